Context: an optimization exercise on an open-source flow, tuned for small area, a short achievable clock period and few clock cycles per item. The choices shown serve that exercise and are no tape-out recipe.
At most, simulation tests tie the RTL to the original design; equivalence was not proved.
Order is by start time. A run may have started before the one above it ended, and the first run may already hold edits.
Not every run is shown, and edits may drop behaviour that the tests do not exercise.
Only the layout flow was run in runs 2 to 4, 7 to 16, 20, 21, 24, 25, 29 and 32; the RTL was not checked for function there.
No activity file was given, so power comes from the tool's default toggle rates.

==> design/flow/design.v <==
module riscv_base_divider (
    input           clk_i,
    input           rst_i,
    input           opcode_valid_i,      
    input  [31:0]   opcode_opcode_i,     
    input  [31:0]   opcode_pc_i,         
    input           opcode_invalid_i,    
    input  [4:0]    opcode_rd_idx_i,     
    input  [4:0]    opcode_ra_idx_i,     
    input  [4:0]    opcode_rb_idx_i,     
    input  [31:0]   opcode_ra_operand_i, 
    input  [31:0]   opcode_rb_operand_i, 
    output          writeback_valid_o,   
    output [31:0]   writeback_value_o    
);
    wire inst_div_w  = (opcode_opcode_i & 32'hfe00707f) == 32'h2004033;     
    wire inst_divu_w = (opcode_opcode_i & 32'hfe00707f) == 32'h2005033;   
    wire inst_rem_w  = (opcode_opcode_i & 32'hfe00707f) == 32'h2006033;     
    wire inst_remu_w = (opcode_opcode_i & 32'hfe00707f) == 32'h2007033;   
    wire div_rem_inst_w = inst_div_w | inst_divu_w | inst_rem_w | inst_remu_w;
    wire signed_operation_w = inst_div_w | inst_rem_w;
    wire div_operation_w = inst_div_w | inst_divu_w;
    wire div_by_zero_w = (opcode_rb_operand_i == 32'h0);
    wire overflow_w = signed_operation_w & 
                      (opcode_ra_operand_i == 32'h80000000) & 
                      (opcode_rb_operand_i == 32'hFFFFFFFF);
    wire valid_div_req_w = opcode_valid_i & div_rem_inst_w & ~opcode_invalid_i;
    wire div_start_w = valid_div_req_w & ~div_by_zero_w & ~overflow_w & ~div_busy_q;
    wire special_case_w = valid_div_req_w & (div_by_zero_w | overflow_w);
    wire div_complete_w = (cycle_counter_q == 5'd0) & div_busy_q;
    wire dividend_negative_w = signed_operation_w & opcode_ra_operand_i[31];
    wire divisor_negative_w = signed_operation_w & opcode_rb_operand_i[31];
    wire result_negative_w = signed_operation_w & 
                             ((div_operation_w & (opcode_ra_operand_i[31] ^ opcode_rb_operand_i[31])) |
                              (~div_operation_w & opcode_ra_operand_i[31]));  
    wire [31:0] dividend_abs_w = dividend_negative_w ? (~opcode_ra_operand_i + 1'b1) : opcode_ra_operand_i;
    wire [31:0] divisor_abs_w = divisor_negative_w ? (~opcode_rb_operand_i + 1'b1) : opcode_rb_operand_i;
    reg [31:0] remainder_q;      
    reg [31:0] quotient_q;       
    reg [31:0] divisor_q;        
    reg [5:0]  cycle_counter_q;  
    reg        div_busy_q;       
    reg        div_inst_q;       
    reg        invert_result_q;  
    reg        valid_q;          
    reg [31:0] result_q;         
    always @(posedge clk_i or posedge rst_i) begin
        if (rst_i) begin
            div_busy_q <= 1'b0;
        end else begin
            if (div_start_w) begin
                div_busy_q <= 1'b1;
            end else if (div_complete_w) begin
                div_busy_q <= 1'b0;
            end
        end
    end
    always @(posedge clk_i or posedge rst_i) begin
        if (rst_i) begin
            cycle_counter_q <= 6'd0;
        end else begin
            if (div_start_w) begin
                cycle_counter_q <= 6'd32;  
            end else if (div_busy_q & (cycle_counter_q != 6'd0)) begin
                cycle_counter_q <= cycle_counter_q - 1'b1;
            end
        end
    end
    always @(posedge clk_i or posedge rst_i) begin
        if (rst_i) begin
            div_inst_q <= 1'b0;
        end else begin
            if (div_start_w) begin
                div_inst_q <= div_operation_w;
            end
        end
    end
    always @(posedge clk_i or posedge rst_i) begin
        if (rst_i) begin
            invert_result_q <= 1'b0;
        end else begin
            if (div_start_w) begin
                invert_result_q <= result_negative_w & |opcode_rb_operand_i;
            end
        end
    end
    always @(posedge clk_i or posedge rst_i) begin
        if (rst_i) begin
            divisor_q <= 32'h0;
        end else begin
            if (div_start_w) begin
                divisor_q <= divisor_abs_w;
            end
        end
    end
    always @(posedge clk_i or posedge rst_i) begin
        if (rst_i) begin
            remainder_q <= 32'h0;
            quotient_q <= 32'h0;
        end else begin
            if (div_start_w) begin
                remainder_q <= 32'h0;
                quotient_q <= dividend_abs_w;   
            end else if (div_busy_q & (cycle_counter_q != 5'd0)) begin
                remainder_q <= {remainder_q[30:0], quotient_q[31]};
                quotient_q <= quotient_q << 1;
                if ({1'b0, remainder_q[30:0], quotient_q[31]} >= {1'b0, divisor_q}) begin
                    remainder_q <= {remainder_q[30:0], quotient_q[31]} - divisor_q;
                    quotient_q[0] <= 1'b1;   
                end else begin
                    quotient_q[0] <= 1'b0;   
                end
            end
        end
    end
    always @(posedge clk_i or posedge rst_i) begin
        if (rst_i) begin
            valid_q <= 1'b0;
        end else begin
            valid_q <= div_complete_w | special_case_w;
        end
    end
    wire [31:0] final_quotient_w = invert_result_q ? (~quotient_q + 1'b1) : quotient_q;
    wire [31:0] final_remainder_w = invert_result_q ? (~remainder_q + 1'b1) : remainder_q;
    always @(posedge clk_i or posedge rst_i) begin
        if (rst_i) begin
            result_q <= 32'h0;
        end else begin
            if (div_complete_w) begin
                result_q <= div_inst_q ? final_quotient_w : final_remainder_w;
            end else if (special_case_w) begin
                if (div_by_zero_w) begin
                    result_q <= div_operation_w ? 32'hFFFFFFFF : opcode_ra_operand_i;
                end else if (overflow_w) begin
                    result_q <= div_operation_w ? 32'h80000000 : 32'h0;
                end
            end
        end
    end
    assign writeback_valid_o = valid_q;
    assign writeback_value_o = result_q;
endmodule
==> design/flow/run.sh <==
#!/bin/bash
# synth_recipe.tcl (not shown) runs the flow's synth.tcl, then flattens the netlist and writes it again
# the make line also repeats each setting of config.mk as NAME=value (left out here)
make -C /OpenROAD-flow-scripts/flow DESIGN_CONFIG=/design/flow/config.mk WORK_HOME=/design/flow/orfs CLKGATE_MAP_FILE= SYNTH_SCRIPT=/design/flow/synth_recipe.tcl finish
==> design/flow/config.mk <==
export PLATFORM = sky130hd
export DESIGN_NAME = riscv_base_divider
export DESIGN_NICKNAME = riscv_base_divider
export VERILOG_FILES = /design/flow/design.v
export SDC_FILE = /design/flow/constraint.sdc
export NUM_CORES = 4
export LEC_CHECK = 0
export CAP_MARGIN = 20
export CORE_MARGIN = 2
export CORE_UTILIZATION = 40
export SLEW_MARGIN = 20
==> design/flow/constraint.sdc <==
create_clock -name core_clock -period 6.0 [get_ports {clk_i}]
set_input_delay 1.2000 -clock core_clock [delete_from_list [all_inputs] [get_ports {clk_i}]]
set_output_delay 1.2000 -clock core_clock [all_outputs]
set_load 0.01 [all_outputs]
==> impl_results.md, run 1 <==
- Status: complete, no violations
- Total leakage power: approximately 5 nW
- Slew Limit Headroom: 0.422
- HPWL after detailed placement: about 24000 um
- Crit path max-delay cell type: or4_1
- Skew-Pair Late Insertion Delay: approximately 0.43 ns
- Xor and xnor area share after synthesis: 0.109
- Syn Area/Cell: ~8 sq um
- Initial antenna violation count: 0
- Internal power: between 3 and 4 mW
- Global Route Usage Sum: 0.238
- RePlAce Congestion: about 0.87
- Die Y: 170 um
- Hold Path Sink: result_q[19]$_DFFE_PP0P_
- Fill cells: between 2000 and 3000
- Hold Path Class: register to register
- Core area: ~27000 sq um
- Area delta synth->final: 18.2%
- CTS H-tree lvls: 4
- Net Sw Power: about 2.7 mW
- DRT iter0 DRCs: approximately 770
- Share of layout cells above drive strength 1: 0.0493
- Proportion of power drawn by flip-flops and latches: 0.298
- Minimum clock period: about 4.4 ns
- Setup skew after layout: just over 0.009 ns
- Post-CTS Setup Bufs: 0
- Unrepaired setup endpoints after global routing: no
- Crit. path cell count: 9
- Placed Cells: 1770
- Yosys warns: 1
- Cell family with most CP delay: simple AND/OR/NAND/NOR gates
- Reg-to-reg slack, setup: between 2 and 2.5 ns
- Switch share: 0.443
- Peak supply drop: roughly 0.3 mV
- Max Slew Vio Count: 0
- Final nets: 1634
- Routed wire per std cell: 18.6 um
- Asr flop ratio synth: 1.00
- Largest family of logic cells by synthesized area: compound AO/OA/AOI/OAI gates
- Initial Util: 0.407
- Clk pwr share: 0.177
- Post-Syn Instances: 1371
- Boundary Pins: 180
- Worst min-delay path startpoint: result_q[19]$_DFFE_PP0P_
- Crit share post-route: 0.733
- Area of the die: 28700 sq um
- Crit Path Max Fanout: 39
- CP arrival: between 4 and 5 ns
- FF+latch count, synth: between 100 and 150
- Register Area: approximately 3500 sq um
- Synth Flop Type: dfrtp_1
- FMAX: 227 MHz
- Finish-stage setup viols: 0
- Drt first pass iters: 5
- Required time worst endpoint: 6.34 ns
- FF-to-FF End: remainder_q[31]$_DFFE_PP0P_
- Number of global-route vias before repair: 9938
- Worst Setup End Kind: register
- Logic pwr share: 0.524
- Largest stage delay on the critical path: around 0.64 ns
- Multi-input logic area: roughly 7000 sq um
- Final ANT Viol Nets: 0
- Critical path class: input port to register
- TritonCTS clock tree: built
- Largest net degree at the start of global routing: 95
- Hold Buf Count CTS: 0
- IO Port Bufs: approximately 120
- Slew @ Worst Pin: about 0.87 ns
- Hold violation total from the final report: 0
- Synth Area in Simple Gates: 0.209
- Total chip power: around 6 mW
- Worst-path clk slew: ~0.060 ns
- Row count: 60
- Worst path bufs/invs: 2
- R2R Path Start: quotient_q[31]$_DFFE_PP0P_
- Dpl cell area: roughly 12000 sq um
- Avg Vias per Cell: 5.78
- Worst R2R Path Depth: 11
- DRC Markers: 0
- Worst hold stages: 2
- Max Root-Sink Buffers: 2
- Final Non-Filler Cells: between 1500 and 2000
- Clock Sinks: around 140
- Mapped Area: ~11000 sq um
- Clock root buffer: clkbuf_16
- Via count: ~10000
- Cell area after layout: between 10000 and 15000 sq um
- Crit-path cells: clkdlybuf4s50_1, or4_1, nor4_1, nand3_1, nor3_1, or4_4, and2_4, inv_1, o221ai_1
- First-pass GRT wire length: 54300 um
- Max-cap violations: 0
- Total grt overflow: 0
- Sequential area share after synthesis: 0.315
- Area share of fa/ha/maj cells after synthesis: 0.0452
- Compound-gate portion of the synthesized area: 0.253
- # resized after CTS: 0
- CTS Buf Count: 17
- PwrDens: roughly 470 nW/um^2
- # diodes: 0
- Post-synth EDFFs: 0
- Final TNS setup: 0 ns
- Synth Net Count: 1557
- Netlist cell types: between 70 and 80
- Startpoint Class: input port
- Die extent in x: 170 um
- Mux contribution to synthesized area: 0.0159
- DRT Wirelength: between 30000 and 40000 um
-- metrics by stage --
step           worst slack (ns)   util  hold slack [ns]
4_1_cts                    1.65  0.481            0.482
3_5_place_dp               1.23  0.459            0.469
3_3_place_gp               1.26  0.459            0.462
5_1_grt                    1.38  0.481            0.509
6_report                   1.60  0.481            0.478
2_1_floorplan              1.10      -            0.450
-- power by group through the flow --
stage               Sequential [mW]  Combinational [mW]  Clock (mW)
global route                   1.85                3.56        1.12
CTS                            1.78                3.15        1.08
floorplan                      1.65                2.36           0
detailed placement             1.80                3.13           0
finish                         1.80                3.16        1.07
global placement               1.79                3.11           0
-- cell usage in the layout (no fill, tap or decap), drive strengths merged, types with 9 or more instances in the layout --
cell type      count
a21o              14
a21oi            102
a221o             24
a31oi             15
and2              13
and3              10
buf               20
clkbuf            24
clkdlybuf4s50    117
dfrtp            138
ha                38
inv               59
mux2i             14
nand2            155
nand2b            15
nand3             46
nand4             20
nor2              89
nor3              26
nor4              19
o211ai            28
o21a              10
o21ai            146
o31ai             28
o41ai             14
or2                9
or3               21
or4               16
xnor2             72
xor2              65
-- sequential cells by signal, summed over array words and instances (netlist names) --
register	cells
valid_q	1
remainder_q	32
quotient_q	32
divisor_q	32
div_inst_q	1
result_q	32
cycle_counter_q	6
invert_result_q	1
div_busy_q	1
-- how the worst max path moves through the flow --
| stage | to | start | slack [ns] |
|---|---|---|---|
| floorplan | cycle_counter_q[0]$_DFFE_PP0P_ | rst_i | 1.10 |
| global placement | quotient_q[0]$_DFFE_PP0P_ | opcode_ra_operand_i[17] | 1.26 |
| detailed placement | quotient_q[0]$_DFFE_PP0P_ | opcode_ra_operand_i[17] | 1.23 |
| CTS | quotient_q[0]$_DFFE_PP0P_ | opcode_ra_operand_i[17] | 1.65 |
| global route | quotient_q[1]$_DFFE_PP0P_ | opcode_ra_operand_i[17] | 1.38 |
| finish | quotient_q[0]$_DFFE_PP0P_ | opcode_ra_operand_i[17] | 1.60 |
-- synth_stat cells, types with 17 or more instances --
| cell type | count | area share |
|---|---|---|
| a21oi_1 | 102 | 0.047 |
| a221o_1 | 24 | 0.022 |
| clkbuf_1 | 60 | 0.021 |
| dfrtp_1 | 138 | 0.32 |
| ha_1 | 38 | 0.043 |
| inv_1 | 58 | 0.020 |
| nand2_1 | 155 | 0.053 |
| nand3_1 | 46 | 0.021 |
| nand4_1 | 20 | 0.011 |
| nor2_1 | 89 | 0.030 |
| nor3_1 | 26 | 0.012 |
| nor4_1 | 17 | 0.0097 |
| o211ai_1 | 28 | 0.019 |
| o21ai_0 | 142 | 0.065 |
| o31ai_1 | 28 | 0.019 |
| or3_1 | 21 | 0.012 |
| xnor2_1 | 72 | 0.058 |
| xor2_1 | 65 | 0.052 |
-- worst reg2reg max path, cell delays in order (launching register included) --
cell and delay, ns:
dfrtp_1 0.46, inv_1 0.11, ha_1 0.24, fa_1 0.38, nand2b_1 0.19, a21o_1 0.21, a21oi_1 0.38, nor4b_1 0.13
o211ai_1 0.59, nand2_1 0.56, or3_1 0.52, nand3_1 0.08
-- layout make-up --
class | count | share of cell area
clock buffer | 24 | 0.0379
inverter | 60 | 0.0178
timing repair buffer | 137 | 0.102
sequential | 138 | 0.266
tap | 341 | 0.0329
clock inverter | 7 | 0.00695
multi-input combinational | 1094 | 0.536
-- logic make-up after synthesis --
| group | Yosys count |
|---|---|
| adders and majority gates | 39 |
| buffers and inverters | 139 |
| AOI/OAI and AO/OA | 439 |
| DFF | 138 |
| muxes | 16 |
| and+or+nand+nor | 463 |
| xor gates and xnor gates | 137 |
-- layer usage --
layer,share of wire,GRT usage
met2,0.46,0.393
met1,0.48,0.332
met5,0,0
met4,0.019,0.0635
met3,0.044,0.0257
Testbench counts, summed over its fixed seeds: cycles 108,800, divs 3,200.
==> run 2, diff against run 1 <==
==> design/flow/design.v (replaced) <==
module riscv_base_divider (
    input           clk_i,
    input           rst_i,
    input           opcode_valid_i,
    input  [31:0]   opcode_opcode_i,
    input  [31:0]   opcode_pc_i,
    input           opcode_invalid_i,
    input  [4:0]    opcode_rd_idx_i,
    input  [4:0]    opcode_ra_idx_i,
    input  [4:0]    opcode_rb_idx_i,
    input  [31:0]   opcode_ra_operand_i,
    input  [31:0]   opcode_rb_operand_i,
    output          writeback_valid_o,
    output [31:0]   writeback_value_o
);
    wire inst_div_w  = (opcode_opcode_i & 32'hfe00707f) == 32'h2004033;
    wire inst_divu_w = (opcode_opcode_i & 32'hfe00707f) == 32'h2005033;
    wire inst_rem_w  = (opcode_opcode_i & 32'hfe00707f) == 32'h2006033;
    wire inst_remu_w = (opcode_opcode_i & 32'hfe00707f) == 32'h2007033;
    wire div_rem_inst_w = inst_div_w | inst_divu_w | inst_rem_w | inst_remu_w;
    wire valid_req_w = opcode_valid_i & div_rem_inst_w & ~opcode_invalid_i;
    localparam [1:0] S_IDLE = 2'd0, S_SETUP = 2'd1, S_ITER = 2'd2, S_FIX = 2'd3;
    reg [1:0]  state_q;
    reg        valid_q;
    reg [32:0] rem_q;      
    reg [32:0] div_q;      
    reg [31:0] quo_q;      
    reg [5:0]  cnt_q;
    reg        is_div_q;
    reg        signed_q;
    reg        an_q;       
    reg        sub_q;      
    function [5:0] bitlen;
        input [31:0] x;
        integer i;
        begin
            bitlen = 6'd0;
            for (i = 0; i < 32; i = i + 1)
                if (x[i]) bitlen = i + 1;
        end
    endfunction
    wire        an_w   = rem_q[32];
    wire        bn_w   = div_q[32];
    wire [5:0]  ma_w   = bitlen(rem_q[31:0] ^ {32{an_w}});
    wire [5:0]  mb_w   = bitlen(div_q[31:0] ^ {32{bn_w}});
    wire        bzero_w = (div_q == 33'd0);
    wire [6:0]  s_w    = {1'b0, ma_w} - {1'b0, mb_w} + {6'd0, an_w};
    wire        sneg_w = s_w[6];
    wire [32:0] dshift_w = div_q << s_w[5:0];
    wire [32:0] t_w    = sub_q ? (rem_q - div_q) : (rem_q + div_q);
    wire        tzero_w = (t_w == 33'd0);
    wire        acc_w  = an_q ? (t_w[32] | tzero_w) : ~t_w[32];
    wire        last_w = (cnt_q == 6'd0);
    wire        fix_w  = is_div_q & ~sub_q;
    always @(posedge clk_i or posedge rst_i) begin
        if (rst_i) begin
            state_q <= S_IDLE;
            valid_q <= 1'b0;
        end else begin
            valid_q <= 1'b0;
            case (state_q)
                S_IDLE:  if (valid_req_w) state_q <= S_SETUP;
                S_SETUP: if (bzero_w | sneg_w) begin
                             state_q <= S_IDLE;
                             valid_q <= 1'b1;
                         end else
                             state_q <= S_ITER;
                S_ITER:  if (last_w) begin
                             if (fix_w) state_q <= S_FIX;
                             else begin
                                 state_q <= S_IDLE;
                                 valid_q <= 1'b1;
                             end
                         end
                default: begin
                             state_q <= S_IDLE;
                             valid_q <= 1'b1;
                         end
            endcase
        end
    end
    always @(posedge clk_i) begin
        case (state_q)
            S_IDLE: begin
                is_div_q <= ~opcode_opcode_i[13];
                signed_q <= ~opcode_opcode_i[12];
                rem_q <= {~opcode_opcode_i[12] & opcode_ra_operand_i[31], opcode_ra_operand_i};
                div_q <= {~opcode_opcode_i[12] & opcode_rb_operand_i[31], opcode_rb_operand_i};
            end
            S_SETUP: begin
                an_q  <= an_w;
                sub_q <= ~(an_w ^ bn_w);
                quo_q <= {32{bzero_w}};
                cnt_q <= s_w[5:0];
                div_q <= dshift_w;
            end
            S_ITER: begin
                if (acc_w) rem_q <= t_w;
                quo_q <= {quo_q[30:0], acc_w};
                div_q <= {div_q[32], div_q[32:1]};
                cnt_q <= cnt_q - 6'd1;
            end
            default: begin
                quo_q <= ~quo_q + 32'd1;
            end
        endcase
    end
    assign writeback_valid_o = valid_q;
    assign writeback_value_o = is_div_q ? quo_q : rem_q[31:0];
endmodule
==> impl_results.md, run 2 <==
- Netlist cell types: between 80 and 90
- Crit Path Max Fanout: 5
- Critical path class: register to register
- Top layer in use: met4
- Crit share post-route: 0.957
- Area of the die: roughly 32000 sq um
- Via count: around 12000
- Initial Util: 0.407
- Post-synth EDFFs: between 100 and 150
- Hold violation total from the final report: 0
- Synth top area share: 0.266
- Skew-Pair Late Insertion Delay: roughly 0.38 ns
- Routed wire per std cell: between 15 and 20 um
- Share of layout cells above drive strength 1: 0.185
- Post-Syn Instances: ~1500
- Minimum clock period: about 5.7 ns
- Status: complete, no violations
- Multi-input logic area: between 8000 and 9000 sq um
- Top cells by count, synth: nand2_1 (180), nor2_1 (164), a21oi_1 (150)
- Die Y: around 180 um
- Syn Area/Cell: around 8.0 sq um
- Die extent in x: around 180 um
- DRT Wirelength: just under 40000 um
- Largest stage delay on the critical path: about 0.7 ns
- Startpoint Class: register
- Setup skew after layout: between 0.015 and 0.02 ns
- Fill cells: 2837
- FMAX: about 170 MHz
- Clock Sinks: 110
- TritonCTS clock tree: built
- Dpl cell area: about 14000 sq um
- Number of global-route vias before repair: approximately 11000
- Regs by FF count: div_q x33, rem_q x33, quo_q x31
- Required time worst endpoint: about 6 ns
- # diodes: 0
- Top-count cell post-synth: nand2_1
- Boundary Pins: 180
- IO Port Bufs: 117
- FF+latch count, synth: between 100 and 150
- Yosys warns: 1
- Met3 WL: 2320 um
- Drt first pass iters: 6
- CTS Buf Count: 9
- Min setup slack post-route: approximately 0.26 ns
- Area delta synth->final: 24.9%
- CP arrival: a little under 6 ns
- Final ANT Viol Nets: 0
- Max Root-Sink Buffers: 2
- Clock root buffer: clkbuf_16
- First-pass GRT wire length: between 60000 and 70000 um
- Register Area: roughly 3300 sq um
- Row count: 63
- Max Slew Vio Count: 0
- Cell area after layout: 15100 sq um
- Met2 WL: 19100 um
- Hold Buf Count CTS: 0
- Worst-path clk slew: ~0.080 ns
- Slew Limit Headroom: 0.514
- Mapped Area: between 10000 and 15000 sq um
- Commonest non-fill, non-tap cell in the layout: nand2_1
- Main area contributors after synthesis: edfxtp_1 (27%), a21oi_1 (6.2%), nand2_1 (5.6%), ha_1 (5.5%), xnor2_1 (5.1%)
- Worst Setup End Kind: register
- Sequential area share after synthesis: 0.272
- Max-cap violations: 0
- Crit path max-delay cell type: fa_2
- Post-place setup slack: -0.0725 ns
- DRC Markers: 0
- Post-synth top area cell: edfxtp_1
- Core area: a little under 30000 sq um
- Synth Flop Type: edfxtp_1
- Hold Path Class: register to register
- Largest net degree at the start of global routing: 74
- Finish-stage setup viols: 0
- RePlAce Congestion: roughly 0.9
- DRT iter0 DRCs: about 950
- Initial antenna violation count: 0
- Global Route Usage Sum: 0.248
- Commonest cells after routing, fill and taps aside: nand2_1 (176), nor2_1 (159), a21oi_1 (138)
- Final nets: around 1900
- Unrepaired setup endpoints after global routing: yes
- Asr flop ratio synth: 0.0273
- Synth Net Count: between 1500 and 2000
- CTS H-tree lvls: 3
- Slew @ Worst Pin: 0.728 ns
- Avg Vias per Cell: ~5.9
- Total grt overflow: 0
- DRT met1 WL: 17300 um
- HPWL after detailed placement: around 30000 um
[run 2: cell types whose count changed after synthesis, sizes merged, moves of 21 or more]
cell	change
mux2	+52
clkbuf	+37
a221o	-21
xor2	-38
nor3	+30
dfrtp	-135
a21oi	+52
a22oi	+22
nand2	+25
o21ai	-63
nor2	+75
o31ai	-23
edfxtp	+107
[run 2: kinds of logic (layout without fill, tap and decap cells)]
kind of cell | after synthesis | in the layout | share of synthesized area
buffers and inverters | 161 | 306 | 0.0514
muxes | 102 | 102 | 0.108
xor gates and xnor gates | 98 | 98 | 0.0710
adders and majority gates | 55 | 55 | 0.0582
and+or+nand+nor | 564 | 564 | 0.216
AOI/OAI and AO/OA | 420 | 420 | 0.224
DFF | 110 | 110 | 0.272
[run 2: stage by stage]
step	hold WS (ns)	setup TNS (ns)	utilization	cells
5_1_grt	0.657	-0.522	0.508	2045
4_1_cts	0.619	0	0.495	2037
3_3_place_gp	0.568	-0.208	0.481	2018
6_report	0.618	0	0.508	2045
3_5_place_dp	0.589	-0.253	0.481	2018
2_1_floorplan	0.491	0	-	1510
[run 2: layer usage]
| metal | track usage | up-vias |
|---|---|---|
| met1 | 0.335 | 5718 |
| met3 | 0.0274 | 74 |
| met2 | 0.421 | 455 |
| li1 | - | 5816 |
| met5 | 0 | - |
| met4 | 0.0635 | 0 |
[run 2: final timing paths]
check | from | end | slack (ns) | depth (start not counted)
setup / recovery | rem_q[1]$_DFFE_PP_ | div_q[22]$_DFFE_PP_ | 0.26 | 28
hold / removal | cnt_q[0]$_DFFE_PN_ | cnt_q[0]$_DFFE_PN_ | 0.62 | 1
setup reg to reg | rem_q[1]$_DFFE_PP_ | div_q[22]$_DFFE_PP_ | 0.26 | 28
hold reg to reg | cnt_q[0]$_DFFE_PN_ | cnt_q[0]$_DFFE_PN_ | 0.62 | 1
max in group asynchronous | rst_i | state_q[1]$_DFFE_PP0P_ | 4.87 | 2
min in group asynchronous | rst_i | valid_q$_DFF_PP0_ | 1.00 | 2
[run 2: repair_timing]
item,4_1_cts,5_1_grt
pin swaps,5,39
buffers inserted,2,8
setup endpoints to repair,11,66
gates cloned,1,1
resized for setup,18,84
[run 2: area by class of cell]
class | count | area share
Multi-Input combinational cell | 1239 | 0.569
Sequential cell | 110 | 0.218
Timing Repair Buffer | 240 | 0.148
Tap cell | 390 | 0.0323
Clock buffer | 9 | 0.0149
Inverter | 50 | 0.0124
Clock inverter | 7 | 0.00588
[run 2: critical path: cells and delay by family (launching register included)]
family / cells / cell delay (ns)
buffers and inverters: 6 / 0.81
flip-flops: 1 / 0.44
AND/OR/NAND/NOR: 5 / 0.79
multiplexers: 2 / 0.77
AO/OA/AOI/OAI: 12 / 1.58
adder cells (fa/ha/maj): 3 / 1.06
Power of run 2 is not shown: default switching activity piles up to over one toggle a cycle in this logic, so the estimate is an artifact.
==> run 3, diff against run 2 <==
==> design/flow/design.v (replaced) <==
module riscv_base_divider (
    input           clk_i,
    input           rst_i,
    input           opcode_valid_i,
    input  [31:0]   opcode_opcode_i,
    input  [31:0]   opcode_pc_i,
    input           opcode_invalid_i,
    input  [4:0]    opcode_rd_idx_i,
    input  [4:0]    opcode_ra_idx_i,
    input  [4:0]    opcode_rb_idx_i,
    input  [31:0]   opcode_ra_operand_i,
    input  [31:0]   opcode_rb_operand_i,
    output          writeback_valid_o,
    output [31:0]   writeback_value_o
);
    wire inst_div_w  = (opcode_opcode_i & 32'hfe00707f) == 32'h2004033;
    wire inst_divu_w = (opcode_opcode_i & 32'hfe00707f) == 32'h2005033;
    wire inst_rem_w  = (opcode_opcode_i & 32'hfe00707f) == 32'h2006033;
    wire inst_remu_w = (opcode_opcode_i & 32'hfe00707f) == 32'h2007033;
    wire div_rem_inst_w = inst_div_w | inst_divu_w | inst_rem_w | inst_remu_w;
    wire valid_req_w = opcode_valid_i & div_rem_inst_w & ~opcode_invalid_i;
    localparam [1:0] S_IDLE = 2'd0, S_SETUP = 2'd1, S_ITER = 2'd2;
    reg [1:0]  state_q;
    reg        valid_q;
    reg [33:0] rem_q;      
    reg [33:0] div_q;      
    reg [31:0] quo_q;      
    reg [5:0]  cnt_q;      
    reg        is_div_q;
    reg        an_q;       
    reg        sub_q;      
    reg        inv_q;      
    function [5:0] msb32;
        input [31:0] x;
        reg [15:0] n1; reg [15:0] p1;
        reg [7:0]  n2; reg [15:0] p2;
        reg [3:0]  n3; reg [11:0] p3;
        reg [1:0]  n4; reg [7:0]  p4;
        integer i;
        begin
            for (i = 0; i < 16; i = i + 1) begin
                n1[i] = x[2*i+1] | x[2*i];
                p1[i] = x[2*i+1];
            end
            for (i = 0; i < 8; i = i + 1) begin
                n2[i] = n1[2*i+1] | n1[2*i];
                p2[2*i+:2] = n1[2*i+1] ? {1'b1, p1[2*i+1]} : {1'b0, p1[2*i]};
            end
            for (i = 0; i < 4; i = i + 1) begin
                n3[i] = n2[2*i+1] | n2[2*i];
                p3[3*i+:3] = n2[2*i+1] ? {1'b1, p2[2*(2*i+1)+:2]} : {1'b0, p2[2*(2*i)+:2]};
            end
            for (i = 0; i < 2; i = i + 1) begin
                n4[i] = n3[2*i+1] | n3[2*i];
                p4[4*i+:4] = n3[2*i+1] ? {1'b1, p3[3*(2*i+1)+:3]} : {1'b0, p3[3*(2*i)+:3]};
            end
            msb32 = {n4[1] | n4[0], n4[1] ? {1'b1, p4[7:4]} : {1'b0, p4[3:0]}};
        end
    endfunction
    wire        sgn_w   = ~opcode_opcode_i[12];
    wire        an_in_w = sgn_w & opcode_ra_operand_i[31];
    wire        bn_in_w = sgn_w & opcode_rb_operand_i[31];
    wire [5:0]  ma_w    = msb32(opcode_ra_operand_i ^ {32{an_in_w}});
    wire [5:0]  mb_w    = msb32(opcode_rb_operand_i ^ {32{bn_in_w}});
    wire [5:0]  s_w     = {1'b0, ma_w[4:0]} - {1'b0, mb_w[4:0]}
                          + {5'd0, ma_w[5]} - {5'd0, mb_w[5]} + {5'd0, an_in_w};
    wire [33:0] t_w     = rem_q + (div_q ^ {34{sub_q}}) + {33'd0, sub_q};
    wire        tzero_w = (t_w == 34'd0);
    wire        acc_w   = an_q ? (t_w[33] | tzero_w) : ~t_w[33];
    wire        bzero_w  = (div_q == 34'd0);
    wire        negq_w   = is_div_q & ~sub_q & ~bzero_w;
    wire        presub_w = acc_w & ~(is_div_q & sub_q);
    wire        last_w   = (cnt_q == 6'd0);
    always @(posedge clk_i or posedge rst_i) begin
        if (rst_i) begin
            state_q <= S_IDLE;
            valid_q <= 1'b0;
        end else begin
            valid_q <= 1'b0;
            case (state_q)
                S_IDLE:  if (valid_req_w) state_q <= S_SETUP;
                S_SETUP: if (bzero_w | ~acc_w) begin
                             state_q <= S_IDLE;
                             valid_q <= 1'b1;
                         end else
                             state_q <= S_ITER;
                default: if (last_w) begin
                             state_q <= S_IDLE;
                             valid_q <= 1'b1;
                         end
            endcase
        end
    end
    always @(posedge clk_i) begin
        case (state_q)
            S_IDLE: begin
                is_div_q <= ~opcode_opcode_i[13];
                an_q     <= an_in_w;
                sub_q    <= ~(an_in_w ^ bn_in_w);
                rem_q    <= {{2{an_in_w}}, opcode_ra_operand_i};
                div_q    <= {{2{bn_in_w}}, opcode_rb_operand_i};
                cnt_q    <= s_w;
            end
            S_SETUP: begin
                if (presub_w & ~bzero_w) rem_q <= t_w;
                inv_q <= negq_w;
                quo_q <= {32{bzero_w | (negq_w & acc_w)}};
                div_q <= div_q << cnt_q;
            end
            default: begin
                if (acc_w) rem_q <= t_w;
                quo_q <= {quo_q[30:0], acc_w ^ inv_q};
                div_q <= {div_q[33], div_q[33:1]};
                cnt_q <= cnt_q - 6'd1;
            end
        endcase
    end
    assign writeback_valid_o = valid_q;
    assign writeback_value_o = is_div_q ? quo_q : rem_q[31:0];
endmodule
--- a/design/flow/config.mk
+++ b/design/flow/config.mk
@@ -9,3 +9,4 @@
 export CORE_MARGIN = 2
 export CORE_UTILIZATION = 40
+export SETUP_SLACK_MARGIN = 3.0
 export SLEW_MARGIN = 20
==> impl_results.md, run 3 <==
- Status: complete, no violations
- DRC Markers: 0
- DRT iter0 DRCs: ~1200
- HPWL after detailed placement: slightly above 30000 um
- Max Slew Vio Count: 0
- Largest net degree at the start of global routing: just over 50
- Crit share post-route: 0.776
- Core area: between 20000 and 30000 sq um
- Row count: 61
- CP arrival: between 4 and 5 ns
- Main area contributors after synthesis: edfxtp_1 (20%), nand2_1 (6.7%), dfxtp_1 (5.8%), ha_1 (5.2%), mux2_2 (5.1%)
- CP startpoint: opcode_opcode_i[12]
- First-pass GRT wire length: between 60000 and 70000 um
- FMAX: ~210 MHz
- Compound-gate portion of the synthesized area: 0.250
- Minimum clock period: 4.66 ns
- Post-Syn Instances: between 1000 and 1500
- Unrepaired setup endpoints after global routing: yes
- Avg Vias per Cell: between 6 and 7
- Netlist cell types: 83
- Max-cap violations: 0
- Worst min-delay path startpoint: quo_q[13]$_DFFE_PN_
- Skew-Pair Late Insertion Delay: 0.44 ns
- Die Y: 172 um
- Area delta synth->final: 41.0%
- TritonCTS clock tree: built
- Drt first pass iters: 7
- Clock Sinks: about 110
- Xor and xnor area share after synthesis: 0.0525
- Routed wire per std cell: ~22 um
- Fill cells: 2528
- Synth Flop Type: edfxtp_1
- Final nets: approximately 1800
- Dpl cell area: 13000 sq um
- Syn Area/Cell: 8.11 sq um
- Synth top area share: 0.205
- Post-synth top area cell: edfxtp_1
- Share of layout cells above drive strength 1: 0.301
- Largest family of logic cells by synthesized area: compound AO/OA/AOI/OAI gates
- Clock root buffer: clkbuf_16
- Worst Setup End Kind: register
- Hold Buf Count CTS: 0
- Worst hold stages: 2
- Boundary Pins: 180
- Worst-path clk slew: approximately 0.06 ns
- Finish-stage setup viols: 0
- Total grt overflow: 0
- Setup skew after layout: around 0.013 ns
- Slew Limit Headroom: 0.415
- Slew @ Worst Pin: approximately 0.88 ns
- Global Route Usage Sum: 0.295
- Regs by FF count: div_q x34, rem_q x34, quo_q x32
- Yosys warns: 1
- IO Port Bufs: roughly 120
- Crit Path Max Fanout: 5
- Final ANT Viol Nets: 0
- Commonest cells after routing, fill and taps aside: nand2_1 (192), edfxtp_1 (77), nor2_1 (76)
- Post-synth EDFFs: slightly below 80
- DRT Wirelength: approximately 44000 um
- Asr flop ratio synth: 0.0265
- Hold Path Sink: quo_q[14]$_DFFE_PN_
- Initial Util: 0.407
- Die extent in x: 172 um
- Mapped Area: between 10000 and 15000 sq um
- FF-to-FF End: rem_q[11]$_DFFE_PP_
- Hold Path Class: register to register
- R2R Path Start: sub_q$_DFFE_PP_
- FF+latch count, synth: 113
- Fin util: 0.573
- Reg-to-reg slack, setup: around 1.6 ns
- Sequential area share after synthesis: 0.270
- Number of global-route vias before repair: roughly 11000
- Area share of fa/ha/maj cells after synthesis: 0.0609
- Critical path class: input port to register
- Cell area after layout: 15900 sq um
- RePlAce Congestion: between 0.9 and 1
- Commonest non-fill, non-tap cell in the layout: nand2_1
- Area of the die: ~30000 sq um
- CTS H-tree lvls: 4
- Synth Net Count: 1591
- Synth Area in Simple Gates: 0.206
- Top-count cell post-synth: nand2_1
- Via count: 12100
- Hold violation total from the final report: 0
- Worst R2R Path Depth: 15
- Required time worst endpoint: ~6 ns
- CTS Buf Count: 17
- Mux contribution to synthesized area: 0.113
- Final TNS setup: 0 ns
- Startpoint Class: input port
- Top cells by count, synth: nand2_1 (202), o21ai_0 (98), a21oi_1 (92)
- Initial antenna violation count: 1
- # diodes: 0
- Max Root-Sink Buffers: 2
[run 3: cell types whose count changed after synthesis, moves of 17 or more]
cell      change
a21oi_1      -58
clkbuf_1     -40
dfxtp_1      +33
edfxtp_1     -30
nand2_1      +22
nor2_1       -79
nor3_1       -17
o21ai_0      +17
o21ai_2      +29
xnor2_1      -52
xor2_1       +19
[run 3: routing by layer]
metal / track usage / part of all wire / routed length [um]
met5: 0 / 0.00023 / 10
met4: 0.108 / 0.032 / 1410
met3: 0.0501 / 0.092 / 4020
met2: 0.438 / 0.43 / 18800
met1: 0.428 / 0.45 / 19500
[run 3: kinds of logic (layout without fill, tap and decap cells)]
family                     Yosys count  after routing
AOI/OAI and AO/OA                  422            423
xor gates and xnor gates            66             66
adders and majority gates           52             52
buffers and inverters              136            316
DFF                                113            113
muxes                              109            109
and+or+nand+nor                    494            494
[run 3: cell type report]
class                           instances  area, sq um  area share
Clock buffer                           20          467      0.0293
Clock inverter                         12          133     0.00833
Inverter                               53          216      0.0136
Multi-Input combinational cell       1144         9220       0.579
Sequential cell                       113         3050       0.191
Tap cell                              378          473      0.0297
Timing Repair Buffer                  231         2370       0.149
[run 3: stage by stage]
| step | hold WS (ns) | setup slack (ns) | std cells |
|---|---|---|---|
| floorplan | 0.477 | 1.17 | 1392 |
| global placement | 0.521 | 0.193 | 1828 |
| CTS | 0.543 | 1.34 | 1928 |
| global route | 0.563 | 1.20 | 1951 |
| detailed placement | 0.530 | 0.130 | 1828 |
| finish | 0.543 | 1.34 | 1951 |
[run 3: worst max path at each step]
stage	depth (start not counted)	slack (ns)	end
floorplan	22	1.17	cnt_q[5]$_DFFE_PN_
global placement	22	0.19	cnt_q[5]$_DFFE_PN_
detailed placement	22	0.13	cnt_q[5]$_DFFE_PN_
CTS	22	1.34	cnt_q[5]$_DFFE_PN_
global route	22	1.20	cnt_q[5]$_DFFE_PN_
finish	22	1.34	cnt_q[5]$_DFFE_PN_
[run 3: critical path, stage by stage]
cell,delay [ns]
buf_12,0.10
nand2b_4,0.16
inv_8,0.09
buf_6,0.12
a31oi_4,0.08
o22ai_2,0.22
a21oi_1,0.09
or3_1,0.32
a21oi_2,0.17
o21ai_2,0.07
a222oi_1,0.32
fa_1,0.52
fa_2,0.37
inv_2,0.07
ha_4,0.12
inv_2,0.03
fa_2,0.32
inv_2,0.06
a21o_1,0.11
a21oi_2,0.05
xnor2_1,0.13
a21oi_1,0.08
[run 3: timing repair]
item                                   4_1_cts  5_1_grt
endpoints found under the hold margin        0        0
setup endpoints to repair                  132      110
pin swaps                                   68       59
buffers inserted                            58       23
resized for setup                          296      137
cloned                                      10        0
Power of run 3 is not shown: the default activity estimate is doubtful for this run.
==> run 4, diff against run 3 <==
--- a/design/flow/config.mk
+++ b/design/flow/config.mk
@@ -9,4 +9,4 @@
 export CORE_MARGIN = 2
 export CORE_UTILIZATION = 40
-export SETUP_SLACK_MARGIN = 3.0
+export SETUP_SLACK_MARGIN = 3.6
 export SLEW_MARGIN = 20
==> impl_results.md, run 4 <==
- Max Root-Sink Buffers: 2
- Slew Limit Headroom: 0.436
- Area of the die: about 30000 sq um
- Commonest cells after routing, fill and taps aside: nand2_1 (181), buf_4 (101), edfxtp_1 (77)
- Routed wire per std cell: approximately 24 um
- FMAX: about 220 MHz
- Core area: between 20000 and 30000 sq um
- Total grt overflow: 0
- Area delta synth->final: 55.4%
- Required time worst endpoint: 6.17 ns
- Max Slew Vio Count: 0
- RePlAce Congestion: roughly 0.94
- FF+latch count, synth: between 100 and 150
- Top cells by count, synth: nand2_1 (202), o21ai_0 (98), a21oi_1 (92)
- TritonCTS clock tree: built
- Top-count cell post-synth: nand2_1
- CTS Buf Count: 17
- Via count: around 13000
- # diodes: 0
- Worst Setup End Kind: register
- Netlist cell types: 83
- Initial antenna violation count: 0
- Largest net degree at the start of global routing: 75
- Minimum clock period: roughly 4.6 ns
- Crit Path Max Fanout: 5
- DRT Wirelength: 47800 um
- Finish-stage setup viols: 0
- Row count: 61
- Skew-Pair Late Insertion Delay: approximately 0.44 ns
- Clock root buffer: clkbuf_16
- Mux contribution to synthesized area: 0.113
- Min setup slack post-route: roughly 1.4 ns
- Avg Vias per Cell: about 6.3
- Cell area after layout: around 18000 sq um
- Compound-gate portion of the synthesized area: 0.250
- Post-synth top area cell: edfxtp_1
- Synth Area in Simple Gates: 0.206
- Regs by FF count: div_q x34, rem_q x34, quo_q x32
- Synth top area share: 0.205
- Mapped Area: around 11000 sq um
- CP arrival: just under 5 ns
- Hold Path Class: register to register
- HPWL after detailed placement: between 20000 and 30000 um
- First-pass GRT wire length: ~68000 um
- Dpl cell area: 13100 sq um
- Initial Util: 0.407
- CTS H-tree lvls: 4
- Sequential area share after synthesis: 0.270
- Final TNS setup: 0 ns
- Worst-path clk slew: 0.06 ns
- Status: complete, no violations
- Yosys warns: 1
- Commonest non-fill, non-tap cell in the layout: nand2_1
- Global Route Usage Sum: 0.307
- Fill cells: between 2000 and 2500
- DRT iter0 DRCs: 1524
- Fin util: 0.632
- Hold Buf Count CTS: 0
- Number of global-route vias before repair: approximately 11000
- Post-synth EDFFs: slightly below 80
- Startpoint Class: input port
- Final nets: around 1800
- Die Y: around 170 um
- Drt first pass iters: 6
- Largest family of logic cells by synthesized area: compound AO/OA/AOI/OAI gates
- Synth Net Count: 1591
- Syn Area/Cell: 8.11 sq um
- Setup skew after layout: 0.00860 ns
- Post-place setup slack: about 0.22 ns
- Area share of fa/ha/maj cells after synthesis: 0.0609
- Post-Syn Instances: approximately 1400
- Die extent in x: between 150 and 200 um
- Max-cap violations: 0
- Multi-input logic area: 9990 sq um
- Unrepaired setup endpoints after global routing: yes
- Clock Sinks: ~110
- Slew @ Worst Pin: around 0.85 ns
- Register Area: 3050 sq um
- Critical path class: input port to register
- Hold violation total from the final report: 0
- Share of layout cells above drive strength 1: 0.388
- Synth Flop Type: edfxtp_1
- Crit share post-route: 0.772
- IO Port Bufs: ~120
- Final ANT Viol Nets: 0
- Xor and xnor area share after synthesis: 0.0525
- Asr flop ratio synth: 0.0265
- DRC Markers: 0
- Main area contributors after synthesis: edfxtp_1 (20%), nand2_1 (6.7%), dfxtp_1 (5.8%), ha_1 (5.2%), mux2_2 (5.1%)
- Boundary Pins: 180
## run 4: path summary, 6_finish.rpt
kind,slack (ns),start,cells after the start,end
setup reg to reg,1.60,sub_q$_DFFE_PP_,16,quo_q[28]$_DFFE_PN_
hold / removal,0.55,quo_q[11]$_DFFE_PN_,2,quo_q[12]$_DFFE_PN_
setup / recovery,1.37,opcode_ra_operand_i[3],20,cnt_q[5]$_DFFE_PN_
max in group asynchronous,4.89,rst_i,2,state_q[0]$_DFFE_PP0P_
hold reg to reg,0.55,quo_q[11]$_DFFE_PN_,2,quo_q[12]$_DFFE_PN_
min in group asynchronous,0.94,rst_i,2,valid_q$_DFF_PP0_
## run 4: cell type report
class / count / area share
Multi-Input combinational cell: 1145 / 0.569
Timing Repair Buffer: 299 / 0.184
Sequential cell: 113 / 0.174
Tap cell: 378 / 0.0269
Clock buffer: 20 / 0.0249
Inverter: 53 / 0.0131
Clock inverter: 12 / 0.00805
## run 4: per-stage QoR
step / hold WS (ns) / instances
6_report: 0.546 / 2020
5_1_grt: 0.571 / 2020
4_1_cts: 0.549 / 1974
3_5_place_dp: 0.533 / 1831
3_3_place_gp: 0.519 / 1831
2_1_floorplan: 0.477 / 1392
## run 4: layer usage
layer	global-route usage	wire (um)	vias up
li1	-	-	5707
met1	0.429	19700	6063
met2	0.467	21200	738
met3	0.0639	5010	144
met4	0.112	1910	0
met5	0	0	-
## run 4: repair_timing
item                                   in CTS  in global routing
buffers inserted                           98                 45
setup endpoints to repair                 175                159
gates cloned                               13                  1
pin swaps                                  80                 91
endpoints found under the hold margin       0                  0
resized for setup                         526                163
## run 4: critical path: stages
cell and delay [ns]:
clkdlybuf4s15_1 0.25, nor3_2 0.22, a31oi_1 0.08, o22ai_2 0.22, a21oi_2 0.07, or3_1 0.33, a21oi_2 0.17, o21ai_2 0.07
a222oi_1 0.32, fa_1 0.51, fa_2 0.37, inv_2 0.07, ha_4 0.12, inv_2 0.03, fa_2 0.32, inv_2 0.07
a21o_1 0.11, a21oi_2 0.05, xnor2_1 0.13, a21oi_1 0.08
## run 4: cells by family after synthesis
logic type	after synthesis
DFF	113
AOI/OAI and AO/OA	422
xor gates and xnor gates	66
adders and majority gates	52
and+or+nand+nor	494
buffers and inverters	136
muxes	109
Power of run 4 is left out: the tool's default activity adds up to more than one toggle a clock period on the data nets, which glitch-free logic cannot reach.
==> run 5, diff against run 4 <==
--- a/design/flow/design.v
+++ b/design/flow/design.v
@@ -27,10 +27,14 @@
     reg [31:0] quo_q;      
     reg [5:0]  cnt_q;      
+    reg [5:0]  mb_q;       
     reg        is_div_q;
     reg        an_q;       
     reg        sub_q;      
+    reg        bzero_q;    
     reg        inv_q;      
-    function [5:0] msb32;
-        input [31:0] x;
+    function [5:0] sigbits;
+        input [31:0] v;
+        input        top;
+        reg [31:0] y;
         reg [15:0] n1; reg [15:0] p1;
         reg [7:0]  n2; reg [15:0] p2;
@@ -39,7 +43,8 @@
         integer i;
         begin
+            y = v ^ {top, v[31:1]};
             for (i = 0; i < 16; i = i + 1) begin
-                n1[i] = x[2*i+1] | x[2*i];
-                p1[i] = x[2*i+1];
+                n1[i] = y[2*i+1] | y[2*i];
+                p1[i] = y[2*i+1];
             end
             for (i = 0; i < 8; i = i + 1) begin
@@ -55,5 +60,5 @@
                 p4[4*i+:4] = n3[2*i+1] ? {1'b1, p3[3*(2*i+1)+:3]} : {1'b0, p3[3*(2*i)+:3]};
             end
-            msb32 = {n4[1] | n4[0], n4[1] ? {1'b1, p4[7:4]} : {1'b0, p4[3:0]}};
+            sigbits = {n4[1] | n4[0], n4[1] ? {1'b1, p4[7:4]} : {1'b0, p4[3:0]}};
         end
     endfunction
@@ -61,13 +66,37 @@
     wire        an_in_w = sgn_w & opcode_ra_operand_i[31];
     wire        bn_in_w = sgn_w & opcode_rb_operand_i[31];
-    wire [5:0]  ma_w    = msb32(opcode_ra_operand_i ^ {32{an_in_w}});
-    wire [5:0]  mb_w    = msb32(opcode_rb_operand_i ^ {32{bn_in_w}});
-    wire [5:0]  s_w     = {1'b0, ma_w[4:0]} - {1'b0, mb_w[4:0]}
-                          + {5'd0, ma_w[5]} - {5'd0, mb_w[5]} + {5'd0, an_in_w};
-    wire [33:0] t_w     = rem_q + (div_q ^ {34{sub_q}}) + {33'd0, sub_q};
-    wire        tzero_w = (t_w == 34'd0);
+    wire        sub_in_w = ~(an_in_w ^ bn_in_w);
+    reg  [34:0] pg_g, pg_p;
+    integer     k, d;
+    always @* begin
+        pg_g = {rem_q & div_q, sub_q};
+        pg_p = {rem_q ^ div_q, 1'b0};
+        for (d = 1; d < 64; d = d * 2)
+            for (k = 0; k < 35; k = k + 1)
+                if (k % (2*d) == 2*d-1) begin
+                    pg_g[k] = pg_g[k] | (pg_p[k] & pg_g[k-d]);
+                    pg_p[k] = pg_p[k] & pg_p[k-d];
+                end
+        for (d = 16; d >= 1; d = d / 2)
+            for (k = 0; k < 35; k = k + 1)
+                if (k >= 3*d-1 && (k - (3*d-1)) % (2*d) == 0) begin
+                    pg_g[k] = pg_g[k] | (pg_p[k] & pg_g[k-d]);
+                    pg_p[k] = pg_p[k] & pg_p[k-d];
+                end
+    end
+    wire [33:0] hp_w    = rem_q ^ div_q;
+    wire [33:0] t_w     = hp_w ^ pg_g[33:0];
+    wire [33:0] zb_w    = ~(hp_w ^ {rem_q[32:0] | div_q[32:0], sub_q});
+    wire        tzero_w = &zb_w;
     wire        acc_w   = an_q ? (t_w[33] | tzero_w) : ~t_w[33];
-    wire        bzero_w  = (div_q == 34'd0);
-    wire        negq_w   = is_div_q & ~sub_q & ~bzero_w;
+    wire [5:0]  s_w      = cnt_q - mb_q + {5'd0, an_q};
+    reg  [33:0] dsh_w;
+    integer     j;
+    always @* begin
+        dsh_w = div_q;
+        for (j = 0; j < 6; j = j + 1)
+            if (s_w[j]) dsh_w = (dsh_w << (1 << j)) | ({34{sub_q}} & ((34'd1 << (1 << j)) - 34'd1));
+    end
+    wire        negq_w   = is_div_q & ~sub_q & ~bzero_q;
     wire        presub_w = acc_w & ~(is_div_q & sub_q);
     wire        last_w   = (cnt_q == 6'd0);
@@ -80,5 +109,5 @@
             case (state_q)
                 S_IDLE:  if (valid_req_w) state_q <= S_SETUP;
-                S_SETUP: if (bzero_w | ~acc_w) begin
+                S_SETUP: if (bzero_q | ~acc_w) begin
                              state_q <= S_IDLE;
                              valid_q <= 1'b1;
@@ -92,4 +121,6 @@
         end
     end
+    wire [5:0] ma_in_w = sigbits(opcode_ra_operand_i, an_in_w);
+    wire [5:0] mb_in_w = sigbits(opcode_rb_operand_i, bn_in_w);
     always @(posedge clk_i) begin
         case (state_q)
@@ -97,14 +128,17 @@
                 is_div_q <= ~opcode_opcode_i[13];
                 an_q     <= an_in_w;
-                sub_q    <= ~(an_in_w ^ bn_in_w);
+                sub_q    <= sub_in_w;
+                bzero_q  <= (opcode_rb_operand_i == 32'd0);
                 rem_q    <= {{2{an_in_w}}, opcode_ra_operand_i};
-                div_q    <= {{2{bn_in_w}}, opcode_rb_operand_i};
-                cnt_q    <= s_w;
+                div_q    <= {{2{bn_in_w}}, opcode_rb_operand_i} ^ {34{sub_in_w}};
+                cnt_q    <= {1'b0, ma_in_w[4:0]} + {5'd0, ma_in_w[5]};
+                mb_q     <= {1'b0, mb_in_w[4:0]} + {5'd0, mb_in_w[5]};
             end
             S_SETUP: begin
-                if (presub_w & ~bzero_w) rem_q <= t_w;
+                if (presub_w & ~bzero_q) rem_q <= t_w;
                 inv_q <= negq_w;
-                quo_q <= {32{bzero_w | (negq_w & acc_w)}};
-                div_q <= div_q << cnt_q;
+                quo_q <= {32{bzero_q | (negq_w & acc_w)}};
+                div_q <= dsh_w;
+                cnt_q <= s_w;
             end
             default: begin
--- a/design/flow/config.mk
+++ b/design/flow/config.mk
@@ -9,4 +9,4 @@
 export CORE_MARGIN = 2
 export CORE_UTILIZATION = 40
-export SETUP_SLACK_MARGIN = 3.6
+export SETUP_SLACK_MARGIN = 3.2
 export SLEW_MARGIN = 20
==> impl_results.md, run 5 <==
- Fill cells: ~2500
- Yosys warns: 1
- First-pass GRT wire length: around 66000 um
- Slew Limit Headroom: 0.349
- Die extent in x: 174 um
- Critical path class: register to register
- DRC Markers: 0
- Hold Buf Count CTS: 0
- Total leakage power: around 7 nW
- Sequential area share after synthesis: 0.276
- Final ANT Viol Nets: 0
- Largest net degree at the start of global routing: 79
- Switch share: 0.441
- Main area contributors after synthesis: edfxtp_1 (20%), ha_1 (10%), dfxtp_1 (6.6%), xnor2_1 (6.1%), mux4_2 (5.8%)
- Peak supply drop: roughly 0.53 mV
- Commonest cells after routing, fill and taps aside: nand2_1 (152), buf_4 (137), inv_1 (89)
- Top cells by count, synth: nand2_1 (174), inv_1 (128), o21ai_0 (97)
- Die Y: 174 um
- CTS Buf Count: 17
- Clock root buffer: clkbuf_16
- Row count: between 60 and 70
- Register Area: ~3300 sq um
- Max-cap violations: 0
- Startpoint Class: register
- Proportion of power drawn by flip-flops and latches: 0.167
- Post-synth EDFFs: a little under 80
- Via count: 11700
- HPWL after detailed placement: just under 30000 um
- DRT Wirelength: roughly 45000 um
- RePlAce Congestion: between 0.9 and 1
- Crit share post-route: 0.582
- TritonCTS clock tree: built
- Synth top area share: 0.204
- Unrepaired setup endpoints after global routing: yes
- Setup skew after layout: 0.0195 ns
- Hold Path Class: register to register
- PwrDens: 371 nW/um^2
- Max Root-Sink Buffers: 2
- CP arrival: between 3 and 4 ns
- Clock Sinks: between 100 and 150
- Final nets: approximately 1800
- Commonest non-fill, non-tap cell in the layout: nand2_1
- Syn Area/Cell: 8.65 sq um
- CP startpoint: sub_q$_DFFE_PP_
- Net Sw Power: ~2.7 mW
- Top-count cell post-synth: nand2_1
- FMAX: approximately 290 MHz
- Clk pwr share: 0.187
- FF+latch count, synth: 120
- Drt first pass iters: 6
- # diodes: 0
- Slew @ Worst Pin: a little under 1 ns
- Number of global-route vias before repair: 10900
- Netlist cell types: 72
- Area delta synth->final: 43.5%
- Worst min-delay path startpoint: div_q[32]$_DFFE_PP_
- Synth Net Count: 1603
- Max Slew Vio Count: 0
- Fin util: 0.582
- Core area: 28600 sq um
- Initial Util: 0.405
- CTS H-tree lvls: 4
- Avg Vias per Cell: around 6
- Crit Path Max Fanout: 4
- Boundary Pins: 180
- Area of the die: approximately 30000 sq um
- Minimum clock period: roughly 3.5 ns
- Asr flop ratio synth: 0.0250
- Initial antenna violation count: 0
- R2R Path Start: sub_q$_DFFE_PP_
- Total grt overflow: 0
- Final TNS setup: 0 ns
- Multi-input logic area: 9080 sq um
- Share of layout cells above drive strength 1: 0.396
- Global Route Usage Sum: 0.285
- Logic pwr share: 0.646
- Worst Setup End Kind: register
- Routed wire per std cell: approximately 23 um
- DRT iter0 DRCs: between 1000 and 1500
- Status: complete, no violations
- Regs by FF count: div_q x34, rem_q x34, quo_q x32
- IO Port Bufs: roughly 120
- Post-Syn Instances: about 1300
- Dpl cell area: 13400 sq um
- Synth Flop Type: edfxtp_1
- Post-synth top area cell: edfxtp_1
- Internal power: between 3 and 4 mW
- Mapped Area: about 12000 sq um
- Finish-stage setup viols: 0
- Required time worst endpoint: 6.17 ns
- Cell area after layout: 16700 sq um
- Hold violation total from the final report: 0
- Skew-Pair Late Insertion Delay: roughly 0.44 ns
- Worst-path clk slew: 0.06 ns
==> run 5: changes by cell type in the layout (fill, tap and decap cells not counted), sizes merged, moves of 24 or more <==
cell,previous run,this run
a21o,14,42
clkdlybuf4s50,48,24
ha,47,96
inv,49,128
mux2,51,1
mux2i,49,21
nand2,203,174
o21ai,133,100
xnor2,19,81
==> run 5: metrics by stage <==
step | instances | total power, mW | setup WS [ns] | hold WS [ns]
3_3_place_gp | 1788 | 3.83 | 1.66 | 0.526
6_report | 1979 | 6.18 | 2.51 | 0.543
3_5_place_dp | 1788 | 3.84 | 1.63 | 0.532
2_1_floorplan | 1342 | 3.07 | 0.803 | 0.470
5_1_grt | 1979 | 6.43 | 2.43 | 0.557
4_1_cts | 1907 | 5.56 | 2.60 | 0.542
==> run 5: metal layers <==
layer	track usage	vias to the layer above	part of all wire
met4	0.121	0	0.046
met2	0.453	643	0.46
met1	0.390	5704	0.41
li1	-	5271	-
met5	0	-	0
met3	0.0387	119	0.082
==> run 5: cell type report <==
class,instances,share of cell area
Inverter,130,0.0313
Tap cell,384,0.0289
Sequential cell,120,0.197
Timing Repair Buffer,293,0.160
Clock buffer,18,0.0258
Multi-Input combinational cell,1020,0.545
Clock inverter,14,0.0123
==> run 5: cells by family after synthesis <==
kind of cell             synth area share
AO/OA/AOI/OAI                       0.212
AND/OR/NAND/NOR                     0.145
buffers and inverters              0.0679
flip-flops                          0.276
XOR/XNOR                           0.0860
adder cells (fa/ha/maj)             0.135
multiplexers                       0.0776
==> run 5: final timing paths <==
check                      cells after the start  slack [ns]                endpoint
max                                           11        2.51     rem_q[26]$_DFFE_PP_
min                                            1        0.54       div_q[31]$_DFF_P_
max reg2reg                                   11        2.51     rem_q[26]$_DFFE_PP_
min reg2reg                                    1        0.54       div_q[31]$_DFF_P_
max in group asynchronous                      2        4.93  state_q[1]$_DFFE_PP0P_
min in group asynchronous                      2        0.93       valid_q$_DFF_PP0_
==> run 5: power groups by stage <==
stage	clock network [mW]	registers (mW)	logic, mW
after floorplan	0	1.00	2.07
after global placement	0	1.05	2.78
after detailed placement	0	1.05	2.79
after CTS	1.15	1.03	3.38
after global routing	1.18	1.04	4.21
final	1.16	1.03	3.99
==> run 5: timing repair <==
action,in CTS,in global routing
gates resized for setup,521,233
setup buffers,80,66
pin swaps,55,98
cloned,7,6
setup endpoints to repair,172,168
==> run 5: worst max-delay path, cell delays in order, from the launching register on <==
cell and delay [ns]:
edfxtp_1 0.51, fa_2 0.45, a21o_1 0.18, a41o_1 0.23, o31ai_4 0.36, a21oi_2 0.15, a211o_1 0.39, a21o_1 0.18
a21o_1 0.18, fa_2 0.41, xnor2_2 0.13, o21ai_1 0.07
Testbench counts for the RTL of run 5, summed over its fixed seeds: cycles 24,731, divs 3,200.
==> run 6, diff against run 5 <==
--- a/design/flow/config.mk
+++ b/design/flow/config.mk
@@ -9,4 +9,4 @@
 export CORE_MARGIN = 2
 export CORE_UTILIZATION = 40
-export SETUP_SLACK_MARGIN = 3.2
+export SETUP_SLACK_MARGIN = 2.0
 export SLEW_MARGIN = 20
==> impl_results.md, run 6 <==
- Internal power: between 2 and 3 mW
- Synth top area share: 0.204
- Net Sw Power: roughly 2.3 mW
- Crit path max-delay cell type: a221oi_2
- Asr flop ratio synth: 0.0250
- Setup skew after layout: 0.0128 ns
- Crit share post-route: 0.646
- Number of global-route vias before repair: 10000
- HPWL after detailed placement: between 20000 and 30000 um
- Global Route Usage Sum: 0.246
- Clock root buffer: clkbuf_16
- RePlAce Congestion: just over 0.9
- Final Non-Filler Cells: 1831
- IO Port Bufs: around 120
- Hold Path Class: register to register
- Required time worst endpoint: 6.15 ns
- Synth Flop Type: edfxtp_1
- Final nets: between 1500 and 2000
- Startpoint Class: register
- Drt first pass iters: 5
- Most used cell, CP: a21oi_1
- Synth Net Count: 1603
- Commonest non-fill, non-tap cell in the layout: nand2_1
- Minimum clock period: between 3 and 4 ns
- Avg Vias per Cell: 5.62
- DRC Markers: 0
- Area of the die: just over 30000 sq um
- First-pass GRT wire length: ~58000 um
- Area delta synth->final: 20.8%
- CP arrival: about 4 ns
- Critical path class: register to register
- Worst hold stages: 1
- Crit-path cells: inv_1, ha_1, a21oi_1, o21ai_0, a221oi_2, a21oi_1, a211o_1, a221o_1, fa_1, xnor2_1, a21oi_1
- Netlist cell types: 72
- Clock Sinks: 120
- Slew @ Worst Pin: 0.832 ns
- Clk pwr share: 0.219
- Post-synth top area cell: edfxtp_1
- Die Y: 174 um
- Core area: 28600 sq um
- CTS Buf Count: 17
- Share of layout cells above drive strength 1: 0.116
- Proportion of power drawn by flip-flops and latches: 0.209
- Initial Util: 0.405
- Row count: 62
- CTS H-tree lvls: 4
- Reg-to-reg slack, setup: between 2 and 2.5 ns
- Post-Syn Instances: about 1300
- # diodes: 0
- Max Root-Sink Buffers: 2
- Switch share: 0.461
- Final ANT Viol Nets: 0
- Slew Limit Headroom: 0.444
- Peak supply drop: 0.251 mV
- Top-count cell post-synth: nand2_1
- Initial antenna violation count: 0
- Boundary Pins: 180
- Fill cells: ~2700
- DRT Wirelength: about 38000 um
- Regs by FF count: div_q x34, rem_q x34, quo_q x32
- Via count: between 10000 and 15000
- Worst R2R Path Depth: 11
- Post-synth EDFFs: a little under 80
- PwrDens: roughly 350 nW/um^2
- Max Slew Vio Count: 0
- FMAX: approximately 260 MHz
- FF+latch count, synth: 120
- Routed wire per std cell: between 20 and 25 um
- Largest stage delay on the critical path: 0.58 ns
- DRT iter0 DRCs: 887
- Yosys warns: 1
- Commonest cells after routing, fill and taps aside: nand2_1 (174), inv_1 (128), clkdlybuf4s50_1 (111)
- Max-cap violations: 0
- Syn Area/Cell: ~8.6 sq um
- Crit Path Max Fanout: 7
- Skew-Pair Late Insertion Delay: 0.44 ns
- Final TNS setup: 0 ns
- Finish-stage setup viols: 0
- TritonCTS clock tree: built
- Total leakage power: about 6 nW
- Die extent in x: 174 um
- Hold violation total from the final report: 0
- Status: complete, no violations
- Worst path bufs/invs: 1
- Worst-path clk slew: around 0.07 ns
- Unrepaired setup endpoints after global routing: no
- Placed Cells: about 1800
- Hold Path Sink: cnt_q[0]$_DFF_P_
- Mapped Area: roughly 12000 sq um
- Total grt overflow: 0
- Worst min-delay path startpoint: cnt_q[0]$_DFF_P_
- Logic pwr share: 0.573
- R2R Path Start: div_q[10]$_DFF_P_
- Cell family with most CP delay: compound AO/OA/AOI/OAI gates
- Main area contributors after synthesis: edfxtp_1 (20%), ha_1 (10%), dfxtp_1 (6.6%), xnor2_1 (6.1%), mux4_2 (5.8%)
- Top cells by count, synth: nand2_1 (174), inv_1 (128), o21ai_0 (97)
- Largest net degree at the start of global routing: 68
- Sequential area share after synthesis: 0.276
- FF-to-FF End: rem_q[32]$_DFFE_PP_
- Worst Setup End Kind: register
-- run 6: cell type report --
class	instances	area (sq um)	area share
clock buffers	17	425	0.0303
clock inverters	15	166	0.0119
inverters	130	488	0.0348
multi-input cells	1019	7840	0.559
flip-flops and latches	120	3210	0.229
well taps	384	480	0.0343
repair buffers	146	1410	0.100
-- run 6: layer usage --
metal | share of wire | GRT usage | vias up
met3 | 0.056 | 0.0306 | 59
met1 | 0.46 | 0.342 | 4924
met5 | 0 | 0 | -
met4 | 0.025 | 0.0837 | 0
met2 | 0.46 | 0.398 | 372
li1 | - | - | 4942
-- run 6: power by group through the flow --
stage	clock network (mW)	registers, mW	logic, mW
5_1_grt	1.11	1.03	3.02
6_report	1.07	1.02	2.81
4_1_cts	1.08	1.02	2.74
3_3_place_gp	0	1.04	2.71
3_5_place_dp	0	1.04	2.72
2_1_floorplan	0	1.00	1.97
-- run 6: repair_timing --
item	4_1_cts	5_1_grt
endpoints found under the setup margin	32	26
hold buffers	0	0
gates resized for setup	12	15
hold endpoints to repair	0	0
pin swaps	1	1
setup buffers	1	4
cloned	0	0
-- run 6: worst max-delay path by stage --
| stage | start | to | depth (start not counted) | slack (ns) |
|---|---|---|---|---|
| after floorplan | div_q[12]$_DFF_P_ | rem_q[0]$_DFFE_PP_ | 11 | 0.80 |
| after global placement | opcode_rb_operand_i[31] | mb_q[4]$_DFFE_PP_ | 12 | 1.24 |
| after detailed placement | opcode_rb_operand_i[31] | mb_q[4]$_DFFE_PP_ | 12 | 1.16 |
| after CTS | opcode_ra_operand_i[24] | cnt_q[1]$_DFF_P_ | 11 | 2.01 |
| after global routing | div_q[10]$_DFF_P_ | rem_q[32]$_DFFE_PP_ | 11 | 2.00 |
| final | div_q[10]$_DFF_P_ | rem_q[32]$_DFFE_PP_ | 11 | 2.13 |
-- run 6: through the flow --
step / setup slack [ns] / power, mW / hold slack, ns / area, sq um / util
global route: 2.00 / 5.16 / 0.571 / 14000 / 0.490
CTS: 2.01 / 4.85 / 0.534 / 13900 / 0.486
detailed placement: 1.16 / 3.76 / 0.515 / 13300 / 0.464
global placement: 1.24 / 3.75 / 0.524 / 13300 / 0.464
finish: 2.13 / 4.90 / 0.538 / 14000 / 0.490
floorplan: 0.803 / 2.97 / 0.465 / 11700 / -
-- run 6: kinds of logic (layout without fill, tap and decap cells) --
kind of cell | after synthesis | count (layout) | synth area share
AOI/OAI and AO/OA | 373 | 373 | 0.212
adders and majority gates | 114 | 114 | 0.135
muxes | 52 | 52 | 0.0776
buffers and inverters | 203 | 308 | 0.0679
xor gates and xnor gates | 114 | 114 | 0.0860
DFF | 120 | 120 | 0.276
and+or+nand+nor | 366 | 366 | 0.145
==> run 7, diff against run 6 <==
--- a/design/flow/design.v
+++ b/design/flow/design.v
@@ -108,5 +108,8 @@
             valid_q <= 1'b0;
             case (state_q)
-                S_IDLE:  if (valid_req_w) state_q <= S_SETUP;
+                S_IDLE:  if (valid_req_w) begin
+                             if (early_w) valid_q <= 1'b1;
+                             else         state_q <= S_SETUP;
+                         end
                 S_SETUP: if (bzero_q | ~acc_w) begin
                              state_q <= S_IDLE;
@@ -123,7 +126,11 @@
     wire [5:0] ma_in_w = sigbits(opcode_ra_operand_i, an_in_w);
     wire [5:0] mb_in_w = sigbits(opcode_rb_operand_i, bn_in_w);
+    wire [6:0] ma_cnt_w = {2'b0, ma_in_w[4:0]} + {6'd0, ma_in_w[5]} + {6'd0, an_in_w};
+    wire [6:0] mb_cnt_w = {2'b0, mb_in_w[4:0]} + {6'd0, mb_in_w[5]};
+    wire       early_w  = ma_cnt_w < mb_cnt_w;
     always @(posedge clk_i) begin
         case (state_q)
             S_IDLE: begin
+                quo_q    <= 32'd0;
                 is_div_q <= ~opcode_opcode_i[13];
                 an_q     <= an_in_w;
--- a/design/flow/config.mk
+++ b/design/flow/config.mk
@@ -8,5 +8,5 @@
 export CAP_MARGIN = 20
 export CORE_MARGIN = 2
-export CORE_UTILIZATION = 40
+export CORE_UTILIZATION = 60
 export SETUP_SLACK_MARGIN = 2.0
 export SLEW_MARGIN = 20
==> impl_results.md, run 7 <==
- Status: complete, no violations
- Max Root-Sink Buffers: 2
- Max Slew Vio Count: 0
- Hold Buf Count CTS: 0
- Asr flop ratio synth: 0.0250
- Commonest non-fill, non-tap cell in the layout: nand2_1
- Syn Area/Cell: slightly above 8 sq um
- CP startpoint: opcode_rb_operand_i[23]
- TritonCTS clock tree: built
- Post-Syn Instances: about 1400
- Crit Path Max Fanout: 3
- Crit share post-route: 0.679
- FF+latch count, synth: 120
- Finish-stage setup viols: 0
- Register Area: between 2000 and 3000 sq um
- Avg Vias per Cell: ~6.3
- Synth Flop Type: dfxtp_1
- Netlist cell types: between 70 and 80
- Max-cap violations: 0
- PwrDens: 352 nW/um^2
- Clock Sinks: 120
- Via count: roughly 11000
- DRT Wirelength: between 30000 and 40000 um
- Post-synth EDFFs: 47
- R2R Path Start: div_q[14]$_DFF_P_
- Core area: 18800 sq um
- Hold violation total from the final report: 0
- Unrepaired setup endpoints after global routing: yes
- Final nets: around 1800
- HPWL after detailed placement: 27800 um
- Yosys warns: 1
- Required time worst endpoint: roughly 6.4 ns
- Initial Util: 0.612
- Die Y: about 140 um
- CTS H-tree lvls: 4
- Share of layout cells above drive strength 1: 0.176
- Routed wire per std cell: ~21 um
- First-pass GRT wire length: roughly 57000 um
- Boundary Pins: 180
- Area of the die: 20300 sq um
- Clock root buffer: clkbuf_16
- Largest net degree at the start of global routing: 85
- Commonest cells after routing, fill and taps aside: nand2_1 (194), inv_1 (125), o21ai_0 (119)
- Drt first pass iters: 5
- Sequential area share after synthesis: 0.251
- Fill cells: between 1000 and 1500
- Slew Limit Headroom: 0.273
- Mapped Area: ~11000 sq um
- Post-synth top area cell: edfxtp_1
- # diodes: 0
- Area delta synth->final: 22.8%
- Die extent in x: approximately 140 um
- Total grt overflow: 0
- IO Port Bufs: 117
- Multi-input logic area: around 8300 sq um
- Global Route Usage Sum: 0.370
- DRC Markers: 0
- Startpoint Class: input port
- Synth top area share: 0.123
- Hold Path Class: register to register
- Number of global-route vias before repair: 10400
- Skew-Pair Late Insertion Delay: 0.43 ns
- Worst-path clk slew: roughly 0.060 ns
- FMAX: 245 MHz
- Top cells by count, synth: nand2_1 (195), inv_1 (133), o21ai_0 (126)
- Setup skew after layout: 0.0132 ns
- Total leakage power: ~6.2 nW
- Top-count cell post-synth: nand2_1
- CTS Buf Count: 17
- Final ANT Viol Nets: 0
- Initial antenna violation count: 0
- CP arrival: 4.45 ns
- Synth Net Count: around 1700
- DRT iter0 DRCs: between 1000 and 1500
- Worst Setup End Kind: register
- Regs by FF count: div_q x34, rem_q x34, quo_q x32
- Minimum clock period: between 4 and 5 ns
- Row count: 50
- Critical path class: input port to register
- Peak supply drop: 0.302 mV
- Slew @ Worst Pin: between 1 and 1.5 ns
- Final TNS setup: 0 ns
- RePlAce Congestion: between 1 and 1.5
- Worst min-delay path startpoint: quo_q[5]$_DFF_P_
- Total chip power: around 5 mW
- Main area contributors after synthesis: edfxtp_1 (12%), dfxtp_1 (12%), ha_1 (11%), xnor2_1 (6.6%), nand2_1 (6.4%)
==> run 7: cell count changes after synthesis, moves of 10 or more <==
cell,change
edfxtp_1,-32
a21o_2,-26
dfxtp_1,+32
a2bb2oi_1,-14
o21ai_0,+29
nand2_2,+31
o21bai_1,-16
a22oi_1,+10
nand2_1,+21
==> run 7: cell families after synthesis <==
kind of cell | after synthesis | share of synthesized area
AO/OA/AOI/OAI | 376 | 0.204
XOR/XNOR | 116 | 0.0884
adder cells (fa/ha/maj) | 122 | 0.145
AND/OR/NAND/NOR | 412 | 0.166
multiplexers | 53 | 0.0731
buffers and inverters | 207 | 0.0719
flip-flops | 120 | 0.251
==> run 7: repair_timing <==
item,in CTS,in global routing
setup endpoints to repair,21,12
resized for setup,130,102
pin swaps,30,30
setup buffers,27,12
==> run 7: cell type report <==
type,instances,area share
well taps,234,0.0208
clock inverters,11,0.00931
repair buffers,172,0.105
flip-flops and latches,120,0.205
inverters,134,0.0356
clock buffers,21,0.0357
multi-input cells,1079,0.589
==> run 7: routing by layer <==
metal  global-route usage  vias to the layer above  routed length (um)
met4                0.143                        0                1520
met2                0.566                      642               16700
met3               0.0851                      100                4010
li1                     -                     5183                   -
met1                0.509                     5227               15300
met5                    0                        -                   0
==> run 7: path summary, 6_finish.rpt <==
check	endpoint	slack, ns	depth (start not counted)
worst min-delay path	quo_q[6]$_DFF_P_	0.46	2
worst max register to register	rem_q[29]$_DFFE_PP_	2.15	13
max in group asynchronous	state_q[1]$_DFFE_PP0P_	4.87	2
worst max-delay path	valid_q$_DFF_PP0_	1.92	21
min in group asynchronous	state_q[0]$_DFFE_PP0P_	0.98	2
worst min register to register	quo_q[6]$_DFF_P_	0.46	2
==> run 7: through the flow <==
| stage | util | instance area, sq um | setup WS, ns | instances | hold slack, ns |
|---|---|---|---|---|---|
| 5_1_grt | 0.752 | 14100 | 1.61 | 1771 | 0.475 |
| 4_1_cts | 0.741 | 13900 | 1.81 | 1759 | 0.464 |
| 2_1_floorplan | - | 11600 | 1.89 | 1406 | 0.427 |
| 6_report | 0.752 | 14100 | 1.92 | 1771 | 0.463 |
| 3_5_place_dp | 0.689 | 12900 | 0.914 | 1700 | 0.451 |
| 3_3_place_gp | 0.689 | 12900 | 0.949 | 1699 | 0.445 |
==> run 7: worst max-delay path: stages <==
cell and delay [ns]:
clkdlybuf4s15_1 0.25, inv_2 0.08, ha_4 0.24, nor4_4 0.21, o21ai_1 0.14, a21oi_1 0.21, nor2_1 0.08, nor2_1 0.18
o21ai_1 0.09, a21oi_1 0.17, ha_2 0.25, ha_4 0.21, inv_2 0.06, ha_4 0.19, a21o_1 0.16, a21oi_2 0.10
nor2b_1 0.05, o21ai_1 0.11, nand2b_1 0.12, a211oi_2 0.23, a211o_1 0.12
==> run 7: report_power, final <==
| group | leakage (nW) | switching, mW | total [mW] | internal [mW] |
|---|---|---|---|---|
| registers | 1.11 | 0.0958 | 1.00 | 0.906 |
| clock network | 0.314 | 0.413 | 1.10 | 0.691 |
| logic | 4.75 | 1.76 | 2.86 | 1.10 |
==> run 8, diff against run 7 <==
--- a/design/flow/design.v
+++ b/design/flow/design.v
@@ -88,5 +88,5 @@
     wire [33:0] t_w     = hp_w ^ pg_g[33:0];
     wire [33:0] zb_w    = ~(hp_w ^ {rem_q[32:0] | div_q[32:0], sub_q});
-    wire        tzero_w = &zb_w;
+    wire        tzero_w = (t_w == 34'd0);
     wire        acc_w   = an_q ? (t_w[33] | tzero_w) : ~t_w[33];
     wire [5:0]  s_w      = cnt_q - mb_q + {5'd0, an_q};
==> impl_results.md, run 8 <==
- Syn Area/Cell: ~8.5 sq um
- CTS H-tree lvls: 4
- Slew Limit Headroom: 0.443
- Regs by FF count: div_q x34, rem_q x34, quo_q x32
- Die Y: between 100 and 150 um
- Final ANT Viol Nets: 0
- Clock root buffer: clkbuf_16
- Top-count cell post-synth: nand2_1
- Boundary Pins: 180
- Asr flop ratio synth: 0.0250
- Commonest non-fill, non-tap cell in the layout: nand2_1
- IO Port Bufs: around 120
- Commonest cells after routing, fill and taps aside: nand2_1 (155), o21ai_0 (91), a21oi_1 (79)
- Number of global-route vias before repair: around 10000
- Total chip power: about 5.2 mW
- TritonCTS clock tree: built
- Final nets: about 1600
- Crit share post-route: 0.858
- Yosys warns: 1
- Finish-stage setup viols: 0
- Minimum clock period: slightly above 5 ns
- Unrepaired setup endpoints after global routing: yes
- First-pass GRT wire length: 54300 um
- Fill cells: between 1000 and 1500
- Synth Net Count: 1483
- Initial Util: 0.612
- Avg Vias per Cell: 6.61
- Synth Flop Type: dfxtp_1
- Die extent in x: 137 um
- Area share of fa/ha/maj cells after synthesis: 0.119
- Total grt overflow: 0
- Routed wire per std cell: 23.5 um
- CTS Buf Count: 17
- Initial antenna violation count: 0
- PwrDens: approximately 370 nW/um^2
- Post-Syn Instances: roughly 1200
- Synth Area in Simple Gates: 0.149
- Post-synth top area cell: edfxtp_1
- Share of layout cells above drive strength 1: 0.220
- RePlAce Congestion: slightly below 1
- Drt first pass iters: 7
- Xor and xnor area share after synthesis: 0.0695
- Setup skew after layout: 0.0143 ns
- Synth top area share: 0.133
- Final TNS setup: 0 ns
- Global Route Usage Sum: 0.387
- Main area contributors after synthesis: edfxtp_1 (13%), dfxtp_1 (13%), ha_1 (8.3%), nand2_1 (5.6%), xnor2_1 (4.6%)
- DRC Markers: 0
- Status: complete, no violations
- Worst-path clk slew: approximately 0.060 ns
- Max-cap violations: 0
- Crit Path Max Fanout: 3
- DRT Wirelength: between 30000 and 40000 um
- # diodes: 0
- FF+latch count, synth: 120
- Area delta synth->final: 31.8%
- Hold Buf Count CTS: 0
- Mapped Area: about 11000 sq um
- Worst R2R Path Depth: 19
- Max Root-Sink Buffers: 2
- Peak supply drop: 0.320 mV
- Sequential area share after synthesis: 0.273
- Largest family of logic cells by synthesized area: compound AO/OA/AOI/OAI gates
- Hold Path Class: register to register
- Mux contribution to synthesized area: 0.114
- Top cells by count, synth: nand2_1 (158), o21ai_0 (97), inv_1 (88)
- Total leakage power: just over 6 nW
- Netlist cell types: about 70
- Area of the die: approximately 19000 sq um
- Startpoint Class: register
- Clock Sinks: 120
- Largest net degree at the start of global routing: 69
- CP arrival: 5.52 ns
- Skew-Pair Late Insertion Delay: 0.44 ns
- DRT iter0 DRCs: 1388
- Core area: 17300 sq um
- Worst hold stages: 1
- Post-synth EDFFs: between 40 and 50
- Required time worst endpoint: approximately 6.4 ns
- Reg-to-reg slack, setup: 0.85 ns
- Worst Setup End Kind: register
- Compound-gate portion of the synthesized area: 0.217
- Row count: 48
- FMAX: 194 MHz
- HPWL after detailed placement: ~26000 um
- Via count: 10900
- Slew @ Worst Pin: roughly 0.83 ns
- Hold violation total from the final report: 0
- Max Slew Vio Count: 0
- Critical path class: register to register
## run 8: cell count changes after synthesis, moves of 24 or more
cell	change
a21o_1	+24
ha_1	-33
inv_1	-45
mux2_2	+26
mux2i_1	+26
nand2_1	-37
nand2_2	-31
o21ai_0	-29
xnor2_1	-31
## run 8: cells by family after synthesis
logic type,after synthesis
buffers and inverters,155
XOR/XNOR,84
AO/OA/AOI/OAI,356
flip-flops,120
multiplexers,97
AND/OR/NAND/NOR,346
adder cells (fa/ha/maj),89
## run 8: power breakdown
group / switching [mW] / total [mW] / internal (mW)
combinational: 1.87 / 3.09 / 1.22
clock: 0.433 / 1.14 / 0.706
sequential: 0.0904 / 0.996 / 0.906
total: 2.39 / 5.22 / 2.83
## run 8: through the flow
stage / instances / worst slack [ns] / utilization / area, sq um / hold WS, ns
finish: 1642 / 0.853 / 0.807 / 14000 / 0.452
global route: 1642 / 0.779 / 0.807 / 14000 / 0.466
CTS: 1619 / 0.997 / 0.779 / 13500 / 0.454
detailed placement: 1550 / 0.452 / 0.700 / 12100 / 0.437
global placement: 1550 / 0.552 / 0.700 / 12100 / 0.430
floorplan: 1247 / 1.20 / - / 10700 / 0.424
## run 8: path summary, 6_finish.rpt
check	to	startpoint
worst min register to register	quo_q[21]$_DFF_P_	quo_q[20]$_DFF_P_
min in group asynchronous	valid_q$_DFF_PP0_	rst_i
worst min-delay path	quo_q[21]$_DFF_P_	quo_q[20]$_DFF_P_
worst max-delay path	quo_q[0]$_DFF_P_	sub_q$_DFFE_PP_
max in group asynchronous	state_q[1]$_DFFE_PP0P_	rst_i
worst max register to register	quo_q[0]$_DFF_P_	sub_q$_DFFE_PP_
## run 8: cell type report
type                       instances  area [sq um]  share of cell area
clock buffer                      19           475              0.0341
clock inverter                    12           160              0.0115
sequential                       120          2890               0.207
multi-input combinational        972          7830               0.561
inverter                          89           339              0.0243
tap                              225           282              0.0202
timing repair buffer             205          1970               0.141
## run 8: layer usage
| metal | GRT usage | share of wire | vias up |
|---|---|---|---|
| met5 | 0 | 0 | - |
| met2 | 0.598 | 0.44 | 812 |
| li1 | - | - | 4811 |
| met1 | 0.516 | 0.39 | 5062 |
| met3 | 0.101 | 0.11 | 169 |
| met4 | 0.164 | 0.054 | 0 |
## run 8: what timing repair did
| item | in CTS | in global routing |
|---|---|---|
| pin swaps | 38 | 29 |
| resized for setup | 222 | 49 |
| gates cloned | 3 | 4 |
| buffers inserted | 35 | 18 |
| setup endpoints to repair | 82 | 83 |
## run 8: worst max-delay path, cell delays in order (launching register included)
cell and delay, ns:
edfxtp_1 0.43, fa_2 0.46, a211oi_4 0.30, o211ai_1 0.18
or4b_4 0.27, a21oi_4 0.06, or2_4 0.25, a31o_4 0.24
fa_2 0.47, nand2b_4 0.16, or4_4 0.50, nor4_4 0.24
nand4_1 0.22, nand3_2 0.15, mux2i_4 0.09, buf_4 0.16
buf_6 0.12, buf_4 0.14, nor4_1 0.44, a211o_1 0.20
==> run 9, diff against run 8 <==
--- a/design/flow/design.v
+++ b/design/flow/design.v
@@ -88,5 +88,5 @@
     wire [33:0] t_w     = hp_w ^ pg_g[33:0];
     wire [33:0] zb_w    = ~(hp_w ^ {rem_q[32:0] | div_q[32:0], sub_q});
-    wire        tzero_w = (t_w == 34'd0);
+    wire        tzero_w = &zb_w;
     wire        acc_w   = an_q ? (t_w[33] | tzero_w) : ~t_w[33];
     wire [5:0]  s_w      = cnt_q - mb_q + {5'd0, an_q};
--- a/design/flow/config.mk
+++ b/design/flow/config.mk
@@ -8,5 +8,5 @@
 export CAP_MARGIN = 20
 export CORE_MARGIN = 2
-export CORE_UTILIZATION = 60
+export CORE_UTILIZATION = 40
 export SETUP_SLACK_MARGIN = 2.0
 export SLEW_MARGIN = 20
==> impl_results.md, run 9 <==
- R2R Path Start: div_q[14]$_DFF_P_
- Crit Path Max Fanout: 7
- IO Port Bufs: 117
- Status: complete, no violations
- Die Y: about 170 um
- Initial antenna violation count: 1
- CP arrival: 4.41 ns
- Number of global-route vias before repair: roughly 10000
- FMAX: approximately 250 MHz
- Slew @ Worst Pin: ~1.1 ns
- Hold Path Class: register to register
- Row count: between 60 and 70
- Regs by FF count: div_q x34, rem_q x34, quo_q x32
- Core area: about 28000 sq um
- CTS H-tree lvls: 4
- Max Slew Vio Count: 0
- Worst-path clk slew: 0.06 ns
- Finish-stage setup viols: 0
- Critical path class: input port to register
- Fin util: 0.501
- Routed wire per std cell: between 20 and 25 um
- Worst hold stages: 2
- Crit share post-route: 0.673
- Fill cells: roughly 2800
- Post-synth EDFFs: 47
- Worst R2R Path Depth: 10
- Syn Area/Cell: 8.17 sq um
- Hold Path Sink: quo_q[5]$_DFF_P_
- Avg Vias per Cell: around 5.6
- RePlAce Congestion: around 0.94
- Multi-input logic area: 8300 sq um
- Boundary Pins: 180
- FF-to-FF End: rem_q[17]$_DFFE_PP_
- Top-count cell post-synth: nand2_1
- Placed Cells: about 1900
- Clock Sinks: 120
- Hold violation total from the final report: 0
- Post-Syn Instances: 1406
- First-pass GRT wire length: a little under 60000 um
- Drt first pass iters: 6
- DRT Wirelength: approximately 39000 um
- FF+latch count, synth: 120
- Final Non-Filler Cells: 1929
- PwrDens: 345 nW/um^2
- Global Route Usage Sum: 0.254
- Initial Util: 0.404
- Largest net degree at the start of global routing: 86
- Die extent in x: roughly 170 um
- Via count: 10800
- Synth Net Count: between 1500 and 2000
- Worst Setup End Kind: register
- HPWL after detailed placement: a little under 30000 um
- Required time worst endpoint: around 6.4 ns
- Yosys warns: 1
- Synth top area share: 0.123
- Final ANT Viol Nets: 0
- Max-cap violations: 0
- Top cells by count, synth: nand2_1 (195), inv_1 (133), o21ai_0 (126)
- Commonest cells after routing, fill and taps aside: nand2_1 (195), inv_1 (123), o21ai_0 (122)
- Minimum clock period: 4.04 ns
- Worst min-delay path startpoint: quo_q[4]$_DFF_P_
- Slew Limit Headroom: 0.289
- Synth Flop Type: dfxtp_1
- Register Area: approximately 2900 sq um
- Peak supply drop: 0.347 mV
- Skew-Pair Late Insertion Delay: 0.43 ns
- Area delta synth->final: 24.1%
- Clock root buffer: clkbuf_16
- Commonest non-fill, non-tap cell in the layout: nand2_1
- Final nets: 1800
- Total grt overflow: 0
- Unrepaired setup endpoints after global routing: yes
- TritonCTS clock tree: built
- Setup skew after layout: around 0.014 ns
- Asr flop ratio synth: 0.0250
- Netlist cell types: 75
- Mapped Area: roughly 11000 sq um
- Post-synth top area cell: edfxtp_1
- CTS Buf Count: 17
- Total leakage power: 6.12 nW
- Sequential area share after synthesis: 0.251
- Area of the die: 30100 sq um
- Main area contributors after synthesis: edfxtp_1 (12%), dfxtp_1 (12%), ha_1 (11%), xnor2_1 (6.6%), nand2_1 (6.4%)
- Share of layout cells above drive strength 1: 0.179
- Max Root-Sink Buffers: 2
- DRT iter0 DRCs: ~890
- DRC Markers: 0
- Final TNS setup: 0 ns
- Reg-to-reg slack, setup: about 2.1 ns
- Startpoint Class: input port
==> run 9: changes by cell type after synthesis, sizes merged, moves of 10 or more <==
| cell | previous run | this run |
|---|---|---|
| nand2 | 158 | 226 |
| inv | 88 | 133 |
| ha | 70 | 103 |
| o21ai | 98 | 129 |
| xnor2 | 56 | 87 |
| mux2 | 34 | 7 |
| mux2i | 48 | 22 |
| a21o | 42 | 19 |
| a21oi | 86 | 97 |
| a22oi | 14 | 24 |
==> run 9: routing by layer <==
layer | GRT usage | share of wire | up-vias
li1 | - | - | 5183
met1 | 0.344 | 0.44 | 5166
met2 | 0.395 | 0.45 | 425
met3 | 0.0618 | 0.077 | 65
met4 | 0.0886 | 0.033 | 0
met5 | 0 | 0 | -
==> run 9: repair_timing <==
action                                  in CTS  in global routing
pin swaps                                   28                 19
endpoints found under the setup margin      15                 24
resized for setup                          188                 45
cloned                                       1                  0
setup buffers                               26                 16
hold buffers                                 0                  0
==> run 9: final cells by class <==
| class | count | area share |
|---|---|---|
| clock inverter | 9 | 0.00711 |
| timing repair buffer | 178 | 0.106 |
| antenna | 1 | 0.000176 |
| clock buffer | 23 | 0.0328 |
| sequential | 120 | 0.203 |
| tap | 384 | 0.0337 |
| inverter | 134 | 0.0353 |
| multi-input combinational | 1080 | 0.582 |
==> run 9: kinds of logic (layout without fill, tap and decap cells) <==
group                    Yosys count  after routing  synth area share
buffers and inverters            207            344            0.0719
multiplexers                      53             53            0.0731
XOR/XNOR                         116            116            0.0884
AO/OA/AOI/OAI                    376            377             0.204
other                              0              1                 0
AND/OR/NAND/NOR                  412            412             0.166
adder cells (fa/ha/maj)          122            122             0.145
flip-flops                       120            120             0.251
==> run 9: worst max path at each step <==
stage                             from                end  slack, ns  cells after the start
6_report       opcode_ra_operand_i[26]  valid_q$_DFF_PP0_       1.96                     18
3_3_place_gp   opcode_rb_operand_i[31]  valid_q$_DFF_PP0_       0.87                     18
5_1_grt        opcode_ra_operand_i[26]  valid_q$_DFF_PP0_       1.83                     18
2_1_floorplan  opcode_ra_operand_i[26]  valid_q$_DFF_PP0_       1.89                     16
4_1_cts        opcode_ra_operand_i[25]  valid_q$_DFF_PP0_       1.91                     18
3_5_place_dp   opcode_rb_operand_i[31]  valid_q$_DFF_PP0_       0.85                     18
==> run 9: worst max-delay path, cell delays in order <==
cell,delay (ns)
buf_6,0.11
or3_4,0.36
or3_4,0.35
o21ai_4,0.07
nor2b_4,0.16
a21boi_2,0.17
a221oi_2,0.07
buf_4,0.15
fa_2,0.39
ha_4,0.28
ha_4,0.18
a21o_1,0.16
a21oi_2,0.12
nor2b_1,0.05
o21ai_1,0.11
nand2b_1,0.13
a211oi_2,0.22
a211o_1,0.12
==> run 9: stage by stage <==
step	power, mW	cell area (sq um)	worst slack [ns]	hold slack [ns]
finish	4.91	14300	1.96	0.450
global route	5.22	14300	1.83	0.477
CTS	4.78	14100	1.91	0.451
detailed placement	3.72	13100	0.846	0.440
global placement	3.72	13100	0.870	0.431
floorplan	2.93	11600	1.89	0.427
==> run 9: report_power, final <==
group	switching, mW	total [mW]	internal, mW	leakage, nW
Combinational	1.78	2.91	1.14	4.73
Sequential	0.0843	0.990	0.906	1.11
Clock	0.384	1.01	0.629	0.272
==> run 10, diff against run 9 <==
--- a/design/flow/design.v
+++ b/design/flow/design.v
@@ -67,8 +67,19 @@
     wire        bn_in_w = sgn_w & opcode_rb_operand_i[31];
     wire        sub_in_w = ~(an_in_w ^ bn_in_w);
+    reg  [33:0] lowz_w;
+    integer     m, e;
+    always @* begin
+        lowz_w = {~bn_in_w, ~opcode_rb_operand_i, 1'b1};
+        for (e = 1; e < 64; e = e * 2)
+            for (m = 0; m < 34; m = m + 1)
+                if (m % (2*e) == 2*e-1) lowz_w[m] = lowz_w[m] & lowz_w[m-e];
+        for (e = 16; e >= 1; e = e / 2)
+            for (m = 0; m < 34; m = m + 1)
+                if (m >= 3*e-1 && (m - (3*e-1)) % (2*e) == 0) lowz_w[m] = lowz_w[m] & lowz_w[m-e];
+    end
     reg  [34:0] pg_g, pg_p;
     integer     k, d;
     always @* begin
-        pg_g = {rem_q & div_q, sub_q};
+        pg_g = {rem_q & div_q, 1'b1};
         pg_p = {rem_q ^ div_q, 1'b0};
         for (d = 1; d < 64; d = d * 2)
@@ -87,6 +98,5 @@
     wire [33:0] hp_w    = rem_q ^ div_q;
     wire [33:0] t_w     = hp_w ^ pg_g[33:0];
-    wire [33:0] zb_w    = ~(hp_w ^ {rem_q[32:0] | div_q[32:0], sub_q});
-    wire        tzero_w = &zb_w;
+    wire        tzero_w = &hp_w;
     wire        acc_w   = an_q ? (t_w[33] | tzero_w) : ~t_w[33];
     wire [5:0]  s_w      = cnt_q - mb_q + {5'd0, an_q};
@@ -96,5 +106,5 @@
         dsh_w = div_q;
         for (j = 0; j < 6; j = j + 1)
-            if (s_w[j]) dsh_w = (dsh_w << (1 << j)) | ({34{sub_q}} & ((34'd1 << (1 << j)) - 34'd1));
+            if (s_w[j]) dsh_w = (dsh_w << (1 << j)) | ((34'd1 << (1 << j)) - 34'd1);
     end
     wire        negq_w   = is_div_q & ~sub_q & ~bzero_q;
@@ -108,8 +118,5 @@
             valid_q <= 1'b0;
             case (state_q)
-                S_IDLE:  if (valid_req_w) begin
-                             if (early_w) valid_q <= 1'b1;
-                             else         state_q <= S_SETUP;
-                         end
+                S_IDLE:  if (valid_req_w) state_q <= S_SETUP;
                 S_SETUP: if (bzero_q | ~acc_w) begin
                              state_q <= S_IDLE;
@@ -126,11 +133,7 @@
     wire [5:0] ma_in_w = sigbits(opcode_ra_operand_i, an_in_w);
     wire [5:0] mb_in_w = sigbits(opcode_rb_operand_i, bn_in_w);
-    wire [6:0] ma_cnt_w = {2'b0, ma_in_w[4:0]} + {6'd0, ma_in_w[5]} + {6'd0, an_in_w};
-    wire [6:0] mb_cnt_w = {2'b0, mb_in_w[4:0]} + {6'd0, mb_in_w[5]};
-    wire       early_w  = ma_cnt_w < mb_cnt_w;
     always @(posedge clk_i) begin
         case (state_q)
             S_IDLE: begin
-                quo_q    <= 32'd0;
                 is_div_q <= ~opcode_opcode_i[13];
                 an_q     <= an_in_w;
@@ -138,5 +141,5 @@
                 bzero_q  <= (opcode_rb_operand_i == 32'd0);
                 rem_q    <= {{2{an_in_w}}, opcode_ra_operand_i};
-                div_q    <= {{2{bn_in_w}}, opcode_rb_operand_i} ^ {34{sub_in_w}};
+                div_q    <= {{2{bn_in_w}}, opcode_rb_operand_i} ^ ({34{sub_in_w}} | lowz_w);
                 cnt_q    <= {1'b0, ma_in_w[4:0]} + {5'd0, ma_in_w[5]};
                 mb_q     <= {1'b0, mb_in_w[4:0]} + {5'd0, mb_in_w[5]};
==> impl_results.md, run 10 <==
- Share of layout cells above drive strength 1: 0.124
- Minimum clock period: approximately 3.9 ns
- Yosys warns: 1
- CTS Buf Count: 17
- Post-Syn Instances: ~1300
- FMAX: ~260 MHz
- Hold Path Class: register to register
- Top layer in use: met4
- Hold violation total from the final report: 0
- Synth Net Count: between 1500 and 2000
- First-pass GRT wire length: just over 50000 um
- Sequential area share after synthesis: 0.294
- Worst R2R Path Depth: 12
- Via count: just under 10000
- Unrepaired setup endpoints after global routing: yes
- Number of global-route vias before repair: 9242
- Clock root buffer: clkbuf_16
- HPWL after detailed placement: roughly 25000 um
- DRT Wirelength: about 33000 um
- Synth Flop Type: edfxtp_1
- Syn Area/Cell: just over 8 sq um
- Peak supply drop: a little over 0.3 mV
- DRT met1 WL: 14900 um
- FF-to-FF End: div_q[32]$_DFFE_PP_
- Core area: between 20000 and 30000 sq um
- DRC Markers: 0
- Dpl cell area: 12400 sq um
- Max Root-Sink Buffers: 2
- Regs by FF count: div_q x34, rem_q x34, quo_q x32
- Final ANT Viol Nets: 0
- IO Port Bufs: 117
- Boundary Pins: 180
- Total leakage power: 5.40 nW
- CP startpoint: an_q$_DFFE_PP_
- Worst hold slack: roughly 0.53 ns
- Post-synth EDFFs: ~80
- Max Slew Vio Count: 0
- Mapped Area: around 11000 sq um
- Global Route Usage Sum: 0.227
- Required time worst endpoint: 6.16 ns
- CP arrival: between 4 and 5 ns
- Top cells by count, synth: nand2_1 (203), a21oi_1 (110), inv_1 (102)
- Reg-to-reg slack, setup: around 2.1 ns
- Top-count cell post-synth: nand2_1
- Avg Vias per Cell: roughly 5.6
- Netlist cell types: 74
- Finish-stage setup viols: 0
- Initial Util: 0.405
- Status: complete, no violations
- Placed Cells: 1737
- Total grt overflow: 0
- Area delta synth->final: 21.2%
- Area of the die: between 20000 and 30000 sq um
- Clock Sinks: 120
- FF+latch count, synth: 120
- Crit share post-route: 0.647
- Worst Setup End Kind: register
- TritonCTS clock tree: built
- RePlAce Congestion: between 0.9 and 1
- CTS H-tree lvls: 4
- Worst-path clk slew: approximately 0.060 ns
- Max-cap violations: 0
- Die Y: around 170 um
- PwrDens: between 300 and 400 nW/um^2
- Slew @ Worst Pin: approximately 1.2 ns
- Slew Limit Headroom: 0.227
- Row count: 60
- Main area contributors after synthesis: edfxtp_1 (22%), ha_1 (9.2%), nand2_1 (7.0%), dfxtp_1 (7.0%), a21oi_1 (5.1%)
- Synth top area share: 0.218
- DRT iter0 DRCs: around 720
- Final nets: ~1700
- Final Non-Filler Cells: 1775
- Critical path class: register to register
- Met3 WL: between 2000 and 2500 um
- Setup skew after layout: roughly 0.016 ns
- Largest net degree at the start of global routing: slightly above 80
- # diodes: 0
- CP endpoint: div_q[32]$_DFFE_PP_
- Cell area after layout: around 13000 sq um
- Fill cells: approximately 2600
- Met2 WL: about 15000 um
- Skew-Pair Late Insertion Delay: between 0.4 and 0.5 ns
- Drt first pass iters: 5
- Crit Path Max Fanout: 21
- Die extent in x: 169 um
- Commonest non-fill, non-tap cell in the layout: nand2_1
- Post-synth top area cell: edfxtp_1
- Asr flop ratio synth: 0.0250
- Startpoint Class: register
- Commonest cells after routing, fill and taps aside: nand2_1 (203), clkdlybuf4s50_1 (109), a21oi_1 (108)
- Routed wire per std cell: about 19 um
- R2R Path Start: an_q$_DFFE_PP_
- Final TNS setup: 0 ns
- Initial antenna violation count: 0
run 10: changes by cell type after synthesis, moves of 24 or more:
| cell | delta |
|---|---|
| inv_1 | -31 |
| nor2_1 | +31 |
| a22oi_1 | -24 |
| dfxtp_1 | -32 |
| o21ai_0 | -25 |
| xnor2_1 | -41 |
| edfxtp_1 | +32 |
run 10: cell type report:
cell class | instances | area, sq um | area share
Clock buffer | 19 | 433 | 0.0328
Clock inverter | 13 | 154 | 0.0117
Inverter | 102 | 387 | 0.0293
Multi-Input combinational cell | 1038 | 7220 | 0.546
Sequential cell | 120 | 3210 | 0.243
Tap cell | 341 | 427 | 0.0323
Timing Repair Buffer | 142 | 1380 | 0.105
run 10: cells by family after synthesis:
family	share of synthesized area
mux	0.0766
fa+ha+maj	0.123
flops	0.294
compound gates	0.189
simple gates	0.200
xor+xnor	0.0514
buf+inv	0.0649
run 10: stage by stage:
step / total power [mW] / worst slack (ns) / utilization
finish: 4.64 / 2.12 / 0.491
global route: 4.94 / 1.89 / 0.491
CTS: 4.54 / 1.92 / 0.486
detailed placement: 3.48 / 1.27 / 0.463
global placement: 3.47 / 1.34 / 0.463
floorplan: 2.77 / 1.14 / -
run 10: repair_timing:
action	4_1_cts	5_1_grt
hold buffers	0	0
gates resized for setup	6	28
cloned	0	1
pin swaps	2	4
setup buffers	1	4
endpoints found under the setup margin	16	35
run 10: where the power goes:
group	switching (mW)	internal [mW]	leakage (nW)	total (mW)
combinational	1.59	0.985	3.98	2.57
clock	0.406	0.650	0.281	1.06
sequential	0.0769	0.935	1.14	1.01
total	2.07	2.57	5.40	4.64
run 10: metal layers:
layer  vias to the layer above  GRT usage
met5                         -          0
met4                         0     0.0684
met3                        42     0.0484
met2                       276      0.362
met1                      4657      0.310
li1                       4924          -
run 10: critical path, stage by stage, from the launching register on:
cell	delay, ns
edfxtp_1	0.42
inv_1	0.09
ha_1	0.28
inv_1	0.04
ha_2	0.18
fa_1	0.52
xnor2_2	0.88
o21ai_0	0.36
nand2_1	0.14
o311ai_0	0.15
o21ai_1	0.12
a21oi_1	0.08
a221o_1	0.35
run 10: worst min-delay path by stage:
stage / endpoint / cells after the start / start / slack [ns]
detailed placement: div_q[21]$_DFF_P_ / 2 / div_q[22]$_DFF_P_ / 0.51
CTS: div_q[29]$_DFF_P_ / 2 / div_q[30]$_DFF_P_ / 0.52
global route: div_q[21]$_DFF_P_ / 2 / div_q[22]$_DFF_P_ / 0.56
floorplan: div_q[29]$_DFF_P_ / 2 / div_q[30]$_DFF_P_ / 0.46
global placement: div_q[21]$_DFF_P_ / 2 / div_q[22]$_DFF_P_ / 0.49
finish: div_q[21]$_DFF_P_ / 2 / div_q[22]$_DFF_P_ / 0.53
==> run 11, diff against run 10 <==
--- a/design/flow/design.v
+++ b/design/flow/design.v
@@ -118,5 +118,8 @@
             valid_q <= 1'b0;
             case (state_q)
-                S_IDLE:  if (valid_req_w) state_q <= S_SETUP;
+                S_IDLE:  if (valid_req_w) begin
+                             if (early_w) valid_q <= 1'b1;
+                             else         state_q <= S_SETUP;
+                         end
                 S_SETUP: if (bzero_q | ~acc_w) begin
                              state_q <= S_IDLE;
@@ -133,7 +136,12 @@
     wire [5:0] ma_in_w = sigbits(opcode_ra_operand_i, an_in_w);
     wire [5:0] mb_in_w = sigbits(opcode_rb_operand_i, bn_in_w);
+    wire       lt0_w   = ma_in_w[4:0] < mb_in_w[4:0];
+    wire       lt1_w   = {1'b0, ma_in_w[4:0]} + 6'd1 < {1'b0, mb_in_w[4:0]};
+    wire       early_w = mb_in_w[5] & (ma_in_w[5] ? (an_in_w ? lt1_w : lt0_w)
+                                                  : (~an_in_w | (mb_in_w[4:0] != 5'd0)));
     always @(posedge clk_i) begin
         case (state_q)
             S_IDLE: begin
+                quo_q    <= 32'd0;
                 is_div_q <= ~opcode_opcode_i[13];
                 an_q     <= an_in_w;
==> impl_results.md, run 11 <==
- Via count: ~10000
- Total leakage power: approximately 5.9 nW
- DRC Markers: 0
- Max Slew Vio Count: 0
- Post-synth top area cell: edfxtp_1
- DRT iter0 DRCs: just under 1000
- Mapped Area: around 11000 sq um
- Regs by FF count: div_q x34, rem_q x34, quo_q x32
- Hold violation total from the final report: 0
- Max-cap violations: 0
- Post-Syn Instances: between 1000 and 1500
- Register Area: 2890 sq um
- First-pass GRT wire length: between 50000 and 60000 um
- CTS H-tree lvls: 4
- Share of layout cells above drive strength 1: 0.169
- Slew @ Worst Pin: around 0.96 ns
- CP arrival: 4.27 ns
- Minimum clock period: slightly below 4 ns
- Die Y: 169 um
- Critical path class: input port to register
- Crit Path Max Fanout: 5
- TritonCTS clock tree: built
- Row count: 60
- CTS Buf Count: 17
- Global Route Usage Sum: 0.257
- Synth Net Count: about 1600
- Total grt overflow: 0
- Clock root buffer: clkbuf_16
- Final TNS setup: 0 ns
- Avg Vias per Cell: around 5.8
- Top cells by count, synth: nand2_1 (218), inv_1 (95), nor2_1 (93)
- Required time worst endpoint: 6.31 ns
- HPWL after detailed placement: 27800 um
- # diodes: 0
- Initial antenna violation count: 0
- Cell area after layout: around 14000 sq um
- Area of the die: roughly 28000 sq um
- Dpl cell area: between 10000 and 15000 sq um
- Hold Buf Count CTS: 0
- Finish-stage setup viols: 0
- Multi-input logic area: approximately 7900 sq um
- Status: complete, no violations
- Unrepaired setup endpoints after global routing: yes
- Initial Util: 0.404
- Largest net degree at the start of global routing: 93
- Number of global-route vias before repair: 9755
- FMAX: around 250 MHz
- FF+latch count, synth: 120
- Sequential area share after synthesis: 0.267
- Syn Area/Cell: 8.26 sq um
- Core area: between 20000 and 30000 sq um
- Area delta synth->final: 26.9%
- DRT Wirelength: ~37000 um
- Slew Limit Headroom: 0.359
- Post-synth EDFFs: 47
- Crit share post-route: 0.660
- Commonest non-fill, non-tap cell in the layout: nand2_1
- Final ANT Viol Nets: 0
- Netlist cell types: 84
- Synth Flop Type: dfxtp_1
- Drt first pass iters: 5
- Fill cells: ~2500
- Final nets: 1693
- PwrDens: around 330 nW/um^2
- Asr flop ratio synth: 0.0250
- Worst Setup End Kind: register
- Main area contributors after synthesis: edfxtp_1 (13%), dfxtp_1 (13%), ha_1 (10%), nand2_1 (7.6%), xnor2_1 (4.1%)
- Synth top area share: 0.130
- Setup skew after layout: around 0.014 ns
- IO Port Bufs: about 120
- Startpoint Class: input port
- Worst-path clk slew: roughly 0.070 ns
- Boundary Pins: 180
- Top-count cell post-synth: nand2_1
- Max Root-Sink Buffers: 2
- RePlAce Congestion: roughly 0.95
- Commonest cells after routing, fill and taps aside: nand2_1 (218), nor2_1 (91), inv_1 (87)
- Clock Sinks: 120
- Routed wire per std cell: 20.5 um
- Peak supply drop: approximately 0.35 mV
- Skew-Pair Late Insertion Delay: 0.43 ns
- Hold Path Class: register to register
- Yosys warns: 1
- Die extent in x: approximately 170 um
[run 11: cell types whose count changed in the layout (fill, tap and decap cells not counted), sizes merged, moves of 10 or more]
cell and change:
a21oi -38, clkdlybuf4s50 -28, buf +38, a21o +10, mux2i +16, dfxtp +32
o21ai -18, edfxtp -32, nand2 -16
[run 11: cell type report]
cell class,instances,area share
Clock inverter,15,0.0126
Timing Repair Buffer,176,0.115
Multi-Input combinational cell,1030,0.573
Clock buffer,17,0.0310
Tap cell,341,0.0310
Inverter,96,0.0266
Sequential cell,120,0.210
[run 11: what timing repair did]
item	CTS	global route
endpoints found under the setup margin	23	11
pin swaps	12	25
buffers inserted	14	22
resized for setup	49	116
[run 11: power breakdown]
group	switching (mW)	leakage [nW]	total (mW)	internal (mW)
sequential	0.0859	1.12	0.990	0.904
clock	0.470	0.298	1.07	0.598
combinational	1.52	4.50	2.51	0.986
total	2.08	5.92	4.57	2.49
[run 11: worst max-delay path, stage by stage]
cell and delay, ns:
clkdlybuf4s50_1 0.55, inv_2 0.09, ha_4 0.26, nor4_4 0.37
nand4_1 0.15, buf_4 0.18, o2111ai_2 0.20, inv_1 0.12
ha_1 0.24, o41ai_2 0.32, o21ai_1 0.10, nand2_1 0.07
a31o_1 0.12, o21ai_1 0.08, a22o_1 0.20
[run 11: logic make-up after synthesis]
logic type | synth area share
mux | 0.0960
simple gates | 0.189
xor+xnor | 0.0558
fa+ha+maj | 0.133
buf+inv | 0.0594
compound gates | 0.201
flops | 0.267
[run 11: per-stage QoR]
stage / setup slack [ns] / hold slack [ns] / power [mW] / utilization / cells
after CTS: 1.95 / 0.441 / 4.44 / 0.492 / 1773
final: 2.04 / 0.439 / 4.57 / 0.513 / 1795
after global placement: 1.05 / 0.425 / 3.32 / 0.463 / 1727
after global routing: 1.91 / 0.448 / 4.81 / 0.513 / 1795
after floorplan: 1.99 / 0.418 / 2.63 / - / 1312
after detailed placement: 1.03 / 0.431 / 3.33 / 0.463 / 1727
[run 11: layer usage]
layer / GRT usage / vias to the layer above / wire [um]
li1: - / 4991 / -
met1: 0.371 / 4977 / 17100
met2: 0.402 / 415 / 16700
met3: 0.0304 / 54 / 2150
met4: 0.0776 / 0 / 877
met5: 0 / - / 0
[run 11: final timing paths]
check,cells after the start,endpoint,slack (ns),start
hold / removal,2,quo_q[15]$_DFF_P_,0.44,quo_q[14]$_DFF_P_
setup / recovery,15,state_q[0]$_DFFE_PP0P_,2.04,opcode_rb_operand_i[26]
setup reg to reg,12,div_q[23]$_DFF_P_,2.35,an_q$_DFFE_PP_
hold reg to reg,2,quo_q[15]$_DFF_P_,0.44,quo_q[14]$_DFF_P_
max in group asynchronous,2,state_q[1]$_DFFE_PP0P_,4.88,rst_i
min in group asynchronous,2,valid_q$_DFF_PP0_,0.96,rst_i
==> run 12, diff against run 11 <==
--- a/design/flow/design.v
+++ b/design/flow/design.v
@@ -118,8 +118,5 @@
             valid_q <= 1'b0;
             case (state_q)
-                S_IDLE:  if (valid_req_w) begin
-                             if (early_w) valid_q <= 1'b1;
-                             else         state_q <= S_SETUP;
-                         end
+                S_IDLE:  if (valid_req_w) state_q <= S_SETUP;
                 S_SETUP: if (bzero_q | ~acc_w) begin
                              state_q <= S_IDLE;
@@ -136,12 +133,7 @@
     wire [5:0] ma_in_w = sigbits(opcode_ra_operand_i, an_in_w);
     wire [5:0] mb_in_w = sigbits(opcode_rb_operand_i, bn_in_w);
-    wire       lt0_w   = ma_in_w[4:0] < mb_in_w[4:0];
-    wire       lt1_w   = {1'b0, ma_in_w[4:0]} + 6'd1 < {1'b0, mb_in_w[4:0]};
-    wire       early_w = mb_in_w[5] & (ma_in_w[5] ? (an_in_w ? lt1_w : lt0_w)
-                                                  : (~an_in_w | (mb_in_w[4:0] != 5'd0)));
     always @(posedge clk_i) begin
         case (state_q)
             S_IDLE: begin
-                quo_q    <= 32'd0;
                 is_div_q <= ~opcode_opcode_i[13];
                 an_q     <= an_in_w;
==> design/flow/flow/run.sh (new file) <==
#!/bin/bash
set -euo pipefail
export BUFFER_PORTS_ARGS="-buffer_cell sky130_fd_sc_hd__buf_2"
bash standard.sh > flow.log 2>&1
==> design/flow/standard.sh (new file) <==
#!/bin/bash
# synth_recipe.tcl (not shown) runs the flow's synth.tcl, then flattens the netlist and writes it again
# the make line also repeats each setting of config.mk as NAME=value (left out here)
make -C /OpenROAD-flow-scripts/flow DESIGN_CONFIG=/design/flow/config.mk WORK_HOME=/design/flow/orfs CLKGATE_MAP_FILE= SYNTH_SCRIPT=/design/flow/synth_recipe.tcl "${@:-finish}"
removed: design/flow/run.sh
==> impl_results.md, run 12 <==
- Status: complete, no violations
- Netlist cell types: between 70 and 80
- Crit-path cells: buf_2, or4_1, o22ai_2, and2b_2, o211ai_1, o211ai_1, nand3_1, a221oi_1, ha_1, ha_1, nand2b_1, o311ai_0, a221oi_1, a21oi_1
- Placed Cells: 1736
- Hold violation total from the final report: 0
- Area share of fa/ha/maj cells after synthesis: 0.123
- Number of global-route vias before repair: approximately 9200
- Critical path class: input port to register
- Synth Area in Simple Gates: 0.200
- Max Slew Vio Count: 0
- DRC Markers: 0
- Clk pwr share: 0.227
- Total chip power: roughly 4.5 mW
- Logic pwr share: 0.549
- Compound-gate portion of the synthesized area: 0.189
- Row count: 60
- Drt first pass iters: 5
- Largest stage delay on the critical path: between 0.5 and 0.6 ns
- TritonCTS clock tree: built
- Mux contribution to synthesized area: 0.0766
- Net Sw Power: just over 2 mW
- Finish-stage setup viols: 0
- Min setup slack post-route: around 2.2 ns
- Largest family of logic cells by synthesized area: simple AND/OR/NAND/NOR gates
- Largest net degree at the start of global routing: 82
- Dpl cell area: 11800 sq um
- Total leakage power: between 5 and 6 nW
- Peak supply drop: a little over 0.3 mV
- Area delta synth->final: 14.5%
- Fill cells: 2658
- CTS H-tree lvls: 4
- Regs by FF count: div_q x34, rem_q x34, quo_q x32
- Startpoint Class: input port
- Skew-Pair Late Insertion Delay: about 0.42 ns
- Synth Net Count: 1577
- RePlAce Congestion: ~0.96
- PwrDens: approximately 360 nW/um^2
- Final TNS setup: 0 ns
- Final nets: around 1700
- Setup skew after layout: around 0.012 ns
- CP arrival: between 4 and 5 ns
- Crit path max-delay cell type: or4_1
- DRT iter0 DRCs: approximately 800
- Final Non-Filler Cells: 1770
- Main area contributors after synthesis: edfxtp_1 (22%), ha_1 (9.2%), nand2_1 (7.0%), dfxtp_1 (7.0%), a21oi_1 (5.1%)
- First-pass GRT wire length: around 50000 um
- Worst-path clk slew: around 0.06 ns
- Clock root buffer: clkbuf_16
- Total grt overflow: 0
- Hold Path Class: register to register
- IO Port Bufs: about 120
- Proportion of power drawn by flip-flops and latches: 0.224
- Internal power: about 2.5 mW
- Die Y: about 170 um
- Global Route Usage Sum: 0.228
- Post-synth top area cell: edfxtp_1
- Initial antenna violation count: 0
- Via count: 9949
- # diodes: 0
- Commonest cells after routing, fill and taps aside: nand2_1 (203), buf_2 (117), a21oi_1 (110)
- Crit share post-route: 0.630
- Top layer in use: met4
- Switch share: 0.447
- DRT Wirelength: 32500 um
- FF+latch count, synth: 120
- Crit Path Max Fanout: 7
- CTS Buf Count: 17
- Post-place setup slack: between 1.5 and 2 ns
- Avg Vias per Cell: about 5.6
- Slew @ Worst Pin: 1.02 ns
- Boundary Pins: 180
- Share of layout cells above drive strength 1: 0.191
- Syn Area/Cell: 8.18 sq um
- Initial Util: 0.405
- Met3 WL: between 1500 and 2000 um
- Mapped Area: roughly 11000 sq um
- Routed wire per std cell: approximately 18 um
- Area of the die: approximately 29000 sq um
- Met2 WL: between 10000 and 15000 um
- Final ANT Viol Nets: 0
- Slew Limit Headroom: 0.318
- Worst Setup End Kind: register
- Max Root-Sink Buffers: 2
- Cell area after layout: approximately 12000 sq um
- Post-Syn Instances: ~1300
- Max-cap violations: 0
- Sequential area share after synthesis: 0.294
- DRT met1 WL: approximately 15000 um
- Worst path bufs/invs: 1
- Synth top area share: 0.218
- Commonest non-fill, non-tap cell in the layout: nand2_1
- Asr flop ratio synth: 0.0250
- FMAX: approximately 260 MHz
- Clock Sinks: 120
- Yosys warns: 1
- Required time worst endpoint: 6.35 ns
- Cell family with most CP delay: compound AO/OA/AOI/OAI gates
- Post-synth EDFFs: roughly 80
- Top-count cell post-synth: nand2_1
- Xor and xnor area share after synthesis: 0.0514
- HPWL after detailed placement: roughly 25000 um
- Unrepaired setup endpoints after global routing: no
- Top cells by count, synth: nand2_1 (203), a21oi_1 (110), inv_1 (102)
- Synth Flop Type: edfxtp_1
- Die extent in x: roughly 170 um
- Core area: ~27000 sq um
- Minimum clock period: roughly 3.8 ns
==> run 12: changes by cell type in the layout (fill, tap and decap cells not counted), moves of 14 or more <==
cell / change
dfxtp_1: -32
nand2_2: +31
inv_1: +14
mux2i_1: -17
buf_4: -37
nand2_1: -15
edfxtp_1: +32
ha_4: -16
clkdlybuf4s50_1: -81
o21ai_1: -27
a21oi_1: +37
buf_2: +115
o21ai_0: +46
==> run 12: path summary, 6_finish.rpt <==
check                                        start                      to  slack [ns]  depth (start not counted)
min                              div_q[22]$_DFF_P_       div_q[21]$_DFF_P_        0.52                          2
max                        opcode_ra_operand_i[11]        cnt_q[4]$_DFF_P_        2.22                         14
max reg2reg                         an_q$_DFFE_PP_       div_q[27]$_DFF_P_        2.23                         14
min in group asynchronous                    rst_i       valid_q$_DFF_PP0_        0.64                          2
min reg2reg                      div_q[22]$_DFF_P_       div_q[21]$_DFF_P_        0.52                          2
max in group asynchronous                    rst_i  state_q[0]$_DFFE_PP0P_        5.20                          2
==> run 12: kinds of logic (layout without fill, tap and decap cells) <==
family | count (synthesis) | count (layout)
AO/OA/AOI/OAI | 340 | 340
XOR/XNOR | 64 | 64
adder cells (fa/ha/maj) | 97 | 97
buffers and inverters | 176 | 272
flip-flops | 120 | 120
multiplexers | 59 | 59
AND/OR/NAND/NOR | 477 | 477
==> run 12: power groups by stage <==
stage          logic [mW]  registers, mW  clock network [mW]
6_report             2.49           1.02                1.03
5_1_grt              2.74           1.02                1.07
4_1_cts              2.42           1.01                1.04
3_5_place_dp         2.39           1.03                   0
3_3_place_gp         2.37           1.03                   0
2_1_floorplan        1.78          0.995                   0
==> run 12: area by class of cell <==
cell class / count / area (sq um) / share of cell area
multi-input cells: 1037 / 7130 / 0.571
well taps: 341 / 427 / 0.0342
repair buffers: 138 / 747 / 0.0599
inverters: 102 / 387 / 0.0310
clock inverters: 6 / 60.1 / 0.00481
clock buffers: 26 / 522 / 0.0418
flip-flops and latches: 120 / 3210 / 0.257
==> run 12: metrics by stage <==
stage / hold slack, ns / util
floorplan: 0.462 / -
global placement: 0.497 / 0.441
detailed placement: 0.500 / 0.441
CTS: 0.511 / 0.463
global route: 0.545 / 0.464
finish: 0.519 / 0.464
==> run 12: routing by layer <==
metal / global-route usage / vias up
li1: - / 4905
met1: 0.320 / 4699
met2: 0.358 / 290
met3: 0.0346 / 55
met4: 0.0792 / 0
met5: 0 / -
==> run 12: timing repair <==
item / in CTS / in global routing
buffers inserted: 2 / 0
gates cloned: 0 / 0
resized for setup: 2 / 7
hold endpoints to repair: 0 / 0
hold buffers: 0 / 0
pin swaps: 0 / 0
setup endpoints to repair: 12 / 19
==> run 12: tightest hold or removal path, cell delays in order, from the launching register on <==
cell,delay (ns)
dfxtp_1,0.34
inv_1,0.06
mux2i_1,0.06
==> run 13, diff against run 12 <==
==> design/flow/flow/run.sh (replaced) <==
#!/bin/bash
set -euo pipefail
export BUFFER_PORTS_ARGS="-buffer_cell sky130_fd_sc_hd__buf_1"
bash standard.sh > flow.log 2>&1
==> impl_results.md, run 13 <==
- Status: complete, no violations
- Startpoint Class: register
- Share of layout cells above drive strength 1: 0.109
- Final TNS setup: 0 ns
- # diodes: 0
- Core area: 26900 sq um
- Worst R2R Path Depth: 13
- Area of the die: roughly 29000 sq um
- Worst-path clk slew: approximately 0.060 ns
- Slew Limit Headroom: 0.336
- Row count: 60
- Synth Area in Simple Gates: 0.200
- Total chip power: between 4 and 5 mW
- TritonCTS clock tree: built
- R2R Path Start: an_q$_DFFE_PP_
- Worst Setup End Kind: register
- DRC Markers: 0
- Minimum clock period: 3.85 ns
- Via count: 9937
- Xor and xnor area share after synthesis: 0.0514
- Total grt overflow: 0
- FMAX: around 260 MHz
- Mapped Area: 10900 sq um
- Regs by FF count: div_q x34, rem_q x34, quo_q x32
- Post-place setup slack: between 1.5 and 2 ns
- Final nets: 1662
- Largest net degree at the start of global routing: a little over 80
- Internal power: about 2.5 mW
- Max Slew Vio Count: 0
- Asr flop ratio synth: 0.0250
- Commonest cells after routing, fill and taps aside: nand2_1 (203), buf_1 (117), a21oi_1 (109)
- Grt peak-use layer: met2
- Post-synth EDFFs: 79
- Switch share: 0.445
- Clock Sinks: between 100 and 150
- Total leakage power: approximately 5 nW
- DRT iter0 DRCs: 748
- Synth top area share: 0.218
- Hold violation total from the final report: 0
- Compound-gate portion of the synthesized area: 0.189
- Met2 GRT Util: 0.360
- Slew @ Worst Pin: 0.995 ns
- CTS H-tree lvls: 4
- Global Route Usage Sum: 0.227
- Syn Area/Cell: roughly 8.2 sq um
- FF-to-FF End: div_q[23]$_DFF_P_
- Top-count cell post-synth: nand2_1
- Hold Buf Count CTS: 0
- DRT Wirelength: between 30000 and 40000 um
- Yosys warns: 1
- Crit share post-route: 0.642
- CP arrival: around 4 ns
- Clk pwr share: 0.228
- Top cells by count, synth: nand2_1 (203), a21oi_1 (110), inv_1 (102)
- Proportion of power drawn by flip-flops and latches: 0.222
- Unrepaired setup endpoints after global routing: yes
- Max-cap violations: 0
- Sequential area share after synthesis: 0.294
- FF+latch count, synth: between 100 and 150
- Crit Path Max Fanout: 19
- Netlist cell types: 74
- Die Y: roughly 170 um
- Boundary Pins: 180
- Post-synth top area cell: edfxtp_1
- Critical path class: register to register
- Drt first pass iters: 6
- RePlAce Congestion: ~1
- Met1 Track Usage GR: 0.321
- Worst min-delay path startpoint: div_q[22]$_DFF_P_
- Commonest non-fill, non-tap cell in the layout: nand2_1
- Synth Net Count: around 1600
- Min setup slack post-route: between 2 and 2.5 ns
- HPWL after detailed placement: around 25000 um
- Area delta synth->final: 13.4%
- Hold Path Sink: div_q[21]$_DFF_P_
- Mux contribution to synthesized area: 0.0766
- Routed wire per std cell: ~18 um
- CTS Buf Count: 17
- Reg-to-reg slack, setup: approximately 2.1 ns
- Number of global-route vias before repair: around 9000
- Initial antenna violation count: 0
- Max Root-Sink Buffers: 2
- Largest stage delay on the critical path: approximately 0.55 ns
- Required time worst endpoint: roughly 6.3 ns
- Hold Path Class: register to register
- Worst hold stages: 2
- Area share of fa/ha/maj cells after synthesis: 0.123
- Finish-stage setup viols: 0
- Initial Util: 0.405
- Peak supply drop: 0.372 mV
- Post-Syn Instances: between 1000 and 1500
- Logic pwr share: 0.549
- Crit-path cells: inv_1, ha_1, inv_1, ha_2, fa_1, buf_6, buf_6, o21ai_0, mux2i_1, o21ai_0, nand3_1, a211oi_1, a21oi_1
- Clock root buffer: clkbuf_16
- PwrDens: around 370 nW/um^2
- Cell area after layout: around 12000 sq um
- Setup skew after layout: between 0.01 and 0.015 ns
- Synth Flop Type: edfxtp_1
- Met3 Usage GRT: 0.0297
- Largest family of logic cells by synthesized area: simple AND/OR/NAND/NOR gates
- Fill cells: roughly 2700
- Die extent in x: approximately 170 um
- Crit path max-delay cell type: o21ai_0
- Dpl cell area: around 12000 sq um
- Skew-Pair Late Insertion Delay: ~0.43 ns
- Avg Vias per Cell: roughly 5.6
- Net Sw Power: a little over 2 mW
- Main area contributors after synthesis: edfxtp_1 (22%), ha_1 (9.2%), nand2_1 (7.0%), dfxtp_1 (7.0%), a21oi_1 (5.1%)
- First-pass GRT wire length: about 50000 um
- Final ANT Viol Nets: 0
- IO Port Bufs: between 100 and 150
==> run 13: changes by cell type in the layout (fill, tap and decap cells not counted), sizes merged <==
cell and change:
buf +2, inv -1, clkbuf -4, bufinv +2, clkinvlp +1, clkinv +2
==> run 13: kinds of logic (layout without fill, tap and decap cells) <==
family                     Yosys count  after routing
DFF                                120            120
and+or+nand+nor                    477            477
adders and majority gates           97             97
buffers and inverters              176            274
muxes                               59             59
AOI/OAI and AO/OA                  340            340
xor gates and xnor gates            64             64
==> run 13: repair_timing <==
action / in CTS / in global routing
buffers inserted: 0 / 2
endpoints found under the setup margin: 0 / 14
resized for setup: 0 / 10
==> run 13: worst max path at each step <==
stage,from,cells after the start,slack (ns),endpoint
after floorplan,rem_q[3]$_DFFE_PP_,11,1.14,rem_q[0]$_DFFE_PP_
after global placement,opcode_ra_operand_i[11],14,1.71,cnt_q[4]$_DFF_P_
after detailed placement,opcode_ra_operand_i[11],14,1.62,cnt_q[4]$_DFF_P_
after CTS,opcode_ra_operand_i[11],14,2.06,cnt_q[4]$_DFF_P_
after global routing,opcode_ra_operand_i[11],14,1.95,cnt_q[4]$_DFF_P_
final,an_q$_DFFE_PP_,13,2.15,div_q[23]$_DFF_P_
==> run 13: critical path: cells and delay by family (launching register included) <==
family | cells | cell delay [ns]
AOI/OAI and AO/OA | 4 | 1.37
muxes | 1 | 0.33
and+or+nand+nor | 1 | 0.09
DFF | 1 | 0.43
adders and majority gates | 3 | 0.95
buffers and inverters | 4 | 0.52
==> run 13: power by group through the flow <==
stage                     registers (mW)  logic, mW  clock network, mW
after global routing                1.02       2.77               1.09
after global placement              1.03       2.38                  0
after floorplan                    0.995       1.78                  0
after detailed placement            1.03       2.40                  0
final                               1.02       2.51               1.04
after CTS                           1.01       2.41               1.06
==> run 13: area by class of cell <==
cell class              instances  area [sq um]  share of cell area
clock buffers                  22           454              0.0368
clock inverters                10           129              0.0104
inverters                     102           387              0.0313
multi-input cells            1037          7130               0.577
flip-flops and latches        120          3210               0.260
well taps                     341           427              0.0345
repair buffers                140           619              0.0501
==> run 13: through the flow <==
step | hold WS, ns | utilization | std cells
finish | 0.531 | 0.460 | 1772
floorplan | 0.462 | - | 1333
CTS | 0.525 | 0.457 | 1770
global placement | 0.500 | 0.436 | 1738
detailed placement | 0.515 | 0.436 | 1738
global route | 0.534 | 0.460 | 1772
==> run 13: per-layer routing <==
layer  vias to the layer above  wire length (um)  share of wire
met2                       319             15000           0.46
met1                      4676             15100           0.47
met3                        42              1570          0.048
met4                         0               776          0.024
met5                         -                 0              0
li1                       4900                 -              -
==> run 14, diff against run 13 <==
--- a/design/flow/design.v
+++ b/design/flow/design.v
@@ -118,5 +118,8 @@
             valid_q <= 1'b0;
             case (state_q)
-                S_IDLE:  if (valid_req_w) state_q <= S_SETUP;
+                S_IDLE:  if (valid_req_w) begin
+                             if (early_w) valid_q <= 1'b1;
+                             else         state_q <= S_SETUP;
+                         end
                 S_SETUP: if (bzero_q | ~acc_w) begin
                              state_q <= S_IDLE;
@@ -133,7 +136,12 @@
     wire [5:0] ma_in_w = sigbits(opcode_ra_operand_i, an_in_w);
     wire [5:0] mb_in_w = sigbits(opcode_rb_operand_i, bn_in_w);
+    wire       lt0_w   = ma_in_w[4:0] < mb_in_w[4:0];
+    wire       lt1_w   = {1'b0, ma_in_w[4:0]} + 6'd1 < {1'b0, mb_in_w[4:0]};
+    wire       early_w = mb_in_w[5] & (ma_in_w[5] ? (an_in_w ? lt1_w : lt0_w)
+                                                  : (~an_in_w | (mb_in_w[4:0] != 5'd0)));
     always @(posedge clk_i) begin
         case (state_q)
             S_IDLE: begin
+                quo_q    <= 32'd0;
                 is_div_q <= ~opcode_opcode_i[13];
                 an_q     <= an_in_w;
==> design/flow/flow/run.sh (replaced) <==
#!/bin/bash
set -euo pipefail
export BUFFER_PORTS_ARGS="-buffer_cell sky130_fd_sc_hd__buf_2"
bash standard.sh > flow.log 2>&1
==> impl_results.md, run 14 <==
- Peak supply drop: 0.291 mV
- RePlAce Congestion: about 0.96
- Register Area: 2890 sq um
- TritonCTS clock tree: built
- DRT iter0 DRCs: roughly 1100
- Finish-stage setup viols: 0
- Total grt overflow: 0
- Post-synth EDFFs: 47
- Post-Syn Instances: between 1000 and 1500
- Largest net degree at the start of global routing: 70
- Crit. path cell count: 17
- CP endpoint: valid_q$_DFF_PP0_
- CP startpoint: opcode_ra_operand_i[10]
- Initial Util: 0.404
- Setup skew after layout: roughly 0.013 ns
- Crit Path Max Fanout: 6
- Boundary Pins: 180
- Fill cells: 2595
- Startpoint Class: input port
- Worst path bufs/invs: 1
- Crit path max-delay cell type: or4_4
- Crit share post-route: 0.660
- Area delta synth->final: 16.2%
- Slew Limit Headroom: 0.491
- Final ANT Viol Nets: 0
- Total chip power: approximately 4.4 mW
- Via count: about 10000
- Netlist cell types: between 80 and 90
- Worst-path clk slew: 0.07 ns
- Dpl cell area: roughly 12000 sq um
- Drt first pass iters: 8
- Main area contributors after synthesis: edfxtp_1 (13%), dfxtp_1 (13%), ha_1 (10%), nand2_1 (7.6%), xnor2_1 (4.1%)
- DRC Markers: 0
- Sequential area share after synthesis: 0.267
- Most used cell, CP: o211ai_1
- Final TNS setup: 0 ns
- Area of the die: between 20000 and 30000 sq um
- Top-count cell post-synth: nand2_1
- Top cells by count, synth: nand2_1 (218), inv_1 (95), nor2_1 (93)
- Global Route Usage Sum: 0.244
- Max-cap violations: 0
- Crit-path cells: buf_6, or4_4, o22ai_4, and2b_4, a221oi_2, o221ai_2, a21o_1, ha_2, nand3_2, xnor2_2, ha_1, o41ai_2, o21ai_1, nand2_1, a31o_1, o211ai_1, o211ai_1
- Die extent in x: about 170 um
- FF-to-FF End: div_q[22]$_DFF_P_
- Hold violation total from the final report: 0
- Synth Net Count: ~1600
- Placed Cells: 1722
- IO Port Bufs: approximately 120
- Commonest cells after routing, fill and taps aside: nand2_1 (218), buf_2 (114), inv_1 (95)
- Slew @ Worst Pin: approximately 0.74 ns
- Total leakage power: 5.66 nW
- Post-synth top area cell: edfxtp_1
- Row count: 60
- Clock Sinks: 120
- Required time worst endpoint: approximately 6.3 ns
- Commonest non-fill, non-tap cell in the layout: nand2_1
- CP arrival: 4.26 ns
- Synth top area share: 0.130
- Die Y: about 170 um
- Worst R2R Path Depth: 11
- Reg-to-reg slack, setup: ~2.2 ns
- Max Slew Vio Count: 0
- Regs by FF count: div_q x34, rem_q x34, quo_q x32
- Critical path class: input port to register
- Minimum clock period: 3.96 ns
- Syn Area/Cell: between 8 and 9 sq um
- FF+latch count, synth: 120
- Cell family with most CP delay: compound AO/OA/AOI/OAI gates
- HPWL after detailed placement: around 27000 um
- CTS H-tree lvls: 4
- First-pass GRT wire length: about 54000 um
- FMAX: roughly 250 MHz
- Max Root-Sink Buffers: 2
- PwrDens: roughly 350 nW/um^2
- Final Non-Filler Cells: ~1800
- Final nets: approximately 1700
- Yosys warns: 1
- Cell area after layout: between 10000 and 15000 sq um
- # diodes: 0
- Worst Setup End Kind: register
- CTS Buf Count: 17
- Number of global-route vias before repair: 9432
- Share of layout cells above drive strength 1: 0.190
- Core area: about 27000 sq um
- Clock root buffer: clkbuf_16
- Routed wire per std cell: a little under 20 um
- Unrepaired setup endpoints after global routing: yes
- DRT Wirelength: 35100 um
- R2R Path Start: an_q$_DFFE_PP_
- Multi-input logic area: ~7500 sq um
- Largest stage delay on the critical path: ~0.54 ns
- Avg Vias per Cell: approximately 5.8
- Hold Path Class: register to register
- Initial antenna violation count: 0
- Synth Flop Type: dfxtp_1
- Asr flop ratio synth: 0.0250
- Mapped Area: about 11000 sq um
- Hold Buf Count CTS: 0
- Skew-Pair Late Insertion Delay: between 0.4 and 0.5 ns
- Status: complete, no violations
-- run 14: cell count changes after synthesis, moves of 10 or more --
| cell | change |
|---|---|
| o21ai_0 | -44 |
| a21oi_1 | -36 |
| dfxtp_1 | +32 |
| edfxtp_1 | -32 |
| nand2_2 | -31 |
| o21ai_1 | +28 |
| mux2i_1 | +16 |
| nand2_1 | +15 |
| a21o_1 | +10 |
-- run 14: per-layer routing --
layer,vias up,share of wire,global-route usage
met5,-,0,0
met3,81,0.069,0.0348
li1,4928,-,-
met1,4837,0.46,0.349
met2,426,0.44,0.374
met4,0,0.034,0.0937
-- run 14: area by class of cell --
class                           instances  area share
Inverter                               96      0.0288
Clock inverter                         14      0.0113
Timing Repair Buffer                  146      0.0656
Tap cell                              341      0.0339
Multi-Input combinational cell       1030       0.595
Sequential cell                       120       0.230
Clock buffer                           18      0.0358
-- run 14: kinds of logic (layout without fill, tap and decap cells) --
logic type / count (synthesis) / count (layout) / share of synthesized area
buf+inv: 162 / 274 / 0.0594
mux: 80 / 80 / 0.0960
xor+xnor: 69 / 69 / 0.0558
compound gates: 330 / 330 / 0.201
flops: 120 / 120 / 0.267
fa+ha+maj: 105 / 105 / 0.133
simple gates: 446 / 446 / 0.189
-- run 14: worst min-delay path by stage --
stage	startpoint	to	slack, ns	depth (start not counted)
2_1_floorplan	quo_q[13]$_DFF_P_	quo_q[14]$_DFF_P_	0.42	2
3_3_place_gp	quo_q[4]$_DFF_P_	quo_q[5]$_DFF_P_	0.42	2
3_5_place_dp	quo_q[14]$_DFF_P_	quo_q[15]$_DFF_P_	0.43	2
4_1_cts	quo_q[20]$_DFF_P_	quo_q[21]$_DFF_P_	0.44	2
5_1_grt	quo_q[20]$_DFF_P_	quo_q[21]$_DFF_P_	0.45	2
6_report	quo_q[20]$_DFF_P_	quo_q[21]$_DFF_P_	0.43	2
-- run 14: worst reg2reg max path, delay by kind of cell (launching register included) --
kind | cells | cell delay (ns)
flip-flops | 1 | 0.39
AO/OA/AOI/OAI | 4 | 1.18
adder cells (fa/ha/maj) | 3 | 1.29
multiplexers | 1 | 0.59
buffers and inverters | 2 | 0.15
AND/OR/NAND/NOR | 1 | 0.08
-- run 14: report_power, final --
group          internal [mW]  switching [mW]
clock                  0.578           0.462
combinational          0.897            1.45
sequential             0.904          0.0930
total                   2.38            2.00
-- run 14: timing repair --
action,in CTS,in global routing
gates resized for setup,5,22
buffers inserted,4,7
pin swaps,5,18
hold endpoints to repair,0,0
endpoints found under the setup margin,11,29
-- run 14: through the flow --
stage	hold WS (ns)	utilization	setup slack, ns
2_1_floorplan	0.418	-	1.99
3_3_place_gp	0.422	0.439	1.45
3_5_place_dp	0.429	0.439	1.41
4_1_cts	0.439	0.463	2.00
5_1_grt	0.450	0.470	1.90
6_report	0.433	0.470	2.04
==> run 15, diff against run 14 <==
--- a/design/flow/design.v
+++ b/design/flow/design.v
@@ -23,6 +23,6 @@
     reg [1:0]  state_q;
     reg        valid_q;
-    reg [33:0] rem_q;      
-    reg [33:0] div_q;      
+    reg [32:0] rem_q;      
+    reg [32:0] div_q;      
     reg [31:0] quo_q;      
     reg [5:0]  cnt_q;      
@@ -67,16 +67,16 @@
     wire        bn_in_w = sgn_w & opcode_rb_operand_i[31];
     wire        sub_in_w = ~(an_in_w ^ bn_in_w);
-    reg  [33:0] lowz_w;
+    reg  [32:0] lowz_w;
     integer     m, e;
     always @* begin
-        lowz_w = {~bn_in_w, ~opcode_rb_operand_i, 1'b1};
+        lowz_w = {~opcode_rb_operand_i, 1'b1};
         for (e = 1; e < 64; e = e * 2)
-            for (m = 0; m < 34; m = m + 1)
+            for (m = 0; m < 33; m = m + 1)
                 if (m % (2*e) == 2*e-1) lowz_w[m] = lowz_w[m] & lowz_w[m-e];
         for (e = 16; e >= 1; e = e / 2)
-            for (m = 0; m < 34; m = m + 1)
+            for (m = 0; m < 33; m = m + 1)
                 if (m >= 3*e-1 && (m - (3*e-1)) % (2*e) == 0) lowz_w[m] = lowz_w[m] & lowz_w[m-e];
     end
-    reg  [34:0] pg_g, pg_p;
+    reg  [33:0] pg_g, pg_p;
     integer     k, d;
     always @* begin
@@ -84,5 +84,5 @@
         pg_p = {rem_q ^ div_q, 1'b0};
         for (d = 1; d < 64; d = d * 2)
-            for (k = 0; k < 35; k = k + 1)
+            for (k = 0; k < 34; k = k + 1)
                 if (k % (2*d) == 2*d-1) begin
                     pg_g[k] = pg_g[k] | (pg_p[k] & pg_g[k-d]);
@@ -90,5 +90,5 @@
                 end
         for (d = 16; d >= 1; d = d / 2)
-            for (k = 0; k < 35; k = k + 1)
+            for (k = 0; k < 34; k = k + 1)
                 if (k >= 3*d-1 && (k - (3*d-1)) % (2*d) == 0) begin
                     pg_g[k] = pg_g[k] | (pg_p[k] & pg_g[k-d]);
@@ -96,15 +96,15 @@
                 end
     end
-    wire [33:0] hp_w    = rem_q ^ div_q;
-    wire [33:0] t_w     = hp_w ^ pg_g[33:0];
+    wire [32:0] hp_w    = rem_q ^ div_q;
+    wire [32:0] t_w     = hp_w ^ pg_g[32:0];
     wire        tzero_w = &hp_w;
-    wire        acc_w   = an_q ? (t_w[33] | tzero_w) : ~t_w[33];
+    wire        acc_w   = an_q ? (t_w[32] | tzero_w) : ~t_w[32];
     wire [5:0]  s_w      = cnt_q - mb_q + {5'd0, an_q};
-    reg  [33:0] dsh_w;
+    reg  [32:0] dsh_w;
     integer     j;
     always @* begin
         dsh_w = div_q;
         for (j = 0; j < 6; j = j + 1)
-            if (s_w[j]) dsh_w = (dsh_w << (1 << j)) | ((34'd1 << (1 << j)) - 34'd1);
+            if (s_w[j]) dsh_w = (dsh_w << (1 << j)) | ((33'd1 << (1 << j)) - 33'd1);
     end
     wire        negq_w   = is_div_q & ~sub_q & ~bzero_q;
@@ -122,5 +122,5 @@
                              else         state_q <= S_SETUP;
                          end
-                S_SETUP: if (bzero_q | ~acc_w) begin
+                S_SETUP: if (bzero_q | ~acc_w | tzero_w) begin
                              state_q <= S_IDLE;
                              valid_q <= 1'b1;
@@ -148,6 +148,6 @@
                 sub_q    <= sub_in_w;
                 bzero_q  <= (opcode_rb_operand_i == 32'd0);
-                rem_q    <= {{2{an_in_w}}, opcode_ra_operand_i};
-                div_q    <= {{2{bn_in_w}}, opcode_rb_operand_i} ^ ({34{sub_in_w}} | lowz_w);
+                rem_q    <= {an_in_w, opcode_ra_operand_i};
+                div_q    <= {bn_in_w, opcode_rb_operand_i} ^ ({33{sub_in_w}} | lowz_w);
                 cnt_q    <= {1'b0, ma_in_w[4:0]} + {5'd0, ma_in_w[5]};
                 mb_q     <= {1'b0, mb_in_w[4:0]} + {5'd0, mb_in_w[5]};
@@ -156,5 +156,6 @@
                 if (presub_w & ~bzero_q) rem_q <= t_w;
                 inv_q <= negq_w;
-                quo_q <= {32{bzero_q | (negq_w & acc_w)}};
+                quo_q <= {{31{bzero_q | (negq_w & acc_w)}},
+                          bzero_q | (negq_w & acc_w) | (tzero_w & is_div_q & sub_q)};
                 div_q <= dsh_w;
                 cnt_q <= s_w;
@@ -163,5 +164,5 @@
                 if (acc_w) rem_q <= t_w;
                 quo_q <= {quo_q[30:0], acc_w ^ inv_q};
-                div_q <= {div_q[33], div_q[33:1]};
+                div_q <= {div_q[32], div_q[32:1]};
                 cnt_q <= cnt_q - 6'd1;
             end
==> design/flow/flow/run.sh (replaced) <==
#!/bin/bash
set -euo pipefail
export BUFFER_PORTS_ARGS="-buffer_cell sky130_fd_sc_hd__buf_1"
bash standard.sh > flow.log 2>&1
==> impl_results.md, run 15 <==
- Status: complete, no violations
- Startpoint Class: input port
- Sequential area share after synthesis: 0.270
- Avg Vias per Cell: between 5 and 6
- Yosys warns: 1
- Worst-path clk slew: roughly 0.050 ns
- Via count: between 10000 and 15000
- Crit Path Max Fanout: 3
- Required time worst endpoint: approximately 6.3 ns
- Peak supply drop: 0.223 mV
- Clock Sinks: 118
- # diodes: 0
- Top-count cell post-synth: nand2_1
- Total leakage power: around 5.2 nW
- Share of layout cells above drive strength 1: 0.131
- Die extent in x: roughly 170 um
- Worst hold slack: roughly 0.44 ns
- Commonest non-fill, non-tap cell in the layout: nand2_1
- TritonCTS clock tree: built
- Area of the die: between 20000 and 30000 sq um
- Commonest cells after routing, fill and taps aside: nand2_1 (187), buf_1 (112), nor2_1 (95)
- Synth Net Count: 1512
- Crit-path cells: buf_8, or4_1, o22a_1, or4_1, a31oi_1, or3_4, ha_4, a31oi_4, a21oi_2, ha_1, a221oi_2, a21oi_1, o41a_1, a41oi_2, o21ai_1
- HPWL after detailed placement: approximately 27000 um
- Worst Setup End Kind: register
- PwrDens: ~330 nW/um^2
- Unrepaired setup endpoints after global routing: yes
- Initial Util: 0.405
- Most used cell, CP: or4_1
- Final nets: 1632
- Synth top area share: 0.132
- RePlAce Congestion: 0.966
- Global Route Usage Sum: 0.249
- Post-synth EDFFs: 46
- DRT iter0 DRCs: around 950
- CTS Buf Count: 17
- Hold violation total from the final report: 0
- Crit path max-delay cell type: or4_1
- Largest net degree at the start of global routing: 83
- Slew @ Worst Pin: ~0.94 ns
- Initial antenna violation count: 0
- Skew-Pair Late Insertion Delay: approximately 0.43 ns
- Max-cap violations: 0
- IO Port Bufs: ~120
- CP arrival: around 4.6 ns
- Post-synth top area cell: dfxtp_1
- Asr flop ratio synth: 0.0254
- Synth Flop Type: dfxtp_1
- DRT Wirelength: approximately 35000 um
- Routed wire per std cell: about 20 um
- Top cells by count, synth: nand2_1 (188), nor2_1 (95), inv_1 (93)
- Row count: 59
- Final TNS setup: 0 ns
- Final ANT Viol Nets: 0
- Clock root buffer: clkbuf_16
- Slew Limit Headroom: 0.377
- DRC Markers: 0
- Hold Path Class: register to register
- Post-Syn Instances: 1261
- Area delta synth->final: 17.4%
- Die Y: 166 um
- Largest stage delay on the critical path: 0.50 ns
- FMAX: ~230 MHz
- CTS H-tree lvls: 4
- Total grt overflow: 0
- Netlist cell types: 84
- Critical path class: input port to register
- Max Root-Sink Buffers: 2
- Main area contributors after synthesis: dfxtp_1 (13%), edfxtp_1 (13%), ha_1 (10%), nand2_1 (6.7%), mux4_2 (4.5%)
- Setup skew after layout: around 0.013 ns
- Minimum clock period: 4.27 ns
- First-pass GRT wire length: 54000 um
- Max Slew Vio Count: 0
- Number of global-route vias before repair: approximately 9500
- Syn Area/Cell: roughly 8.3 sq um
- Crit share post-route: 0.711
- Core area: roughly 26000 sq um
- FF+latch count, synth: 118
- Fill cells: approximately 2500
- Boundary Pins: 180
- Drt first pass iters: 6
- Regs by FF count: div_q x33, rem_q x33, quo_q x32
- Finish-stage setup viols: 0
- Mapped Area: about 10000 sq um
[run 15: worst paths after layout]
check                                         from                     end  slack, ns  cells past startpoint
min                              quo_q[14]$_DFF_P_       quo_q[15]$_DFF_P_       0.44                      2
max                        opcode_ra_operand_i[12]  state_q[0]$_DFFE_PP0P_       1.73                     15
min reg2reg                      quo_q[14]$_DFF_P_       quo_q[15]$_DFF_P_       0.44                      2
max in group asynchronous                    rst_i  state_q[1]$_DFFE_PP0P_       5.25                      2
max reg2reg                       div_q[5]$_DFF_P_     rem_q[26]$_DFFE_PP_       2.13                     16
min in group asynchronous                    rst_i  state_q[1]$_DFFE_PP0P_       0.60                      2
[run 15: cell families after synthesis]
kind of cell,share of synthesized area
compound gates,0.194
xor+xnor,0.0559
fa+ha+maj,0.136
buf+inv,0.0598
flops,0.270
mux,0.0961
simple gates,0.188
[run 15: worst max-delay path, delay by kind of cell]
| kind | cells | cell delay [ns] |
|---|---|---|
| adder cells (fa/ha/maj) | 2 | 0.43 |
| buffers and inverters | 1 | 0.10 |
| AO/OA/AOI/OAI | 9 | 1.65 |
| AND/OR/NAND/NOR | 3 | 1.18 |
[run 15: power breakdown]
group	switching, mW	leakage (nW)	internal [mW]
registers	0.0807	1.10	0.892
logic	1.32	3.85	0.853
clock network	0.372	0.260	0.582
total	1.77	5.21	2.33
[run 15: metrics by stage]
step	instances	setup WS [ns]	cell area [sq um]	total power [mW]	util
after floorplan	1261	1.64	10500	2.46	-
after global placement	1669	0.977	11300	2.99	0.436
after detailed placement	1669	0.808	11300	3.01	0.436
after CTS	1717	1.73	12100	4.02	0.469
after global routing	1727	1.55	12300	4.33	0.475
final	1727	1.73	12300	4.10	0.475
[run 15: final cells by class]
| cell class | instances | area (sq um) | share of cell area |
|---|---|---|---|
| Sequential cell | 118 | 2840 | 0.231 |
| Clock buffer | 21 | 460 | 0.0374 |
| Tap cell | 335 | 419 | 0.0340 |
| Multi-Input combinational cell | 988 | 7300 | 0.592 |
| Inverter | 94 | 353 | 0.0286 |
| Clock inverter | 9 | 80.1 | 0.00650 |
| Timing Repair Buffer | 162 | 865 | 0.0702 |
[run 15: timing repair]
item                       in CTS  in global routing
hold buffers                    0                  0
gates resized for setup        38                 21
pin swaps                      13                 15
gates cloned                    2                  0
setup buffers                  16                 10
setup endpoints to repair      71                 73
[run 15: per-layer routing]
| metal | vias up | track usage | wire (um) |
|---|---|---|---|
| met5 | - | 0 | 0 |
| met3 | 42 | 0.0338 | 2020 |
| met1 | 4899 | 0.350 | 16000 |
| met2 | 351 | 0.403 | 16500 |
| li1 | 4804 | - | - |
| met4 | 0 | 0.0677 | 721 |
==> run 16, diff against run 15 <==
--- a/design/flow/design.v
+++ b/design/flow/design.v
@@ -32,5 +32,4 @@
     reg        sub_q;      
     reg        bzero_q;    
-    reg        inv_q;      
     function [5:0] sigbits;
         input [31:0] v;
@@ -155,5 +154,4 @@
             S_SETUP: begin
                 if (presub_w & ~bzero_q) rem_q <= t_w;
-                inv_q <= negq_w;
                 quo_q <= {{31{bzero_q | (negq_w & acc_w)}},
                           bzero_q | (negq_w & acc_w) | (tzero_w & is_div_q & sub_q)};
@@ -163,5 +161,5 @@
             default: begin
                 if (acc_w) rem_q <= t_w;
-                quo_q <= {quo_q[30:0], acc_w ^ inv_q};
+                quo_q <= {quo_q[30:0], acc_w ^ negq_w};
                 div_q <= {div_q[32], div_q[32:1]};
                 cnt_q <= cnt_q - 6'd1;
--- a/design/flow/config.mk
+++ b/design/flow/config.mk
@@ -9,4 +9,4 @@
 export CORE_MARGIN = 2
 export CORE_UTILIZATION = 40
-export SETUP_SLACK_MARGIN = 2.0
+export SETUP_SLACK_MARGIN = 2.4
 export SLEW_MARGIN = 20
==> impl_results.md, run 16 <==
- Final ANT Viol Nets: 0
- Die extent in x: 166 um
- Clk pwr share: 0.231
- Unrepaired setup endpoints after global routing: yes
- Routed wire per std cell: approximately 21 um
- Grt peak-use layer: met2
- Critical path class: input port to register
- CTS Buf Count: 17
- Share of layout cells above drive strength 1: 0.209
- Logic pwr share: 0.547
- FF+latch count, synth: approximately 120
- Hold Buf Count CTS: 0
- Synth Flop Type: dfxtp_1
- Avg Vias per Cell: 5.89
- Multi-input logic area: about 7900 sq um
- Final TNS setup: 0 ns
- Post-synth EDFFs: 45
- Post-Syn Instances: between 1000 and 1500
- DRT iter0 DRCs: between 900 and 1000
- Max Slew Vio Count: 0
- Slew @ Worst Pin: ~0.98 ns
- First-pass GRT wire length: 55400 um
- Asr flop ratio synth: 0.0256
- Post-synth top area cell: dfxtp_1
- Synth Area in Simple Gates: 0.169
- Die Y: approximately 170 um
- Minimum clock period: between 4 and 5 ns
- Mapped Area: 10500 sq um
- # diodes: 0
- Total chip power: roughly 4.4 mW
- DRT Wirelength: approximately 37000 um
- PwrDens: 328 nW/um^2
- Hold violation total from the final report: 0
- Largest family of logic cells by synthesized area: compound AO/OA/AOI/OAI gates
- Largest stage delay on the critical path: between 0.5 and 0.6 ns
- Area delta synth->final: 26.9%
- Main area contributors after synthesis: dfxtp_1 (13%), edfxtp_1 (13%), ha_1 (10%), nand2_1 (5.4%), xnor2_1 (4.1%)
- Synth Net Count: around 1500
- Peak supply drop: around 0.26 mV
- Compound-gate portion of the synthesized area: 0.225
- Core area: approximately 26000 sq um
- Startpoint Class: input port
- Slew Limit Headroom: 0.349
- CTS H-tree lvls: 4
- Met3 Usage GRT: 0.0388
- Synth top area share: 0.132
- Area share of fa/ha/maj cells after synthesis: 0.137
- Total grt overflow: 0
- Internal power: 2.40 mW
- Fill cells: about 2400
- TritonCTS clock tree: built
- Mux contribution to synthesized area: 0.0879
- Worst-path clk slew: about 0.070 ns
- Met1 Track Usage GR: 0.353
- Max Root-Sink Buffers: 2
- Number of global-route vias before repair: between 9000 and 10000
- Yosys warns: 1
- Register Area: between 2000 and 3000 sq um
- Xor and xnor area share after synthesis: 0.0559
- Drt first pass iters: 5
- DRC Markers: 0
- FMAX: between 200 and 250 MHz
- Skew-Pair Late Insertion Delay: approximately 0.43 ns
- Clock Sinks: between 100 and 150
- RePlAce Congestion: 0.912
- Syn Area/Cell: approximately 8.5 sq um
- Global Route Usage Sum: 0.255
- Status: complete, no violations
- Netlist cell types: 84
- Commonest non-fill, non-tap cell in the layout: nand2_1
- Crit-path cells: clkbuf_2, or4_4, o22ai_1, and4_2, a41oi_4, nand3b_1, xnor2_1, ha_1, a21o_1, nand2_1, nand3b_1, buf_4, a41oi_4, nor3_2, a221o_1
- Met2 GRT Util: 0.412
- Worst Setup End Kind: register
- Setup skew after layout: between 0.015 and 0.02 ns
- Via count: between 10000 and 15000
- CP arrival: between 4 and 5 ns
- Crit path max-delay cell type: or4_4
- Initial antenna violation count: 0
- Required time worst endpoint: about 6.3 ns
- Area of the die: between 20000 and 30000 sq um
- Regs by FF count: div_q x33, rem_q x33, quo_q x32
- Crit Path Max Fanout: 7
- Top cells by count, synth: nand2_1 (151), inv_1 (90), ha_1 (88)
- Hold Path Class: register to register
- Top-count cell post-synth: nand2_1
- Crit share post-route: 0.687
- Finish-stage setup viols: 0
- Clock root buffer: clkbuf_16
- Sequential area share after synthesis: 0.267
- Row count: 59
- IO Port Bufs: 117
- Boundary Pins: 180
- Max-cap violations: 0
- Proportion of power drawn by flip-flops and latches: 0.222
- Initial Util: 0.405
- Total leakage power: between 5 and 6 nW
- Net Sw Power: around 2.0 mW
- Final nets: between 1500 and 2000
- HPWL after detailed placement: ~27000 um
- Switch share: 0.450
- Commonest cells after routing, fill and taps aside: nand2_1 (146), buf_1 (96), inv_1 (89)
- Largest net degree at the start of global routing: 86
## run 16: cell types whose count changed in the layout (fill, tap and decap cells not counted), sizes merged, moves of 9 or more
cell,delta
a21o,+32
o211ai,+10
a21oi,-21
nand2,-33
nor2,-10
buf,+24
nor2b,+9
## run 16: kinds of logic (layout without fill, tap and decap cells)
family	count (synthesis)	count (layout)
adder cells (fa/ha/maj)	105	105
flip-flops	117	117
buffers and inverters	156	320
XOR/XNOR	67	67
AND/OR/NAND/NOR	379	383
multiplexers	71	71
AO/OA/AOI/OAI	348	348
## run 16: area by class of cell
class,instances,area share
multi-input cells,974,0.593
repair buffers,196,0.0942
inverters,92,0.0262
clock buffers,18,0.0338
flip-flops and latches,117,0.212
well taps,335,0.0314
clock inverters,14,0.00939
## run 16: timing repair
item	CTS	global route
buffers inserted	41	19
setup endpoints to repair	89	91
cloned	5	3
gates resized for setup	85	74
pin swaps	32	23
## run 16: final timing paths
path,start,end,slack [ns],depth (start not counted)
setup reg to reg,rem_q[3]$_DFFE_PP_,quo_q[18]$_DFF_P_,1.89,19
setup / recovery,opcode_ra_operand_i[27],state_q[0]$_DFFE_PP0P_,1.88,15
min in group asynchronous,rst_i,valid_q$_DFF_PP0_,0.61,2
max in group asynchronous,rst_i,state_q[1]$_DFFE_PP0P_,5.25,2
hold / removal,quo_q[11]$_DFF_P_,quo_q[12]$_DFF_P_,0.45,1
hold reg to reg,quo_q[11]$_DFF_P_,quo_q[12]$_DFF_P_,0.45,1
## run 16: worst max-delay path, delay by kind of cell
kind / cells / cell delay (ns)
AOI/OAI and AO/OA: 5 / 1.04
xor gates and xnor gates: 1 / 0.14
adders and majority gates: 1 / 0.33
buffers and inverters: 2 / 0.34
and+or+nand+nor: 6 / 1.39
## run 16: power by group through the flow
stage	Sequential, mW	Clock [mW]	Combinational [mW]
finish	0.973	1.01	2.39
detailed placement	0.985	0	2.05
global placement	0.983	0	2.04
global route	0.978	1.05	2.56
CTS	0.970	1.02	2.19
floorplan	0.942	0	1.54
## run 16: stage by stage
step           instance area (sq um)  instances  hold WS, ns   util  setup slack (ns)
2_1_floorplan                  10700       1243        0.420      -              1.88
3_3_place_gp                   11400       1646        0.425  0.441              1.16
3_5_place_dp                   11400       1646        0.438  0.441              1.11
4_1_cts                        12800       1724        0.452  0.495              2.02
5_1_grt                        13300       1746        0.459  0.514              1.77
6_report                       13300       1746        0.446  0.514              1.88
## run 16: routing by layer
metal,vias up,routed length [um]
met5,-,0
met3,61,2310
met4,0,960
li1,4868,-
met2,433,17100
met1,4924,16300
==> run 17, diff against run 16 <==
--- a/design/flow/design.v
+++ b/design/flow/design.v
@@ -99,5 +99,5 @@
     wire        tzero_w = &hp_w;
     wire        acc_w   = an_q ? (t_w[32] | tzero_w) : ~t_w[32];
-    wire [5:0]  s_w      = cnt_q - mb_q + {5'd0, an_q};
+    wire [5:0]  s_w      = cnt_q - mb_q;
     reg  [32:0] dsh_w;
     integer     j;
@@ -110,4 +110,6 @@
     wire        presub_w = acc_w & ~(is_div_q & sub_q);
     wire        last_w   = (cnt_q == 6'd0);
+    wire       early_w = (state_q == S_SETUP) & (cnt_q < mb_q);
+    wire       idle_w  = (state_q == S_IDLE) | early_w;
     always @(posedge clk_i or posedge rst_i) begin
         if (rst_i) begin
@@ -117,9 +119,8 @@
             valid_q <= 1'b0;
             case (state_q)
-                S_IDLE:  if (valid_req_w) begin
-                             if (early_w) valid_q <= 1'b1;
-                             else         state_q <= S_SETUP;
-                         end
-                S_SETUP: if (bzero_q | ~acc_w | tzero_w) begin
+                S_IDLE:  if (valid_req_w) state_q <= S_SETUP;
+                S_SETUP: if (early_w) begin
+                             if (!valid_req_w) state_q <= S_IDLE;
+                         end else if (bzero_q | ~acc_w | tzero_w) begin
                              state_q <= S_IDLE;
                              valid_q <= 1'b1;
@@ -135,11 +136,7 @@
     wire [5:0] ma_in_w = sigbits(opcode_ra_operand_i, an_in_w);
     wire [5:0] mb_in_w = sigbits(opcode_rb_operand_i, bn_in_w);
-    wire       lt0_w   = ma_in_w[4:0] < mb_in_w[4:0];
-    wire       lt1_w   = {1'b0, ma_in_w[4:0]} + 6'd1 < {1'b0, mb_in_w[4:0]};
-    wire       early_w = mb_in_w[5] & (ma_in_w[5] ? (an_in_w ? lt1_w : lt0_w)
-                                                  : (~an_in_w | (mb_in_w[4:0] != 5'd0)));
     always @(posedge clk_i) begin
-        case (state_q)
-            S_IDLE: begin
+        case ({idle_w, state_q})
+            {1'b1, S_IDLE}, {1'b1, S_SETUP}: begin
                 quo_q    <= 32'd0;
                 is_div_q <= ~opcode_opcode_i[13];
@@ -149,8 +146,8 @@
                 rem_q    <= {an_in_w, opcode_ra_operand_i};
                 div_q    <= {bn_in_w, opcode_rb_operand_i} ^ ({33{sub_in_w}} | lowz_w);
-                cnt_q    <= {1'b0, ma_in_w[4:0]} + {5'd0, ma_in_w[5]};
+                cnt_q    <= {1'b0, ma_in_w[4:0]} + {5'd0, ma_in_w[5]} + {5'd0, an_in_w};
                 mb_q     <= {1'b0, mb_in_w[4:0]} + {5'd0, mb_in_w[5]};
             end
-            S_SETUP: begin
+            {1'b0, S_SETUP}: begin
                 if (presub_w & ~bzero_q) rem_q <= t_w;
                 quo_q <= {{31{bzero_q | (negq_w & acc_w)}},
@@ -167,5 +164,5 @@
         endcase
     end
-    assign writeback_valid_o = valid_q;
+    assign writeback_valid_o = valid_q | early_w;
     assign writeback_value_o = is_div_q ? quo_q : rem_q[31:0];
 endmodule
==> impl_results.md, run 17 <==
- Status: complete, no violations
- Netlist cell types: slightly below 80
- Yosys warns: 1
- Final nets: approximately 1500
- Post-Syn Instances: 1186
- Initial Util: 0.408
- Synth top area share: 0.134
- DRT iter0 DRCs: 990
- CP arrival: 3.72 ns
- Area delta synth->final: 19.0%
- Asr flop ratio synth: 0.0256
- Top cells by count, synth: nand2_1 (117), a21oi_1 (93), nor2_1 (84)
- Startpoint Class: register
- Slew Limit Headroom: 0.358
- Global Route Usage Sum: 0.257
- Regs by FF count: div_q x33, rem_q x33, quo_q x32
- Minimum clock period: 3.58 ns
- Required time worst endpoint: 6.14 ns
- Commonest cells after routing, fill and taps aside: nand2_1 (116), buf_1 (112), a21oi_1 (87)
- Top-count cell post-synth: nand2_1
- Routed wire per std cell: between 20 and 25 um
- Core area: about 25000 sq um
- Dpl cell area: 11200 sq um
- Skew-Pair Late Insertion Delay: around 0.43 ns
- Total grt overflow: 0
- Clock Sinks: 117
- Peak supply drop: roughly 0.20 mV
- Max-cap violations: 0
- Synth Net Count: approximately 1400
- First-pass GRT wire length: ~52000 um
- Final ANT Viol Nets: 0
- Finish-stage setup viols: 0
- Mapped Area: ~10000 sq um
- Sequential area share after synthesis: 0.273
- HPWL after detailed placement: ~26000 um
- Worst Setup End Kind: register
- Drt first pass iters: 5
- Share of layout cells above drive strength 1: 0.153
- Fill cells: approximately 2400
- Worst-path clk slew: about 0.060 ns
- Die extent in x: approximately 160 um
- PwrDens: about 330 nW/um^2
- Max Slew Vio Count: 0
- Via count: around 9800
- Post-synth top area cell: dfxtp_1
- RePlAce Congestion: about 1
- Slew @ Worst Pin: 0.954 ns
- Die Y: approximately 160 um
- TritonCTS clock tree: built
- Total leakage power: about 5.3 nW
- Row count: 58
- DRT Wirelength: between 30000 and 40000 um
- CTS Buf Count: 17
- # diodes: 0
- Total chip power: ~4 mW
- Setup skew after layout: about 0.0083 ns
- Syn Area/Cell: 8.66 sq um
- Synth Flop Type: dfxtp_1
- Largest net degree at the start of global routing: 69
- Crit-path cells: ha_4, a21o_1, a21o_1, a21oi_1, o21a_1, o31ai_4, a21oi_2, o21ai_2, fa_2, xnor2_2, nand3_1, o21a_1, o21ai_2, a21boi_4, buf_6, clkbuf_16
- FF+latch count, synth: approximately 120
- Unrepaired setup endpoints after global routing: yes
- Cell area after layout: roughly 12000 sq um
- Final TNS setup: 0 ns
- Crit path max-delay cell type: edfxtp_1
- Clock root buffer: clkbuf_16
- Crit share post-route: 0.596
- Area of the die: between 20000 and 30000 sq um
- Largest stage delay on the critical path: 0.43 ns
- DRC Markers: 0
- Number of global-route vias before repair: ~9000
- Avg Vias per Cell: between 5 and 6
- FMAX: ~280 MHz
- Hold Path Class: register to register
- Critical path class: register to register
- Hold violation total from the final report: 0
- Crit Path Max Fanout: 8
- Initial antenna violation count: 0
- Post-synth EDFFs: 45
- Boundary Pins: between 150 and 200
- IO Port Bufs: roughly 120
- Commonest non-fill, non-tap cell in the layout: nand2_1
- CTS H-tree lvls: 4
- Main area contributors after synthesis: dfxtp_1 (13%), edfxtp_1 (13%), ha_1 (9.1%), mux2i_1 (4.6%), a21oi_1 (4.5%)
- Max Root-Sink Buffers: 2
-- run 17: cell count changes in the layout (fill, tap and decap cells not counted), moves of 8 or more --
cell / before / now
a21oi_1: 64 / 87
a2bb2oi_1: 1 / 9
buf_1: 96 / 112
buf_4: 64 / 27
ha_1: 73 / 63
inv_1: 89 / 68
mux2_2: 30 / 40
mux2i_1: 26 / 47
nand2_1: 146 / 116
o211ai_1: 22 / 7
o21ai_0: 51 / 39
o21ai_1: 20 / 10
-- run 17: where the power goes --
part	switching (mW)	leakage (nW)	total, mW	internal (mW)
clock	0.425	0.280	1.02	0.591
combinational	1.21	3.95	2.06	0.846
sequential	0.0888	1.09	0.973	0.884
total	1.73	5.31	4.05	2.32
-- run 17: final cells by class --
class,count,area [sq um],share of cell area
Tap cell,330,413,0.0338
Clock inverter,14,138,0.0113
Multi-Input combinational cell,929,7220,0.591
Clock buffer,18,439,0.0359
Inverter,76,298,0.0244
Sequential cell,117,2820,0.231
Timing Repair Buffer,157,900,0.0736
-- run 17: worst paths after layout --
check	from	endpoint	slack (ns)	cells past startpoint
worst min-delay path	quo_q[4]$_DFF_P_	quo_q[5]$_DFF_P_	0.45	1
worst max register to register	rem_q[8]$_DFFE_PP_	rem_q[16]$_DFFE_PP_	2.42	16
max in group asynchronous	rst_i	state_q[1]$_DFFE_PP0P_	5.26	2
worst min register to register	quo_q[4]$_DFF_P_	quo_q[5]$_DFF_P_	0.45	1
worst max-delay path	rem_q[8]$_DFFE_PP_	rem_q[16]$_DFFE_PP_	2.42	16
min in group asynchronous	rst_i	valid_q$_DFF_PP0_	0.60	2
-- run 17: logic make-up after synthesis --
logic type / count (synthesis) / synth area share
AO/OA/AOI/OAI: 342 / 0.222
XOR/XNOR: 61 / 0.0520
adder cells (fa/ha/maj): 93 / 0.126
buffers and inverters: 140 / 0.0550
flip-flops: 117 / 0.273
multiplexers: 101 / 0.118
AND/OR/NAND/NOR: 332 / 0.153
-- run 17: layer usage --
layer	vias to the layer above	global-route usage	wire [um]
met5	-	0	0
met4	0	0.0953	1160
met3	77	0.0503	2690
met2	424	0.394	15600
met1	4666	0.357	15700
li1	4598	-	-
-- run 17: critical path: cells and delay by family (launching register included) --
family                     cells  cell delay [ns]
adders and majority gates      2             0.65
AOI/OAI and AO/OA             10             1.62
xor gates and xnor gates       1             0.17
and+or+nand+nor                1             0.09
buffers and inverters          2             0.34
DFF                            1             0.43
-- run 17: repair_timing --
action,CTS,global route
cloned,2,4
gates resized for setup,29,17
pin swaps,3,5
setup endpoints to repair,83,78
hold buffers,0,0
setup buffers,11,7
-- run 17: through the flow --
stage	setup slack, ns	utilization	hold WS [ns]	instances
detailed placement	1.64	0.445	0.436	1585
finish	2.42	0.486	0.449	1641
floorplan	2.40	-	0.425	1186
global route	2.25	0.486	0.461	1641
global placement	1.69	0.445	0.430	1585
CTS	2.42	0.477	0.449	1630
Testbench counts for the RTL of run 17, summed over its fixed seeds: cycles 23,427, divs 3,200.
==> run 18, diff against run 17 <==
--- a/design/flow/config.mk
+++ b/design/flow/config.mk
@@ -9,4 +9,4 @@
 export CORE_MARGIN = 2
 export CORE_UTILIZATION = 40
-export SETUP_SLACK_MARGIN = 2.4
+export SETUP_SLACK_MARGIN = 2.0
 export SLEW_MARGIN = 20
==> impl_results.md, run 18 <==
- Status: complete, no violations
- Worst-path clk slew: 0.06 ns
- Worst path bufs/invs: 2
- Hold Buf Count CTS: 0
- Die Y: ~160 um
- Clock root buffer: clkbuf_16
- Worst Setup End Kind: register
- Area delta synth->final: 15.0%
- Clk pwr share: 0.269
- Post-place setup slack: ~1.1 ns
- Largest stage delay on the critical path: approximately 0.42 ns
- Final TNS setup: 0 ns
- Peak supply drop: roughly 0.24 mV
- Proportion of power drawn by flip-flops and latches: 0.239
- Area of the die: 27000 sq um
- Net Sw Power: approximately 1.7 mW
- Fill cells: between 2000 and 2500
- PwrDens: 342 nW/um^2
- Initial Util: 0.408
- DRC Markers: 0
- Post-synth EDFFs: 45
- Total grt overflow: 0
- Final ANT Viol Nets: 0
- Synth Net Count: around 1400
- CTS Buf Count: 17
- TritonCTS clock tree: built
- Worst min-delay path startpoint: quo_q[5]$_DFF_P_
- Minimum clock period: approximately 3.8 ns
- Crit-path cells: ha_1, a21o_1, a21o_1, a211oi_2, buf_4, o31ai_4, a21oi_2, o21ai_1, fa_1, xnor2_2, nand3_1, o21a_1, o21ai_1, a21boi_4, buf_12
- FF+latch count, synth: 117
- DRT Wirelength: roughly 34000 um
- Finish-stage setup viols: 0
- First-pass GRT wire length: approximately 52000 um
- Crit Path Max Fanout: 16
- Share of layout cells above drive strength 1: 0.111
- Total leakage power: around 5.2 nW
- Row count: 58
- Hold Path Class: register to register
- Setup skew after layout: about 0.011 ns
- Internal power: approximately 2.3 mW
- # diodes: 0
- Hold violation total from the final report: 0
- Slew Limit Headroom: 0.345
- RePlAce Congestion: around 0.94
- Required time worst endpoint: 6.13 ns
- CP arrival: 3.92 ns
- Core area: between 20000 and 30000 sq um
- Logic pwr share: 0.492
- Clock Sinks: about 120
- Global Route Usage Sum: 0.253
- Multi-input logic area: ~7000 sq um
- Slew @ Worst Pin: ~0.96 ns
- Cell family with most CP delay: compound AO/OA/AOI/OAI gates
- Via count: 9644
- Sequential area share after synthesis: 0.273
- Critical path class: register to register
- DRT iter0 DRCs: 935
- Boundary Pins: 180
- FMAX: 264 MHz
- Top cells by count, synth: nand2_1 (117), a21oi_1 (93), nor2_1 (84)
- Crit path max-delay cell type: edfxtp_1
- Initial antenna violation count: 0
- Post-Syn Instances: 1186
- Main area contributors after synthesis: dfxtp_1 (13%), edfxtp_1 (13%), ha_1 (9.1%), mux2i_1 (4.6%), a21oi_1 (4.5%)
- Mapped Area: between 10000 and 15000 sq um
- Syn Area/Cell: a little under 9 sq um
- Synth Flop Type: dfxtp_1
- Avg Vias per Cell: roughly 5.9
- Number of global-route vias before repair: 8886
- Post-synth top area cell: dfxtp_1
- Asr flop ratio synth: 0.0256
- Final nets: roughly 1500
- Max-cap violations: 0
- Crit share post-route: 0.631
- Min setup slack post-route: roughly 2.2 ns
- Drt first pass iters: 6
- Commonest non-fill, non-tap cell in the layout: buf_1
- Register Area: about 2800 sq um
- CTS H-tree lvls: 4
- Startpoint Class: register
- CP startpoint: rem_q[4]$_DFFE_PP_
- Top-count cell post-synth: nand2_1
- HPWL after detailed placement: between 20000 and 30000 um
- Netlist cell types: roughly 80
- Routed wire per std cell: between 20 and 25 um
- Switch share: 0.419
- R2R Path Start: rem_q[4]$_DFFE_PP_
- Synth top area share: 0.134
- Largest net degree at the start of global routing: 69
- Regs by FF count: div_q x33, rem_q x33, quo_q x32
- Die extent in x: 164 um
- IO Port Bufs: between 100 and 150
- Skew-Pair Late Insertion Delay: roughly 0.42 ns
- Yosys warns: 1
- Max Root-Sink Buffers: 2
- Commonest cells after routing, fill and taps aside: buf_1 (117), nand2_1 (116), a21oi_1 (92)
- Max Slew Vio Count: 0
- Unrepaired setup endpoints after global routing: yes
## run 18: worst paths after layout
check                      slack [ns]  cells after the start                endpoint
max in group asynchronous        5.26                      2  state_q[1]$_DFFE_PP0P_
setup reg to reg                 2.21                     15     rem_q[22]$_DFFE_PP_
hold / removal                   0.45                      1        quo_q[6]$_DFF_P_
min in group asynchronous        0.60                      2  state_q[0]$_DFFE_PP0P_
hold reg to reg                  0.45                      1        quo_q[6]$_DFF_P_
setup / recovery                 2.21                     15     rem_q[22]$_DFFE_PP_
## run 18: routing by layer
metal / share of wire / vias to the layer above / GRT usage
li1: - / 4543 / -
met1: 0.44 / 4631 / 0.353
met2: 0.45 / 416 / 0.397
met3: 0.082 / 54 / 0.0540
met4: 0.020 / 0 / 0.0666
met5: 0 / - / 0
## run 18: power groups by stage
stage,logic (mW),registers (mW),clock network [mW]
5_1_grt,2.15,0.973,1.12
3_3_place_gp,1.89,0.981,0
2_1_floorplan,1.46,0.943,0
3_5_place_dp,1.90,0.982,0
4_1_cts,1.92,0.965,1.10
6_report,1.99,0.967,1.09
## run 18: logic make-up (layout without fill, tap and decap cells)
| kind of cell | Yosys count | in the layout | synth area share |
|---|---|---|---|
| and+or+nand+nor | 332 | 332 | 0.153 |
| AOI/OAI and AO/OA | 342 | 342 | 0.222 |
| xor gates and xnor gates | 61 | 61 | 0.0520 |
| muxes | 101 | 101 | 0.118 |
| adders and majority gates | 93 | 93 | 0.126 |
| buffers and inverters | 140 | 252 | 0.0550 |
| DFF | 117 | 117 | 0.273 |
## run 18: timing repair
action	CTS	global route
gates cloned	0	0
setup endpoints to repair	66	70
pin swaps	2	4
gates resized for setup	4	18
buffers inserted	3	6
## run 18: cell type report
type                            instances  share of cell area
Tap cell                              330              0.0349
Sequential cell                       117               0.238
Clock inverter                         12              0.0106
Timing Repair Buffer                  144              0.0571
Inverter                               76              0.0241
Clock buffer                           20              0.0423
Multi-Input combinational cell        929               0.593
## run 18: per-stage QoR
stage                     cells   util  area (sq um)  power [mW]  hold slack, ns
after floorplan            1186      -         10300        2.40           0.425
after global placement     1587  0.438         11000        2.87           0.430
after detailed placement   1587  0.438         11000        2.88           0.438
after CTS                  1622  0.464         11700        3.98           0.454
after global routing       1628  0.469         11800        4.24           0.460
final                      1628  0.469         11800        4.04           0.449
==> run 19, diff against run 18 <==
--- a/design/flow/config.mk
+++ b/design/flow/config.mk
@@ -9,4 +9,4 @@
 export CORE_MARGIN = 2
 export CORE_UTILIZATION = 40
-export SETUP_SLACK_MARGIN = 2.0
+export SETUP_SLACK_MARGIN = 2.8
 export SLEW_MARGIN = 20
==> impl_results.md, run 19 <==
- Status: complete, no violations
- Worst Setup End Kind: register
- Top-count cell post-synth: nand2_1
- Routed wire per std cell: around 22 um
- Critical path class: register to register
- Slew Limit Headroom: 0.449
- Synth top area share: 0.134
- Slew @ Worst Pin: roughly 0.82 ns
- R2R Path Start: rem_q[1]$_DFFE_PP_
- Final TNS setup: 0 ns
- Sequential area share after synthesis: 0.273
- Max Slew Vio Count: 0
- Met3 Usage GRT: 0.0424
- Synth Flop Type: dfxtp_1
- FF+latch count, synth: around 120
- Global Route Usage Sum: 0.274
- Max-cap violations: 0
- Required time worst endpoint: 6.13 ns
- Initial antenna violation count: 1
- RePlAce Congestion: between 0.9 and 1
- FF-to-FF End: rem_q[0]$_DFFE_PP_
- Asr flop ratio synth: 0.0256
- Proportion of power drawn by flip-flops and latches: 0.230
- Via count: 10200
- Crit share post-route: 0.611
- Startpoint Class: register
- FMAX: 273 MHz
- Hold Path Sink: quo_q[16]$_DFF_P_
- Commonest cells after routing, fill and taps aside: nand2_1 (115), buf_1 (85), a21oi_1 (82)
- IO Port Bufs: between 100 and 150
- Most used cell, CP: buf_6
- Boundary Pins: between 150 and 200
- Crit path max-delay cell type: fa_2
- Finish-stage setup viols: 0
- Final ANT Viol Nets: 0
- Commonest non-fill, non-tap cell in the layout: nand2_1
- Fill cells: about 2300
- Initial Util: 0.408
- DRT iter0 DRCs: roughly 1100
- Cell area after layout: between 10000 and 15000 sq um
- Hold violation total from the final report: 0
- Final nets: between 1500 and 2000
- Cell family with most CP delay: compound AO/OA/AOI/OAI gates
- Logic pwr share: 0.543
- Worst R2R Path Depth: 17
- Largest stage delay on the critical path: 0.41 ns
- Met1 Track Usage GR: 0.385
- Hold Buf Count CTS: 0
- Area delta synth->final: 30.1%
- Minimum clock period: about 3.7 ns
- Row count: slightly below 60
- Worst hold stages: 1
- Internal power: about 2.5 mW
- Post-synth EDFFs: 45
- Post-Syn Instances: 1186
- Worst min-delay path startpoint: quo_q[15]$_DFF_P_
- Grt peak-use layer: met2
- CTS H-tree lvls: 4
- Worst path bufs/invs: 3
- Regs by FF count: div_q x33, rem_q x33, quo_q x32
- Worst-path clk slew: 0.05 ns
- Netlist cell types: 79
- Largest net degree at the start of global routing: just under 70
- Area of the die: approximately 27000 sq um
- Main area contributors after synthesis: dfxtp_1 (13%), edfxtp_1 (13%), ha_1 (9.1%), mux2i_1 (4.6%), a21oi_1 (4.5%)
- PwrDens: 319 nW/um^2
- Share of layout cells above drive strength 1: 0.256
- DRC Markers: 0
- Crit-path cells: ha_1, nor2b_1, o21ai_1, a21oi_1, a211oi_4, o31ai_4, a21oi_2, o21ai_2, fa_2, xnor2_4, nand3_2, o21a_4, nand2b_4, a21boi_4, buf_6, buf_6, buf_12
- TritonCTS clock tree: built
- Skew-Pair Late Insertion Delay: about 0.42 ns
- Post-synth top area cell: dfxtp_1
- Top cells by count, synth: nand2_1 (117), a21oi_1 (93), nor2_1 (84)
- First-pass GRT wire length: about 56000 um
- CTS Buf Count: 17
- Hold Path Class: register to register
- Avg Vias per Cell: between 5 and 6
- Mapped Area: between 10000 and 15000 sq um
- Net Sw Power: between 1.5 and 2 mW
- Clock Sinks: roughly 120
- Core area: ~25000 sq um
- Max Root-Sink Buffers: 2
- Unrepaired setup endpoints after global routing: yes
- Total leakage power: between 5 and 6 nW
- CP arrival: between 3 and 4 ns
- Reg-to-reg slack, setup: 2.33 ns
- Clk pwr share: 0.227
- Dpl cell area: 11300 sq um
- DRT Wirelength: 37100 um
- HPWL after detailed placement: 26300 um
- Syn Area/Cell: about 8.7 sq um
- Number of global-route vias before repair: 9760
- Setup skew after layout: approximately 0.016 ns
- Synth Net Count: around 1400
- Total grt overflow: 0
- Drt first pass iters: 6
- Yosys warns: 1
- Die Y: between 150 and 200 um
- Peak supply drop: around 0.16 mV
- Crit Path Max Fanout: 6
- Met2 GRT Util: 0.430
- Switch share: 0.419
- Clock root buffer: clkbuf_16
- Die extent in x: 164 um
- # diodes: 0
## run 19: cell counts after synthesis
No cell type changed its count.
## run 19: final cells by class
class                           count  area, sq um  share of cell area
Clock buffer                       25          507              0.0379
Tap cell                          330          413              0.0309
Multi-Input combinational cell    931         7720               0.578
Timing Repair inverter              1         7.51            0.000562
Timing Repair Buffer              212         1520               0.114
Sequential cell                   117         2830               0.211
Inverter                           76          324              0.0242
Clock inverter                      7         46.3             0.00346
## run 19: through the flow
| step | power [mW] | cells | setup slack [ns] | hold slack (ns) | util |
|---|---|---|---|---|---|
| 4_1_cts | 4.06 | 1669 | 2.40 | 0.452 | 0.510 |
| 3_5_place_dp | 2.91 | 1586 | 1.58 | 0.436 | 0.447 |
| 6_report | 4.26 | 1699 | 2.33 | 0.451 | 0.531 |
| 2_1_floorplan | 2.43 | 1186 | 2.40 | 0.424 | - |
| 3_3_place_gp | 2.89 | 1586 | 1.65 | 0.430 | 0.447 |
| 5_1_grt | 4.46 | 1699 | 2.20 | 0.470 | 0.531 |
## run 19: metal layers
metal | vias up | routed length [um] | part of all wire
met1 | 4899 | 16100 | 0.43
met3 | 77 | 2970 | 0.080
met2 | 490 | 17100 | 0.46
met4 | 2 | 939 | 0.025
met5 | - | 13 | 0.00035
li1 | 4708 | - | -
## run 19: kinds of logic after synthesis
family	Yosys count	synth area share
AOI/OAI and AO/OA	342	0.222
xor gates and xnor gates	61	0.0520
adders and majority gates	93	0.126
buffers and inverters	140	0.0550
DFF	117	0.273
muxes	101	0.118
and+or+nand+nor	332	0.153
## run 19: worst max-delay path by stage
stage	depth (start not counted)	start	slack [ns]	to
final	17	rem_q[1]$_DFFE_PP_	2.33	rem_q[0]$_DFFE_PP_
after global routing	18	rem_q[1]$_DFFE_PP_	2.20	quo_q[7]$_DFF_P_
after CTS	17	rem_q[16]$_DFFE_PP_	2.40	rem_q[20]$_DFFE_PP_
after detailed placement	10	opcode_ra_operand_i[31]	1.58	cnt_q[2]$_DFF_P_
after global placement	10	opcode_ra_operand_i[31]	1.65	cnt_q[2]$_DFF_P_
after floorplan	14	rem_q[16]$_DFFE_PP_	2.40	rem_q[0]$_DFFE_PP_
## run 19: what timing repair did
action,CTS,global route
buffers inserted,44,29
cloned,7,1
hold endpoints to repair,0,0
resized for setup,135,79
endpoints found under the setup margin,103,100
pin swaps,30,35
## run 19: power groups by stage
stage / registers [mW] / logic, mW / clock network [mW]
after floorplan: 0.946 / 1.49 / 0
after global placement: 0.988 / 1.90 / 0
after detailed placement: 0.990 / 1.92 / 0
after CTS: 0.974 / 2.12 / 0.972
after global routing: 0.981 / 2.47 / 1.01
final: 0.978 / 2.31 / 0.967
==> run 20, diff against run 19 <==
--- a/design/flow/design.v
+++ b/design/flow/design.v
@@ -31,9 +31,9 @@
     reg        an_q;       
     reg        sub_q;      
-    reg        bzero_q;    
     function [5:0] sigbits;
         input [31:0] v;
         input        top;
         reg [31:0] y;
+        reg [31:0] x;
         reg [15:0] n1; reg [15:0] p1;
         reg [7:0]  n2; reg [15:0] p2;
@@ -43,7 +43,8 @@
         begin
             y = v ^ {top, v[31:1]};
+            x = {y[30:0], 1'b1};
             for (i = 0; i < 16; i = i + 1) begin
-                n1[i] = y[2*i+1] | y[2*i];
-                p1[i] = y[2*i+1];
+                n1[i] = x[2*i+1] | x[2*i];
+                p1[i] = x[2*i+1];
             end
             for (i = 0; i < 8; i = i + 1) begin
@@ -59,5 +60,5 @@
                 p4[4*i+:4] = n3[2*i+1] ? {1'b1, p3[3*(2*i+1)+:3]} : {1'b0, p3[3*(2*i)+:3]};
             end
-            sigbits = {n4[1] | n4[0], n4[1] ? {1'b1, p4[7:4]} : {1'b0, p4[3:0]}};
+            sigbits = y[31] ? 6'd32 : {1'b0, n4[1] ? {1'b1, p4[7:4]} : {1'b0, p4[3:0]}};
         end
     endfunction
@@ -99,5 +100,5 @@
     wire        tzero_w = &hp_w;
     wire        acc_w   = an_q ? (t_w[32] | tzero_w) : ~t_w[32];
-    wire [5:0]  s_w      = cnt_q - mb_q;
+    wire [6:0]  s_w      = {1'b0, cnt_q} - {1'b0, mb_q} + {6'd0, an_q};
     reg  [32:0] dsh_w;
     integer     j;
@@ -107,8 +108,9 @@
             if (s_w[j]) dsh_w = (dsh_w << (1 << j)) | ((33'd1 << (1 << j)) - 33'd1);
     end
+    wire        bzero_q  = (mb_q == 6'd0) & (an_q ^ sub_q);
     wire        negq_w   = is_div_q & ~sub_q & ~bzero_q;
     wire        presub_w = acc_w & ~(is_div_q & sub_q);
     wire        last_w   = (cnt_q == 6'd0);
-    wire       early_w = (state_q == S_SETUP) & (cnt_q < mb_q);
+    wire       early_w = (state_q == S_SETUP) & s_w[6];
     wire       idle_w  = (state_q == S_IDLE) | early_w;
     always @(posedge clk_i or posedge rst_i) begin
@@ -143,9 +145,8 @@
                 an_q     <= an_in_w;
                 sub_q    <= sub_in_w;
-                bzero_q  <= (opcode_rb_operand_i == 32'd0);
                 rem_q    <= {an_in_w, opcode_ra_operand_i};
                 div_q    <= {bn_in_w, opcode_rb_operand_i} ^ ({33{sub_in_w}} | lowz_w);
-                cnt_q    <= {1'b0, ma_in_w[4:0]} + {5'd0, ma_in_w[5]} + {5'd0, an_in_w};
-                mb_q     <= {1'b0, mb_in_w[4:0]} + {5'd0, mb_in_w[5]};
+                cnt_q    <= ma_in_w;
+                mb_q     <= mb_in_w;
             end
             {1'b0, S_SETUP}: begin
@@ -154,5 +155,5 @@
                           bzero_q | (negq_w & acc_w) | (tzero_w & is_div_q & sub_q)};
                 div_q <= dsh_w;
-                cnt_q <= s_w;
+                cnt_q <= s_w[5:0];
             end
             default: begin
--- a/design/flow/config.mk
+++ b/design/flow/config.mk
@@ -9,4 +9,5 @@
 export CORE_MARGIN = 2
 export CORE_UTILIZATION = 40
-export SETUP_SLACK_MARGIN = 2.8
+export CTS_BUF_LIST = sky130_fd_sc_hd__clkbuf_8
+export SETUP_SLACK_MARGIN = 2.4
 export SLEW_MARGIN = 20
==> impl_results.md, run 20 <==
- Die extent in x: between 150 and 200 um
- CP arrival: between 2 and 3 ns
- Crit Path Max Fanout: 3
- Regs by FF count: div_q x33, rem_q x33, quo_q x32
- Die Y: approximately 160 um
- Max Root-Sink Buffers: 2
- Crit share post-route: 0.665
- Largest net degree at the start of global routing: 81
- Final nets: about 1500
- Yosys warns: 1
- Top cells by count, synth: nand2_1 (142), a21oi_1 (92), nor2_1 (82)
- Max Slew Vio Count: 0
- Worst-path clk slew: roughly 0.080 ns
- Initial Util: 0.405
- Worst hold stages: 1
- Hold Path Class: register to register
- Clk pwr share: 0.195
- Via count: 9472
- Unrepaired setup endpoints after global routing: yes
- Startpoint Class: register
- Routed wire per std cell: 19.0 um
- Worst Setup End Kind: primary output
- Synth top area share: 0.136
- Slew Limit Headroom: 0.265
- Syn Area/Cell: around 8.6 sq um
- Skew-Pair Late Insertion Delay: roughly 0.46 ns
- Cell area after layout: about 12000 sq um
- Commonest non-fill, non-tap cell in the layout: nand2_1
- DRT Wirelength: roughly 31000 um
- Net Sw Power: about 1.6 mW
- Netlist cell types: 82
- Clock root buffer: clkbuf_8
- Post-synth top area cell: dfxtp_1
- Area of the die: 26700 sq um
- Multi-input logic area: between 7000 and 8000 sq um
- Fill cells: approximately 2500
- Peak supply drop: 0.151 mV
- FMAX: ~250 MHz
- PwrDens: roughly 320 nW/um^2
- Total grt overflow: 0
- Setup skew after layout: 0.0119 ns
- Switch share: 0.423
- Main area contributors after synthesis: dfxtp_1 (14%), edfxtp_1 (13%), ha_1 (7.8%), nand2_1 (5.3%), mux2_2 (4.8%)
- Finish-stage setup viols: 0
- DRT iter0 DRCs: 849
- Slew @ Worst Pin: around 1.1 ns
- Global Route Usage Sum: 0.232
- Register Area: between 2000 and 3000 sq um
- Asr flop ratio synth: 0.0259
- IO Port Bufs: approximately 120
- DRC Markers: 0
- Sequential area share after synthesis: 0.274
- FF+latch count, synth: 116
- Top-count cell post-synth: nand2_1
- Proportion of power drawn by flip-flops and latches: 0.264
- Hold violation total from the final report: 0
- Number of global-route vias before repair: 8948
- Mapped Area: 10200 sq um
- Synth Net Count: ~1400
- TritonCTS clock tree: built
- Max-cap violations: 0
- Minimum clock period: approximately 4.0 ns
- Share of layout cells above drive strength 1: 0.157
- HPWL after detailed placement: 22600 um
- CTS H-tree lvls: 4
- Core area: ~25000 sq um
- Dpl cell area: between 10000 and 15000 sq um
- Commonest cells after routing, fill and taps aside: nand2_1 (142), buf_1 (116), a21oi_1 (87)
- Final ANT Viol Nets: 0
- # diodes: 0
- First-pass GRT wire length: roughly 48000 um
- Status: complete, no violations
- Critical path class: register to primary output
- Internal power: about 2.2 mW
- Avg Vias per Cell: ~5.7
- CTS Buf Count: 17
- Drt first pass iters: 8
- Row count: a little under 60
- Logic pwr share: 0.541
- Final TNS setup: 0 ns
- Boundary Pins: 180
- Post-synth EDFFs: between 40 and 50
- Worst R2R Path Depth: 17
- Initial antenna violation count: 0
- RePlAce Congestion: 0.917
- Clock Sinks: roughly 120
- Post-Syn Instances: approximately 1200
- Synth Flop Type: dfxtp_1
- Total leakage power: 5.09 nW
- Required time worst endpoint: 4.80 ns
- Area delta synth->final: 17.7%
-- run 20: final cells by class --
type | count | area share
sequential | 116 | 0.233
inverter | 75 | 0.0243
clock inverter | 15 | 0.0126
multi-input combinational | 933 | 0.599
tap | 330 | 0.0346
timing repair buffer | 163 | 0.0767
clock buffer | 17 | 0.0196
-- run 20: through the flow --
| step | hold WS [ns] | utilization | std cells | worst slack, ns | total power [mW] |
|---|---|---|---|---|---|
| after floorplan | 0.425 | - | 1179 | 2.42 | 2.33 |
| after global placement | 0.430 | 0.434 | 1582 | 1.81 | 2.78 |
| after detailed placement | 0.435 | 0.434 | 1582 | 1.78 | 2.78 |
| after CTS | 0.453 | 0.464 | 1631 | 2.01 | 3.60 |
| after global routing | 0.479 | 0.477 | 1649 | 1.90 | 4.04 |
| final | 0.449 | 0.477 | 1649 | 2.01 | 3.80 |
-- run 20: power by group through the flow --
stage	sequential (mW)	clock (mW)	combinational, mW
after global routing	1.01	0.780	2.24
after detailed placement	1.02	0	1.77
after CTS	1.00	0.748	1.85
after floorplan	0.967	0	1.36
final	1.00	0.741	2.06
after global placement	1.02	0	1.77
-- run 20: path summary, 6_finish.rpt --
kind	start	end	slack, ns
hold / removal	quo_q[28]$_DFF_P_	quo_q[29]$_DFF_P_	0.45
min in group asynchronous	rst_i	valid_q$_DFF_PP0_	0.57
max in group asynchronous	rst_i	state_q[1]$_DFFE_PP0P_	5.29
hold reg to reg	quo_q[28]$_DFF_P_	quo_q[29]$_DFF_P_	0.45
setup / recovery	mb_q[0]$_SDFFCE_PP0P_	writeback_valid_o	2.01
setup reg to reg	rem_q[8]$_DFFE_PP_	quo_q[0]$_DFF_P_	2.37
-- run 20: cell families after synthesis --
group,after synthesis,share of synthesized area
AOI/OAI and AO/OA,335,0.216
xor gates and xnor gates,75,0.0647
adders and majority gates,80,0.111
buffers and inverters,134,0.0565
DFF,116,0.274
muxes,85,0.113
and+or+nand+nor,354,0.165
-- run 20: routing by layer --
metal	wire, um	vias up	GRT usage
li1	-	4563	-
met1	13700	4531	0.311
met2	14900	334	0.385
met3	2020	44	0.0389
met4	715	0	0.0628
met5	0	-	0
-- run 20: what timing repair did --
item                                    CTS  global route
resized for setup                        38            33
hold buffers                              0             0
buffers inserted                         15            13
cloned                                    2             5
pin swaps                                14            14
endpoints found under the setup margin  118            83
-- run 20: critical path, stage by stage (launching register included) --
cell and delay [ns]:
edfxtp_1 0.44, ha_1 0.29, inv_1 0.09, ha_4 0.14, inv_2 0.03, fa_2 0.33, nand2b_4 0.17, a21o_1 0.20
a311oi_4 0.33, a31o_2 0.21, buf_6 0.10
==> run 21, diff against run 20 <==
--- a/design/flow/config.mk
+++ b/design/flow/config.mk
@@ -9,5 +9,4 @@
 export CORE_MARGIN = 2
 export CORE_UTILIZATION = 40
-export CTS_BUF_LIST = sky130_fd_sc_hd__clkbuf_8
 export SETUP_SLACK_MARGIN = 2.4
 export SLEW_MARGIN = 20
==> impl_results.md, run 21 <==
- Required time worst endpoint: ~4.8 ns
- Routed wire per std cell: about 19 um
- Via count: between 9000 and 10000
- Initial antenna violation count: 0
- CTS H-tree lvls: 4
- Finish-stage setup viols: 0
- Commonest cells after routing, fill and taps aside: nand2_1 (142), buf_1 (116), a21oi_1 (87)
- Cell area after layout: 12200 sq um
- Yosys warns: 1
- Asr flop ratio synth: 0.0259
- Top-count cell post-synth: nand2_1
- IO Port Bufs: around 120
- Global Route Usage Sum: 0.233
- Worst hold slack: around 0.45 ns
- Sequential area share after synthesis: 0.274
- Hold Path Class: register to register
- Largest net degree at the start of global routing: a little over 80
- Worst-path clk slew: ~0.06 ns
- CP arrival: roughly 2.8 ns
- Row count: 58
- DRT Wirelength: just over 30000 um
- FMAX: between 200 and 300 MHz
- CTS Buf Count: 17
- HPWL after detailed placement: ~23000 um
- Post-Syn Instances: 1179
- Synth Flop Type: dfxtp_1
- Commonest non-fill, non-tap cell in the layout: nand2_1
- Total leakage power: between 5 and 6 nW
- Core area: 25000 sq um
- Top cells by count, synth: nand2_1 (142), a21oi_1 (92), nor2_1 (82)
- Met2 WL: 14900 um
- Slew Limit Headroom: 0.349
- Minimum clock period: 3.95 ns
- Syn Area/Cell: roughly 8.6 sq um
- Unrepaired setup endpoints after global routing: yes
- Mapped Area: between 10000 and 15000 sq um
- Drt first pass iters: 6
- Max-cap violations: 0
- Hold violation total from the final report: 0
- DRC Markers: 0
- First-pass GRT wire length: ~48000 um
- RePlAce Congestion: 0.917
- Post-place setup slack: between 1.5 and 2 ns
- Clock root buffer: clkbuf_16
- Skew-Pair Late Insertion Delay: about 0.44 ns
- Avg Vias per Cell: approximately 5.8
- Crit Path Max Fanout: 3
- Slew @ Worst Pin: a little under 1 ns
- Total grt overflow: 0
- Final ANT Viol Nets: 0
- Dpl cell area: around 11000 sq um
- Synth Net Count: 1406
- Final TNS setup: 0 ns
- DRT iter0 DRCs: approximately 800
- Netlist cell types: 82
- Post-synth top area cell: dfxtp_1
- Clock Sinks: between 100 and 150
- Initial Util: 0.405
- Synth top area share: 0.136
- FF+latch count, synth: 116
- Number of global-route vias before repair: 8978
- Startpoint Class: register
- Status: complete, no violations
- Max Slew Vio Count: 0
- Share of layout cells above drive strength 1: 0.160
- Hold Buf Count CTS: 0
- Fill cells: 2436
- Worst Setup End Kind: primary output
- Main area contributors after synthesis: dfxtp_1 (14%), edfxtp_1 (13%), ha_1 (7.8%), nand2_1 (5.3%), mux2_2 (4.8%)
- Max Root-Sink Buffers: 2
- Crit share post-route: 0.658
- Min setup slack post-route: between 2 and 2.5 ns
- Final nets: between 1500 and 2000
- Regs by FF count: div_q x33, rem_q x33, quo_q x32
- Critical path class: register to primary output
- Multi-input logic area: 7120 sq um
- Setup skew after layout: approximately 0.015 ns
- Met3 WL: 2070 um
- Total chip power: roughly 4.1 mW
- PwrDens: between 300 and 400 nW/um^2
- Die extent in x: 163 um
- Area of the die: 26700 sq um
- Die Y: ~160 um
- Top layer in use: met4
- TritonCTS clock tree: built
- Area delta synth->final: 19.9%
- DRT met1 WL: 13400 um
- Register Area: 2790 sq um
- # diodes: 0
- Peak supply drop: roughly 0.23 mV
- Post-synth EDFFs: 44
- Boundary Pins: between 150 and 200
run 21: stage by stage:
step / instances / util
6_report: 1651 / 0.486
5_1_grt: 1651 / 0.486
4_1_cts: 1632 / 0.472
3_5_place_dp: 1582 / 0.434
3_3_place_gp: 1582 / 0.434
2_1_floorplan: 1179 / -
run 21: final timing paths:
path	to	start	slack, ns	cells past startpoint
max reg2reg	rem_q[4]$_DFFE_PP_	rem_q[8]$_DFFE_PP_	2.42	16
max in group asynchronous	state_q[1]$_DFFE_PP0P_	rst_i	5.26	2
max	writeback_valid_o	mb_q[0]$_SDFFCE_PP0P_	2.05	10
min reg2reg	quo_q[5]$_DFF_P_	quo_q[4]$_DFF_P_	0.45	1
min in group asynchronous	valid_q$_DFF_PP0_	rst_i	0.60	2
min	quo_q[5]$_DFF_P_	quo_q[4]$_DFF_P_	0.45	1
run 21: metal layers:
layer / global-route usage / up-vias
li1: - / 4560
met1: 0.312 / 4557
met2: 0.380 / 338
met3: 0.0411 / 52
met4: 0.0809 / 0
met5: 0 / -
run 21: final cells by class:
type                            count  share of cell area
Tap cell                          330              0.0339
Timing Repair Buffer              168              0.0809
Sequential cell                   116               0.229
Inverter                           75              0.0239
Clock inverter                     10             0.00864
Clock buffer                       22              0.0383
Multi-Input combinational cell    930               0.585
run 21: power by group:
group / switching, mW / internal, mW / leakage, nW
logic: 1.15 / 0.893 / 3.85
registers: 0.110 / 0.896 / 1.07
clock network: 0.380 / 0.630 / 0.277
run 21: logic make-up after synthesis:
| kind of cell | count (synthesis) | synth area share |
|---|---|---|
| compound gates | 335 | 0.216 |
| xor+xnor | 75 | 0.0647 |
| fa+ha+maj | 80 | 0.111 |
| buf+inv | 134 | 0.0565 |
| flops | 116 | 0.274 |
| mux | 85 | 0.113 |
| simple gates | 354 | 0.165 |
run 21: worst max-delay path, stage by stage (launching register included):
cell and delay (ns):
edfxtp_1 0.43, ha_1 0.29, inv_1 0.08, ha_4 0.13, inv_2 0.03, fa_2 0.33, nand2b_4 0.17, a21o_1 0.20
a311oi_4 0.33, a31o_2 0.21, buf_6 0.10
run 21: what timing repair did:
action	in CTS	in global routing
endpoints found under the hold margin	0	0
setup buffers	16	15
gates resized for setup	40	31
setup endpoints to repair	118	83
pin swaps	13	19
gates cloned	2	3
==> run 22, diff against run 21 <==
--- a/design/flow/design.v
+++ b/design/flow/design.v
@@ -112,5 +112,5 @@
     wire        presub_w = acc_w & ~(is_div_q & sub_q);
     wire        last_w   = (cnt_q == 6'd0);
-    wire       early_w = (state_q == S_SETUP) & s_w[6];
+    wire       early_w = (state_q == S_SETUP) & ~an_q & (cnt_q < mb_q);
     wire       idle_w  = (state_q == S_IDLE) | early_w;
     always @(posedge clk_i or posedge rst_i) begin
==> impl_results.md, run 22 <==
- Max Root-Sink Buffers: 2
- Area delta synth->final: 18.9%
- Crit-path cells: ha_4, a21o_1, a21o_1, a21oi_2, o21a_1, nor2_1, a21oi_2, o21ai_2, fa_2, xnor2_2, nand3_1, o21a_1, ha_2, nor2_4, nor2_4, buf_12, buf_12, a21o_1
- Top cells by count, synth: nand2_1 (148), a21oi_1 (79), inv_1 (74)
- Startpoint Class: register
- Number of global-route vias before repair: around 9000
- Crit Path Max Fanout: 8
- Via count: 9513
- Worst hold stages: 1
- First-pass GRT wire length: 50100 um
- Synth Net Count: between 1000 and 1500
- # diodes: 0
- DRT Wirelength: roughly 33000 um
- DRC Markers: 0
- Clock root buffer: clkbuf_16
- Initial antenna violation count: 0
- Final ANT Viol Nets: 0
- Max Slew Vio Count: 0
- Regs by FF count: div_q x33, rem_q x33, quo_q x32
- Skew-Pair Late Insertion Delay: ~0.43 ns
- IO Port Bufs: 117
- Commonest non-fill, non-tap cell in the layout: nand2_1
- Drt first pass iters: 6
- Slew Limit Headroom: 0.388
- Syn Area/Cell: roughly 8.6 sq um
- Worst Setup End Kind: register
- Sequential area share after synthesis: 0.275
- Slew @ Worst Pin: 0.914 ns
- Worst-path clk slew: 0.06 ns
- Post-synth top area cell: dfxtp_1
- Yosys warns: 1
- Core area: approximately 25000 sq um
- Hold Path Class: register to register
- DRT iter0 DRCs: a little under 900
- Post-Syn Instances: around 1200
- Avg Vias per Cell: 5.79
- Boundary Pins: 180
- Finish-stage setup viols: 0
- Share of layout cells above drive strength 1: 0.143
- Final TNS setup: 0 ns
- Die extent in x: between 150 and 200 um
- RePlAce Congestion: 0.930
- Synth top area share: 0.137
- TritonCTS clock tree: built
- Hold violation total from the final report: 0
- Most used cell, CP: a21o_1
- Netlist cell types: 86
- Clock Sinks: roughly 120
- Critical path class: register to register
- Largest net degree at the start of global routing: between 50 and 60
- CTS Buf Count: 17
- CP startpoint: rem_q[16]$_DFFE_PP_
- Synth Flop Type: dfxtp_1
- Setup skew after layout: a little over 0.01 ns
- HPWL after detailed placement: roughly 24000 um
- Crit path max-delay cell type: edfxtp_1
- R2R Path Start: rem_q[16]$_DFFE_PP_
- Required time worst endpoint: ~6.3 ns
- Max-cap violations: 0
- Area of the die: between 20000 and 30000 sq um
- Status: complete, no violations
- Worst R2R Path Depth: 18
- Initial Util: 0.405
- Row count: 58
- Minimum clock period: roughly 3.5 ns
- Asr flop ratio synth: 0.0259
- Main area contributors after synthesis: dfxtp_1 (14%), edfxtp_1 (13%), ha_1 (7.7%), nand2_1 (5.5%), mux2i_1 (4.9%)
- FMAX: 284 MHz
- Die Y: around 160 um
- Worst min-delay path startpoint: quo_q[25]$_DFF_P_
- CTS H-tree lvls: 4
- Final nets: approximately 1500
- Crit share post-route: 0.587
- Unrepaired setup endpoints after global routing: yes
- Post-synth EDFFs: 44
- Mapped Area: a little over 10000 sq um
- Top-count cell post-synth: nand2_1
- Largest stage delay on the critical path: roughly 0.45 ns
- CP arrival: 3.84 ns
- FF+latch count, synth: about 120
- Routed wire per std cell: 20.0 um
- Commonest cells after routing, fill and taps aside: nand2_1 (147), buf_1 (117), inv_1 (73)
- Global Route Usage Sum: 0.244
- Total grt overflow: 0
## run 22: cell types whose count changed after synthesis, sizes merged, moves of 5 or more
cell / previous run / this run
mux4: 19 / 10
nor2: 85 / 58
nand2: 142 / 149
o21ai: 70 / 76
or2: 6 / 0
mux2i: 23 / 49
o22ai: 9 / 15
a211oi: 14 / 8
a21oi: 92 / 79
nor3: 26 / 31
o211ai: 4 / 9
a311oi: 7 / 2
## run 22: logic make-up (layout without fill, tap and decap cells)
kind of cell,Yosys count,in the layout,synth area share
AND/OR/NAND/NOR,334,335,0.157
AO/OA/AOI/OAI,332,332,0.215
buffers and inverters,137,274,0.0549
flip-flops,116,116,0.275
multiplexers,100,100,0.116
adder cells (fa/ha/maj),81,81,0.114
XOR/XNOR,74,75,0.0682
## run 22: worst paths after layout
| check | endpoint | slack, ns |
|---|---|---|
| max in group asynchronous | state_q[1]$_DFFE_PP0P_ | 5.25 |
| worst min register to register | quo_q[26]$_DFF_P_ | 0.45 |
| worst max register to register | quo_q[17]$_DFF_P_ | 2.48 |
| worst max-delay path | quo_q[17]$_DFF_P_ | 2.48 |
| min in group asynchronous | state_q[0]$_DFFE_PP0P_ | 0.61 |
| worst min-delay path | quo_q[26]$_DFF_P_ | 0.45 |
## run 22: area by class of cell
cell class,instances,area [sq um]
clock buffer,17,425
clock inverter,15,204
fill,2433,12900
inverter,75,285
multi-input combinational,923,7010
sequential,116,2790
tap,330,413
timing repair buffer,167,906
## run 22: timing repair
action | 4_1_cts | 5_1_grt
hold buffers | 0 | 0
gates cloned | 0 | 3
setup endpoints to repair | 96 | 80
resized for setup | 20 | 28
setup buffers | 9 | 16
pin swaps | 4 | 12
## run 22: metal layers
metal / up-vias / global-route usage / wire (um)
li1: 4518 / - / -
met2: 386 / 0.380 / 14800
met5: - / 0 / 0
met4: 0 / 0.105 / 1370
met1: 4523 / 0.331 / 14500
met3: 86 / 0.0453 / 2270
## run 22: worst max-delay path, delay by kind of cell (launching register included)
family                     cells  cell delay [ns]
buffers and inverters          2             0.29
DFF                            1             0.45
xor gates and xnor gates       1             0.22
and+or+nand+nor                4             0.30
AOI/OAI and AO/OA              8             1.29
adders and majority gates      3             0.85
## run 22: per-stage QoR
stage / utilization / instance area [sq um] / worst slack, ns / hold slack [ns] / std cells
floorplan: - / 10100 / 2.49 / 0.425 / 1174
global placement: 0.436 / 10900 / 1.71 / 0.430 / 1583
detailed placement: 0.436 / 10900 / 1.72 / 0.433 / 1583
CTS: 0.468 / 11700 / 2.40 / 0.452 / 1624
global route: 0.482 / 12000 / 2.34 / 0.466 / 1643
finish: 0.482 / 12000 / 2.48 / 0.449 / 1643
Testbench counts for the RTL of run 22, summed over its fixed seeds: cycles 23,597, divs 3,200.
Power of run 22 is not shown: the default activity estimate is doubtful for this run.
==> run 23, diff against run 22 <==
--- a/design/flow/config.mk
+++ b/design/flow/config.mk
@@ -9,4 +9,5 @@
 export CORE_MARGIN = 2
 export CORE_UTILIZATION = 40
+export CTS_BUF_LIST = sky130_fd_sc_hd__clkbuf_8
 export SETUP_SLACK_MARGIN = 2.4
 export SLEW_MARGIN = 20
==> impl_results.md, run 23 <==
- Finish-stage setup viols: 0
- Post-synth EDFFs: 44
- CTS H-tree lvls: 4
- CP arrival: 3.66 ns
- DRC Markers: 0
- Startpoint Class: register
- # diodes: 0
- Commonest non-fill, non-tap cell in the layout: nand2_1
- Worst Setup End Kind: register
- Synth Net Count: 1402
- Critical path class: register to register
- HPWL after detailed placement: about 24000 um
- Hold Path Class: register to register
- Netlist cell types: 86
- Synth Flop Type: dfxtp_1
- Area of the die: ~27000 sq um
- Mapped Area: roughly 10000 sq um
- Crit Path Max Fanout: 17
- Regs by FF count: div_q x33, rem_q x33, quo_q x32
- Initial antenna violation count: 0
- Post-Syn Instances: approximately 1200
- First-pass GRT wire length: ~50000 um
- DRT Wirelength: 32600 um
- Final ANT Viol Nets: 0
- Main area contributors after synthesis: dfxtp_1 (14%), edfxtp_1 (13%), ha_1 (7.7%), nand2_1 (5.5%), mux2i_1 (4.9%)
- Clock root buffer: clkbuf_8
- Clock Sinks: ~120
- Hold violation total from the final report: 0
- Slew @ Worst Pin: approximately 0.86 ns
- Max Root-Sink Buffers: 2
- Yosys warns: 1
- Post-place setup slack: 1.72 ns
- Final Non-Filler Cells: approximately 1600
- Placed Cells: around 1600
- Fill cells: ~2500
- Min setup slack post-route: ~2.5 ns
- FF+latch count, synth: ~120
- Routed wire per std cell: 19.9 um
- Minimum clock period: around 3.5 ns
- CTS Buf Count: 17
- RePlAce Congestion: around 0.93
- Unrepaired setup endpoints after global routing: yes
- Status: complete, no violations
- Die extent in x: roughly 160 um
- Drt first pass iters: 6
- Worst hold slack: ~0.45 ns
- IO Port Bufs: 117
- Core area: about 25000 sq um
- Asr flop ratio synth: 0.0259
- Number of global-route vias before repair: around 9000
- Initial Util: 0.405
- Commonest cells after routing, fill and taps aside: nand2_1 (147), buf_1 (117), inv_1 (73), a21oi_1 (73)
- Slew Limit Headroom: 0.424
- TritonCTS clock tree: built
- Syn Area/Cell: approximately 8.6 sq um
- Share of layout cells above drive strength 1: 0.140
- Die Y: roughly 160 um
- Global Route Usage Sum: 0.242
- Avg Vias per Cell: 5.80
- Row count: 58
- Total grt overflow: 0
- Area delta synth->final: 16.6%
- Skew-Pair Late Insertion Delay: roughly 0.46 ns
- Max-cap violations: 0
- Via count: about 9500
- Synth top area share: 0.137
- Sequential area share after synthesis: 0.275
- Required time worst endpoint: 6.13 ns
- Top cells by count, synth: nand2_1 (148), a21oi_1 (79), inv_1 (74)
- Largest net degree at the start of global routing: 53
- Worst-path clk slew: about 0.080 ns
- Top-count cell post-synth: nand2_1
- FMAX: between 200 and 300 MHz
- Final TNS setup: 0 ns
- Setup skew after layout: 0.0156 ns
- Crit share post-route: 0.587
- Boundary Pins: 180
- Max Slew Vio Count: 0
- Post-synth top area cell: dfxtp_1
- Final nets: roughly 1500
- DRT iter0 DRCs: approximately 780
-- run 23: cell families after synthesis --
logic type      after synthesis  share of synthesized area
flops                       116                      0.275
buf+inv                     137                     0.0549
fa+ha+maj                    81                      0.114
simple gates                334                      0.157
mux                         100                      0.116
xor+xnor                     74                     0.0682
compound gates              332                      0.215
-- run 23: worst paths after layout --
path | from | endpoint | slack [ns] | cells after the start
setup / recovery | rem_q[1]$_DFFE_PP_ | rem_q[25]$_DFFE_PP_ | 2.48 | 13
hold / removal | quo_q[25]$_DFF_P_ | quo_q[26]$_DFF_P_ | 0.45 | 1
setup reg to reg | rem_q[1]$_DFFE_PP_ | rem_q[25]$_DFFE_PP_ | 2.48 | 13
hold reg to reg | quo_q[25]$_DFF_P_ | quo_q[26]$_DFF_P_ | 0.45 | 1
max in group asynchronous | rst_i | state_q[1]$_DFFE_PP0P_ | 5.28 | 2
min in group asynchronous | rst_i | state_q[0]$_DFFE_PP0P_ | 0.57 | 2
-- run 23: timing repair --
item                                    CTS  global route
gates cloned                              0             3
resized for setup                        20            26
pin swaps                                 4            13
hold buffers                              0             0
buffers inserted                          9            12
endpoints found under the setup margin   96            80
-- run 23: routing by layer --
layer	vias to the layer above	share of wire	routed length [um]	GRT usage
met1	4505	0.44	14400	0.332
met2	382	0.45	14700	0.383
met4	0	0.041	1350	0.101
li1	4528	-	-	-
met5	-	0	0	0
met3	84	0.067	2170	0.0349
-- run 23: metrics by stage --
step           instance area (sq um)  utilization
6_report                       11800        0.472
5_1_grt                        11800        0.472
4_1_cts                        11500        0.460
3_5_place_dp                   10900        0.436
3_3_place_gp                   10900        0.436
2_1_floorplan                  10100            -
-- run 23: layout make-up --
type	instances	area (sq um)	area share
Clock buffer	17	234	0.0198
Sequential cell	116	2790	0.236
Inverter	75	285	0.0242
Clock inverter	15	204	0.0173
Timing Repair Buffer	163	881	0.0747
Tap cell	330	413	0.0350
Multi-Input combinational cell	923	6990	0.593
-- run 23: critical path, stage by stage, from the launching register on --
cell and delay (ns):
edfxtp_1 0.43, ha_1 0.34, a21o_1 0.16, a21o_1 0.23
a21oi_4 0.20, o21ai_1 0.11, a21oi_2 0.22, o21ai_2 0.10
fa_2 0.38, xnor2_2 0.21, nand3_1 0.09, o21a_1 0.13
o21ai_1 0.28, nand2_4 0.28
Power of run 23 is not shown: the default activity estimate is doubtful for this run.
==> run 24, diff against run 23 <==
--- a/design/flow/design.v
+++ b/design/flow/design.v
@@ -101,10 +101,11 @@
     wire        acc_w   = an_q ? (t_w[32] | tzero_w) : ~t_w[32];
     wire [6:0]  s_w      = {1'b0, cnt_q} - {1'b0, mb_q} + {6'd0, an_q};
+    wire [4:0]  sc_w     = s_w[4:0] | {5{s_w[5]}};
     reg  [32:0] dsh_w;
     integer     j;
     always @* begin
         dsh_w = div_q;
-        for (j = 0; j < 6; j = j + 1)
-            if (s_w[j]) dsh_w = (dsh_w << (1 << j)) | ((33'd1 << (1 << j)) - 33'd1);
+        for (j = 0; j < 5; j = j + 1)
+            if (sc_w[j]) dsh_w = (dsh_w << (1 << j)) | ((33'd1 << (1 << j)) - 33'd1);
     end
     wire        bzero_q  = (mb_q == 6'd0) & (an_q ^ sub_q);
@@ -112,4 +113,7 @@
     wire        presub_w = acc_w & ~(is_div_q & sub_q);
     wire        last_w   = (cnt_q == 6'd0);
+    wire        rem_k_w  = (state_q == S_ITER) |
+                           ((state_q == S_SETUP) & ~(is_div_q & sub_q) & ~bzero_q);
+    wire        rem_en_w = (rem_k_w & an_q & tzero_w) | (rem_k_w & ~(t_w[32] ^ an_q));
     wire       early_w = (state_q == S_SETUP) & ~an_q & (cnt_q < mb_q);
     wire       idle_w  = (state_q == S_IDLE) | early_w;
@@ -151,12 +155,12 @@
             end
             {1'b0, S_SETUP}: begin
-                if (presub_w & ~bzero_q) rem_q <= t_w;
+                if (rem_en_w) rem_q <= t_w;
                 quo_q <= {{31{bzero_q | (negq_w & acc_w)}},
                           bzero_q | (negq_w & acc_w) | (tzero_w & is_div_q & sub_q)};
                 div_q <= dsh_w;
-                cnt_q <= s_w[5:0];
+                cnt_q <= {1'b0, sc_w};
             end
             default: begin
-                if (acc_w) rem_q <= t_w;
+                if (rem_en_w) rem_q <= t_w;
                 quo_q <= {quo_q[30:0], acc_w ^ negq_w};
                 div_q <= {div_q[32], div_q[32:1]};
==> impl_results.md, run 24 <==
- Critical path class: register to register
- Post-place setup slack: about 1.3 ns
- Area of the die: around 28000 sq um
- Syn Area/Cell: between 8 and 9 sq um
- Post-Syn Instances: 1304
- Initial antenna violation count: 0
- Minimum clock period: 4.09 ns
- Dpl cell area: approximately 11000 sq um
- Netlist cell types: between 80 and 90
- Finish-stage setup viols: 0
- Unrepaired setup endpoints after global routing: yes
- Largest net degree at the start of global routing: 55
- Worst-path clk slew: roughly 0.080 ns
- Commonest cells after routing, fill and taps aside: nand2_1 (221), buf_1 (117), buf_4 (78)
- Number of global-route vias before repair: roughly 10000
- Required time worst endpoint: around 6.2 ns
- Slew @ Worst Pin: roughly 0.85 ns
- Clock root buffer: clkbuf_8
- Final nets: around 1700
- Main area contributors after synthesis: dfxtp_1 (13%), edfxtp_1 (12%), nand2_1 (7.9%), ha_1 (7.3%), xnor2_1 (4.3%)
- Cell area after layout: ~14000 sq um
- Via count: between 10000 and 15000
- Top-count cell post-synth: nand2_1
- Sequential area share after synthesis: 0.262
- Post-synth top area cell: dfxtp_1
- HPWL after detailed placement: roughly 28000 um
- Status: complete, no violations
- Die Y: approximately 170 um
- Slew Limit Headroom: 0.434
- Asr flop ratio synth: 0.0259
- Placed Cells: between 1500 and 2000
- Drt first pass iters: 6
- Total leakage power: around 5.7 nW
- Hold Path Class: register to register
- Max Slew Vio Count: 0
- Skew-Pair Late Insertion Delay: roughly 0.47 ns
- Final TNS setup: 0 ns
- TritonCTS clock tree: built
- Top cells by count, synth: nand2_1 (223), nor2_1 (78), o21ai_0 (77)
- CP arrival: between 4 and 5 ns
- RePlAce Congestion: slightly below 1
- CTS H-tree lvls: 4
- Worst Setup End Kind: register
- Die extent in x: ~170 um
- CTS Buf Count: 17
- Final Non-Filler Cells: approximately 1800
- PwrDens: approximately 290 nW/um^2
- Synth Net Count: approximately 1500
- Peak supply drop: ~0.16 mV
- DRC Markers: 0
- Routed wire per std cell: about 21 um
- Hold violation total from the final report: 0
- Synth Flop Type: dfxtp_1
- Boundary Pins: between 150 and 200
- Initial Util: 0.407
- Clock Sinks: around 120
- Share of layout cells above drive strength 1: 0.230
- Max Root-Sink Buffers: 2
- First-pass GRT wire length: 59800 um
- Crit Path Max Fanout: 8
- FMAX: approximately 240 MHz
- Mapped Area: roughly 11000 sq um
- Yosys warns: 1
- Setup skew after layout: roughly 0.015 ns
- Row count: about 60
- Commonest non-fill, non-tap cell in the layout: nand2_1
- Core area: about 26000 sq um
- Fill cells: around 2500
- Total chip power: between 3 and 4 mW
- Crit share post-route: 0.681
- IO Port Bufs: about 120
- Max-cap violations: 0
- Regs by FF count: div_q x33, rem_q x33, quo_q x32
- Total grt overflow: 0
- Avg Vias per Cell: around 6
- Area delta synth->final: 28.3%
- Min setup slack post-route: around 1.9 ns
- DRT Wirelength: ~39000 um
- Synth top area share: 0.130
- Startpoint Class: register
- Post-synth EDFFs: 44
- FF+latch count, synth: approximately 120
- DRT iter0 DRCs: between 1000 and 1500
- Global Route Usage Sum: 0.275
- # diodes: 0
- Final ANT Viol Nets: 0
run 24: changes by cell type in the layout (fill, tap and decap cells not counted), sizes merged, moves of 12 or more:
| cell | change |
|---|---|
| a21o | -32 |
| a221oi | +12 |
| buf | +62 |
| nand2 | +73 |
| nand3 | +18 |
| nor2 | +21 |
run 24: stage by stage:
step | hold slack (ns) | util
after detailed placement | 0.431 | 0.437
after CTS | 0.441 | 0.496
after floorplan | 0.422 | -
final | 0.443 | 0.522
after global placement | 0.426 | 0.437
after global routing | 0.465 | 0.522
run 24: area by class of cell:
class                   instances  area, sq um  area share
clock buffers                  18          248      0.0182
repair buffers                225         1500       0.110
clock inverters                14          128     0.00939
flip-flops and latches        116         2790       0.205
inverters                      74          283      0.0208
well taps                     335          419      0.0308
multi-input cells            1052         8230       0.605
run 24: cells by family after synthesis:
family | Yosys count | share of synthesized area
AO/OA/AOI/OAI | 338 | 0.217
XOR/XNOR | 73 | 0.0611
adder cells (fa/ha/maj) | 81 | 0.109
buffers and inverters | 139 | 0.0531
flip-flops | 116 | 0.262
multiplexers | 82 | 0.0852
AND/OR/NAND/NOR | 475 | 0.212
run 24: power breakdown:
part | leakage [nW] | internal, mW | switching, mW
logic | 4.43 | 1.00 | 1.24
clock network | 0.187 | 0.342 | 0.386
registers | 1.07 | 0.887 | 0.0984
total | 5.69 | 2.23 | 1.73
run 24: critical path, cell delays in order, from the launching register on:
cell      delay (ns)
dfxtp_2         0.49
ha_4            0.25
a21o_1          0.17
a21o_1          0.18
a21oi_2         0.15
nor2_1          0.11
nor4_4          0.31
o31ai_2         0.15
a221oi_2        0.30
o21ai_2         0.12
fa_2            0.41
xor2_4          0.22
nand3_2         0.10
o21ai_2         0.13
nor2_2          0.07
a21oi_2         0.20
o21ai_4         0.08
buf_6           0.14
buf_6           0.12
buf_16          0.14
run 24: path summary, 6_finish.rpt:
check,slack (ns),startpoint,depth (start not counted),endpoint
worst min register to register,0.44,quo_q[10]$_DFF_P_,2,quo_q[11]$_DFF_P_
max in group asynchronous,5.27,rst_i,2,state_q[1]$_DFFE_PP0P_
worst max register to register,1.91,div_q[8]$_DFF_P_,19,rem_q[27]$_DFFE_PP_
worst max-delay path,1.91,div_q[8]$_DFF_P_,19,rem_q[27]$_DFFE_PP_
worst min-delay path,0.44,quo_q[10]$_DFF_P_,2,quo_q[11]$_DFF_P_
min in group asynchronous,0.57,rst_i,2,valid_q$_DFF_PP0_
run 24: routing by layer:
metal	up-vias	routed length, um	GRT usage
li1	5127	-	-
met1	5270	16600	0.363
met2	579	17300	0.420
met3	130	3550	0.0651
met4	0	1930	0.141
met5	-	0	0
run 24: timing repair:
action / in CTS / in global routing
resized for setup: 131 / 87
hold buffers: 0 / 0
pin swaps: 41 / 43
endpoints found under the setup margin: 103 / 111
buffers inserted: 53 / 29
cloned: 7 / 0
==> run 25, diff against run 24 <==
--- a/design/flow/design.v
+++ b/design/flow/design.v
@@ -113,7 +113,4 @@
     wire        presub_w = acc_w & ~(is_div_q & sub_q);
     wire        last_w   = (cnt_q == 6'd0);
-    wire        rem_k_w  = (state_q == S_ITER) |
-                           ((state_q == S_SETUP) & ~(is_div_q & sub_q) & ~bzero_q);
-    wire        rem_en_w = (rem_k_w & an_q & tzero_w) | (rem_k_w & ~(t_w[32] ^ an_q));
     wire       early_w = (state_q == S_SETUP) & ~an_q & (cnt_q < mb_q);
     wire       idle_w  = (state_q == S_IDLE) | early_w;
@@ -155,5 +152,5 @@
             end
             {1'b0, S_SETUP}: begin
-                if (rem_en_w) rem_q <= t_w;
+                if (presub_w & ~bzero_q) rem_q <= t_w;
                 quo_q <= {{31{bzero_q | (negq_w & acc_w)}},
                           bzero_q | (negq_w & acc_w) | (tzero_w & is_div_q & sub_q)};
@@ -162,5 +159,5 @@
             end
             default: begin
-                if (rem_en_w) rem_q <= t_w;
+                if (acc_w) rem_q <= t_w;
                 quo_q <= {quo_q[30:0], acc_w ^ negq_w};
                 div_q <= {div_q[32], div_q[32:1]};
==> impl_results.md, run 25 <==
- IO Port Bufs: 117
- Share of layout cells above drive strength 1: 0.214
- Minimum clock period: about 4 ns
- Area of the die: approximately 27000 sq um
- Top-count cell post-synth: nand2_1
- Slew Limit Headroom: 0.196
- Syn Area/Cell: ~8.3 sq um
- Skew-Pair Late Insertion Delay: 0.48 ns
- Post-Syn Instances: between 1000 and 1500
- Initial antenna violation count: 0
- Final Non-Filler Cells: about 1800
- Yosys warns: 1
- Die extent in x: approximately 170 um
- Drt first pass iters: 6
- PwrDens: roughly 400 nW/um^2
- Boundary Pins: 180
- Worst hold stages: 2
- Area delta synth->final: 24.9%
- Avg Vias per Cell: 6.04
- Slew @ Worst Pin: between 1 and 1.5 ns
- Min setup slack post-route: between 1.5 and 2 ns
- Largest net degree at the start of global routing: slightly above 70
- First-pass GRT wire length: 54500 um
- Worst R2R Path Depth: 19
- Post-synth top area cell: dfxtp_1
- CTS H-tree lvls: 4
- Commonest cells after routing, fill and taps aside: nand2_1 (168), buf_1 (117), o21ai_0 (68)
- Row count: 58
- Crit share post-route: 0.675
- Crit-path cells: ha_1, nor2b_1, o21ai_1, a21oi_2, o21bai_2, a311oi_2, a221oi_2, inv_2, a211oi_4, o21ai_2, fa_2, xor2_2, and3_4, nor2_4, ha_4, o21ai_4, buf_12, clkbuf_16, nand2_2
- Crit Path Max Fanout: 8
- Main area contributors after synthesis: dfxtp_1 (13%), edfxtp_1 (13%), ha_1 (7.5%), nand2_1 (7.4%), mux2i_1 (5.5%)
- Clock root buffer: clkbuf_8
- Clock Sinks: 116
- Final TNS setup: 0 ns
- Cell area after layout: roughly 13000 sq um
- Worst path bufs/invs: 3
- Post-synth EDFFs: 44
- Hold Path Class: register to register
- Global Route Usage Sum: 0.260
- Top cells by count, synth: nand2_1 (206), o21ai_0 (75), dfxtp_1 (69), inv_1 (69)
- Crit. path cell count: 19
- Regs by FF count: div_q x33, rem_q x33, quo_q x32
- Routed wire per std cell: approximately 21 um
- DRT iter0 DRCs: a little over 1000
- Commonest non-fill, non-tap cell in the layout: nand2_1
- Cell family with most CP delay: compound AO/OA/AOI/OAI gates
- DRC Markers: 0
- TritonCTS clock tree: built
- Crit path max-delay cell type: a221oi_2
- Final ANT Viol Nets: 0
- Critical path class: register to register
- Core area: around 25000 sq um
- Dpl cell area: 11100 sq um
- Final nets: 1641
- Total grt overflow: 0
- Asr flop ratio synth: 0.0259
- Hold Buf Count CTS: 0
- Worst-path clk slew: 0.09 ns
- Die Y: 165 um
- Worst hold slack: 0.445 ns
- Synth top area share: 0.133
- Peak supply drop: between 0.15 and 0.2 mV
- CP arrival: around 4.4 ns
- CTS Buf Count: 17
- Finish-stage setup viols: 0
- HPWL after detailed placement: ~26000 um
- Total leakage power: approximately 5.5 nW
- Setup skew after layout: ~0.025 ns
- FMAX: around 250 MHz
- Fill cells: 2393
- Max Root-Sink Buffers: 2
- Max-cap violations: 0
- Via count: 10600
- Hold violation total from the final report: 0
- Startpoint Class: register
- Post-place setup slack: between 1.5 and 2 ns
- RePlAce Congestion: roughly 0.94
- FF+latch count, synth: between 100 and 150
- Synth Net Count: 1481
- # diodes: 0
- Max Slew Vio Count: 0
- Number of global-route vias before repair: between 9000 and 10000
- DRT Wirelength: 37300 um
- Worst Setup End Kind: register
- Unrepaired setup endpoints after global routing: yes
- Largest stage delay on the critical path: between 0.4 and 0.5 ns
- Placed Cells: about 1700
- Mapped Area: slightly above 10000 sq um
- Required time worst endpoint: ~6.4 ns
- Synth Flop Type: dfxtp_1
- Netlist cell types: 80
- Status: complete, no violations
- Initial Util: 0.410
- Sequential area share after synthesis: 0.267
run 25: cell types whose count changed after synthesis, moves of 7 or more:
cell / change
nor2_1: -16
mux2i_1: +18
a21oi_1: -7
nand2_1: -17
nand4_1: -8
run 25: worst paths after layout:
kind | to | from | slack (ns)
hold / removal | quo_q[17]$_DFF_P_ | quo_q[16]$_DFF_P_ | 0.45
setup reg to reg | quo_q[16]$_DFF_P_ | rem_q[1]$_DFFE_PP_ | 1.95
hold reg to reg | quo_q[17]$_DFF_P_ | quo_q[16]$_DFF_P_ | 0.45
max in group asynchronous | state_q[1]$_DFFE_PP0P_ | rst_i | 5.27
min in group asynchronous | valid_q$_DFF_PP0_ | rst_i | 0.58
setup / recovery | quo_q[16]$_DFF_P_ | rem_q[1]$_DFFE_PP_ | 1.95
run 25: final cells by class:
class                      instances  area [sq um]  area share
multi-input combinational       1003          7720       0.595
clock buffer                      17           234      0.0180
sequential                       116          2780       0.214
tap                              330           413      0.0318
timing repair buffer             204          1390       0.107
clock inverter                    15           176      0.0136
inverter                          71           269      0.0207
run 25: layer usage:
| metal | track usage | up-vias | routed length (um) |
|---|---|---|---|
| met4 | 0.122 | 0 | 1700 |
| met5 | 0 | - | 0 |
| met2 | 0.406 | 499 | 16700 |
| met1 | 0.349 | 5114 | 16200 |
| li1 | - | 4865 | - |
| met3 | 0.0445 | 128 | 2800 |
run 25: metrics by stage:
stage / util / power [mW]
after global placement: 0.438 / 3.47
after floorplan: - / 2.92
after CTS: 0.475 / 4.59
after detailed placement: 0.438 / 3.49
after global routing: 0.513 / 5.46
final: 0.513 / 5.21
run 25: what timing repair did:
| item | in CTS | in global routing |
|---|---|---|
| resized for setup | 49 | 136 |
| setup endpoints to repair | 105 | 110 |
| buffers inserted | 32 | 30 |
| cloned | 3 | 7 |
| pin swaps | 8 | 39 |
run 25: worst min-delay path, delay by kind of cell (launching register included):
family | cells | cell delay (ns)
simple gates | 2 | 0.11
flops | 1 | 0.31
run 25: where the power goes:
group	leakage [nW]	switching (mW)	total (mW)	internal [mW]
sequential	1.07	0.191	1.14	0.949
combinational	4.19	1.80	3.27	1.47
clock	0.203	0.390	0.803	0.413
run 25: logic make-up (layout without fill, tap and decap cells):
logic type,Yosys count,count (layout),share of synthesized area
simple gates,428,430,0.190
buf+inv,136,307,0.0578
flops,116,116,0.267
compound gates,320,320,0.209
mux,103,103,0.106
fa+ha+maj,81,81,0.111
xor+xnor,69,69,0.0581
==> run 26, diff against run 25 <==
--- a/design/flow/design.v
+++ b/design/flow/design.v
@@ -101,11 +101,10 @@
     wire        acc_w   = an_q ? (t_w[32] | tzero_w) : ~t_w[32];
     wire [6:0]  s_w      = {1'b0, cnt_q} - {1'b0, mb_q} + {6'd0, an_q};
-    wire [4:0]  sc_w     = s_w[4:0] | {5{s_w[5]}};
     reg  [32:0] dsh_w;
     integer     j;
     always @* begin
         dsh_w = div_q;
-        for (j = 0; j < 5; j = j + 1)
-            if (sc_w[j]) dsh_w = (dsh_w << (1 << j)) | ((33'd1 << (1 << j)) - 33'd1);
+        for (j = 0; j < 6; j = j + 1)
+            if (s_w[j]) dsh_w = (dsh_w << (1 << j)) | ((33'd1 << (1 << j)) - 33'd1);
     end
     wire        bzero_q  = (mb_q == 6'd0) & (an_q ^ sub_q);
@@ -156,5 +155,5 @@
                           bzero_q | (negq_w & acc_w) | (tzero_w & is_div_q & sub_q)};
                 div_q <= dsh_w;
-                cnt_q <= {1'b0, sc_w};
+                cnt_q <= s_w[5:0];
             end
             default: begin
--- a/design/flow/config.mk
+++ b/design/flow/config.mk
@@ -10,4 +10,4 @@
 export CORE_UTILIZATION = 40
 export CTS_BUF_LIST = sky130_fd_sc_hd__clkbuf_8
-export SETUP_SLACK_MARGIN = 2.4
+export SETUP_SLACK_MARGIN = 2.6
 export SLEW_MARGIN = 20
==> impl_results.md, run 26 <==
- Status: complete, no violations
- FF+latch count, synth: around 120
- Final ANT Viol Nets: 0
- IO Port Bufs: roughly 120
- Post-Syn Instances: 1174
- Max Root-Sink Buffers: 2
- Initial antenna violation count: 0
- Top-count cell post-synth: nand2_1
- Required time worst endpoint: 6.35 ns
- Row count: 58
- Post-synth EDFFs: between 40 and 50
- Netlist cell types: 86
- Asr flop ratio synth: 0.0259
- Max-cap violations: 0
- Final TNS setup: 0 ns
- Total grt overflow: 0
- Slew Limit Headroom: 0.410
- Most used cell, CP: a21o_1
- Regs by FF count: div_q x33, rem_q x33, quo_q x32
- Routed wire per std cell: 20.2 um
- Finish-stage setup viols: 0
- Mapped Area: slightly above 10000 sq um
- Sequential area share after synthesis: 0.275
- Startpoint Class: register
- Area of the die: approximately 27000 sq um
- Skew-Pair Late Insertion Delay: approximately 0.47 ns
- Commonest non-fill, non-tap cell in the layout: nand2_1
- CP arrival: 3.87 ns
- First-pass GRT wire length: 51200 um
- Initial Util: 0.405
- Largest stage delay on the critical path: around 0.46 ns
- TritonCTS clock tree: built
- Setup skew after layout: roughly 0.017 ns
- Share of layout cells above drive strength 1: 0.167
- Die extent in x: approximately 160 um
- Crit share post-route: 0.586
- Largest net degree at the start of global routing: 53
- Global Route Usage Sum: 0.251
- Crit path max-delay cell type: edfxtp_1
- Min setup slack post-route: approximately 2.5 ns
- Unrepaired setup endpoints after global routing: yes
- Avg Vias per Cell: roughly 5.8
- Crit-path cells: ha_4, a21o_1, a21o_1, a21o_1, o21ai_2, nor2_2, a21oi_2, o21ai_2, fa_2, xnor2_2, nand3_1, o21a_1, ha_2, nor2_4, nor2_4, buf_12, a211o_1
- Main area contributors after synthesis: dfxtp_1 (14%), edfxtp_1 (13%), ha_1 (7.7%), nand2_1 (5.5%), mux2i_1 (4.9%)
- RePlAce Congestion: roughly 0.95
- Hold Path Class: register to register
- Top cells by count, synth: nand2_1 (148), a21oi_1 (79), inv_1 (74)
- CTS Buf Count: 17
- Crit Path Max Fanout: 8
- Synth top area share: 0.137
- Commonest cells after routing, fill and taps aside: nand2_1 (147), buf_1 (116), inv_1 (74)
- Die Y: around 160 um
- Drt first pass iters: 6
- Yosys warns: 1
- # diodes: 0
- Area delta synth->final: 19.9%
- Worst Setup End Kind: register
- Fill cells: 2434
- CTS H-tree lvls: 4
- DRT Wirelength: between 30000 and 40000 um
- Worst-path clk slew: 0.08 ns
- Number of global-route vias before repair: 9054
- Synth Flop Type: dfxtp_1
- Slew @ Worst Pin: 0.881 ns
- Minimum clock period: between 3 and 4 ns
- Post-synth top area cell: dfxtp_1
- Post-place setup slack: between 1.5 and 2 ns
- Syn Area/Cell: approximately 8.6 sq um
- DRC Markers: 0
- Synth Net Count: 1402
- Core area: about 25000 sq um
- DRT iter0 DRCs: between 900 and 1000
- Final nets: approximately 1500
- Hold violation total from the final report: 0
- Critical path class: register to register
- Boundary Pins: 180
- HPWL after detailed placement: approximately 24000 um
- Worst path bufs/invs: 1
- Clock Sinks: between 100 and 150
- Max Slew Vio Count: 0
- Via count: a little under 10000
- Clock root buffer: clkbuf_8
- FMAX: 284 MHz
- Cell family with most CP delay: compound AO/OA/AOI/OAI gates
[run 26: worst paths after layout]
path,to,cells after the start,slack (ns),from
max in group asynchronous,state_q[1]$_DFFE_PP0P_,2,5.29,rst_i
hold reg to reg,quo_q[25]$_DFF_P_,1,0.45,quo_q[24]$_DFF_P_
setup reg to reg,quo_q[0]$_DFF_P_,17,2.48,rem_q[12]$_DFFE_PP_
hold / removal,quo_q[25]$_DFF_P_,1,0.45,quo_q[24]$_DFF_P_
setup / recovery,quo_q[0]$_DFF_P_,17,2.48,rem_q[12]$_DFFE_PP_
min in group asynchronous,state_q[0]$_DFFE_PP0P_,2,0.57,rst_i
[run 26: cell families after synthesis]
logic type / after synthesis / synth area share
AND/OR/NAND/NOR: 334 / 0.157
flip-flops: 116 / 0.275
XOR/XNOR: 74 / 0.0682
adder cells (fa/ha/maj): 81 / 0.114
AO/OA/AOI/OAI: 332 / 0.215
buffers and inverters: 137 / 0.0549
multiplexers: 100 / 0.116
[run 26: timing repair]
item,4_1_cts,5_1_grt
pin swaps,20,19
endpoints found under the setup margin,103,108
hold buffers,0,0
cloned,5,0
setup buffers,23,23
gates resized for setup,43,36
endpoints found under the hold margin,0,0
[run 26: through the flow]
step | cells | utilization | hold slack (ns) | cell area [sq um]
after CTS | 1638 | 0.472 | 0.457 | 11800
after global routing | 1661 | 0.486 | 0.479 | 12100
final | 1661 | 0.486 | 0.449 | 12100
after detailed placement | 1578 | 0.435 | 0.436 | 10900
after global placement | 1578 | 0.435 | 0.431 | 10900
after floorplan | 1174 | - | 0.425 | 10100
[run 26: final cells by class]
type | count | area (sq um) | area share
Clock buffer | 17 | 234 | 0.0193
Clock inverter | 15 | 156 | 0.0129
Inverter | 75 | 285 | 0.0235
Multi-Input combinational cell | 923 | 7110 | 0.587
Sequential cell | 116 | 2790 | 0.230
Tap cell | 330 | 413 | 0.0341
Timing Repair Buffer | 185 | 1130 | 0.0935
[run 26: worst register-to-register path, delay by kind of cell, from the launching register on]
| family | cells | cell delay (ns) |
|---|---|---|
| adder cells (fa/ha/maj) | 3 | 0.81 |
| XOR/XNOR | 1 | 0.21 |
| buffers and inverters | 1 | 0.20 |
| AND/OR/NAND/NOR | 4 | 0.35 |
| flip-flops | 1 | 0.46 |
| AO/OA/AOI/OAI | 8 | 1.37 |
[run 26: per-layer routing]
| layer | global-route usage | wire, um | vias to the layer above |
|---|---|---|---|
| li1 | - | - | 4576 |
| met3 | 0.0453 | 2460 | 92 |
| met4 | 0.0925 | 1260 | 0 |
| met1 | 0.343 | 14600 | 4603 |
| met5 | 0 | 0 | - |
| met2 | 0.398 | 15200 | 406 |
Testbench counts for the RTL of run 26, summed over its fixed seeds: cycles 23,597, divs 3,200.
Power of run 26 is not shown: the default activity estimate is doubtful for this run.
==> run 27, diff against run 26 <==
--- a/design/flow/config.mk
+++ b/design/flow/config.mk
@@ -8,6 +8,6 @@
 export CAP_MARGIN = 20
 export CORE_MARGIN = 2
-export CORE_UTILIZATION = 40
+export CORE_UTILIZATION = 55
 export CTS_BUF_LIST = sky130_fd_sc_hd__clkbuf_8
-export SETUP_SLACK_MARGIN = 2.6
+export SETUP_SLACK_MARGIN = 2.4
 export SLEW_MARGIN = 20
==> impl_results.md, run 27 <==
- Status: complete, no violations
- DRC Markers: 0
- R2R Path Start: rem_q[12]$_DFFE_PP_
- Worst min-delay path startpoint: quo_q[29]$_DFF_P_
- Clock Sinks: 116
- FF+latch count, synth: approximately 120
- Total grt overflow: 0
- Finish-stage setup viols: 0
- DRT iter0 DRCs: roughly 950
- Final TNS setup: 0 ns
- # diodes: 0
- Worst Setup End Kind: register
- Post-synth EDFFs: 44
- Final ANT Viol Nets: 0
- Main area contributors after synthesis: dfxtp_1 (14%), edfxtp_1 (13%), ha_1 (7.7%), nand2_1 (5.5%), mux2i_1 (4.9%)
- Avg Vias per Cell: a little over 6
- Via count: around 9400
- Area delta synth->final: 15.5%
- Critical path class: register to register
- Clock root buffer: clkbuf_8
- HPWL after detailed placement: approximately 23000 um
- Unrepaired setup endpoints after global routing: yes
- Max Root-Sink Buffers: 2
- Worst-path clk slew: ~0.090 ns
- CP startpoint: rem_q[12]$_DFFE_PP_
- Fin util: 0.648
- Required time worst endpoint: slightly above 6 ns
- Regs by FF count: div_q x33, rem_q x33, quo_q x32
- FMAX: around 270 MHz
- Share of layout cells above drive strength 1: 0.140
- Largest stage delay on the critical path: approximately 0.44 ns
- Top-count cell post-synth: nand2_1
- Initial antenna violation count: 0
- TritonCTS clock tree: built
- CP endpoint: rem_q[5]$_DFFE_PP_
- Most used cell, CP: a21o_1
- Dpl cell area: approximately 11000 sq um
- Asr flop ratio synth: 0.0259
- Post-Syn Instances: around 1200
- Worst hold slack: 0.455 ns
- Worst R2R Path Depth: 15
- Synth top area share: 0.137
- Top cells by count, synth: nand2_1 (148), a21oi_1 (79), inv_1 (74)
- Synth Net Count: about 1400
- CP arrival: between 3 and 4 ns
- DRT Wirelength: approximately 31000 um
- Post-synth top area cell: dfxtp_1
- Drt first pass iters: 8
- Die Y: around 140 um
- Sequential area share after synthesis: 0.275
- Netlist cell types: 86
- Mapped Area: between 10000 and 15000 sq um
- FF-to-FF End: rem_q[5]$_DFFE_PP_
- Minimum clock period: 3.69 ns
- Worst path bufs/invs: 1
- Slew @ Worst Pin: around 1.3 ns
- Area of the die: between 15000 and 20000 sq um
- Crit Path Max Fanout: 17
- Skew-Pair Late Insertion Delay: around 0.47 ns
- Reg-to-reg slack, setup: roughly 2.3 ns
- Global Route Usage Sum: 0.313
- Number of global-route vias before repair: 8635
- Row count: 49
- Hold Path Class: register to register
- CTS Buf Count: 17
- Crit-path cells: ha_4, a21o_1, a21o_1, a21o_1, o21ai_2, nor2_1, a21oi_2, o21ai_2, fa_2, xnor2_4, nand3_1, o21a_1, o21ai_0, nand2_4, buf_12
- Commonest cells after routing, fill and taps aside: nand2_1 (147), buf_1 (117), inv_1 (74)
- Final nets: ~1500
- Die extent in x: ~140 um
- Max Slew Vio Count: 0
- Crit share post-route: 0.615
- Cell area after layout: approximately 12000 sq um
- RePlAce Congestion: ~0.96
- IO Port Bufs: between 100 and 150
- Slew Limit Headroom: 0.135
- Max-cap violations: 0
- Commonest non-fill, non-tap cell in the layout: nand2_1
- Yosys warns: 1
- Startpoint Class: register
- Boundary Pins: 180
- Crit. path cell count: 15
- Hold Buf Count CTS: 0
- CTS H-tree lvls: 4
- Largest net degree at the start of global routing: 76
- Hold violation total from the final report: 0
- Routed wire per std cell: slightly above 20 um
- First-pass GRT wire length: roughly 48000 um
- Cell family with most CP delay: compound AO/OA/AOI/OAI gates
- Syn Area/Cell: between 8 and 9 sq um
- Synth Flop Type: dfxtp_1
- Crit path max-delay cell type: edfxtp_1
- Setup skew after layout: around 0.017 ns
- Core area: approximately 18000 sq um
- Initial Util: 0.561
run 27: cell counts after synthesis:
No cell type changed its count.
run 27: final cells by class:
type	instances	area (sq um)
Timing Repair Buffer	156	822
Timing Repair inverter	1	7.51
Clock inverter	14	200
Fill cell	1638	6340
Clock buffer	18	248
Inverter	75	285
Sequential cell	116	2790
Tap cell	229	287
Multi-Input combinational cell	923	7040
run 27: metal layers:
metal	track usage	part of all wire	vias up
met2	0.481	0.44	415
met3	0.0578	0.087	45
li1	-	-	4504
met5	0	0	-
met4	0.0800	0.018	0
met1	0.457	0.45	4427
run 27: cell families after synthesis:
family	share of synthesized area
adder cells (fa/ha/maj)	0.114
XOR/XNOR	0.0682
AO/OA/AOI/OAI	0.215
flip-flops	0.275
multiplexers	0.116
buffers and inverters	0.0549
AND/OR/NAND/NOR	0.157
run 27: stage by stage:
step / worst slack, ns / instances
finish: 2.31 / 1532
global route: 2.23 / 1532
CTS: 2.31 / 1519
detailed placement: 1.58 / 1472
global placement: 1.64 / 1472
floorplan: 2.49 / 1174
run 27: worst min path at each step:
stage                   endpoint  slack (ns)  depth (start not counted)
2_1_floorplan  quo_q[10]$_DFF_P_        0.42                          1
4_1_cts        quo_q[16]$_DFF_P_        0.46                          1
3_5_place_dp    quo_q[4]$_DFF_P_        0.44                          1
5_1_grt         quo_q[9]$_DFF_P_        0.47                          1
6_report       quo_q[30]$_DFF_P_        0.45                          1
3_3_place_gp   quo_q[24]$_DFF_P_        0.43                          1
run 27: what timing repair did:
item / 4_1_cts / 5_1_grt
pin swaps: 4 / 21
cloned: 3 / 2
hold endpoints to repair: 0 / 0
setup buffers: 12 / 11
gates resized for setup: 29 / 29
setup endpoints to repair: 92 / 75
run 27: worst register-to-register path, delay by kind of cell, from the launching register on:
family / cells / cell delay (ns)
XOR/XNOR: 1 / 0.18
AND/OR/NAND/NOR: 3 / 0.35
AO/OA/AOI/OAI: 8 / 1.53
buffers and inverters: 1 / 0.18
flip-flops: 1 / 0.44
adder cells (fa/ha/maj): 2 / 0.69
Power of run 27 is not shown: the default activity estimate is doubtful for this run.
==> run 28, diff against run 27 <==
--- a/design/flow/config.mk
+++ b/design/flow/config.mk
@@ -8,6 +8,7 @@
 export CAP_MARGIN = 20
 export CORE_MARGIN = 2
-export CORE_UTILIZATION = 55
+export CORE_UTILIZATION = 40
 export CTS_BUF_LIST = sky130_fd_sc_hd__clkbuf_8
 export SETUP_SLACK_MARGIN = 2.4
 export SLEW_MARGIN = 20
+export TNS_END_PERCENT = 10
==> impl_results.md, run 28 <==
- Status: complete, no violations
- FF+latch count, synth: around 120
- Crit path max-delay cell type: fa_2
- Clock Sinks: ~120
- Boundary Pins: 180
- Post-synth EDFFs: 44
- Skew-Pair Late Insertion Delay: ~0.46 ns
- RePlAce Congestion: ~0.93
- Worst-path clk slew: roughly 0.070 ns
- Global Route Usage Sum: 0.242
- Max-cap violations: 0
- Regs by FF count: div_q x33, rem_q x33, quo_q x32
- Largest stage delay on the critical path: around 0.58 ns
- Main area contributors after synthesis: dfxtp_1 (14%), edfxtp_1 (13%), ha_1 (7.7%), nand2_1 (5.5%), mux2i_1 (4.9%)
- Hold Path Class: register to register
- Clock root buffer: clkbuf_8
- Yosys warns: 1
- Slew Limit Headroom: 0.437
- Die Y: 163 um
- Commonest non-fill, non-tap cell in the layout: nand2_1
- Slew @ Worst Pin: roughly 0.84 ns
- CTS H-tree lvls: 4
- Initial antenna violation count: 0
- Drt first pass iters: 6
- Final TNS setup: 0 ns
- Area delta synth->final: 15.3%
- Most used cell, CP: mux2i_1
- Sequential area share after synthesis: 0.275
- # diodes: 0
- CTS Buf Count: 17
- Critical path class: register to register
- Final nets: 1516
- Row count: 58
- Worst hold slack: about 0.45 ns
- Setup skew after layout: 0.0162 ns
- Via count: between 9000 and 10000
- TritonCTS clock tree: built
- Die extent in x: approximately 160 um
- Worst Setup End Kind: register
- IO Port Bufs: 117
- Top cells by count, synth: nand2_1 (148), a21oi_1 (79), inv_1 (74)
- Synth Flop Type: dfxtp_1
- Cell area after layout: about 12000 sq um
- Required time worst endpoint: around 6.4 ns
- DRT Wirelength: ~32000 um
- Total grt overflow: 0
- Max Root-Sink Buffers: 2
- Synth top area share: 0.137
- Dpl cell area: about 11000 sq um
- Final ANT Viol Nets: 0
- Initial Util: 0.405
- Startpoint Class: register
- Number of global-route vias before repair: slightly below 9000
- Crit-path cells: ha_1, inv_1, ha_2, fa_2, buf_6, clkinvlp_4, buf_4, mux2i_1, mux2i_1, mux2_2, nor2_1, o21ai_1, a2bb2oi_1
- Unrepaired setup endpoints after global routing: yes
- Avg Vias per Cell: about 5.8
- Routed wire per std cell: just under 20 um
- Hold violation total from the final report: 0
- Share of layout cells above drive strength 1: 0.131
- First-pass GRT wire length: roughly 50000 um
- CP arrival: a little under 4 ns
- Crit share post-route: 0.598
- DRT iter0 DRCs: approximately 780
- Finish-stage setup viols: 0
- Max Slew Vio Count: 0
- Asr flop ratio synth: 0.0259
- Crit Path Max Fanout: 24
- Commonest cells after routing, fill and taps aside: nand2_1 (147), buf_1 (117), a21oi_1 (74)
- Core area: between 20000 and 25000 sq um
- Area of the die: between 20000 and 30000 sq um
- Minimum clock period: roughly 3.6 ns
- Largest net degree at the start of global routing: between 50 and 60
- Post-Syn Instances: 1174
- Synth Net Count: roughly 1400
- Top-count cell post-synth: nand2_1
- DRC Markers: 0
- Netlist cell types: 86
- Syn Area/Cell: approximately 8.6 sq um
- FMAX: 279 MHz
- Mapped Area: between 10000 and 15000 sq um
- HPWL after detailed placement: roughly 24000 um
- Post-synth top area cell: dfxtp_1
## run 28: repair_timing
action	in CTS	in global routing
gates resized for setup	10	25
pin swaps	3	5
setup buffers	7	8
cloned	0	1
endpoints found under the hold margin	0	0
hold buffers	0	0
setup endpoints to repair	96	80
## run 28: kinds of logic (layout without fill, tap and decap cells)
group,count (synthesis),in the layout,synth area share
fa+ha+maj,81,81,0.114
xor+xnor,74,74,0.0682
mux,100,100,0.116
buf+inv,137,264,0.0549
compound gates,332,332,0.215
simple gates,334,334,0.157
flops,116,116,0.275
## run 28: routing by layer
| metal | track usage | routed length [um] | vias up |
|---|---|---|---|
| met3 | 0.0349 | 1860 | 82 |
| met4 | 0.0994 | 1250 | 0 |
| li1 | - | - | 4501 |
| met5 | 0 | 0 | - |
| met1 | 0.331 | 14400 | 4483 |
| met2 | 0.384 | 14600 | 365 |
## run 28: stage by stage
stage / setup WS [ns] / instances / util
after floorplan: 2.49 / 1174 / -
after global placement: 1.71 / 1583 / 0.436
after detailed placement: 1.72 / 1583 / 0.436
after CTS: 2.27 / 1622 / 0.459
after global routing: 2.27 / 1631 / 0.467
final: 2.41 / 1631 / 0.467
## run 28: final timing paths
check	slack (ns)	from	cells after the start	to
max in group asynchronous	5.29	rst_i	2	state_q[1]$_DFFE_PP0P_
hold reg to reg	0.45	quo_q[25]$_DFF_P_	1	quo_q[26]$_DFF_P_
hold / removal	0.45	quo_q[25]$_DFF_P_	1	quo_q[26]$_DFF_P_
min in group asynchronous	0.57	rst_i	2	state_q[0]$_DFFE_PP0P_
setup / recovery	2.41	mb_q[0]$_SDFFCE_PP0P_	13	div_q[30]$_DFF_P_
setup reg to reg	2.41	mb_q[0]$_SDFFCE_PP0P_	13	div_q[30]$_DFF_P_
## run 28: area by class of cell
type	instances	area, sq um
timing repair buffer	157	811
sequential	116	2790
clock inverter	15	204
fill	2490	13300
multi-input combinational	921	6930
inverter	75	285
clock buffer	17	234
tap	330	413
## run 28: worst max-delay path, delay by kind of cell, from the launching register on
kind            cells  cell delay (ns)
fa+ha+maj           3             1.08
mux                 3             0.85
buf+inv             4             0.76
flops               1             0.46
compound gates      2             0.24
simple gates        1             0.11
Power of run 28 is not shown: the default activity estimate is doubtful for this run.
==> run 29, diff against run 28 <==
--- a/design/flow/design.v
+++ b/design/flow/design.v
@@ -20,5 +20,5 @@
     wire div_rem_inst_w = inst_div_w | inst_divu_w | inst_rem_w | inst_remu_w;
     wire valid_req_w = opcode_valid_i & div_rem_inst_w & ~opcode_invalid_i;
-    localparam [1:0] S_IDLE = 2'd0, S_SETUP = 2'd1, S_ITER = 2'd2;
+    localparam [1:0] S_IDLE = 2'd0, S_SETUP = 2'd1, S_ITER = 2'd2, S_ZERO = 2'd3;
     reg [1:0]  state_q;
     reg        valid_q;
@@ -124,4 +124,6 @@
                 S_SETUP: if (early_w) begin
                              if (!valid_req_w) state_q <= S_IDLE;
+                         end else if (negq_w & ~acc_w) begin
+                             state_q <= S_ZERO;
                          end else if (bzero_q | ~acc_w | tzero_w) begin
                              state_q <= S_IDLE;
@@ -129,5 +131,9 @@
                          end else
                              state_q <= S_ITER;
-                default: if (last_w) begin
+                S_ITER:  if (last_w) begin
+                             state_q <= S_IDLE;
+                             valid_q <= 1'b1;
+                         end
+                default: begin
                              state_q <= S_IDLE;
                              valid_q <= 1'b1;
@@ -152,8 +158,11 @@
             {1'b0, S_SETUP}: begin
                 if (presub_w & ~bzero_q) rem_q <= t_w;
-                quo_q <= {{31{bzero_q | (negq_w & acc_w)}},
-                          bzero_q | (negq_w & acc_w) | (tzero_w & is_div_q & sub_q)};
+                quo_q <= {{31{bzero_q | negq_w}},
+                          bzero_q | negq_w | (tzero_w & is_div_q & sub_q)};
                 div_q <= dsh_w;
                 cnt_q <= s_w[5:0];
+            end
+            {1'b0, S_ZERO}: begin
+                quo_q <= 32'd0;
             end
             default: begin
--- a/design/flow/config.mk
+++ b/design/flow/config.mk
@@ -12,3 +12,2 @@
 export SETUP_SLACK_MARGIN = 2.4
 export SLEW_MARGIN = 20
-export TNS_END_PERCENT = 10
==> impl_results.md, run 29 <==
- Status: complete, no violations
- Drt first pass iters: 5
- Global Route Usage Sum: 0.256
- Met3 Usage GRT: 0.0450
- Largest net degree at the start of global routing: just over 70
- HPWL after detailed placement: approximately 25000 um
- Final ANT Viol Nets: 0
- Regs by FF count: div_q x33, rem_q x33, quo_q x32
- Total grt overflow: 0
- Area delta synth->final: 19.1%
- Fill cells: between 2000 and 3000
- Final nets: 1549
- Post-place setup slack: roughly 1.7 ns
- Worst Setup End Kind: register
- Min setup slack post-route: 1.99 ns
- Fin util: 0.481
- Crit path max-delay cell type: edfxtp_1
- Synth top area share: 0.233
- Commonest non-fill, non-tap cell in the layout: nand2_1
- Worst-path clk slew: about 0.08 ns
- Final Non-Filler Cells: around 1700
- Crit Path Max Fanout: 9
- Top cells by count, synth: nand2_1 (146), inv_1 (97), edfxtp_1 (81)
- Share of layout cells above drive strength 1: 0.164
- Synth Net Count: between 1000 and 1500
- Post-synth top area cell: edfxtp_1
- Skew-Pair Late Insertion Delay: around 0.48 ns
- Synth Flop Type: edfxtp_1
- CTS H-tree lvls: 4
- Cell area after layout: 12400 sq um
- Largest stage delay on the critical path: 0.51 ns
- Die extent in x: roughly 170 um
- Worst R2R Path Depth: 16
- Grt peak-use layer: met2
- Netlist cell types: between 70 and 80
- Commonest cells after routing, fill and taps aside: nand2_1 (145), buf_1 (117), inv_1 (94)
- Hold Buf Count CTS: 0
- DRC Markers: 0
- Worst hold slack: about 0.45 ns
- Met2 GRT Util: 0.402
- Area of the die: roughly 27000 sq um
- Xor and xnor area share after synthesis: 0.0637
- Boundary Pins: between 150 and 200
- Dpl cell area: 11200 sq um
- Post-synth EDFFs: 81
- Die Y: approximately 170 um
- Compound-gate portion of the synthesized area: 0.205
- Max Root-Sink Buffers: 2
- CTS Buf Count: 17
- Via count: 9872
- Hold Path Sink: quo_q[26]$_DFF_P_
- Total leakage power: 5.29 nW
- Reg-to-reg slack, setup: 1.99 ns
- Core area: about 26000 sq um
- Yosys warns: 1
- Unrepaired setup endpoints after global routing: yes
- Minimum clock period: 4.01 ns
- Routed wire per std cell: between 20 and 25 um
- Final TNS setup: 0 ns
- Max Slew Vio Count: 0
- Most used cell, CP: buf_4
- Critical path class: register to register
- Met1 Track Usage GR: 0.352
- Hold Path Class: register to register
- PwrDens: a little over 300 nW/um^2
- First-pass GRT wire length: approximately 53000 um
- Crit share post-route: 0.668
- Peak supply drop: roughly 0.12 mV
- Worst min-delay path startpoint: quo_q[25]$_DFF_P_
- FMAX: ~250 MHz
- Asr flop ratio synth: 0.0259
- Startpoint Class: register
- Synth Area in Simple Gates: 0.154
- CP startpoint: div_q[6]$_DFFE_PP_
- RePlAce Congestion: just over 0.9
- Slew @ Worst Pin: 1.25 ns
- Required time worst endpoint: 6.18 ns
- Placed Cells: 1593
- Number of global-route vias before repair: about 9000
- Syn Area/Cell: 8.85 sq um
- IO Port Bufs: between 100 and 150
- Post-Syn Instances: ~1200
- Mux contribution to synthesized area: 0.105
- Crit-path cells: ha_1, nand4_1, a21oi_1, a2111oi_2, buf_4, o221ai_2, a21oi_2, o31ai_2, fa_2, xor2_2, and2_4, a21o_4, nor3b_4, buf_4, o31a_4, buf_12
- Largest family of logic cells by synthesized area: compound AO/OA/AOI/OAI gates
- Total chip power: roughly 3.8 mW
- Row count: 59
- Main area contributors after synthesis: edfxtp_1 (23%), ha_1 (7.4%), dfxtp_1 (6.1%), nand2_1 (5.3%), mux4_2 (4.8%)
- DRT Wirelength: 35100 um
- FF+latch count, synth: roughly 120
- Initial Util: 0.404
- R2R Path Start: div_q[6]$_DFFE_PP_
- Sequential area share after synthesis: 0.302
- Clock Sinks: around 120
- TritonCTS clock tree: built
- FF-to-FF End: rem_q[25]$_DFFE_PP_
- Max-cap violations: 0
- Setup skew after layout: roughly 0.016 ns
- Initial antenna violation count: 1
- Mapped Area: 10400 sq um
- Finish-stage setup viols: 0
- Worst hold stages: 1
- Avg Vias per Cell: 5.91
- CP arrival: between 4 and 5 ns
- Slew Limit Headroom: 0.162
- Hold violation total from the final report: 0
- Clock root buffer: clkbuf_8
- DRT iter0 DRCs: 1109
- Top-count cell post-synth: nand2_1
- Area share of fa/ha/maj cells after synthesis: 0.111
-- run 29: layout make-up --
| cell class | count | area, sq um | area share |
|---|---|---|---|
| flip-flops and latches | 116 | 3150 | 0.254 |
| multi-input cells | 909 | 7070 | 0.570 |
| clock buffers | 17 | 234 | 0.0188 |
| repair buffers | 178 | 1040 | 0.0838 |
| well taps | 335 | 419 | 0.0338 |
| clock inverters | 15 | 121 | 0.00977 |
| diodes | 1 | 2.50 | 0.000202 |
| inverters | 99 | 378 | 0.0304 |
-- run 29: logic make-up after synthesis --
| group | after synthesis |
|---|---|
| AND/OR/NAND/NOR | 349 |
| AO/OA/AOI/OAI | 324 |
| buffers and inverters | 155 |
| multiplexers | 78 |
| adder cells (fa/ha/maj) | 81 |
| flip-flops | 116 |
| XOR/XNOR | 75 |
-- run 29: metal layers --
metal | vias up | share of wire | wire length (um)
met2 | 501 | 0.45 | 15900
met5 | - | 0 | 0
met4 | 0 | 0.035 | 1240
met3 | 75 | 0.083 | 2910
met1 | 4712 | 0.43 | 15100
li1 | 4584 | - | -
-- run 29: power by group --
group | internal, mW | leakage, nW | total (mW) | switching (mW)
sequential | 0.967 | 1.15 | 1.07 | 0.101
combinational | 0.907 | 3.96 | 2.04 | 1.14
clock | 0.295 | 0.177 | 0.703 | 0.408
-- run 29: worst max-delay path by stage --
stage                          end  slack (ns)  cells after the start
2_1_floorplan   rem_q[0]$_DFFE_PP_        2.32                     14
3_3_place_gp   rem_q[25]$_DFFE_PP_        1.74                     15
3_5_place_dp   div_q[14]$_DFFE_PP_        1.73                     11
4_1_cts        rem_q[25]$_DFFE_PP_        2.05                     17
5_1_grt        rem_q[26]$_DFFE_PP_        1.86                     17
6_report       rem_q[25]$_DFFE_PP_        1.99                     16
-- run 29: what timing repair did --
action | in CTS | in global routing
pin swaps | 5 | 18
endpoints found under the setup margin | 107 | 60
gates cloned | 3 | 3
gates resized for setup | 30 | 55
buffers inserted | 16 | 22
-- run 29: critical path: cells and delay by family (launching register included) --
kind / cells / cell delay (ns)
AOI/OAI and AO/OA: 7 / 1.12
xor gates and xnor gates: 1 / 0.21
buffers and inverters: 3 / 0.51
DFF: 1 / 0.51
and+or+nand+nor: 3 / 0.53
adders and majority gates: 2 / 0.81
==> run 30, diff against run 29 <==
--- a/design/flow/design.v
+++ b/design/flow/design.v
@@ -20,5 +20,5 @@
     wire div_rem_inst_w = inst_div_w | inst_divu_w | inst_rem_w | inst_remu_w;
     wire valid_req_w = opcode_valid_i & div_rem_inst_w & ~opcode_invalid_i;
-    localparam [1:0] S_IDLE = 2'd0, S_SETUP = 2'd1, S_ITER = 2'd2, S_ZERO = 2'd3;
+    localparam [1:0] S_IDLE = 2'd0, S_SETUP = 2'd1, S_ITER = 2'd2;
     reg [1:0]  state_q;
     reg        valid_q;
@@ -124,6 +124,4 @@
                 S_SETUP: if (early_w) begin
                              if (!valid_req_w) state_q <= S_IDLE;
-                         end else if (negq_w & ~acc_w) begin
-                             state_q <= S_ZERO;
                          end else if (bzero_q | ~acc_w | tzero_w) begin
                              state_q <= S_IDLE;
@@ -131,9 +129,5 @@
                          end else
                              state_q <= S_ITER;
-                S_ITER:  if (last_w) begin
-                             state_q <= S_IDLE;
-                             valid_q <= 1'b1;
-                         end
-                default: begin
+                default: if (last_w) begin
                              state_q <= S_IDLE;
                              valid_q <= 1'b1;
@@ -158,11 +152,8 @@
             {1'b0, S_SETUP}: begin
                 if (presub_w & ~bzero_q) rem_q <= t_w;
-                quo_q <= {{31{bzero_q | negq_w}},
-                          bzero_q | negq_w | (tzero_w & is_div_q & sub_q)};
+                quo_q <= {{31{bzero_q | (negq_w & acc_w)}},
+                          bzero_q | (negq_w & acc_w) | (tzero_w & is_div_q & sub_q)};
                 div_q <= dsh_w;
                 cnt_q <= s_w[5:0];
-            end
-            {1'b0, S_ZERO}: begin
-                quo_q <= 32'd0;
             end
             default: begin
--- a/design/flow/config.mk
+++ b/design/flow/config.mk
@@ -10,4 +10,5 @@
 export CORE_UTILIZATION = 40
 export CTS_BUF_LIST = sky130_fd_sc_hd__clkbuf_8
+export CTS_CLUSTER_SIZE = 30
 export SETUP_SLACK_MARGIN = 2.4
 export SLEW_MARGIN = 20
==> impl_results.md, run 30 <==
- Max Root-Sink Buffers: 2
- Core area: 25000 sq um
- Avg Vias per Cell: 5.80
- Crit path max-delay cell type: edfxtp_1
- Total grt overflow: 0
- Final nets: 1524
- CP arrival: about 3.7 ns
- Top-count cell post-synth: nand2_1
- Slew @ Worst Pin: 0.860 ns
- Yosys warns: 1
- Worst Setup End Kind: register
- Top cells by count, synth: nand2_1 (148), a21oi_1 (79), inv_1 (74)
- Global Route Usage Sum: 0.242
- FF-to-FF End: rem_q[25]$_DFFE_PP_
- HPWL after detailed placement: about 24000 um
- Via count: roughly 9500
- FF+latch count, synth: 116
- Skew-Pair Late Insertion Delay: 0.46 ns
- Final TNS setup: 0 ns
- Main area contributors after synthesis: dfxtp_1 (14%), edfxtp_1 (13%), ha_1 (7.7%), nand2_1 (5.5%), mux2i_1 (4.9%)
- Final ANT Viol Nets: 0
- Sequential area share after synthesis: 0.275
- Post-Syn Instances: around 1200
- Worst path bufs/invs: 0
- Synth Net Count: between 1000 and 1500
- Crit Path Max Fanout: 17
- Mapped Area: 10100 sq um
- Die Y: 163 um
- Reg-to-reg slack, setup: between 2 and 2.5 ns
- Crit-path cells: ha_1, a21o_1, a21o_1, a21oi_4, o21ai_1, a21oi_2, o21ai_2, fa_2, xnor2_2, nand3_1, o21a_1, o21ai_1, nand2_4
- Netlist cell types: 86
- Area delta synth->final: 16.6%
- Hold Path Class: register to register
- Status: complete, no violations
- Startpoint Class: register
- Cell family with most CP delay: compound AO/OA/AOI/OAI gates
- Largest stage delay on the critical path: 0.43 ns
- Required time worst endpoint: about 6.1 ns
- Max Slew Vio Count: 0
- CTS Buf Count: 17
- Finish-stage setup viols: 0
- Worst R2R Path Depth: 13
- Commonest cells after routing, fill and taps aside: nand2_1 (147), buf_1 (117), inv_1 (73), a21oi_1 (73)
- Share of layout cells above drive strength 1: 0.140
- Initial antenna violation count: 0
- Worst hold stages: 1
- Hold Path Sink: quo_q[26]$_DFF_P_
- FMAX: 284 MHz
- Worst hold slack: between 0.4 and 0.5 ns
- Dpl cell area: 10900 sq um
- Clock Sinks: around 120
- Syn Area/Cell: ~8.6 sq um
- DRT Wirelength: 32600 um
- Initial Util: 0.405
- Unrepaired setup endpoints after global routing: yes
- Critical path class: register to register
- RePlAce Congestion: between 0.9 and 1
- Largest net degree at the start of global routing: 53
- Post-synth EDFFs: 44
- Row count: 58
- Hold Buf Count CTS: 0
- Regs by FF count: div_q x33, rem_q x33, quo_q x32
- Worst-path clk slew: approximately 0.080 ns
- Hold violation total from the final report: 0
- Clock root buffer: clkbuf_8
- Slew Limit Headroom: 0.424
- Drt first pass iters: 6
- R2R Path Start: rem_q[1]$_DFFE_PP_
- Worst min-delay path startpoint: quo_q[25]$_DFF_P_
- Synth top area share: 0.137
- Post-synth top area cell: dfxtp_1
- DRC Markers: 0
- Crit share post-route: 0.587
- Cell area after layout: about 12000 sq um
- Asr flop ratio synth: 0.0259
- Area of the die: between 20000 and 30000 sq um
- Fin util: 0.472
- # diodes: 0
- CTS H-tree lvls: 4
- IO Port Bufs: around 120
- First-pass GRT wire length: 49800 um
- Setup skew after layout: around 0.016 ns
- Boundary Pins: 180
- TritonCTS clock tree: built
- Max-cap violations: 0
- Minimum clock period: 3.52 ns
- Die extent in x: ~160 um
- Routed wire per std cell: between 15 and 20 um
- Commonest non-fill, non-tap cell in the layout: nand2_1
- DRT iter0 DRCs: 779
- Number of global-route vias before repair: 8915
- Synth Flop Type: dfxtp_1
==> run 30: cell count changes in the layout (fill, tap and decap cells not counted), moves of 7 or more <==
| cell | before | now |
|---|---|---|
| mux4_2 | 22 | 10 |
| buf_4 | 48 | 38 |
| o21ai_0 | 73 | 64 |
| edfxtp_1 | 81 | 44 |
| nor2_1 | 70 | 56 |
| inv_1 | 94 | 73 |
| mux2_2 | 25 | 40 |
| dfxtp_1 | 32 | 64 |
| a21o_1 | 48 | 56 |
| a31oi_1 | 7 | 14 |
| mux2i_1 | 18 | 46 |
==> run 30: through the flow <==
stage	cells	setup WS, ns
floorplan	1174	2.49
global placement	1583	1.71
detailed placement	1583	1.72
CTS	1624	2.40
global route	1639	2.34
finish	1639	2.48
==> run 30: how the worst max path moves through the flow <==
stage / start / to / slack [ns] / cells past startpoint
after floorplan: rem_q[12]$_DFFE_PP_ / rem_q[0]$_DFFE_PP_ / 2.49 / 13
after global placement: rem_q[1]$_DFFE_PP_ / rem_q[6]$_DFFE_PP_ / 1.71 / 13
after detailed placement: rem_q[1]$_DFFE_PP_ / rem_q[3]$_DFFE_PP_ / 1.72 / 13
after CTS: rem_q[20]$_DFFE_PP_ / rem_q[25]$_DFFE_PP_ / 2.40 / 14
after global routing: rem_q[8]$_DFFE_PP_ / rem_q[25]$_DFFE_PP_ / 2.34 / 14
final: rem_q[1]$_DFFE_PP_ / rem_q[25]$_DFFE_PP_ / 2.48 / 13
==> run 30: cells by family after synthesis <==
family / after synthesis / synth area share
AOI/OAI and AO/OA: 332 / 0.215
muxes: 100 / 0.116
buffers and inverters: 137 / 0.0549
xor gates and xnor gates: 74 / 0.0682
adders and majority gates: 81 / 0.114
DFF: 116 / 0.275
and+or+nand+nor: 334 / 0.157
==> run 30: area by class of cell <==
cell class / instances / area (sq um)
multi-input combinational: 923 / 6990
inverter: 75 / 285
clock buffer: 17 / 234
clock inverter: 15 / 204
tap: 330 / 413
sequential: 116 / 2790
fill: 2477 / 13200
timing repair buffer: 163 / 881
==> run 30: metal layers <==
| metal | global-route usage | routed length [um] | vias to the layer above |
|---|---|---|---|
| li1 | - | - | 4528 |
| met2 | 0.383 | 14700 | 382 |
| met1 | 0.332 | 14400 | 4505 |
| met5 | 0 | 0 | - |
| met3 | 0.0349 | 2170 | 84 |
| met4 | 0.101 | 1350 | 0 |
==> run 30: repair_timing <==
item | 4_1_cts | 5_1_grt
resized for setup | 20 | 26
buffers inserted | 9 | 12
endpoints found under the hold margin | 0 | 0
gates cloned | 0 | 3
pin swaps | 4 | 13
setup endpoints to repair | 96 | 80
==> run 30: worst register-to-register path, cell delays in order (launching register included) <==
cell	delay, ns
edfxtp_1	0.43
ha_1	0.34
a21o_1	0.16
a21o_1	0.23
a21oi_4	0.20
o21ai_1	0.11
a21oi_2	0.22
o21ai_2	0.10
fa_2	0.38
xnor2_2	0.21
nand3_1	0.09
o21a_1	0.13
o21ai_1	0.28
nand2_4	0.29
Testbench counts for the RTL of run 30, summed over its fixed seeds: cycles 23,597, divs 3,200.
Power of run 30 is not shown: the default activity estimate is doubtful for this run.
==> run 31, diff against run 30 <==
--- a/design/flow/config.mk
+++ b/design/flow/config.mk
@@ -6,9 +6,9 @@
 export NUM_CORES = 4
 export LEC_CHECK = 0
+export ABC_AREA = 1
 export CAP_MARGIN = 20
 export CORE_MARGIN = 2
 export CORE_UTILIZATION = 40
 export CTS_BUF_LIST = sky130_fd_sc_hd__clkbuf_8
-export CTS_CLUSTER_SIZE = 30
 export SETUP_SLACK_MARGIN = 2.4
 export SLEW_MARGIN = 20
==> impl_results.md, run 31 <==
- Status: complete, no violations
- Die extent in x: 165 um
- Global Route Usage Sum: 0.257
- Post-Syn Instances: 1582
- RePlAce Congestion: 0.944
- Setup skew after layout: ~0.024 ns
- Largest net degree at the start of global routing: between 60 and 70
- DRT Wirelength: 34900 um
- Finish-stage setup viols: 0
- Avg Vias per Cell: around 5.3
- Commonest cells after routing, fill and taps aside: nand2_1 (522), nand3_1 (221), inv_1 (135)
- Share of layout cells above drive strength 1: 0.109
- Max Slew Vio Count: 0
- # diodes: 0
- DRC Markers: 0
- Crit-path cells: ha_1, nand2_1, inv_1, a21oi_2, nand2_2, nand2_1, nand2_2, nand2_2, nand2_2, nand2_2, nand2_4, nand2_2, nand2_2, fa_2, xor2_2, nor2_1, nand2_1, nand3_2, a21oi_4, buf_6, buf_16
- DRT iter0 DRCs: 990
- Number of global-route vias before repair: about 10000
- Commonest non-fill, non-tap cell in the layout: nand2_1
- Hold Path Class: register to register
- Area of the die: between 20000 and 30000 sq um
- Core area: ~25000 sq um
- Asr flop ratio synth: 0.0259
- Slew Limit Headroom: 0.395
- CTS Buf Count: 17
- Crit Path Max Fanout: 5
- Regs by FF count: div_q x33, rem_q x33, quo_q x32
- Post-synth top area cell: nand2_1
- Crit share post-route: 0.595
- Final nets: 1933
- Main area contributors after synthesis: nand2_1 (20%), dfxtp_1 (13%), edfxtp_1 (13%), nand3_1 (11%), ha_1 (7.5%)
- Total grt overflow: 0
- CP arrival: 3.75 ns
- Area delta synth->final: 16.8%
- Required time worst endpoint: a little over 6 ns
- Compound-gate portion of the synthesized area: 0.0933
- Startpoint Class: register
- Worst min-delay path startpoint: quo_q[2]$_DFF_P_
- Synth Net Count: 1810
- Mux contribution to synthesized area: 0.0174
- Minimum clock period: approximately 3.6 ns
- Critical path class: register to register
- Hold violation total from the final report: 0
- Worst Setup End Kind: register
- Max Root-Sink Buffers: 2
- Area share of fa/ha/maj cells after synthesis: 0.111
- Clock root buffer: clkbuf_8
- Final ANT Viol Nets: 0
- IO Port Bufs: ~120
- Top-count cell post-synth: nand2_1
- Unrepaired setup endpoints after global routing: yes
- Row count: 58
- Hold Buf Count CTS: 0
- Synth Area in Simple Gates: 0.380
- Initial Util: 0.409
- HPWL after detailed placement: roughly 26000 um
- Final TNS setup: 0 ns
- Syn Area/Cell: 6.56 sq um
- Dpl cell area: about 11000 sq um
- Largest stage delay on the critical path: roughly 0.42 ns
- Yosys warns: 1
- Skew-Pair Late Insertion Delay: 0.46 ns
- First-pass GRT wire length: roughly 54000 um
- Routed wire per std cell: 17.0 um
- Top cells by count, synth: nand2_1 (552), nand3_1 (223), inv_1 (138)
- Die Y: 165 um
- TritonCTS clock tree: built
- Clock Sinks: between 100 and 150
- CTS H-tree lvls: 4
- Via count: roughly 11000
- FF+latch count, synth: around 120
- FMAX: 280 MHz
- R2R Path Start: rem_q[5]$_DFFE_PP_
- Slew @ Worst Pin: 0.907 ns
- Largest family of logic cells by synthesized area: simple AND/OR/NAND/NOR gates
- CP startpoint: rem_q[5]$_DFFE_PP_
- Worst-path clk slew: roughly 0.09 ns
- Drt first pass iters: 6
- Crit path max-delay cell type: edfxtp_1
- Mapped Area: 10400 sq um
- Netlist cell types: 53
- Cell area after layout: 12100 sq um
- Max-cap violations: 0
- Boundary Pins: between 150 and 200
- Synth Flop Type: dfxtp_1
- Initial antenna violation count: 0
- Post-synth EDFFs: 44
- Xor and xnor area share after synthesis: 0.0479
- Most used cell, CP: nand2_2
- Sequential area share after synthesis: 0.268
- Synth top area share: 0.200
run 31: changes by cell type in the layout (fill, tap and decap cells not counted), sizes merged, moves of 12 or more:
cell / delta
a21o: -52
a21oi: -29
inv: +74
mux2: -25
mux2i: -49
nand2: +406
nand3: +204
nor2: +50
nor3: -25
xnor2: -32
xor2: +12
run 31: area by class of cell:
type | count | area [sq um]
Sequential cell | 116 | 2790
Clock inverter | 15 | 185
Tap cell | 330 | 413
Multi-Input combinational cell | 1262 | 7020
Fill cell | 2617 | 13200
Timing Repair Buffer | 164 | 918
Inverter | 143 | 543
Clock buffer | 17 | 234
Timing Repair inverter | 1 | 7.51
run 31: cells by family (layout without fill, tap and decap cells):
kind of cell             after synthesis  in the layout
multiplexers                          16             16
AO/OA/AOI/OAI                        174            175
XOR/XNOR                              55             55
flip-flops                           116            116
AND/OR/NAND/NOR                      935            935
buffers and inverters                205            340
adder cells (fa/ha/maj)               81             81
run 31: final timing paths:
kind	to	slack, ns	cells past startpoint
worst max-delay path	rem_q[7]$_DFFE_PP_	2.43	21
worst min-delay path	quo_q[3]$_DFF_P_	0.46	2
worst max register to register	rem_q[7]$_DFFE_PP_	2.43	21
worst min register to register	quo_q[3]$_DFF_P_	0.46	2
max in group asynchronous	state_q[1]$_DFFE_PP0P_	5.30	2
min in group asynchronous	valid_q$_DFF_PP0_	0.56	2
run 31: timing repair:
item | CTS | global route
cloned | 4 | 1
setup endpoints to repair | 96 | 100
buffers inserted | 14 | 19
pin swaps | 6 | 18
gates resized for setup | 24 | 58
run 31: routing by layer:
layer  vias to the layer above  global-route usage  part of all wire
met1                      4966               0.365              0.47
met3                        38              0.0392             0.062
li1                       5461                   -                 -
met4                         0              0.0688             0.020
met2                       355               0.406              0.45
met5                         -                   0                 0
run 31: worst max-delay path, delay by kind of cell (launching register included):
kind                       cells  cell delay, ns
and+or+nand+nor               13            1.16
DFF                            1            0.42
AOI/OAI and AO/OA              2            0.42
buffers and inverters          3            0.32
xor gates and xnor gates       1            0.22
adders and majority gates      2            0.71
run 31: stage by stage:
| stage | setup slack [ns] | hold WS (ns) | cells | utilization |
|---|---|---|---|---|
| finish | 2.43 | 0.462 | 2048 | 0.478 |
| global route | 2.28 | 0.492 | 2048 | 0.478 |
| CTS | 2.39 | 0.447 | 2028 | 0.463 |
| detailed placement | 1.58 | 0.438 | 1978 | 0.435 |
| global placement | 1.64 | 0.425 | 1978 | 0.435 |
| floorplan | 2.41 | 0.421 | 1582 | - |
Power of run 31 is left out: the tool's default activity adds up to more than one toggle a clock period on the data nets, which glitch-free logic cannot reach.
==> run 32, diff against run 31 <==
--- a/design/flow/design.v
+++ b/design/flow/design.v
@@ -112,5 +112,6 @@
     wire        presub_w = acc_w & ~(is_div_q & sub_q);
     wire        last_w   = (cnt_q == 6'd0);
-    wire       early_w = (state_q == S_SETUP) & ~an_q & (cnt_q < mb_q);
+    wire       early_w = (state_q == S_SETUP) &
+                         (an_q ? ({1'b0, cnt_q} + 7'd1 < {1'b0, mb_q}) : (cnt_q < mb_q));
     wire       idle_w  = (state_q == S_IDLE) | early_w;
     always @(posedge clk_i or posedge rst_i) begin
--- a/design/flow/config.mk
+++ b/design/flow/config.mk
@@ -6,5 +6,4 @@
 export NUM_CORES = 4
 export LEC_CHECK = 0
-export ABC_AREA = 1
 export CAP_MARGIN = 20
 export CORE_MARGIN = 2
==> impl_results.md, run 32 <==
- DRT iter0 DRCs: 858
- Fill cells: 2535
- RePlAce Congestion: about 0.95
- Initial antenna violation count: 0
- Required time worst endpoint: roughly 6.2 ns
- Post-synth top area cell: dfxtp_1
- Commonest cells after routing, fill and taps aside: nand2_1 (128), buf_1 (116), inv_1 (107)
- Status: complete, no violations
- Synth Net Count: 1459
- Final TNS setup: 0 ns
- Routed wire per std cell: 19.9 um
- Clock Sinks: 116
- Main area contributors after synthesis: dfxtp_1 (14%), edfxtp_1 (13%), ha_1 (8.3%), a21oi_1 (4.9%), nand2_1 (4.7%)
- IO Port Bufs: about 120
- Worst Setup End Kind: register
- Syn Area/Cell: about 8.3 sq um
- Hold Path Class: register to register
- Area delta synth->final: 18.5%
- Commonest non-fill, non-tap cell in the layout: nand2_1
- Mapped Area: approximately 10000 sq um
- Synth Flop Type: dfxtp_1
- Total leakage power: 5.24 nW
- Core area: ~25000 sq um
- Peak supply drop: 0.139 mV
- Number of global-route vias before repair: 9033
- Post-synth EDFFs: 44
- Via count: 9830
- Drt first pass iters: 6
- Minimum clock period: 3.85 ns
- Worst hold slack: 0.456 ns
- Max-cap violations: 0
- Largest net degree at the start of global routing: 84
- Avg Vias per Cell: roughly 5.8
- Worst-path clk slew: around 0.080 ns
- CTS Buf Count: 17
- Final ANT Viol Nets: 0
- Initial Util: 0.407
- Hold violation total from the final report: 0
- Die extent in x: around 160 um
- Slew @ Worst Pin: roughly 1.3 ns
- Hold Buf Count CTS: 0
- Die Y: 164 um
- Boundary Pins: 180
- Asr flop ratio synth: 0.0259
- Global Route Usage Sum: 0.251
- Area of the die: between 20000 and 30000 sq um
- Row count: between 50 and 60
- Final nets: 1600
- Dpl cell area: 11000 sq um
- TritonCTS clock tree: built
- Top cells by count, synth: nand2_1 (129), inv_1 (106), a21oi_1 (100)
- Clock root buffer: clkbuf_8
- Max Slew Vio Count: 0
- Post-Syn Instances: 1225
- FF+latch count, synth: about 120
- Setup skew after layout: about 0.022 ns
- Critical path class: register to register
- First-pass GRT wire length: approximately 52000 um
- Crit Path Max Fanout: 6
- Startpoint Class: register
- Unrepaired setup endpoints after global routing: yes
- Top-count cell post-synth: nand2_1
- Regs by FF count: div_q x33, rem_q x33, quo_q x32
- Max Root-Sink Buffers: 2
- HPWL after detailed placement: between 20000 and 30000 um
- Cell area after layout: 12100 sq um
- CTS H-tree lvls: 4
- Share of layout cells above drive strength 1: 0.141
- Netlist cell types: 76
- Yosys warns: 1
- Crit share post-route: 0.641
- Total grt overflow: 0
- PwrDens: about 300 nW/um^2
- Skew-Pair Late Insertion Delay: between 0.4 and 0.5 ns
- FMAX: about 260 MHz
- Sequential area share after synthesis: 0.272
- DRC Markers: 0
- Finish-stage setup viols: 0
- DRT Wirelength: 34000 um
- Slew Limit Headroom: 0.121
- Synth top area share: 0.135
- CP arrival: about 4 ns
- # diodes: 0
==> run 32: changes by cell type after synthesis, moves of 30 or more <==
cell / delta
a21o_1: +39
inv_1: -32
mux2i_1: +30
a21oi_1: +51
nand3_1: -202
nand2_1: -423
==> run 32: layer usage <==
metal / track usage / wire [um] / up-vias
li1: - / - / 4702
met1: 0.349 / 15400 / 4689
met2: 0.394 / 15300 / 376
met3: 0.0364 / 2110 / 63
met4: 0.0933 / 1120 / 0
met5: 0 / 0 / -
==> run 32: worst paths after layout <==
check                              startpoint                      to  slack (ns)  depth (start not counted)
hold / removal               quo_q[3]$_DFF_P_        quo_q[4]$_DFF_P_        0.46                          1
max in group asynchronous               rst_i  state_q[1]$_DFFE_PP0P_        5.30                          2
setup / recovery           rem_q[1]$_DFFE_PP_     rem_q[18]$_DFFE_PP_        2.15                         17
setup reg to reg           rem_q[1]$_DFFE_PP_     rem_q[18]$_DFFE_PP_        2.15                         17
min in group asynchronous               rst_i       valid_q$_DFF_PP0_        0.56                          2
hold reg to reg              quo_q[3]$_DFF_P_        quo_q[4]$_DFF_P_        0.46                          1
==> run 32: logic make-up (layout without fill, tap and decap cells) <==
logic type	count (synthesis)	count (layout)	synth area share
DFF	116	116	0.272
adders and majority gates	87	87	0.120
AOI/OAI and AO/OA	362	362	0.227
xor gates and xnor gates	78	78	0.0668
buffers and inverters	169	322	0.0679
muxes	74	74	0.0966
and+or+nand+nor	339	340	0.150
==> run 32: layout make-up <==
type	count	area (sq um)	share of cell area
multi-input cells	941	7040	0.581
inverters	109	412	0.0340
repair buffers	181	1080	0.0890
flip-flops and latches	116	2800	0.231
clock inverters	15	135	0.0112
clock buffers	17	234	0.0193
well taps	330	413	0.0341
==> run 32: stage by stage <==
stage               power [mW]   util  setup slack (ns)  cells
detailed placement        2.74  0.437              1.65   1630
floorplan                 2.25      -              2.42   1225
global route              3.94  0.482              2.02   1709
CTS                       3.57  0.467              2.11   1682
finish                    3.72  0.482              2.15   1709
global placement          2.73  0.437              1.71   1630
==> run 32: critical path, cell delays in order, from the launching register on <==
cell and delay [ns]:
edfxtp_1 0.41, ha_1 0.34, nor2b_4 0.13, o21ai_1 0.12, nand2b_1 0.08, a21o_1 0.21
a2111o_1 0.46, a21oi_2 0.21, o21ai_2 0.10, fa_2 0.39, xnor2_2 0.17, and2_4 0.18
a21oi_2 0.18, buf_4 0.15, o21ai_4 0.08, nand2_4 0.11, buf_12 0.11, buf_16 0.11
==> run 32: power breakdown <==
group	internal [mW]	switching, mW
logic	0.855	1.16
registers	0.899	0.0965
clock network	0.329	0.384
==> run 32: timing repair <==
item,in CTS,in global routing
endpoints found under the setup margin,111,92
gates resized for setup,39,34
setup buffers,17,26
gates cloned,3,1
pin swaps,13,19
==> run 33, diff against run 32 <==
--- a/design/flow/design.v
+++ b/design/flow/design.v
@@ -112,6 +112,5 @@
     wire        presub_w = acc_w & ~(is_div_q & sub_q);
     wire        last_w   = (cnt_q == 6'd0);
-    wire       early_w = (state_q == S_SETUP) &
-                         (an_q ? ({1'b0, cnt_q} + 7'd1 < {1'b0, mb_q}) : (cnt_q < mb_q));
+    wire       early_w = (state_q == S_SETUP) & ~an_q & (cnt_q < mb_q);
     wire       idle_w  = (state_q == S_IDLE) | early_w;
     always @(posedge clk_i or posedge rst_i) begin
--- a/design/flow/config.mk
+++ b/design/flow/config.mk
@@ -10,4 +10,5 @@
 export CORE_UTILIZATION = 40
 export CTS_BUF_LIST = sky130_fd_sc_hd__clkbuf_8
+export PLACE_DENSITY = 0.75
 export SETUP_SLACK_MARGIN = 2.4
 export SLEW_MARGIN = 20
==> impl_results.md, run 33 <==
- DRT iter0 DRCs: ~1200
- Slew Limit Headroom: 0.258
- Largest net degree at the start of global routing: 54
- Max Slew Vio Count: 0
- Drt first pass iters: 5
- Initial Util: 0.405
- Post-synth top area cell: dfxtp_1
- Sequential area share after synthesis: 0.275
- Global Route Usage Sum: 0.241
- Required time worst endpoint: roughly 6.4 ns
- HPWL after detailed placement: roughly 24000 um
- FF+latch count, synth: roughly 120
- Fill cells: 2390
- Avg Vias per Cell: between 6 and 7
- Routed wire per std cell: 20.3 um
- Top-count cell post-synth: nand2_1
- Setup skew after layout: about 0.023 ns
- Initial antenna violation count: 0
- Hold Buf Count CTS: 0
- Worst Setup End Kind: register
- Max-cap violations: 0
- Boundary Pins: between 150 and 200
- Via count: ~9900
- Synth Net Count: ~1400
- TritonCTS clock tree: built
- Minimum clock period: roughly 3.7 ns
- Post-synth EDFFs: 44
- Share of layout cells above drive strength 1: 0.143
- First-pass GRT wire length: around 50000 um
- Total grt overflow: 0
- Netlist cell types: 86
- Startpoint Class: register
- Clock Sinks: 116
- Row count: 58
- Unrepaired setup endpoints after global routing: yes
- Status: complete, no violations
- Yosys warns: 1
- CTS Buf Count: 17
- Final TNS setup: 0 ns
- Slew @ Worst Pin: 1.10 ns
- Max Root-Sink Buffers: 2
- IO Port Bufs: roughly 120
- Main area contributors after synthesis: dfxtp_1 (14%), edfxtp_1 (13%), ha_1 (7.7%), nand2_1 (5.5%), mux2i_1 (4.9%)
- Die extent in x: 163 um
- DRT Wirelength: roughly 33000 um
- Number of global-route vias before repair: ~9000
- Synth Flop Type: dfxtp_1
- Post-Syn Instances: roughly 1200
- Finish-stage setup viols: 0
- Worst-path clk slew: 0.10 ns
- Die Y: 163 um
- Area of the die: 26600 sq um
- RePlAce Congestion: 0.977
- DRC Markers: 0
- CP arrival: 4.09 ns
- FMAX: around 270 MHz
- Area delta synth->final: 16.5%
- Crit Path Max Fanout: 6
- Top cells by count, synth: nand2_1 (148), a21oi_1 (79), inv_1 (74)
- Final nets: approximately 1500
- Clock root buffer: clkbuf_8
- Commonest non-fill, non-tap cell in the layout: nand2_1
- Synth top area share: 0.137
- CTS H-tree lvls: 4
- Crit share post-route: 0.612
- Final ANT Viol Nets: 0
- Hold Path Class: register to register
- Syn Area/Cell: roughly 8.6 sq um
- Skew-Pair Late Insertion Delay: between 0.4 and 0.5 ns
- Mapped Area: around 10000 sq um
- Hold violation total from the final report: 0
- Commonest cells after routing, fill and taps aside: nand2_1 (147), buf_1 (117), inv_1 (73)
- Asr flop ratio synth: 0.0259
- Critical path class: register to register
- Regs by FF count: div_q x33, rem_q x33, quo_q x32
- Core area: around 25000 sq um
run 33: cell count changes in the layout (fill, tap and decap cells not counted), sizes merged, moves of 14 or more:
cell	before	now
nor2	96	58
nand2	130	150
a21oi	100	79
buf	179	158
mux2i	30	49
mux2	27	41
inv	113	78
run 33: routing by layer:
metal,track usage,vias to the layer above,wire length (um)
li1,-,4520,-
met1,0.315,4687,13400
met2,0.383,586,15100
met3,0.0397,142,3020
met4,0.123,0,1730
met5,0,-,0
run 33: layout make-up:
| type | count | area, sq um | share of cell area |
|---|---|---|---|
| antenna | 1 | 2.50 | 0.000212 |
| clock buffer | 18 | 248 | 0.0210 |
| clock inverter | 14 | 128 | 0.0108 |
| timing repair buffer | 160 | 876 | 0.0744 |
| multi-input combinational | 923 | 7040 | 0.598 |
| inverter | 75 | 285 | 0.0242 |
| tap | 330 | 413 | 0.0351 |
| sequential | 116 | 2790 | 0.237 |
run 33: through the flow:
| step | hold WS [ns] | cell area (sq um) | worst slack, ns | utilization | std cells |
|---|---|---|---|---|---|
| after global routing | 0.477 | 11800 | 2.26 | 0.472 | 1636 |
| after CTS | 0.458 | 11500 | 2.33 | 0.460 | 1626 |
| after global placement | 0.429 | 10800 | 1.70 | 0.434 | 1577 |
| after floorplan | 0.425 | 10100 | 2.49 | - | 1174 |
| final | 0.442 | 11800 | 2.33 | 0.472 | 1637 |
| after detailed placement | 0.441 | 10800 | 1.50 | 0.434 | 1577 |
run 33: critical path, cell delays in order (launching register included):
cell and delay (ns):
edfxtp_1 0.46, ha_4 0.26, a21o_1 0.16, a21o_1 0.17, a21o_1 0.20, o21ai_2 0.19
nor2_2 0.06, a21oi_2 0.20, o21ai_2 0.10, fa_2 0.44, xnor2_4 0.17, nand3_2 0.07
o21a_1 0.16, ha_2 0.20, nor2_2 0.05, nor2_4 0.39, clkbuf_16 0.24, a21o_1 0.08
run 33: what timing repair did:
action	in CTS	in global routing
endpoints found under the setup margin	89	84
gates cloned	1	4
pin swaps	7	20
buffers inserted	16	6
gates resized for setup	23	36
run 33: final timing paths:
path	start	to	slack, ns	depth (start not counted)
max	rem_q[12]$_DFFE_PP_	quo_q[6]$_DFF_P_	2.33	17
min	quo_q[9]$_DFF_P_	quo_q[10]$_DFF_P_	0.44	1
max reg2reg	rem_q[12]$_DFFE_PP_	quo_q[6]$_DFF_P_	2.33	17
min reg2reg	quo_q[9]$_DFF_P_	quo_q[10]$_DFF_P_	0.44	1
max in group asynchronous	rst_i	state_q[1]$_DFFE_PP0P_	5.30	2
min in group asynchronous	rst_i	valid_q$_DFF_PP0_	0.57	2
run 33: logic make-up after synthesis:
| logic type | after synthesis | synth area share |
|---|---|---|
| AND/OR/NAND/NOR | 334 | 0.157 |
| AO/OA/AOI/OAI | 332 | 0.215 |
| buffers and inverters | 137 | 0.0549 |
| flip-flops | 116 | 0.275 |
| multiplexers | 100 | 0.116 |
| adder cells (fa/ha/maj) | 81 | 0.114 |
| XOR/XNOR | 74 | 0.0682 |
Testbench counts for the RTL of run 33, summed over its fixed seeds: cycles 23,597, divs 3,200.
Power of run 33 is not shown: the default activity estimate is doubtful for this run.
==> run 34, diff against run 33 <==
--- a/design/flow/config.mk
+++ b/design/flow/config.mk
@@ -10,5 +10,4 @@
 export CORE_UTILIZATION = 40
 export CTS_BUF_LIST = sky130_fd_sc_hd__clkbuf_8
-export PLACE_DENSITY = 0.75
-export SETUP_SLACK_MARGIN = 2.4
+export SETUP_SLACK_MARGIN = 2.5
 export SLEW_MARGIN = 20
==> impl_results.md, run 34 <==
- Regs by FF count: div_q x33, rem_q x33, quo_q x32
- Fill cells: roughly 2500
- Hold violation total from the final report: 0
- Commonest non-fill, non-tap cell in the layout: nand2_1
- Main area contributors after synthesis: dfxtp_1 (14%), edfxtp_1 (13%), ha_1 (7.7%), nand2_1 (5.5%), mux2i_1 (4.9%)
- Mux contribution to synthesized area: 0.116
- Top cells by count, synth: nand2_1 (148), a21oi_1 (79), inv_1 (74)
- Worst-path clk slew: ~0.090 ns
- Max-cap violations: 0
- Synth Area in Simple Gates: 0.157
- Worst min-delay path startpoint: quo_q[4]$_DFF_P_
- Synth Net Count: around 1400
- DRC Markers: 0
- CTS Buf Count: 17
- Skew-Pair Late Insertion Delay: roughly 0.47 ns
- Netlist cell types: 86
- Hold Buf Count CTS: 0
- Worst Setup End Kind: register
- Die Y: 163 um
- First-pass GRT wire length: 50600 um
- Worst hold stages: 1
- Synth top area share: 0.137
- CP arrival: just under 4 ns
- Slew @ Worst Pin: 1.06 ns
- Max Slew Vio Count: 0
- Area of the die: approximately 27000 sq um
- Commonest cells after routing, fill and taps aside: nand2_1 (147), buf_1 (117), inv_1 (74)
- Post-synth top area cell: dfxtp_1
- DRT Wirelength: roughly 33000 um
- Multi-input logic area: just over 7000 sq um
- Post-synth EDFFs: 44
- Crit Path Max Fanout: 8
- Min setup slack post-route: around 2.4 ns
- Row count: 58
- Top-count cell post-synth: nand2_1
- Setup skew after layout: between 0.02 and 0.025 ns
- Initial Util: 0.405
- Required time worst endpoint: ~6.4 ns
- Initial antenna violation count: 0
- Largest family of logic cells by synthesized area: compound AO/OA/AOI/OAI gates
- Hold Path Sink: quo_q[5]$_DFF_P_
- Final TNS setup: 0 ns
- Die extent in x: about 160 um
- Yosys warns: 1
- HPWL after detailed placement: about 24000 um
- Area delta synth->final: 18.1%
- Register Area: around 2800 sq um
- # diodes: 0
- Post-Syn Instances: 1174
- Area share of fa/ha/maj cells after synthesis: 0.114
- Reg-to-reg slack, setup: 2.42 ns
- Crit share post-route: 0.597
- IO Port Bufs: between 100 and 150
- Routed wire per std cell: ~20 um
- Share of layout cells above drive strength 1: 0.148
- Final ANT Viol Nets: 0
- Drt first pass iters: 6
- Worst R2R Path Depth: 18
- Xor and xnor area share after synthesis: 0.0682
- Global Route Usage Sum: 0.247
- DRT iter0 DRCs: about 950
- Finish-stage setup viols: 0
- Largest net degree at the start of global routing: between 50 and 60
- Total grt overflow: 0
- Slew Limit Headroom: 0.292
- Unrepaired setup endpoints after global routing: yes
- Startpoint Class: register
- TritonCTS clock tree: built
- Hold Path Class: register to register
- FF+latch count, synth: around 120
- Avg Vias per Cell: 5.78
- R2R Path Start: rem_q[12]$_DFFE_PP_
- Max Root-Sink Buffers: 2
- CTS H-tree lvls: 4
- Via count: between 9000 and 10000
- Sequential area share after synthesis: 0.275
- Core area: about 25000 sq um
- Number of global-route vias before repair: between 8000 and 9000
- RePlAce Congestion: approximately 0.96
- Final nets: roughly 1500
- Mapped Area: a little over 10000 sq um
- Compound-gate portion of the synthesized area: 0.215
- Clock root buffer: clkbuf_8
- Critical path class: register to register
- Syn Area/Cell: between 8 and 9 sq um
- Synth Flop Type: dfxtp_1
- FF-to-FF End: quo_q[28]$_DFF_P_
- Minimum clock period: ~3.6 ns
- FMAX: about 280 MHz
- Clock Sinks: approximately 120
- Asr flop ratio synth: 0.0259
- Status: complete, no violations
- Boundary Pins: 180
- Post-place setup slack: ~1.8 ns
run 34: cell families (layout without fill, tap and decap cells):
family,after synthesis,in the layout
flip-flops,116,116
adder cells (fa/ha/maj),81,81
multiplexers,100,100
AND/OR/NAND/NOR,334,335
XOR/XNOR,74,75
buffers and inverters,137,275
AO/OA/AOI/OAI,332,332
run 34: layout make-up:
type                    count  area share
clock inverters            15      0.0170
repair buffers            168      0.0824
flip-flops and latches    116       0.233
inverters                  75      0.0239
clock buffers              17      0.0196
well taps                 330      0.0346
multi-input cells         923       0.589
run 34: metal layers:
metal	wire length, um	track usage
met5	0	0
met1	14900	0.339
met4	1040	0.0865
met2	15000	0.397
met3	2040	0.0374
run 34: through the flow:
stage / hold slack [ns] / utilization / area, sq um / instances
finish: 0.446 / 0.478 / 11900 / 1644
global placement: 0.430 / 0.435 / 10900 / 1577
floorplan: 0.425 / - / 10100 / 1174
CTS: 0.450 / 0.470 / 11700 / 1629
detailed placement: 0.435 / 0.435 / 10900 / 1577
global route: 0.453 / 0.478 / 11900 / 1644
run 34: critical path, cell delays in order (launching register included):
cell and delay, ns:
edfxtp_1 0.45, ha_4 0.27, a21o_1 0.15, a21o_1 0.15, a21o_1 0.23, o21ai_2 0.18
nor2_2 0.07, a21oi_2 0.20, o21ai_2 0.10, fa_2 0.40, xnor2_4 0.20, nand3_2 0.08
o21a_1 0.13, ha_2 0.19, nor2_4 0.11, nor2_4 0.07, buf_12 0.19, clkbuf_16 0.16
a21o_1 0.15
run 34: worst max path at each step:
stage	start	end	slack (ns)	depth (start not counted)
after detailed placement	rem_q[1]$_DFFE_PP_	quo_q[0]$_DFF_P_	1.76	16
after global routing	rem_q[12]$_DFFE_PP_	quo_q[28]$_DFF_P_	2.31	18
after floorplan	rem_q[12]$_DFFE_PP_	quo_q[10]$_DFF_P_	2.58	17
after CTS	mb_q[0]$_SDFFCE_PP0P_	div_q[21]$_DFF_P_	2.50	10
after global placement	rem_q[8]$_DFFE_PP_	quo_q[0]$_DFF_P_	1.80	17
final	rem_q[12]$_DFFE_PP_	quo_q[28]$_DFF_P_	2.42	18
run 34: repair_timing:
action / 4_1_cts / 5_1_grt
buffers inserted: 17 / 12
pin swaps: 16 / 9
endpoints found under the setup margin: 98 / 82
resized for setup: 41 / 15
gates cloned: 3 / 3
Power of run 34 is not shown: the default activity estimate is doubtful for this run.
==> run 35, diff against run 34 <==
--- a/design/flow/config.mk
+++ b/design/flow/config.mk
@@ -6,8 +6,8 @@
 export NUM_CORES = 4
 export LEC_CHECK = 0
-export CAP_MARGIN = 20
+export CAP_MARGIN = 5
 export CORE_MARGIN = 2
 export CORE_UTILIZATION = 40
 export CTS_BUF_LIST = sky130_fd_sc_hd__clkbuf_8
-export SETUP_SLACK_MARGIN = 2.5
-export SLEW_MARGIN = 20
+export SETUP_SLACK_MARGIN = 2.4
+export SLEW_MARGIN = 5
==> impl_results.md, run 35 <==
- FMAX: between 200 and 300 MHz
- Drt first pass iters: 6
- CTS H-tree lvls: 4
- Final nets: between 1500 and 2000
- Syn Area/Cell: around 8.6 sq um
- Dpl cell area: 10900 sq um
- Mux contribution to synthesized area: 0.116
- Fill cells: approximately 2500
- Worst-path clk slew: about 0.08 ns
- Final TNS setup: 0 ns
- Regs by FF count: div_q x33, rem_q x33, quo_q x32
- Largest net degree at the start of global routing: 53
- Main area contributors after synthesis: dfxtp_1 (14%), edfxtp_1 (13%), ha_1 (7.7%), nand2_1 (5.5%), mux2i_1 (4.9%)
- Initial Util: 0.405
- Post-Syn Instances: about 1200
- Worst hold slack: ~0.45 ns
- Area of the die: between 20000 and 30000 sq um
- Max-cap violations: 0
- Post-synth top area cell: dfxtp_1
- Xor and xnor area share after synthesis: 0.0682
- Netlist cell types: 86
- Unrepaired setup endpoints after global routing: yes
- Sequential area share after synthesis: 0.275
- Commonest non-fill, non-tap cell in the layout: nand2_1
- Slew @ Worst Pin: ~0.86 ns
- Number of global-route vias before repair: approximately 8900
- Critical path class: register to register
- CP arrival: ~3.7 ns
- Minimum clock period: around 3.5 ns
- Hold Buf Count CTS: 0
- Clock Sinks: approximately 120
- Required time worst endpoint: 6.13 ns
- Die extent in x: 163 um
- Row count: a little under 60
- Synth top area share: 0.137
- Worst Setup End Kind: register
- HPWL after detailed placement: approximately 24000 um
- Via count: around 9500
- DRT Wirelength: 32600 um
- Final Non-Filler Cells: roughly 1600
- Yosys warns: 1
- Synth Net Count: approximately 1400
- Slew Limit Headroom: 0.424
- First-pass GRT wire length: 49800 um
- Largest family of logic cells by synthesized area: compound AO/OA/AOI/OAI gates
- Finish-stage setup viols: 0
- Boundary Pins: 180
- Total grt overflow: 0
- Multi-input logic area: 6990 sq um
- Clock root buffer: clkbuf_8
- Post-synth EDFFs: between 40 and 50
- Commonest cells after routing, fill and taps aside: nand2_1 (147), buf_1 (117), inv_1 (73), a21oi_1 (73)
- Setup skew after layout: ~0.016 ns
- Die Y: 163 um
- DRT iter0 DRCs: a little under 800
- Register Area: around 2800 sq um
- Synth Flop Type: dfxtp_1
- Synth Area in Simple Gates: 0.157
- DRC Markers: 0
- # diodes: 0
- Hold Path Class: register to register
- Cell area after layout: 11800 sq um
- Mapped Area: 10100 sq um
- Area delta synth->final: 16.6%
- Status: complete, no violations
- Hold violation total from the final report: 0
- RePlAce Congestion: roughly 0.93
- Max Root-Sink Buffers: 2
- CTS Buf Count: 17
- Top cells by count, synth: nand2_1 (148), a21oi_1 (79), inv_1 (74)
- Avg Vias per Cell: about 5.8
- Asr flop ratio synth: 0.0259
- Initial antenna violation count: 0
- Skew-Pair Late Insertion Delay: about 0.46 ns
- IO Port Bufs: ~120
- FF+latch count, synth: 116
- Top-count cell post-synth: nand2_1
- Global Route Usage Sum: 0.242
- Crit Path Max Fanout: 17
- Placed Cells: approximately 1600
- Routed wire per std cell: approximately 20 um
- Share of layout cells above drive strength 1: 0.140
- Max Slew Vio Count: 0
- TritonCTS clock tree: built
- Final ANT Viol Nets: 0
- Crit share post-route: 0.587
- Area share of fa/ha/maj cells after synthesis: 0.114
- Core area: roughly 25000 sq um
- Compound-gate portion of the synthesized area: 0.215
- Startpoint Class: register
-- run 35: per-stage QoR --
stage / setup WS, ns / utilization
global placement: 1.71 / 0.436
floorplan: 2.49 / -
finish: 2.48 / 0.472
CTS: 2.40 / 0.460
detailed placement: 1.72 / 0.436
global route: 2.34 / 0.472
-- run 35: worst paths after layout --
| kind | slack (ns) | start | cells after the start | endpoint |
|---|---|---|---|---|
| max | 2.48 | rem_q[1]$_DFFE_PP_ | 13 | rem_q[25]$_DFFE_PP_ |
| min | 0.45 | quo_q[25]$_DFF_P_ | 1 | quo_q[26]$_DFF_P_ |
| max reg2reg | 2.48 | rem_q[1]$_DFFE_PP_ | 13 | rem_q[25]$_DFFE_PP_ |
| min reg2reg | 0.45 | quo_q[25]$_DFF_P_ | 1 | quo_q[26]$_DFF_P_ |
| max in group asynchronous | 5.28 | rst_i | 2 | state_q[1]$_DFFE_PP0P_ |
| min in group asynchronous | 0.57 | rst_i | 2 | state_q[0]$_DFFE_PP0P_ |
-- run 35: critical path, stage by stage (launching register included) --
cell	delay, ns
edfxtp_1	0.43
ha_1	0.34
a21o_1	0.16
a21o_1	0.23
a21oi_4	0.20
o21ai_1	0.11
a21oi_2	0.22
o21ai_2	0.10
fa_2	0.38
xnor2_2	0.21
nand3_1	0.09
o21a_1	0.13
o21ai_1	0.28
nand2_4	0.28
-- run 35: repair_timing --
item                                    4_1_cts  5_1_grt
resized for setup                            20       26
endpoints found under the setup margin       96       80
setup buffers                                 9       12
pin swaps                                     4       13
cloned                                        0        3
-- run 35: layer usage --
metal / wire [um] / track usage
met2: 14700 / 0.383
met3: 2170 / 0.0349
met5: 0 / 0
met4: 1350 / 0.101
met1: 14400 / 0.332
-- run 35: final cells by class --
| type | instances | area share |
|---|---|---|
| clock buffer | 17 | 0.0198 |
| timing repair buffer | 163 | 0.0747 |
| tap | 330 | 0.0350 |
| inverter | 75 | 0.0242 |
| multi-input combinational | 923 | 0.593 |
| sequential | 116 | 0.236 |
| clock inverter | 15 | 0.0173 |
-- run 35: kinds of logic (layout without fill, tap and decap cells) --
group	count (synthesis)	in the layout
DFF	116	116
adders and majority gates	81	81
and+or+nand+nor	334	335
xor gates and xnor gates	74	75
buffers and inverters	137	270
AOI/OAI and AO/OA	332	332
muxes	100	100
Power of run 35 is not shown: the default activity estimate is doubtful for this run.
==> run 36, diff against run 35 <==
--- a/design/flow/config.mk
+++ b/design/flow/config.mk
@@ -6,8 +6,9 @@
 export NUM_CORES = 4
 export LEC_CHECK = 0
-export CAP_MARGIN = 5
+export CAP_MARGIN = 20
 export CORE_MARGIN = 2
 export CORE_UTILIZATION = 40
 export CTS_BUF_LIST = sky130_fd_sc_hd__clkbuf_8
+export GPL_ROUTABILITY_DRIVEN = 0
 export SETUP_SLACK_MARGIN = 2.4
-export SLEW_MARGIN = 5
+export SLEW_MARGIN = 20
==> impl_results.md, run 36 <==
- Number of global-route vias before repair: between 8000 and 9000
- Critical path class: register to register
- Startpoint Class: register
- TritonCTS clock tree: built
- Slew @ Worst Pin: 1.22 ns
- Max Slew Vio Count: 0
- Status: complete, no violations
- Minimum clock period: about 3.6 ns
- Post-synth top area cell: dfxtp_1
- Max-cap violations: 0
- Final TNS setup: 0 ns
- FF+latch count, synth: between 100 and 150
- Boundary Pins: 180
- Largest net degree at the start of global routing: between 70 and 80
- Row count: 58
- Xor and xnor area share after synthesis: 0.0682
- Sequential area share after synthesis: 0.275
- First-pass GRT wire length: around 50000 um
- DRT Wirelength: 32500 um
- Synth Area in Simple Gates: 0.157
- Largest stage delay on the critical path: ~0.46 ns
- Commonest cells after routing, fill and taps aside: nand2_1 (147), buf_1 (117), inv_1 (74)
- Max Root-Sink Buffers: 2
- DRC Markers: 0
- Synth Flop Type: dfxtp_1
- Hold Path Class: register to register
- Unrepaired setup endpoints after global routing: yes
- Mux contribution to synthesized area: 0.116
- Top cells by count, synth: nand2_1 (148), a21oi_1 (79), inv_1 (74)
- Regs by FF count: div_q x33, rem_q x33, quo_q x32
- Crit path max-delay cell type: edfxtp_1
- DRT iter0 DRCs: roughly 830
- FMAX: around 280 MHz
- Mapped Area: approximately 10000 sq um
- Routed wire per std cell: 19.8 um
- Compound-gate portion of the synthesized area: 0.215
- Fin util: 0.473
- Yosys warns: 1
- Commonest non-fill, non-tap cell in the layout: nand2_1
- Initial antenna violation count: 0
- Avg Vias per Cell: 5.79
- Netlist cell types: 86
- Slew Limit Headroom: 0.182
- Die extent in x: 163 um
- Synth top area share: 0.137
- Crit-path cells: ha_4, a21o_1, a21o_1, a21oi_2, nor2b_1, o21ai_1, a21oi_2, o21ai_2, fa_2, xnor2_4, nand3_2, o21a_1, ha_2, nor2_4, nor2_4, buf_12, buf_16, a21o_1
- Worst Setup End Kind: register
- Share of layout cells above drive strength 1: 0.142
- Finish-stage setup viols: 0
- Worst path bufs/invs: 2
- Final ANT Viol Nets: 0
- Crit Path Max Fanout: 8
- Skew-Pair Late Insertion Delay: between 0.4 and 0.5 ns
- Area of the die: roughly 27000 sq um
- CP arrival: about 4.0 ns
- Die Y: roughly 160 um
- Main area contributors after synthesis: dfxtp_1 (14%), edfxtp_1 (13%), ha_1 (7.7%), nand2_1 (5.5%), mux2i_1 (4.9%)
- Hold Buf Count CTS: 0
- Post-Syn Instances: ~1200
- Cell family with most CP delay: compound AO/OA/AOI/OAI gates
- Crit share post-route: 0.599
- Post-synth EDFFs: between 40 and 50
- Top-count cell post-synth: nand2_1
- Syn Area/Cell: approximately 8.6 sq um
- Area share of fa/ha/maj cells after synthesis: 0.114
- Clock root buffer: clkbuf_8
- Synth Net Count: 1402
- Asr flop ratio synth: 0.0259
- Hold violation total from the final report: 0
- Most used cell, CP: a21o_1
- CTS Buf Count: 17
- Via count: between 9000 and 10000
- Total grt overflow: 0
- Area delta synth->final: 16.8%
- IO Port Bufs: between 100 and 150
- Global Route Usage Sum: 0.241
- Worst-path clk slew: 0.09 ns
- Setup skew after layout: about 0.018 ns
- Initial Util: 0.405
- Required time worst endpoint: ~6.4 ns
- Clock Sinks: 116
- CTS H-tree lvls: 4
- Drt first pass iters: 5
- HPWL after detailed placement: between 20000 and 25000 um
- Largest family of logic cells by synthesized area: compound AO/OA/AOI/OAI gates
- Final nets: about 1500
- Core area: 25000 sq um
==> run 36: cell counts after synthesis <==
Identical to the previous run, type by type.
==> run 36: final cells by class <==
class / instances / area [sq um]
fillers: 2522 / 13200
multi-input cells: 923 / 7000
flip-flops and latches: 116 / 2790
repair buffers: 163 / 933
well taps: 330 / 413
inverters: 75 / 285
clock buffers: 17 / 234
clock inverters: 15 / 146
repair inverters: 1 / 7.51
diodes: 1 / 2.50
==> run 36: cells by family (layout without fill, tap and decap cells) <==
logic type,Yosys count,in the layout
AO/OA/AOI/OAI,332,332
flip-flops,116,116
XOR/XNOR,74,75
buffers and inverters,137,271
other,0,1
adder cells (fa/ha/maj),81,81
AND/OR/NAND/NOR,334,335
multiplexers,100,100
==> run 36: worst reg2reg max path: stages, from the launching register on <==
cell	delay, ns
edfxtp_1	0.46
ha_4	0.27
a21o_1	0.17
a21o_1	0.17
a21oi_2	0.17
nor2b_1	0.14
o21ai_1	0.10
a21oi_2	0.25
o21ai_2	0.11
fa_2	0.39
xnor2_4	0.22
nand3_2	0.08
o21a_1	0.13
ha_2	0.19
nor2_4	0.09
nor2_4	0.08
buf_12	0.19
buf_16	0.14
a21o_1	0.15
==> run 36: worst paths after layout <==
| check | startpoint | to | slack, ns | depth (start not counted) |
|---|---|---|---|---|
| worst max-delay path | rem_q[8]$_DFFE_PP_ | quo_q[13]$_DFF_P_ | 2.40 | 18 |
| worst min-delay path | quo_q[25]$_DFF_P_ | quo_q[26]$_DFF_P_ | 0.46 | 1 |
| worst max register to register | rem_q[8]$_DFFE_PP_ | quo_q[13]$_DFF_P_ | 2.40 | 18 |
| worst min register to register | quo_q[25]$_DFF_P_ | quo_q[26]$_DFF_P_ | 0.46 | 1 |
| max in group asynchronous | rst_i | state_q[1]$_DFFE_PP0P_ | 5.28 | 2 |
| min in group asynchronous | rst_i | state_q[0]$_DFFE_PP0P_ | 0.57 | 2 |
==> run 36: repair_timing <==
item,in CTS,in global routing
endpoints found under the hold margin,0,0
pin swaps,10,16
cloned,3,3
setup endpoints to repair,98,82
gates resized for setup,32,20
setup buffers,15,12
==> run 36: through the flow <==
| step | setup slack, ns | hold slack, ns | instances | cell area (sq um) |
|---|---|---|---|---|
| after CTS | 2.40 | 0.457 | 1625 | 11500 |
| after floorplan | 2.49 | 0.425 | 1174 | 10100 |
| after global placement | 1.72 | 0.431 | 1575 | 10800 |
| final | 2.40 | 0.457 | 1641 | 11800 |
| after detailed placement | 1.65 | 0.435 | 1575 | 10800 |
| after global routing | 2.25 | 0.472 | 1640 | 11800 |
==> run 36: routing by layer <==
metal / GRT usage / vias to the layer above / part of all wire
met2: 0.371 / 370 / 0.45
li1: - / 4525 / -
met4: 0.0925 / 0 / 0.034
met1: 0.343 / 4541 / 0.45
met3: 0.0323 / 63 / 0.063
met5: 0 / - / 0
Power of run 36 is not shown: the default activity estimate is doubtful for this run.
==> run 37, diff against run 36 <==
--- a/design/flow/config.mk
+++ b/design/flow/config.mk
@@ -10,5 +10,4 @@
 export CORE_UTILIZATION = 40
 export CTS_BUF_LIST = sky130_fd_sc_hd__clkbuf_8
-export GPL_ROUTABILITY_DRIVEN = 0
-export SETUP_SLACK_MARGIN = 2.4
+export SETUP_SLACK_MARGIN = 2.2
 export SLEW_MARGIN = 20
==> impl_results.md, run 37 <==
- IO Port Bufs: 117
- Post-synth EDFFs: 44
- Worst R2R Path Depth: 18
- Area delta synth->final: 16.3%
- Crit Path Max Fanout: 16
- Clock Sinks: approximately 120
- Hold Path Class: register to register
- Critical path class: register to register
- Worst-path clk slew: around 0.090 ns
- Die extent in x: 163 um
- Syn Area/Cell: around 8.6 sq um
- Placed Cells: roughly 1600
- Hold Buf Count CTS: 0
- RePlAce Congestion: between 0.9 and 1
- Row count: 58
- Synth Net Count: about 1400
- Required time worst endpoint: 6.36 ns
- CP arrival: between 4 and 5 ns
- Max-cap violations: 0
- Final nets: 1520
- FF-to-FF End: quo_q[27]$_DFF_P_
- # diodes: 0
- Post-synth top area cell: dfxtp_1
- Worst min-delay path startpoint: quo_q[4]$_DFF_P_
- Startpoint Class: register
- Global Route Usage Sum: 0.236
- Drt first pass iters: 6
- Crit share post-route: 0.612
- Yosys warns: 1
- Slew Limit Headroom: 0.208
- Crit-path cells: ha_4, a21o_1, a21o_1, a21oi_2, nor2b_4, o21ai_2, a21oi_2, o21ai_2, fa_2, xnor2_2, buf_4, o21a_1, ha_2, nor2_4, nor2_4, buf_12, clkbuf_16, a21o_1
- Mapped Area: 10100 sq um
- FMAX: between 200 and 300 MHz
- Finish-stage setup viols: 0
- R2R Path Start: rem_q[8]$_DFFE_PP_
- TritonCTS clock tree: built
- Avg Vias per Cell: around 5.8
- Main area contributors after synthesis: dfxtp_1 (14%), edfxtp_1 (13%), ha_1 (7.7%), nand2_1 (5.5%), mux2i_1 (4.9%)
- Unrepaired setup endpoints after global routing: no
- Synth top area share: 0.137
- Post-Syn Instances: between 1000 and 1500
- HPWL after detailed placement: between 20000 and 25000 um
- Sequential area share after synthesis: 0.275
- Worst hold stages: 1
- Core area: around 25000 sq um
- FF+latch count, synth: roughly 120
- Largest stage delay on the critical path: between 0.4 and 0.5 ns
- Commonest non-fill, non-tap cell in the layout: nand2_1
- Share of layout cells above drive strength 1: 0.133
- Skew-Pair Late Insertion Delay: between 0.4 and 0.5 ns
- Crit path max-delay cell type: edfxtp_1
- Largest net degree at the start of global routing: 76
- Via count: roughly 9400
- Worst hold slack: approximately 0.45 ns
- Max Slew Vio Count: 0
- Final TNS setup: 0 ns
- Synth Flop Type: dfxtp_1
- Max Root-Sink Buffers: 2
- Netlist cell types: 86
- DRT Wirelength: around 32000 um
- Routed wire per std cell: 19.6 um
- Worst Setup End Kind: register
- Initial Util: 0.405
- Setup skew after layout: approximately 0.025 ns
- Regs by FF count: div_q x33, rem_q x33, quo_q x32
- Total grt overflow: 0
- Final Non-Filler Cells: around 1600
- Area of the die: roughly 27000 sq um
- Clock root buffer: clkbuf_8
- First-pass GRT wire length: 48600 um
- Minimum clock period: 3.67 ns
- Hold Path Sink: quo_q[5]$_DFF_P_
- Die Y: ~160 um
- Hold violation total from the final report: 0
- Commonest cells after routing, fill and taps aside: nand2_1 (148), buf_1 (117), inv_1 (74), a21oi_1 (74), dfxtp_1 (65)
- Reg-to-reg slack, setup: ~2.3 ns
- Most used cell, CP: a21o_1
- Fin util: 0.471
- DRC Markers: 0
- Top-count cell post-synth: nand2_1
- Boundary Pins: 180
- Slew @ Worst Pin: around 1.2 ns
- Asr flop ratio synth: 0.0259
- Status: complete, no violations
- Top cells by count, synth: nand2_1 (148), a21oi_1 (79), inv_1 (74)
- Final ANT Viol Nets: 0
- Initial antenna violation count: 0
- Number of global-route vias before repair: 8521
- DRT iter0 DRCs: 930
- CTS H-tree lvls: 4
- CTS Buf Count: 17
[run 37: cell type report]
class | instances | area [sq um]
clock inverters | 15 | 205
repair buffers | 161 | 842
inverters | 75 | 285
multi-input cells | 921 | 6990
well taps | 330 | 413
fillers | 2494 | 13200
clock buffers | 17 | 234
flip-flops and latches | 116 | 2780
[run 37: cell families (layout without fill, tap and decap cells)]
group	Yosys count	in the layout	synth area share
xor+xnor	74	74	0.0682
buf+inv	137	268	0.0549
simple gates	334	334	0.157
compound gates	332	332	0.215
fa+ha+maj	81	81	0.114
flops	116	116	0.275
mux	100	100	0.116
[run 37: per-stage QoR]
step | area (sq um) | setup WS, ns
floorplan | 10100 | 2.20
global placement | 10800 | 1.68
detailed placement | 10800 | 1.66
CTS | 11400 | 2.06
global route | 11800 | 2.15
finish | 11800 | 2.33
[run 37: critical path: cells and delay by family, from the launching register on]
kind	cells	cell delay (ns)
buffers and inverters	3	0.49
adder cells (fa/ha/maj)	3	0.83
XOR/XNOR	1	0.17
flip-flops	1	0.44
AO/OA/AOI/OAI	8	1.29
AND/OR/NAND/NOR	3	0.33
[run 37: routing by layer]
| layer | share of wire | up-vias | track usage | wire length (um) |
|---|---|---|---|---|
| met3 | 0.057 | 64 | 0.0303 | 1820 |
| met2 | 0.47 | 354 | 0.381 | 14900 |
| met4 | 0.025 | 0 | 0.0692 | 804 |
| met5 | 0 | - | 0 | 0 |
| met1 | 0.45 | 4512 | 0.331 | 14500 |
| li1 | - | 4509 | - | - |
[run 37: timing repair]
action	in CTS	in global routing
pin swaps	3	9
resized for setup	11	31
buffers inserted	8	21
gates cloned	0	1
setup endpoints to repair	80	80
[run 37: worst max-delay path by stage]
stage | to | start
3_3_place_gp | quo_q[0]$_DFF_P_ | rem_q[1]$_DFFE_PP_
4_1_cts | quo_q[0]$_DFF_P_ | rem_q[8]$_DFFE_PP_
3_5_place_dp | quo_q[0]$_DFF_P_ | div_q[8]$_DFF_P_
2_1_floorplan | rem_q[0]$_DFFE_PP_ | rem_q[12]$_DFFE_PP_
5_1_grt | quo_q[17]$_DFF_P_ | rem_q[24]$_DFFE_PP_
6_report | quo_q[27]$_DFF_P_ | rem_q[8]$_DFFE_PP_
Power of run 37 is not shown: the default activity estimate is doubtful for this run.
==> run 38, diff against run 37 <==
--- a/design/flow/config.mk
+++ b/design/flow/config.mk
@@ -10,4 +10,4 @@
 export CORE_UTILIZATION = 40
 export CTS_BUF_LIST = sky130_fd_sc_hd__clkbuf_8
-export SETUP_SLACK_MARGIN = 2.2
+export SETUP_SLACK_MARGIN = 2.3
 export SLEW_MARGIN = 20
==> impl_results.md, run 38 <==
- Max Slew Vio Count: 0
- Worst Setup End Kind: register
- Avg Vias per Cell: about 5.8
- FF-to-FF End: div_q[12]$_DFF_P_
- Hold Path Sink: quo_q[26]$_DFF_P_
- Asr flop ratio synth: 0.0259
- Startpoint Class: register
- Regs by FF count: div_q x33, rem_q x33, quo_q x32
- Cell area after layout: approximately 12000 sq um
- Post-synth EDFFs: 44
- Synth top area share: 0.137
- Worst hold stages: 1
- Worst-path clk slew: 0.07 ns
- CP arrival: a little under 4 ns
- Register Area: around 2800 sq um
- Initial Util: 0.405
- Total grt overflow: 0
- Via count: roughly 9400
- Commonest non-fill, non-tap cell in the layout: nand2_1
- HPWL after detailed placement: about 24000 um
- FMAX: ~280 MHz
- Clock root buffer: clkbuf_8
- Yosys warns: 1
- DRT iter0 DRCs: roughly 800
- Boundary Pins: 180
- Routed wire per std cell: 19.6 um
- Drt first pass iters: 5
- Die Y: between 150 and 200 um
- Die extent in x: between 150 and 200 um
- DRT Wirelength: 32000 um
- Worst R2R Path Depth: 12
- CTS H-tree lvls: 4
- Row count: between 50 and 60
- Syn Area/Cell: ~8.6 sq um
- Synth Net Count: between 1000 and 1500
- Top cells by count, synth: nand2_1 (148), a21oi_1 (79), inv_1 (74)
- Initial antenna violation count: 0
- Crit share post-route: 0.596
- Sequential area share after synthesis: 0.275
- Commonest cells after routing, fill and taps aside: nand2_1 (147), buf_1 (117), a21oi_1 (74)
- Hold violation total from the final report: 0
- Reg-to-reg slack, setup: approximately 2.4 ns
- DRC Markers: 0
- Final ANT Viol Nets: 0
- RePlAce Congestion: a little over 0.9
- Core area: around 25000 sq um
- Mapped Area: 10100 sq um
- Synth Flop Type: dfxtp_1
- Global Route Usage Sum: 0.242
- Final nets: between 1500 and 2000
- Largest net degree at the start of global routing: 53
- Crit Path Max Fanout: 24
- TritonCTS clock tree: built
- Post-synth top area cell: dfxtp_1
- Slew Limit Headroom: 0.440
- Share of layout cells above drive strength 1: 0.134
- Final TNS setup: 0 ns
- Hold Buf Count CTS: 0
- Status: complete, no violations
- Number of global-route vias before repair: between 8000 and 9000
- Max Root-Sink Buffers: 2
- # diodes: 0
- Finish-stage setup viols: 0
- Top-count cell post-synth: nand2_1
- FF+latch count, synth: approximately 120
- Area delta synth->final: 15.5%
- Multi-input logic area: 6930 sq um
- Clock Sinks: about 120
- Slew @ Worst Pin: 0.839 ns
- Worst min-delay path startpoint: quo_q[25]$_DFF_P_
- Area of the die: between 20000 and 30000 sq um
- Skew-Pair Late Insertion Delay: about 0.47 ns
- Main area contributors after synthesis: dfxtp_1 (14%), edfxtp_1 (13%), ha_1 (7.7%), nand2_1 (5.5%), mux2i_1 (4.9%)
- Max-cap violations: 0
- Post-Syn Instances: 1174
- R2R Path Start: mb_q[0]$_SDFFCE_PP0P_
- First-pass GRT wire length: 49800 um
- Minimum clock period: around 3.6 ns
- Netlist cell types: 86
- Worst hold slack: between 0.4 and 0.5 ns
- Unrepaired setup endpoints after global routing: yes
- Fill cells: about 2500
- CTS Buf Count: 17
- IO Port Bufs: 117
- Fin util: 0.468
- Dpl cell area: between 10000 and 15000 sq um
- Setup skew after layout: ~0.015 ns
- Critical path class: register to register
- Hold Path Class: register to register
- Required time worst endpoint: 6.35 ns
run 38: cell types whose count changed in the layout (fill, tap and decap cells not counted), moves of 2 or more:
cell / previous run / this run
mux2i_1: 48 / 46
mux2i_2: 1 / 3
nor2_2: 0 / 2
nor2_4: 2 / 0
o21ai_2: 4 / 1
xnor2_4: 4 / 2
xor2_2: 0 / 2
xor2_4: 2 / 0
run 38: timing repair:
item	4_1_cts	5_1_grt
setup buffers	9	8
resized for setup	13	23
endpoints found under the setup margin	87	72
pin swaps	4	5
cloned	0	1
run 38: logic make-up (layout without fill, tap and decap cells):
kind of cell | after synthesis | after routing | synth area share
multiplexers | 100 | 100 | 0.116
AO/OA/AOI/OAI | 332 | 332 | 0.215
buffers and inverters | 137 | 266 | 0.0549
AND/OR/NAND/NOR | 334 | 334 | 0.157
flip-flops | 116 | 116 | 0.275
XOR/XNOR | 74 | 74 | 0.0682
adder cells (fa/ha/maj) | 81 | 81 | 0.114
run 38: per-stage QoR:
stage | std cells | worst slack (ns)
after floorplan | 1174 | 2.49
after global placement | 1583 | 1.71
after detailed placement | 1583 | 1.72
after CTS | 1624 | 2.30
after global routing | 1633 | 2.28
final | 1633 | 2.42
run 38: worst max-delay path by stage:
| stage | from | endpoint | slack [ns] | depth (start not counted) |
|---|---|---|---|---|
| floorplan | rem_q[12]$_DFFE_PP_ | rem_q[0]$_DFFE_PP_ | 2.49 | 13 |
| global placement | rem_q[1]$_DFFE_PP_ | rem_q[6]$_DFFE_PP_ | 1.71 | 13 |
| detailed placement | rem_q[1]$_DFFE_PP_ | rem_q[3]$_DFFE_PP_ | 1.72 | 13 |
| CTS | rem_q[1]$_DFFE_PP_ | quo_q[0]$_DFF_P_ | 2.30 | 16 |
| global route | rem_q[8]$_DFFE_PP_ | quo_q[0]$_DFF_P_ | 2.28 | 17 |
| finish | mb_q[0]$_SDFFCE_PP0P_ | div_q[12]$_DFF_P_ | 2.42 | 12 |
run 38: cell type report:
| type | count | area share |
|---|---|---|
| clock buffers | 17 | 0.0200 |
| multi-input cells | 921 | 0.594 |
| flip-flops and latches | 116 | 0.238 |
| well taps | 330 | 0.0353 |
| repair buffers | 159 | 0.0707 |
| inverters | 75 | 0.0244 |
| clock inverters | 15 | 0.0175 |
run 38: worst max-delay path: stages (launching register included):
cell and delay, ns:
edfxtp_1 0.46, ha_1 0.32, inv_1 0.04, ha_2 0.18
fa_2 0.58, buf_6 0.25, clkinvlp_4 0.25, mux2i_1 0.19
o21ai_0 0.56, nand2_1 0.10, o21ai_1 0.16, a21oi_1 0.11
a221o_1 0.27
run 38: metal layers:
layer / up-vias / global-route usage / wire, um / part of all wire
li1: 4500 / - / - / -
met3: 84 / 0.0349 / 2010 / 0.063
met2: 367 / 0.383 / 14300 / 0.45
met4: 0 / 0.0994 / 1300 / 0.041
met5: - / 0 / 0 / 0
met1: 4461 / 0.332 / 14300 / 0.45
Power of run 38 is not shown: the default activity estimate is doubtful for this run.
==> run 39, diff against run 38 <==
--- a/design/flow/config.mk
+++ b/design/flow/config.mk
@@ -8,6 +8,6 @@
 export CAP_MARGIN = 20
 export CORE_MARGIN = 2
-export CORE_UTILIZATION = 40
+export CORE_UTILIZATION = 33
 export CTS_BUF_LIST = sky130_fd_sc_hd__clkbuf_8
-export SETUP_SLACK_MARGIN = 2.3
+export SETUP_SLACK_MARGIN = 2.4
 export SLEW_MARGIN = 20
==> impl_results.md, run 39 <==
- Number of global-route vias before repair: approximately 8900
- Commonest cells after routing, fill and taps aside: nand2_1 (147), buf_1 (117), inv_1 (73)
- Largest family of logic cells by synthesized area: compound AO/OA/AOI/OAI gates
- Die extent in x: approximately 180 um
- FF+latch count, synth: between 100 and 150
- Share of layout cells above drive strength 1: 0.141
- Post-Syn Instances: 1174
- Xor and xnor area share after synthesis: 0.0682
- Global Route Usage Sum: 0.208
- Slew Limit Headroom: 0.115
- Minimum clock period: around 3.7 ns
- Area delta synth->final: 17.4%
- Final ANT Viol Nets: 0
- IO Port Bufs: ~120
- Row count: between 60 and 70
- Initial Util: 0.333
- Initial antenna violation count: 0
- # diodes: 0
- HPWL after detailed placement: ~24000 um
- Slew @ Worst Pin: approximately 1.3 ns
- FF-to-FF End: quo_q[2]$_DFF_P_
- Clock root buffer: clkbuf_8
- FMAX: between 200 and 300 MHz
- Hold violation total from the final report: 0
- Sequential area share after synthesis: 0.275
- Regs by FF count: div_q x33, rem_q x33, quo_q x32
- CTS H-tree lvls: 4
- TritonCTS clock tree: built
- Commonest non-fill, non-tap cell in the layout: nand2_1
- RePlAce Congestion: between 0.9 and 1
- Synth Area in Simple Gates: 0.157
- Total grt overflow: 0
- Area of the die: roughly 32000 sq um
- Worst hold stages: 1
- Fill cells: between 3000 and 4000
- Worst Setup End Kind: register
- Top cells by count, synth: nand2_1 (148), a21oi_1 (79), inv_1 (74)
- Worst R2R Path Depth: 18
- Synth Flop Type: dfxtp_1
- Via count: between 9000 and 10000
- Final nets: about 1500
- Post-synth EDFFs: 44
- Critical path class: register to register
- Synth Net Count: roughly 1400
- Skew-Pair Late Insertion Delay: between 0.4 and 0.5 ns
- R2R Path Start: div_q[8]$_DFF_P_
- Max Slew Vio Count: 0
- Netlist cell types: 86
- DRT Wirelength: about 33000 um
- Startpoint Class: register
- Max-cap violations: 0
- Synth top area share: 0.137
- Final TNS setup: 0 ns
- Syn Area/Cell: about 8.6 sq um
- Worst-path clk slew: about 0.08 ns
- Register Area: between 2000 and 3000 sq um
- Main area contributors after synthesis: dfxtp_1 (14%), edfxtp_1 (13%), ha_1 (7.7%), nand2_1 (5.5%), mux2i_1 (4.9%)
- CP arrival: between 4 and 5 ns
- First-pass GRT wire length: 50800 um
- Worst min-delay path startpoint: quo_q[24]$_DFF_P_
- CTS Buf Count: 17
- Asr flop ratio synth: 0.0259
- Mux contribution to synthesized area: 0.116
- Avg Vias per Cell: around 5.6
- Crit Path Max Fanout: 7
- Top-count cell post-synth: nand2_1
- Boundary Pins: 180
- Hold Path Class: register to register
- Finish-stage setup viols: 0
- Die Y: between 150 and 200 um
- Mapped Area: roughly 10000 sq um
- Largest net degree at the start of global routing: 76
- Required time worst endpoint: approximately 6.4 ns
- Crit share post-route: 0.616
- Status: complete, no violations
- Drt first pass iters: 5
- Hold Path Sink: quo_q[25]$_DFF_P_
- Yosys warns: 1
- Core area: a little over 30000 sq um
- DRT iter0 DRCs: about 690
- Multi-input logic area: 7000 sq um
- Routed wire per std cell: around 20 um
- Unrepaired setup endpoints after global routing: yes
- Clock Sinks: about 120
- Max Root-Sink Buffers: 2
- Area share of fa/ha/maj cells after synthesis: 0.114
- DRC Markers: 0
- Compound-gate portion of the synthesized area: 0.215
- Post-synth top area cell: dfxtp_1
- Setup skew after layout: about 0.018 ns
- Reg-to-reg slack, setup: about 2.3 ns
-- run 39: changes by cell type in the layout (fill, tap and decap cells not counted), moves of 2 or more --
cell,delta
clkinv_4,+3
buf_4,+6
a21oi_2,+3
o21ai_2,+2
mux2i_2,-3
mux2i_1,+3
nor2_4,+2
a21oi_1,-2
clkinvlp_4,-3
-- run 39: metal layers --
layer  track usage  up-vias  wire, um
met4        0.0776        0      1210
met1         0.285     4526     14900
li1              -     4532         -
met3        0.0346       80      2130
met5             0        -         0
met2         0.326      350     15200
-- run 39: layout make-up --
type | instances | area share
well taps | 396 | 0.0417
repair buffers | 165 | 0.0741
clock inverters | 14 | 0.0149
multi-input cells | 923 | 0.590
flip-flops and latches | 116 | 0.235
clock buffers | 18 | 0.0209
inverters | 75 | 0.0240
-- run 39: worst max-delay path, cell delays in order, from the launching register on --
cell,delay [ns]
dfxtp_1,0.49
ha_4,0.27
a21o_1,0.20
a21o_1,0.19
a21oi_2,0.17
nor2b_4,0.16
o21ai_2,0.08
a21oi_2,0.19
o21ai_2,0.10
fa_2,0.44
xnor2_4,0.23
nand3_1,0.09
o21a_1,0.14
ha_2,0.19
nor2_4,0.10
nor2_4,0.08
buf_12,0.19
buf_12,0.13
a21o_1,0.15
-- run 39: through the flow --
step	util	cells	hold WS, ns	area, sq um	setup slack (ns)
after global routing	0.391	1707	0.471	11900	2.20
after global placement	0.360	1643	0.431	10900	1.76
after detailed placement	0.360	1643	0.434	10900	1.72
after CTS	0.384	1691	0.458	11600	2.41
final	0.391	1707	0.453	11900	2.31
after floorplan	-	1174	0.425	10100	2.49
-- run 39: how the worst max path moves through the flow --
stage	endpoint	cells past startpoint	from	slack [ns]
finish	quo_q[2]$_DFF_P_	18	div_q[8]$_DFF_P_	2.31
global route	quo_q[5]$_DFF_P_	18	rem_q[12]$_DFFE_PP_	2.20
CTS	quo_q[3]$_DFF_P_	17	rem_q[8]$_DFFE_PP_	2.41
detailed placement	rem_q[4]$_DFFE_PP_	13	rem_q[1]$_DFFE_PP_	1.72
global placement	rem_q[5]$_DFFE_PP_	14	rem_q[8]$_DFFE_PP_	1.76
floorplan	rem_q[0]$_DFFE_PP_	13	rem_q[12]$_DFFE_PP_	2.49
-- run 39: cells by family (layout without fill, tap and decap cells) --
group / after synthesis / count (layout)
flops: 116 / 116
fa+ha+maj: 81 / 81
buf+inv: 137 / 272
compound gates: 332 / 332
mux: 100 / 100
simple gates: 334 / 335
xor+xnor: 74 / 75
-- run 39: timing repair --
item	4_1_cts	5_1_grt
setup endpoints to repair	88	83
pin swaps	5	17
gates resized for setup	24	20
hold buffers	0	0
gates cloned	2	1
setup buffers	14	15
Power of run 39 is not shown: the default activity estimate is doubtful for this run.
==> run 40, diff against run 39 <==
--- a/design/flow/config.mk
+++ b/design/flow/config.mk
@@ -8,5 +8,5 @@
 export CAP_MARGIN = 20
 export CORE_MARGIN = 2
-export CORE_UTILIZATION = 33
+export CORE_UTILIZATION = 46
 export CTS_BUF_LIST = sky130_fd_sc_hd__clkbuf_8
 export SETUP_SLACK_MARGIN = 2.4
==> impl_results.md, run 40 <==
- Status: complete, no violations
- Final nets: roughly 1500
- Regs by FF count: div_q x33, rem_q x33, quo_q x32
- Startpoint Class: register
- Synth top area share: 0.137
- Required time worst endpoint: between 6 and 7 ns
- Mapped Area: 10100 sq um
- Top-count cell post-synth: nand2_1
- Final TNS setup: 0 ns
- Drt first pass iters: 7
- Commonest cells after routing, fill and taps aside: nand2_1 (147), buf_1 (117), inv_1 (75)
- Hold Path Class: register to register
- Critical path class: register to register
- Die extent in x: 152 um
- Post-synth EDFFs: 44
- Largest net degree at the start of global routing: 53
- Main area contributors after synthesis: dfxtp_1 (14%), edfxtp_1 (13%), ha_1 (7.7%), nand2_1 (5.5%), mux2i_1 (4.9%)
- Clock root buffer: clkbuf_8
- Core area: 21700 sq um
- HPWL after detailed placement: roughly 24000 um
- Synth Flop Type: dfxtp_1
- Max Root-Sink Buffers: 2
- # diodes: 0
- Slew @ Worst Pin: between 1 and 1.5 ns
- Area delta synth->final: 14.6%
- FMAX: 283 MHz
- Routed wire per std cell: slightly above 20 um
- RePlAce Congestion: ~1
- Die Y: roughly 150 um
- Finish-stage setup viols: 0
- IO Port Bufs: around 120
- Crit share post-route: 0.590
- DRT iter0 DRCs: 893
- DRT Wirelength: 31900 um
- TritonCTS clock tree: built
- Worst-path clk slew: around 0.10 ns
- Post-synth top area cell: dfxtp_1
- First-pass GRT wire length: 49300 um
- Total grt overflow: 0
- Asr flop ratio synth: 0.0259
- Initial antenna violation count: 0
- Clock Sinks: 116
- Avg Vias per Cell: 5.96
- Share of layout cells above drive strength 1: 0.133
- Top cells by count, synth: nand2_1 (148), a21oi_1 (79), inv_1 (74)
- Synth Net Count: around 1400
- Global Route Usage Sum: 0.270
- CTS Buf Count: 17
- Post-Syn Instances: between 1000 and 1500
- Commonest non-fill, non-tap cell in the layout: nand2_1
- Netlist cell types: 86
- Setup skew after layout: 0.0216 ns
- Yosys warns: 1
- Unrepaired setup endpoints after global routing: yes
- Worst Setup End Kind: register
- CTS H-tree lvls: 4
- Row count: 54
- Slew Limit Headroom: 0.273
- Hold Buf Count CTS: 0
- Max-cap violations: 0
- Via count: 9421
- Final ANT Viol Nets: 0
- DRC Markers: 0
- Skew-Pair Late Insertion Delay: roughly 0.47 ns
- Syn Area/Cell: around 8.6 sq um
- Hold violation total from the final report: 0
- Number of global-route vias before repair: around 8700
- Initial Util: 0.466
- Crit Path Max Fanout: 7
- Sequential area share after synthesis: 0.275
- Max Slew Vio Count: 0
- CP arrival: approximately 3.9 ns
- FF+latch count, synth: about 120
- Minimum clock period: approximately 3.5 ns
- Boundary Pins: between 150 and 200
- Area of the die: roughly 23000 sq um
## run 40: layer usage
layer,GRT usage,vias to the layer above,wire length (um)
met4,0.0966,0,1050
met1,0.367,4442,14100
met2,0.421,412,14400
met3,0.0643,71,2370
met5,0,-,0
li1,-,4496,-
## run 40: stage by stage
stage / setup slack (ns) / util / hold slack [ns] / instance area, sq um / std cells
after floorplan: 2.49 / - / 0.425 / 10100 / 1174
after global placement: 1.64 / 0.496 / 0.433 / 10800 / 1524
after detailed placement: 1.51 / 0.496 / 0.434 / 10800 / 1524
after CTS: 2.41 / 0.525 / 0.460 / 11400 / 1571
after global routing: 2.33 / 0.534 / 0.473 / 11600 / 1581
final: 2.46 / 0.534 / 0.451 / 11600 / 1581
## run 40: worst max-delay path, stage by stage, from the launching register on
cell and delay, ns:
edfxtp_1 0.48, ha_1 0.33, inv_1 0.06, ha_4 0.17
fa_1 0.55, a21oi_1 0.32, o21bai_1 0.30, xnor2_4 0.40
mux4_2 0.37, nand2_1 0.08, a21oi_1 0.09, o32a_1 0.29
## run 40: kinds of logic after synthesis
family / Yosys count / synth area share
flops: 116 / 0.275
fa+ha+maj: 81 / 0.114
simple gates: 334 / 0.157
buf+inv: 137 / 0.0549
xor+xnor: 74 / 0.0682
compound gates: 332 / 0.215
mux: 100 / 0.116
## run 40: worst paths after layout
path                                       start                      to  slack, ns  depth (start not counted)
max                        mb_q[0]$_SDFFCE_PP0P_       div_q[21]$_DFF_P_       2.46                         11
min                            quo_q[24]$_DFF_P_       quo_q[25]$_DFF_P_       0.45                          1
max reg2reg                mb_q[0]$_SDFFCE_PP0P_       div_q[21]$_DFF_P_       2.46                         11
min reg2reg                    quo_q[24]$_DFF_P_       quo_q[25]$_DFF_P_       0.45                          1
max in group asynchronous                  rst_i  state_q[1]$_DFFE_PP0P_       5.26                          2
min in group asynchronous                  rst_i       valid_q$_DFF_PP0_       0.58                          2
## run 40: area by class of cell
class | count | area, sq um
Inverter | 75 | 282
Sequential cell | 116 | 2780
Fill cell | 2099 | 10100
Timing Repair Buffer | 156 | 767
Clock inverter | 15 | 146
Multi-Input combinational cell | 922 | 7020
Clock buffer | 17 | 234
Tap cell | 280 | 350
## run 40: timing repair
item	4_1_cts	5_1_grt
setup buffers	14	10
gates resized for setup	23	24
pin swaps	8	7
endpoints found under the setup margin	89	76
gates cloned	1	0
endpoints found under the hold margin	0	0
Power of run 40 is not shown: the default activity estimate is doubtful for this run.
==> run 41, diff against run 40 <==
--- a/design/flow/config.mk
+++ b/design/flow/config.mk
@@ -8,5 +8,5 @@
 export CAP_MARGIN = 20
 export CORE_MARGIN = 2
-export CORE_UTILIZATION = 46
+export CORE_UTILIZATION = 50
 export CTS_BUF_LIST = sky130_fd_sc_hd__clkbuf_8
 export SETUP_SLACK_MARGIN = 2.4
==> impl_results.md, run 41 <==
- Status: complete, no violations
- Minimum clock period: around 3.6 ns
- Post-synth top area cell: dfxtp_1
- Reg-to-reg slack, setup: approximately 2.4 ns
- Worst Setup End Kind: register
- Grt peak-use layer: met2
- CP startpoint: rem_q[16]$_DFFE_PP_
- CP endpoint: quo_q[2]$_DFF_P_
- CTS H-tree lvls: 4
- Hold Path Class: register to register
- HPWL after detailed placement: 23700 um
- Total grt overflow: 0
- TritonCTS clock tree: built
- Worst min-delay path startpoint: quo_q[14]$_DFF_P_
- Post-synth EDFFs: 44
- Post-Syn Instances: about 1200
- Required time worst endpoint: 6.37 ns
- Max Root-Sink Buffers: 2
- Synth Area in Simple Gates: 0.157
- Drt first pass iters: 6
- Netlist cell types: 86
- Slew @ Worst Pin: about 1.2 ns
- Initial antenna violation count: 0
- Area of the die: 21400 sq um
- Initial Util: 0.505
- Regs by FF count: div_q x33, rem_q x33, quo_q x32
- FF-to-FF End: quo_q[2]$_DFF_P_
- DRT iter0 DRCs: approximately 890
- DRT Wirelength: about 33000 um
- Setup skew after layout: 0.0204 ns
- Synth Flop Type: dfxtp_1
- Area delta synth->final: 16.6%
- RePlAce Congestion: between 0.9 and 1
- Final nets: approximately 1500
- Die Y: between 100 and 150 um
- Global Route Usage Sum: 0.300
- Mapped Area: 10100 sq um
- Final TNS setup: 0 ns
- Compound-gate portion of the synthesized area: 0.215
- Hold Buf Count CTS: 0
- Asr flop ratio synth: 0.0259
- Commonest cells after routing, fill and taps aside: nand2_1 (147), buf_1 (117), a21oi_1 (74)
- Critical path class: register to register
- Xor and xnor area share after synthesis: 0.0682
- Via count: around 9600
- Top-count cell post-synth: nand2_1
- Post-place setup slack: ~1.7 ns
- Yosys warns: 1
- DRC Markers: 0
- Clock Sinks: 116
- Met3 Usage GRT: 0.0463
- Largest family of logic cells by synthesized area: compound AO/OA/AOI/OAI gates
- Crit share post-route: 0.599
- CTS Buf Count: 17
- Sequential area share after synthesis: 0.275
- Largest net degree at the start of global routing: 76
- Top cells by count, synth: nand2_1 (148), a21oi_1 (79), inv_1 (74)
- Fill cells: 1923
- Finish-stage setup viols: 0
- First-pass GRT wire length: about 50000 um
- Synth top area share: 0.137
- Main area contributors after synthesis: dfxtp_1 (14%), edfxtp_1 (13%), ha_1 (7.7%), nand2_1 (5.5%), mux2i_1 (4.9%)
- R2R Path Start: rem_q[16]$_DFFE_PP_
- Slew Limit Headroom: 0.205
- FMAX: between 200 and 300 MHz
- Met2 GRT Util: 0.461
- Clock root buffer: clkbuf_8
- Routed wire per std cell: approximately 21 um
- # diodes: 0
- Commonest non-fill, non-tap cell in the layout: nand2_1
- Boundary Pins: 180
- Worst hold slack: around 0.45 ns
- Area share of fa/ha/maj cells after synthesis: 0.114
- Final ANT Viol Nets: 0
- Worst-path clk slew: around 0.080 ns
- Met1 Track Usage GR: 0.430
- Syn Area/Cell: 8.61 sq um
- Worst R2R Path Depth: 18
- Min setup slack post-route: around 2.4 ns
- Max-cap violations: 0
- Share of layout cells above drive strength 1: 0.141
- Hold violation total from the final report: 0
- Crit Path Max Fanout: 5
- Max Slew Vio Count: 0
- Avg Vias per Cell: 6.07
- Unrepaired setup endpoints after global routing: yes
- Core area: about 20000 sq um
- Die extent in x: around 150 um
- Mux contribution to synthesized area: 0.116
- Number of global-route vias before repair: between 8000 and 9000
- Synth Net Count: roughly 1400
- CP arrival: 3.96 ns
- IO Port Bufs: about 120
- Skew-Pair Late Insertion Delay: 0.47 ns
- FF+latch count, synth: approximately 120
- Startpoint Class: register
- Row count: 52
## run 41: cell families (layout without fill, tap and decap cells)
| kind of cell | Yosys count | in the layout |
|---|---|---|
| multiplexers | 100 | 100 |
| AO/OA/AOI/OAI | 332 | 332 |
| adder cells (fa/ha/maj) | 81 | 81 |
| flip-flops | 116 | 116 |
| AND/OR/NAND/NOR | 334 | 335 |
| XOR/XNOR | 74 | 75 |
| buffers and inverters | 137 | 265 |
## run 41: through the flow
stage | cells | cell area [sq um] | util
floorplan | 1174 | 10100 | -
global placement | 1516 | 10800 | 0.537
detailed placement | 1516 | 10800 | 0.537
CTS | 1564 | 11600 | 0.578
global route | 1574 | 11800 | 0.588
finish | 1574 | 11800 | 0.588
## run 41: worst max-delay path, stage by stage, from the launching register on
cell,delay (ns)
edfxtp_1,0.47
ha_4,0.29
a21o_1,0.19
a21o_1,0.19
a21oi_1,0.19
o21a_1,0.16
nor2_1,0.07
a21oi_4,0.14
o21ai_2,0.09
fa_2,0.39
xnor2_4,0.23
nand3_2,0.08
o21a_1,0.13
ha_2,0.18
nor2_4,0.12
nor2_4,0.07
buf_12,0.19
buf_12,0.12
a21o_1,0.16
## run 41: metal layers
metal / part of all wire / vias up
li1: - / 4511
met1: 0.44 / 4487
met2: 0.44 / 483
met3: 0.081 / 77
met4: 0.033 / 0
met5: 0 / -
## run 41: how the worst min path moves through the flow
stage / end / slack (ns) / depth (start not counted)
after global placement: quo_q[20]$_DFF_P_ / 0.43 / 1
after floorplan: quo_q[10]$_DFF_P_ / 0.42 / 1
after CTS: quo_q[16]$_DFF_P_ / 0.46 / 1
final: quo_q[15]$_DFF_P_ / 0.45 / 1
after detailed placement: quo_q[20]$_DFF_P_ / 0.44 / 1
after global routing: quo_q[15]$_DFF_P_ / 0.47 / 1
## run 41: area by class of cell
cell class	count	area, sq um	area share
tap	270	338	0.0287
multi-input combinational	923	7060	0.599
sequential	116	2790	0.236
inverter	75	285	0.0242
clock buffer	17	234	0.0199
clock inverter	15	250	0.0212
timing repair buffer	158	838	0.0711
## run 41: timing repair
action,in CTS,in global routing
gates resized for setup,38,24
setup endpoints to repair,84,85
gates cloned,2,1
pin swaps,10,18
setup buffers,14,9
Power of run 41 is not shown: the default activity estimate is doubtful for this run.

what the ideal ports hide:
In the flow no input, the clock included, has a driving cell. The finished layouts below were timed again as built, in two steps. Step 1: set_driving_cell puts a clkbuf_16 on clk_i and a buf_2 on each other input, an assumption about the parent block. Step 2 also shifts input and output timing later by t, the mid clock arrival at the registers, as if the neighbouring blocks saw the same clock. Slacks: ideal / step 1 / step 2; pairs: ideal / step 1.
run | t, ns | slack for setup (ns) | worst hold slack (ns) | worst setup path after step 2 | worst register clock-pin slew, ns
run 1 | 0.473 | 1.601 / 1.630 / 1.157 | 0.478 / 0.478 / 0.478 | input to register | 0.06 / 0.06
run 2 | 0.421 | 0.260 / 0.260 / 0.260 | 0.618 / 0.618 / 0.618 | register to register | 0.10 / 0.10
run 3 | 0.485 | 1.343 / 1.345 / 0.860 | 0.543 / 0.543 / 0.543 | input to register | 0.07 / 0.07
run 4 | 0.486 | 1.367 / 1.381 / 0.895 | 0.546 / 0.546 / 0.546 | input to register | 0.06 / 0.06
run 5 | 0.479 | 2.509 / 2.509 / 2.406 | 0.543 / 0.543 / 0.543 | input to register | 0.07 / 0.07
run 6 | 0.476 | 2.125 / 2.125 / 1.669 | 0.538 / 0.538 / 0.538 | input to register | 0.07 / 0.07
run 7 | 0.475 | 1.925 / 1.942 / 1.468 | 0.463 / 0.463 / 0.463 | input to register | 0.06 / 0.06
run 8 | 0.487 | 0.853 / 0.853 / 0.853 | 0.452 / 0.452 / 0.452 | register to register | 0.07 / 0.07
run 9 | 0.468 | 1.965 / 1.975 / 1.507 | 0.450 / 0.450 / 0.450 | input to register | 0.06 / 0.06
run 10 | 0.463 | 2.119 / 2.119 / 1.699 | 0.527 / 0.527 / 0.527 | input to register | 0.07 / 0.07
run 11 | 0.472 | 2.043 / 2.066 / 1.594 | 0.439 / 0.439 / 0.439 | input to register | 0.07 / 0.07
run 12 | 0.466 | 2.222 / 2.229 / 1.780 | 0.519 / 0.519 / 0.519 | input to register | 0.06 / 0.06
run 13 | 0.462 | 2.148 / 2.148 / 1.793 | 0.531 / 0.531 / 0.531 | input to register | 0.07 / 0.07
run 14 | 0.475 | 2.040 / 2.053 / 1.577 | 0.433 / 0.433 / 0.433 | input to register | 0.07 / 0.07
run 15 | 0.466 | 1.734 / 1.739 / 1.274 | 0.437 / 0.437 / 0.437 | input to register | 0.06 / 0.06
run 16 | 0.461 | 1.879 / 1.889 / 1.429 | 0.446 / 0.446 / 0.446 | input to register | 0.07 / 0.07
run 17 | 0.468 | 2.424 / 2.424 / 2.026 | 0.449 / 0.449 / 0.449 | input to register | 0.06 / 0.06
run 18 | 0.468 | 2.214 / 2.170 / 1.810 | 0.449 / 0.449 / 0.449 | input to register | 0.06 / 0.06
run 19 | 0.454 | 2.335 / 2.335 / 2.245 | 0.451 / 0.451 / 0.451 | input to register | 0.06 / 0.06
run 20 | 0.489 | 2.011 / 1.974 / 2.219 | 0.449 / 0.449 / 0.449 | input to register | 0.08 / 0.08
run 21 | 0.476 | 2.053 / 2.006 / 2.224 | 0.448 / 0.448 / 0.448 | input to register | 0.06 / 0.06
run 22 | 0.468 | 2.476 / 2.476 / 2.086 | 0.449 / 0.449 / 0.449 | input to register | 0.06 / 0.06
run 23 | 0.492 | 2.477 / 2.477 / 2.103 | 0.455 / 0.455 / 0.455 | input to register | 0.09 / 0.09
run 24 | 0.506 | 1.912 / 1.912 / 1.912 | 0.443 / 0.443 / 0.443 | register to register | 0.09 / 0.09
run 25 | 0.502 | 1.952 / 1.952 / 1.952 | 0.445 / 0.445 / 0.445 | register to register | 0.09 / 0.09
run 26 | 0.499 | 2.482 / 2.482 / 2.187 | 0.449 / 0.449 / 0.449 | input to register | 0.09 / 0.09
run 27 | 0.505 | 2.310 / 2.310 / 2.103 | 0.455 / 0.455 / 0.455 | input to register | 0.09 / 0.09
run 28 | 0.493 | 2.413 / 2.413 / 2.102 | 0.454 / 0.454 / 0.454 | input to register | 0.09 / 0.09
run 29 | 0.509 | 1.995 / 1.995 / 1.995 | 0.450 / 0.450 / 0.450 | register to register | 0.09 / 0.09
run 30 | 0.492 | 2.477 / 2.477 / 2.103 | 0.455 / 0.455 / 0.455 | input to register | 0.09 / 0.09
run 31 | 0.491 | 2.433 / 2.433 / 2.433 | 0.462 / 0.462 / 0.462 | register to register | 0.10 / 0.10
run 32 | 0.495 | 2.153 / 2.153 / 2.153 | 0.456 / 0.456 / 0.456 | register to register | 0.09 / 0.09
run 33 | 0.518 | 2.331 / 2.331 / 2.111 | 0.442 / 0.442 / 0.442 | input to register | 0.10 / 0.10
run 34 | 0.496 | 2.418 / 2.418 / 2.143 | 0.446 / 0.446 / 0.446 | input to register | 0.09 / 0.09
run 35 | 0.492 | 2.477 / 2.477 / 2.103 | 0.455 / 0.455 / 0.455 | input to register | 0.09 / 0.09
run 36 | 0.497 | 2.405 / 2.405 / 2.150 | 0.457 / 0.457 / 0.457 | input to register | 0.09 / 0.09
run 37 | 0.499 | 2.330 / 2.330 / 2.149 | 0.448 / 0.448 / 0.448 | input to register | 0.09 / 0.09
run 38 | 0.495 | 2.424 / 2.424 / 2.092 | 0.454 / 0.454 / 0.454 | input to register | 0.09 / 0.09
run 39 | 0.499 | 2.307 / 2.307 / 2.145 | 0.453 / 0.453 / 0.453 | input to register | 0.09 / 0.09
run 40 | 0.506 | 2.463 / 2.463 / 2.175 | 0.451 / 0.451 / 0.451 | input to register | 0.10 / 0.10
run 41 | 0.506 | 2.408 / 2.408 / 2.174 | 0.455 / 0.455 / 0.455 | input to register | 0.09 / 0.09
After both steps every run listed still meets setup and hold. The setup slack of run 3, which loses most, moves by +0.002 ns with the drivers and by -0.483 ns with both steps.
